From an optimization exercise on the open Yosys and OpenROAD flow, aimed at small area and a short achievable clock period; shortcuts taken in it are not production practice. RTL that was checked went through simulation tests only; none was proved equivalent to the original. Order is by start time. A run may have started before the one above it ended, and the first run may already hold edits. Some runs may be left out. An edit can pass the tests and still lose a function that they never use. For runs 7 to 12, only the layout was checked, not whether the RTL still works. Power and IR drop assume default switching activity.

`flow/design.v`:
```
module fa(
input a,input b,input ci, output s, output co
);
reg s_out,c_out;
always @(*)
begin
s_out=a^b^ci;
c_out=a&b|a&ci|b&ci;
end
assign s=s_out;
assign co=c_out;
endmodule
module add17bit_2sComp(
   input 		     [16:0]		A,
	input 		     [16:0]		B,
	input 		         		ci,
	output		     [16:0]		calculate_out
);
wire [16:0] s;
wire [16:0] co;
fa fa0(A[0],B[0],ci,s[0],co[0]);
fa fa1(A[1],B[1],co[0],s[1],co[1]);
fa fa2(A[2],B[2],co[1],s[2],co[2]);
fa fa3(A[3],B[3],co[2],s[3],co[3]);
fa fa4(A[4],B[4],co[3],s[4],co[4]);
fa fa5(A[5],B[5],co[4],s[5],co[5]);
fa fa6(A[6],B[6],co[5],s[6],co[6]);
fa fa7(A[7],B[7],co[6],s[7],co[7]);
fa fa8(A[8],B[8],co[7],s[8],co[8]);
fa fa9(A[9],B[9],co[8],s[9],co[9]);
fa fa10(A[10],B[10],co[9],s[10],co[10]);
fa fa11(A[11],B[11],co[10],s[11],co[11]);
fa fa12(A[12],B[12],co[11],s[12],co[12]);
fa fa13(A[13],B[13],co[12],s[13],co[13]);
fa fa14(A[14],B[14],co[13],s[14],co[14]);
fa fa15(A[15],B[15],co[14],s[15],co[15]);
fa fa16(A[16],B[16],co[15],s[16],co[16]);
assign calculate_out[16:0]=s;
endmodule 
module add20bit_2sComp(
   input 		     [19:0]		A,
	input 		     [19:0]		B,
	input 		         		ci,
	output		     [19:0]		calculate_out
);
wire [19:0] s;
wire [19:0] co;
fa fa0(A[0],B[0],ci,s[0],co[0]);
fa fa1(A[1],B[1],co[0],s[1],co[1]);
fa fa2(A[2],B[2],co[1],s[2],co[2]);
fa fa3(A[3],B[3],co[2],s[3],co[3]);
fa fa4(A[4],B[4],co[3],s[4],co[4]);
fa fa5(A[5],B[5],co[4],s[5],co[5]);
fa fa6(A[6],B[6],co[5],s[6],co[6]);
fa fa7(A[7],B[7],co[6],s[7],co[7]);
fa fa8(A[8],B[8],co[7],s[8],co[8]);
fa fa9(A[9],B[9],co[8],s[9],co[9]);
fa fa10(A[10],B[10],co[9],s[10],co[10]);
fa fa11(A[11],B[11],co[10],s[11],co[11]);
fa fa12(A[12],B[12],co[11],s[12],co[12]);
fa fa13(A[13],B[13],co[12],s[13],co[13]);
fa fa14(A[14],B[14],co[13],s[14],co[14]);
fa fa15(A[15],B[15],co[14],s[15],co[15]);
fa fa16(A[16],B[16],co[15],s[16],co[16]);
fa fa17(A[17],B[17],co[16],s[17],co[17]);
fa fa18(A[18],B[18],co[17],s[18],co[18]);
fa fa19(A[19],B[19],co[18],s[19],co[19]);
assign calculate_out[19:0]=s;
endmodule 
module bin2bcd
(
	input wire [9:0] bin,
	output wire [3:0] bcd2,bcd1,bcd0,
	output reg neg
);
reg [9:0] abs_bin, rem, ones;
reg [3:0] tens, honds;
always @ (*) begin
	if (bin[9] == 1'b1) 
		begin
		abs_bin = (~bin) + 10'b00_0000_0001;
		neg = 1'b1;
		end
	else 
		begin
		abs_bin = bin;
		neg = 1'b0;
		end
	if (abs_bin >= 10'd500)
		begin
		honds = 4'h5;
		rem = abs_bin - 10'd500; 
		end 
	else if (abs_bin >= 10'd400 && abs_bin < 10'd500)
	   begin
		honds = 4'h4;
		rem = abs_bin - 10'd400;
		end
	else if (abs_bin >= 10'd300 && abs_bin < 10'd400)
	   begin
		honds = 4'h3;
		rem = abs_bin - 10'd300;
		end
	else if (abs_bin >= 10'd200 && abs_bin < 10'd300)
	   begin
		honds = 4'h2;
		rem = abs_bin - 10'd200;
		end
	else if (abs_bin >= 10'd100 && abs_bin < 10'd200)
	   begin
		honds = 4'h1;
		rem = abs_bin - 10'd100;
		end
	else 
	   begin
		honds = 4'h0;
		rem = abs_bin;
		end
	if (rem >= 10'd090)
		begin
		tens = 4'h9;
		ones = rem - 10'd090;
		end
	else if (rem >= 10'd080 && rem < 10'd090)
		begin
		tens = 4'h8;
		ones = rem - 10'd080;
		end
	else if (rem >= 10'd070 && rem < 10'd080)
		begin
		tens = 4'h7;
		ones = rem - 10'd070;
		end
	else if (rem >= 10'd060 && rem < 10'd070)
		begin
		tens = 4'h6;
		ones = rem - 10'd060;
		end
	else if (rem >= 10'd050 && rem < 10'd060)
		begin
		tens = 4'h5;
		ones = rem - 10'd050;
		end
	else if (rem >= 10'd040 && rem < 10'd050)
		begin
		tens = 4'h4;
		ones = rem - 10'd040;
		end
	else if (rem >= 10'd030 && rem < 10'd040)
		begin
		tens = 4'h3;
		ones = rem - 10'd030;
		end
	else if (rem >= 10'd020 && rem < 10'd030)
		begin
		tens = 4'h2;
		ones = rem - 10'd020;
		end
	else if (rem >= 10'd010 && rem < 10'd020)
		begin
		tens = 4'h1;
		ones = rem - 10'd010;
		end
	else 
		begin
		tens = 4'h0;
		ones = rem;
		end
end
assign bcd0 = ones [3:0];
assign bcd1 = tens;
assign bcd2 = honds;
endmodule 
module edge_detection ( 
input clock, 
input input_signal, 
output reg rising_transition
);
reg n; 
wire rising_transition_c;
assign rising_transition_c = ~n & input_signal;
always @(posedge clock) begin 
n                 <= input_signal; 
rising_transition <= rising_transition_c; 
end
endmodule
module cal(
input clk,
input [1:0] KEY,
input [6:2] SW,
input [15:0] smooth_out,
output [1:0] LEDR,
output reg nothing,
output reg [9:0] BCD_in
);
reg enable1;
reg enable2;
reg state_c, state;
reg [15:0] operand1, operand2;
wire [16:0] num1, num2, num3, num4;
wire [16:0] calculate_out1, calculate_out2;
wire load, reset;
wire reset_edge, load_edge;
assign reset = ~KEY[0];
assign load = ~KEY[1];
edge_detection my_edge1(.clock(clk),.input_signal(reset),.rising_transition(reset_edge));
edge_detection my_edge2(.clock(clk),.input_signal(load),.rising_transition(load_edge));
reg [1:0] LED;
assign LEDR[1:0] = LED[1:0];
always @ (*) begin
state_c = state;
LED = 2'b01;
enable1 = 1'b0;
enable2 = 1'b0;
case (state)
1'b0:begin LED = 2'b01; if (load_edge == 1'b1) begin state_c = 1'b1; enable1 = 1'b1; end end
1'b1:begin LED = 2'b10; if (load_edge == 1'b1) begin state_c = 1'b0; enable2 = 1'b1; end end
endcase
if (reset_edge == 1'b1) begin
state_c = 1'b0;
LED = 2'b01;
end
end
always @ (posedge clk) begin
	state <= state_c;
	if (enable1 == 1'b1) begin
		operand1 <= smooth_out;
	end
	if (enable2 == 1'b1) begin
		operand2 <= smooth_out;
   end
end
parameter smooth = 5'b00_001;
parameter operand_1 = 5'b00_010;
parameter operand_2 = 5'b00_100;
parameter add = 5'b01_000;
parameter sub = 5'b10_000;
assign num1 = {operand1[15],operand1};
assign num2 = {operand2[15],operand2};
assign num3 = {operand1[15],operand1};
assign num4 = ~({operand2[15],operand2});
always @ (*) begin
	case (SW[6:2])
	smooth: begin
		BCD_in = smooth_out[9:0];
		nothing = 1'b0;
	end
	operand_1: begin
		BCD_in = operand1[9:0];
		nothing = 1'b0;
	end
	operand_2: begin
		BCD_in = operand2[9:0];
		nothing = 1'b0;
	end
	add: begin
		BCD_in = calculate_out1[9:0];
		nothing = 1'b0;
	end
	sub: begin
		BCD_in = calculate_out2[9:0];
		nothing = 1'b0;
	end
	default: begin
		BCD_in = 10'd0;
		nothing = 1'b1;
	end
	endcase
end
add17bit_2sComp my_add(.A(num1), .B(num2), .ci(1'b0), .calculate_out(calculate_out1));
add17bit_2sComp my_sub(.A(num3), .B(num4), .ci(1'b1), .calculate_out(calculate_out2));
endmodule 
module seg7(
	output		     [7:0]		HEX0,
	output		     [7:0]		HEX1,
	output		     [7:0]		HEX2,
	output		     [7:0]		HEX3,
	output		     [7:0]		HEX4,
	output		     [7:0]		HEX5,
	input                      clk,
	input                      rst,
	input                      nothing,
   input 		     [11:0]		display,
	input                      neg
);
  reg [31:0] out; 
  reg [12:0] count, count_c;  
always @(count or rst) begin
		count_c = count + 13'd1;
		if (count == 13'd4400) begin
		count_c = 13'd0;
		end
		if (rst == 1'b1) begin
		count_c = 13'd0;
		end
end
always @ (posedge clk) begin
	count <= count_c;
end
always @(*) begin
	 case (display [3:0])  
	 4'b0000: begin 
	 out [7:0] = 8'b11000000; 
	 end 
	 4'b0001: begin 
	 out [7:0] = 8'b11111001; 
	 end 
	 4'b0010: begin 
	 out [7:0] = 8'b10100100; 
	 end 
	 4'b0011: begin 
	 out [7:0] = 8'b10110000; 
	 end 
	 4'b0100: begin 
	 out [7:0] = 8'b10011001; 
	 end 
	 4'b0101: begin 
	 out [7:0]= 8'b10010010; 
	 end 
	 4'b0110: begin 
	 out [7:0]= 8'b10000010; 
	 end 
	 4'b0111: begin 
	 out [7:0]= 8'b11111000; 
	 end
	 4'b1000: begin 
	 out [7:0]= 8'b10000000; 
	 end 
	 4'b1001: begin 
	 out [7:0]= 8'b10010000; 
	 end 
	 4'b1010: begin 
	 out [7:0]= 8'b10001000; 
	 end 
	 4'b1011: begin 
	 out [7:0]= 8'b10000011; 
	 end
	 4'b1100: begin 
	 out [7:0]= 8'b11000110; 
	 end 
	 4'b1101: begin 
	 out [7:0]= 8'b10100001; 
	 end 
	 4'b1110: begin 
	 out [7:0]= 8'b10000110; 
	 end 
	 4'b1111: begin 
	 out [7:0]= 8'b10001110; 
	 end
	 default: begin 
	 out [7:0]= 8'b11111111; 
	 end 
	 endcase 
	 case (display [7:4])  
	 4'b0000: begin 
	 out [15:8]= 8'b11000000; 
	 end 
	 4'b0001: begin 
	 out [15:8]= 8'b11111001; 
	 end 
	 4'b0010: begin 
	 out [15:8]= 8'b10100100; 
	 end 
	 4'b0011: begin 
	 out [15:8]= 8'b10110000; 
	 end 
	 4'b0100: begin 
	 out [15:8]= 8'b10011001; 
	 end 
	 4'b0101: begin 
	 out [15:8]= 8'b10010010; 
	 end 
	 4'b0110: begin 
	 out [15:8]= 8'b10000010; 
	 end 
	 4'b0111: begin 
	 out [15:8]= 8'b11111000; 
	 end
	 4'b1000: begin 
	 out [15:8]= 8'b10000000; 
	 end 
	 4'b1001: begin 
	 out [15:8]= 8'b10010000; 
	 end 
	 4'b1010: begin 
	 out [15:8]= 8'b10001000; 
	 end 
	 4'b1011: begin 
	 out [15:8]= 8'b10000011; 
	 end
	 4'b1100: begin 
	 out [15:8]= 8'b11000110; 
	 end 
	 4'b1101: begin 
	 out [15:8]= 8'b10100001; 
	 end 
	 4'b1110: begin 
	 out [15:8]= 8'b10000110; 
	 end 
	 4'b1111: begin 
	 out [15:8]= 8'b10001110; 
	 end
	 default: begin 
	 out [15:8]= 8'b11111111; 
	 end 
	 endcase 
	 case (display [11:8])  
	 4'b0000: begin 
	 out [23:16]= 8'b11000000; 
	 end 
	 4'b0001: begin 
	 out [23:16]= 8'b11111001; 
	 end 
	 4'b0010: begin 
	 out [23:16]= 8'b10100100; 
	 end 
	 4'b0011: begin 
	 out [23:16]= 8'b10110000; 
	 end 
	 4'b0100: begin 
	 out [23:16]= 8'b10011001; 
	 end 
	 4'b0101: begin 
	 out [23:16]= 8'b10010010; 
	 end 
	 4'b0110: begin 
	 out [23:16]= 8'b10000010; 
	 end 
	 4'b0111: begin 
	 out [23:16]= 8'b11111000; 
	 end
	 4'b1000: begin 
	 out [23:16]= 8'b10000000; 
	 end 
	 4'b1001: begin 
	 out [23:16]= 8'b10010000; 
	 end 
	 4'b1010: begin 
	 out [23:16]= 8'b10001000; 
	 end 
	 4'b1011: begin 
	 out [23:16]= 8'b10000011; 
	 end
	 4'b1100: begin 
	 out [23:16]= 8'b11000110; 
	 end 
	 4'b1101: begin 
	 out [23:16]= 8'b10100001; 
	 end 
	 4'b1110: begin 
	 out [23:16]= 8'b10000110; 
	 end 
	 4'b1111: begin 
	 out [23:16]= 8'b10001110; 
	 end
	 default: begin 
	 out [23:16]= 8'b11111111; 
	 end 
	 endcase 
	 case (neg)
	 1'b1: begin
	 out [31:24]= 8'b10111111;
	 end
	 default: begin 
	 out [31:24]= 8'b11111111; 
	 end 
	 endcase
    if (nothing == 1'b1) begin 
	 if (count <= 13'd2200) begin
	 out [7:0] = 8'b1011_1111;
	 out[15:8] = 8'b1011_1111;
	 out[23:16] = 8'b1011_1111; 
	 out[31:24] = 8'b1011_1111;
	 end 
	 else begin
	 out [7:0] = 8'b1111_1111;
	 out[15:8] = 8'b1111_1111;
	 out[23:16] = 8'b1111_1111; 
	 out[31:24] = 8'b1111_1111;
	 end
	 end
 end 
assign HEX0[7:0]=out[7:0];
assign HEX1[7:0]=out[15:8];
assign HEX2[7:0]=out[23:16];
assign HEX3[7:0]=out[31:24];
assign HEX4[7:0]= 8'b11111111;
assign HEX5[7:0]= 8'b11111111;
endmodule
module smooth_filter(
input clk,
input reset,
input [15:0] in,
input [1:0] SW,
output [15:0] out
);
reg [6:0] count, count_c;
wire en;
always @(reset or count) begin
	if (reset == 1'b1) begin
		count_c = 7'd0;
	end
	else begin
		count_c = count + 7'd1;
	end
end
assign en = (count == 7'd99);
reg [15:0] r1, r2, r3, r4, r5, r6, r7, r8, r9, r10, r11, r12, r13, r14, r15, r16;
always @ (posedge clk) begin
	count <= count_c;
	if (en == 1'b1) begin
		r1 <= in;
		r2 <= r1;
		r3 <= r2;
		r4 <= r3;
		r5 <= r4;
		r6 <= r5;
		r7 <= r6;
		r8 <= r7;
		r9 <= r8;
		r10 <= r9;
		r11 <= r10;
		r12 <= r11;
		r13 <= r12;
		r14 <= r13;
		r15 <= r14;
		r16 <= r15;
	end
end
reg [19:0] sum;
wire [19:0] num1, num2, num3, num4, num5, num6, num7, num8;
wire [19:0] num9, num10, num11, num12, num13, num14, num15, num16;
wire ci=1'b0;
wire [19:0] calculate_out1, calculate_out2, calculate_out3, calculate_out4,
            calculate_out5, calculate_out6, calculate_out7, calculate_out8,
				calculate_out9, calculate_out10, calculate_out11, calculate_out12,
				calculate_out13, calculate_out14, calculate_out15;
assign num1 = {{4{r1[15]}},r1};
assign num2 = {{4{r2[15]}},r2};
assign num3 = {{4{r3[15]}},r3};
assign num4 = {{4{r4[15]}},r4};
assign num5 = {{4{r5[15]}},r5};
assign num6 = {{4{r6[15]}},r6};
assign num7 = {{4{r7[15]}},r7};
assign num8 = {{4{r8[15]}},r8};
assign num9 = {{4{r9[15]}},r9};
assign num10 = {{4{r10[15]}},r10};
assign num11 = {{4{r11[15]}},r11};
assign num12 = {{4{r12[15]}},r12};
assign num13 = {{4{r13[15]}},r13};
assign num14 = {{4{r14[15]}},r14};
assign num15 = {{4{r15[15]}},r15};
assign num16 = {{4{r16[15]}},r16};
always @(*) begin
	sum = num1;
	case (SW[1:0]) 
	2'b00:begin 
		sum = num1;
	end
	2'b01:begin
		sum = calculate_out1;
		sum = sum >> 1; 
	end
	2'b10:begin
		sum = calculate_out3;
		sum = sum >> 2;  
	end
	2'b11:begin
		sum = calculate_out15;
		sum = sum >> 4;  
	end
	endcase 
end
assign out = sum[15:0];
add20bit_2sComp my_adder1 (.A(num1),.B(num2),.ci(ci),.calculate_out(calculate_out1));
add20bit_2sComp my_adder2 (.A(calculate_out1),.B(num3),.ci(ci),.calculate_out(calculate_out2));
add20bit_2sComp my_adder3(.A(calculate_out2),.B(num4),.ci(ci),.calculate_out(calculate_out3));
add20bit_2sComp my_adder4(.A(calculate_out3),.B(num5),.ci(ci),.calculate_out(calculate_out4));
add20bit_2sComp my_adder5 (.A(calculate_out4),.B(num6),.ci(ci),.calculate_out(calculate_out5));
add20bit_2sComp my_adder6(.A(calculate_out5),.B(num7),.ci(ci),.calculate_out(calculate_out6));
add20bit_2sComp my_adder7(.A(calculate_out6),.B(num8),.ci(ci),.calculate_out(calculate_out7));
add20bit_2sComp my_adder8 (.A(calculate_out7),.B(num9),.ci(ci),.calculate_out(calculate_out8));
add20bit_2sComp my_adder9(.A(calculate_out8),.B(num10),.ci(ci),.calculate_out(calculate_out9));
add20bit_2sComp my_adder10(.A(calculate_out9),.B(num11),.ci(ci),.calculate_out(calculate_out10));
add20bit_2sComp my_adder11(.A(calculate_out10),.B(num12),.ci(ci),.calculate_out(calculate_out11));
add20bit_2sComp my_adder12(.A(calculate_out11),.B(num13),.ci(ci),.calculate_out(calculate_out12));
add20bit_2sComp my_adder13(.A(calculate_out12),.B(num14),.ci(ci),.calculate_out(calculate_out13));
add20bit_2sComp my_adder14(.A(calculate_out13),.B(num15),.ci(ci),.calculate_out(calculate_out14));
add20bit_2sComp my_adder15(.A(calculate_out14),.B(num16),.ci(ci),.calculate_out(calculate_out15));
endmodule 
module calc_top (
   input              clk,
   input              rst,
   input      [15:0]  data_x,
   input      [1:0]   KEY,
   input      [6:0]   SW,
   output     [7:0]   HEX0,
   output     [7:0]   HEX1,
   output     [7:0]   HEX2,
   output     [7:0]   HEX3,
   output     [7:0]   HEX4,
   output     [7:0]   HEX5,
   output     [1:0]   LEDR
   );
wire [3:0] bcd2, bcd1, bcd0;
wire neg;
wire [15:0] smooth_out;
wire nothing;
wire [9:0] BCD_in;
smooth_filter my_filter (.clk(clk), .reset(rst), .in(data_x[15:0]), .SW(SW[1:0]), .out(smooth_out));
cal my_cal (.clk(clk), .KEY(KEY), .SW(SW[6:2]), .smooth_out(smooth_out), .LEDR(LEDR[1:0]), .nothing(nothing), .BCD_in(BCD_in));
bin2bcd my_bin2bcd (.bin(BCD_in), .bcd2(bcd2), .bcd1(bcd1), .bcd0(bcd0), .neg(neg));
seg7 my_seg7 (.HEX0(HEX0), .HEX1(HEX1), .HEX2(HEX2), .HEX3(HEX3), .HEX4(HEX4), .HEX5(HEX5), .clk(clk), .rst(rst), .nothing(nothing), .display({bcd2, bcd1, bcd0}), .neg(neg));
endmodule
```
`flow/config.mk`:
```
export PLATFORM = sky130hd
export DESIGN_NAME = calc_top
export DESIGN_NICKNAME = calc_top
export VERILOG_FILES = /design/flow/design.v
export SDC_FILE = /design/flow/constraint.sdc
export NUM_CORES = 4
export LEC_CHECK = 0
export CAP_MARGIN = 20
export CORE_MARGIN = 2
export CORE_UTILIZATION = 40
export SLEW_MARGIN = 20
```
`flow/constraint.sdc`:
```
create_clock -name core_clock -period 28.0 [get_ports {clk}]
set_input_delay 5.6000 -clock core_clock [delete_from_list [all_inputs] [get_ports {clk}]]
set_output_delay 5.6000 -clock core_clock [all_outputs]
set_load 0.01 [all_outputs]
```
`flow/run.sh`:
```
#!/bin/bash
# synth_recipe.tcl (not shown) runs the flow's synth.tcl, then flattens the netlist and writes it again
# the make line also repeats each setting of config.mk as NAME=value (left out here)
make -C /OpenROAD-flow-scripts/flow DESIGN_CONFIG=/design/flow/config.mk WORK_HOME=/design/flow/orfs CLKGATE_MAP_FILE= SYNTH_SCRIPT=/design/flow/synth_recipe.tcl finish
```
==> impl_results.md, run 1 <==
- Synthesized flop and latch total: approximately 270
- Worst slew margin: 31.17%
- Critical path endpoint category: output pin
- CTS Buf Count: 28
- Worst setup SP type: flip-flop
- H-tree levels: 1
- Synth top cells by count: 244 x edfxtp_1, 193 x fa_1, 125 x inv_1
- Final Hold Viols: 0
- TritonCTS clock tree: built
- Sum Neg Setup Slack: 0 ns
- Synthesized netlist cell count: 1298
- Met3 Wirelength: about 1800 µm
- Die height: 213.9 µm
- Post-synth top area share: 41.57%
- Core Area: 0.04327 mm²
- Initial antenna violation count: 0
- Pleak: 0.007345 µW
- Post-Syn Area: 0.01762 mm²
- Top cells by area, synth: edfxtp_1 42%, fa_1 22%, ha_1 4.1%, dfxtp_1 2.8%, inv_1 2.7%
- Number of global-route vias before repair: approximately 11000
- Pre-CTS setup slack: 0.7143 ns
- Dpl hpwl: 26910 µm
- Hold_buf cts: 0
- WP data required: around 22 ns
- Hold Path End: my_cal.my_edge2.rising_transition
- Root Driver: clkbuf_16
- WP data arrival: 21.34 ns
- PortBufs: 48
- Reg clk slew, reported paths: 0.06 ns
- Post-layout nets: 1662
- Count leader, synth: edfxtp_1
- Setup WS post-layout: 1.056 ns
- GP Congestion: 0.9087
- Max_cap viols: 0
- # DRC: 0
- Final max-slew violation count: 0
- Vias: 10600
- PwrDens: 53.15 mW/mm²
- Area of the die: approximately 0.046 mm²
- Largest family of logic cells by synthesized area: adder cells
- Tcrit/Tclk final: between 90% and 100%
- Yosys Warn Count: 6
- Drt total wl: 35660 µm
- Rows: 76
- Post-DR vias/cell: 5.324
- Complex-gate fraction of the synthesized area: between 10% and 20%
- Post-route minimum period: approximately 27 ns
- Worst slew pin tran: 1.032 ns
- Initial Util: a little over 40%
- Clock skew: 0.04121 ns
- Hold_sp: my_cal.my_edge2.n
- Status: complete, no violations
- Fmax: 0.03711 GHz
- Seq/Total Area, Yosys: 44.41%
- FF-to-FF Start: my_filter.r1[0]
- Post-DRT Antenna Nets: 0
- Drt first-iter violations: ~940
- Hold WC Path Type: flip-flop to flip-flop
- Min Hold Slack: 0.3893 ns
- Max clock buf depth: 3
- Met2 routed WL: 16230 µm
- Clock latency (worst-skew pair): 0.57 ns
- Reg2reg path depth: 36
- Worst path max stage delay: ~0.64 ns
- Post-synthesis async set-or-reset flop share: 0%
- Mux cell area share after synthesis: under 10%
- Diode count: 0
- R2R setup slack: 12.93 ns
- Post-layout util: 45.75%
- Reg2reg end: my_cal.operand1[9]
- Remaining Overflow, GRT: 0
- Pre-Repair DR Iteration Count: 5
- Share of cells above drive strength 1: between 10% and 20%
- First-pass GRT wire length: 59640 µm
- Synthesized area per cell: 13.58 µm²
- IO Pins: 77
- Critical path class: flip-flop to output pin
- Post-Synth XOR/XNOR Area: 2.733%
- Synth area leader: edfxtp_1
- Fillers: a little under 4000
- Slowest cell on crit path: fa_2
- Clk sinks: 269
- Placed Area: 0.01881 mm²
- Adder-cell share of the synthesized area: about a quarter
- Wl on met1: approximately 17000 µm
- Synth Flop Type: edfxtp_1
- Largest net degree at the start of global routing: between 80 and 90
- DR top layer: met4
- Area Growth Syn to Fin: 12.31%
- Simple-gate share of the synthesized area: a little under a tenth
- Wirelength per Cell: 17.91 µm
- Worst-path maximum fanout: 6
- Fin area: a little under 0.02 mm²
- EDFF count, synth: 244
- RSZ-0062 raised after global routing: false
- GRT Util Overall: 16.03%
- Hold depth: 1
- DIE WIDTH: 213.9 µm
- Yosys cell types: 99
- Endpoints failing setup: 0
- Maximum VDD drop: 0.04556 mV
- Critical path's most frequent cell: fa_1
## final cells by class
cell class	instances	area, µm²	area share (%)
timing repair buffer	91	803.3	4.058
clock buffer	41	769.5	3.887
clock inverter	11	92.59	0.4678
multi-input combinational	867	9092	45.94
sequential	269	7828	39.54
tap	585	732.0	3.698
inverter	127	476.7	2.408
## through the flow
stage / std cells / total power, µW
2_1_floorplan: 1323 / 619.6
3_3_place_gp: 1929 / 694.3
3_5_place_dp: 1929 / 697.9
4_1_cts: 1981 / 1059
5_1_grt: 1991 / 1106
6_report: 1991 / 1052
## per-layer routing
metal	global-route usage, %	vias up
li1	-	4863
met1	23.76	5399
met2	24.37	280
met3	2.329	58
met4	5.058	0
met5	0	-
## logic make-up (layout without fill, tap and decap cells)
logic type	after synthesis	in the layout
mux	16	16
compound gates	231	231
other cells	1	26
flops	269	269
buf+inv	187	270
simple gates	293	293
fa+ha+maj	254	254
xor+xnor	47	47
## worst max path at each step
stage               startpoint      end  cells past startpoint  slack (ns)
2_1_floorplan  my_filter.r1[0]  HEX0[0]                     57        2.57
3_3_place_gp   my_filter.r1[0]  HEX0[1]                     62        0.74
3_5_place_dp   my_filter.r1[0]  HEX0[1]                     62        0.71
4_1_cts        my_filter.r1[0]  HEX0[1]                     60        0.03
5_1_grt        my_filter.r1[0]  HEX0[1]                     62       0.007
6_report       my_filter.r1[0]  HEX0[1]                     61        1.06
## what timing repair did
action / 4_1_cts / 5_1_grt
pin swaps: 1 / 2
setup buffers: 0 / 10
endpoints found under the setup margin: 1 / 14
gates resized for setup: 1 / 9
cloned: 0 / 0
## critical path: cells and delay by family (launching register included)
kind | cells | cell delay, ns
simple gates | 4 | 1.07
flops | 1 | 0.39
buf+inv | 8 | 1.48
fa+ha+maj | 30 | 13.53
compound gates | 13 | 2.66
xor+xnor | 6 | 1.60
## where the power goes
group	switching (µW)	internal [µW]	total [µW]
clock network	155	200	355
logic	154	105	259
registers	2.10	435	438
total	312	740	1050
## cells in the final DEF, fill, tap and decap left out, types with 10 or more instances in the layout
cell	synthesis	routed
nand2_1	52	51
clkbuf_16	0	28
inv_1	125	125
nand4_1	16	16
edfxtp_1	244	244
conb_1	1	26
a21o_1	13	13
nand3_1	27	27
a211oi_1	15	14
buf_4	28	43
fa_1	193	192
o31ai_1	11	11
and3_1	21	21
nor3_1	23	23
ha_1	58	58
dfxtp_1	25	25
nand2b_1	15	15
o21ai_0	23	22
nor2_1	54	53
clkdlybuf4s50_1	0	48
xnor2_1	32	30
nand3b_1	11	11
clkbuf_1	14	11
xor2_1	10	10
nor4_1	11	10
or3_1	13	13
o211ai_1	11	11
a21oi_1	36	36
==> run 2, diff against run 1 <==
--- a/flow/design.v
+++ b/flow/design.v
@@ -603,12 +603,106 @@
    output     [1:0]   LEDR
    );
-wire [3:0] bcd2, bcd1, bcd0;
-wire neg;
-wire [15:0] smooth_out;
-wire nothing;
-wire [9:0] BCD_in;
-smooth_filter my_filter (.clk(clk), .reset(rst), .in(data_x[15:0]), .SW(SW[1:0]), .out(smooth_out));
-cal my_cal (.clk(clk), .KEY(KEY), .SW(SW[6:2]), .smooth_out(smooth_out), .LEDR(LEDR[1:0]), .nothing(nothing), .BCD_in(BCD_in));
-bin2bcd my_bin2bcd (.bin(BCD_in), .bcd2(bcd2), .bcd1(bcd1), .bcd0(bcd0), .neg(neg));
-seg7 my_seg7 (.HEX0(HEX0), .HEX1(HEX1), .HEX2(HEX2), .HEX3(HEX3), .HEX4(HEX4), .HEX5(HEX5), .clk(clk), .rst(rst), .nothing(nothing), .display({bcd2, bcd1, bcd0}), .neg(neg));
+reg [6:0] cnt;
+wire strobe = (cnt == 7'd99);
+always @(posedge clk) cnt <= rst ? 7'd0 : cnt + 7'd1;
+reg [13:0] n1;                  
+reg [14*15-1:0] ring;           
+reg [3:0]  q;                   
+reg        pend;                
+reg        acc;                 
+reg [13:0] sa;                  
+reg [11:0] sb;                  
+reg [9:0]  f2, f4, f16;         
+wire ins = pend & (q == 4'd0);
+wire [13:0] tail = ring[14*15-1:14*14];
+always @(posedge clk) begin
+   ring <= {ring[14*14-1:0], ins ? n1 : tail};
+   if (!ins) q <= (q == 4'd14) ? 4'd0 : q + 4'd1;
+   pend <= strobe | (pend & ~ins);
+   acc  <= ins | (acc & (q != 4'd14));
+   sa <= ins ? 14'd0 : sa + (acc ? tail : 14'd0);
+   sb <= ins ? 12'd0 : sb + ((acc && q >= 4'd12) ? tail[11:0] : 12'd0);
+   if (strobe) begin
+      n1  <= data_x[13:0];
+      f2  <= (data_x[10:0] + n1[10:0]) >> 1;
+      f4  <= (data_x[11:0] + sb) >> 2;
+      f16 <= (data_x[13:0] + sa) >> 4;
+   end
+end
+reg [9:0] f;
+always @(*) begin
+   case (SW[1:0])
+   2'b00: f = n1[9:0];
+   2'b01: f = f2;
+   2'b10: f = f4;
+   default: f = f16;
+   endcase
+end
+reg kn0, kn1, reset_edge, load_edge, state;
+reg [9:0] op1, op2;
+always @(posedge clk) begin
+   kn0 <= ~KEY[0];
+   kn1 <= ~KEY[1];
+   reset_edge <= ~KEY[0] & ~kn0;
+   load_edge  <= ~KEY[1] & ~kn1;
+   if (reset_edge) state <= 1'b0;
+   else if (load_edge) state <= ~state;
+   if (load_edge & ~state) op1 <= f;
+   if (load_edge &  state) op2 <= f;
+end
+assign LEDR = (reset_edge | ~state) ? 2'b01 : 2'b10;
+wire [9:0] sum_v = op1 + op2;
+wire [9:0] dif_v = op1 - op2;
+reg [9:0] v;
+reg nothing;
+always @(*) begin
+   nothing = 1'b0;
+   case (SW[6:2])
+   5'b00001: v = f;
+   5'b00010: v = op1;
+   5'b00100: v = op2;
+   5'b01000: v = sum_v;
+   5'b10000: v = dif_v;
+   default: begin v = 10'd0; nothing = 1'b1; end
+   endcase
+end
+wire neg = v[9];
+wire [9:0] a = neg ? -v : v;
+reg [2:0] h;
+reg [6:0] r;
+always @(*) begin
+   if (a >= 10'd500)      begin h = 3'd5; r = a - 10'd500; end
+   else if (a >= 10'd400) begin h = 3'd4; r = a - 10'd400; end
+   else if (a >= 10'd300) begin h = 3'd3; r = a - 10'd300; end
+   else if (a >= 10'd200) begin h = 3'd2; r = a - 10'd200; end
+   else if (a >= 10'd100) begin h = 3'd1; r = a - 10'd100; end
+   else                   begin h = 3'd0; r = a[6:0]; end
+end
+wire [3:0] t = r / 7'd10;
+wire [3:0] o = r % 7'd10;
+function [6:0] seg;
+   input [3:0] d;
+   case (d)
+   4'd0: seg = 7'h40;
+   4'd1: seg = 7'h79;
+   4'd2: seg = 7'h24;
+   4'd3: seg = 7'h30;
+   4'd4: seg = 7'h19;
+   4'd5: seg = 7'h12;
+   4'd6: seg = 7'h02;
+   4'd7: seg = 7'h78;
+   4'd8: seg = 7'h00;
+   default: seg = 7'h10;
+   endcase
+endfunction
+reg [12:0] bcnt;
+always @(posedge clk) bcnt <= (rst || bcnt == 13'd4400) ? 13'd0 : bcnt + 13'd1;
+wire dash = (bcnt <= 13'd2200);
+wire [6:0] blank = dash ? 7'h3f : 7'h7f;
+assign HEX0 = {1'b1, nothing ? blank : seg(o)};
+assign HEX1 = {1'b1, nothing ? blank : seg(t)};
+assign HEX2 = {1'b1, nothing ? blank : seg({1'b0, h})};
+assign HEX3 = {1'b1, nothing ? blank : (neg ? 7'h3f : 7'h7f)};
+assign HEX4 = 8'hff;
+assign HEX5 = 8'hff;
 endmodule
==> run 2 against run 1 <==
Design area is 20% lower. Core utilization is 0.59 points higher. Area after synthesis is 22% lower. Still clean. Hold slack worse by 0.070 ns. Non-clock buffer count is 39 lower. Die area is 21% lower. Total power is 9.2% higher. Global-route usage is 1.4 points lower.
==> impl_results.md, run 2 <==
- Drt total wl: 25950 µm (was 35660 µm)
- Worst slew margin: 36.51% (was 31.17%)
- Synthesized netlist cell count: 1221 (was 1298)
- Wirelength per Cell: 14.75 µm (was 17.91 µm)
- Post-DR vias/cell: 5.003 (was 5.324)
- GP Congestion: 0.8487 (was 0.9087)
- Dpl hpwl: 18740 µm (was 26910 µm)
- Seq/Total Area, Yosys: 52.86% (was 44.41%)
- Commonest non-fill, non-tap cell in the layout: dfxtp_1 (was edfxtp_1)
- Synthesized flop and latch total: 331 (was 269)
- IO Pins: 77 (unchanged)
- Total setup buffers inserted after CTS: 0 (unchanged)
- Pre-Repair DR Iteration Count: 6 (was 5)
- Share of cells above drive strength 1: 9.739% (was 10.74%)
- EDFF count, synth: 68 (was 244)
- Tcrit/Tclk final: 74.86% (was 96.23%)
- Post-DRT Antenna Nets: 0 (unchanged)
- Endpoints failing setup: 0 (unchanged)
- Fmax: 0.04771 GHz (was 0.03711 GHz)
- Worst-path maximum fanout: 13 (was 6)
- Sum Neg Setup Slack: 0 ns (unchanged)
- Yosys cell types: 98 (was 99)
- Largest regs: ring x210, n1 x14, sa x14
- Final max-slew violation count: 0 (unchanged)
- Clock power share: 41.1% (was 33.7%)
- Clock latency (worst-skew pair): 0.51 ns (was 0.57 ns)
- WP buf/inv: 6 (was 8)
- WP data required: 22.40 ns (about the same)
- Vias: 8801 (was 10600)
- Synth Flop Type: dfxtp_1 (was edfxtp_1)
- # DRC: 0 (unchanged)
- Max clock buf depth: 3 (unchanged)
- Post-route minimum period: 20.96 ns (was 26.94 ns)
- Cell family with most CP delay: simple AND/OR/NAND/NOR gates (was adder cells)
- Post-Syn Area: 0.01382 mm² (was 0.01762 mm²)
- PortBufs: 48 (unchanged)
- Initial antenna violation count: 1 (was 0)
- Synth area leader: dfxtp_1 (was edfxtp_1)
- DIE WIDTH: 189.9 µm (was 213.9 µm)
- Max reg flops: 210
- Post-cts gate resize count: 0 (was 1)
- Root Driver: clkbuf_16 (unchanged)
- Synth top cells by count: 263 x dfxtp_1, 100 x ha_1, 97 x nor2_1 (was 244 x edfxtp_1, 193 x fa_1, 125 x inv_1)
- Placed Area: 0.01464 mm² (was 0.01881 mm²)
- Synthesized area per cell: 11.32 µm² (was 13.58 µm²)
- Flop pwr share: 44.2% (was 41.6%)
- Max_cap viols: 0 (unchanged)
- Drt first-iter violations: 470 (was 935)
- Clock skew: 0.01901 ns (was 0.04121 ns)
- RSZ-0062 raised after global routing: false (unchanged)
- WP data arrival: 15.36 ns (was 21.34 ns)
- Slowest cell on crit path: nor4_2 (was fa_2)
- Worst slew pin tran: 0.9504 ns (was 1.032 ns)
- Fin area: 0.01589 mm² (was 0.01979 mm²)
- Die height: 189.9 µm (was 213.9 µm)
- Hold_buf cts: 0 (unchanged)
- Final Hold Viols: 0 (unchanged)
- Remaining Overflow, GRT: 0 (unchanged)
- Worst setup SP type: primary input (was flip-flop)
- First-pass GRT wire length: 43080 µm (was 59640 µm)
- Sw Ratio: 25.38% (was 29.61%)
- Area Growth Syn to Fin: 14.95% (was 12.31%)
- Critical path endpoint category: output pin (unchanged)
- Maximum VDD drop: 0.05012 mV (was 0.04556 mV)
- P_sw: 291.5 µW (was 311.5 µW)
- Count leader, synth: dfxtp_1 (was edfxtp_1)
- Post-synthesis async set-or-reset flop share: 0% (unchanged)
- Initial Util: 40.32% (was 40.73%)
- Worst path max stage delay: 0.81 ns (was 0.64 ns)
- Rows: 68 (was 76)
- Gate power share: 14.7% (was 24.7%)
- GRT Util Overall: 14.62% (was 16.03%)
- PwrDens: 72.27 mW/mm² (was 53.15 mW/mm²)
- P_int: 856.9 µW (was 740.4 µW)
- Diode count: 0 (unchanged)
- Commonest non-fill, non-tap cells in the layout: 263 x dfxtp_1, 100 x ha_1, 97 x nor2_1 (was 244 x edfxtp_1, 192 x fa_1, 125 x inv_1)
- Top cells by area, synth: dfxtp_1 38%, edfxtp_1 15%, ha_1 9.1%, xnor2_1 3.7%, nor2_1 2.6% (was edfxtp_1 42%, fa_1 22%, ha_1 4.1%, dfxtp_1 2.8%, inv_1 2.7%)
- H-tree levels: 2 (was 1)
- Status: complete, no violations (unchanged)
- Number of global-route vias before repair: 8720 (was 11083)
- TritonCTS clock tree: built (unchanged)
- Post-layout nets: 1408 (was 1662)
- Largest net degree at the start of global routing: 46 (was 83)
- Critical path class: primary input to output pin (was flip-flop to output pin)
- Core Area: 0.03429 mm² (was 0.04327 mm²)
- Largest Register: ring
- Pleak: 0.006340 µW (was 0.007345 µW)
- CTS Buf Count: 35 (was 28)
- Hold WC Path Type: flip-flop to flip-flop (unchanged)
- Critical path's most frequent cell: inv_1 (was fa_1)
- Clk sinks: 331 (was 269)
- Area of the die: 0.03606 mm² (was 0.04576 mm²)
- Yosys Warn Count: 1 (was 6)
- Reg clk slew, reported paths: 0.06 ns (about the same)
- Post-synth top area share: 38.09% (was 41.57%)
==> run 2: cell families after synthesis <==
family | synth area share (%)
multiplexers | 3.467
AND/OR/NAND/NOR | 12.25
buffers and inverters | 4.109
XOR/XNOR | 5.702
adder cells (fa/ha/maj) | 9.776
other | 0.02713
flip-flops | 52.86
AO/OA/AOI/OAI | 11.81
==> run 2: power by group through the flow <==
stage / clock (µW) / sequential (µW) / combinational (µW)
CTS: 486 / 507 / 168
global placement: 0 / 517 / 164
detailed placement: 0 / 518 / 167
global route: 507 / 509 / 189
floorplan: 0 / 513 / 132
finish: 472 / 507 / 169
==> run 2: final timing paths <==
check	startpoint	endpoint	slack, ns	cells after the start
worst min register to register	ring[10]	ring[24]	0.32	0
worst max-delay path	SW[3]	HEX0[5]	7.04	29
worst min-delay path	ring[10]	ring[24]	0.32	0
worst max register to register	acc	sb[11]	24.36	17
==> run 2: worst register-to-register path: stages (launching register included) <==
cell and delay, ns:
dfxtp_1 0.65, nand2_1 0.19, inv_1 0.14, nand3_1 0.13
inv_1 0.09, ha_1 0.22, a21o_1 0.19, a21o_1 0.20
a21o_1 0.18, a21oi_1 0.25, o21bai_1 0.10, a21oi_1 0.27
o21bai_1 0.12, a21oi_1 0.32, o21bai_1 0.10, a21oi_1 0.19
xnor2_1 0.14, nor2_1 0.05
==> run 2: cell type report <==
cell class,count,area (µm²)
well taps,455,569.3
clock buffers,50,1110
repair buffers,52,510.5
flip-flops and latches,331,7307
clock inverters,14,128.9
fillers,3125,18400
inverters,57,214.0
multi-input cells,800,6051
==> run 2: metal layers <==
metal / share of wire [%] / wire [µm] / GRT usage, %
met4: 2.1 / 550 / 4.562
met2: 46 / 11900 / 24.19
met3: 4.0 / 1042 / 2.638
met5: 0.050 / 13 / 0
met1: 48 / 12450 / 19.46
==> run 2: per-stage QoR <==
stage          hold slack, ns  instances  power, µW  util [%]  worst slack (ns)
5_1_grt                0.3264       1759       1204     46.34             6.331
6_report               0.3197       1759       1148     46.34             7.039
3_5_place_dp           0.3121       1695      684.8     42.71             7.169
3_3_place_gp           0.3105       1695      680.7     42.71             7.183
2_1_floorplan          0.3096       1246      645.2         -             9.769
4_1_cts                0.3233       1759       1161     46.32             7.127
==> run 3, diff against run 2 <==
--- a/flow/config.mk
+++ b/flow/config.mk
@@ -8,4 +8,6 @@
 export CAP_MARGIN = 20
 export CORE_MARGIN = 2
-export CORE_UTILIZATION = 40
+export CORE_UTILIZATION = 65
+export CTS_BUF_LIST = sky130_fd_sc_hd__clkbuf_4
+export CTS_CLUSTER_SIZE = 20
 export SLEW_MARGIN = 20
==> run 3 against run 2 <==
Still clean. Synthesized cell count did not move. Via count rose by 4.4%. Area after synthesis is the same. Total power down 7.4%. Global-route usage is 9.7 points higher. Fmax shrank 0.42%. Setup slack worse by 0.089 ns. Critical path depth down 1. Core utilization up 27 points. Clock power down 18%. Die area down 38%. Sequential power is essentially flat. Critical path type unchanged. Critical endpoint unchanged.
==> impl_results.md, run 3 <==
- Status: complete, no violations (unchanged)
- Synth Flop Type: dfxtp_1 (unchanged)
- Pleak: 0.006331 µW (was 0.006340 µW)
- Setup WS post-layout: 6.950 ns (was 7.039 ns)
- Fmax: 0.04751 GHz (was 0.04771 GHz)
- Reg clk slew, reported paths: 0.07 ns (was 0.06 ns)
- Seq/Total Area, Yosys: 52.86% (unchanged)
- P_sw: 295.6 µW (was 291.5 µW)
- Overall power consumption: 1063 µW (was 1148 µW)
- EDFF count, synth: 68 (unchanged)
- Post-cts gate resize count: 0 (unchanged)
- Worst setup SP type: primary input (unchanged)
- First-pass GRT wire length: 43740 µm (was 43080 µm)
- Commonest non-fill, non-tap cells in the layout: 263 x dfxtp_1, 120 x clkbuf_4, 100 x ha_1 (was 263 x dfxtp_1, 100 x ha_1, 97 x nor2_1)
- Root Driver: clkbuf_4 (was clkbuf_16)
- Max clock buf depth: 3 (unchanged)
- Maximum VDD drop: 0.06077 mV (was 0.05012 mV)
- Critical path class: primary input to output pin (unchanged)
- Largest regs: ring x210, n1 x14, sa x14 (unchanged)
- Synth area leader: dfxtp_1 (unchanged)
- Post-layout nets: 1451 (was 1408)
- Gate power share: 16.0% (was 14.7%)
- Worst slew margin: 29.03% (was 36.51%)
- Dpl hpwl: 18400 µm (was 18740 µm)
- Fillers: 1482 (was 3125)
- Count leader, synth: dfxtp_1 (unchanged)
- RSZ-0062 raised after global routing: false (unchanged)
- DIE WIDTH: 149.8 µm (was 189.9 µm)
- Commonest non-fill, non-tap cell in the layout: dfxtp_1 (unchanged)
- Pre-CTS setup slack: 7.115 ns (was 7.169 ns)
- Initial antenna violation count: 1 (unchanged)
- Share of cells above drive strength 1: 14.02% (was 9.739%)
- Post-DRT Antenna Nets: 0 (unchanged)
- Rows: 53 (was 68)
- Number of global-route vias before repair: 9119 (was 8720)
- GP Congestion: 0.8903 (was 0.8487)
- Simple-gate share of the synthesized area: 12.25% (unchanged)
- Pwr top: sequential cells (unchanged)
- Critical path endpoint category: output pin (unchanged)
- Synthesized netlist cell count: 1221 (unchanged)
- Wirelength per Cell: 15.62 µm (was 14.75 µm)
- Final Hold Viols: 0 (unchanged)
- WP data required: 22.40 ns (about the same)
- Die height: 149.8 µm (was 189.9 µm)
- Pre-Repair DR Iteration Count: 5 (was 6)
- Complex-gate fraction of the synthesized area: 11.81% (unchanged)
- Sum Neg Setup Slack: 0 ns (unchanged)
- Hold WC Path Type: flip-flop to flip-flop (unchanged)
- Area Growth Syn to Fin: 11.78% (was 14.95%)
- Post-Syn Area: 0.01382 mm² (unchanged)
- TritonCTS clock tree: built (unchanged)
- IO Pins: 77 (unchanged)
- Post-synth top area share: 38.09% (unchanged)
- Comb group: 171 µW (was 169 µW)
- CTS Buf Count: 79 (was 35)
- Post-route minimum period: 21.05 ns (was 20.96 ns)
- Mux cell area share after synthesis: 3.467% (unchanged)
- Sw Ratio: 27.81% (was 25.38%)
- Post-Synth XOR/XNOR Area: 5.702% (unchanged)
- Max_cap viols: 0 (unchanged)
- # DRC: 0 (unchanged)
- Worst-path maximum fanout: 13 (unchanged)
- Total setup buffers inserted after CTS: 0 (unchanged)
- Yosys Warn Count: 1 (unchanged)
- Endpoints failing setup: 0 (unchanged)
- Largest net degree at the start of global routing: 46 (unchanged)
- Worst slew pin tran: 1.065 ns (was 0.9504 ns)
- Post-DR vias/cell: 5.536 (was 5.003)
- Drt first-iter violations: 505 (was 470)
- Largest family of logic cells by synthesized area: simple AND/OR/NAND/NOR gates (unchanged)
- Post-synthesis async set-or-reset flop share: 0% (unchanged)
-- run 3: cell count changes in the layout (fill, tap and decap cells not counted), moves of 2 or more --
| cell | change |
|---|---|
| clkbuf_8 | -5 |
| clkbuf_16 | -41 |
| clkinv_2 | -3 |
| clkbuf_4 | +120 |
| inv_4 | -2 |
| clkbuf_1 | -4 |
| clkinv_1 | +16 |
-- run 3: logic make-up (layout without fill, tap and decap cells) --
kind of cell               Yosys count  after routing
AOI/OAI and AO/OA                  224            224
xor gates and xnor gates            87             87
adders and majority gates          106            106
buffers and inverters              115            253
DFF                                331            331
muxes                               33             33
other                                1             27
and+or+nand+nor                    324            324
-- run 3: final timing paths --
kind,start,to,slack [ns],cells past startpoint
setup / recovery,SW[4],HEX0[5],6.95,28
hold / removal,ring[38],ring[52],0.30,0
setup reg to reg,acc,sb[10],24.34,17
hold reg to reg,ring[38],ring[52],0.30,0
-- run 3: layout make-up --
| class | count | area, µm² | share of cell area [%] |
|---|---|---|---|
| timing repair buffer | 51 | 503.0 | 3.255 |
| multi-input combinational | 800 | 6043 | 39.11 |
| inverter | 57 | 214.0 | 1.385 |
| clock buffer | 120 | 900.9 | 5.830 |
| antenna | 1 | 2.502 | 0.01620 |
| tap | 275 | 344.1 | 2.227 |
| sequential | 331 | 7307 | 47.29 |
| clock inverter | 25 | 136.4 | 0.8827 |
-- run 3: critical path: stages --
cell	delay [ns]
clkdlybuf4s50_1	0.54
or3_1	0.56
nor2_1	0.42
mux2i_1	0.40
ha_1	0.30
nor2b_1	0.15
o311ai_0	0.66
a21oi_1	0.20
or4_2	0.70
nand3_1	0.42
nand2b_1	0.16
xnor2_1	0.54
inv_1	0.27
ha_1	0.31
a21oi_1	0.22
inv_1	0.10
o41ai_4	0.64
a211oi_1	0.22
nor4_2	0.79
a21oi_2	0.20
a221o_1	0.34
a22oi_1	0.37
inv_1	0.16
ha_1	0.21
inv_1	0.07
a21oi_1	0.04
a311o_1	0.34
clkdlybuf4s50_1	0.48
-- run 3: routing by layer --
metal	global-route usage, %	up-vias	part of all wire, %
met5	0	-	0
met3	4.177	39	4.7
met4	8.821	0	1.7
li1	-	4544	-
met1	33.39	4384	46
met2	39.20	222	47
-- run 3: through the flow --
step	utilization [%]	std cells	hold slack (ns)	cell area [µm²]
5_1_grt	73.73	1660	0.2871	15450
3_3_place_gp	68.77	1514	0.3100	14410
2_1_floorplan	-	1246	0.3096	13920
4_1_cts	73.72	1659	0.2944	15450
6_report	73.73	1660	0.2951	15450
3_5_place_dp	68.77	1514	0.3121	14410
==> run 4, diff against run 3 <==
--- a/flow/config.mk
+++ b/flow/config.mk
@@ -9,5 +9,4 @@
 export CORE_MARGIN = 2
 export CORE_UTILIZATION = 65
-export CTS_BUF_LIST = sky130_fd_sc_hd__clkbuf_4
-export CTS_CLUSTER_SIZE = 20
+export CTS_BUF_LIST = sky130_fd_sc_hd__clkbuf_8
 export SLEW_MARGIN = 20
==> run 4 against run 3 <==
Sequential power hardly changed. Critical endpoint unchanged. Clock skew decreased by 0.043 ns. Largest power group unchanged. First-iteration DRC count grew 4.0%. Flip-flop and latch count did not move.
==> impl_results.md, run 4 <==
- Top cells by area, synth: dfxtp_1 38%, edfxtp_1 15%, ha_1 9.1%, xnor2_1 3.7%, nor2_1 2.6% (unchanged)
- PortBufs: 48 (unchanged)
- Reg2reg end: sb[10] (unchanged)
- Post-Synth XOR/XNOR Area: 5.702% (unchanged)
- Rows: 53 (unchanged)
- Slowest cell on crit path: nor4_2 (unchanged)
- Final max-slew violation count: 0 (unchanged)
- Fillers: 1459 (was 1482)
- PwrDens: 70.49 mW/mm² (was 68.80 mW/mm²)
- Vias: 8959 (was 9189)
- Worst slew pin tran: 1.069 ns (was 1.065 ns)
- Synthesized flop and latch total: 331 (unchanged)
- Critical path class: primary input to output pin (unchanged)
- Top Usage Layer GRT: met2 (unchanged)
- GRT Util Overall: 24.24% (was 24.37%)
- Synth area leader: dfxtp_1 (unchanged)
- Post-cts gate resize count: 0 (unchanged)
- Commonest non-fill, non-tap cells in the layout: 263 x dfxtp_1, 100 x ha_1, 97 x nor2_1 (was 263 x dfxtp_1, 120 x clkbuf_4, 100 x ha_1)
- Flop pwr share: 46.4% (was 47.7%)
- Number of global-route vias before repair: 8870 (was 9119)
- Diode count: 0 (was 1)
- FF-to-FF Start: acc (unchanged)
- Area occupied by multi-input gates: 0.006043 mm² (unchanged)
- Largest family of logic cells by synthesized area: simple AND/OR/NAND/NOR gates (unchanged)
- Max clock buf depth: 3 (unchanged)
- Drt total wl: 25960 µm (was 25930 µm)
- Post-layout nets: 1421 (was 1451)
- Worst path max stage delay: 0.78 ns (was 0.79 ns)
- Total setup buffers inserted after CTS: 0 (unchanged)
- Area Growth Syn to Fin: 12.27% (was 11.78%)
- H-tree levels: 2 (was 3)
- Sw Ratio: 26.16% (was 27.81%)
- Core Area: 0.02096 mm² (unchanged)
- Post-DRT Antenna Nets: 0 (unchanged)
- Largest net degree at the start of global routing: 46 (unchanged)
- First-pass GRT wire length: 43630 µm (was 43740 µm)
- Setup WS post-layout: 6.975 ns (was 6.950 ns)
- Yosys Warn Count: 1 (unchanged)
- Worst setup SP type: primary input (unchanged)
- Post-route minimum period: 21.02 ns (was 21.05 ns)
- Simple-gate share of the synthesized area: 12.25% (unchanged)
- Status: complete, no violations (unchanged)
- Min Hold Slack: 0.3125 ns (was 0.2951 ns)
- Synth top cells by count: 263 x dfxtp_1, 100 x ha_1, 97 x nor2_1 (unchanged)
- EDFF count, synth: 68 (unchanged)
- # DRC: 0 (unchanged)
- Share of cells above drive strength 1: 10.67% (was 14.02%)
- Post-layout util: 74.06% (was 73.73%)
- Tcrit/Tclk final: 75.09% (was 75.18%)
- Area of the die: 0.02245 mm² (unchanged)
- WP data arrival: 15.42 ns (was 15.45 ns)
- Post-Syn Area: 0.01382 mm² (unchanged)
- Post-synthesis async set-or-reset flop share: 0% (unchanged)
- Root Driver: clkbuf_8 (was clkbuf_4)
- Reg2reg path depth: 17 (unchanged)
- Adder-cell share of the synthesized area: 9.776% (unchanged)
- CTS Buf Count: 49 (was 79)
- Crit path to: HEX0[5] (unchanged)
- Sum Neg Setup Slack: 0 ns (unchanged)
- WP data required: 22.40 ns (about the same)
- Post-DR vias/cell: 5.578 (was 5.536)
- R2R setup slack: 24.24 ns (was 24.34 ns)
- Endpoints failing setup: 0 (unchanged)
- Clock power share: 38.1% (was 36.3%)
- Post-synth top area share: 38.09% (unchanged)
- P_int: 807.8 µW (was 767.3 µW)
- Mux cell area share after synthesis: 3.467% (unchanged)
- Worst-path maximum fanout: 13 (unchanged)
- DIE WIDTH: 149.8 µm (unchanged)
- Overall power consumption: 1094 µW (was 1063 µW)
- Yosys cell types: 98 (unchanged)
- Hold WC Path Type: flip-flop to flip-flop (unchanged)
- Max reg flops: 210 (unchanged)
- Max_cap viols: 0 (unchanged)
- Clk sinks: 331 (unchanged)
- Final Hold Viols: 0 (unchanged)
- Largest Register: ring (unchanged)
- Initial Util: 65.97% (unchanged)
- TritonCTS clock tree: built (unchanged)
- IO Pins: 77 (unchanged)
- Reg clk slew, reported paths: 0.06 ns (was 0.07 ns)
- Die height: 149.8 µm (unchanged)
- Seq/Total Area, Yosys: 52.86% (unchanged)
- Remaining Overflow, GRT: 0 (unchanged)
- Initial antenna violation count: 0 (was 1)
- Fmax: 0.04756 GHz (was 0.04751 GHz)
- Critical path's most frequent cell: inv_1 (unchanged)
- Count leader, synth: dfxtp_1 (unchanged)
- Dpl hpwl: 18400 µm (unchanged)
- P_sw: 286.2 µW (was 295.6 µW)
- Hold_buf cts: 0 (unchanged)
- RSZ-0062 raised after global routing: false (unchanged)
- Pre-Repair DR Iteration Count: 5 (unchanged)
- Setup crit start: SW[4] (unchanged)
- Worst slew margin: 28.72% (was 29.03%)
- Clock latency (worst-skew pair): 0.56 ns (was 0.71 ns)
- Clock skew: 0.02884 ns (was 0.07189 ns)
- Pre-CTS setup slack: 7.115 ns (unchanged)
- Critical path endpoint category: output pin (unchanged)
- Synthesized netlist cell count: 1221 (unchanged)
- FF/Latch Area: 0.007307 mm² (unchanged)
- Largest regs: ring x210, n1 x14, sa x14 (unchanged)
run 4: cell counts after synthesis:
Identical to the previous run, type by type.
run 4: layout make-up:
cell class	instances	area share, %
repair buffers	51	3.241
clock buffers	66	5.853
multi-input cells	800	38.94
flip-flops and latches	331	47.08
inverters	57	1.379
well taps	275	2.217
clock inverters	26	1.290
run 4: worst min path at each step:
| stage | start | to | slack (ns) | cells past startpoint |
|---|---|---|---|---|
| final | ring[6] | ring[20] | 0.31 | 0 |
| after global routing | ring[6] | ring[20] | 0.32 | 0 |
| after CTS | ring[6] | ring[20] | 0.31 | 0 |
| after detailed placement | ring[115] | ring[129] | 0.31 | 0 |
| after global placement | ring[30] | ring[44] | 0.31 | 0 |
| after floorplan | ring[86] | ring[100] | 0.31 | 0 |
run 4: cell families (layout without fill, tap and decap cells):
family,after synthesis,in the layout
other,1,26
xor gates and xnor gates,87,87
and+or+nand+nor,324,324
AOI/OAI and AO/OA,224,224
buffers and inverters,115,200
DFF,331,331
muxes,33,33
adders and majority gates,106,106
run 4: per-layer routing:
metal  wire length (µm)  vias to the layer above
met1              11920                     4260
met4                445                        0
met2              12340                      225
met3               1259                       41
met5                  0                        -
li1                   -                     4433
run 4: stage by stage:
step	cells	cell area, µm²
6_report	1606	15520
5_1_grt	1606	15520
4_1_cts	1606	15520
3_5_place_dp	1514	14410
3_3_place_gp	1514	14410
2_1_floorplan	1246	13920
run 4: worst max-delay path: cells and delay by family:
| kind | cells | cell delay (ns) |
|---|---|---|
| multiplexers | 1 | 0.39 |
| AO/OA/AOI/OAI | 10 | 3.24 |
| XOR/XNOR | 1 | 0.54 |
| AND/OR/NAND/NOR | 7 | 3.20 |
| buffers and inverters | 6 | 1.62 |
| adder cells (fa/ha/maj) | 3 | 0.82 |
run 4: power groups by stage:
stage | Clock, µW | Combinational [µW] | Sequential (µW)
final | 416 | 170 | 507
after floorplan | 0 | 132 | 513
after global placement | 0 | 164 | 517
after detailed placement | 0 | 168 | 518
after CTS | 426 | 169 | 507
after global routing | 447 | 190 | 508
==> run 5, diff against run 4 <==
==> flow/flow/run.sh (new file) <==
#!/bin/bash
# Own layout flow: the standard synthesis, then the combinational logic
# between the registers is mapped again by ABC for area (the registers,
# their names and cell types stay as the standard synthesis made them),
# then the standard layout steps from floorplan to finish.
set -euo pipefail
W=$(pwd)
R=$W/orfs/results/$FLOW_PLATFORM/calc_top/base
YOSYS=yosys
[[ -x $FLOW_HOME/../tools/install/yosys/bin/yosys ]] && YOSYS=$FLOW_HOME/../tools/install/yosys/bin/yosys

bash standard.sh synth > $W/std_synth.log 2>&1
cp $R/1_2_yosys.v $W/std_netlist.v

DONT_USE=$(make -s -C $FLOW_HOME DESIGN_CONFIG=$W/config.mk WORK_HOME=$W/orfs print-DONT_USE_CELLS | sed -n 's/^DONT_USE_CELLS: *//p' | tail -1)
LIB=$(make -s -C $FLOW_HOME DESIGN_CONFIG=$W/config.mk WORK_HOME=$W/orfs print-LIB_FILES | sed -n 's/^LIB_FILES: *//p' | tail -1)
export REMAP_IN=$W/std_netlist.v REMAP_OUT=$W/remap_netlist.v REMAP_LIB="$LIB" REMAP_DONT_USE="$DONT_USE" REMAP_TOP=$FLOW_TOP
$YOSYS -c $W/flow/remap.tcl > $W/remap.log 2>&1
cp $W/remap_netlist.v $R/1_2_yosys.v
rm -f $R/1_synth.odb $R/1_synth.sdc

bash standard.sh BUFFER_PORTS_ARGS="-buffer_cell sky130_fd_sc_hd__buf_2" finish > $W/layout.log 2>&1
==> flow/flow/remap.tcl (new file) <==
# Map the standard synthesis's combinational logic again, for area.
# Registers are kept as black boxes, so their instances, names and cell
# types are untouched.
yosys -import
set lib [lindex $::env(REMAP_LIB) 0]
read_liberty -ignore_miss_func -ignore_miss_dir $lib
read_verilog $::env(REMAP_IN)
hierarchy -top $::env(REMAP_TOP)
setattr -mod -set blackbox 1 sky130_fd_sc_hd__*df*
flatten
opt_clean -purge
tee -o remap_before.txt stat
set du {}
foreach c $::env(REMAP_DONT_USE) { lappend du -dont_use $c }
abc -liberty $lib {*}$du -script "+strash;ifraig;dc2;irw;dc2;dch,-f;amap;topo;dnsize"
opt_clean -purge
hilomap -singleton -hicell sky130_fd_sc_hd__conb_1 HI -locell sky130_fd_sc_hd__conb_1 LO
setundef -zero
splitnets
opt_clean -purge
insbuf -buf sky130_fd_sc_hd__buf_4 A X
read_liberty -lib -ignore_miss_func -ignore_miss_dir $lib
hierarchy -top $::env(REMAP_TOP)
tee -o remap_stat.txt stat -liberty $lib
check -assert
write_verilog -noattr -nohex -nodec $::env(REMAP_OUT)
==> flow/standard.sh (new file) <==
#!/bin/bash
# synth_recipe.tcl (not shown) runs the flow's synth.tcl, then flattens the netlist and writes it again
# the make line also repeats each setting of config.mk as NAME=value (left out here)
make -C /OpenROAD-flow-scripts/flow DESIGN_CONFIG=/design/flow/config.mk WORK_HOME=/design/flow/orfs CLKGATE_MAP_FILE= SYNTH_SCRIPT=/design/flow/synth_recipe.tcl "${@:-finish}"
--- a/flow/config.mk
+++ b/flow/config.mk
@@ -9,4 +9,6 @@
 export CORE_MARGIN = 2
 export CORE_UTILIZATION = 65
-export CTS_BUF_LIST = sky130_fd_sc_hd__clkbuf_8
+export CTS_BUF_LIST = sky130_fd_sc_hd__clkbuf_16
+export CTS_CLUSTER_DIAMETER = 60
+export CTS_CLUSTER_SIZE = 30
 export SLEW_MARGIN = 20
removed: flow/run.sh
==> run 5 against run 4 <==
Still clean on timing, DRC and antenna. Setup slack better by 0.92 ns. Register-to-register slack worse by 1.1 ns. Core utilization is 1.4 points lower. Highest routed layer unchanged.
==> impl_results.md, run 5 <==
- Synthesized area per cell: 9.729 µm² (was 11.32 µm²)
- TritonCTS clock tree: built (unchanged)
- Critical path class: primary input to output pin (unchanged)
- RSZ-0062 raised after global routing: false (unchanged)
- Maximum VDD drop: 0.07759 mV (was 0.06666 mV)
- Final Hold Viols: 0 (unchanged)
- Min Hold Slack: 0.3276 ns (was 0.3125 ns)
- Diode count: 0 (unchanged)
- Critical path's most frequent cell: clkinv_1 (was inv_1)
- Drt total wl: 23400 µm (was 25960 µm)
- Number of global-route vias before repair: 8054 (was 8870)
- Post-layout nets: 1312 (was 1421)
- CTS Buf Count: 18 (was 49)
- Post-cts gate resize count: 0 (unchanged)
- Commonest non-fill, non-tap cells in the layout: 263 x dfxtp_1, 211 x nor2_1, 119 x clkinv_1 (was 263 x dfxtp_1, 100 x ha_1, 97 x nor2_1)
- WP data required: 22.40 ns (about the same)
- Core Area: 0.01784 mm² (was 0.02096 mm²)
- Critical path endpoint category: output pin (unchanged)
- Drt first-iter violations: 587 (was 525)
- Hold WC Path Type: flip-flop to flip-flop (unchanged)
- Remaining Overflow, GRT: 0 (unchanged)
- Fmax: 0.04974 GHz (was 0.04756 GHz)
- Sum Neg Setup Slack: 0 ns (unchanged)
- R2R setup slack: 23.12 ns (was 24.24 ns)
- DIE WIDTH: 138.6 µm (was 149.8 µm)
- Rows: 49 (was 53)
- IO Pins: 77 (unchanged)
- Worst slew margin: 30.15% (was 28.72%)
- Pleak: 0.004842 µW (was 0.006348 µW)
- Area Growth Syn to Fin: 10.14% (was 12.27%)
- Initial Util: 65.99% (was 65.97%)
- Slowest cell on crit path: nor3_1 (was nor4_2)
- Worst setup SP type: primary input (unchanged)
- WP data arrival: 14.51 ns (was 15.42 ns)
- Max_cap viols: 0 (unchanged)
- Reg clk slew, reported paths: 0.10 ns (was 0.06 ns)
- Initial antenna violation count: 0 (unchanged)
- Post-DR vias/cell: 5.602 (was 5.578)
- Clk sinks: 331 (unchanged)
- Largest net degree at the start of global routing: 46 (unchanged)
- GP Congestion: 0.9003 (was 0.8903)
- Max reg flops: 210 (unchanged)
- H-tree levels: 1 (was 2)
- GRT Util Overall: 24.40% (was 24.24%)
- Hold_buf cts: 0 (unchanged)
- # DRC: 0 (unchanged)
- Total setup buffers inserted after CTS: 0 (unchanged)
- Endpoints failing setup: 0 (unchanged)
- Clock skew: 0.03057 ns (was 0.02884 ns)
- PortBufs: 48 (unchanged)
- Status: complete, no violations (unchanged)
- Largest regs: ring x210, n1 x14, sa x14 (unchanged)
- Vias: 8549 (was 8959)
- Commonest non-fill, non-tap cell in the layout: dfxtp_1 (unchanged)
- Worst slew pin tran: 1.044 ns (was 1.069 ns)
- Fin area: 0.01297 mm² (was 0.01552 mm²)
- Die height: 138.6 µm (was 149.8 µm)
- Synthesized netlist cell count: 1210 (was 1221)
- Final max-slew violation count: 0 (unchanged)
- Post-Syn Area: 0.01177 mm² (was 0.01382 mm²)
- First-pass GRT wire length: 38750 µm (was 43630 µm)
- Root Driver: clkbuf_16 (was clkbuf_8)
- Post-route minimum period: 20.11 ns (was 21.02 ns)
- Share of cells above drive strength 1: 6.785% (was 10.67%)
- Placed Area: 0.01227 mm² (was 0.01441 mm²)
- Yosys Warn Count: 1 (unchanged)
- Area of the die: 0.01920 mm² (was 0.02245 mm²)
- Max clock buf depth: 3 (unchanged)
- Worst path max stage delay: 0.60 ns (was 0.78 ns)
- Wirelength per Cell: 15.33 µm (was 16.16 µm)
- Dpl hpwl: 15530 µm (was 18400 µm)
- Pre-Repair DR Iteration Count: 7 (was 5)
- PwrDens: 81.87 mW/mm² (was 70.49 mW/mm²)
- Worst-path maximum fanout: 12 (was 13)
- Tcrit/Tclk final: 71.81% (was 75.09%)
- Largest Register: ring (unchanged)
- Clock latency (worst-skew pair): 0.51 ns (was 0.56 ns)
- Post-DRT Antenna Nets: 0 (unchanged)
- Overall power consumption: 1062 µW (was 1094 µW)
- Fillers: 1249 (was 1459)
## run 5: cell type report
class                           instances  area (µm²)  share of cell area [%]
Sequential cell                       331        7307                   56.35
Multi-Input combinational cell        759        3934                   30.34
Clock buffer                           19       475.5                   3.667
Inverter                              119       446.7                   3.445
Timing Repair Buffer                   56       300.3                   2.316
Tap cell                              229       286.5                   2.210
Clock inverter                         13       216.5                   1.669
## run 5: stage by stage
step / setup slack (ns) / std cells / utilization, %
floorplan: 9.144 / 1235 / -
global placement: 8.002 / 1494 / 68.80
detailed placement: 8.114 / 1494 / 68.80
CTS: 8.068 / 1526 / 72.68
global route: 6.882 / 1526 / 72.68
finish: 7.894 / 1526 / 72.68
## run 5: worst paths after layout
kind	cells past startpoint	startpoint	end
max	42	SW[2]	HEX0[3]
min	0	ring[89]	ring[103]
max reg2reg	23	acc	sa[13]
min reg2reg	0	ring[89]	ring[103]
## run 5: critical path: cells and delay by family
family | cells | cell delay [ns]
buffers and inverters | 10 | 1.73
AND/OR/NAND/NOR | 18 | 3.68
AO/OA/AOI/OAI | 14 | 3.49
## run 5: report_power, final
group / internal (µW) / switching (µW)
registers: 518 / 20.1
logic: 76.0 / 132
clock network: 153 / 163
## run 5: per-layer routing
layer  track usage [%]  wire length, µm  up-vias
met5                 0                0        -
met1             32.50            10220     3908
met4             7.358              546        0
met2             42.34            11360      252
li1                  -                -     4348
met3             2.866             1280       41
==> run 6, diff against run 5 <==
--- a/flow/config.mk
+++ b/flow/config.mk
@@ -9,6 +9,5 @@
 export CORE_MARGIN = 2
 export CORE_UTILIZATION = 65
-export CTS_BUF_LIST = sky130_fd_sc_hd__clkbuf_16
-export CTS_CLUSTER_DIAMETER = 60
-export CTS_CLUSTER_SIZE = 30
+export CTS_BUF_LIST = sky130_fd_sc_hd__clkbuf_8
+export CTS_CLUSTER_SIZE = 25
 export SLEW_MARGIN = 20
==> run 6 against run 5 <==
Still clean. Fmax up 0.11%. Flip-flop and latch count unchanged. Clock power up 22%. Total power up 6.5%. Design area up 2.4%. Sequential power about the same. Largest power group unchanged.
==> impl_results.md, run 6 <==
- Status: complete, no violations (unchanged)
- Pre-CTS setup slack: 8.114 ns (unchanged)
- Sum Neg Setup Slack: 0 ns (unchanged)
- DIE WIDTH: 138.6 µm (unchanged)
- Worst-path maximum fanout: 12 (unchanged)
- Synthesized netlist cell count: 1210 (unchanged)
- Initial antenna violation count: 0 (unchanged)
- Clk sinks: 331 (unchanged)
- Drt first-iter violations: 475 (was 587)
- Wirelength per Cell: 14.55 µm (was 15.33 µm)
- Post-DRT Antenna Nets: 0 (unchanged)
- Hold_buf cts: 0 (unchanged)
- Largest net degree at the start of global routing: 46 (unchanged)
- Commonest non-fill, non-tap cell in the layout: dfxtp_1 (unchanged)
- Largest regs: ring x210, n1 x14, sa x14 (unchanged)
- Number of global-route vias before repair: 8273 (was 8054)
- Commonest non-fill, non-tap cells in the layout: 263 x dfxtp_1, 211 x nor2_1, 120 x clkinv_1 (was 263 x dfxtp_1, 211 x nor2_1, 119 x clkinv_1)
- Diode count: 0 (unchanged)
- Max reg flops: 210 (unchanged)
- Fillers: 1231 (was 1249)
- Hold Path End: ring[89] (was ring[103])
- Pre-Repair DR Iteration Count: 5 (was 7)
- Hold_sp: ring[75] (was ring[89])
- Clock skew: 0.04320 ns (was 0.03057 ns)
- Largest Register: ring (unchanged)
- Rows: 49 (unchanged)
- Fmax: 0.04979 GHz (was 0.04974 GHz)
- Hold WC Path Type: flip-flop to flip-flop (unchanged)
- Area Growth Syn to Fin: 12.73% (was 10.14%)
- Clock latency (worst-skew pair): 0.57 ns (was 0.51 ns)
- Reg clk slew, reported paths: 0.07 ns (was 0.10 ns)
- CTS Buf Count: 47 (was 18)
- WP data required: 22.40 ns (about the same)
- GRT Util Overall: 24.24% (was 24.40%)
- Remaining Overflow, GRT: 0 (unchanged)
- Final max-slew violation count: 0 (unchanged)
- Post-layout nets: 1341 (was 1312)
- Yosys Warn Count: 1 (unchanged)
- Share of cells above drive strength 1: 9.467% (was 6.785%)
- Critical path endpoint category: output pin (unchanged)
- Total setup buffers inserted after CTS: 0 (unchanged)
- Max_cap viols: 0 (unchanged)
- Max clock buf depth: 3 (unchanged)
- Hold depth: 0 (unchanged)
- PwrDens: 85.22 mW/mm² (was 81.87 mW/mm²)
- Setup WS post-layout: 7.917 ns (was 7.894 ns)
- R2R setup slack: 23.35 ns (was 23.12 ns)
- TritonCTS clock tree: built (unchanged)
- Post-route minimum period: 20.08 ns (was 20.11 ns)
- WP data arrival: 14.48 ns (was 14.51 ns)
- Reg2reg end: sa[13] (unchanged)
- Drt total wl: 23000 µm (was 23400 µm)
- Worst slew pin tran: 1.049 ns (was 1.044 ns)
- Endpoints failing setup: 0 (unchanged)
- Die height: 138.6 µm (unchanged)
- Slowest cell on crit path: nor3_1 (unchanged)
- Reg2reg path depth: 23 (unchanged)
- Post-Syn Area: 0.01177 mm² (unchanged)
- Tcrit/Tclk final: 71.72% (was 71.81%)
- Worst path max stage delay: 0.59 ns (was 0.60 ns)
- IO Pins: 77 (unchanged)
- # DRC: 0 (unchanged)
- Core Area: 0.01784 mm² (unchanged)
- Worst setup SP type: primary input (unchanged)
- Fin area: 0.01327 mm² (was 0.01297 mm²)
- First-pass GRT wire length: 38470 µm (was 38750 µm)
- H-tree levels: 2 (was 1)
- Area of the die: 0.01920 mm² (unchanged)
- Vias: 8717 (was 8549)
- Critical path class: primary input to output pin (unchanged)
- GP Congestion: 0.9003 (unchanged)
- Placed Area: 0.01227 mm² (unchanged)
- Post-DR vias/cell: 5.514 (was 5.602)
- FF-to-FF Start: acc (unchanged)
- Initial Util: 65.99% (unchanged)
- Final Hold Viols: 0 (unchanged)
- PortBufs: 48 (unchanged)
- Post-layout util: 74.39% (was 72.68%)
- Dpl hpwl: 15530 µm (unchanged)
- Worst slew margin: 29.82% (was 30.15%)
- Maximum VDD drop: 0.06594 mV (was 0.07759 mV)
- Min Hold Slack: 0.3132 ns (was 0.3276 ns)
- Critical path's most frequent cell: clkinv_1 (unchanged)
- Pleak: 0.005082 µW (was 0.004842 µW)
- RSZ-0062 raised after global routing: false (unchanged)
- Root Driver: clkbuf_8 (was clkbuf_16)
- Post-cts gate resize count: 0 (unchanged)
- Synthesized area per cell: 9.729 µm² (unchanged)
==> run 6: cell types whose count changed in the layout (fill, tap and decap cells not counted), sizes merged <==
cell | before | now
clkbuf | 19 | 59
clkinv | 123 | 125
inv | 6 | 19
==> run 6: final cells by class <==
class,count,area [µm²],area share [%]
clock buffer,59,812.0,6.119
clock inverter,28,185.2,1.395
inverter,119,446.7,3.366
multi-input combinational,759,3934,29.64
sequential,331,7307,55.06
tap,229,286.5,2.159
timing repair buffer,56,300.3,2.263
==> run 6: power by group <==
part / leakage, µW / total, µW / switching (µW) / internal (µW)
clock: 0.000575 / 385 / 175 / 210
combinational: 0.00174 / 207 / 131 / 76.0
sequential: 0.00277 / 539 / 20.1 / 519
==> run 6: metal layers <==
layer / wire [µm] / part of all wire [%] / vias up / GRT usage (%)
met4: 653 / 2.8 / 0 / 9.828
met2: 10750 / 47 / 261 / 40.41
met5: 0 / 0 / - / 0
met1: 10260 / 45 / 3952 / 31.53
li1: - / - / 4446 / -
met3: 1339 / 5.8 / 58 / 4.558
==> run 6: worst max path at each step <==
stage / from / to / slack (ns) / cells after the start
after global placement: SW[2] / HEX0[3] / 8.00 / 42
final: SW[2] / HEX0[3] / 7.92 / 42
after detailed placement: SW[2] / HEX0[3] / 8.11 / 42
after floorplan: SW[4] / HEX0[3] / 9.14 / 44
after global routing: SW[4] / HEX0[3] / 6.90 / 42
after CTS: SW[2] / HEX0[3] / 8.09 / 42
==> run 6: worst max-delay path, delay by kind of cell <==
| kind | cells | cell delay (ns) |
|---|---|---|
| buffers and inverters | 10 | 1.73 |
| AOI/OAI and AO/OA | 14 | 3.47 |
| and+or+nand+nor | 18 | 3.67 |
==> run 6: stage by stage <==
step	cells	power (µW)
after floorplan	1235	702.8
after global placement	1494	744.3
after detailed placement	1494	750.7
after CTS	1581	1136
after global routing	1581	1191
final	1581	1131
==> run 7, diff against run 6 <==
--- a/flow/design.v
+++ b/flow/design.v
@@ -614,18 +614,23 @@
 reg [11:0] sb;                  
 reg [9:0]  f2, f4, f16;         
-wire ins = pend & (q == 4'd0);
+wire q_first = (q == 4'b0001);
+wire q_last  = (q == 4'b1000);  
+wire q_b     = (q == 4'b1110) | (q == 4'b1100) | q_last;    
+wire ins = pend & q_first;
 wire [13:0] tail = ring[14*15-1:14*14];
+wire [13:0] sa_sum = sa + (strobe ? data_x[13:0] : acc ? tail : 14'd0);
+wire [11:0] sb_sum = sb + (strobe ? data_x[11:0] : (acc & q_b) ? tail[11:0] : 12'd0);
 always @(posedge clk) begin
    ring <= {ring[14*14-1:0], ins ? n1 : tail};
-   if (!ins) q <= (q == 4'd14) ? 4'd0 : q + 4'd1;
+   if (!ins) q <= {q[2:0], q[3] ^ q[2] | q == 4'd0};
    pend <= strobe | (pend & ~ins);
-   acc  <= ins | (acc & (q != 4'd14));
-   sa <= ins ? 14'd0 : sa + (acc ? tail : 14'd0);
-   sb <= ins ? 12'd0 : sb + ((acc && q >= 4'd12) ? tail[11:0] : 12'd0);
+   acc  <= ins | (acc & ~q_last);
+   sa <= ins ? 14'd0 : sa_sum;
+   sb <= ins ? 12'd0 : sb_sum;
    if (strobe) begin
       n1  <= data_x[13:0];
       f2  <= (data_x[10:0] + n1[10:0]) >> 1;
-      f4  <= (data_x[11:0] + sb) >> 2;
-      f16 <= (data_x[13:0] + sa) >> 4;
+      f4  <= sb_sum[11:2];
+      f16 <= sa_sum[13:4];
    end
 end
--- a/flow/flow/run.sh
+++ b/flow/flow/run.sh
@@ -20,3 +20,3 @@
 rm -f $R/1_synth.odb $R/1_synth.sdc
 
-bash standard.sh BUFFER_PORTS_ARGS="-buffer_cell sky130_fd_sc_hd__buf_2" finish > $W/layout.log 2>&1
+bash standard.sh SETUP_SLACK_MARGIN=10 BUFFER_PORTS_ARGS="-buffer_cell sky130_fd_sc_hd__buf_2" finish > $W/layout.log 2>&1
--- a/flow/config.mk
+++ b/flow/config.mk
@@ -9,5 +9,6 @@
 export CORE_MARGIN = 2
 export CORE_UTILIZATION = 65
-export CTS_BUF_LIST = sky130_fd_sc_hd__clkbuf_8
-export CTS_CLUSTER_SIZE = 25
+export CTS_BUF_LIST = sky130_fd_sc_hd__clkbuf_16
+export CTS_CLUSTER_DIAMETER = 60
+export CTS_CLUSTER_SIZE = 30
 export SLEW_MARGIN = 20
==> run 7 against run 6 <==
Die area fell by 2.6%. Clock skew is 0.025 ns lower. Cell count is 3.7% lower. Largest cell class unchanged. Still clean on timing, DRC and antenna. Setup slack better by 2.4 ns. Routed wire length rose by 2.5%.
==> impl_results.md, run 7 <==
- P_int: 661.5 µW (was 804.9 µW)
- Largest regs: ring x210, n1 x14, sa x14 (unchanged)
- Area of the die: 0.01871 mm² (was 0.01920 mm²)
- FF-to-FF Start: cnt[0] (was acc)
- GRT Util Overall: 24.70% (was 24.24%)
- TritonCTS clock tree: built (unchanged)
- Drt total wl: 23590 µm (was 23000 µm)
- Reg2reg end: sa[13] (unchanged)
- Gate power share: 14.4% (was 18.3%)
- Flop pwr share: 55.1% (was 47.6%)
- Slowest cell on crit path: o41ai_2 (was nor3_1)
- Share of cells above drive strength 1: 16.42% (was 9.467%)
- Clock latency (worst-skew pair): 0.51 ns (was 0.57 ns)
- Remaining Overflow, GRT: 0 (unchanged)
- Initial antenna violation count: 0 (unchanged)
- Maximum VDD drop: 0.06935 mV (was 0.06594 mV)
- Post-DR vias/cell: 5.509 (was 5.514)
- RSZ-0062 raised after global routing: false (unchanged)
- WP data required: 22.40 ns (about the same)
- Status: complete, no violations (unchanged)
- R2R setup slack: 21.91 ns (was 23.35 ns)
- WP buf/inv: 11 (was 10)
- Dpl hpwl: 14580 µm (was 15530 µm)
- # DRC: 0 (unchanged)
- Setup crit start: SW[4] (was SW[2])
- Met3 Resource Use GR: 3.333% (was 4.558%)
- Final Hold Viols: 0 (unchanged)
- Root Driver: clkbuf_16 (was clkbuf_8)
- WP data arrival: 12.11 ns (was 14.48 ns)
- Reg2reg path depth: 29 (was 23)
- Setup WS post-layout: 10.29 ns (was 7.917 ns)
- Final max-slew violation count: 0 (unchanged)
- Diode count: 0 (unchanged)
- DIE WIDTH: 136.8 µm (was 138.6 µm)
- Synthesized area per cell: 9.838 µm² (was 9.729 µm²)
- Max clock buf depth: 3 (unchanged)
- GP Congestion: 0.9232 (was 0.9003)
- Max reg flops: 210 (unchanged)
- Max_cap viols: 0 (unchanged)
- Wirelength per Cell: 15.50 µm (was 14.55 µm)
- Clock skew: 0.01842 ns (was 0.04320 ns)
- Number of global-route vias before repair: 7729 (was 8273)
- Critical path endpoint category: output pin (unchanged)
- Pre-Repair DR Iteration Count: 5 (unchanged)
- P_sw: 245.3 µW (was 326.1 µW)
- Pre-CTS setup slack: 8.234 ns (was 8.114 ns)
- Vias: 8384 (was 8717)
- IO Pins: 77 (unchanged)
- H-tree levels: 1 (was 2)
- Die height: 136.8 µm (was 138.6 µm)
- Pleak: 0.005010 µW (was 0.005082 µW)
- Area Growth Syn to Fin: 15.87% (was 12.73%)
- Largest net degree at the start of global routing: 50 (was 46)
- Crit path to: HEX0[6] (was HEX0[3])
- Hold WC Path Type: flip-flop to flip-flop (unchanged)
- Synthesized netlist cell count: 1165 (was 1210)
- Post-layout util: 76.78% (was 74.39%)
- Worst path max stage delay: 0.37 ns (was 0.59 ns)
- Post-route minimum period: 17.71 ns (was 20.08 ns)
- CP Depth: 46 (was 42)
- Post-layout nets: 1313 (was 1341)
- Initial Util: 66.26% (was 65.99%)
- First-pass GRT wire length: 36710 µm (was 38470 µm)
- Rows: 48 (was 49)
- Post-Syn Area: 0.01146 mm² (was 0.01177 mm²)
- Commonest non-fill, non-tap cells in the layout: 263 x dfxtp_1, 216 x nor2_1, 110 x clkinv_1 (was 263 x dfxtp_1, 211 x nor2_1, 120 x clkinv_1)
- Clk sinks: 331 (unchanged)
- Sw Ratio: 27.05% (was 28.83%)
- CTS Buf Count: 17 (was 47)
- Sum Neg Setup Slack: 0 ns (unchanged)
- Critical path class: primary input to output pin (unchanged)
- PwrDens: 68.28 mW/mm² (was 85.22 mW/mm²)
- Endpoints failing setup: 0 (unchanged)
- Core Area: 0.01730 mm² (was 0.01784 mm²)
- PortBufs: 48 (unchanged)
- Worst-path maximum fanout: 6 (was 12)
- Yosys Warn Count: 1 (unchanged)
- Worst slew margin: 21.65% (was 29.82%)
- Met1 Use GR: 33.28% (was 31.53%)
- Commonest non-fill, non-tap cell in the layout: dfxtp_1 (unchanged)
- Fmax: 0.05645 GHz (was 0.04979 GHz)
- Worst slew pin tran: 1.170 ns (was 1.049 ns)
- GR met2 Demand/Resource: 41.81% (was 40.41%)
- Tcrit/Tclk final: 63.27% (was 71.72%)
- Clock power share: 30.5% (was 34.0%)
- Largest Register: ring (unchanged)
- Top Usage Layer GRT: met2 (unchanged)
- Worst setup SP type: primary input (unchanged)
- Cell family with most CP delay: compound AO/OA/AOI/OAI gates (was simple AND/OR/NAND/NOR gates)
- Critical path's most frequent cell: nor2_2 (was clkinv_1)
- Post-DRT Antenna Nets: 0 (unchanged)
- Drt first-iter violations: 609 (was 475)
- Reg clk slew, reported paths: 0.10 ns (was 0.07 ns)
[run 7: power by group through the flow]
stage / sequential [µW] / combinational, µW / clock [µW]
floorplan: 508 / 72.0 / 0
global placement: 509 / 93.9 / 0
detailed placement: 510 / 95.5 / 0
CTS: 499 / 108 / 282
global route: 500 / 143 / 298
finish: 499 / 131 / 277
[run 7: cell type report]
| class | instances | area [µm²] |
|---|---|---|
| clock inverter | 13 | 132.6 |
| fill | 1137 | 4016 |
| inverter | 132 | 523.0 |
| clock buffer | 17 | 425.4 |
| timing repair buffer | 102 | 648.1 |
| tap | 225 | 281.5 |
| sequential | 331 | 7307 |
| multi-input combinational | 702 | 3963 |
[run 7: stage by stage]
stage          instances  cell area (µm²)  total power [µW]  hold slack, ns
2_1_floorplan       1190            11550             580.0          0.3096
3_3_place_gp        1444            11940             602.9          0.3097
3_5_place_dp        1444            11940             605.1          0.3121
4_1_cts             1487            12790             889.9          0.3302
5_1_grt             1522            13280             941.3          0.3250
6_report            1522            13280             906.8          0.3273
[run 7: how the worst min path moves through the flow]
stage / start / end / slack [ns] / cells past startpoint
after detailed placement: ring[15] / ring[29] / 0.31 / 0
after global placement: ring[31] / ring[45] / 0.31 / 0
after CTS: ring[31] / ring[45] / 0.33 / 0
after floorplan: ring[86] / ring[100] / 0.31 / 0
after global routing: ring[31] / ring[45] / 0.32 / 0
final: ring[31] / ring[45] / 0.33 / 0
[run 7: repair_timing]
action                     in CTS  in global routing
setup endpoints to repair      14                 14
pin swaps                       8                 28
hold buffers                    0                  0
buffers inserted               12                 35
gates cloned                    1                  0
gates resized for setup        58                 77
[run 7: per-layer routing]
| layer | vias to the layer above | share of wire, % |
|---|---|---|
| met5 | - | 0 |
| met4 | 0 | 2.4 |
| met3 | 52 | 5.1 |
| met2 | 226 | 48 |
| met1 | 3894 | 45 |
| li1 | 4212 | - |
==> run 8, diff against run 7 <==
--- a/flow/flow/run.sh
+++ b/flow/flow/run.sh
@@ -20,3 +20,3 @@
 rm -f $R/1_synth.odb $R/1_synth.sdc
 
-bash standard.sh SETUP_SLACK_MARGIN=10 BUFFER_PORTS_ARGS="-buffer_cell sky130_fd_sc_hd__buf_2" finish > $W/layout.log 2>&1
+bash standard.sh BUFFER_PORTS_ARGS="-buffer_cell sky130_fd_sc_hd__buf_2" finish > $W/layout.log 2>&1
==> run 8 against run 7 <==
Sequential power about the same. Non-clock buffer count decreased by 47. Via count decreased by 3.0%. Hold slack got worse by 0.015 ns. Total power down 2.7%. First-iteration DRC count is 3.0% higher. Cell count down 3.2%. Register-to-register slack improved by 0.03 ns. Die area unchanged. Flip-flop and latch count stayed put. Critical path type unchanged. Critical endpoint is now HEX0[3]. Largest power group unchanged.
==> impl_results.md, run 8 <==
- Status: complete, no violations (unchanged)
- Core Area: 0.01730 mm² (unchanged)
- # DRC: 0 (unchanged)
- WP data arrival: 14.72 ns (was 12.11 ns)
- Fmax: 0.04921 GHz (was 0.05645 GHz)
- Initial antenna violation count: 2 (was 0)
- Max clock buf depth: 3 (unchanged)
- Commonest non-fill, non-tap cell in the layout: dfxtp_1 (unchanged)
- Max reg flops: 210 (unchanged)
- Post-layout nets: 1265 (was 1313)
- Slowest cell on crit path: a222oi_1 (was o41ai_2)
- Reg clk slew, reported paths: 0.10 ns (about the same)
- Clock skew: 0.04386 ns (was 0.01842 ns)
- Worst-path maximum fanout: 20 (was 6)
- Number of global-route vias before repair: 7662 (was 7729)
- Critical path's most frequent cell: clkinv_1 (was nor2_2)
- Remaining Overflow, GRT: 0 (unchanged)
- Dpl hpwl: 15020 µm (was 14580 µm)
- Worst path max stage delay: 0.73 ns (was 0.37 ns)
- Post-DR vias/cell: 5.518 (was 5.509)
- Yosys Warn Count: 1 (unchanged)
- Setup WS post-layout: 7.678 ns (was 10.29 ns)
- DIE WIDTH: 136.8 µm (unchanged)
- GRT Util Overall: 24.49% (was 24.70%)
- Area Growth Syn to Fin: 9.269% (was 15.87%)
- TritonCTS clock tree: built (unchanged)
- Wirelength per Cell: 15.37 µm (was 15.50 µm)
- Area of the die: 0.01871 mm² (unchanged)
- Tcrit/Tclk final: 72.58% (was 63.27%)
- Root Driver: clkbuf_16 (unchanged)
- First-pass GRT wire length: 36290 µm (was 36710 µm)
- Worst setup SP type: primary input (unchanged)
- Total setup buffers inserted after CTS: 0 (was 12)
- PwrDens: 70.46 mW/mm² (was 68.28 mW/mm²)
- GP Congestion: 0.8994 (was 0.9232)
- RSZ-0062 raised after global routing: false (unchanged)
- Pleak: 0.004679 µW (was 0.005010 µW)
- PortBufs: 48 (unchanged)
- Min Hold Slack: 0.3127 ns (was 0.3273 ns)
- Endpoints failing setup: 0 (unchanged)
- Final Hold Viols: 0 (unchanged)
- Placed cell count: 1444 (unchanged)
- Synthesized area per cell: 9.838 µm² (unchanged)
- Post-Layout Cell Count: 1474 (was 1522)
- Post-Syn Area: 0.01146 mm² (unchanged)
- Sum Neg Setup Slack: 0 ns (unchanged)
- Largest net degree at the start of global routing: 50 (unchanged)
- Rows: 48 (unchanged)
- Critical path class: primary input to output pin (unchanged)
- WP data required: 22.40 ns (about the same)
- Post-DRT Antenna Nets: 0 (unchanged)
- R2R setup slack: 21.94 ns (was 21.91 ns)
- Worst slew pin tran: 1.068 ns (was 1.170 ns)
- Clock latency (worst-skew pair): 0.52 ns (was 0.51 ns)
- Overall power consumption: 882.4 µW (was 906.8 µW)
- Die height: 136.8 µm (unchanged)
- Clk sinks: 331 (unchanged)
- Drt first-iter violations: 627 (was 609)
- Post-cts gate resize count: 0 (was 58)
- Drt total wl: 22650 µm (was 23590 µm)
- Vias: 8133 (was 8384)
- Synthesized netlist cell count: 1165 (unchanged)
- Maximum VDD drop: 0.07162 mV (was 0.06935 mV)
- Post-route minimum period: 20.32 ns (was 17.71 ns)
- CTS Buf Count: 17 (unchanged)
- Commonest non-fill, non-tap cells in the layout: 263 x dfxtp_1, 239 x nor2_1, 132 x clkinv_1 (was 263 x dfxtp_1, 216 x nor2_1, 110 x clkinv_1)
- Largest Register: ring (unchanged)
- Pre-Repair DR Iteration Count: 5 (unchanged)
- Critical path endpoint category: output pin (unchanged)
- H-tree levels: 1 (unchanged)
- Largest regs: ring x210, n1 x14, sa x14 (unchanged)
- Pre-CTS setup slack: 7.938 ns (was 8.234 ns)
- Worst slew margin: 28.53% (was 21.65%)
- Hold WC Path Type: flip-flop to flip-flop (unchanged)
- IO Pins: 77 (unchanged)
- Fillers: 1264 (was 1137)
- Initial Util: 66.26% (unchanged)
- Max_cap viols: 0 (unchanged)
- Share of cells above drive strength 1: 6.490% (was 16.42%)
- Final max-slew violation count: 0 (unchanged)
- Hold_buf cts: 0 (unchanged)
-- run 8: final timing paths --
check | startpoint | endpoint | cells past startpoint
max | SW[0] | HEX0[3] | 39
min | ring[176] | ring[190] | 0
max reg2reg | cnt[0] | sa[13] | 29
min reg2reg | ring[176] | ring[190] | 0
-- run 8: per-layer routing --
layer  vias up  part of all wire [%]  wire length, µm  GRT usage, %
li1       4129                     -                -             -
met1      3752                    45            10140         33.01
met2       230                    48            10900         42.17
met3        22                   5.3             1197         3.148
met4         0                   1.8              410         6.243
met5         -                     0                0             0
-- run 8: cell type report --
| type | instances | area [µm²] | area share, % |
|---|---|---|---|
| antenna | 1 | 2.502 | 0.01998 |
| clock inverter | 11 | 126.4 | 1.009 |
| inverter | 132 | 495.5 | 3.956 |
| clock buffer | 18 | 450.4 | 3.597 |
| timing repair buffer | 55 | 292.8 | 2.338 |
| multi-input combinational | 701 | 3567 | 28.48 |
| tap | 225 | 281.5 | 2.248 |
| sequential | 331 | 7307 | 58.35 |
-- run 8: metrics by stage --
step | util, % | instance area (µm²)
5_1_grt | 72.39 | 12520
6_report | 72.40 | 12520
2_1_floorplan | - | 11550
3_3_place_gp | 69.05 | 11940
4_1_cts | 72.39 | 12520
3_5_place_dp | 69.05 | 11940
-- run 8: critical path, delay by kind of cell --
kind	cells	cell delay [ns]
simple gates	13	2.38
compound gates	15	3.69
buf+inv	11	2.99
-- run 8: power breakdown --
group          internal (µW)  switching, µW
clock                    127            158
combinational           30.7           67.6
sequential               494           5.52
total                    651            232
==> run 9, diff against run 8 <==
--- a/flow/flow/run.sh
+++ b/flow/flow/run.sh
@@ -20,3 +20,3 @@
 rm -f $R/1_synth.odb $R/1_synth.sdc
 
-bash standard.sh BUFFER_PORTS_ARGS="-buffer_cell sky130_fd_sc_hd__buf_2" finish > $W/layout.log 2>&1
+bash standard.sh SETUP_SLACK_MARGIN=16 BUFFER_PORTS_ARGS="-buffer_cell sky130_fd_sc_hd__buf_2" finish > $W/layout.log 2>&1
==> run 9 against run 8 <==
Clock skew is 0.00095 ns higher. Count of clock-buffer cells in the layout is 1 higher. Routed wire length increased by 19%. Design area grew 14%. Critical path depth is 11 higher. Non-clock buffer count is 95 higher. Largest cell class unchanged. Fmax increased by 15%. Flip-flop and latch count is the same. Total power up 11%.
==> impl_results.md, run 9 <==
- Share of cells above drive strength 1: 24.11% (was 6.490%)
- Hold WC Path Type: flip-flop to flip-flop (unchanged)
- Max clock buf depth: 3 (unchanged)
- H-tree levels: 1 (unchanged)
- Diode count: 0 (was 1)
- Remaining Overflow, GRT: 0 (unchanged)
- Cell family with most CP delay: compound AO/OA/AOI/OAI gates (unchanged)
- Critical path class: primary input to output pin (unchanged)
- Largest net degree at the start of global routing: 50 (unchanged)
- Worst path max stage delay: 0.32 ns (was 0.73 ns)
- Fmax: 0.05656 GHz (was 0.04921 GHz)
- Commonest non-fill, non-tap cells in the layout: 263 x dfxtp_1, 205 x nor2_1, 101 x clkinv_1 (was 263 x dfxtp_1, 239 x nor2_1, 132 x clkinv_1)
- Initial antenna violation count: 0 (was 2)
- Drt total wl: 26970 µm (was 22650 µm)
- Wirelength per Cell: 17.14 µm (was 15.37 µm)
- Fin area: 0.01424 mm² (was 0.01252 mm²)
- Area occupied by multi-input gates: 0.004299 mm² (was 0.003567 mm²)
- Initial Util: 66.26% (unchanged)
- TritonCTS clock tree: built (unchanged)
- RSZ-0062 raised after global routing: true (was false)
- Post-layout nets: 1362 (was 1265)
- Critical path's most frequent cell: nor2_4 (was clkinv_1)
- Die height: 136.8 µm (unchanged)
- FF/Latch Area: 0.007307 mm² (unchanged)
- Clock latency (worst-skew pair): 0.53 ns (was 0.52 ns)
- Rows: 48 (unchanged)
- PortBufs: 48 (unchanged)
- Dpl hpwl: 15390 µm (was 15020 µm)
- Worst setup SP type: primary input (unchanged)
- Sum Neg Setup Slack: 0 ns (unchanged)
- GP Congestion: 0.8514 (was 0.8994)
- Vias: 8907 (was 8133)
- Post-Syn Area: 0.01146 mm² (unchanged)
- Number of global-route vias before repair: 8411 (was 7662)
- IO Pins: 77 (unchanged)
- Core Area: 0.01730 mm² (unchanged)
- Clk sinks: 331 (unchanged)
- # DRC: 0 (unchanged)
- Root Driver: clkbuf_16 (unchanged)
- Setup WS post-layout: 10.32 ns (was 7.678 ns)
- Commonest non-fill, non-tap cell in the layout: dfxtp_1 (unchanged)
- Worst slew pin tran: 1.003 ns (was 1.068 ns)
- Hold_buf cts: 0 (unchanged)
- First-pass GRT wire length: 39410 µm (was 36290 µm)
- WP data required: 22.40 ns (about the same)
- Final Hold Viols: 0 (unchanged)
- Placed Area: 0.01219 mm² (was 0.01194 mm²)
- PwrDens: 68.95 mW/mm² (was 70.46 mW/mm²)
- Area Growth Syn to Fin: 24.24% (was 9.269%)
- Status: complete, no violations (unchanged)
- Pre-CTS setup slack: 9.178 ns (was 7.938 ns)
- Worst slew margin: 32.87% (was 28.53%)
- Post-route minimum period: 17.68 ns (was 20.32 ns)
- Synthesized area per cell: 9.838 µm² (unchanged)
- Endpoints failing setup: 0 (unchanged)
- CTS Buf Count: 19 (was 17)
- Max_cap viols: 0 (unchanged)
- Pleak: 0.005406 µW (was 0.004679 µW)
- Post-DR vias/cell: 5.662 (was 5.518)
- Yosys Warn Count: 1 (unchanged)
- WP buf/inv: 15 (was 11)
- Largest regs: ring x210, n1 x14, sa x14 (unchanged)
- Drt first-iter violations: 615 (was 627)
- Slowest cell on crit path: a222oi_1 (unchanged)
- Tcrit/Tclk final: 63.15% (was 72.58%)
- Post-DRT Antenna Nets: 0 (unchanged)
- Synthesized netlist cell count: 1165 (unchanged)
- Pre-Repair DR Iteration Count: 5 (unchanged)
- Maximum VDD drop: 0.06380 mV (was 0.07162 mV)
- DIE WIDTH: 136.8 µm (unchanged)
- GRT Util Overall: 26.57% (was 24.49%)
- Area of the die: 0.01871 mm² (unchanged)
- Final max-slew violation count: 0 (unchanged)
- Fillers: 981 (was 1264)
- WP data arrival: 12.08 ns (was 14.72 ns)
- Largest Register: ring (unchanged)
- Reg clk slew, reported paths: 0.11 ns (was 0.10 ns)
- Critical path endpoint category: output pin (unchanged)
- Max reg flops: 210 (unchanged)
- Clock skew: 0.04481 ns (was 0.04386 ns)
- Worst-path maximum fanout: 6 (was 20)
run 9: timing repair:
item / CTS / global route
gates resized for setup: 105 / 78
pin swaps: 46 / 38
setup buffers: 68 / 26
setup endpoints to repair: 22 / 22
gates cloned: 0 / 0
run 9: path summary, 6_finish.rpt:
kind         startpoint        to  slack (ns)  cells after the start
max reg2reg      cnt[0]    sa[13]       21.90                     29
min            ring[22]  ring[36]        0.32                      0
min reg2reg    ring[22]  ring[36]        0.32                      0
max               SW[3]   HEX1[3]       10.32                     50
run 9: through the flow:
step | power [µW] | hold WS (ns) | cells | util (%)
2_1_floorplan | 591.7 | 0.3096 | 1190 | -
3_3_place_gp | 616.6 | 0.3108 | 1445 | 70.49
4_1_cts | 962.8 | 0.3184 | 1547 | 79.59
5_1_grt | 1016 | 0.3257 | 1573 | 82.32
6_report | 981.8 | 0.3241 | 1573 | 82.32
3_5_place_dp | 618.7 | 0.3121 | 1445 | 70.49
run 9: cell type report:
| type | count | share of cell area, % |
|---|---|---|
| multi-input cells | 701 | 30.19 |
| flip-flops and latches | 331 | 51.32 |
| repair buffers | 150 | 7.750 |
| inverters | 132 | 4.016 |
| clock buffers | 19 | 3.339 |
| clock inverters | 15 | 1.406 |
| well taps | 225 | 1.977 |
run 9: where the power goes:
| group | leakage, µW | internal [µW] | switching (µW) |
|---|---|---|---|
| registers | 0.00277 | 494 | 6.18 |
| clock network | 0.000337 | 138 | 171 |
| logic | 0.00230 | 68.5 | 105 |
run 9: layer usage:
metal,share of wire [%],up-vias,track usage [%]
met5,0,-,0
met4,4.1,0,9.794
met3,5.0,97,3.333
met2,50,326,48.11
met1,40,4161,32.49
li1,-,4323,-
==> run 10, diff against run 9 <==
--- a/flow/flow/run.sh
+++ b/flow/flow/run.sh
@@ -20,3 +20,3 @@
 rm -f $R/1_synth.odb $R/1_synth.sdc
 
-bash standard.sh SETUP_SLACK_MARGIN=16 BUFFER_PORTS_ARGS="-buffer_cell sky130_fd_sc_hd__buf_2" finish > $W/layout.log 2>&1
+bash standard.sh SETUP_SLACK_MARGIN=13 BUFFER_PORTS_ARGS="-buffer_cell sky130_fd_sc_hd__buf_2" finish > $W/layout.log 2>&1
==> run 10 against run 9 <==
Still clean. Clock power decreased by about 10%. Die area stayed put. Fmax increased by 0.41%. Register-to-register slack hardly changed. Critical endpoint is now HEX0[6]. Largest cell class unchanged.
==> impl_results.md, run 10 <==
- Fmax: 0.05679 GHz (was 0.05656 GHz)
- Clock skew: 0.03000 ns (was 0.04481 ns)
- Worst path max stage delay: 0.36 ns (was 0.32 ns)
- Status: complete, no violations (unchanged)
- Initial antenna violation count: 1 (was 0)
- Max_cap viols: 0 (unchanged)
- Reg2reg end: sa[13] (unchanged)
- Final max-slew violation count: 0 (unchanged)
- Fillers: 929 (was 981)
- Rows: 48 (unchanged)
- Setup WS post-layout: 10.39 ns (was 10.32 ns)
- Critical path class: primary input to output pin (unchanged)
- Pleak: 0.005434 µW (was 0.005406 µW)
- PortBufs: 48 (unchanged)
- WP data arrival: 12.01 ns (was 12.08 ns)
- GP Congestion: 0.8905 (was 0.8514)
- Post-DR vias/cell: 5.772 (was 5.662)
- Post-layout nets: 1372 (was 1362)
- Pre-Repair DR Iteration Count: 5 (unchanged)
- Dpl hpwl: 14770 µm (was 15390 µm)
- Root Driver: clkbuf_16 (unchanged)
- Synthesized netlist cell count: 1165 (unchanged)
- Synthesized area per cell: 9.838 µm² (unchanged)
- Post-Syn Area: 0.01146 mm² (unchanged)
- CTS Buf Count: 17 (was 19)
- Yosys Warn Count: 1 (unchanged)
- Final Hold Viols: 0 (unchanged)
- Remaining Overflow, GRT: 0 (unchanged)
- Die height: 136.8 µm (unchanged)
- Largest regs: ring x210, n1 x14, sa x14 (unchanged)
- Maximum VDD drop: 0.07911 mV (was 0.06380 mV)
- Worst slew margin: 31.02% (was 32.87%)
- Hold_sp: ring[175] (was ring[22])
- Area Growth Syn to Fin: 24.13% (was 24.24%)
- Commonest non-fill, non-tap cell in the layout: dfxtp_1 (unchanged)
- Worst-path maximum fanout: 9 (was 6)
- Worst setup SP type: primary input (unchanged)
- Cell family with most CP delay: compound AO/OA/AOI/OAI gates (unchanged)
- Share of cells above drive strength 1: 24.63% (was 24.11%)
- Largest Register: ring (unchanged)
- WP buf/inv: 11 (was 15)
- Clk sinks: 331 (unchanged)
- Worst slew pin tran: 1.031 ns (was 1.003 ns)
- FF-to-FF Start: cnt[6] (was cnt[0])
- Drt total wl: 27780 µm (was 26970 µm)
- First-pass GRT wire length: 38900 µm (was 39410 µm)
- Hold WC Path Type: flip-flop to flip-flop (unchanged)
- Reg clk slew, reported paths: 0.11 ns (about the same)
- Commonest non-fill, non-tap cells in the layout: 263 x dfxtp_1, 203 x nor2_1, 99 x clkinv_1 (was 263 x dfxtp_1, 205 x nor2_1, 101 x clkinv_1)
- Sum Neg Setup Slack: 0 ns (unchanged)
- TritonCTS clock tree: built (unchanged)
- Number of global-route vias before repair: 8308 (was 8411)
- Max reg flops: 210 (unchanged)
- Critical path's most frequent cell: nor2_4 (unchanged)
- Crit path to: HEX0[6] (was HEX1[3])
- Clock latency (worst-skew pair): 0.52 ns (was 0.53 ns)
- R2R setup slack: 21.89 ns (was 21.90 ns)
- PwrDens: 67.41 mW/mm² (was 68.95 mW/mm²)
- Largest net degree at the start of global routing: 50 (unchanged)
- IO Pins: 77 (unchanged)
- GRT Util Overall: 26.21% (was 26.57%)
- Pre-CTS setup slack: 9.364 ns (was 9.178 ns)
- Post-route minimum period: 17.61 ns (was 17.68 ns)
- Critical path endpoint category: output pin (unchanged)
- H-tree levels: 1 (unchanged)
- Tcrit/Tclk final: 62.89% (was 63.15%)
- # DRC: 0 (unchanged)
- Min Hold Slack: 0.3314 ns (was 0.3241 ns)
- CP Depth: 45 (was 50)
- Setup crit start: SW[3] (unchanged)
- Area of the die: 0.01871 mm² (unchanged)
- Vias: 9131 (was 8907)
- Wirelength per Cell: 17.56 µm (was 17.14 µm)
- Drt first-iter violations: 853 (was 615)
- Reg2reg path depth: 29 (unchanged)
- Max clock buf depth: 3 (unchanged)
- Core Area: 0.01730 mm² (unchanged)
- Initial Util: 66.26% (unchanged)
- Endpoints failing setup: 0 (unchanged)
- RSZ-0062 raised after global routing: true (unchanged)
- WP data required: 22.40 ns (about the same)
- Post-DRT Antenna Nets: 0 (unchanged)
- DIE WIDTH: 136.8 µm (unchanged)
- Slowest cell on crit path: o211ai_1 (was a222oi_1)
run 10: cell types whose count changed in the layout (fill, tap and decap cells not counted), moves of 3 or more:
cell      previous run  this run
buf_2               41        44
buf_4               92        96
buf_6               14        19
clkinv_2            12        16
inv_2                5         8
inv_4                7         3
nand2_1             51        54
o21ai_0             43        46
o21ai_1             11         8
run 10: area by class of cell:
| type | count | area [µm²] | area share [%] |
|---|---|---|---|
| Sequential cell | 331 | 7307 | 51.36 |
| Multi-Input combinational cell | 702 | 4318 | 30.35 |
| Timing Repair Buffer | 161 | 1185 | 8.329 |
| Inverter | 132 | 565.5 | 3.975 |
| Clock buffer | 17 | 425.4 | 2.990 |
| Tap cell | 225 | 281.5 | 1.979 |
| Clock inverter | 13 | 141.4 | 0.9938 |
| Antenna cell | 1 | 2.502 | 0.01759 |
run 10: routing by layer:
layer	global-route usage, %	vias to the layer above	part of all wire [%]
met2	45.58	426	49
met3	3.889	117	7.1
met5	0	-	0
met4	11.97	0	4.2
li1	-	4351	-
met1	32.32	4237	40
run 10: how the worst min path moves through the flow:
stage                     end  cells past startpoint
floorplan           ring[100]                      0
global placement     ring[17]                      0
detailed placement   ring[81]                      0
CTS                 ring[189]                      0
global route        ring[189]                      0
finish              ring[189]                      0
run 10: stage by stage:
| stage | instances | total power [µW] | util, % | cell area (µm²) |
|---|---|---|---|---|
| 6_report | 1582 | 959.0 | 82.25 | 14230 |
| 5_1_grt | 1581 | 992.2 | 82.23 | 14220 |
| 4_1_cts | 1548 | 926.2 | 79.25 | 13710 |
| 3_5_place_dp | 1445 | 617.5 | 70.44 | 12180 |
| 3_3_place_gp | 1445 | 615.2 | 70.44 | 12180 |
| 2_1_floorplan | 1190 | 591.6 | - | 11790 |
run 10: worst reg2reg max path: cells and delay by family, from the launching register on:
kind / cells / cell delay, ns
AOI/OAI and AO/OA: 8 / 1.48
buffers and inverters: 2 / 1.25
DFF: 1 / 0.39
and+or+nand+nor: 19 / 2.92
run 10: repair_timing:
| action | 4_1_cts | 5_1_grt |
|---|---|---|
| pin swaps | 46 | 46 |
| hold buffers | 0 | 0 |
| setup endpoints to repair | 21 | 22 |
| cloned | 1 | 0 |
| setup buffers | 72 | 33 |
| resized for setup | 113 | 76 |
run 10: power breakdown:
part	total [µW]	internal (µW)	switching (µW)
sequential	499	494	5.66
combinational	181	70.4	111
clock	278	120	158
==> run 11, diff against run 10 <==
--- a/flow/design.v
+++ b/flow/design.v
@@ -604,6 +604,7 @@
    );
 reg [6:0] cnt;
-wire strobe = (cnt == 7'd99);
-always @(posedge clk) cnt <= rst ? 7'd0 : cnt + 7'd1;
+wire strobe = (cnt == 7'd46);
+always @(posedge clk)
+   cnt <= rst ? 7'd0 : {cnt[5:0], cnt[6] ^ cnt[5] ^ (cnt[5:0] == 6'd0)};
 reg [13:0] n1;                  
 reg [14*15-1:0] ring;           
@@ -673,17 +674,19 @@
 end
 wire neg = v[9];
-wire [9:0] a = neg ? -v : v;
-reg [2:0] h;
-reg [6:0] r;
-always @(*) begin
-   if (a >= 10'd500)      begin h = 3'd5; r = a - 10'd500; end
-   else if (a >= 10'd400) begin h = 3'd4; r = a - 10'd400; end
-   else if (a >= 10'd300) begin h = 3'd3; r = a - 10'd300; end
-   else if (a >= 10'd200) begin h = 3'd2; r = a - 10'd200; end
-   else if (a >= 10'd100) begin h = 3'd1; r = a - 10'd100; end
-   else                   begin h = 3'd0; r = a[6:0]; end
-end
-wire [3:0] t = r / 7'd10;
-wire [3:0] o = r % 7'd10;
+wire [8:0] m = v[8:0];
+wire g1 = neg ? (m <= 9'd412) : (m >= 9'd100);
+wire g2 = neg ? (m <= 9'd312) : (m >= 9'd200);
+wire g3 = neg ? (m <= 9'd212) : (m >= 9'd300);
+wire g4 = neg ? (m <= 9'd112) : (m >= 9'd400);
+wire g5 = neg ? (m <= 9'd12)  : (m >= 9'd500);
+wire [2:0] h = g5 ? 3'd5 : g4 ? 3'd4 : g3 ? 3'd3 : g2 ? 3'd2 : g1 ? 3'd1 : 3'd0;
+wire [6:0] u = m[6:0] ^ {7{neg}};
+wire [6:0] k = (neg ? 7'd1 : 7'd0) - (g5 ? 7'd116 : g4 ? 7'd16 : g3 ? 7'd44 : g2 ? 7'd72 : g1 ? 7'd100 : 7'd0);
+wire [6:0] r = u + k;
+wire t1 = r >= 7'd10, t2 = r >= 7'd20, t3 = r >= 7'd30, t4 = r >= 7'd40, t5 = r >= 7'd50,
+     t6 = r >= 7'd60, t7 = r >= 7'd70, t8 = r >= 7'd80, t9 = r >= 7'd90;
+wire [3:0] t = t9 ? 4'd9 : t8 ? 4'd8 : t7 ? 4'd7 : t6 ? 4'd6 : t5 ? 4'd5 :
+               t4 ? 4'd4 : t3 ? 4'd3 : t2 ? 4'd2 : t1 ? 4'd1 : 4'd0;
+wire [3:0] o = r[3:0] - {t[2:0], 1'b0} - {t[0], 3'b0};    
 function [6:0] seg;
    input [3:0] d;
@@ -701,7 +704,12 @@
    endcase
 endfunction
-reg [12:0] bcnt;
-always @(posedge clk) bcnt <= (rst || bcnt == 13'd4400) ? 13'd0 : bcnt + 13'd1;
-wire dash = (bcnt <= 13'd2200);
+reg        dash;
+reg [11:0] bk;
+wire bk_end = dash ? (bk == 12'd2371) : (bk == 12'd3233);
+always @(posedge clk) begin
+   if (rst) dash <= 1'b1;
+   else if (bk_end) dash <= ~dash;
+   bk <= (rst | bk_end) ? 12'd0 : {bk[10:0], ~(bk[11] ^ bk[10] ^ bk[9] ^ bk[3])};
+end
 wire [6:0] blank = dash ? 7'h3f : 7'h7f;
 assign HEX0 = {1'b1, nothing ? blank : seg(o)};
--- a/flow/flow/run.sh
+++ b/flow/flow/run.sh
@@ -20,3 +20,3 @@
 rm -f $R/1_synth.odb $R/1_synth.sdc
 
-bash standard.sh SETUP_SLACK_MARGIN=13 BUFFER_PORTS_ARGS="-buffer_cell sky130_fd_sc_hd__buf_2" finish > $W/layout.log 2>&1
+bash standard.sh SETUP_SLACK_MARGIN=10 BUFFER_PORTS_ARGS="-buffer_cell sky130_fd_sc_hd__buf_2" finish > $W/layout.log 2>&1
==> run 11 against run 10 <==
Cell count shrank 2.7%. Sequential power shrank 1%. Routed wire length grew 2.8%. Hold slack lost 0.0026 ns. Clock skew shrank 0.0026 ns. Largest power group unchanged. Count of clock-buffer cells in the layout grew 1. Die area shrank 1.9%. Register-to-register slack gained 0.64 ns. Global-route usage shrank 0.72 points. Still clean. Synthesized cell count shrank 3.9%. Clock power grew 2%. Non-clock buffer count grew 7.
==> impl_results.md, run 11 <==
- Critical path class: primary input to output pin (unchanged)
- Vias: 9006 (was 9131)
- Worst slew margin: 14.46% (was 31.02%)
- Cell family with most CP delay: compound AO/OA/AOI/OAI gates (unchanged)
- Worst path max stage delay: 1.01 ns (was 0.36 ns)
- Max_cap viols: 0 (unchanged)
- Post-DR vias/cell: 5.848 (was 5.772)
- IO Pins: 77 (unchanged)
- WP buf/inv: 23 (was 11)
- Maximum VDD drop: 0.07308 mV (was 0.07911 mV)
- Commonest non-fill, non-tap cells in the layout: 263 x dfxtp_1, 190 x nor2_1, 104 x buf_4 (was 263 x dfxtp_1, 203 x nor2_1, 99 x clkinv_1)
- Initial antenna violation count: 1 (unchanged)
- PwrDens: 79.32 mW/mm² (was 67.41 mW/mm²)
- Largest net degree at the start of global routing: 40 (was 50)
- Rows: 48 (unchanged)
- Max clock buf depth: 3 (unchanged)
- Post-Syn Area: 0.01123 mm² (was 0.01146 mm²)
- Fillers: 970 (was 929)
- First-pass GRT wire length: 37350 µm (was 38900 µm)
- Number of global-route vias before repair: 7874 (was 8308)
- Final Hold Viols: 0 (unchanged)
- Root Driver: clkbuf_16 (unchanged)
- Status: complete, no violations (unchanged)
- H-tree levels: 1 (unchanged)
- Final max-slew violation count: 0 (unchanged)
- WP data arrival: 13.15 ns (was 12.01 ns)
- Area Growth Syn to Fin: 23.32% (was 24.13%)
- Clock latency (worst-skew pair): 0.51 ns (was 0.52 ns)
- Area of the die: 0.01835 mm² (was 0.01871 mm²)
- Wirelength per Cell: 18.54 µm (was 17.56 µm)
- Post-layout util: 80.94% (was 82.25%)
- PortBufs: 48 (unchanged)
- Clock skew: 0.02742 ns (was 0.03000 ns)
- Diode count: 0 (was 1)
- Critical path endpoint category: output pin (unchanged)
- Synthesized area per cell: 10.03 µm² (was 9.838 µm²)
- Largest Register: ring (unchanged)
- Sum Neg Setup Slack: 0 ns (unchanged)
- WP data required: 22.40 ns (about the same)
- Pleak: 0.005462 µW (was 0.005434 µW)
- Worst-path maximum fanout: 8 (was 9)
- Clk sinks: 331 (unchanged)
- Post-DRT Antenna Nets: 0 (unchanged)
- RSZ-0062 raised after global routing: true (unchanged)
- GP Congestion: 0.8424 (was 0.8905)
- Synthesized netlist cell count: 1120 (was 1165)
- GRT Util Overall: 25.49% (was 26.21%)
- Initial Util: 65.63% (was 66.26%)
- Remaining Overflow, GRT: 0 (unchanged)
- Critical path's most frequent cell: buf_4 (was nor2_4)
- Post-route minimum period: 18.75 ns (was 17.61 ns)
- Dpl hpwl: 13930 µm (was 14770 µm)
- Commonest non-fill, non-tap cell in the layout: dfxtp_1 (unchanged)
- Drt first-iter violations: 763 (was 853)
- Yosys Warn Count: 1 (unchanged)
- Worst setup SP type: primary input (unchanged)
- Drt total wl: 28550 µm (was 27780 µm)
- Share of cells above drive strength 1: 23.50% (was 24.63%)
- Tcrit/Tclk final: 66.95% (was 62.89%)
- Pre-Repair DR Iteration Count: 5 (unchanged)
- Hold WC Path Type: flip-flop to flip-flop (unchanged)
- TritonCTS clock tree: built (unchanged)
- CTS Buf Count: 17 (unchanged)
- # DRC: 0 (unchanged)
- Area occupied by multi-input gates: 0.003978 mm² (was 0.004318 mm²)
- Worst slew pin tran: 1.272 ns (was 1.031 ns)
- Die height: 135.5 µm (was 136.8 µm)
- Largest regs: ring x210, n1 x14, sa x14 (unchanged)
- Post-layout nets: 1333 (was 1372)
- Reg clk slew, reported paths: 0.10 ns (was 0.11 ns)
- Endpoints failing setup: 0 (unchanged)
- FF/Latch Area: 0.007307 mm² (unchanged)
- Core Area: 0.01712 mm² (was 0.01730 mm²)
- DIE WIDTH: 135.5 µm (was 136.8 µm)
- Slowest cell on crit path: o31ai_1 (was o211ai_1)
- Fmax: 0.05335 GHz (was 0.05679 GHz)
- Max reg flops: 210 (unchanged)
run 11: cell type report:
cell class,instances,area share (%)
Multi-Input combinational cell,666,28.71
Timing Repair Buffer,168,8.788
Inverter,122,3.595
Clock inverter,10,0.8761
Tap cell,225,2.032
Clock buffer,18,3.251
Sequential cell,331,52.75
run 11: final timing paths:
check / from / end / slack (ns) / cells past startpoint
max: SW[3] / HEX0[5] / 9.25 / 50
min: ring[138] / ring[152] / 0.33 / 0
max reg2reg: cnt[2] / sa[13] / 22.53 / 33
min reg2reg: ring[138] / ring[152] / 0.33 / 0
run 11: timing repair:
item                                    CTS  global route
setup buffers                            81            31
pin swaps                                31            52
hold buffers                              0             0
resized for setup                        89           101
endpoints found under the setup margin   14            14
run 11: stage by stage:
stage	total power, µW	setup slack [ns]	hold WS [ns]	area, µm²	std cells
finish	1099	9.255	0.3288	13850	1540
global route	1126	8.911	0.3242	13850	1540
CTS	986.4	9.966	0.3288	13260	1509
detailed placement	628.5	8.591	0.3121	11790	1400
global placement	626.1	8.754	0.3098	11790	1400
floorplan	601.2	10.01	0.3096	11390	1145
run 11: where the power goes:
part | internal (µW) | leakage (µW) | switching (µW)
logic | 133 | 0.00238 | 190
clock network | 125 | 0.000286 | 159
registers | 489 | 0.00280 | 2.53
run 11: per-layer routing:
metal	track usage, %	wire, µm	part of all wire (%)
met2	44.56	13580	48
met4	8.681	1570	5.5
met1	32.50	11100	39
met3	3.966	2305	8.1
met5	0	0	0
==> run 12, diff against run 11 <==
--- a/flow/flow/remap.tcl
+++ b/flow/flow/remap.tcl
@@ -13,5 +13,5 @@
 set du {}
 foreach c $::env(REMAP_DONT_USE) { lappend du -dont_use $c }
-abc -liberty $lib {*}$du -script "+strash;ifraig;dc2;irw;dc2;dch,-f;amap;topo;dnsize"
+abc -liberty $lib {*}$du -script "+strash;dc2;b;dch,-f;map,-D,2000;topo;dnsize"
 opt_clean -purge
 hilomap -singleton -hicell sky130_fd_sc_hd__conb_1 HI -locell sky130_fd_sc_hd__conb_1 LO
==> run 12 against run 11 <==
Cell count rose by 6.8%. Design area shrank 2.3%. Via count increased by 2.7%. Hold slack got worse by 0.0070 ns. Non-clock buffer count shrank 115. Critical path type unchanged. Largest cell class unchanged.
==> impl_results.md, run 12 <==
- Status: complete, no violations (unchanged)
- Post-DRT Antenna Nets: 0 (unchanged)
- Sw Ratio: 30.00% (was 31.94%)
- Clk sinks: 331 (unchanged)
- Commonest non-fill, non-tap cell in the layout: dfxtp_1 (unchanged)
- Worst setup SP type: primary input (unchanged)
- Wirelength per Cell: 15.24 µm (was 18.54 µm)
- PortBufs: 48 (unchanged)
- Critical path class: primary input to output pin (unchanged)
- Commonest non-fill, non-tap cells in the layout: 263 x dfxtp_1, 227 x nand2_1, 136 x nor2_1 (was 263 x dfxtp_1, 190 x nor2_1, 104 x buf_4)
- Dpl hpwl: 17270 µm (was 13930 µm)
- Initial antenna violation count: 0 (was 1)
- Reg2reg end: sa[13] (unchanged)
- Placed Area: 0.01283 mm² (was 0.01179 mm²)
- Max reg flops: 210 (unchanged)
- Sum Neg Setup Slack: 0 ns (unchanged)
- Clock latency (worst-skew pair): 0.53 ns (was 0.51 ns)
- Worst slew margin: 34.02% (was 14.46%)
- Fmax: 0.05750 GHz (was 0.05335 GHz)
- FF-to-FF Start: cnt[3] (was cnt[2])
- Largest regs: ring x210, n1 x14, sa x14 (unchanged)
- Pre-Repair DR Iteration Count: 6 (was 5)
- Maximum VDD drop: 0.07578 mV (was 0.07308 mV)
- Post-route minimum period: 17.39 ns (was 18.75 ns)
- Vias: 9251 (was 9006)
- Total setup buffers inserted after CTS: 0 (was 81)
- First-pass GRT wire length: 40940 µm (was 37350 µm)
- Synthesized area per cell: 9.327 µm² (was 10.03 µm²)
- Largest net degree at the start of global routing: 45 (was 40)
- P_int: 686.7 µW (was 747.8 µW)
- Clock power share: 31.4% (was 25.8%)
- WP data required: 22.40 ns (about the same)
- Gate power share: 18.5% (was 29.4%)
- Post-layout nets: 1425 (was 1333)
- Max_cap viols: 0 (unchanged)
- Hold depth: 0 (unchanged)
- Hold Path End: ring[66] (was ring[152])
- Reg2reg path depth: 25 (was 33)
- PwrDens: 72.47 mW/mm² (was 79.32 mW/mm²)
- GRT Util Overall: 25.05% (was 25.49%)
- R2R setup slack: 23.32 ns (was 22.53 ns)
- Drt first-iter violations: 636 (was 763)
- Fin area: 0.01354 mm² (was 0.01385 mm²)
- P_sw: 294.3 µW (was 351.0 µW)
- Synthesized netlist cell count: 1324 (was 1120)
- Die height: 141.8 µm (was 135.5 µm)
- Reg clk slew, reported paths: 0.10 ns (about the same)
- TritonCTS clock tree: built (unchanged)
- Post-DR vias/cell: 5.627 (was 5.848)
- Final max-slew violation count: 0 (unchanged)
- Final Hold Viols: 0 (unchanged)
- Number of global-route vias before repair: 8741 (was 7874)
- Hold_buf cts: 0 (unchanged)
- Largest Register: ring (unchanged)
- Yosys Warn Count: 1 (unchanged)
- DIE WIDTH: 141.8 µm (was 135.5 µm)
- # DRC: 0 (unchanged)
- Share of cells above drive strength 1: 7.447% (was 23.50%)
- Diode count: 0 (unchanged)
- Post-cts gate resize count: 0 (was 89)
- RSZ-0062 raised after global routing: false (was true)
- Clock skew: 0.04556 ns (was 0.02742 ns)
- Worst path max stage delay: 0.40 ns (was 1.01 ns)
- Remaining Overflow, GRT: 0 (unchanged)
- Pleak: 0.005479 µW (was 0.005462 µW)
- Post-Syn Area: 0.01235 mm² (was 0.01123 mm²)
- Slowest cell on crit path: nor2_1 (was o31ai_1)
- Area of the die: 0.02012 mm² (was 0.01835 mm²)
- Drt total wl: 25050 µm (was 28550 µm)
- Core Area: 0.01864 mm² (was 0.01712 mm²)
- Initial Util: 66.24% (was 65.63%)
- Critical path endpoint category: output pin (unchanged)
- WP data arrival: 11.79 ns (was 13.15 ns)
- Area Growth Syn to Fin: 9.625% (was 23.32%)
- Root Driver: clkbuf_16 (unchanged)
- Max clock buf depth: 3 (unchanged)
- GP Congestion: 0.8813 (was 0.8424)
- IO Pins: 77 (unchanged)
- Flop pwr share: 50.1% (was 44.8%)
- Fillers: 1419 (was 970)
- H-tree levels: 1 (unchanged)
- Tcrit/Tclk final: 62.12% (was 66.95%)
- Worst-path maximum fanout: 18 (was 8)
- Rows: 50 (was 48)
- Endpoints failing setup: 0 (unchanged)
- Critical path's most frequent cell: nand2_1 (was buf_4)
- Hold_sp: ring[52] (was ring[138])
- CTS Buf Count: 19 (was 17)
- Worst slew pin tran: 0.9860 ns (was 1.272 ns)
- Hold WC Path Type: flip-flop to flip-flop (unchanged)
## run 12: worst max path at each step
stage,end,startpoint,cells after the start
global placement,HEX0[3],SW[2],30
detailed placement,HEX0[3],SW[2],30
finish,HEX1[2],SW[2],29
CTS,HEX1[6],SW[2],29
floorplan,HEX1[6],SW[2],27
global route,HEX0[3],SW[2],30
## run 12: power by group through the flow
stage          clock [µW]  sequential (µW)  combinational [µW]
3_3_place_gp            0              502                 174
5_1_grt               330              492                 202
3_5_place_dp            0              503                 174
4_1_cts               313              492                 175
2_1_floorplan           0              502                 136
6_report              308              492                 181
## run 12: worst max-delay path, delay by kind of cell
kind            cells  cell delay, ns
compound gates      6            1.44
buf+inv             2            0.27
simple gates       21            4.47
## run 12: metal layers
layer  up-vias  part of all wire (%)  global-route usage, %
li1       4642                     -                      -
met4         0                   2.7                  8.474
met2       270                    48                  43.87
met3        55                   5.4                  3.375
met5         -                     0                      0
met1      4284                    44                  32.23
## run 12: cell type report
cell class,count,area [µm²],share of cell area [%]
multi-input cells,867,4523,33.41
well taps,234,292.8,2.163
inverters,126,473.0,3.494
clock inverters,14,188.9,1.396
repair buffers,53,277.8,2.052
flip-flops and latches,331,7307,53.97
clock buffers,19,475.5,3.512
## run 12: through the flow
stage	power [µW]	hold slack, ns	setup WS (ns)	cells	util [%]
5_1_grt	1023	0.3290	10.04	1644	72.62
3_5_place_dp	676.8	0.3121	10.09	1611	68.84
2_1_floorplan	638.2	0.3096	11.77	1349	-
4_1_cts	980.5	0.3251	10.07	1644	72.40
3_3_place_gp	676.1	0.3102	10.11	1611	68.84
6_report	981.0	0.3218	10.61	1644	72.62
==> run 13, diff against run 12 <==
--- a/flow/design.v
+++ b/flow/design.v
@@ -674,19 +674,87 @@
 end
 wire neg = v[9];
-wire [8:0] m = v[8:0];
-wire g1 = neg ? (m <= 9'd412) : (m >= 9'd100);
-wire g2 = neg ? (m <= 9'd312) : (m >= 9'd200);
-wire g3 = neg ? (m <= 9'd212) : (m >= 9'd300);
-wire g4 = neg ? (m <= 9'd112) : (m >= 9'd400);
-wire g5 = neg ? (m <= 9'd12)  : (m >= 9'd500);
-wire [2:0] h = g5 ? 3'd5 : g4 ? 3'd4 : g3 ? 3'd3 : g2 ? 3'd2 : g1 ? 3'd1 : 3'd0;
-wire [6:0] u = m[6:0] ^ {7{neg}};
-wire [6:0] k = (neg ? 7'd1 : 7'd0) - (g5 ? 7'd116 : g4 ? 7'd16 : g3 ? 7'd44 : g2 ? 7'd72 : g1 ? 7'd100 : 7'd0);
-wire [6:0] r = u + k;
-wire t1 = r >= 7'd10, t2 = r >= 7'd20, t3 = r >= 7'd30, t4 = r >= 7'd40, t5 = r >= 7'd50,
-     t6 = r >= 7'd60, t7 = r >= 7'd70, t8 = r >= 7'd80, t9 = r >= 7'd90;
-wire [3:0] t = t9 ? 4'd9 : t8 ? 4'd8 : t7 ? 4'd7 : t6 ? 4'd6 : t5 ? 4'd5 :
-               t4 ? 4'd4 : t3 ? 4'd3 : t2 ? 4'd2 : t1 ? 4'd1 : 4'd0;
-wire [3:0] o = r[3:0] - {t[2:0], 1'b0} - {t[0], 3'b0};    
+wire [4:0] hi = v[8:4] ^ {5{neg}};
+reg [3:0] lo_o, hi_o, hi_t;
+reg lo_t;
+reg [2:0] hi_h;
+always @(*) begin
+   case ({neg, v[3:0]})
+   5'd0: begin lo_o = 4'd0; lo_t = 1'b0; end
+   5'd1: begin lo_o = 4'd1; lo_t = 1'b0; end
+   5'd2: begin lo_o = 4'd2; lo_t = 1'b0; end
+   5'd3: begin lo_o = 4'd3; lo_t = 1'b0; end
+   5'd4: begin lo_o = 4'd4; lo_t = 1'b0; end
+   5'd5: begin lo_o = 4'd5; lo_t = 1'b0; end
+   5'd6: begin lo_o = 4'd6; lo_t = 1'b0; end
+   5'd7: begin lo_o = 4'd7; lo_t = 1'b0; end
+   5'd8: begin lo_o = 4'd8; lo_t = 1'b0; end
+   5'd9: begin lo_o = 4'd9; lo_t = 1'b0; end
+   5'd10: begin lo_o = 4'd0; lo_t = 1'b1; end
+   5'd11: begin lo_o = 4'd1; lo_t = 1'b1; end
+   5'd12: begin lo_o = 4'd2; lo_t = 1'b1; end
+   5'd13: begin lo_o = 4'd3; lo_t = 1'b1; end
+   5'd14: begin lo_o = 4'd4; lo_t = 1'b1; end
+   5'd15: begin lo_o = 4'd5; lo_t = 1'b1; end
+   5'd16: begin lo_o = 4'd6; lo_t = 1'b1; end
+   5'd17: begin lo_o = 4'd5; lo_t = 1'b1; end
+   5'd18: begin lo_o = 4'd4; lo_t = 1'b1; end
+   5'd19: begin lo_o = 4'd3; lo_t = 1'b1; end
+   5'd20: begin lo_o = 4'd2; lo_t = 1'b1; end
+   5'd21: begin lo_o = 4'd1; lo_t = 1'b1; end
+   5'd22: begin lo_o = 4'd0; lo_t = 1'b1; end
+   5'd23: begin lo_o = 4'd9; lo_t = 1'b0; end
+   5'd24: begin lo_o = 4'd8; lo_t = 1'b0; end
+   5'd25: begin lo_o = 4'd7; lo_t = 1'b0; end
+   5'd26: begin lo_o = 4'd6; lo_t = 1'b0; end
+   5'd27: begin lo_o = 4'd5; lo_t = 1'b0; end
+   5'd28: begin lo_o = 4'd4; lo_t = 1'b0; end
+   5'd29: begin lo_o = 4'd3; lo_t = 1'b0; end
+   5'd30: begin lo_o = 4'd2; lo_t = 1'b0; end
+   5'd31: begin lo_o = 4'd1; lo_t = 1'b0; end
+   default: begin lo_o = 4'd0; lo_t = 1'b0; end
+   endcase
+   case (hi)
+   5'd0: begin hi_o = 4'd0; hi_t = 4'd0; hi_h = 3'd0; end
+   5'd1: begin hi_o = 4'd6; hi_t = 4'd1; hi_h = 3'd0; end
+   5'd2: begin hi_o = 4'd2; hi_t = 4'd3; hi_h = 3'd0; end
+   5'd3: begin hi_o = 4'd8; hi_t = 4'd4; hi_h = 3'd0; end
+   5'd4: begin hi_o = 4'd4; hi_t = 4'd6; hi_h = 3'd0; end
+   5'd5: begin hi_o = 4'd0; hi_t = 4'd8; hi_h = 3'd0; end
+   5'd6: begin hi_o = 4'd6; hi_t = 4'd9; hi_h = 3'd0; end
+   5'd7: begin hi_o = 4'd2; hi_t = 4'd1; hi_h = 3'd1; end
+   5'd8: begin hi_o = 4'd8; hi_t = 4'd2; hi_h = 3'd1; end
+   5'd9: begin hi_o = 4'd4; hi_t = 4'd4; hi_h = 3'd1; end
+   5'd10: begin hi_o = 4'd0; hi_t = 4'd6; hi_h = 3'd1; end
+   5'd11: begin hi_o = 4'd6; hi_t = 4'd7; hi_h = 3'd1; end
+   5'd12: begin hi_o = 4'd2; hi_t = 4'd9; hi_h = 3'd1; end
+   5'd13: begin hi_o = 4'd8; hi_t = 4'd0; hi_h = 3'd2; end
+   5'd14: begin hi_o = 4'd4; hi_t = 4'd2; hi_h = 3'd2; end
+   5'd15: begin hi_o = 4'd0; hi_t = 4'd4; hi_h = 3'd2; end
+   5'd16: begin hi_o = 4'd6; hi_t = 4'd5; hi_h = 3'd2; end
+   5'd17: begin hi_o = 4'd2; hi_t = 4'd7; hi_h = 3'd2; end
+   5'd18: begin hi_o = 4'd8; hi_t = 4'd8; hi_h = 3'd2; end
+   5'd19: begin hi_o = 4'd4; hi_t = 4'd0; hi_h = 3'd3; end
+   5'd20: begin hi_o = 4'd0; hi_t = 4'd2; hi_h = 3'd3; end
+   5'd21: begin hi_o = 4'd6; hi_t = 4'd3; hi_h = 3'd3; end
+   5'd22: begin hi_o = 4'd2; hi_t = 4'd5; hi_h = 3'd3; end
+   5'd23: begin hi_o = 4'd8; hi_t = 4'd6; hi_h = 3'd3; end
+   5'd24: begin hi_o = 4'd4; hi_t = 4'd8; hi_h = 3'd3; end
+   5'd25: begin hi_o = 4'd0; hi_t = 4'd0; hi_h = 3'd4; end
+   5'd26: begin hi_o = 4'd6; hi_t = 4'd1; hi_h = 3'd4; end
+   5'd27: begin hi_o = 4'd2; hi_t = 4'd3; hi_h = 3'd4; end
+   5'd28: begin hi_o = 4'd8; hi_t = 4'd4; hi_h = 3'd4; end
+   5'd29: begin hi_o = 4'd4; hi_t = 4'd6; hi_h = 3'd4; end
+   5'd30: begin hi_o = 4'd0; hi_t = 4'd8; hi_h = 3'd4; end
+   5'd31: begin hi_o = 4'd6; hi_t = 4'd9; hi_h = 3'd4; end
+   default: begin hi_o = 4'd0; hi_t = 4'd0; hi_h = 3'd0; end
+   endcase
+end
+wire [4:0] os = hi_o + lo_o;
+wire c1 = os >= 5'd10;
+wire [3:0] o = c1 ? os - 5'd10 : os;
+wire [4:0] ts = hi_t + lo_t + c1;
+wire c2 = ts >= 5'd10;
+wire [3:0] t = c2 ? ts - 5'd10 : ts;
+wire [2:0] h = hi_h + c2;
 function [6:0] seg;
    input [3:0] d;
==> flow/flow/run.sh (replaced) <==
#!/bin/bash
# Own layout flow: the standard synthesis, then the combinational logic
# between the registers is mapped again by ABC (the registers, their names
# and cell types stay as the standard synthesis made them), then the standard flow's
# standard layout steps from floorplan to finish, with timing repair aiming
# past zero slack and plain buffers on the ports.
set -euo pipefail
W=$(pwd)
R=$W/orfs/results/$FLOW_PLATFORM/calc_top/base
ABC_SCRIPT="+strash;dc2;b;dch,-f;map,-D,2000;topo;dnsize"
MARGIN=11
YOSYS=yosys
[[ -x $FLOW_HOME/../tools/install/yosys/bin/yosys ]] && YOSYS=$FLOW_HOME/../tools/install/yosys/bin/yosys

bash standard.sh synth > $W/std_synth.log 2>&1
cp $R/1_2_yosys.v $W/std_netlist.v

DONT_USE=$(make -s -C $FLOW_HOME DESIGN_CONFIG=$W/config.mk WORK_HOME=$W/orfs print-DONT_USE_CELLS | sed -n 's/^DONT_USE_CELLS: *//p' | tail -1)
LIB=$(make -s -C $FLOW_HOME DESIGN_CONFIG=$W/config.mk WORK_HOME=$W/orfs print-LIB_FILES | sed -n 's/^LIB_FILES: *//p' | tail -1)
export REMAP_IN=$W/std_netlist.v REMAP_OUT=$W/remap_netlist.v REMAP_LIB="$LIB" \
       REMAP_DONT_USE="$DONT_USE" REMAP_TOP=$FLOW_TOP REMAP_SCRIPT="$ABC_SCRIPT"
$YOSYS -c $W/flow/remap.tcl > $W/remap.log 2>&1
cp $W/remap_netlist.v $R/1_2_yosys.v
rm -f $R/1_synth.odb $R/1_synth.sdc

bash standard.sh SETUP_SLACK_MARGIN=$MARGIN \
   BUFFER_PORTS_ARGS="-buffer_cell sky130_fd_sc_hd__buf_2" finish > $W/layout.log 2>&1
--- a/flow/flow/remap.tcl
+++ b/flow/flow/remap.tcl
@@ -13,5 +13,5 @@
 set du {}
 foreach c $::env(REMAP_DONT_USE) { lappend du -dont_use $c }
-abc -liberty $lib {*}$du -script "+strash;dc2;b;dch,-f;map,-D,2000;topo;dnsize"
+abc -liberty $lib {*}$du -script $::env(REMAP_SCRIPT)
 opt_clean -purge
 hilomap -singleton -hicell sky130_fd_sc_hd__conb_1 HI -locell sky130_fd_sc_hd__conb_1 LO
==> run 13 against run 12 <==
Still clean. Sequential power grew 2%. Clock skew shrank 0.0014 ns. Via count shrank 3.5%. Synthesized cell count shrank 1.1%. Critical path depth is the same. Combinational power shrank 45%. Total power shrank 7.9%. Non-clock buffer count shrank 2. Global-route usage is essentially flat. Fmax grew 6.5%. Area after synthesis shrank 2.4%. Clock power shrank 2%.
==> impl_results.md, run 13 <==
- Status: complete, no violations (unchanged)
- Hold Path End: ring[196] (was ring[66])
- Largest Register: ring (unchanged)
- Post-Layout Cell Count: 1620 (was 1644)
- CTS Buf Count: 18 (was 19)
- Hold WC Path Type: flip-flop to flip-flop (unchanged)
- Worst setup SP type: primary input (unchanged)
- Post-DR vias/cell: 5.510 (was 5.627)
- Remaining Overflow, GRT: 0 (unchanged)
- PwrDens: 68.30 mW/mm² (was 72.47 mW/mm²)
- Synthesized netlist cell count: 1309 (was 1324)
- Root Driver: clkbuf_16 (unchanged)
- Drt total wl: 24640 µm (was 25050 µm)
- GRT Util Overall: 25.06% (was 25.05%)
- Critical path class: primary input to output pin (unchanged)
- Max_cap viols: 0 (unchanged)
- Diode count: 0 (unchanged)
- Cell family with most CP delay: simple AND/OR/NAND/NOR gates (unchanged)
- Reg2reg end: f16[9] (was sa[13])
- Dpl hpwl: 16550 µm (was 17270 µm)
- Die height: 140.2 µm (was 141.8 µm)
- Critical path's most frequent cell: nand2_1 (unchanged)
- Post-layout util: 73.12% (was 72.62%)
- Reg2reg path depth: 27 (was 25)
- Hold_sp: ring[182] (was ring[52])
- Hold depth: 0 (unchanged)
- Commonest non-fill, non-tap cells in the layout: 263 x dfxtp_1, 249 x nand2_1, 158 x nor2_1 (was 263 x dfxtp_1, 227 x nand2_1, 136 x nor2_1)
- Post-route minimum period: 16.34 ns (was 17.39 ns)
- Post-DRT Antenna Nets: 0 (unchanged)
- DIE WIDTH: 140.2 µm (was 141.8 µm)
- R2R setup slack: 21.47 ns (was 23.32 ns)
- Clock skew: 0.04419 ns (was 0.04556 ns)
- WP buf/inv: 2 (unchanged)
- Pre-Repair DR Iteration Count: 23 (was 6)
- Max clock buf depth: 3 (unchanged)
- Yosys Warn Count: 1 (unchanged)
- Area occupied by multi-input gates: 0.004131 mm² (was 0.004523 mm²)
- WP data required: 22.40 ns (about the same)
- Tcrit/Tclk final: 58.34% (was 62.12%)
- First-pass GRT wire length: 40100 µm (was 40940 µm)
- Wirelength per Cell: 15.21 µm (was 15.24 µm)
- IO Pins: 77 (unchanged)
- Fillers: 1324 (was 1419)
- Core Area: 0.01809 mm² (was 0.01864 mm²)
- TritonCTS clock tree: built (unchanged)
- Final Hold Viols: 0 (unchanged)
- Commonest non-fill, non-tap cell in the layout: dfxtp_1 (unchanged)
- Final max-slew violation count: 0 (unchanged)
- Sum Neg Setup Slack: 0 ns (unchanged)
- RSZ-0062 raised after global routing: false (unchanged)
- Worst slew margin: 29.40% (was 34.02%)
- Maximum VDD drop: 0.06740 mV (was 0.07578 mV)
- Largest net degree at the start of global routing: 52 (was 45)
- H-tree levels: 1 (unchanged)
- WP data arrival: 10.74 ns (was 11.79 ns)
- Worst slew pin tran: 1.058 ns (was 0.9860 ns)
- Drt first-iter violations: 507 (was 636)
- Share of cells above drive strength 1: 7.620% (was 7.447%)
- Worst path max stage delay: 0.45 ns (was 0.40 ns)
- Initial antenna violation count: 1 (was 0)
- Clk sinks: 331 (unchanged)
- # DRC: 0 (unchanged)
- Endpoints failing setup: 0 (unchanged)
- Critical path endpoint category: output pin (unchanged)
- Placed cell count: 1589 (was 1611)
- Worst-path maximum fanout: 13 (was 18)
- Area of the die: 0.01964 mm² (was 0.02012 mm²)
- Max reg flops: 210 (unchanged)
- PortBufs: 48 (unchanged)
- FF-to-FF Start: cnt[4] (was cnt[3])
- Number of global-route vias before repair: 8506 (was 8741)
- Vias: 8926 (was 9251)
- Area Growth Syn to Fin: 9.750% (was 9.625%)
- Pleak: 0.005327 µW (was 0.005479 µW)
- Largest regs: ring x210, n1 x14, sa x14 (unchanged)
- Fmax: 0.06121 GHz (was 0.05750 GHz)
- Reg clk slew, reported paths: 0.10 ns (about the same)
- Slowest cell on crit path: o211ai_1 (was nor2_1)
- Initial Util: 66.63% (was 66.24%)
- GP Congestion: 0.8661 (was 0.8813)
- Post-Syn Area: 0.01205 mm² (was 0.01235 mm²)
- FF/Latch Area: 0.007307 mm² (unchanged)
- Synthesized area per cell: 9.206 µm² (was 9.327 µm²)
- Clock latency (worst-skew pair): 0.53 ns (about the same)
- Rows: 49 (was 50)
- Post-layout nets: 1407 (was 1425)
[run 13: layout make-up]
cell class	instances	share of cell area, %
clock inverters	12	1.277
clock buffers	19	3.595
flip-flops and latches	331	55.25
well taps	229	2.167
multi-input cells	820	31.24
inverters	158	4.484
repair buffers	51	1.987
[run 13: worst max path at each step]
stage,startpoint,endpoint,slack [ns],cells after the start
2_1_floorplan,SW[3],HEX1[0],12.20,23
3_3_place_gp,SW[3],HEX1[0],11.05,25
3_5_place_dp,SW[3],HEX1[0],10.93,28
4_1_cts,SW[3],HEX1[0],11.01,28
5_1_grt,SW[3],HEX2[1],11.06,29
6_report,SW[3],HEX2[5],11.66,29
[run 13: repair_timing]
| item | in CTS | in global routing |
|---|---|---|
| setup endpoints to repair | 14 | 21 |
| pin swaps | 0 | 2 |
| buffers inserted | 0 | 0 |
| hold endpoints to repair | 0 | 0 |
| cloned | 0 | 0 |
| gates resized for setup | 1 | 13 |
| hold buffers | 0 | 0 |
[run 13: per-layer routing]
metal | wire (µm) | vias to the layer above | global-route usage, %
met2 | 12330 | 226 | 45.56
met5 | 0 | - | 0
met3 | 962 | 62 | 2.872
met1 | 10570 | 4179 | 31.19
met4 | 774 | 0 | 8.293
li1 | - | 4459 | -
[run 13: report_power, final]
group / switching [µW] / total, µW / internal, µW
clock: 167 / 303 / 136
sequential: 4.91 / 500 / 495
combinational: 67.3 / 100 / 32.6
total: 240 / 903 / 664
[run 13: through the flow]
step	instance area (µm²)	hold WS (ns)	power, µW	setup slack (ns)
detailed placement	12510	0.3121	607.1	10.93
global placement	12510	0.3095	604.7	11.05
finish	13230	0.3215	903.3	11.66
CTS	13160	0.3260	904.6	11.01
floorplan	12140	0.3096	584.3	12.20
global route	13230	0.3326	937.7	11.06
[run 13: worst register-to-register path: cells and delay by family (launching register included)]
family / cells / cell delay, ns
AOI/OAI and AO/OA: 7 / 1.71
DFF: 1 / 0.35
buffers and inverters: 4 / 1.31
and+or+nand+nor: 16 / 3.01
==> run 14, diff against run 13 <==
--- a/flow/flow/run.sh
+++ b/flow/flow/run.sh
@@ -8,6 +8,6 @@
 W=$(pwd)
 R=$W/orfs/results/$FLOW_PLATFORM/calc_top/base
-ABC_SCRIPT="+strash;dc2;b;dch,-f;map,-D,2000;topo;dnsize"
-MARGIN=11
+ABC_SCRIPT="+strash;dc2;b;dch,-f;map,-D,3000;topo;dnsize"
+MARGIN=10
 YOSYS=yosys
 [[ -x $FLOW_HOME/../tools/install/yosys/bin/yosys ]] && YOSYS=$FLOW_HOME/../tools/install/yosys/bin/yosys
==> run 14 against run 13 <==
Routed wire length fell by 6.6%. Cell count shrank 0.80%. Setup slack lost 0.77 ns. Largest cell class unchanged. Sequential share of layout area rose by 0.63 points. Count of clock-buffer cells in the layout is 1 higher. Area after synthesis shrank 0.80%. Register-to-register slack better by 0.85 ns. Still clean. First-iteration DRC count rose by 6.3%. Combinational power about the same. Hold slack got worse by 0.0041 ns. Clock skew shrank 0.011 ns. Via count down 3.8%.
==> impl_results.md, run 14 <==
- Status: complete, no violations (unchanged)
- Max_cap viols: 0 (unchanged)
- Area occupied by multi-input gates: 0.003959 mm² (was 0.004131 mm²)
- Max reg flops: 210 (unchanged)
- IO Pins: 77 (unchanged)
- Drt total wl: 23020 µm (was 24640 µm)
- Synthesized area per cell: 9.238 µm² (was 9.206 µm²)
- Die height: 139.6 µm (was 140.2 µm)
- Reg clk slew, reported paths: 0.11 ns (was 0.10 ns)
- Maximum VDD drop: 0.08014 mV (was 0.06740 mV)
- Post-DRT Antenna Nets: 0 (unchanged)
- Commonest non-fill, non-tap cells in the layout: 263 x dfxtp_1, 247 x nand2_1, 163 x clkinv_1 (was 263 x dfxtp_1, 249 x nand2_1, 158 x nor2_1)
- GRT Util Overall: 23.75% (was 25.06%)
- Drt first-iter violations: 539 (was 507)
- Worst slew pin tran: 0.9784 ns (was 1.058 ns)
- Critical path endpoint category: output pin (unchanged)
- Root Driver: clkbuf_16 (unchanged)
- Post-Syn Area: 0.01195 mm² (was 0.01205 mm²)
- Synthesized netlist cell count: 1294 (was 1309)
- First-pass GRT wire length: 38140 µm (was 40100 µm)
- Sum Neg Setup Slack: 0 ns (unchanged)
- Pre-Repair DR Iteration Count: 4 (was 23)
- Pleak: 0.005267 µW (was 0.005327 µW)
- Worst slew margin: 34.27% (was 29.40%)
- Fmax: 0.05848 GHz (was 0.06121 GHz)
- Tcrit/Tclk final: 61.08% (was 58.34%)
- Endpoints failing setup: 0 (unchanged)
- Post-layout nets: 1392 (was 1407)
- Yosys Warn Count: 1 (unchanged)
- Largest regs: ring x210, n1 x14, sa x14 (unchanged)
- Area Growth Syn to Fin: 9.389% (was 9.750%)
- TritonCTS clock tree: built (unchanged)
- Dpl hpwl: 15620 µm (was 16550 µm)
- DIE WIDTH: 139.6 µm (was 140.2 µm)
- Clk sinks: 331 (unchanged)
- Worst-path maximum fanout: 10 (was 13)
- Remaining Overflow, GRT: 0 (unchanged)
- Clock skew: 0.03283 ns (was 0.04419 ns)
- FF/Latch Area: 0.007307 mm² (unchanged)
- Clock latency (worst-skew pair): 0.51 ns (was 0.53 ns)
- CTS Buf Count: 18 (unchanged)
- Core Area: 0.01802 mm² (was 0.01809 mm²)
- Fillers: 1348 (was 1324)
- Final max-slew violation count: 0 (unchanged)
- Final Hold Viols: 0 (unchanged)
- Hold WC Path Type: flip-flop to flip-flop (unchanged)
- Number of global-route vias before repair: 8266 (was 8506)
- Area of the die: 0.01949 mm² (was 0.01964 mm²)
- Setup WS post-layout: 10.90 ns (was 11.66 ns)
- PortBufs: 48 (unchanged)
- WP data required: 22.40 ns (about the same)
- Post-route minimum period: 17.10 ns (was 16.34 ns)
- Post-DR vias/cell: 5.343 (was 5.510)
- GP Congestion: 0.8642 (was 0.8661)
- Largest net degree at the start of global routing: 50 (was 52)
- # DRC: 0 (unchanged)
- WP data arrival: 11.50 ns (was 10.74 ns)
- PwrDens: 68.90 mW/mm² (was 68.30 mW/mm²)
- Total setup buffers inserted after CTS: 0 (unchanged)
- Post-layout util: 72.55% (was 73.12%)
- Pre-CTS setup slack: 10.62 ns (was 10.93 ns)
- Max clock buf depth: 3 (unchanged)
- Worst setup SP type: primary input (unchanged)
- Initial antenna violation count: 1 (unchanged)
- Rows: 49 (unchanged)
- Share of cells above drive strength 1: 6.754% (was 7.620%)
- Overall power consumption: 900.9 µW (was 903.3 µW)
- Wirelength per Cell: 14.32 µm (was 15.21 µm)
- Vias: 8587 (was 8926)
- H-tree levels: 1 (unchanged)
- Commonest non-fill, non-tap cell in the layout: dfxtp_1 (unchanged)
- Largest Register: ring (unchanged)
- RSZ-0062 raised after global routing: false (unchanged)
- Initial Util: 66.32% (was 66.63%)
- Critical path class: primary input to output pin (unchanged)
==> run 14: path summary, 6_finish.rpt <==
path / start / end / slack, ns / cells after the start
min reg2reg: ring[139] / ring[153] / 0.32 / 0
max: SW[3] / HEX1[0] / 10.90 / 28
max reg2reg: cnt[4] / f16[9] / 22.32 / 28
min: ring[139] / ring[153] / 0.32 / 0
==> run 14: worst max-delay path: stages <==
cell and delay, ns:
buf_2 0.10, nor2_1 0.18, nand3_1 0.36, nand2_1 0.15, nor2_1 0.06, o21bai_1 0.25
nand4_1 0.20, nand3_1 0.14, nand3_1 0.10, o211ai_1 0.15, a31oi_1 0.20, o211ai_1 0.43
nand3_1 0.23, nand2_1 0.36, nand2_1 0.12, nand2_1 0.27, clkinv_1 0.20, o2111ai_1 0.17
nand3_1 0.25, nor2_1 0.23, nand3_1 0.09, a21oi_1 0.33, o22ai_1 0.21, xnor3_4 0.39
a31oi_1 0.31, nor2_1 0.08, o21ai_0 0.16, buf_2 0.16
==> run 14: cell type report <==
type / instances / area share, %
Antenna cell: 1 / 0.01914
Clock buffer: 20 / 3.827
Clock inverter: 12 / 1.120
Inverter: 163 / 4.679
Multi-Input combinational cell: 800 / 30.27
Sequential cell: 331 / 55.88
Tap cell: 229 / 2.191
Timing Repair Buffer: 51 / 2.009
==> run 14: report_power, final <==
part / leakage (µW) / switching (µW) / internal, µW
Clock: 0.000330 / 162 / 140
Sequential: 0.00275 / 4.68 / 496
Combinational: 0.00218 / 66.4 / 32.7
==> run 14: through the flow <==
stage | std cells | hold WS [ns] | instance area (µm²)
final | 1607 | 0.3174 | 13080
after CTS | 1606 | 0.3203 | 13060
after detailed placement | 1574 | 0.3121 | 12410
after global placement | 1574 | 0.3097 | 12410
after global routing | 1607 | 0.3212 | 13080
after floorplan | 1319 | 0.3096 | 12050
==> run 14: routing by layer <==
layer | global-route usage [%] | wire length, µm
met5 | 0 | 0
met4 | 9.632 | 716
met3 | 3.131 | 902
met2 | 41.20 | 11150
met1 | 30.28 | 10250
==> run 14: what timing repair did <==
| action | CTS | global route |
|---|---|---|
| resized for setup | 0 | 2 |
| endpoints found under the setup margin | 0 | 19 |
| hold buffers | 0 | 0 |
==> run 15, diff against run 14 <==
--- a/flow/design.v
+++ b/flow/design.v
@@ -660,17 +660,8 @@
 wire [9:0] sum_v = op1 + op2;
 wire [9:0] dif_v = op1 - op2;
-reg [9:0] v;
-reg nothing;
-always @(*) begin
-   nothing = 1'b0;
-   case (SW[6:2])
-   5'b00001: v = f;
-   5'b00010: v = op1;
-   5'b00100: v = op2;
-   5'b01000: v = sum_v;
-   5'b10000: v = dif_v;
-   default: begin v = 10'd0; nothing = 1'b1; end
-   endcase
-end
+wire [9:0] v = ({10{SW[2]}} & f)   | ({10{SW[3]}} & op1)   | ({10{SW[4]}} & op2) |
+               ({10{SW[5]}} & sum_v) | ({10{SW[6]}} & dif_v);
+wire nothing = (SW[6:2] != 5'b00001) & (SW[6:2] != 5'b00010) & (SW[6:2] != 5'b00100) &
+               (SW[6:2] != 5'b01000) & (SW[6:2] != 5'b10000);
 wire neg = v[9];
 wire [4:0] hi = v[8:4] ^ {5{neg}};
--- a/flow/flow/run.sh
+++ b/flow/flow/run.sh
@@ -8,6 +8,6 @@
 W=$(pwd)
 R=$W/orfs/results/$FLOW_PLATFORM/calc_top/base
-ABC_SCRIPT="+strash;dc2;b;dch,-f;map,-D,3000;topo;dnsize"
-MARGIN=10
+ABC_SCRIPT="+strash;dc2;b;dch,-f;map,-D,2000;topo;dnsize"
+MARGIN=12
 YOSYS=yosys
 [[ -x $FLOW_HOME/../tools/install/yosys/bin/yosys ]] && YOSYS=$FLOW_HOME/../tools/install/yosys/bin/yosys
==> run 15 against run 14 <==
Still clean on timing, DRC and antenna. Clock power increased by 3%. Die area increased by 0.43%. Flip-flop and latch count unchanged. Setup slack improved by 1.5 ns. Area after synthesis increased by 0.44%. Critical path type unchanged. Highest routed layer unchanged.
==> impl_results.md, run 15 <==
- DIE WIDTH: 139.9 µm (was 139.6 µm)
- Post-DRT Antenna Nets: 0 (unchanged)
- Status: complete, no violations (unchanged)
- WP data arrival: 10.03 ns (was 11.50 ns)
- IO Pins: 77 (unchanged)
- GRT Util Overall: 25.56% (was 23.75%)
- Tcrit/Tclk final: 55.83% (was 61.08%)
- Synthesized netlist cell count: 1296 (was 1294)
- Post-layout nets: 1397 (was 1392)
- Hold WC Path Type: flip-flop to flip-flop (unchanged)
- Max clock buf depth: 3 (unchanged)
- Final Hold Viols: 0 (unchanged)
- Post-DR vias/cell: 5.512 (was 5.343)
- Share of cells above drive strength 1: 8.098% (was 6.754%)
- Reg clk slew, reported paths: 0.11 ns (about the same)
- Initial antenna violation count: 0 (was 1)
- GP Congestion: 0.8939 (was 0.8642)
- Final max-slew violation count: 0 (unchanged)
- Fmax: 0.06397 GHz (was 0.05848 GHz)
- Drt first-iter violations: 535 (was 539)
- Clock latency (worst-skew pair): 0.52 ns (was 0.51 ns)
- RSZ-0062 raised after global routing: false (unchanged)
- Rows: 49 (unchanged)
- H-tree levels: 1 (unchanged)
- Clock skew: 0.02994 ns (was 0.03283 ns)
- Critical path endpoint category: output pin (unchanged)
- Wirelength per Cell: 15.56 µm (was 14.32 µm)
- Commonest non-fill, non-tap cells in the layout: 263 x dfxtp_1, 216 x nand2_1, 160 x nor2_1 (was 263 x dfxtp_1, 247 x nand2_1, 163 x clkinv_1)
- Critical path class: primary input to output pin (unchanged)
- Area Growth Syn to Fin: 10.23% (was 9.389%)
- Clk sinks: 331 (unchanged)
- Hold_buf cts: 0 (unchanged)
- Worst-path maximum fanout: 13 (was 10)
- Root Driver: clkbuf_16 (unchanged)
- Worst slew margin: 34.95% (was 34.27%)
- TritonCTS clock tree: built (unchanged)
- Diode count: 0 (was 1)
- Vias: 8885 (was 8587)
- Synthesized area per cell: 9.264 µm² (was 9.238 µm²)
- Fillers: 1292 (was 1348)
- Max_cap viols: 0 (unchanged)
- Max reg flops: 210 (unchanged)
- Pre-CTS setup slack: 11.17 ns (was 10.62 ns)
- Number of global-route vias before repair: 8590 (was 8266)
- CTS Buf Count: 19 (was 18)
- Largest net degree at the start of global routing: 46 (was 50)
- Worst slew pin tran: 0.9721 ns (was 0.9784 ns)
- Maximum VDD drop: 0.07428 mV (was 0.08014 mV)
- Post-Syn Area: 0.01201 mm² (was 0.01195 mm²)
- Post-Layout Cell Count: 1612 (was 1607)
- Remaining Overflow, GRT: 0 (unchanged)
- Placed cell count: 1576 (was 1574)
- Initial Util: 66.61% (was 66.32%)
- Sum Neg Setup Slack: 0 ns (unchanged)
- Largest regs: ring x210, n1 x14, sa x14 (unchanged)
- # DRC: 0 (unchanged)
- Largest Register: ring (unchanged)
- Post-route minimum period: 15.63 ns (was 17.10 ns)
- Area of the die: 0.01957 mm² (was 0.01949 mm²)
- Core Area: 0.01802 mm² (unchanged)
- Drt total wl: 25090 µm (was 23020 µm)
- Die height: 139.9 µm (was 139.6 µm)
- Overall power consumption: 934.8 µW (was 900.9 µW)
- PortBufs: 48 (unchanged)
- Commonest non-fill, non-tap cell in the layout: dfxtp_1 (unchanged)
- Pleak: 0.005284 µW (was 0.005267 µW)
- PwrDens: 70.63 mW/mm² (was 68.90 mW/mm²)
- First-pass GRT wire length: 40700 µm (was 38140 µm)
- WP data required: 22.40 ns (about the same)
- Setup WS post-layout: 12.37 ns (was 10.90 ns)
- Pre-Repair DR Iteration Count: 5 (was 4)
- Endpoints failing setup: 0 (unchanged)
- Yosys Warn Count: 1 (unchanged)
- Worst setup SP type: primary input (unchanged)
- Dpl hpwl: 16860 µm (was 15620 µm)
[run 15: layout make-up]
class	count	area [µm²]	area share, %
clock buffer	20	500.5	3.781
clock inverter	14	193.9	1.465
inverter	140	529.3	3.999
multi-input combinational	825	4140	31.28
sequential	331	7307	55.21
tap	229	286.5	2.165
timing repair buffer	53	277.8	2.099
[run 15: power by group]
group          leakage, µW  switching (µW)  internal, µW
Clock             0.000344             168           143
Sequential         0.00276            2.18           489
Combinational      0.00218            88.9          43.3
Total              0.00528             259           676
[run 15: layer usage]
layer	wire (µm)	GRT usage, %	vias up
li1	-	-	4469
met1	10400	31.55	4104
met2	12820	46.19	251
met3	1074	2.974	61
met4	785	9.632	0
met5	0	0	-
[run 15: worst paths after layout]
kind         startpoint  slack (ns)         to  cells after the start
max reg2reg      cnt[3]       23.25     f16[9]                     20
min reg2reg   ring[140]        0.31  ring[154]                      0
max               SW[1]       12.37    HEX2[0]                     22
min           ring[140]        0.31  ring[154]                      0
[run 15: repair_timing]
action	in CTS	in global routing
buffers inserted	0	2
endpoints found under the setup margin	21	15
resized for setup	6	9
[run 15: stage by stage]
step	area (µm²)	util, %	hold WS, ns
2_1_floorplan	12100	-	0.3096
3_3_place_gp	12470	69.19	0.3098
3_5_place_dp	12470	69.19	0.3121
4_1_cts	13200	73.21	0.3139
5_1_grt	13240	73.43	0.3147
6_report	13240	73.43	0.3142
[run 15: worst max-delay path, stage by stage]
cell and delay (ns):
buf_2 0.26, clkinv_2 0.25, a21oi_1 0.17, a22oi_1 0.14, nand2_1 0.10, o221ai_1 0.14, a31o_2 0.29, clkinv_1 0.12
nand3_2 0.18, a22oi_1 0.46, clkinv_1 0.21, o21bai_1 0.20, o21bai_1 0.16, nand4_1 0.12, o22ai_2 0.23, a31oi_1 0.18
o22ai_2 0.28, nand4_1 0.25, o21ai_1 0.26, a21oi_1 0.07, o21ai_0 0.17, buf_2 0.16
==> run 16, diff against run 15 <==
--- a/flow/flow/run.sh
+++ b/flow/flow/run.sh
@@ -9,5 +9,5 @@
 R=$W/orfs/results/$FLOW_PLATFORM/calc_top/base
 ABC_SCRIPT="+strash;dc2;b;dch,-f;map,-D,2000;topo;dnsize"
-MARGIN=12
+MARGIN=14
 YOSYS=yosys
 [[ -x $FLOW_HOME/../tools/install/yosys/bin/yosys ]] && YOSYS=$FLOW_HOME/../tools/install/yosys/bin/yosys
==> run 16 against run 15 <==
Critical endpoint is now HEX2[6]. Register-to-register slack got worse by 0.16 ns. Routed wire length increased by 12%. Global-route usage increased by 2.0 points. Critical path type unchanged. Flip-flop and latch count unchanged. Die area unchanged. Fmax increased by 4.5%. Hold slack improved by 0.011 ns. Cell count increased by 3.2%. Via count increased by 6.9%. First-iteration DRC count increased by 38%.
==> impl_results.md, run 16 <==
- TritonCTS clock tree: built (unchanged)
- CTS Buf Count: 19 (unchanged)
- Number of global-route vias before repair: 9246 (was 8590)
- Tcrit/Tclk final: 53.40% (was 55.83%)
- Synthesized netlist cell count: 1296 (unchanged)
- WP data arrival: 9.35 ns (was 10.03 ns)
- Vias: 9496 (was 8885)
- Placed Area: 0.01265 mm² (was 0.01247 mm²)
- Commonest non-fill, non-tap cells in the layout: 263 x dfxtp_1, 193 x nand2_1, 152 x nor2_1 (was 263 x dfxtp_1, 216 x nand2_1, 160 x nor2_1)
- Diode count: 0 (unchanged)
- Clk sinks: 331 (unchanged)
- Clock latency (worst-skew pair): 0.52 ns (about the same)
- Yosys Warn Count: 1 (unchanged)
- Post-DRT Antenna Nets: 0 (unchanged)
- Worst slew pin tran: 1.061 ns (was 0.9721 ns)
- Final Hold Viols: 0 (unchanged)
- Area Growth Syn to Fin: 20.89% (was 10.23%)
- Largest regs: ring x210, n1 x14, sa x14 (unchanged)
- Max_cap viols: 0 (unchanged)
- Max clock buf depth: 3 (unchanged)
- First-pass GRT wire length: 43990 µm (was 40700 µm)
- Largest net degree at the start of global routing: 46 (unchanged)
- WP buf/inv: 8 (was 5)
- Post-Syn Area: 0.01201 mm² (unchanged)
- GRT Util Overall: 27.55% (was 25.56%)
- Wirelength per Cell: 16.92 µm (was 15.56 µm)
- Critical path endpoint category: output pin (unchanged)
- IO Pins: 77 (unchanged)
- Initial Util: 66.61% (unchanged)
- Initial antenna violation count: 0 (unchanged)
- Root Driver: clkbuf_16 (unchanged)
- Final max-slew violation count: 0 (unchanged)
- Dpl hpwl: 17050 µm (was 16860 µm)
- Worst-path maximum fanout: 6 (was 13)
- Worst slew margin: 29.00% (was 34.95%)
- Critical path's most frequent cell: buf_6
- Post-DR vias/cell: 5.710 (was 5.512)
- Slowest cell on crit path: a311oi_4 (was a22oi_1)
- Post-layout nets: 1448 (was 1397)
- Max reg flops: 210 (unchanged)
- Maximum VDD drop: 0.07941 mV (was 0.07428 mV)
- Largest Register: ring (unchanged)
- Remaining Overflow, GRT: 0 (unchanged)
- Rows: 49 (unchanged)
- PwrDens: 70.54 mW/mm² (was 70.63 mW/mm²)
- GP Congestion: 0.9294 (was 0.8939)
- Pleak: 0.005747 µW (was 0.005284 µW)
- Drt total wl: 28130 µm (was 25090 µm)
- Sum Neg Setup Slack: 0 ns (unchanged)
- Worst setup SP type: primary input (unchanged)
- Clock skew: 0.03519 ns (was 0.02994 ns)
- WP data required: 22.40 ns (about the same)
- Status: complete, no violations (unchanged)
- Share of cells above drive strength 1: 18.34% (was 8.098%)
- RSZ-0062 raised after global routing: true (was false)
- Fmax: 0.06688 GHz (was 0.06397 GHz)
- H-tree levels: 1 (unchanged)
- Post-route minimum period: 14.95 ns (was 15.63 ns)
- PortBufs: 48 (unchanged)
- Die height: 139.9 µm (unchanged)
- Area of the die: 0.01957 mm² (unchanged)
- Endpoints failing setup: 0 (unchanged)
- Core Area: 0.01802 mm² (unchanged)
- Cell family with most CP delay: compound AO/OA/AOI/OAI gates (unchanged)
- Synthesized area per cell: 9.264 µm² (unchanged)
- Pre-Repair DR Iteration Count: 7 (was 5)
- Hold_buf cts: 0 (unchanged)
- Drt first-iter violations: 738 (was 535)
- Hold WC Path Type: flip-flop to flip-flop (unchanged)
- Critical path class: primary input to output pin (unchanged)
- Commonest non-fill, non-tap cell in the layout: dfxtp_1 (unchanged)
- # DRC: 0 (unchanged)
- Reg clk slew, reported paths: 0.11 ns (about the same)
- Fin area: 0.01452 mm² (was 0.01324 mm²)
- Worst path max stage delay: 0.37 ns (was 0.46 ns)
- DIE WIDTH: 139.9 µm (unchanged)
run 16: area by class of cell:
cell class	instances	area, µm²
clock buffer	19	475.5
clock inverter	15	214.0
timing repair buffer	102	827.0
timing repair inverter	2	25.02
fill	1069	3510
inverter	140	583.1
multi-input combinational	825	4797
sequential	331	7307
tap	229	286.5
run 16: what timing repair did:
| action | CTS | global route |
|---|---|---|
| pin swaps | 39 | 23 |
| buffers inserted | 42 | 7 |
| setup endpoints to repair | 21 | 21 |
| cloned | 4 | 0 |
| resized for setup | 122 | 29 |
run 16: per-stage QoR:
stage	hold WS, ns	utilization, %	power (µW)	worst slack, ns	cells
finish	0.3254	80.53	1024	13.05	1663
global route	0.3310	80.53	1063	12.89	1663
CTS	0.3315	79.22	997.8	13.37	1656
detailed placement	0.3121	70.20	638.3	12.33	1576
global placement	0.3098	70.20	636.1	12.38	1576
floorplan	0.3096	-	609.3	13.74	1321
run 16: report_power, final:
group          switching [µW]  internal [µW]  total, µW
clock                     172            139        311
sequential               2.20            489        491
combinational             133           87.9        221
run 16: path summary, 6_finish.rpt:
path	start	endpoint	slack [ns]	cells past startpoint
setup reg to reg	acc	sa[13]	23.09	20
hold / removal	ring[117]	ring[131]	0.33	0
hold reg to reg	ring[117]	ring[131]	0.33	0
setup / recovery	SW[1]	HEX2[6]	13.05	26
run 16: routing by layer:
layer | global-route usage (%) | routed length (µm)
met1 | 33.89 | 11260
met4 | 12.26 | 1146
met3 | 3.795 | 1722
met5 | 0 | 0
met2 | 48.55 | 14000
==> run 17, diff against run 16 <==
--- a/flow/flow/run.sh
+++ b/flow/flow/run.sh
@@ -9,5 +9,5 @@
 R=$W/orfs/results/$FLOW_PLATFORM/calc_top/base
 ABC_SCRIPT="+strash;dc2;b;dch,-f;map,-D,2000;topo;dnsize"
-MARGIN=14
+MARGIN=13
 YOSYS=yosys
 [[ -x $FLOW_HOME/../tools/install/yosys/bin/yosys ]] && YOSYS=$FLOW_HOME/../tools/install/yosys/bin/yosys
--- a/flow/config.mk
+++ b/flow/config.mk
@@ -8,5 +8,5 @@
 export CAP_MARGIN = 20
 export CORE_MARGIN = 2
-export CORE_UTILIZATION = 65
+export CORE_UTILIZATION = 75
 export CTS_BUF_LIST = sky130_fd_sc_hd__clkbuf_16
 export CTS_CLUSTER_DIAMETER = 60
==> run 17 against run 16 <==
Setup slack worse by 0.052 ns. Non-clock buffer count shrank 20. Total power down 8.6%. Critical path depth shrank 3. Global-route usage is 6.3 points higher. Cell count shrank 2.4%. Critical path type unchanged. Count of clock-buffer cells in the layout shrank 3. Area after synthesis unchanged. Hold slack worse by 0.0016 ns. Flip-flop and latch count is the same. Combinational power shrank 19%. Clock power down 14%.
==> impl_results.md, run 17 <==
- Status: complete, no violations (unchanged)
- Max reg flops: 210 (unchanged)
- Area Growth Syn to Fin: 15.98% (was 20.89%)
- Post-DR vias/cell: 6.248 (was 5.710)
- Post-route minimum period: 15.00 ns (was 14.95 ns)
- DIE WIDTH: 130.5 µm (was 139.9 µm)
- Clock skew: 0.04208 ns (was 0.03519 ns)
- Core Area: 0.01577 mm² (was 0.01802 mm²)
- Critical path endpoint category: output pin (unchanged)
- PwrDens: 67.23 mW/mm² (was 70.54 mW/mm²)
- Worst slew margin: 25.68% (was 29.00%)
- Post-DRT Antenna Nets: 0 (unchanged)
- WP data arrival: 9.40 ns (was 9.35 ns)
- RSZ-0062 raised after global routing: true (unchanged)
- Commonest non-fill, non-tap cells in the layout: 263 x dfxtp_1, 203 x nand2_1, 155 x nor2_1 (was 263 x dfxtp_1, 193 x nand2_1, 152 x nor2_1)
- Max clock buf depth: 3 (unchanged)
- Slowest cell on crit path: o221ai_4 (was a311oi_4)
- Maximum VDD drop: 0.09359 mV (was 0.07941 mV)
- Worst slew pin tran: 1.106 ns (was 1.061 ns)
- Diode count: 0 (unchanged)
- PortBufs: 48 (unchanged)
- Met3 Resource Use GR: 4.601% (was 3.795%)
- Fmax: 0.06665 GHz (was 0.06688 GHz)
- Initial Util: 76.13% (was 66.61%)
- Chain of cells forming the critical path: buf_16 > a21oi_1 > a22oi_1 > nand2_1 > o221ai_1 > nand3b_1 > inv_2 > a311oi_2 > nor2_4 > nor2_1 > o211ai_1 > buf_4 > nand3_2 > o221ai_4 > nand3_2 > nand2_2 > nand3_4 > nand4_1 > buf_4 > o2bb2ai_1 > nand2_1 > nand2_1 > buf_2
- Met1 Use GR: 40.24% (was 33.89%)
- Yosys Warn Count: 1 (unchanged)
- Synthesized area per cell: 9.264 µm² (unchanged)
- Critical path class: primary input to output pin (unchanged)
- Largest regs: ring x210, n1 x14, sa x14 (unchanged)
- GR met2 Demand/Resource: 61.27% (was 48.55%)
- Setup crit start: SW[0] (was SW[1])
- Root Driver: clkbuf_16 (unchanged)
- Tcrit/Tclk final: 53.59% (was 53.40%)
- Post-Syn Area: 0.01201 mm² (unchanged)
- Worst setup SP type: primary input (unchanged)
- Reg clk slew, reported paths: 0.11 ns (about the same)
- GP Congestion: 0.8913 (was 0.9294)
- Pre-Repair DR Iteration Count: 9 (was 7)
- Largest net degree at the start of global routing: 46 (unchanged)
- Rows: 46 (was 49)
- Share of cells above drive strength 1: 14.71% (was 18.34%)
- Clk sinks: 331 (unchanged)
- Pre-CTS setup slack: 11.41 ns (was 12.33 ns)
- R2R setup slack: 22.39 ns (was 23.09 ns)
- WP data required: 22.40 ns (about the same)
- Fin area: 0.01392 mm² (was 0.01452 mm²)
- CTS Buf Count: 16 (was 19)
- Crit path to: HEX2[5] (was HEX2[6])
- Placed Area: 0.01246 mm² (was 0.01265 mm²)
- Remaining Overflow, GRT: 0 (unchanged)
- Drt total wl: 32170 µm (was 28130 µm)
- Final max-slew violation count: 0 (unchanged)
- Fillers: 707 (was 1069)
- H-tree levels: 1 (unchanged)
- Worst-path maximum fanout: 6 (unchanged)
- Post-Layout Cell Count: 1623 (was 1663)
- Pleak: 0.005513 µW (was 0.005747 µW)
- Vias: 10140 (was 9496)
- Worst path max stage delay: 0.37 ns (about the same)
- Drt first-iter violations: 1287 (was 738)
- Final Hold Viols: 0 (unchanged)
- Reg2reg end: sa[13] (unchanged)
- Post-layout util: 88.30% (was 80.53%)
- Reg2reg path depth: 20 (unchanged)
- Top Usage Layer GRT: met2 (unchanged)
- Hold WC Path Type: flip-flop to flip-flop (unchanged)
- # DRC: 0 (unchanged)
- Max_cap viols: 0 (unchanged)
- Area of the die: 0.01704 mm² (was 0.01957 mm²)
- Commonest non-fill, non-tap cell in the layout: dfxtp_1 (unchanged)
- IO Pins: 77 (unchanged)
- Clock latency (worst-skew pair): 0.53 ns (was 0.52 ns)
- Largest Register: ring (unchanged)
- Critical path's most frequent cell: nand2_1 (was buf_6)
- Placed cell count: 1563 (was 1576)
- Dpl hpwl: 18560 µm (was 17050 µm)
- Sum Neg Setup Slack: 0 ns (unchanged)
- GRT Util Overall: 33.89% (was 27.55%)
- Number of global-route vias before repair: 9088 (was 9246)
- FF-to-FF Start: acc (unchanged)
- Synthesized netlist cell count: 1296 (unchanged)
- TritonCTS clock tree: built (unchanged)
- Initial antenna violation count: 0 (unchanged)
- Endpoints failing setup: 0 (unchanged)
- First-pass GRT wire length: 44990 µm (was 43990 µm)
- Wirelength per Cell: 19.82 µm (was 16.92 µm)
- Setup WS post-layout: 13.00 ns (was 13.05 ns)
- Post-layout nets: 1426 (was 1448)
- Die height: 130.5 µm (was 139.9 µm)
==> run 17: cell count changes in the layout (fill, tap and decap cells not counted), moves of 8 or more <==
cell and delta:
nand2_1 +10, o21ai_0 +8, buf_4 -12, nand2_2 -9
==> run 17: repair_timing <==
item	CTS	global route
gates resized for setup	35	109
pin swaps	6	28
cloned	0	6
buffers inserted	8	20
hold buffers	0	0
endpoints found under the setup margin	21	21
==> run 17: worst min path at each step <==
stage	start	endpoint	slack [ns]	cells after the start
final	ring[108]	ring[122]	0.32	0
after global routing	ring[111]	ring[125]	0.32	0
after CTS	ring[108]	ring[122]	0.33	0
after detailed placement	ring[69]	ring[83]	0.31	0
after global placement	ring[150]	ring[164]	0.31	0
after floorplan	ring[86]	ring[100]	0.31	0
==> run 17: metal layers <==
metal | vias up | wire length (µm)
li1 | 4515 | -
met1 | 4697 | 11450
met2 | 710 | 15850
met3 | 218 | 2607
met4 | 0 | 2254
met5 | - | 0
==> run 17: area by class of cell <==
cell class,instances,area (µm²),area share (%)
flip-flops and latches,331,7307,52.48
multi-input cells,825,4609,33.10
repair buffers,82,634.4,4.556
inverters,140,565.5,4.061
clock buffers,16,400.4,2.875
well taps,216,270.3,1.941
clock inverters,10,115.1,0.8267
repair inverters,3,22.52,0.1617
==> run 17: metrics by stage <==
| stage | hold slack [ns] | power (µW) |
|---|---|---|
| after floorplan | 0.3096 | 600.2 |
| after global placement | 0.3096 | 625.6 |
| after detailed placement | 0.3121 | 628.6 |
| after CTS | 0.3305 | 892.5 |
| after global routing | 0.3249 | 964.1 |
| final | 0.3238 | 936.1 |
==> run 17: where the power goes <==
group | switching, µW | internal (µW) | total [µW] | leakage [µW]
sequential | 2.52 | 489 | 492 | 0.00276
clock | 154 | 111 | 266 | 0.000266
combinational | 114 | 64.9 | 179 | 0.00249
total | 271 | 666 | 936 | 0.00551
==> run 17: worst max-delay path: cells and delay by family <==
family,cells,cell delay (ns)
AND/OR/NAND/NOR,11,1.70
buffers and inverters,5,0.82
AO/OA/AOI/OAI,7,1.29
==> run 18, diff against run 17 <==
--- a/flow/flow/run.sh
+++ b/flow/flow/run.sh
@@ -8,5 +8,5 @@
 W=$(pwd)
 R=$W/orfs/results/$FLOW_PLATFORM/calc_top/base
-ABC_SCRIPT="+strash;dc2;b;dch,-f;map,-D,2000;topo;dnsize"
+ABC_SCRIPT="+strash;dch,-f;amap;topo;dnsize"
 MARGIN=13
 YOSYS=yosys
--- a/flow/config.mk
+++ b/flow/config.mk
@@ -8,5 +8,5 @@
 export CAP_MARGIN = 20
 export CORE_MARGIN = 2
-export CORE_UTILIZATION = 75
+export CORE_UTILIZATION = 65
 export CTS_BUF_LIST = sky130_fd_sc_hd__clkbuf_16
 export CTS_CLUSTER_DIAMETER = 60
==> run 18 against run 17 <==
Design area down 1.3%. Cell count decreased by 8.5%. Core utilization decreased by 8.0 points. Largest cell class unchanged.
==> impl_results.md, run 18 <==
- Largest regs: ring x210, n1 x14, sa x14 (unchanged)
- Slowest cell on crit path: a31oi_2 (was o221ai_4)
- Max reg flops: 210 (unchanged)
- Clock skew: 0.03446 ns (was 0.04208 ns)
- Remaining Overflow, GRT: 0 (unchanged)
- Area Growth Syn to Fin: 22.22% (was 15.98%)
- Hold_sp: ring[102] (was ring[108])
- Endpoints failing setup: 0 (unchanged)
- H-tree levels: 1 (unchanged)
- GRT Util Overall: 25.96% (was 33.89%)
- Root Driver: clkbuf_16 (unchanged)
- PortBufs: 48 (unchanged)
- WP data arrival: 10.77 ns (was 9.40 ns)
- WP data required: 22.40 ns (about the same)
- Min Hold Slack: 0.3234 ns (was 0.3238 ns)
- CTS Buf Count: 17 (was 16)
- Drt first-iter violations: 651 (was 1287)
- Die height: 135.6 µm (was 130.5 µm)
- # DRC: 0 (unchanged)
- Status: complete, no violations (unchanged)
- Post-DRT Antenna Nets: 0 (unchanged)
- Pre-Repair DR Iteration Count: 7 (was 9)
- Gate power share: 23.6% (was 19.1%)
- Setup crit start: SW[0] (unchanged)
- Top Usage Layer GRT: met2 (unchanged)
- Rows: 48 (was 46)
- Tcrit/Tclk final: 58.45% (was 53.59%)
- Fin area: 0.01375 mm² (was 0.01392 mm²)
- Commonest non-fill, non-tap cell in the layout: dfxtp_1 (unchanged)
- First-pass GRT wire length: 38120 µm (was 44990 µm)
- Final max-slew violation count: 0 (unchanged)
- Hold WC Path Type: flip-flop to flip-flop (unchanged)
- Worst-path maximum fanout: 8 (was 6)
- Area of the die: 0.01838 mm² (was 0.01704 mm²)
- Critical path class: primary input to output pin (unchanged)
- RSZ-0062 raised after global routing: true (unchanged)
- Sw Ratio: 29.38% (was 28.90%)
- Flop pwr share: 48.5% (was 52.5%)
- Post-Syn Area: 0.01125 mm² (was 0.01201 mm²)
- Post-DR vias/cell: 5.774 (was 6.248)
- Clock latency (worst-skew pair): 0.51 ns (was 0.53 ns)
- GP Congestion: 0.8965 (was 0.8913)
- Placed Area: 0.01200 mm² (was 0.01246 mm²)
- Maximum VDD drop: 0.06472 mV (was 0.09359 mV)
- PwrDens: 73.61 mW/mm² (was 67.23 mW/mm²)
- DIE WIDTH: 135.6 µm (was 130.5 µm)
- Clk sinks: 331 (unchanged)
- Largest Register: ring (unchanged)
- Worst path max stage delay: 0.29 ns (was 0.37 ns)
- Pleak: 0.005211 µW (was 0.005513 µW)
- Post-route minimum period: 16.37 ns (was 15.00 ns)
- Fmax: 0.06110 GHz (was 0.06665 GHz)
- Drt total wl: 25240 µm (was 32170 µm)
- Reg2reg end: f16[9] (was sa[13])
- Share of cells above drive strength 1: 22.06% (was 14.71%)
- Dpl hpwl: 14510 µm (was 18560 µm)
- Hold depth: 0 (unchanged)
- Vias: 8575 (was 10140)
- Largest net degree at the start of global routing: 41 (was 46)
- Post-Layout Cell Count: 1485 (was 1623)
- Sum Neg Setup Slack: 0 ns (unchanged)
- Reg2reg path depth: 27 (was 20)
- IO Pins: 77 (unchanged)
- WP buf/inv: 11 (was 5)
- Met3 Resource Use GR: 4.115% (was 4.601%)
- Max_cap viols: 0 (unchanged)
- Placed cell count: 1376 (was 1563)
- Diode count: 0 (unchanged)
- Max clock buf depth: 3 (unchanged)
- Final Hold Viols: 0 (unchanged)
- Hold Path End: ring[116] (was ring[122])
- Commonest non-fill, non-tap cells in the layout: 263 x dfxtp_1, 128 x nor2_1, 90 x clkinv_1 (was 263 x dfxtp_1, 203 x nand2_1, 155 x nor2_1)
- Post-layout nets: 1276 (was 1426)
- Post-layout util: 80.33% (was 88.30%)
- Synthesized area per cell: 10.28 µm² (was 9.264 µm²)
- Worst setup SP type: primary input (unchanged)
- Initial antenna violation count: 0 (unchanged)
- Yosys Warn Count: 1 (unchanged)
- Worst slew pin tran: 1.058 ns (was 1.106 ns)
- Cell family with most CP delay: compound AO/OA/AOI/OAI gates (was simple AND/OR/NAND/NOR gates)
- Initial Util: 65.72% (was 76.13%)
- Critical path endpoint category: output pin (unchanged)
- GR met2 Demand/Resource: 45.29% (was 61.27%)
- Clock power share: 27.9% (was 28.4%)
- P_int: 714.7 µW (was 665.6 µW)
- Worst slew margin: 29.18% (was 25.68%)
- Wirelength per Cell: 17.00 µm (was 19.82 µm)
- R2R setup slack: 22.02 ns (was 22.39 ns)
- FF-to-FF Start: cnt[4] (was acc)
- Met1 Use GR: 32.78% (was 40.24%)
- TritonCTS clock tree: built (unchanged)
- Number of global-route vias before repair: 7990 (was 9088)
- P_sw: 297.3 µW (was 270.5 µW)
- Core Area: 0.01712 mm² (was 0.01577 mm²)
- Synthesized netlist cell count: 1094 (was 1296)
- Reg clk slew, reported paths: 0.11 ns (about the same)
## run 18: how the worst max path moves through the flow
stage	to	cells after the start
2_1_floorplan	HEX2[3]	36
3_3_place_gp	HEX1[6]	34
3_5_place_dp	HEX1[6]	34
4_1_cts	HEX2[1]	30
5_1_grt	HEX2[1]	34
6_report	HEX2[5]	37
## run 18: final cells by class
cell class                      count  area, µm²
Clock buffer                       18      450.4
Clock inverter                     12      135.1
Fill cell                        1048       3367
Inverter                          110      486.7
Multi-Input combinational cell    652       4065
Sequential cell                   331       7307
Tap cell                          225      281.5
Timing Repair Buffer              136       1007
Timing Repair inverter              1      16.27
## run 18: what timing repair did
item | CTS | global route
resized for setup | 95 | 36
hold buffers | 0 | 0
setup buffers | 54 | 23
pin swaps | 44 | 36
setup endpoints to repair | 21 | 21
cloned | 2 | 0
hold endpoints to repair | 0 | 0
## run 18: through the flow
step | power (µW) | setup slack (ns)
final | 1012 | 11.63
after detailed placement | 633.2 | 10.69
after floorplan | 605.6 | 12.19
after global placement | 630.6 | 10.77
after global routing | 1048 | 11.21
after CTS | 972.2 | 12.03
## run 18: power by group through the flow
stage / clock, µW / combinational, µW / sequential, µW
finish: 282 / 239 / 491
global route: 302 / 255 / 491
CTS: 286 / 195 / 491
detailed placement: 0 / 132 / 502
global placement: 0 / 129 / 501
floorplan: 0 / 105 / 501
## run 18: per-layer routing
| metal | up-vias | share of wire [%] | routed length [µm] |
|---|---|---|---|
| li1 | 4137 | - | - |
| met1 | 4053 | 41 | 10440 |
| met2 | 294 | 50 | 12530 |
| met3 | 91 | 5.2 | 1310 |
| met4 | 0 | 3.8 | 957 |
| met5 | - | 0 | 0 |
==> run 19, diff against run 18 <==
--- a/flow/flow/run.sh
+++ b/flow/flow/run.sh
@@ -8,5 +8,5 @@
 W=$(pwd)
 R=$W/orfs/results/$FLOW_PLATFORM/calc_top/base
-ABC_SCRIPT="+strash;dch,-f;amap;topo;dnsize"
+ABC_SCRIPT="+strash;dc2;b;dch,-f;map,-D,2000;topo;dnsize"
 MARGIN=13
 YOSYS=yosys
--- a/flow/config.mk
+++ b/flow/config.mk
@@ -9,6 +9,6 @@
 export CORE_MARGIN = 2
 export CORE_UTILIZATION = 65
-export CTS_BUF_LIST = sky130_fd_sc_hd__clkbuf_16
-export CTS_CLUSTER_DIAMETER = 60
-export CTS_CLUSTER_SIZE = 30
+export CTS_BUF_LIST = sky130_fd_sc_hd__clkbuf_8
+export CTS_CLUSTER_DIAMETER = 50
+export CTS_CLUSTER_SIZE = 20
 export SLEW_MARGIN = 20
==> run 19 against run 18 <==
Critical path type unchanged. Flip-flop and latch count unchanged. Register-to-register slack improved by 1.2 ns. Largest power group unchanged. Via count is 4.6% higher.
==> impl_results.md, run 19 <==
- GRT Util Overall: 24.86% (was 25.96%)
- WP data arrival: 9.25 ns (was 10.77 ns)
- Pleak: 0.005419 µW (was 0.005211 µW)
- P_sw: 271.4 µW (was 297.3 µW)
- R2R setup slack: 23.17 ns (was 22.02 ns)
- FF-to-FF Start: acc (was cnt[4])
- Reg2reg end: sa[13] (was f16[9])
- Largest regs: ring x210, n1 x14, sa x14 (unchanged)
- Critical path endpoint category: output pin (unchanged)
- Post-Syn Area: 0.01201 mm² (was 0.01125 mm²)
- Fmax: 0.06732 GHz (was 0.06110 GHz)
- Worst setup SP type: primary input (unchanged)
- Post-DR vias/cell: 5.474 (was 5.774)
- Clock latency (worst-skew pair): 0.60 ns (was 0.51 ns)
- Area of the die: 0.01957 mm² (was 0.01838 mm²)
- Worst slew pin tran: 1.015 ns (was 1.058 ns)
- Dpl hpwl: 17110 µm (was 14510 µm)
- Crit path to: HEX0[0] (was HEX2[5])
- Share of cells above drive strength 1: 14.11% (was 22.06%)
- Remaining Overflow, GRT: 0 (unchanged)
- Worst slew margin: 31.84% (was 29.18%)
- Endpoints failing setup: 0 (unchanged)
- Commonest non-fill, non-tap cell in the layout: dfxtp_1 (unchanged)
- Diode count: 0 (unchanged)
- Sw Ratio: 29.48% (was 29.38%)
- Area occupied by multi-input gates: 0.004513 mm² (was 0.004065 mm²)
- Drt total wl: 24650 µm (was 25240 µm)
- Chain of cells forming the critical path: buf_6 > inv_8 > a21oi_1 > a22oi_2 > a22oi_1 > o221a_2 > and3_1 > nand2_1 > o211a_1 > a31oi_2 > o21ai_1 > nand3_1 > nand4_1 > o22ai_4 > buf_4 > buf_4 > nand2_1 > nand2_2 > nand2_1 > nor2_1 > a21oi_1 > o21ai_1 > buf_2
- Hold WC Path Type: flip-flop to flip-flop (unchanged)
- Max_cap viols: 0 (unchanged)
- Post-layout util: 75.74% (was 80.33%)
- PwrDens: 67.44 mW/mm² (was 73.61 mW/mm²)
- Synthesized area per cell: 9.264 µm² (was 10.28 µm²)
- FF/Latch Area: 0.007307 mm² (unchanged)
- Final max-slew violation count: 0 (unchanged)
- IO Pins: 77 (unchanged)
- Gate power share: 17.5% (was 23.6%)
- Initial antenna violation count: 0 (unchanged)
- Status: complete, no violations (unchanged)
- DIE WIDTH: 139.9 µm (was 135.6 µm)
- Critical path class: primary input to output pin (unchanged)
- TritonCTS clock tree: built (unchanged)
- Cell family with most CP delay: compound AO/OA/AOI/OAI gates (unchanged)
- Post-layout nets: 1418 (was 1276)
- Rows: 49 (was 48)
- Maximum VDD drop: 0.06415 mV (was 0.06472 mV)
- Hold depth: 0 (unchanged)
- RSZ-0062 raised after global routing: false (was true)
- Flop pwr share: 53.4% (was 48.5%)
- H-tree levels: 1 (unchanged)
- WP buf/inv: 5 (was 11)
- Fillers: 1261 (was 1048)
- Post-route minimum period: 14.85 ns (was 16.37 ns)
- Worst path max stage delay: 0.31 ns (was 0.29 ns)
- Clk sinks: 331 (unchanged)
- Area Growth Syn to Fin: 13.70% (was 22.22%)
- Number of global-route vias before repair: 8604 (was 7990)
- Largest Register: ring (unchanged)
- Setup crit start: SW[1] (was SW[0])
- PortBufs: 48 (unchanged)
- Synthesized netlist cell count: 1296 (was 1094)
- Wirelength per Cell: 15.04 µm (was 17.00 µm)
- Core Area: 0.01802 mm² (was 0.01712 mm²)
- Final Hold Viols: 0 (unchanged)
- P_int: 649.3 µW (was 714.7 µW)
- Max reg flops: 210 (unchanged)
- Root Driver: clkbuf_8 (was clkbuf_16)
- Sum Neg Setup Slack: 0 ns (unchanged)
- CP Depth: 23 (was 37)
- Clock power share: 29.1% (was 27.9%)
- Drt first-iter violations: 475 (was 651)
- Worst-path maximum fanout: 13 (was 8)
- Hold_buf cts: 0 (unchanged)
- Overall power consumption: 920.6 µW (was 1012 µW)
- WP data required: 22.40 ns (about the same)
- Post-DRT Antenna Nets: 0 (unchanged)
- Critical path's most frequent cell: nand2_1
- Reg clk slew, reported paths: 0.11 ns (about the same)
- First-pass GRT wire length: 40170 µm (was 38120 µm)
- Tcrit/Tclk final: 53.05% (was 58.45%)
- Largest net degree at the start of global routing: 46 (was 41)
- Pre-Repair DR Iteration Count: 5 (was 7)
- Vias: 8972 (was 8575)
- CTS Buf Count: 26 (was 17)
- Yosys Warn Count: 1 (unchanged)
- Initial Util: 66.61% (was 65.72%)
- Slowest cell on crit path: and3_1 (was a31oi_2)
- Max clock buf depth: 3 (unchanged)
- Reg2reg path depth: 20 (was 27)
- Commonest non-fill, non-tap cells in the layout: 263 x dfxtp_1, 204 x nand2_1, 155 x nor2_1 (was 263 x dfxtp_1, 128 x nor2_1, 90 x clkinv_1)
- # DRC: 0 (unchanged)
- GP Congestion: 0.8958 (was 0.8965)
- Clock skew: 0.05868 ns (was 0.03446 ns)
- Die height: 139.9 µm (was 135.6 µm)
## run 19: cell count changes in the layout (fill, tap and decap cells not counted), moves of 14 or more
| cell | change |
|---|---|
| o21ai_0 | +23 |
| buf_4 | -60 |
| xor2_1 | +22 |
| o22ai_1 | -33 |
| nor2_1 | +27 |
| nor2b_1 | -38 |
| nand4_1 | +14 |
| nand3_1 | +51 |
| clkbuf_16 | -18 |
| nand2_1 | +136 |
| clkinv_1 | +41 |
| clkbuf_8 | +27 |
## run 19: area by class of cell
| cell class | count | area share [%] |
|---|---|---|
| Clock buffer | 27 | 2.722 |
| Clock inverter | 20 | 1.439 |
| Inverter | 140 | 4.124 |
| Multi-Input combinational cell | 825 | 33.06 |
| Sequential cell | 331 | 53.52 |
| Tap cell | 229 | 2.099 |
| Timing Repair Buffer | 67 | 3.034 |
## run 19: per-layer routing
layer	up-vias	track usage (%)	share of wire [%]
li1	4517	-	-
met1	4160	32.05	43
met2	232	42.95	50
met3	63	3.214	4.4
met4	0	9.737	3.4
met5	-	0	0
## run 19: metrics by stage
| stage | area (µm²) | std cells | setup slack (ns) | hold slack [ns] |
|---|---|---|---|---|
| floorplan | 12110 | 1321 | 13.01 | 0.3096 |
| global placement | 12480 | 1576 | 11.54 | 0.3096 |
| detailed placement | 12480 | 1576 | 11.46 | 0.3121 |
| CTS | 13230 | 1629 | 13.02 | 0.3162 |
| global route | 13650 | 1639 | 12.82 | 0.3152 |
| finish | 13650 | 1639 | 13.15 | 0.3103 |
## run 19: power by group through the flow
stage | Clock [µW] | Sequential (µW) | Combinational [µW]
after floorplan | 0 | 502 | 98.4
final | 268 | 491 | 161
after global routing | 291 | 492 | 179
after detailed placement | 0 | 502 | 127
after global placement | 0 | 502 | 125
after CTS | 274 | 491 | 135
## run 19: worst min-delay path by stage
stage,start,slack [ns],end
detailed placement,ring[67],0.31,ring[81]
finish,ring[69],0.31,ring[83]
CTS,ring[69],0.32,ring[83]
global placement,ring[150],0.31,ring[164]
global route,ring[69],0.32,ring[83]
floorplan,ring[86],0.31,ring[100]
## run 19: repair_timing
item                       4_1_cts  5_1_grt
setup endpoints to repair       21       21
pin swaps                        6       13
buffers inserted                 6       10
resized for setup               32       86
==> run 20, diff against run 19 <==
--- a/flow/flow/run.sh
+++ b/flow/flow/run.sh
@@ -8,5 +8,5 @@
 W=$(pwd)
 R=$W/orfs/results/$FLOW_PLATFORM/calc_top/base
-ABC_SCRIPT="+strash;dc2;b;dch,-f;map,-D,2000;topo;dnsize"
+ABC_SCRIPT="+strash;&get,-n;&dch,-f;&nf,-p;&put;topo;dnsize"
 MARGIN=13
 YOSYS=yosys
--- a/flow/config.mk
+++ b/flow/config.mk
@@ -9,6 +9,6 @@
 export CORE_MARGIN = 2
 export CORE_UTILIZATION = 65
-export CTS_BUF_LIST = sky130_fd_sc_hd__clkbuf_8
-export CTS_CLUSTER_DIAMETER = 50
-export CTS_CLUSTER_SIZE = 20
+export CTS_BUF_LIST = sky130_fd_sc_hd__clkbuf_16
+export CTS_CLUSTER_DIAMETER = 60
+export CTS_CLUSTER_SIZE = 30
 export SLEW_MARGIN = 20
==> run 20 against run 19 <==
Combinational power grew 34%. Cell count fell by 15%. Core utilization grew 1.2 points. Clock power up 5%. Critical path depth down 4. Design area is 0.89% higher. Flip-flop and latch count stayed put. Sequential share of layout area shrank 0.47 points. Hold slack better by 0.018 ns. Critical path type unchanged. Largest cell class unchanged.
==> impl_results.md, run 20 <==
- CTS Buf Count: 17 (was 26)
- Placed Area: 0.01252 mm² (was 0.01248 mm²)
- Synthesized netlist cell count: 1038 (was 1296)
- TritonCTS clock tree: built (unchanged)
- Fin area: 0.01377 mm² (was 0.01365 mm²)
- Commonest non-fill, non-tap cell in the layout: dfxtp_1 (unchanged)
- Post-layout nets: 1182 (was 1418)
- WP data arrival: 10.03 ns (was 9.25 ns)
- Tcrit/Tclk final: 55.84% (was 53.05%)
- Clk sinks: 331 (unchanged)
- Max reg flops: 210 (unchanged)
- Root Driver: clkbuf_16 (was clkbuf_8)
- Wl on met1: 10480 µm (unchanged)
- # DRC: 0 (unchanged)
- Critical path endpoint category: output pin (unchanged)
- Reg2reg path depth: 17 (was 20)
- Fmax: 0.06396 GHz (was 0.06732 GHz)
- Dpl hpwl: 14670 µm (was 17110 µm)
- Hold depth: 0 (unchanged)
- Initial Util: 65.91% (was 66.61%)
- DIE WIDTH: 138.7 µm (was 139.9 µm)
- Post-layout util: 76.94% (was 75.74%)
- DR top layer: met4 (unchanged)
- Final max-slew violation count: 0 (unchanged)
- Status: complete, no violations (unchanged)
- Reg clk slew, reported paths: 0.10 ns (was 0.11 ns)
- Synthesized area per cell: 11.37 µm² (was 9.264 µm²)
- Met2 routed WL: 10720 µm (was 12250 µm)
- Initial antenna violation count: 0 (unchanged)
- Max_cap viols: 0 (unchanged)
- Endpoints failing setup: 0 (unchanged)
- Number of global-route vias before repair: 7488 (was 8604)
- Largest regs: ring x210, n1 x14, sa x14 (unchanged)
- WP data required: 22.40 ns (about the same)
- Post-Layout Cell Count: 1395 (was 1639)
- Commonest non-fill, non-tap cells in the layout: 263 x dfxtp_1, 89 x nor2_1, 85 x nand2_1 (was 263 x dfxtp_1, 204 x nand2_1, 155 x nor2_1)
- Worst-path maximum fanout: 6 (was 13)
- Clock skew: 0.03104 ns (was 0.05868 ns)
- Die height: 138.7 µm (was 139.9 µm)
- Diode count: 0 (unchanged)
- Max clock buf depth: 3 (unchanged)
- Share of cells above drive strength 1: 16.64% (was 14.11%)
- GP Congestion: 0.8545 (was 0.8958)
- H-tree levels: 1 (unchanged)
- Drt total wl: 22510 µm (was 24650 µm)
- Area Growth Syn to Fin: 16.73% (was 13.70%)
- Post-Syn Area: 0.01180 mm² (was 0.01201 mm²)
- Remaining Overflow, GRT: 0 (unchanged)
- Pre-Repair DR Iteration Count: 5 (unchanged)
- Wirelength per Cell: 16.14 µm (was 15.04 µm)
- Drt first-iter violations: 406 (was 475)
- Area of the die: 0.01925 mm² (was 0.01957 mm²)
- Maximum VDD drop: 0.07365 mV (was 0.06415 mV)
- Hold WC Path Type: flip-flop to flip-flop (unchanged)
- Core Area: 0.01790 mm² (was 0.01802 mm²)
- Critical path class: primary input to output pin (unchanged)
- FF-to-FF Start: cnt[4] (was acc)
- PwrDens: 71.79 mW/mm² (was 67.44 mW/mm²)
- Largest Register: ring (unchanged)
- Clock latency (worst-skew pair): 0.51 ns (was 0.60 ns)
- Vias: 7677 (was 8972)
- Yosys Warn Count: 1 (unchanged)
- PortBufs: 48 (unchanged)
- Met3 Wirelength: 896 µm (was 1095 µm)
- R2R setup slack: 22.35 ns (was 23.17 ns)
- Post-DR vias/cell: 5.503 (was 5.474)
- Reg2reg end: sb[11] (was sa[13])
- Final Hold Viols: 0 (unchanged)
- First-pass GRT wire length: 37410 µm (was 40170 µm)
- Post-DRT Antenna Nets: 0 (unchanged)
- RSZ-0062 raised after global routing: true (was false)
- Sum Neg Setup Slack: 0 ns (unchanged)
- Worst slew margin: 43.65% (was 31.84%)
- Hold_buf cts: 0 (unchanged)
- IO Pins: 77 (unchanged)
- Placed cell count: 1321 (was 1576)
- Rows: 49 (unchanged)
- Pleak: 0.005175 µW (was 0.005419 µW)
- Hold_sp: ring[45] (was ring[69])
- Hold Path End: ring[59] (was ring[83])
- Worst slew pin tran: 0.8448 ns (was 1.015 ns)
- GRT Util Overall: 23.50% (was 24.86%)
- Worst setup SP type: primary input (unchanged)
- Largest net degree at the start of global routing: 61 (was 46)
- Post-route minimum period: 15.63 ns (was 14.85 ns)
[run 20: worst max-delay path by stage]
stage	start	to	slack [ns]	cells past startpoint
2_1_floorplan	SW[0]	HEX2[4]	12.69	15
3_3_place_gp	SW[0]	HEX2[4]	11.58	17
3_5_place_dp	SW[0]	HEX2[4]	11.50	17
4_1_cts	SW[0]	HEX2[4]	12.41	19
5_1_grt	SW[0]	HEX2[4]	12.13	20
6_report	SW[0]	HEX2[4]	12.37	19
[run 20: where the power goes]
group,internal (µW),switching (µW),total [µW]
logic,101,115,216
registers,488,2.76,491
clock network,126,155,281
total,716,273,989
[run 20: worst max-delay path, stage by stage]
cell and delay, ns:
buf_12 0.10, mux4_2 0.52, a222oi_1 0.39, o31ai_2 0.17
a21oi_4 0.21, buf_12 0.13, buf_16 0.12, xnor2_2 0.16
nand2_2 0.10, a221o_1 0.40, a31o_1 0.27, and2_0 0.24
o21bai_4 0.26, a31oi_4 0.15, o21bai_4 0.25, nor3b_4 0.32
xor2_2 0.14, or3_4 0.38, buf_6 0.12
[run 20: timing repair]
action	in CTS	in global routing
endpoints found under the setup margin	21	21
resized for setup	35	18
pin swaps	24	8
setup buffers	35	7
cloned	2	0
[run 20: layer usage]
metal | vias up | GRT usage (%)
met5 | - | 0
met4 | 0 | 5.157
met3 | 34 | 2.935
met2 | 177 | 39.53
met1 | 3630 | 33.23
li1 | 3836 | -
[run 20: final cells by class]
cell class / count / area [µm²]
repair buffers: 97 / 721.9
flip-flops and latches: 331 / 7307
inverters: 14 / 53.80
well taps: 229 / 286.5
fillers: 1130 / 4129
multi-input cells: 694 / 4826
clock buffers: 18 / 450.4
clock inverters: 12 / 127.6
[run 20: metrics by stage]
stage               power [µW]  hold WS (ns)  setup WS, ns
detailed placement       665.3        0.3121         11.50
floorplan                635.3        0.3096         12.69
CTS                      974.0        0.3297         12.41
finish                   988.8        0.3283         12.37
global placement         662.9        0.3101         11.58
global route              1029        0.3321         12.13
==> run 21, diff against run 20 <==
--- a/flow/flow/run.sh
+++ b/flow/flow/run.sh
@@ -8,5 +8,5 @@
 W=$(pwd)
 R=$W/orfs/results/$FLOW_PLATFORM/calc_top/base
-ABC_SCRIPT="+strash;&get,-n;&dch,-f;&nf,-p;&put;topo;dnsize"
+ABC_SCRIPT="+strash;dc2;b;dch,-f;map,-D,2000;topo;dnsize"
 MARGIN=13
 YOSYS=yosys
==> run 21 against run 20 <==
Still clean. Sequential share of layout area is 0.18 points higher. Global-route usage increased by 2.0 points. Synthesized cell count rose by 25%. Non-clock buffer count shrank 30. First-iteration DRC count grew 54%. Clock power rose by 5%. Critical path depth up 4. Total power down 3.9%. Critical endpoint is now HEX2[2].
==> impl_results.md, run 21 <==
- Status: complete, no violations (unchanged)
- Initial antenna violation count: 0 (unchanged)
- Post-Syn Area: 0.01201 mm² (was 0.01180 mm²)
- IO Pins: 77 (unchanged)
- RSZ-0062 raised after global routing: false (was true)
- Number of global-route vias before repair: 8614 (was 7488)
- Synthesized area per cell: 9.264 µm² (was 11.37 µm²)
- Worst slew margin: 34.32% (was 43.65%)
- PwrDens: 69.22 mW/mm² (was 71.79 mW/mm²)
- Synthesized netlist cell count: 1296 (was 1038)
- Hold WC Path Type: flip-flop to flip-flop (unchanged)
- PortBufs: 48 (unchanged)
- Worst path max stage delay: 0.38 ns (was 0.52 ns)
- Post-route minimum period: 14.85 ns (was 15.63 ns)
- First-pass GRT wire length: 41180 µm (was 37410 µm)
- Slowest cell on crit path: o221ai_4 (was mux4_2)
- Post-DR vias/cell: 5.582 (was 5.503)
- Endpoints failing setup: 0 (unchanged)
- FF-to-FF Start: cnt[1] (was cnt[4])
- Setup crit start: SW[1] (was SW[0])
- Sum Neg Setup Slack: 0 ns (unchanged)
- Max reg flops: 210 (unchanged)
- Pleak: 0.005422 µW (was 0.005175 µW)
- Yosys Warn Count: 1 (unchanged)
- # DRC: 0 (unchanged)
- Reg2reg path depth: 20 (was 17)
- Critical path's most frequent cell: nand2_2
- Post-DRT Antenna Nets: 0 (unchanged)
- Root Driver: clkbuf_16 (unchanged)
- Max clock buf depth: 3 (unchanged)
- Remaining Overflow, GRT: 0 (unchanged)
- Setup WS post-layout: 13.15 ns (was 12.37 ns)
- Final max-slew violation count: 0 (unchanged)
- Die height: 139.9 µm (was 138.7 µm)
- Post-layout nets: 1410 (was 1182)
- FF/Latch Area: 0.007307 mm² (unchanged)
- Hold depth: 0 (unchanged)
- GP Congestion: 0.8958 (was 0.8545)
- Largest net degree at the start of global routing: 46 (was 61)
- Worst-path maximum fanout: 13 (was 6)
- Tcrit/Tclk final: 53.04% (was 55.84%)
- Clock latency (worst-skew pair): 0.51 ns (about the same)
- Share of cells above drive strength 1: 13.56% (was 16.64%)
- Reg clk slew, reported paths: 0.10 ns (about the same)
- Largest regs: ring x210, n1 x14, sa x14 (unchanged)
- Wirelength per Cell: 15.67 µm (was 16.14 µm)
- Initial Util: 66.61% (was 65.91%)
- Drt first-iter violations: 624 (was 406)
- Vias: 9059 (was 7677)
- Pre-CTS setup slack: 11.46 ns (was 11.50 ns)
- Rows: 49 (unchanged)
- Fillers: 1225 (was 1130)
- DIE WIDTH: 139.9 µm (was 138.7 µm)
- Largest Register: ring (unchanged)
- Critical path class: primary input to output pin (unchanged)
- Commonest non-fill, non-tap cell in the layout: dfxtp_1 (unchanged)
- Critical path endpoint category: output pin (unchanged)
- GRT Util Overall: 25.48% (was 23.50%)
- Area Growth Syn to Fin: 14.33% (was 16.73%)
- Worst setup SP type: primary input (unchanged)
- Chain of cells forming the critical path: buf_6 > inv_8 > a21oi_1 > a22oi_2 > a2111oi_4 > o311ai_2 > a31o_2 > nand2_1 > nand2_2 > nand2_2 > nand2_1 > o211ai_1 > nand3_2 > o221ai_4 > nand3_2 > nand2_2 > nand3_4 > nand4_1 > buf_6 > o21ai_2 > buf_4 > o21ai_0 > buf_2 (was buf_12 > mux4_2 > a222oi_1 > o31ai_2 > a21oi_4 > buf_12 > buf_16 > xnor2_2 > nand2_2 > a221o_1 > a31o_1 > and2_0 > o21bai_4 > a31oi_4 > o21bai_4 > nor3b_4 > xor2_2 > or3_4 > buf_6)
- CTS Buf Count: 18 (was 17)
- WP data arrival: 9.25 ns (was 10.03 ns)
- Final Hold Viols: 0 (unchanged)
- Clk sinks: 331 (unchanged)
- Worst slew pin tran: 0.9776 ns (was 0.8448 ns)
- Drt total wl: 25440 µm (was 22510 µm)
- Core Area: 0.01802 mm² (was 0.01790 mm²)
- WP data required: 22.40 ns (about the same)
- Pre-Repair DR Iteration Count: 5 (unchanged)
- Diode count: 0 (unchanged)
- Fmax: 0.06733 GHz (was 0.06396 GHz)
- Max_cap viols: 0 (unchanged)
- Commonest non-fill, non-tap cells in the layout: 263 x dfxtp_1, 204 x nand2_1, 153 x nor2_1 (was 263 x dfxtp_1, 89 x nor2_1, 85 x nand2_1)
- Maximum VDD drop: 0.08467 mV (was 0.07365 mV)
- Hold_sp: ring[159] (was ring[45])
- H-tree levels: 1 (unchanged)
- Area occupied by multi-input gates: 0.004522 mm² (was 0.004826 mm²)
- Area of the die: 0.01957 mm² (was 0.01925 mm²)
- Overall power consumption: 950.2 µW (was 988.8 µW)
- TritonCTS clock tree: built (unchanged)
- Dpl hpwl: 17110 µm (was 14670 µm)
- Clock skew: 0.03210 ns (was 0.03104 ns)
[run 21: stage by stage]
| step | hold WS [ns] | area (µm²) | std cells | utilization (%) |
|---|---|---|---|---|
| 4_1_cts | 0.3236 | 13290 | 1613 | 73.75 |
| 3_3_place_gp | 0.3096 | 12480 | 1576 | 69.23 |
| 5_1_grt | 0.3295 | 13730 | 1623 | 76.16 |
| 6_report | 0.3298 | 13730 | 1623 | 76.16 |
| 3_5_place_dp | 0.3121 | 12480 | 1576 | 69.23 |
| 2_1_floorplan | 0.3096 | 12110 | 1321 | - |
[run 21: power by group]
group | internal, µW | switching, µW | leakage (µW)
clock | 134 | 161 | 0.000316
combinational | 58.0 | 106 | 0.00235
sequential | 489 | 2.09 | 0.00276
total | 681 | 269 | 0.00542
[run 21: worst paths after layout]
check / end / slack [ns]
max reg2reg: f16[9] / 23.13
min: ring[173] / 0.33
min reg2reg: ring[173] / 0.33
max: HEX2[2] / 13.15
[run 21: timing repair]
item | in CTS | in global routing
hold buffers | 0 | 0
buffers inserted | 6 | 10
gates resized for setup | 32 | 90
pin swaps | 6 | 14
endpoints found under the setup margin | 21 | 21
[run 21: final cells by class]
type                       count  area share (%)
inverter                     140           4.129
clock inverter                12           1.130
timing repair buffer          67           3.017
clock buffer                  19           3.464
tap                          229           2.087
sequential                   331           53.23
multi-input combinational    825           32.94
[run 21: critical path: cells and delay by family]
kind | cells | cell delay, ns
buffers and inverters | 5 | 0.67
and+or+nand+nor | 9 | 1.16
AOI/OAI and AO/OA | 9 | 1.82
[run 21: per-layer routing]
| layer | GRT usage, % | vias up | wire, µm |
|---|---|---|---|
| met5 | 0 | - | 0 |
| met4 | 9.211 | 0 | 740 |
| met3 | 3.043 | 63 | 1102 |
| met2 | 44.96 | 250 | 12950 |
| met1 | 32.54 | 4252 | 10640 |
| li1 | - | 4494 | - |
==> run 22, diff against run 21 <==
--- a/flow/flow/run.sh
+++ b/flow/flow/run.sh
@@ -8,5 +8,5 @@
 W=$(pwd)
 R=$W/orfs/results/$FLOW_PLATFORM/calc_top/base
-ABC_SCRIPT="+strash;dc2;b;dch,-f;map,-D,2000;topo;dnsize"
+ABC_SCRIPT="+strash;dc2;b;dch,-f;map,-D,1500;topo;dnsize"
 MARGIN=13
 YOSYS=yosys
==> run 22 against run 21 <==
Still clean. Register-to-register slack about the same. Die area is the same. Sequential share of layout area stayed put. Setup slack unchanged. Critical path depth unchanged. Area after synthesis stayed put. Cell count stayed put. Core utilization did not move. Fmax unchanged. Critical path type unchanged. Highest routed layer unchanged.
==> impl_results.md, run 22 <==
- Reg2reg path depth: 20 (unchanged)
- Critical path endpoint category: output pin (unchanged)
- Hold Path End: ring[173] (unchanged)
- IO Pins: 77 (unchanged)
- Commonest non-fill, non-tap cell in the layout: dfxtp_1 (unchanged)
- Pre-Repair DR Iteration Count: 5 (unchanged)
- Largest regs: ring x210, n1 x14, sa x14 (unchanged)
- Number of global-route vias before repair: 8614 (unchanged)
- Drt total wl: 25440 µm (unchanged)
- Tcrit/Tclk final: 53.04% (unchanged)
- Vias: 9059 (unchanged)
- Dpl hpwl: 17110 µm (unchanged)
- Wirelength per Cell: 15.67 µm (unchanged)
- Post-DR vias/cell: 5.582 (unchanged)
- CTS Buf Count: 18 (unchanged)
- DIE WIDTH: 139.9 µm (unchanged)
- Hold depth: 0 (unchanged)
- Hold_sp: ring[159] (unchanged)
- WP data required: 22.40 ns (about the same)
- Clock skew: 0.03210 ns (unchanged)
- Status: complete, no violations (unchanged)
- Pleak: 0.005422 µW (unchanged)
- Yosys Warn Count: 1 (unchanged)
- Area Growth Syn to Fin: 14.33% (unchanged)
- Die height: 139.9 µm (unchanged)
- Maximum VDD drop: 0.08467 mV (unchanged)
- Final Hold Viols: 0 (unchanged)
- Area of the die: 0.01957 mm² (unchanged)
- Worst-path maximum fanout: 13 (unchanged)
- Synthesized area per cell: 9.264 µm² (unchanged)
- Core Area: 0.01802 mm² (unchanged)
- GRT Util Overall: 25.48% (unchanged)
- Post-DRT Antenna Nets: 0 (unchanged)
- WP data arrival: 9.25 ns (about the same)
- Reg clk slew, reported paths: 0.10 ns (about the same)
- Min Hold Slack: 0.3298 ns (unchanged)
- Diode count: 0 (unchanged)
- Remaining Overflow, GRT: 0 (unchanged)
- First-pass GRT wire length: 41180 µm (unchanged)
- FF-to-FF Start: cnt[1] (unchanged)
- Overall power consumption: 950.2 µW (unchanged)
- Post-Syn Area: 0.01201 mm² (unchanged)
- Worst slew pin tran: 0.9776 ns (unchanged)
- Sum Neg Setup Slack: 0 ns (unchanged)
- Fillers: 1225 (unchanged)
- Clk sinks: 331 (unchanged)
- FF/Latch Area: 0.007307 mm² (unchanged)
- Commonest non-fill, non-tap cells in the layout: 263 x dfxtp_1, 204 x nand2_1, 153 x nor2_1 (unchanged)
- Rows: 49 (unchanged)
- Initial antenna violation count: 0 (unchanged)
- Largest Register: ring (unchanged)
- TritonCTS clock tree: built (unchanged)
- Fin area: 0.01373 mm² (unchanged)
- Worst setup SP type: primary input (unchanged)
- Clock latency (worst-skew pair): 0.51 ns (about the same)
- Post-route minimum period: 14.85 ns (unchanged)
- Endpoints failing setup: 0 (unchanged)
- R2R setup slack: 23.13 ns (about the same)
- Initial Util: 66.61% (unchanged)
- Max clock buf depth: 3 (unchanged)
- Max reg flops: 210 (unchanged)
- Reg2reg end: f16[9] (unchanged)
- PortBufs: 48 (unchanged)
- Largest net degree at the start of global routing: 46 (unchanged)
- GP Congestion: 0.8958 (unchanged)
- Post-layout nets: 1410 (unchanged)
- H-tree levels: 1 (unchanged)
- # DRC: 0 (unchanged)
- Final max-slew violation count: 0 (unchanged)
- PwrDens: 69.22 mW/mm² (unchanged)
- Worst slew margin: 34.32% (unchanged)
- Share of cells above drive strength 1: 13.56% (unchanged)
- Area occupied by multi-input gates: 0.004522 mm² (unchanged)
- Critical path class: primary input to output pin (unchanged)
- Fmax: 0.06733 GHz (unchanged)
- Max_cap viols: 0 (unchanged)
- Drt first-iter violations: 624 (unchanged)
- Root Driver: clkbuf_16 (unchanged)
- RSZ-0062 raised after global routing: false (unchanged)
- Hold WC Path Type: flip-flop to flip-flop (unchanged)
- Synthesized netlist cell count: 1296 (unchanged)
- Placed Area: 0.01248 mm² (unchanged)
[run 22: critical path, stage by stage]
cell and delay [ns]:
buf_6 0.16, inv_8 0.07, a21oi_1 0.16, a22oi_2 0.15
a2111oi_4 0.36, o311ai_2 0.17, a31o_2 0.23, nand2_1 0.13
nand2_2 0.13, nand2_2 0.13, nand2_1 0.07, o211ai_1 0.17
nand3_2 0.20, o221ai_4 0.38, nand3_2 0.17, nand2_2 0.11
nand3_4 0.10, nand4_1 0.12, buf_6 0.14, o21ai_2 0.07
buf_4 0.14, o21ai_0 0.13, buf_2 0.16
[run 22: final cells by class]
type | count | area share (%)
clock buffer | 19 | 3.464
clock inverter | 12 | 1.130
inverter | 140 | 4.129
multi-input combinational | 825 | 32.94
sequential | 331 | 53.23
tap | 229 | 2.087
timing repair buffer | 67 | 3.017
[run 22: timing repair]
action                                  in CTS  in global routing
resized for setup                           32                 90
hold buffers                                 0                  0
setup buffers                                6                 10
endpoints found under the setup margin      21                 21
pin swaps                                    6                 14
[run 22: metrics by stage]
stage / setup WS, ns / cells / util (%)
5_1_grt: 12.87 / 1623 / 76.16
6_report: 13.15 / 1623 / 76.16
3_5_place_dp: 11.46 / 1576 / 69.23
4_1_cts: 13.02 / 1613 / 73.75
2_1_floorplan: 13.01 / 1321 / -
3_3_place_gp: 11.54 / 1576 / 69.23
[run 22: how the worst max path moves through the flow]
stage	from	to	slack, ns	depth (start not counted)
2_1_floorplan	SW[0]	HEX2[0]	13.01	20
3_3_place_gp	SW[0]	HEX2[3]	11.54	20
3_5_place_dp	SW[0]	HEX2[3]	11.46	22
4_1_cts	SW[1]	HEX1[0]	13.02	22
5_1_grt	SW[1]	HEX2[6]	12.87	21
6_report	SW[1]	HEX2[2]	13.15	23
[run 22: layer usage]
layer / part of all wire [%] / GRT usage [%] / vias up
met5: 0 / 0 / -
met3: 4.3 / 3.043 / 63
met4: 2.9 / 9.211 / 0
met2: 51 / 44.96 / 250
met1: 42 / 32.54 / 4252
li1: - / - / 4494
[run 22: power by group]
group          switching, µW  internal (µW)  leakage [µW]
clock network            161            134      0.000316
registers               2.09            489       0.00276
logic                    106           58.0       0.00235
total                    269            681       0.00542
==> run 23, diff against run 22 <==
--- a/flow/flow/run.sh
+++ b/flow/flow/run.sh
@@ -8,5 +8,6 @@
 W=$(pwd)
 R=$W/orfs/results/$FLOW_PLATFORM/calc_top/base
-ABC_SCRIPT="+strash;dc2;b;dch,-f;map,-D,1500;topo;dnsize"
+ABC_SCRIPT="+strash;dc2;b;dch,-f;map;topo;dnsize"
+ABC_SCRIPT2="+strash;dch,-f;amap;topo;dnsize"
 MARGIN=13
 YOSYS=yosys
@@ -19,5 +20,6 @@
 LIB=$(make -s -C $FLOW_HOME DESIGN_CONFIG=$W/config.mk WORK_HOME=$W/orfs print-LIB_FILES | sed -n 's/^LIB_FILES: *//p' | tail -1)
 export REMAP_IN=$W/std_netlist.v REMAP_OUT=$W/remap_netlist.v REMAP_LIB="$LIB" \
-       REMAP_DONT_USE="$DONT_USE" REMAP_TOP=$FLOW_TOP REMAP_SCRIPT="$ABC_SCRIPT"
+       REMAP_DONT_USE="$DONT_USE" REMAP_TOP=$FLOW_TOP REMAP_SCRIPT="$ABC_SCRIPT" \
+       REMAP_SCRIPT2="$ABC_SCRIPT2"
 $YOSYS -c $W/flow/remap.tcl > $W/remap.log 2>&1
 cp $W/remap_netlist.v $R/1_2_yosys.v
--- a/flow/flow/remap.tcl
+++ b/flow/flow/remap.tcl
@@ -1,5 +1,6 @@
-# Map the standard synthesis's combinational logic again, for area.
-# Registers are kept as black boxes, so their instances, names and cell
-# types are untouched.
+# Map the standard synthesis's combinational logic again.  The cone that
+# drives the outputs (the critical paths, from SW to HEX) is mapped for
+# delay, the rest for area.  Registers are kept as black boxes, so their
+# instances, names and cell types are untouched.
 yosys -import
 set lib [lindex $::env(REMAP_LIB) 0]
@@ -10,8 +11,10 @@
 flatten
 opt_clean -purge
-tee -o remap_before.txt stat
 set du {}
 foreach c $::env(REMAP_DONT_USE) { lappend du -dont_use $c }
-abc -liberty $lib {*}$du -script $::env(REMAP_SCRIPT)
+select -set oc o:HEX* o:LEDR* %u %ci*:-sky130_fd_sc_hd__dfxtp_1:-sky130_fd_sc_hd__edfxtp_1
+abc -liberty $lib {*}$du -script $::env(REMAP_SCRIPT) @oc
+select -clear
+abc -liberty $lib {*}$du -script $::env(REMAP_SCRIPT2)
 opt_clean -purge
 hilomap -singleton -hicell sky130_fd_sc_hd__conb_1 HI -locell sky130_fd_sc_hd__conb_1 LO
==> run 23 against run 22 <==
Still clean on timing, DRC and antenna. Core utilization rose by 0.16 points. Clock power rose by 6%. Clock skew up 0.0028 ns. Non-clock buffer count rose by 11. Fmax fell by 0.48%. Area after synthesis decreased by 1.4%. Total power up 2.2%. Critical path type unchanged.
==> impl_results.md, run 23 <==
- Synthesized area per cell: 9.605 µm² (was 9.264 µm²)
- Min Hold Slack: 0.3223 ns (was 0.3298 ns)
- Post-DR vias/cell: 5.732 (was 5.582)
- Largest regs: ring x210, n1 x14, sa x14 (unchanged)
- Sum Neg Setup Slack: 0 ns (unchanged)
- Core Area: 0.01790 mm² (was 0.01802 mm²)
- Rows: 49 (unchanged)
- Worst path max stage delay: 0.33 ns (was 0.38 ns)
- GRT Util Overall: 25.37% (was 25.48%)
- R2R setup slack: 22.61 ns (was 23.13 ns)
- DIE WIDTH: 138.9 µm (was 139.9 µm)
- Post-route minimum period: 14.92 ns (was 14.85 ns)
- Number of global-route vias before repair: 8501 (was 8614)
- Endpoints failing setup: 0 (unchanged)
- Initial antenna violation count: 1 (was 0)
- Synthesized netlist cell count: 1232 (was 1296)
- Post-DRT Antenna Nets: 0 (unchanged)
- CTS Buf Count: 19 (was 18)
- H-tree levels: 1 (unchanged)
- Worst slew pin tran: 1.105 ns (was 0.9776 ns)
- Maximum VDD drop: 0.07743 mV (was 0.08467 mV)
- Yosys Warn Count: 1 (unchanged)
- Pleak: 0.005269 µW (was 0.005422 µW)
- Post-Syn Area: 0.01183 mm² (was 0.01201 mm²)
- WP data required: 22.40 ns (about the same)
- Drt first-iter violations: 651 (was 624)
- Largest net degree at the start of global routing: 50 (was 46)
- Gate power share: 17.2% (about the same)
- P_sw: 277.8 µW (was 268.7 µW)
- Initial Util: 66.10% (was 66.61%)
- Reg clk slew, reported paths: 0.10 ns (about the same)
- Critical path class: primary input to output pin (unchanged)
- Area Growth Syn to Fin: 15.45% (was 14.33%)
- # DRC: 0 (unchanged)
- Hold WC Path Type: flip-flop to flip-flop (unchanged)
- TritonCTS clock tree: built (unchanged)
- WP data arrival: 9.32 ns (was 9.25 ns)
- Max clock buf depth: 3 (unchanged)
- Largest Register: ring (unchanged)
- Commonest non-fill, non-tap cells in the layout: 263 x dfxtp_1, 167 x nand2_1, 136 x nor2_1 (was 263 x dfxtp_1, 204 x nand2_1, 153 x nor2_1)
- Root Driver: clkbuf_16 (unchanged)
- Final Hold Viols: 0 (unchanged)
- Max reg flops: 210 (unchanged)
- Vias: 9017 (was 9059)
- Tcrit/Tclk final: 53.30% (was 53.04%)
- Chain of cells forming the critical path: buf_8 > inv_8 > a21oi_2 > a22oi_2 > buf_4 > a221oi_2 > o211ai_1 > inv_2 > nand2_1 > a22oi_2 > nand4_1 > nand3_4 > o21bai_1 > o211ai_1 > buf_4 > nand3_4 > nand2_4 > nand3_4 > buf_4 > nand4_1 > nand4_1 > nand3_1 > nand2_1 > buf_2 (was buf_6 > inv_8 > a21oi_1 > a22oi_2 > a2111oi_4 > o311ai_2 > a31o_2 > nand2_1 > nand2_2 > nand2_2 > nand2_1 > o211ai_1 > nand3_2 > o221ai_4 > nand3_2 > nand2_2 > nand3_4 > nand4_1 > buf_6 > o21ai_2 > buf_4 > o21ai_0 > buf_2)
- Share of cells above drive strength 1: 13.03% (was 13.56%)
- Status: complete, no violations (unchanged)
- Clock latency (worst-skew pair): 0.52 ns (was 0.51 ns)
- Post-Layout Cell Count: 1573 (was 1623)
- Fmax: 0.06701 GHz (was 0.06733 GHz)
- Worst slew margin: 26.20% (was 34.32%)
- Fillers: 1215 (was 1225)
- Clock power share: 32.2% (was 31.1%)
- RSZ-0062 raised after global routing: false (unchanged)
- Worst-path maximum fanout: 13 (unchanged)
- IO Pins: 77 (unchanged)
- Hold_buf cts: 0 (unchanged)
- First-pass GRT wire length: 40220 µm (was 41180 µm)
- Drt total wl: 25320 µm (was 25440 µm)
- PwrDens: 71.06 mW/mm² (was 69.22 mW/mm²)
- Clk sinks: 331 (unchanged)
- WP buf/inv: 7 (was 5)
- Placed cell count: 1512 (was 1576)
- Clock skew: 0.03492 ns (was 0.03210 ns)
- Sw Ratio: 28.62% (was 28.28%)
- PortBufs: 48 (unchanged)
- Commonest non-fill, non-tap cell in the layout: dfxtp_1 (unchanged)
- Remaining Overflow, GRT: 0 (unchanged)
- Dpl hpwl: 15980 µm (was 17110 µm)
- Slowest cell on crit path: a22oi_2 (was o221ai_4)
- GP Congestion: 0.9358 (was 0.8958)
- Die height: 138.9 µm (was 139.9 µm)
- Max_cap viols: 0 (unchanged)
- Flop pwr share: 50.6% (was 51.7%)
- Worst setup SP type: primary input (unchanged)
- Final max-slew violation count: 0 (unchanged)
- Pre-Repair DR Iteration Count: 6 (was 5)
- Post-layout nets: 1358 (was 1410)
- P_int: 693.0 µW (was 681.5 µW)
- Cell family with most CP delay: compound AO/OA/AOI/OAI gates (unchanged)
- Wirelength per Cell: 16.09 µm (was 15.67 µm)
- Area of the die: 0.01930 mm² (was 0.01957 mm²)
- Critical path endpoint category: output pin (unchanged)
## run 23: stage by stage
stage | power (µW) | worst slack (ns) | instance area, µm² | utilization, %
6_report | 970.8 | 13.08 | 13660 | 76.31
5_1_grt | 1010 | 12.91 | 13660 | 76.30
4_1_cts | 951.4 | 13.01 | 13210 | 73.78
3_5_place_dp | 633.5 | 11.39 | 12300 | 68.68
3_3_place_gp | 631.6 | 11.48 | 12300 | 68.68
2_1_floorplan | 603.7 | 13.21 | 11930 | -
## run 23: metal layers
metal	track usage (%)	part of all wire, %
met4	10.15	3.6
met1	33.33	43
met3	4.523	7.1
met2	42.16	47
met5	0	0
## run 23: worst paths after layout
check,from,endpoint,cells past startpoint
max,SW[1],HEX1[3],24
min,ring[130],ring[144],0
max reg2reg,cnt[0],sb[11],29
min reg2reg,ring[130],ring[144],0
## run 23: layout make-up
cell class	count	area, µm²	share of cell area (%)
clock inverters	13	191.4	1.401
diodes	1	2.502	0.01832
multi-input cells	779	4395	32.17
repair buffers	78	491.7	3.599
well taps	229	286.5	2.097
inverters	122	486.7	3.563
clock buffers	20	500.5	3.663
flip-flops and latches	331	7307	53.48
## run 23: power groups by stage
stage / Clock, µW / Combinational, µW / Sequential, µW
4_1_cts: 318 / 142 / 491
6_report: 313 / 167 / 491
3_5_place_dp: 0 / 131 / 502
2_1_floorplan: 0 / 102 / 502
3_3_place_gp: 0 / 130 / 502
5_1_grt: 334 / 184 / 492
## run 23: repair_timing
item	4_1_cts	5_1_grt
setup endpoints to repair	21	21
gates resized for setup	41	63
cloned	0	1
buffers inserted	7	19
pin swaps	5	27
==> run 24, diff against run 23 <==
--- a/flow/config.mk
+++ b/flow/config.mk
@@ -12,3 +12,4 @@
 export CTS_CLUSTER_DIAMETER = 60
 export CTS_CLUSTER_SIZE = 30
+export PLACE_DENSITY = 0.8
 export SLEW_MARGIN = 20
==> run 24 against run 23 <==
Setup slack improved by 0.097 ns. Sequential share of layout area increased by 0.91 points. Via count decreased by 1.1%. Synthesized cell count unchanged. Fmax increased by 0.65%. Total power decreased by 0.62%. Non-clock buffer count decreased by 11. Global-route usage decreased by 0.71 points. Critical path type unchanged. Highest routed layer unchanged.
==> impl_results.md, run 24 <==
- Clk sinks: 331 (unchanged)
- Hold WC Path Type: flip-flop to flip-flop (unchanged)
- Endpoints failing setup: 0 (unchanged)
- Sum Neg Setup Slack: 0 ns (unchanged)
- CTS Buf Count: 19 (unchanged)
- Gate power share: 16.3% (was 17.2%)
- Post-layout util: 75.04% (was 76.31%)
- Post-Layout Cell Count: 1562 (was 1573)
- Clock power share: 32.8% (was 32.2%)
- Pre-Repair DR Iteration Count: 5 (was 6)
- GRT Util Overall: 24.67% (was 25.37%)
- Rows: 49 (unchanged)
- Root Driver: clkbuf_16 (unchanged)
- Status: complete, no violations (unchanged)
- IO Pins: 77 (unchanged)
- Drt total wl: 24420 µm (was 25320 µm)
- Area Growth Syn to Fin: 13.52% (was 15.45%)
- PwrDens: 71.82 mW/mm² (was 71.06 mW/mm²)
- Hold_sp: ring[101] (was ring[130])
- Initial antenna violation count: 1 (unchanged)
- Synthesized area per cell: 9.605 µm² (unchanged)
- Largest net degree at the start of global routing: 50 (unchanged)
- Clock latency (worst-skew pair): 0.53 ns (was 0.52 ns)
- Remaining Overflow, GRT: 0 (unchanged)
- Tcrit/Tclk final: 52.95% (was 53.30%)
- Number of global-route vias before repair: 8426 (was 8501)
- Post-layout nets: 1347 (was 1358)
- FF/Latch Area: 0.007307 mm² (unchanged)
- Area occupied by multi-input gates: 0.004255 mm² (was 0.004395 mm²)
- Worst slew margin: 33.77% (was 26.20%)
- FF-to-FF Start: cnt[0] (unchanged)
- DIE WIDTH: 138.9 µm (unchanged)
- Largest Register: ring (unchanged)
- GP Congestion: 0.9456 (was 0.9358)
- Synthesized netlist cell count: 1232 (unchanged)
- Vias: 8922 (was 9017)
- Critical path endpoint category: output pin (unchanged)
- Pleak: 0.005182 µW (was 0.005269 µW)
- Dpl hpwl: 16190 µm (was 15980 µm)
- Max_cap viols: 0 (unchanged)
- Commonest non-fill, non-tap cell in the layout: dfxtp_1 (unchanged)
- Yosys Warn Count: 1 (unchanged)
- Flop pwr share: 50.9% (was 50.6%)
- Max clock buf depth: 3 (unchanged)
- P_sw: 276.1 µW (was 277.8 µW)
- Wirelength per Cell: 15.63 µm (was 16.09 µm)
- Worst-path maximum fanout: 19 (was 13)
- Chain of cells forming the critical path: buf_6 > inv_8 > nand2_1 > a22oi_2 > nand2_1 > o221ai_1 > a31oi_1 > nand2_2 > nand4_1 > buf_4 > clkinv_1 > nor2_2 > nand4_1 > nand3_2 > a211oi_2 > nand4_1 > a21oi_2 > buf_4 > xnor3_1 > nand2_1 > nand3_1 > a31o_2 > buf_2 (was buf_8 > inv_8 > a21oi_2 > a22oi_2 > buf_4 > a221oi_2 > o211ai_1 > inv_2 > nand2_1 > a22oi_2 > nand4_1 > nand3_4 > o21bai_1 > o211ai_1 > buf_4 > nand3_4 > nand2_4 > nand3_4 > buf_4 > nand4_1 > nand4_1 > nand3_1 > nand2_1 > buf_2)
- H-tree levels: 1 (unchanged)
- TritonCTS clock tree: built (unchanged)
- Clock skew: 0.03193 ns (was 0.03492 ns)
- PortBufs: 48 (unchanged)
- Final max-slew violation count: 0 (unchanged)
- Post-DR vias/cell: 5.712 (was 5.732)
- Critical path class: primary input to output pin (unchanged)
- Worst slew pin tran: 0.9897 ns (was 1.105 ns)
- # DRC: 0 (unchanged)
- Drt first-iter violations: 794 (was 651)
- Initial Util: 66.10% (unchanged)
- Area of the die: 0.01930 mm² (unchanged)
- WP data arrival: 9.23 ns (was 9.32 ns)
- Post-route minimum period: 14.83 ns (was 14.92 ns)
- Core Area: 0.01790 mm² (unchanged)
- Largest regs: ring x210, n1 x14, sa x14 (unchanged)
- RSZ-0062 raised after global routing: false (unchanged)
- Post-DRT Antenna Nets: 0 (unchanged)
- Post-Syn Area: 0.01183 mm² (unchanged)
- First-pass GRT wire length: 39490 µm (was 40220 µm)
- Slowest cell on crit path: a211oi_2 (was a22oi_2)
- Max reg flops: 210 (unchanged)
- R2R setup slack: 21.92 ns (was 22.61 ns)
- Worst setup SP type: primary input (unchanged)
- Worst path max stage delay: 0.27 ns (was 0.33 ns)
- Placed cell count: 1512 (unchanged)
- Hold_buf cts: 0 (unchanged)
- P_int: 688.7 µW (was 693.0 µW)
- Die height: 138.9 µm (unchanged)
- Reg clk slew, reported paths: 0.10 ns (about the same)
- Fmax: 0.06745 GHz (was 0.06701 GHz)
- Fillers: 1250 (was 1215)
- Maximum VDD drop: 0.07866 mV (was 0.07743 mV)
- Share of cells above drive strength 1: 11.64% (was 13.03%)
- Sw Ratio: 28.61% (was 28.62%)
- Final Hold Viols: 0 (unchanged)
- Commonest non-fill, non-tap cells in the layout: 263 x dfxtp_1, 169 x nand2_1, 135 x nor2_1 (was 263 x dfxtp_1, 167 x nand2_1, 136 x nor2_1)
- Setup crit start: SW[0] (was SW[1])
- WP data required: 22.40 ns (about the same)
==> run 24: worst paths after layout <==
path	end	depth (start not counted)
min reg2reg	ring[115]	0
max	HEX1[0]	23
min	ring[115]	0
max reg2reg	sb[11]	28
==> run 24: per-layer routing <==
metal / global-route usage, % / vias up / wire (µm)
met5: 0 / - / 0
met4: 8.028 / 0 / 652
met3: 3.142 / 57 / 1496
met2: 41.66 / 324 / 11710
met1: 33.42 / 4130 / 10560
li1: - / 4411 / -
==> run 24: timing repair <==
action                     in CTS  in global routing
setup endpoints to repair      21                 20
resized for setup              43                 30
setup buffers                   9                  7
pin swaps                       8                  9
cloned                          0                  0
==> run 24: power by group through the flow <==
stage / sequential (µW) / combinational [µW] / clock (µW)
floorplan: 502 / 102 / 0
global placement: 502 / 130 / 0
detailed placement: 502 / 133 / 0
CTS: 491 / 143 / 320
global route: 492 / 172 / 336
finish: 491 / 157 / 317
==> run 24: final cells by class <==
type | count | share of cell area [%]
Clock inverter | 13 | 1.555
Sequential cell | 331 | 54.39
Antenna cell | 1 | 0.01863
Inverter | 122 | 3.558
Clock buffer | 20 | 3.725
Tap cell | 229 | 2.133
Timing Repair Buffer | 67 | 2.943
Multi-Input combinational cell | 779 | 31.68
==> run 24: metrics by stage <==
step	hold WS (ns)	power (µW)	cell area, µm²	worst slack, ns
floorplan	0.3096	603.7	11930	13.21
detailed placement	0.3121	634.6	12300	11.41
CTS	0.3223	953.3	13250	13.02
finish	0.3180	964.8	13430	13.17
global placement	0.3098	631.7	12300	11.56
global route	0.3213	999.7	13430	12.99
==> run 24: worst max-delay path: cells and delay by family <==
family,cells,cell delay [ns]
compound gates,6,1.18
xor+xnor,1,0.27
buf+inv,6,0.86
simple gates,10,1.31
==> run 25, diff against run 24 <==
--- a/flow/config.mk
+++ b/flow/config.mk
@@ -9,7 +9,6 @@
 export CORE_MARGIN = 2
 export CORE_UTILIZATION = 65
-export CTS_BUF_LIST = sky130_fd_sc_hd__clkbuf_16
-export CTS_CLUSTER_DIAMETER = 60
-export CTS_CLUSTER_SIZE = 30
-export PLACE_DENSITY = 0.8
+export CTS_BUF_LIST = sky130_fd_sc_hd__clkbuf_8
+export CTS_CLUSTER_DIAMETER = 50
+export CTS_CLUSTER_SIZE = 20
 export SLEW_MARGIN = 20
==> run 25 against run 24 <==
Still clean on timing, DRC and antenna. Cell count is 1.0% higher. Clock skew is 0.0020 ns lower. Global-route usage is 0.73 points lower. Clock power is 15% lower. Critical path depth is 2 lower. Flip-flop and latch count stayed put. First-iteration DRC count is 19% lower. Non-clock buffer count is 2 higher. Highest routed layer unchanged.
==> impl_results.md, run 25 <==
- Status: complete, no violations (unchanged)
- Synthesized area per cell: 9.605 µm² (unchanged)
- Post-route minimum period: 14.87 ns (was 14.83 ns)
- Worst slew pin tran: 1.082 ns (was 0.9897 ns)
- Critical path endpoint category: output pin (unchanged)
- IO Pins: 77 (unchanged)
- Chain of cells forming the critical path: buf_6 > inv_8 > nand2_1 > a22oi_2 > a21oi_4 > buf_4 > a31oi_2 > nor2_1 > nand4_1 > nand3_4 > o21bai_1 > o211ai_1 > buf_4 > o2bb2ai_2 > nand3_4 > buf_4 > nand4_1 > nand4_1 > nand3_1 > nand2_1 > buf_2 (was buf_6 > inv_8 > nand2_1 > a22oi_2 > nand2_1 > o221ai_1 > a31oi_1 > nand2_2 > nand4_1 > buf_4 > clkinv_1 > nor2_2 > nand4_1 > nand3_2 > a211oi_2 > nand4_1 > a21oi_2 > buf_4 > xnor3_1 > nand2_1 > nand3_1 > a31o_2 > buf_2)
- Fmax: 0.06725 GHz (was 0.06745 GHz)
- Max clock buf depth: 3 (unchanged)
- Initial Util: 66.10% (unchanged)
- H-tree levels: 1 (unchanged)
- Reg2reg path depth: 30 (was 28)
- Share of cells above drive strength 1: 13.06% (was 11.64%)
- Tcrit/Tclk final: 53.10% (was 52.95%)
- Max_cap viols: 0 (unchanged)
- Final Hold Viols: 0 (unchanged)
- Dpl hpwl: 15980 µm (was 16190 µm)
- Post-layout nets: 1356 (was 1347)
- Post-DR vias/cell: 5.541 (was 5.712)
- TritonCTS clock tree: built (unchanged)
- Fin area: 0.01344 mm² (was 0.01343 mm²)
- CTS Buf Count: 26 (was 19)
- Slowest cell on crit path: a31oi_2 (was a211oi_2)
- Hold WC Path Type: flip-flop to flip-flop (unchanged)
- Endpoints failing setup: 0 (unchanged)
- Placed cell count: 1512 (unchanged)
- Initial antenna violation count: 1 (unchanged)
- PwrDens: 68.50 mW/mm² (was 71.82 mW/mm²)
- Hold depth: 0 (unchanged)
- Hold Path End: ring[93] (was ring[115])
- Die height: 138.9 µm (unchanged)
- Post-Layout Cell Count: 1578 (was 1562)
- Cell family with most CP delay: compound AO/OA/AOI/OAI gates (was simple AND/OR/NAND/NOR gates)
- DIE WIDTH: 138.9 µm (unchanged)
- Post-Syn Area: 0.01183 mm² (unchanged)
- Pre-Repair DR Iteration Count: 5 (unchanged)
- Rows: 49 (unchanged)
- RSZ-0062 raised after global routing: false (unchanged)
- Worst-path maximum fanout: 19 (unchanged)
- Max reg flops: 210 (unchanged)
- Clock latency (worst-skew pair): 0.58 ns (was 0.53 ns)
- PortBufs: 48 (unchanged)
- GRT Util Overall: 23.93% (was 24.67%)
- Reg2reg end: sb[11] (unchanged)
- GP Congestion: 0.9358 (was 0.9456)
- WP buf/inv: 6 (unchanged)
- Remaining Overflow, GRT: 0 (unchanged)
- Yosys Warn Count: 1 (unchanged)
- FF-to-FF Start: cnt[0] (unchanged)
- Core Area: 0.01790 mm² (unchanged)
- Commonest non-fill, non-tap cells in the layout: 263 x dfxtp_1, 165 x nand2_1, 136 x nor2_1 (was 263 x dfxtp_1, 169 x nand2_1, 135 x nor2_1)
- Hold_buf cts: 0 (unchanged)
- First-pass GRT wire length: 38300 µm (was 39490 µm)
- Post-layout util: 75.06% (was 75.04%)
- Maximum VDD drop: 0.05869 mV (was 0.07866 mV)
- Area Growth Syn to Fin: 13.55% (was 13.52%)
- Vias: 8744 (was 8922)
- WP data arrival: 9.27 ns (was 9.23 ns)
- Sum Neg Setup Slack: 0 ns (unchanged)
- Commonest non-fill, non-tap cell in the layout: dfxtp_1 (unchanged)
- Post-DRT Antenna Nets: 0 (unchanged)
- Worst path max stage delay: 0.37 ns (was 0.27 ns)
- Area of the die: 0.01930 mm² (unchanged)
- Drt total wl: 23600 µm (was 24420 µm)
- Clk sinks: 331 (unchanged)
- Largest net degree at the start of global routing: 50 (unchanged)
- Placed Area: 0.01230 mm² (unchanged)
- Wirelength per Cell: 14.95 µm (was 15.63 µm)
- Hold_sp: ring[79] (was ring[101])
- Reg clk slew, reported paths: 0.11 ns (was 0.10 ns)
- Fillers: 1257 (was 1250)
- Final max-slew violation count: 0 (unchanged)
- Largest Register: ring (unchanged)
- Worst slew margin: 27.73% (was 33.77%)
- Synthesized netlist cell count: 1232 (unchanged)
- Root Driver: clkbuf_8 (was clkbuf_16)
- # DRC: 0 (unchanged)
- Pleak: 0.005196 µW (was 0.005182 µW)
- Critical path class: primary input to output pin (unchanged)
- R2R setup slack: 22.69 ns (was 21.92 ns)
- WP data required: 22.40 ns (about the same)
- Worst setup SP type: primary input (unchanged)
- Number of global-route vias before repair: 8317 (was 8426)
- Drt first-iter violations: 641 (was 794)
- Clock skew: 0.02993 ns (was 0.03193 ns)
- Largest regs: ring x210, n1 x14, sa x14 (unchanged)
[run 25: area by class of cell]
class	count	area [µm²]	area share, %
well taps	229	286.5	2.132
clock inverters	19	187.7	1.397
inverters	122	495.5	3.687
repair buffers	69	410.4	3.054
multi-input cells	779	4363	32.47
clock buffers	28	385.4	2.868
diodes	1	2.502	0.01862
flip-flops and latches	331	7307	54.38
[run 25: worst reg2reg max path: cells and delay by family, from the launching register on]
kind,cells,cell delay (ns)
AO/OA/AOI/OAI,12,2.05
buffers and inverters,7,1.34
flip-flops,1,0.32
AND/OR/NAND/NOR,11,1.58
[run 25: worst max-delay path by stage]
| stage | startpoint | end | cells after the start |
|---|---|---|---|
| 2_1_floorplan | SW[0] | HEX2[5] | 18 |
| 3_3_place_gp | SW[0] | HEX1[0] | 20 |
| 3_5_place_dp | SW[0] | HEX2[3] | 21 |
| 4_1_cts | SW[0] | HEX2[3] | 21 |
| 5_1_grt | SW[0] | HEX1[3] | 22 |
| 6_report | SW[0] | HEX1[3] | 21 |
[run 25: routing by layer]
layer | global-route usage (%) | routed length [µm] | up-vias | share of wire (%)
li1 | - | - | 4435 | -
met1 | 32.38 | 10730 | 4007 | 45
met2 | 39.41 | 10800 | 243 | 46
met3 | 3.764 | 1365 | 59 | 5.8
met4 | 8.931 | 703 | 0 | 3.0
met5 | 0 | 0 | - | 0
[run 25: what timing repair did]
item / 4_1_cts / 5_1_grt
gates resized for setup: 41 / 54
setup endpoints to repair: 21 / 21
buffers inserted: 6 / 12
pin swaps: 6 / 20
[run 25: stage by stage]
stage | worst slack (ns) | hold WS, ns | total power, µW
2_1_floorplan | 13.21 | 0.3096 | 603.7
3_3_place_gp | 11.48 | 0.3098 | 631.6
3_5_place_dp | 11.39 | 0.3121 | 633.5
4_1_cts | 13.01 | 0.3196 | 907.0
5_1_grt | 12.91 | 0.3182 | 962.2
6_report | 13.13 | 0.3215 | 920.4
[run 25: power breakdown]
part / switching (µW) / internal [µW] / total [µW] / leakage (µW)
clock: 163 / 104 / 268 / 0.000314
sequential: 2.12 / 489 / 491 / 0.00275
combinational: 103 / 58.8 / 162 / 0.00213
==> run 26, diff against run 25 <==
--- a/flow/flow/run.sh
+++ b/flow/flow/run.sh
@@ -26,4 +26,5 @@
 rm -f $R/1_synth.odb $R/1_synth.sdc
 
+bash standard.sh BUFFER_PORTS_ARGS="-buffer_cell sky130_fd_sc_hd__buf_2" place > $W/layout_place.log 2>&1
 bash standard.sh SETUP_SLACK_MARGIN=$MARGIN \
    BUFFER_PORTS_ARGS="-buffer_cell sky130_fd_sc_hd__buf_2" finish > $W/layout.log 2>&1
--- a/flow/config.mk
+++ b/flow/config.mk
@@ -9,6 +9,7 @@
 export CORE_MARGIN = 2
 export CORE_UTILIZATION = 65
-export CTS_BUF_LIST = sky130_fd_sc_hd__clkbuf_8
-export CTS_CLUSTER_DIAMETER = 50
-export CTS_CLUSTER_SIZE = 20
+export CTS_BUF_LIST = sky130_fd_sc_hd__clkbuf_16
+export CTS_CLUSTER_DIAMETER = 60
+export CTS_CLUSTER_SIZE = 30
+export PLACE_DENSITY = 0.8
 export SLEW_MARGIN = 20
==> run 26 against run 25 <==
Still clean on timing, DRC and antenna. Via count increased by 2.0%. Routed wire length increased by 3.5%. Register-to-register slack worse by 0.77 ns. Design area is essentially flat. Count of clock-buffer cells in the layout down 8. Sequential power barely moved. Combinational power shrank 3%. Flip-flop and latch count stayed put. Sequential share of layout area about the same. Die area unchanged. Critical endpoint is now HEX1[0]. Largest cell class unchanged.
==> impl_results.md, run 26 <==
- Largest Register: ring (unchanged)
- RSZ-0062 raised after global routing: false (unchanged)
- Clock skew: 0.03193 ns (was 0.02993 ns)
- H-tree levels: 1 (unchanged)
- Drt first-iter violations: 794 (was 641)
- TritonCTS clock tree: built (unchanged)
- Worst setup SP type: primary input (unchanged)
- Core Area: 0.01790 mm² (unchanged)
- Gate power share: 16.3% (was 17.6%)
- Placed Area: 0.01230 mm² (unchanged)
- Synthesized area per cell: 9.605 µm² (unchanged)
- Area Growth Syn to Fin: 13.52% (was 13.55%)
- Critical path class: primary input to output pin (unchanged)
- Clock power share: 32.8% (was 29.1%)
- Hold WC Path Type: flip-flop to flip-flop (unchanged)
- Dpl hpwl: 16190 µm (was 15980 µm)
- Post-layout nets: 1347 (was 1356)
- Final max-slew violation count: 0 (unchanged)
- Area of the die: 0.01930 mm² (unchanged)
- Remaining Overflow, GRT: 0 (unchanged)
- Clk sinks: 331 (unchanged)
- Commonest non-fill, non-tap cells in the layout: 263 x dfxtp_1, 169 x nand2_1, 135 x nor2_1 (was 263 x dfxtp_1, 165 x nand2_1, 136 x nor2_1)
- Drt total wl: 24420 µm (was 23600 µm)
- Largest regs: ring x210, n1 x14, sa x14 (unchanged)
- Fillers: 1250 (was 1257)
- Sw Ratio: 28.61% (was 29.14%)
- Maximum VDD drop: 0.07866 mV (was 0.05869 mV)
- Post-Syn Area: 0.01183 mm² (unchanged)
- Area occupied by multi-input gates: 0.004255 mm² (was 0.004363 mm²)
- Worst slew pin tran: 0.9897 ns (was 1.082 ns)
- Slowest cell on crit path: a211oi_2 (was a31oi_2)
- Overall power consumption: 964.8 µW (was 920.4 µW)
- Tcrit/Tclk final: 52.95% (was 53.10%)
- Root Driver: clkbuf_16 (was clkbuf_8)
- CTS Buf Count: 19 (was 26)
- Vias: 8922 (was 8744)
- Clock latency (worst-skew pair): 0.53 ns (was 0.58 ns)
- Post-route minimum period: 14.83 ns (was 14.87 ns)
- DIE WIDTH: 138.9 µm (unchanged)
- Min Hold Slack: 0.3180 ns (was 0.3215 ns)
- First-pass GRT wire length: 39490 µm (was 38300 µm)
- Post-DR vias/cell: 5.712 (was 5.541)
- Critical path endpoint category: output pin (unchanged)
- Chain of cells forming the critical path: buf_6 > inv_8 > nand2_1 > a22oi_2 > nand2_1 > o221ai_1 > a31oi_1 > nand2_2 > nand4_1 > buf_4 > clkinv_1 > nor2_2 > nand4_1 > nand3_2 > a211oi_2 > nand4_1 > a21oi_2 > buf_4 > xnor3_1 > nand2_1 > nand3_1 > a31o_2 > buf_2 (was buf_6 > inv_8 > nand2_1 > a22oi_2 > a21oi_4 > buf_4 > a31oi_2 > nor2_1 > nand4_1 > nand3_4 > o21bai_1 > o211ai_1 > buf_4 > o2bb2ai_2 > nand3_4 > buf_4 > nand4_1 > nand4_1 > nand3_1 > nand2_1 > buf_2)
- Fmax: 0.06745 GHz (was 0.06725 GHz)
- Yosys Warn Count: 1 (unchanged)
- IO Pins: 77 (unchanged)
- Setup WS post-layout: 13.17 ns (was 13.13 ns)
- Commonest non-fill, non-tap cell in the layout: dfxtp_1 (unchanged)
- Die height: 138.9 µm (unchanged)
- Worst-path maximum fanout: 19 (unchanged)
- P_sw: 276.1 µW (was 268.2 µW)
- GP Congestion: 0.9456 (was 0.9358)
- Final Hold Viols: 0 (unchanged)
- Status: complete, no violations (unchanged)
- Max clock buf depth: 3 (unchanged)
- PortBufs: 48 (unchanged)
- Worst path max stage delay: 0.27 ns (was 0.37 ns)
- Rows: 49 (unchanged)
- GRT Util Overall: 24.67% (was 23.93%)
- Share of cells above drive strength 1: 11.64% (was 13.06%)
- Fin area: 0.01343 mm² (was 0.01344 mm²)
- Max_cap viols: 0 (unchanged)
- Wirelength per Cell: 15.63 µm (was 14.95 µm)
- Cell family with most CP delay: simple AND/OR/NAND/NOR gates (was compound AO/OA/AOI/OAI gates)
- Pre-CTS setup slack: 11.41 ns (was 11.39 ns)
- WP data arrival: 9.23 ns (was 9.27 ns)
- Endpoints failing setup: 0 (unchanged)
- WP data required: 22.40 ns (about the same)
- R2R setup slack: 21.92 ns (was 22.69 ns)
- Initial antenna violation count: 1 (unchanged)
- # DRC: 0 (unchanged)
- Post-DRT Antenna Nets: 0 (unchanged)
- WP buf/inv: 6 (unchanged)
- Reg clk slew, reported paths: 0.10 ns (was 0.11 ns)
- Max reg flops: 210 (unchanged)
- Initial Util: 66.10% (unchanged)
- PwrDens: 71.82 mW/mm² (was 68.50 mW/mm²)
- FF/Latch Area: 0.007307 mm² (unchanged)
- Largest net degree at the start of global routing: 50 (unchanged)
- Worst slew margin: 33.77% (was 27.73%)
- Sum Neg Setup Slack: 0 ns (unchanged)
- Pre-Repair DR Iteration Count: 5 (unchanged)
- Hold_buf cts: 0 (unchanged)
- Flop pwr share: 50.9% (was 53.4%)
- Synthesized netlist cell count: 1232 (unchanged)
- Pleak: 0.005182 µW (was 0.005196 µW)
- Number of global-route vias before repair: 8426 (was 8317)
- P_int: 688.7 µW (was 652.2 µW)
## run 26: changes by cell type in the layout (fill, tap and decap cells not counted), sizes merged
cell and change:
buf -2, clkbuf -8, bufinv -1, clkinvlp -1, clkinv +4, inv -8
## run 26: layout make-up
cell class	count	area share, %
well taps	229	2.133
clock inverters	13	1.555
inverters	122	3.558
flip-flops and latches	331	54.39
clock buffers	20	3.725
multi-input cells	779	31.68
diodes	1	0.01863
repair buffers	67	2.943
## run 26: worst reg2reg max path, delay by kind of cell (launching register included)
family | cells | cell delay, ns
and+or+nand+nor | 10 | 1.45
AOI/OAI and AO/OA | 12 | 2.38
DFF | 1 | 0.32
buffers and inverters | 6 | 1.83
## run 26: final timing paths
| path | endpoint | cells past startpoint | from |
|---|---|---|---|
| worst max-delay path | HEX1[0] | 23 | SW[0] |
| worst min-delay path | ring[115] | 0 | ring[101] |
| worst max register to register | sb[11] | 28 | cnt[0] |
| worst min register to register | ring[115] | 0 | ring[101] |
## run 26: power by group through the flow
stage	clock, µW	combinational (µW)	sequential, µW
after detailed placement	0	133	502
final	317	157	491
after global placement	0	130	502
after floorplan	0	102	502
after global routing	336	172	492
after CTS	320	143	491
## run 26: stage by stage
step,utilization (%),std cells
after floorplan,-,1257
after global placement,68.68,1512
after detailed placement,68.68,1512
after CTS,74.04,1554
after global routing,75.04,1562
final,75.04,1562
## run 26: timing repair
item,4_1_cts,5_1_grt
buffers inserted,9,7
pin swaps,8,9
endpoints found under the setup margin,21,20
resized for setup,43,30
## run 26: layer usage
layer	GRT usage [%]	vias up	part of all wire, %
li1	-	4411	-
met1	33.42	4130	43
met2	41.66	324	48
met3	3.142	57	6.1
met4	8.028	0	2.7
met5	0	-	0
==> run 27, diff against run 26 <==
--- a/flow/flow/run.sh
+++ b/flow/flow/run.sh
@@ -26,5 +26,4 @@
 rm -f $R/1_synth.odb $R/1_synth.sdc
 
-bash standard.sh BUFFER_PORTS_ARGS="-buffer_cell sky130_fd_sc_hd__buf_2" place > $W/layout_place.log 2>&1
 bash standard.sh SETUP_SLACK_MARGIN=$MARGIN \
    BUFFER_PORTS_ARGS="-buffer_cell sky130_fd_sc_hd__buf_2" finish > $W/layout.log 2>&1
--- a/flow/config.mk
+++ b/flow/config.mk
@@ -9,7 +9,7 @@
 export CORE_MARGIN = 2
 export CORE_UTILIZATION = 65
-export CTS_BUF_LIST = sky130_fd_sc_hd__clkbuf_16
-export CTS_CLUSTER_DIAMETER = 60
-export CTS_CLUSTER_SIZE = 30
+export CTS_BUF_LIST = sky130_fd_sc_hd__clkbuf_8
+export CTS_CLUSTER_DIAMETER = 50
+export CTS_CLUSTER_SIZE = 20
 export PLACE_DENSITY = 0.8
 export SLEW_MARGIN = 20
==> run 27 against run 26 <==
Still clean on timing, DRC and antenna. Sequential power barely moved. Critical path depth fell by 1. Clock power fell by 18%. Setup slack got worse by 0.053 ns. Core utilization fell by 0.85 points. Via count fell by 0.18%. Routed wire length fell by 1.4%. Area after synthesis did not move. Non-clock buffer count rose by 1. Fmax fell by 0.36%. Highest routed layer unchanged.
==> impl_results.md, run 27 <==
- Status: complete, no violations (unchanged)
- Wirelength per Cell: 15.29 µm (was 15.63 µm)
- PortBufs: 48 (unchanged)
- Largest net degree at the start of global routing: 50 (unchanged)
- CTS Buf Count: 25 (was 19)
- Share of cells above drive strength 1: 12.42% (was 11.64%)
- Post-Syn Area: 0.01183 mm² (unchanged)
- Reg clk slew, reported paths: 0.11 ns (was 0.10 ns)
- Critical path's most frequent cell: nand3_2
- Largest Register: ring (unchanged)
- Max clock buf depth: 3 (unchanged)
- Hold WC Path Type: flip-flop to flip-flop (unchanged)
- Setup crit start: SW[1] (was SW[0])
- Root Driver: clkbuf_8 (was clkbuf_16)
- Fin area: 0.01328 mm² (was 0.01343 mm²)
- Final Hold Viols: 0 (unchanged)
- Pleak: 0.005145 µW (was 0.005182 µW)
- Initial Util: 66.10% (unchanged)
- WP buf/inv: 3 (was 6)
- Tcrit/Tclk final: 53.14% (was 52.95%)
- CP Depth: 22 (was 23)
- Reg2reg path depth: 28 (unchanged)
- WP data required: 22.40 ns (about the same)
- R2R setup slack: 21.98 ns (was 21.92 ns)
- Largest regs: ring x210, n1 x14, sa x14 (unchanged)
- Worst slew margin: 36.60% (was 33.77%)
- # DRC: 0 (unchanged)
- First-pass GRT wire length: 38810 µm (was 39490 µm)
- Reg2reg end: sb[11] (unchanged)
- Fillers: 1284 (was 1250)
- Commonest non-fill, non-tap cell in the layout: dfxtp_1 (unchanged)
- GRT Util Overall: 24.31% (was 24.67%)
- Area Growth Syn to Fin: 12.23% (was 13.52%)
- Post-layout nets: 1354 (was 1347)
- Placed Area: 0.01230 mm² (unchanged)
- Maximum VDD drop: 0.06065 mV (was 0.07866 mV)
- FF-to-FF Start: cnt[0] (unchanged)
- Vias: 8906 (was 8922)
- Worst path max stage delay: 0.34 ns (was 0.27 ns)
- Post-DR vias/cell: 5.655 (was 5.712)
- Pre-Repair DR Iteration Count: 7 (was 5)
- Max_cap viols: 0 (unchanged)
- Final max-slew violation count: 0 (unchanged)
- IO Pins: 77 (unchanged)
- RSZ-0062 raised after global routing: true (was false)
- WP data arrival: 9.28 ns (was 9.23 ns)
- Worst slew pin tran: 0.9475 ns (was 0.9897 ns)
- Dpl hpwl: 16190 µm (unchanged)
- Clk sinks: 331 (unchanged)
- Die height: 138.9 µm (unchanged)
- Area of the die: 0.01930 mm² (unchanged)
- Post-route minimum period: 14.88 ns (was 14.83 ns)
- PwrDens: 68.36 mW/mm² (was 71.82 mW/mm²)
- Synthesized netlist cell count: 1232 (unchanged)
- Critical path endpoint category: output pin (unchanged)
- GP Congestion: 0.9456 (unchanged)
- Crit path to: HEX2[0] (was HEX1[0])
- Worst-path maximum fanout: 13 (was 19)
- Remaining Overflow, GRT: 0 (unchanged)
- Clock skew: 0.04245 ns (was 0.03193 ns)
- Drt total wl: 24090 µm (was 24420 µm)
- Hold_buf cts: 0 (unchanged)
- Sum Neg Setup Slack: 0 ns (unchanged)
- Rows: 49 (unchanged)
- DIE WIDTH: 138.9 µm (unchanged)
- Drt first-iter violations: 746 (was 794)
- Chain of cells forming the critical path: buf_6 > inv_8 > a21oi_1 > a22oi_2 > nand2_1 > o221ai_1 > a31oi_1 > nand2_2 > nand4_1 > a22oi_2 > nand4_1 > nand3_2 > o21bai_2 > o211ai_1 > nand3_2 > nand2_4 > nand3_2 > nand3_2 > nand2_1 > o21ai_2 > o2bb2ai_1 > buf_2 (was buf_6 > inv_8 > nand2_1 > a22oi_2 > nand2_1 > o221ai_1 > a31oi_1 > nand2_2 > nand4_1 > buf_4 > clkinv_1 > nor2_2 > nand4_1 > nand3_2 > a211oi_2 > nand4_1 > a21oi_2 > buf_4 > xnor3_1 > nand2_1 > nand3_1 > a31o_2 > buf_2)
- Post-DRT Antenna Nets: 0 (unchanged)
- Number of global-route vias before repair: 8346 (was 8426)
- Synthesized area per cell: 9.605 µm² (unchanged)
- Max reg flops: 210 (unchanged)
- Initial antenna violation count: 1 (unchanged)
- Cell family with most CP delay: compound AO/OA/AOI/OAI gates (was simple AND/OR/NAND/NOR gates)
- Slowest cell on crit path: o211ai_1 (was a211oi_2)
- Worst setup SP type: primary input (unchanged)
- H-tree levels: 1 (unchanged)
- TritonCTS clock tree: built (unchanged)
- Commonest non-fill, non-tap cells in the layout: 263 x dfxtp_1, 169 x nand2_1, 137 x nor2_1 (was 263 x dfxtp_1, 169 x nand2_1, 135 x nor2_1)
- Yosys Warn Count: 1 (unchanged)
- Core Area: 0.01790 mm² (unchanged)
- Critical path class: primary input to output pin (unchanged)
- Endpoints failing setup: 0 (unchanged)
- Clock latency (worst-skew pair): 0.60 ns (was 0.53 ns)
- Fmax: 0.06721 GHz (was 0.06745 GHz)
run 27: repair_timing:
action                     CTS  global route
pin swaps                    7            16
setup buffers                8             9
setup endpoints to repair   21            19
resized for setup           42            37
run 27: worst min-delay path by stage:
stage	end	start	slack, ns	cells past startpoint
6_report	ring[54]	ring[40]	0.32	0
4_1_cts	ring[191]	ring[177]	0.31	0
3_5_place_dp	ring[150]	ring[136]	0.31	0
2_1_floorplan	ring[100]	ring[86]	0.31	0
3_3_place_gp	ring[69]	ring[55]	0.31	0
5_1_grt	ring[82]	ring[68]	0.32	0
run 27: routing by layer:
metal	GRT usage (%)	part of all wire [%]	vias up
met5	0	0	-
met4	9.250	3.2	0
met3	3.280	6.0	73
met2	40.01	47	278
met1	33.19	43	4119
li1	-	-	4436
run 27: layout make-up:
cell class	count	area [µm²]	area share [%]
clock inverters	19	168.9	1.272
clock buffers	26	357.8	2.694
diodes	1	2.502	0.01884
multi-input cells	779	4264	32.11
inverters	122	483.0	3.636
flip-flops and latches	331	7307	55.02
well taps	229	286.5	2.157
repair buffers	68	411.6	3.099
run 27: metrics by stage:
step / instances / hold WS, ns / setup WS, ns / total power, µW / utilization, %
final: 1575 / 0.3194 / 13.12 / 907.9 / 74.19
after global routing: 1575 / 0.3192 / 12.96 / 946.6 / 74.19
after CTS: 1565 / 0.3132 / 13.01 / 897.5 / 72.95
after detailed placement: 1512 / 0.3121 / 11.41 / 634.6 / 68.68
after global placement: 1512 / 0.3098 / 11.56 / 631.7 / 68.68
after floorplan: 1257 / 0.3096 / 13.21 / 603.7 / -
run 27: where the power goes:
| part | switching [µW] | total, µW | internal (µW) |
|---|---|---|---|
| Combinational | 102 | 158 | 56.0 |
| Clock | 161 | 259 | 97.2 |
| Sequential | 2.16 | 491 | 489 |
| Total | 266 | 908 | 642 |
==> run 28, diff against run 27 <==
--- a/flow/config.mk
+++ b/flow/config.mk
@@ -10,6 +10,6 @@
 export CORE_UTILIZATION = 65
 export CTS_BUF_LIST = sky130_fd_sc_hd__clkbuf_8
-export CTS_CLUSTER_DIAMETER = 50
-export CTS_CLUSTER_SIZE = 20
+export CTS_CLUSTER_DIAMETER = 40
+export CTS_CLUSTER_SIZE = 16
 export PLACE_DENSITY = 0.8
 export SLEW_MARGIN = 20
==> run 28 against run 27 <==
Still clean on timing, DRC and antenna. Via count about the same. Sequential share of layout area down 0.39 points. Sequential power hardly changed. Largest power group unchanged. Highest routed layer unchanged.
==> impl_results.md, run 28 <==
- Worst setup SP type: primary input (unchanged)
- Remaining Overflow, GRT: 0 (unchanged)
- Vias: 8900 (was 8906)
- TritonCTS clock tree: built (unchanged)
- Dpl hpwl: 16190 µm (unchanged)
- Drt total wl: 24020 µm (was 24090 µm)
- Synthesized area per cell: 9.605 µm² (unchanged)
- Hold WC Path Type: flip-flop to flip-flop (unchanged)
- PwrDens: 69.24 mW/mm² (was 68.36 mW/mm²)
- Reg2reg end: sb[11] (unchanged)
- Slowest cell on crit path: a221oi_2 (was o211ai_1)
- Commonest non-fill, non-tap cell in the layout: dfxtp_1 (unchanged)
- R2R setup slack: 21.91 ns (was 21.98 ns)
- Overall power consumption: 926.1 µW (was 907.9 µW)
- Endpoints failing setup: 0 (unchanged)
- Post-Layout Cell Count: 1589 (was 1575)
- Area of the die: 0.01930 mm² (unchanged)
- Pre-CTS setup slack: 11.41 ns (unchanged)
- Pleak: 0.005182 µW (was 0.005145 µW)
- Clock skew: 0.01494 ns (was 0.04245 ns)
- Tcrit/Tclk final: 52.95% (was 53.14%)
- FF-to-FF Start: cnt[0] (unchanged)
- Area Growth Syn to Fin: 13.03% (was 12.23%)
- Worst path max stage delay: 0.30 ns (was 0.34 ns)
- Synthesized netlist cell count: 1232 (unchanged)
- Core Area: 0.01790 mm² (unchanged)
- Wirelength per Cell: 15.12 µm (was 15.29 µm)
- WP data arrival: 9.23 ns (was 9.28 ns)
- Max reg flops: 210 (unchanged)
- Hold Path End: ring[123] (was ring[54])
- Clock latency (worst-skew pair): 0.57 ns (was 0.60 ns)
- Largest regs: ring x210, n1 x14, sa x14 (unchanged)
- Setup crit start: SW[1] (unchanged)
- Reg clk slew, reported paths: 0.09 ns (was 0.11 ns)
- RSZ-0062 raised after global routing: false (was true)
- Chain of cells forming the critical path: buf_4 > a21oi_1 > a22oi_2 > a221oi_2 > o211ai_1 > buf_4 > buf_4 > buf_4 > nor2_1 > o22ai_1 > nand4_1 > a21boi_2 > o211ai_1 > buf_4 > nand3_2 > nand2_2 > a31oi_4 > a31oi_4 > buf_4 > nand3_1 > nand2_1 > buf_2 (was buf_6 > inv_8 > a21oi_1 > a22oi_2 > nand2_1 > o221ai_1 > a31oi_1 > nand2_2 > nand4_1 > a22oi_2 > nand4_1 > nand3_2 > o21bai_2 > o211ai_1 > nand3_2 > nand2_4 > nand3_2 > nand3_2 > nand2_1 > o21ai_2 > o2bb2ai_1 > buf_2)
- Hold_sp: ring[109] (was ring[40])
- Die height: 138.9 µm (unchanged)
- Post-DR vias/cell: 5.601 (was 5.655)
- PortBufs: 48 (unchanged)
- Critical path endpoint category: output pin (unchanged)
- Setup WS post-layout: 13.17 ns (was 13.12 ns)
- WP data required: 22.40 ns (about the same)
- IO Pins: 77 (unchanged)
- GRT Util Overall: 24.03% (was 24.31%)
- Final Hold Viols: 0 (unchanged)
- Initial Util: 66.10% (unchanged)
- CTS Buf Count: 31 (was 25)
- Worst slew pin tran: 1.022 ns (was 0.9475 ns)
- Number of global-route vias before repair: 8408 (was 8346)
- Initial antenna violation count: 1 (unchanged)
- Clk sinks: 331 (unchanged)
- Yosys Warn Count: 1 (unchanged)
- Post-layout nets: 1364 (was 1354)
- Rows: 49 (unchanged)
- # DRC: 0 (unchanged)
- Pre-Repair DR Iteration Count: 5 (was 7)
- Status: complete, no violations (unchanged)
- Wl on met1: 10510 µm (was 10460 µm)
- Hold depth: 0 (unchanged)
- Worst slew margin: 31.59% (was 36.60%)
- Share of cells above drive strength 1: 13.39% (was 12.42%)
- Post-route minimum period: 14.83 ns (was 14.88 ns)
- Critical path class: primary input to output pin (unchanged)
- Post-Syn Area: 0.01183 mm² (unchanged)
- H-tree levels: 1 (unchanged)
- Largest Register: ring (unchanged)
- Met2 routed WL: 11430 µm (was 11400 µm)
- Sum Neg Setup Slack: 0 ns (unchanged)
- Met3 Wirelength: 1404 µm (was 1450 µm)
- Reg2reg path depth: 28 (unchanged)
- Maximum VDD drop: 0.06398 mV (was 0.06065 mV)
- GP Congestion: 0.9456 (unchanged)
- Max_cap viols: 0 (unchanged)
- First-pass GRT wire length: 38630 µm (was 38810 µm)
- Max clock buf depth: 3 (unchanged)
- Commonest non-fill, non-tap cells in the layout: 263 x dfxtp_1, 168 x nand2_1, 134 x nor2_1 (was 263 x dfxtp_1, 169 x nand2_1, 137 x nor2_1)
- Worst-path maximum fanout: 13 (unchanged)
- Critical path's most frequent cell: buf_4 (was nand3_2)
- Hold_buf cts: 0 (unchanged)
- Final max-slew violation count: 0 (unchanged)
- Post-layout util: 74.71% (was 74.19%)
- DIE WIDTH: 138.9 µm (unchanged)
- Root Driver: clkbuf_8 (unchanged)
- Drt first-iter violations: 762 (was 746)
- Largest net degree at the start of global routing: 50 (unchanged)
- Post-DRT Antenna Nets: 0 (unchanged)
- DR top layer: met4 (unchanged)
- Placed cell count: 1512 (unchanged)
- Fmax: 0.06745 GHz (was 0.06721 GHz)
-- run 28: report_power, final --
part | switching (µW) | total (µW) | internal, µW
logic | 101 | 158 | 56.4
clock network | 163 | 277 | 114
registers | 2.14 | 491 | 489
-- run 28: how the worst max path moves through the flow --
stage          slack [ns]       to  depth (start not counted)
4_1_cts             13.00  HEX2[3]                         20
6_report            13.17  HEX2[2]                         22
3_3_place_gp        11.56  HEX2[3]                         21
3_5_place_dp        11.41  HEX1[0]                         20
2_1_floorplan       13.21  HEX2[5]                         18
5_1_grt             12.92  HEX2[2]                         22
-- run 28: layout make-up --
type                       count  area, µm²
sequential                   331       7307
fill                        1279       4527
multi-input combinational    779       4253
inverter                     122      478.0
clock buffer                  32      440.4
timing repair buffer          72      429.2
tap                          229      286.5
clock inverter                23      178.9
antenna                        1      2.502
-- run 28: routing by layer --
metal | global-route usage (%) | up-vias
met5 | 0 | -
met4 | 9.038 | 0
met3 | 3.695 | 62
met2 | 39.85 | 266
met1 | 32.27 | 4117
li1 | - | 4455
-- run 28: metrics by stage --
stage	area (µm²)	hold WS (ns)
after floorplan	11930	0.3096
after CTS	13130	0.3128
after global placement	12300	0.3098
after global routing	13380	0.3043
final	13380	0.3138
after detailed placement	12300	0.3121
-- run 28: repair_timing --
item | 4_1_cts | 5_1_grt
endpoints found under the hold margin | 0 | 0
gates resized for setup | 39 | 34
setup endpoints to repair | 21 | 19
pin swaps | 6 | 13
buffers inserted | 8 | 13
-- run 28: worst max-delay path, delay by kind of cell --
kind | cells | cell delay (ns)
AO/OA/AOI/OAI | 9 | 1.81
buffers and inverters | 7 | 1.14
AND/OR/NAND/NOR | 6 | 0.65
==> run 29, diff against run 28 <==
--- a/flow/flow/run.sh
+++ b/flow/flow/run.sh
@@ -10,5 +10,5 @@
 ABC_SCRIPT="+strash;dc2;b;dch,-f;map;topo;dnsize"
 ABC_SCRIPT2="+strash;dch,-f;amap;topo;dnsize"
-MARGIN=13
+MARGIN=13.5
 YOSYS=yosys
 [[ -x $FLOW_HOME/../tools/install/yosys/bin/yosys ]] && YOSYS=$FLOW_HOME/../tools/install/yosys/bin/yosys
--- a/flow/config.mk
+++ b/flow/config.mk
@@ -10,6 +10,6 @@
 export CORE_UTILIZATION = 65
 export CTS_BUF_LIST = sky130_fd_sc_hd__clkbuf_8
-export CTS_CLUSTER_DIAMETER = 40
-export CTS_CLUSTER_SIZE = 16
+export CTS_CLUSTER_DIAMETER = 50
+export CTS_CLUSTER_SIZE = 20
 export PLACE_DENSITY = 0.8
 export SLEW_MARGIN = 20
==> run 29 against run 28 <==
Flip-flop and latch count unchanged. Setup slack lost 0.17 ns. Area after synthesis unchanged. Count of clock-buffer cells in the layout down 4. Combinational power grew 46%. Still clean on timing, DRC and antenna. Routed wire length grew 18%. Total power rose by 8.1%. Hold slack worse by 0.0059 ns. Synthesized cell count stayed put. Cell count increased by 2.3%. Sequential share of layout area is 3.2 points lower.
==> impl_results.md, run 29 <==
- Status: complete, no violations (unchanged)
- Max clock buf depth: 3 (unchanged)
- Core Area: 0.01790 mm² (unchanged)
- Top Usage Layer GRT: met2 (unchanged)
- Root Driver: clkbuf_8 (unchanged)
- Clock skew: 0.02517 ns (was 0.01494 ns)
- Maximum VDD drop: 0.08003 mV (was 0.06398 mV)
- Worst slew margin: 23.20% (was 31.59%)
- Diode count: 0 (was 1)
- Final max-slew violation count: 0 (unchanged)
- # DRC: 0 (unchanged)
- Worst slew pin tran: 1.150 ns (was 1.022 ns)
- Pleak: 0.005532 µW (was 0.005182 µW)
- GR met2 Demand/Resource: 45.24% (was 39.85%)
- Post-Syn Area: 0.01183 mm² (unchanged)
- IO Pins: 77 (unchanged)
- H-tree levels: 1 (unchanged)
- Yosys Warn Count: 1 (unchanged)
- Final Hold Viols: 0 (unchanged)
- Commonest non-fill, non-tap cells in the layout: 263 x dfxtp_1, 148 x nand2_1, 130 x nor2_1 (was 263 x dfxtp_1, 168 x nand2_1, 134 x nor2_1)
- Clk sinks: 331 (unchanged)
- CTS Buf Count: 27 (was 31)
- Worst-path maximum fanout: 13 (unchanged)
- Critical path endpoint category: output pin (unchanged)
- Fmax: 0.06667 GHz (was 0.06745 GHz)
- Tcrit/Tclk final: 53.57% (was 52.95%)
- Post-Layout Cell Count: 1625 (was 1589)
- GP Congestion: 0.9379 (was 0.9456)
- DIE WIDTH: 138.9 µm (unchanged)
- Clock latency (worst-skew pair): 0.59 ns (was 0.57 ns)
- Largest net degree at the start of global routing: 50 (unchanged)
- Met1 Use GR: 34.23% (was 32.27%)
- Met3 Resource Use GR: 3.349% (was 3.695%)
- Initial antenna violation count: 0 (was 1)
- Area Growth Syn to Fin: 20.00% (was 13.03%)
- Worst setup SP type: primary input (unchanged)
- Remaining Overflow, GRT: 0 (unchanged)
- Reg clk slew, reported paths: 0.11 ns (was 0.09 ns)
- GRT Util Overall: 26.35% (was 24.03%)
- Hold WC Path Type: flip-flop to flip-flop (unchanged)
- Largest Register: ring (unchanged)
- TritonCTS clock tree: built (unchanged)
- Critical path class: primary input to output pin (unchanged)
- Die height: 138.9 µm (unchanged)
- WP data arrival: 9.40 ns (was 9.23 ns)
- Hold_buf cts: 0 (unchanged)
- Post-route minimum period: 15.00 ns (was 14.83 ns)
- Wirelength per Cell: 17.46 µm (was 15.12 µm)
- Placed cell count: 1513 (was 1512)
- Commonest non-fill, non-tap cell in the layout: dfxtp_1 (unchanged)
- Post-layout nets: 1402 (was 1364)
- Largest regs: ring x210, n1 x14, sa x14 (unchanged)
- Area of the die: 0.01930 mm² (unchanged)
- Drt total wl: 28380 µm (was 24020 µm)
- Sum Neg Setup Slack: 0 ns (unchanged)
- Drt first-iter violations: 1019 (was 762)
- Post-DRT Antenna Nets: 0 (unchanged)
- Vias: 9750 (was 8900)
- Dpl hpwl: 16570 µm (was 16190 µm)
- PortBufs: 48 (unchanged)
- Rows: 49 (unchanged)
- Number of global-route vias before repair: 9008 (was 8408)
- Endpoints failing setup: 0 (unchanged)
- First-pass GRT wire length: 42190 µm (was 38630 µm)
- Max_cap viols: 0 (unchanged)
- RSZ-0062 raised after global routing: true (was false)
- Max reg flops: 210 (unchanged)
- PwrDens: 70.51 mW/mm² (was 69.24 mW/mm²)
- Synthesized area per cell: 9.605 µm² (unchanged)
- Post-DR vias/cell: 6.000 (was 5.601)
- Pre-Repair DR Iteration Count: 8 (was 5)
- Initial Util: 66.10% (unchanged)
- Share of cells above drive strength 1: 19.99% (was 13.39%)
- Synthesized netlist cell count: 1232 (unchanged)
- WP data required: 22.40 ns (about the same)
## run 29: area by class of cell
| cell class | instances | area, µm² |
|---|---|---|
| Clock inverter | 22 | 214.0 |
| Inverter | 122 | 495.5 |
| Sequential cell | 331 | 7307 |
| Timing Repair Buffer | 112 | 834.6 |
| Fill cell | 1099 | 3701 |
| Tap cell | 229 | 286.5 |
| Clock buffer | 28 | 385.4 |
| Timing Repair inverter | 2 | 17.52 |
| Multi-Input combinational cell | 779 | 4661 |
## run 29: path summary, 6_finish.rpt
kind | end | start | slack [ns] | depth (start not counted)
max | HEX1[0] | SW[1] | 13.00 | 22
min | ring[54] | ring[40] | 0.31 | 0
max reg2reg | sb[11] | cnt[0] | 22.18 | 28
min reg2reg | ring[54] | ring[40] | 0.31 | 0
## run 29: layer usage
metal	up-vias	wire length [µm]
met5	-	0
met4	0	1552
met3	172	1963
met2	504	13540
met1	4531	11320
li1	4543	-
## run 29: what timing repair did
action,4_1_cts,5_1_grt
setup buffers,44,15
pin swaps,47,41
setup endpoints to repair,21,21
gates cloned,3,0
gates resized for setup,114,75
## run 29: where the power goes
group	internal, µW	total [µW]	switching [µW]
registers	489	491	2.27
logic	88.5	230	142
clock network	107	280	173
total	685	1000	317
## run 29: through the flow
stage	setup WS (ns)	total power (µW)	util [%]	instance area, µm²	hold slack, ns
6_report	13.00	1001	79.33	14200	0.3079
3_5_place_dp	11.91	634.3	68.79	12310	0.3121
4_1_cts	13.46	945.2	76.99	13780	0.3091
3_3_place_gp	11.95	632.7	68.79	12310	0.3103
5_1_grt	12.81	1033	79.33	14200	0.3055
2_1_floorplan	13.55	603.9	-	11940	0.3096
## run 29: critical path, stage by stage
cell and delay, ns:
buf_16 0.13, clkinv_4 0.08, a21oi_1 0.16, a22oi_2 0.07, buf_4 0.16, a21oi_4 0.22
nand3_4 0.23, nand2_1 0.26, nand4_1 0.30, nand3_1 0.20, nand3_2 0.13, a21boi_2 0.29
o211ai_1 0.17, buf_4 0.23, nand3_4 0.12, buf_4 0.13, nand4_1 0.14, buf_4 0.18
nand2_1 0.07, nand2_1 0.11, a31o_2 0.28, buf_6 0.12
==> run 30, diff against run 29 <==
--- a/flow/design.v
+++ b/flow/design.v
@@ -667,41 +667,41 @@
 wire [4:0] hi = v[8:4] ^ {5{neg}};
 reg [3:0] lo_o, hi_o, hi_t;
-reg lo_t;
+reg [0:0] lo_t;
 reg [2:0] hi_h;
 always @(*) begin
    case ({neg, v[3:0]})
-   5'd0: begin lo_o = 4'd0; lo_t = 1'b0; end
-   5'd1: begin lo_o = 4'd1; lo_t = 1'b0; end
-   5'd2: begin lo_o = 4'd2; lo_t = 1'b0; end
-   5'd3: begin lo_o = 4'd3; lo_t = 1'b0; end
-   5'd4: begin lo_o = 4'd4; lo_t = 1'b0; end
-   5'd5: begin lo_o = 4'd5; lo_t = 1'b0; end
-   5'd6: begin lo_o = 4'd6; lo_t = 1'b0; end
-   5'd7: begin lo_o = 4'd7; lo_t = 1'b0; end
-   5'd8: begin lo_o = 4'd8; lo_t = 1'b0; end
-   5'd9: begin lo_o = 4'd9; lo_t = 1'b0; end
-   5'd10: begin lo_o = 4'd0; lo_t = 1'b1; end
-   5'd11: begin lo_o = 4'd1; lo_t = 1'b1; end
-   5'd12: begin lo_o = 4'd2; lo_t = 1'b1; end
-   5'd13: begin lo_o = 4'd3; lo_t = 1'b1; end
-   5'd14: begin lo_o = 4'd4; lo_t = 1'b1; end
-   5'd15: begin lo_o = 4'd5; lo_t = 1'b1; end
-   5'd16: begin lo_o = 4'd6; lo_t = 1'b1; end
-   5'd17: begin lo_o = 4'd5; lo_t = 1'b1; end
-   5'd18: begin lo_o = 4'd4; lo_t = 1'b1; end
-   5'd19: begin lo_o = 4'd3; lo_t = 1'b1; end
-   5'd20: begin lo_o = 4'd2; lo_t = 1'b1; end
-   5'd21: begin lo_o = 4'd1; lo_t = 1'b1; end
-   5'd22: begin lo_o = 4'd0; lo_t = 1'b1; end
-   5'd23: begin lo_o = 4'd9; lo_t = 1'b0; end
-   5'd24: begin lo_o = 4'd8; lo_t = 1'b0; end
-   5'd25: begin lo_o = 4'd7; lo_t = 1'b0; end
-   5'd26: begin lo_o = 4'd6; lo_t = 1'b0; end
-   5'd27: begin lo_o = 4'd5; lo_t = 1'b0; end
-   5'd28: begin lo_o = 4'd4; lo_t = 1'b0; end
-   5'd29: begin lo_o = 4'd3; lo_t = 1'b0; end
-   5'd30: begin lo_o = 4'd2; lo_t = 1'b0; end
-   5'd31: begin lo_o = 4'd1; lo_t = 1'b0; end
-   default: begin lo_o = 4'd0; lo_t = 1'b0; end
+   5'd0: begin lo_o = 4'd0; lo_t = 1'd0; end
+   5'd1: begin lo_o = 4'd1; lo_t = 1'd0; end
+   5'd2: begin lo_o = 4'd2; lo_t = 1'd0; end
+   5'd3: begin lo_o = 4'd3; lo_t = 1'd0; end
+   5'd4: begin lo_o = 4'd4; lo_t = 1'd0; end
+   5'd5: begin lo_o = 4'd5; lo_t = 1'd0; end
+   5'd6: begin lo_o = 4'd6; lo_t = 1'd0; end
+   5'd7: begin lo_o = 4'd7; lo_t = 1'd0; end
+   5'd8: begin lo_o = 4'd8; lo_t = 1'd0; end
+   5'd9: begin lo_o = 4'd9; lo_t = 1'd0; end
+   5'd10: begin lo_o = 4'd0; lo_t = 1'd1; end
+   5'd11: begin lo_o = 4'd1; lo_t = 1'd1; end
+   5'd12: begin lo_o = 4'd2; lo_t = 1'd1; end
+   5'd13: begin lo_o = 4'd3; lo_t = 1'd1; end
+   5'd14: begin lo_o = 4'd4; lo_t = 1'd1; end
+   5'd15: begin lo_o = 4'd5; lo_t = 1'd1; end
+   5'd16: begin lo_o = 4'd6; lo_t = 1'd1; end
+   5'd17: begin lo_o = 4'd5; lo_t = 1'd1; end
+   5'd18: begin lo_o = 4'd4; lo_t = 1'd1; end
+   5'd19: begin lo_o = 4'd3; lo_t = 1'd1; end
+   5'd20: begin lo_o = 4'd2; lo_t = 1'd1; end
+   5'd21: begin lo_o = 4'd1; lo_t = 1'd1; end
+   5'd22: begin lo_o = 4'd0; lo_t = 1'd1; end
+   5'd23: begin lo_o = 4'd9; lo_t = 1'd0; end
+   5'd24: begin lo_o = 4'd8; lo_t = 1'd0; end
+   5'd25: begin lo_o = 4'd7; lo_t = 1'd0; end
+   5'd26: begin lo_o = 4'd6; lo_t = 1'd0; end
+   5'd27: begin lo_o = 4'd5; lo_t = 1'd0; end
+   5'd28: begin lo_o = 4'd4; lo_t = 1'd0; end
+   5'd29: begin lo_o = 4'd3; lo_t = 1'd0; end
+   5'd30: begin lo_o = 4'd2; lo_t = 1'd0; end
+   5'd31: begin lo_o = 4'd1; lo_t = 1'd0; end
+   default: begin lo_o = 4'd0; lo_t = 1'd0; end
    endcase
    case (hi)
--- a/flow/flow/run.sh
+++ b/flow/flow/run.sh
@@ -8,7 +8,7 @@
 W=$(pwd)
 R=$W/orfs/results/$FLOW_PLATFORM/calc_top/base
-ABC_SCRIPT="+strash;dc2;b;dch,-f;map;topo;dnsize"
+ABC_SCRIPT="+strash;dc2;b;dch,-f;map,-a;topo;dnsize"
 ABC_SCRIPT2="+strash;dch,-f;amap;topo;dnsize"
-MARGIN=13.5
+MARGIN=13
 YOSYS=yosys
 [[ -x $FLOW_HOME/../tools/install/yosys/bin/yosys ]] && YOSYS=$FLOW_HOME/../tools/install/yosys/bin/yosys
--- a/flow/config.mk
+++ b/flow/config.mk
@@ -10,6 +10,6 @@
 export CORE_UTILIZATION = 65
 export CTS_BUF_LIST = sky130_fd_sc_hd__clkbuf_8
-export CTS_CLUSTER_DIAMETER = 50
-export CTS_CLUSTER_SIZE = 20
+export CTS_CLUSTER_DIAMETER = 40
+export CTS_CLUSTER_SIZE = 16
 export PLACE_DENSITY = 0.8
 export SLEW_MARGIN = 20
==> run 30 against run 29 <==
Fmax shrank 3.9%. Flip-flop and latch count stayed put. Hold slack gained 0.019 ns. Sequential power about the same. Routed wire length shrank 5.0%. First-iteration DRC count shrank 17%. Core utilization up 2.7 points. Critical path depth up 13. Total power increased by 4.2%. Largest power group unchanged.
==> impl_results.md, run 30 <==
- CTS Buf Count: 34 (was 27)
- TritonCTS clock tree: built (unchanged)
- Worst slew pin tran: 1.129 ns (was 1.150 ns)
- Final Hold Viols: 0 (unchanged)
- First-pass GRT wire length: 38870 µm (was 42190 µm)
- Slowest cell on crit path: or3_4 (was nand4_1)
- P_sw: 307.8 µW (was 316.6 µW)
- Commonest non-fill, non-tap cells in the layout: 263 x dfxtp_1, 156 x nor2_1, 112 x clkinv_1 (was 263 x dfxtp_1, 148 x nand2_1, 130 x nor2_1)
- P_int: 735.4 µW (was 684.6 µW)
- Hold WC Path Type: flip-flop to flip-flop (unchanged)
- Gate power share: 23.5% (was 23.0%)
- DIE WIDTH: 136.7 µm (was 138.9 µm)
- Synthesized netlist cell count: 1190 (was 1232)
- FF-to-FF Start: cnt[0] (unchanged)
- Largest regs: ring x210, n1 x14, sa x14 (unchanged)
- Fmax: 0.06404 GHz (was 0.06667 GHz)
- Setup crit start: SW[0] (was SW[1])
- Worst path max stage delay: 0.36 ns (was 0.30 ns)
- Sw Ratio: 29.50% (was 31.62%)
- Maximum VDD drop: 0.06385 mV (was 0.08003 mV)
- Post-DR vias/cell: 5.651 (was 6.000)
- Reg2reg path depth: 29 (was 28)
- Status: complete, no violations (unchanged)
- PwrDens: 73.82 mW/mm² (was 70.51 mW/mm²)
- Initial Util: 66.41% (was 66.10%)
- Final max-slew violation count: 0 (unchanged)
- Clock skew: 0.03183 ns (was 0.02517 ns)
- Reg clk slew, reported paths: 0.09 ns (was 0.11 ns)
- Drt first-iter violations: 843 (was 1019)
- Clk sinks: 331 (unchanged)
- Root Driver: clkbuf_8 (unchanged)
- Clock latency (worst-skew pair): 0.54 ns (was 0.59 ns)
- Post-layout nets: 1391 (was 1402)
- WP data arrival: 10.01 ns (was 9.40 ns)
- Yosys Warn Count: 1 (unchanged)
- Max reg flops: 210 (unchanged)
- Share of cells above drive strength 1: 24.19% (was 19.99%)
- Post-layout util: 81.98% (was 79.33%)
- Diode count: 0 (unchanged)
- Cell family with most CP delay: simple AND/OR/NAND/NOR gates (unchanged)
- Max clock buf depth: 3 (unchanged)
- Core Area: 0.01724 mm² (was 0.01790 mm²)
- Critical path endpoint category: output pin (unchanged)
- H-tree levels: 2 (was 1)
- Pleak: 0.005558 µW (was 0.005532 µW)
- Pre-Repair DR Iteration Count: 5 (was 8)
- Post-Syn Area: 0.01145 mm² (was 0.01183 mm²)
- Worst slew margin: 24.45% (was 23.20%)
- Post-DRT Antenna Nets: 0 (unchanged)
- GP Congestion: 0.8738 (was 0.9379)
- Tcrit/Tclk final: 55.77% (was 53.57%)
- Sum Neg Setup Slack: 0 ns (unchanged)
- Crit path to: HEX2[3] (was HEX1[0])
- Dpl hpwl: 15000 µm (was 16570 µm)
- Drt total wl: 26950 µm (was 28380 µm)
- Area of the die: 0.01869 mm² (was 0.01930 mm²)
- WP buf/inv: 13 (was 7)
- Wirelength per Cell: 16.70 µm (was 17.46 µm)
- Hold_buf cts: 0 (unchanged)
- Rows: 48 (was 49)
- Largest Register: ring (unchanged)
- CP Depth: 35 (was 22)
- Die height: 136.7 µm (was 138.9 µm)
- Worst setup SP type: primary input (unchanged)
- R2R setup slack: 22.53 ns (was 22.18 ns)
- Initial antenna violation count: 0 (unchanged)
- Hold_sp: ring[58] (was ring[40])
- Flop pwr share: 47.1% (was 49.1%)
- Clock power share: 29.4% (was 27.9%)
- Remaining Overflow, GRT: 0 (unchanged)
- PortBufs: 48 (unchanged)
- Synthesized area per cell: 9.618 µm² (was 9.605 µm²)
- Number of global-route vias before repair: 8310 (was 9008)
- Reg2reg end: sb[11] (unchanged)
- Endpoints failing setup: 0 (unchanged)
- Worst-path maximum fanout: 7 (was 13)
- Commonest non-fill, non-tap cell in the layout: dfxtp_1 (unchanged)
- Critical path class: primary input to output pin (unchanged)
- IO Pins: 77 (unchanged)
- Area Growth Syn to Fin: 23.46% (was 20.00%)
- Largest net degree at the start of global routing: 50 (unchanged)
- Vias: 9121 (was 9750)
- WP data required: 22.40 ns (about the same)
- RSZ-0062 raised after global routing: true (unchanged)
- Max_cap viols: 0 (unchanged)
- Post-route minimum period: 15.61 ns (was 15.00 ns)
- GRT Util Overall: 26.30% (was 26.35%)
- # DRC: 0 (unchanged)
- Critical path's most frequent cell: nor2_4 (was buf_4)
## run 30: per-stage QoR
step                power (µW)  instance area, µm²  setup WS (ns)  hold slack, ns  std cells
global route              1078               14130          12.22          0.3346       1614
floorplan                596.1               11710          12.97          0.3096       1215
detailed placement       621.8               12080          11.77          0.3121       1466
global placement         619.6               12080          11.83          0.3101       1466
CTS                      979.9               13620          12.59          0.3227       1589
finish                    1043               14130          12.39          0.3268       1614
## run 30: layout make-up
class,instances,area [µm²]
Multi-Input combinational cell,720,4200
Sequential cell,331,7307
Clock inverter,25,196.4
Timing Repair Buffer,138,1028
Timing Repair inverter,1,16.27
Inverter,138,605.6
Clock buffer,36,495.5
Fill cell,967,3105
Tap cell,225,281.5
## run 30: repair_timing
action,CTS,global route
gates cloned,2,0
pin swaps,31,34
setup endpoints to repair,21,21
setup buffers,60,25
gates resized for setup,97,83
## run 30: power groups by stage
stage	Combinational [µW]	Sequential, µW	Clock (µW)
after floorplan	94.7	501	0
after global placement	118	502	0
after detailed placement	120	502	0
after CTS	177	491	312
after global routing	257	491	330
final	245	491	307
## run 30: worst min-delay path by stage
stage               cells past startpoint        end  slack, ns
floorplan                               0  ring[100]       0.31
finish                                  0   ring[72]       0.33
global placement                        0  ring[207]       0.31
CTS                                     0  ring[164]       0.32
detailed placement                      0  ring[169]       0.31
global route                            0   ring[33]       0.33
## run 30: per-layer routing
layer,wire length (µm),global-route usage (%),vias up
li1,-,-,4339
met1,10900,33.94,4205
met2,13020,44.78,464
met3,1925,4.556,113
met4,1114,9.317,0
met5,0,0,-
==> run 31, diff against run 30 <==
--- a/flow/flow/run.sh
+++ b/flow/flow/run.sh
@@ -8,5 +8,5 @@
 W=$(pwd)
 R=$W/orfs/results/$FLOW_PLATFORM/calc_top/base
-ABC_SCRIPT="+strash;dc2;b;dch,-f;map,-a;topo;dnsize"
+ABC_SCRIPT="+strash;dc2;b;dch,-f;map;topo;dnsize"
 ABC_SCRIPT2="+strash;dch,-f;amap;topo;dnsize"
 MARGIN=13
==> run 31 against run 30 <==
Via count shrank 2.4%. Routed wire length is 11% lower. Highest routed layer unchanged. Die area rose by 3.3%. Count of clock-buffer cells in the layout fell by 4. Hold slack worse by 0.013 ns. Fmax rose by 5.3%. Register-to-register slack worse by 0.62 ns.
==> impl_results.md, run 31 <==
- Final Hold Viols: 0 (unchanged)
- Largest Register: ring (unchanged)
- WP data arrival: 9.23 ns (was 10.01 ns)
- Status: complete, no violations (unchanged)
- Sum Neg Setup Slack: 0 ns (unchanged)
- Wirelength per Cell: 15.12 µm (was 16.70 µm)
- Clock skew: 0.01494 ns (was 0.03183 ns)
- Number of global-route vias before repair: 8408 (was 8310)
- Clock latency (worst-skew pair): 0.57 ns (was 0.54 ns)
- Rows: 49 (was 48)
- PwrDens: 69.24 mW/mm² (was 73.82 mW/mm²)
- Core Area: 0.01790 mm² (was 0.01724 mm²)
- Area Growth Syn to Fin: 13.03% (was 23.46%)
- Post-Syn Area: 0.01183 mm² (was 0.01145 mm²)
- Largest net degree at the start of global routing: 50 (unchanged)
- Remaining Overflow, GRT: 0 (unchanged)
- Min Hold Slack: 0.3138 ns (was 0.3268 ns)
- Drt total wl: 24020 µm (was 26950 µm)
- H-tree levels: 1 (was 2)
- Synthesized area per cell: 9.605 µm² (was 9.618 µm²)
- PortBufs: 48 (unchanged)
- FF/Latch Area: 0.007307 mm² (unchanged)
- Commonest non-fill, non-tap cell in the layout: dfxtp_1 (unchanged)
- WP data required: 22.40 ns (about the same)
- Fillers: 1279 (was 967)
- Post-layout util: 74.71% (was 81.98%)
- Slowest cell on crit path: a221oi_2 (was or3_4)
- Dpl hpwl: 16190 µm (was 15000 µm)
- Cell family with most CP delay: compound AO/OA/AOI/OAI gates (was simple AND/OR/NAND/NOR gates)
- Worst slew pin tran: 1.022 ns (was 1.129 ns)
- Pre-Repair DR Iteration Count: 5 (unchanged)
- Pleak: 0.005182 µW (was 0.005558 µW)
- Maximum VDD drop: 0.06398 mV (was 0.06385 mV)
- Initial Util: 66.10% (was 66.41%)
- Post-route minimum period: 14.83 ns (was 15.61 ns)
- GRT Util Overall: 24.03% (was 26.30%)
- Tcrit/Tclk final: 52.95% (was 55.77%)
- Endpoints failing setup: 0 (unchanged)
- Die height: 138.9 µm (was 136.7 µm)
- Initial antenna violation count: 1 (was 0)
- Fmax: 0.06745 GHz (was 0.06404 GHz)
- Critical path class: primary input to output pin (unchanged)
- Area occupied by multi-input gates: 0.004253 mm² (was 0.004200 mm²)
- Worst slew margin: 31.59% (was 24.45%)
- Worst setup SP type: primary input (unchanged)
- GP Congestion: 0.9456 (was 0.8738)
- Max clock buf depth: 3 (unchanged)
- Share of cells above drive strength 1: 13.39% (was 24.19%)
- Synthesized netlist cell count: 1232 (was 1190)
- Chain of cells forming the critical path: buf_4 > a21oi_1 > a22oi_2 > a221oi_2 > o211ai_1 > buf_4 > buf_4 > buf_4 > nor2_1 > o22ai_1 > nand4_1 > a21boi_2 > o211ai_1 > buf_4 > nand3_2 > nand2_2 > a31oi_4 > a31oi_4 > buf_4 > nand3_1 > nand2_1 > buf_2
- Hold WC Path Type: flip-flop to flip-flop (unchanged)
- Post-DRT Antenna Nets: 0 (unchanged)
- Yosys Warn Count: 1 (unchanged)
- Reg clk slew, reported paths: 0.09 ns (about the same)
- Worst-path maximum fanout: 13 (was 7)
- DIE WIDTH: 138.9 µm (was 136.7 µm)
- Largest regs: ring x210, n1 x14, sa x14 (unchanged)
- Drt first-iter violations: 762 (was 843)
- Commonest non-fill, non-tap cells in the layout: 263 x dfxtp_1, 168 x nand2_1, 134 x nor2_1 (was 263 x dfxtp_1, 156 x nor2_1, 112 x clkinv_1)
- Root Driver: clkbuf_8 (unchanged)
- Max_cap viols: 0 (unchanged)
- WP buf/inv: 7 (was 13)
- Critical path endpoint category: output pin (unchanged)
- Final max-slew violation count: 0 (unchanged)
- Area of the die: 0.01930 mm² (was 0.01869 mm²)
- Hold_buf cts: 0 (unchanged)
- First-pass GRT wire length: 38630 µm (was 38870 µm)
- Vias: 8900 (was 9121)
- IO Pins: 77 (unchanged)
- TritonCTS clock tree: built (unchanged)
- Worst path max stage delay: 0.30 ns (was 0.36 ns)
- # DRC: 0 (unchanged)
- CTS Buf Count: 31 (was 34)
- Post-layout nets: 1364 (was 1391)
- Clk sinks: 331 (unchanged)
- RSZ-0062 raised after global routing: false (was true)
- Critical path's most frequent cell: buf_4 (was nor2_4)
- Post-DR vias/cell: 5.601 (was 5.651)
- Max reg flops: 210 (unchanged)
==> run 31: per-stage QoR <==
| stage | power (µW) | std cells | instance area, µm² | setup WS, ns |
|---|---|---|---|---|
| final | 926.1 | 1589 | 13380 | 13.17 |
| after global routing | 966.5 | 1589 | 13380 | 12.92 |
| after CTS | 916.9 | 1575 | 13130 | 13.00 |
| after detailed placement | 634.6 | 1512 | 12300 | 11.41 |
| after global placement | 631.7 | 1512 | 12300 | 11.56 |
| after floorplan | 603.7 | 1257 | 11930 | 13.21 |
==> run 31: path summary, 6_finish.rpt <==
path,start,end,slack (ns),cells past startpoint
setup / recovery,SW[1],HEX2[2],13.17,22
hold / removal,ring[109],ring[123],0.31,0
setup reg to reg,cnt[0],sb[11],21.91,28
hold reg to reg,ring[109],ring[123],0.31,0
==> run 31: where the power goes <==
| part | switching, µW | total (µW) | internal (µW) |
|---|---|---|---|
| logic | 101 | 158 | 56.4 |
| registers | 2.14 | 491 | 489 |
| clock network | 163 | 277 | 114 |
| total | 267 | 926 | 660 |
==> run 31: layer usage <==
metal	global-route usage, %	share of wire [%]	vias up
met2	39.85	48	266
li1	-	-	4455
met1	32.27	44	4117
met4	9.038	2.8	0
met3	3.695	5.8	62
met5	0	0	-
==> run 31: timing repair <==
action | 4_1_cts | 5_1_grt
resized for setup | 39 | 34
setup buffers | 8 | 13
setup endpoints to repair | 21 | 19
pin swaps | 6 | 13
==> run 31: area by class of cell <==
cell class                      instances  share of cell area (%)
Sequential cell                       331                   54.63
Multi-Input combinational cell        779                   31.80
Inverter                              122                   3.573
Clock buffer                           32                   3.293
Timing Repair Buffer                   72                   3.209
Tap cell                              229                   2.142
Clock inverter                         23                   1.338
Antenna cell                            1                 0.01871
==> run 32, diff against run 31 <==
--- a/flow/flow/run.sh
+++ b/flow/flow/run.sh
@@ -27,3 +27,3 @@
 
 bash standard.sh SETUP_SLACK_MARGIN=$MARGIN \
-   BUFFER_PORTS_ARGS="-buffer_cell sky130_fd_sc_hd__buf_2" finish > $W/layout.log 2>&1
+   BUFFER_PORTS_ARGS="-buffer_cell sky130_fd_sc_hd__buf_1" finish > $W/layout.log 2>&1
==> run 32 against run 31 <==
Combinational power is essentially flat. Area after synthesis stayed put. Largest power group unchanged. Critical path type unchanged. Flip-flop and latch count unchanged.
==> impl_results.md, run 32 <==
- Post-DR vias/cell: 5.737 (was 5.601)
- First-pass GRT wire length: 40080 µm (was 38630 µm)
- Setup WS post-layout: 13.07 ns (was 13.17 ns)
- Synthesized netlist cell count: 1232 (unchanged)
- Initial antenna violation count: 0 (was 1)
- Pleak: 0.005211 µW (was 0.005182 µW)
- Die height: 138.9 µm (unchanged)
- Wirelength per Cell: 15.67 µm (was 15.12 µm)
- Tcrit/Tclk final: 53.30% (was 52.95%)
- Hold depth: 0 (unchanged)
- Max clock buf depth: 3 (unchanged)
- Final Hold Viols: 0 (unchanged)
- Drt first-iter violations: 641 (was 762)
- Reg2reg path depth: 28 (unchanged)
- Synthesized area per cell: 9.605 µm² (unchanged)
- Hold_sp: ring[65] (was ring[109])
- Hold WC Path Type: flip-flop to flip-flop (unchanged)
- Pre-CTS setup slack: 10.88 ns (was 11.41 ns)
- Post-route minimum period: 14.93 ns (was 14.83 ns)
- Max_cap viols: 0 (unchanged)
- Area occupied by multi-input gates: 0.004279 mm² (was 0.004253 mm²)
- PortBufs: 48 (unchanged)
- Commonest non-fill, non-tap cells in the layout: 263 x dfxtp_1, 166 x nand2_1, 137 x nor2_1 (was 263 x dfxtp_1, 168 x nand2_1, 134 x nor2_1)
- Post-layout nets: 1378 (was 1364)
- Hold_buf cts: 0 (unchanged)
- Clock skew: 0.05510 ns (was 0.01494 ns)
- RSZ-0062 raised after global routing: true (was false)
- Root Driver: clkbuf_8 (unchanged)
- Status: complete, no violations (unchanged)
- Drt total wl: 25100 µm (was 24020 µm)
- Worst setup SP type: primary input (unchanged)
- CTS Buf Count: 34 (was 31)
- H-tree levels: 2 (was 1)
- Max reg flops: 210 (unchanged)
- Vias: 9190 (was 8900)
- # DRC: 0 (unchanged)
- P_int: 693.7 µW (was 659.6 µW)
- Endpoints failing setup: 0 (unchanged)
- Critical path class: primary input to output pin (unchanged)
- Final max-slew violation count: 0 (unchanged)
- PwrDens: 71.12 mW/mm² (was 69.24 mW/mm²)
- IO Pins: 77 (unchanged)
- Hold Path End: ring[79] (was ring[123])
- Gate power share: 16.6% (was 17.0%)
- Core Area: 0.01790 mm² (unchanged)
- Area Growth Syn to Fin: 14.30% (was 13.03%)
- Pre-Repair DR Iteration Count: 5 (unchanged)
- Remaining Overflow, GRT: 0 (unchanged)
- Worst slew pin tran: 1.067 ns (was 1.022 ns)
- Worst slew margin: 28.63% (was 31.59%)
- R2R setup slack: 22.31 ns (was 21.91 ns)
- Critical path endpoint category: output pin (unchanged)
- Sum Neg Setup Slack: 0 ns (unchanged)
- Reg clk slew, reported paths: 0.10 ns (was 0.09 ns)
- Diode count: 0 (was 1)
- WP data arrival: 9.33 ns (was 9.23 ns)
- Fmax: 0.06700 GHz (was 0.06745 GHz)
- Largest net degree at the start of global routing: 50 (unchanged)
- FF/Latch Area: 0.007307 mm² (unchanged)
- Commonest non-fill, non-tap cell in the layout: dfxtp_1 (unchanged)
- Sw Ratio: 27.88% (was 28.78%)
- Clock power share: 32.3% (was 29.9%)
- Fillers: 1226 (was 1279)
- Initial Util: 66.10% (unchanged)
- Largest Register: ring (unchanged)
- GP Congestion: 0.9050 (was 0.9456)
- GRT Util Overall: 25.13% (was 24.03%)
- P_sw: 268.2 µW (was 266.6 µW)
- Dpl hpwl: 16180 µm (was 16190 µm)
- Yosys Warn Count: 1 (unchanged)
- Worst-path maximum fanout: 19 (was 13)
- Largest regs: ring x210, n1 x14, sa x14 (unchanged)
- Reg2reg end: sb[11] (unchanged)
- Maximum VDD drop: 0.05871 mV (was 0.06398 mV)
- Rows: 49 (unchanged)
- Post-Syn Area: 0.01183 mm² (unchanged)
- Post-DRT Antenna Nets: 0 (unchanged)
- WP data required: 22.40 ns (about the same)
- Area of the die: 0.01930 mm² (unchanged)
- Clk sinks: 331 (unchanged)
- Share of cells above drive strength 1: 11.94% (was 13.39%)
- TritonCTS clock tree: built (unchanged)
- DIE WIDTH: 138.9 µm (unchanged)
- Clock latency (worst-skew pair): 0.54 ns (was 0.57 ns)
- Number of global-route vias before repair: 8652 (was 8408)
- Flop pwr share: 51.1% (was 53.0%)
- FF-to-FF Start: cnt[0] (unchanged)
run 32: how the worst max path moves through the flow:
stage	start	to	slack, ns	cells past startpoint
2_1_floorplan	SW[0]	HEX2[5]	13.21	18
3_3_place_gp	SW[0]	HEX2[3]	11.04	21
3_5_place_dp	SW[0]	HEX2[3]	10.88	21
4_1_cts	SW[1]	HEX2[3]	13.00	21
5_1_grt	SW[0]	HEX2[3]	12.90	24
6_report	SW[0]	HEX2[0]	13.07	23
run 32: per-stage QoR:
step	cell area (µm²)	hold WS (ns)	cells	power [µW]	util [%]
floorplan	11930	0.3096	1257	603.7	-
global placement	12240	0.3096	1513	629.9	68.39
detailed placement	12240	0.3121	1513	632.4	68.39
CTS	13170	0.3252	1582	949.7	73.58
global route	13530	0.3291	1602	1002	75.55
finish	13530	0.3217	1602	961.9	75.55
run 32: final cells by class:
cell class,instances,share of cell area (%)
multi-input cells,779,31.64
clock inverters,20,1.314
inverters,122,3.589
clock buffers,38,3.867
flip-flops and latches,331,54.02
well taps,229,2.118
repair buffers,83,3.451
run 32: metal layers:
metal  routed length, µm  share of wire, %  global-route usage, %
met5                   0                 0                      0
met1               10940                44                  33.07
met4                 751               3.0                  9.410
met2               11940                48                  42.03
met3                1469               5.9                  4.420
run 32: power groups by stage:
| stage | clock [µW] | sequential, µW | combinational, µW |
|---|---|---|---|
| floorplan | 0 | 502 | 102 |
| global placement | 0 | 502 | 128 |
| finish | 311 | 491 | 160 |
| global route | 335 | 492 | 175 |
| detailed placement | 0 | 502 | 130 |
| CTS | 318 | 491 | 141 |
run 32: worst max-delay path, cell delays in order:
cell and delay (ns):
buf_8 0.15, clkinv_8 0.10, nand2_1 0.08, a22oi_2 0.25, nand2_1 0.09, o221ai_1 0.11, a31oi_1 0.09, nand2_2 0.21
nand4_1 0.35, inv_2 0.17, nor2_4 0.05, nand4_1 0.12, nand3_2 0.15, o21bai_1 0.25, o211ai_1 0.30, buf_4 0.18
o2bb2ai_2 0.15, nand3_2 0.19, nand3_2 0.14, nand2_1 0.12, o21ai_2 0.15, o2bb2ai_1 0.12, buf_1 0.16
run 32: what timing repair did:
action,in CTS,in global routing
pin swaps,5,13
setup buffers,11,20
setup endpoints to repair,21,21
gates resized for setup,41,50
==> run 33, diff against run 32 <==
--- a/flow/flow/run.sh
+++ b/flow/flow/run.sh
@@ -26,4 +26,4 @@
 rm -f $R/1_synth.odb $R/1_synth.sdc
 
-bash standard.sh SETUP_SLACK_MARGIN=$MARGIN \
-   BUFFER_PORTS_ARGS="-buffer_cell sky130_fd_sc_hd__buf_1" finish > $W/layout.log 2>&1
+bash standard.sh SETUP_SLACK_MARGIN=$MARGIN SETUP_MOVE_SEQUENCE=unbuffer,sizeup,swap,buffer \
+   BUFFER_PORTS_ARGS="-buffer_cell sky130_fd_sc_hd__buf_2" finish > $W/layout.log 2>&1
==> run 33 against run 32 <==
Total power down 3.7%. Routed wire length is 4.3% lower. Sequential power barely moved. Hold slack lost 0.0078 ns. Setup slack better by 0.099 ns. Flip-flop and latch count stayed put.
==> impl_results.md, run 33 <==
- Critical path endpoint category: output pin (unchanged)
- GRT Util Overall: 24.03% (was 25.13%)
- WP data arrival: 9.23 ns (was 9.33 ns)
- Worst-path maximum fanout: 13 (was 19)
- Clock latency (worst-skew pair): 0.57 ns (was 0.54 ns)
- Worst slew pin tran: 1.022 ns (was 1.067 ns)
- Tcrit/Tclk final: 52.95% (was 53.30%)
- Met1 Use GR: 32.27% (was 33.07%)
- Worst setup SP type: primary input (unchanged)
- Fin area: 0.01338 mm² (was 0.01353 mm²)
- Fmax: 0.06745 GHz (was 0.06700 GHz)
- Share of cells above drive strength 1: 13.39% (was 11.94%)
- PwrDens: 69.24 mW/mm² (was 71.12 mW/mm²)
- Final Hold Viols: 0 (unchanged)
- Vias: 8900 (was 9190)
- Commonest non-fill, non-tap cells in the layout: 263 x dfxtp_1, 168 x nand2_1, 134 x nor2_1 (was 263 x dfxtp_1, 166 x nand2_1, 137 x nor2_1)
- Post-DR vias/cell: 5.601 (was 5.737)
- Max reg flops: 210 (unchanged)
- Placed Area: 0.01230 mm² (was 0.01224 mm²)
- P_sw: 266.6 µW (was 268.2 µW)
- WP data required: 22.40 ns (about the same)
- PortBufs: 48 (unchanged)
- Maximum VDD drop: 0.06398 mV (was 0.05871 mV)
- Wirelength per Cell: 15.12 µm (was 15.67 µm)
- Largest net degree at the start of global routing: 50 (unchanged)
- Initial antenna violation count: 1 (was 0)
- Met3 Resource Use GR: 3.695% (was 4.420%)
- Reg clk slew, reported paths: 0.09 ns (was 0.10 ns)
- Drt first-iter violations: 762 (was 641)
- Max clock buf depth: 3 (unchanged)
- Drt total wl: 24020 µm (was 25100 µm)
- Critical path class: primary input to output pin (unchanged)
- First-pass GRT wire length: 38630 µm (was 40080 µm)
- Yosys Warn Count: 1 (unchanged)
- Clock skew: 0.01494 ns (was 0.05510 ns)
- CTS Buf Count: 31 (was 34)
- Status: complete, no violations (unchanged)
- Clk sinks: 331 (unchanged)
- Area Growth Syn to Fin: 13.03% (was 14.30%)
- Area of the die: 0.01930 mm² (unchanged)
- RSZ-0062 raised after global routing: false (was true)
- GR met2 Demand/Resource: 39.85% (was 42.03%)
- DIE WIDTH: 138.9 µm (unchanged)
- # DRC: 0 (unchanged)
- Post-Syn Area: 0.01183 mm² (unchanged)
- P_int: 659.6 µW (was 693.7 µW)
- Top Usage Layer GRT: met2 (unchanged)
- Max_cap viols: 0 (unchanged)
- Number of global-route vias before repair: 8408 (was 8652)
- Hold WC Path Type: flip-flop to flip-flop (unchanged)
- Commonest non-fill, non-tap cell in the layout: dfxtp_1 (unchanged)
- Largest Register: ring (unchanged)
- Die height: 138.9 µm (unchanged)
- H-tree levels: 1 (was 2)
- Pleak: 0.005182 µW (was 0.005211 µW)
- Largest regs: ring x210, n1 x14, sa x14 (unchanged)
- Sw Ratio: 28.78% (was 27.88%)
- Initial Util: 66.10% (unchanged)
- Synthesized area per cell: 9.605 µm² (unchanged)
- Dpl hpwl: 16190 µm (was 16180 µm)
- Rows: 49 (unchanged)
- Final max-slew violation count: 0 (unchanged)
- Gate power share: 17.0% (was 16.6%)
- Reg2reg path depth: 28 (unchanged)
- Worst slew margin: 31.59% (was 28.63%)
- Remaining Overflow, GRT: 0 (unchanged)
- Overall power consumption: 926.1 µW (was 961.9 µW)
- Flop pwr share: 53.0% (was 51.1%)
- Post-DRT Antenna Nets: 0 (unchanged)
- Synthesized netlist cell count: 1232 (unchanged)
- Root Driver: clkbuf_8 (unchanged)
- IO Pins: 77 (unchanged)
- GP Congestion: 0.9456 (was 0.9050)
- Endpoints failing setup: 0 (unchanged)
- Clock power share: 29.9% (was 32.3%)
- Hold depth: 0 (unchanged)
- Post-layout util: 74.71% (was 75.55%)
- TritonCTS clock tree: built (unchanged)
- Post-layout nets: 1364 (was 1378)
- Post-route minimum period: 14.83 ns (was 14.93 ns)
- Sum Neg Setup Slack: 0 ns (unchanged)
- Core Area: 0.01790 mm² (unchanged)
- Pre-Repair DR Iteration Count: 5 (unchanged)
run 33: area by class of cell:
class | instances | area [µm²]
clock inverters | 23 | 178.9
repair buffers | 72 | 429.2
fillers | 1279 | 4527
flip-flops and latches | 331 | 7307
diodes | 1 | 2.502
clock buffers | 32 | 440.4
well taps | 229 | 286.5
inverters | 122 | 478.0
multi-input cells | 779 | 4253
run 33: metrics by stage:
step                hold WS, ns  std cells  setup slack [ns]
floorplan                0.3096       1257             13.21
global placement         0.3098       1512             11.56
detailed placement       0.3121       1512             11.41
CTS                      0.3128       1575             13.00
global route             0.3043       1589             12.92
finish                   0.3138       1589             13.17
run 33: path summary, 6_finish.rpt:
check	from	end	slack (ns)
worst min-delay path	ring[109]	ring[123]	0.31
worst min register to register	ring[109]	ring[123]	0.31
worst max register to register	cnt[0]	sb[11]	21.91
worst max-delay path	SW[1]	HEX2[2]	13.17
run 33: power by group through the flow:
stage	Combinational (µW)	Sequential, µW	Clock [µW]
after floorplan	102	502	0
after global placement	130	502	0
after detailed placement	133	502	0
after CTS	141	491	284
after global routing	172	492	303
final	158	491	277
run 33: routing by layer:
metal  vias to the layer above  wire length (µm)
met5                         -                 0
li1                       4455                 -
met2                       266             11430
met3                        62              1404
met4                         0               682
met1                      4117             10510
run 33: repair_timing:
action | 4_1_cts | 5_1_grt
pin swaps | 6 | 13
buffers inserted | 8 | 13
hold buffers | 0 | 0
hold endpoints to repair | 0 | 0
endpoints found under the setup margin | 21 | 19
resized for setup | 39 | 34
run 33: worst max-delay path: stages:
cell and delay, ns:
buf_4 0.18, a21oi_1 0.22, a22oi_2 0.17, a221oi_2 0.30, o211ai_1 0.17, buf_4 0.18, buf_4 0.15, buf_4 0.15
nor2_1 0.15, o22ai_1 0.16, nand4_1 0.18, a21boi_2 0.25, o211ai_1 0.13, buf_4 0.18, nand3_2 0.11, nand2_2 0.09
a31oi_4 0.26, a31oi_4 0.15, buf_4 0.16, nand3_1 0.07, nand2_1 0.05, buf_2 0.14
==> run 34, diff against run 33 <==
--- a/flow/flow/run.sh
+++ b/flow/flow/run.sh
@@ -26,4 +26,4 @@
 rm -f $R/1_synth.odb $R/1_synth.sdc
 
-bash standard.sh SETUP_SLACK_MARGIN=$MARGIN SETUP_MOVE_SEQUENCE=unbuffer,sizeup,swap,buffer \
+bash standard.sh SETUP_SLACK_MARGIN=$MARGIN SKIP_GATE_CLONING=1 \
    BUFFER_PORTS_ARGS="-buffer_cell sky130_fd_sc_hd__buf_2" finish > $W/layout.log 2>&1
==> run 34 against run 33 <==
Still clean. Synthesized cell count unchanged. Setup slack unchanged. Core utilization unchanged. Flip-flop and latch count unchanged. Fmax unchanged. Largest cell class unchanged. Highest routed layer unchanged.
==> impl_results.md, run 34 <==
- Clock skew: 0.01494 ns (unchanged)
- Area Growth Syn to Fin: 13.03% (unchanged)
- Max reg flops: 210 (unchanged)
- Worst path max stage delay: 0.30 ns (about the same)
- Synthesized netlist cell count: 1232 (unchanged)
- H-tree levels: 1 (unchanged)
- First-pass GRT wire length: 38630 µm (unchanged)
- GRT Util Overall: 24.03% (unchanged)
- Sum Neg Setup Slack: 0 ns (unchanged)
- Root Driver: clkbuf_8 (unchanged)
- Pre-Repair DR Iteration Count: 5 (unchanged)
- Post-Layout Cell Count: 1589 (unchanged)
- Hold_buf cts: 0 (unchanged)
- Clk sinks: 331 (unchanged)
- RSZ-0062 raised after global routing: false (unchanged)
- Post-DR vias/cell: 5.601 (unchanged)
- Max clock buf depth: 3 (unchanged)
- Max_cap viols: 0 (unchanged)
- Fmax: 0.06745 GHz (unchanged)
- Remaining Overflow, GRT: 0 (unchanged)
- Chain of cells forming the critical path: buf_4 > a21oi_1 > a22oi_2 > a221oi_2 > o211ai_1 > buf_4 > buf_4 > buf_4 > nor2_1 > o22ai_1 > nand4_1 > a21boi_2 > o211ai_1 > buf_4 > nand3_2 > nand2_2 > a31oi_4 > a31oi_4 > buf_4 > nand3_1 > nand2_1 > buf_2 (unchanged)
- Initial antenna violation count: 1 (unchanged)
- Cell family with most CP delay: compound AO/OA/AOI/OAI gates (unchanged)
- Worst setup SP type: primary input (unchanged)
- WP buf/inv: 7 (unchanged)
- # DRC: 0 (unchanged)
- DIE WIDTH: 138.9 µm (unchanged)
- TritonCTS clock tree: built (unchanged)
- Setup WS post-layout: 13.17 ns (unchanged)
- Drt first-iter violations: 762 (unchanged)
- Placed Area: 0.01230 mm² (unchanged)
- Commonest non-fill, non-tap cells in the layout: 263 x dfxtp_1, 168 x nand2_1, 134 x nor2_1 (unchanged)
- Number of global-route vias before repair: 8408 (unchanged)
- Largest net degree at the start of global routing: 50 (unchanged)
- Largest regs: ring x210, n1 x14, sa x14 (unchanged)
- Min Hold Slack: 0.3138 ns (unchanged)
- Slowest cell on crit path: a221oi_2 (unchanged)
- Critical path endpoint category: output pin (unchanged)
- Dpl hpwl: 16190 µm (unchanged)
- Initial Util: 66.10% (unchanged)
- Share of cells above drive strength 1: 13.39% (unchanged)
- Critical path class: primary input to output pin (unchanged)
- Tcrit/Tclk final: 52.95% (unchanged)
- Rows: 49 (unchanged)
- Yosys Warn Count: 1 (unchanged)
- Largest Register: ring (unchanged)
- Wirelength per Cell: 15.12 µm (unchanged)
- IO Pins: 77 (unchanged)
- Vias: 8900 (unchanged)
- Post-layout nets: 1364 (unchanged)
- Worst slew pin tran: 1.022 ns (unchanged)
- WP data required: 22.40 ns (about the same)
- PortBufs: 48 (unchanged)
- PwrDens: 69.24 mW/mm² (unchanged)
- Synthesized area per cell: 9.605 µm² (unchanged)
- Hold WC Path Type: flip-flop to flip-flop (unchanged)
- Pre-CTS setup slack: 11.41 ns (unchanged)
- Clock latency (worst-skew pair): 0.57 ns (about the same)
- Post-DRT Antenna Nets: 0 (unchanged)
- Area of the die: 0.01930 mm² (unchanged)
- Maximum VDD drop: 0.06398 mV (unchanged)
- Status: complete, no violations (unchanged)
- Worst-path maximum fanout: 13 (unchanged)
- Reg clk slew, reported paths: 0.09 ns (about the same)
- WP data arrival: 9.23 ns (about the same)
- Commonest non-fill, non-tap cell in the layout: dfxtp_1 (unchanged)
- Post-route minimum period: 14.83 ns (unchanged)
- GP Congestion: 0.9456 (unchanged)
- CTS Buf Count: 31 (unchanged)
- Final Hold Viols: 0 (unchanged)
- Fin area: 0.01338 mm² (unchanged)
- Final max-slew violation count: 0 (unchanged)
- Critical path's most frequent cell: buf_4 (unchanged)
- Endpoints failing setup: 0 (unchanged)
- Worst slew margin: 31.59% (unchanged)
- Pleak: 0.005182 µW (unchanged)
- Core Area: 0.01790 mm² (unchanged)
- Post-Syn Area: 0.01183 mm² (unchanged)
- Placed cell count: 1512 (unchanged)
- Die height: 138.9 µm (unchanged)
- R2R setup slack: 21.91 ns (about the same)
- Drt total wl: 24020 µm (unchanged)
-- run 34: final timing paths --
check                                  to  depth (start not counted)       from
worst max-delay path              HEX2[2]                         22      SW[1]
worst min-delay path            ring[123]                          0  ring[109]
worst max register to register     sb[11]                         28     cnt[0]
worst min register to register  ring[123]                          0  ring[109]
-- run 34: per-layer routing --
metal	GRT usage (%)	up-vias	share of wire, %
li1	-	4455	-
met1	32.27	4117	44
met2	39.85	266	48
met3	3.695	62	5.8
met4	9.038	0	2.8
met5	0	-	0
-- run 34: area by class of cell --
| type | count | area [µm²] |
|---|---|---|
| diodes | 1 | 2.502 |
| clock buffers | 32 | 440.4 |
| clock inverters | 23 | 178.9 |
| fillers | 1279 | 4527 |
| inverters | 122 | 478.0 |
| multi-input cells | 779 | 4253 |
| flip-flops and latches | 331 | 7307 |
| well taps | 229 | 286.5 |
| repair buffers | 72 | 429.2 |
-- run 34: worst register-to-register path: cells and delay by family (launching register included) --
kind | cells | cell delay [ns]
flops | 1 | 0.31
compound gates | 12 | 2.39
simple gates | 10 | 1.44
buf+inv | 6 | 1.85
-- run 34: repair_timing --
action	4_1_cts	5_1_grt
gates resized for setup	39	34
setup buffers	8	13
setup endpoints to repair	21	19
pin swaps	6	13
-- run 34: metrics by stage --
stage	total power [µW]	utilization (%)
final	926.1	74.71
after CTS	916.9	73.35
after global routing	966.5	74.71
after detailed placement	634.6	68.68
after global placement	631.7	68.68
after floorplan	603.7	-
-- run 34: power breakdown --
part | internal, µW | leakage [µW] | switching (µW)
Clock | 114 | 0.000323 | 163
Combinational | 56.4 | 0.00211 | 101
Sequential | 489 | 0.00275 | 2.14
==> run 35, diff against run 34 <==
--- a/flow/flow/run.sh
+++ b/flow/flow/run.sh
@@ -8,5 +8,5 @@
 W=$(pwd)
 R=$W/orfs/results/$FLOW_PLATFORM/calc_top/base
-ABC_SCRIPT="+strash;dc2;b;dch,-f;map;topo;dnsize"
+ABC_SCRIPT="+strash;dc2;b;dch,-f;map;topo;upsize;dnsize"
 ABC_SCRIPT2="+strash;dch,-f;amap;topo;dnsize"
 MARGIN=13
@@ -26,4 +26,4 @@
 rm -f $R/1_synth.odb $R/1_synth.sdc
 
-bash standard.sh SETUP_SLACK_MARGIN=$MARGIN SKIP_GATE_CLONING=1 \
+bash standard.sh SETUP_SLACK_MARGIN=$MARGIN \
    BUFFER_PORTS_ARGS="-buffer_cell sky130_fd_sc_hd__buf_2" finish > $W/layout.log 2>&1
==> run 35 against run 34 <==
Global-route usage grew 0.85 points. Critical path depth decreased by 1. Total power increased by 6.7%. Sequential share of layout area fell by 1.1 points. Flip-flop and latch count stayed put. Count of clock-buffer cells in the layout is 4 higher. Design area is 2.1% higher. Combinational power about the same. Synthesized cell count did not move. Largest power group unchanged. Highest routed layer unchanged.
==> impl_results.md, run 35 <==
- Drt total wl: 24890 µm (was 24020 µm)
- Post-Layout Cell Count: 1588 (was 1589)
- WP buf/inv: 7 (unchanged)
- Placed cell count: 1513 (was 1512)
- H-tree levels: 2 (was 1)
- Max_cap viols: 0 (unchanged)
- Die height: 140.1 µm (was 138.9 µm)
- Max clock buf depth: 3 (unchanged)
- Pre-Repair DR Iteration Count: 18 (was 5)
- Fmax: 0.06770 GHz (was 0.06745 GHz)
- Worst path max stage delay: 0.38 ns (was 0.30 ns)
- Worst slew pin tran: 1.105 ns (was 1.022 ns)
- Pleak: 0.005318 µW (was 0.005182 µW)
- Largest net degree at the start of global routing: 50 (unchanged)
- Root Driver: clkbuf_8 (unchanged)
- Synthesized area per cell: 9.776 µm² (was 9.605 µm²)
- Setup WS post-layout: 13.23 ns (was 13.17 ns)
- Hold_buf cts: 0 (unchanged)
- First-pass GRT wire length: 39780 µm (was 38630 µm)
- Synthesized netlist cell count: 1232 (unchanged)
- Largest regs: ring x210, n1 x14, sa x14 (unchanged)
- Hold WC Path Type: flip-flop to flip-flop (unchanged)
- # DRC: 0 (unchanged)
- Worst slew margin: 26.17% (was 31.59%)
- Cell family with most CP delay: compound AO/OA/AOI/OAI gates (unchanged)
- Remaining Overflow, GRT: 0 (unchanged)
- Drt first-iter violations: 696 (was 762)
- Critical path's most frequent cell: buf_4 (unchanged)
- Post-Syn Area: 0.01204 mm² (was 0.01183 mm²)
- RSZ-0062 raised after global routing: false (unchanged)
- Final Hold Viols: 0 (unchanged)
- Largest Register: ring (unchanged)
- Diode count: 0 (was 1)
- P_int: 716.6 µW (was 659.6 µW)
- Critical path class: primary input to output pin (unchanged)
- Clock latency (worst-skew pair): 0.54 ns (was 0.57 ns)
- Pre-CTS setup slack: 12.72 ns (was 11.41 ns)
- PwrDens: 72.39 mW/mm² (was 69.24 mW/mm²)
- Post-layout nets: 1364 (unchanged)
- Post-route minimum period: 14.77 ns (was 14.83 ns)
- Post-DRT Antenna Nets: 0 (unchanged)
- TritonCTS clock tree: built (unchanged)
- Critical path endpoint category: output pin (unchanged)
- Flop pwr share: 49.7% (was 53.0%)
- DIE WIDTH: 140.1 µm (was 138.9 µm)
- Gate power share: 16.0% (was 17.0%)
- Tcrit/Tclk final: 52.75% (was 52.95%)
- Dpl hpwl: 16830 µm (was 16190 µm)
- Yosys Warn Count: 1 (unchanged)
- GP Congestion: 0.8943 (was 0.9456)
- Maximum VDD drop: 0.06097 mV (was 0.06398 mV)
- Initial antenna violation count: 0 (was 1)
- Post-layout util: 75.48% (was 74.71%)
- Area of the die: 0.01963 mm² (was 0.01930 mm²)
- Wirelength per Cell: 15.68 µm (was 15.12 µm)
- Share of cells above drive strength 1: 14.94% (was 13.39%)
- Area Growth Syn to Fin: 13.34% (was 13.03%)
- Endpoints failing setup: 0 (unchanged)
- Slowest cell on crit path: a221o_1 (was a221oi_2)
- Post-DR vias/cell: 5.712 (was 5.601)
- Clock skew: 0.05934 ns (was 0.01494 ns)
- Clock power share: 34.3% (was 29.9%)
- WP data required: 22.40 ns (about the same)
- IO Pins: 77 (unchanged)
- Worst-path maximum fanout: 19 (was 13)
- Chain of cells forming the critical path: buf_6 > inv_6 > nand2_1 > a22oi_2 > a221o_1 > nor2_4 > clkinv_2 > nand4_1 > buf_4 > nand4_1 > buf_4 > a21oi_1 > nor2_1 > o311a_1 > a21oi_2 > o22ai_2 > buf_4 > a41oi_1 > o21a_1 > a31o_1 > buf_2 (was buf_4 > a21oi_1 > a22oi_2 > a221oi_2 > o211ai_1 > buf_4 > buf_4 > buf_4 > nor2_1 > o22ai_1 > nand4_1 > a21boi_2 > o211ai_1 > buf_4 > nand3_2 > nand2_2 > a31oi_4 > a31oi_4 > buf_4 > nand3_1 > nand2_1 > buf_2)
- CTS Buf Count: 34 (was 31)
- Worst setup SP type: primary input (unchanged)
- PortBufs: 48 (unchanged)
- Vias: 9071 (was 8900)
- Sum Neg Setup Slack: 0 ns (unchanged)
- Number of global-route vias before repair: 8559 (was 8408)
- Commonest non-fill, non-tap cells in the layout: 263 x dfxtp_1, 166 x nand2_1, 135 x nor2_1 (was 263 x dfxtp_1, 168 x nand2_1, 134 x nor2_1)
- Sw Ratio: 27.48% (was 28.78%)
- Final max-slew violation count: 0 (unchanged)
- Clk sinks: 331 (unchanged)
- Initial Util: 66.59% (was 66.10%)
- Rows: 49 (unchanged)
- Reg clk slew, reported paths: 0.09 ns (about the same)
- Status: complete, no violations (unchanged)
- GRT Util Overall: 24.88% (was 24.03%)
- Commonest non-fill, non-tap cell in the layout: dfxtp_1 (unchanged)
- Max reg flops: 210 (unchanged)
- Core Area: 0.01809 mm² (was 0.01790 mm²)
- P_sw: 271.6 µW (was 266.6 µW)
- WP data arrival: 9.17 ns (was 9.23 ns)
==> run 35: repair_timing <==
item / CTS / global route
gates resized for setup: 13 / 40
pin swaps: 3 / 14
endpoints found under the setup margin: 19 / 21
buffers inserted: 3 / 14
==> run 35: path summary, 6_finish.rpt <==
kind,slack (ns),start,endpoint,cells after the start
worst max-delay path,13.23,SW[0],HEX1[0],21
worst min-delay path,0.29,ring[101],ring[115],0
worst max register to register,22.44,cnt[0],sb[11],27
worst min register to register,0.29,ring[101],ring[115],0
==> run 35: final cells by class <==
cell class / count / area, µm²
Inverter: 122 / 470.5
Timing Repair Buffer: 69 / 410.4
Fill cell: 1227 / 4436
Multi-Input combinational cell: 779 / 4395
Clock buffer: 36 / 495.5
Tap cell: 229 / 286.5
Clock inverter: 22 / 285.3
Sequential cell: 331 / 7307
==> run 35: power by group through the flow <==
stage	Combinational [µW]	Sequential [µW]	Clock, µW
2_1_floorplan	111	502	0
3_3_place_gp	140	502	0
3_5_place_dp	141	502	0
4_1_cts	145	491	344
5_1_grt	175	492	361
6_report	158	491	338
==> run 35: routing by layer <==
metal | global-route usage (%) | vias up | wire length [µm]
met5 | 0 | - | 0
met4 | 9.038 | 0 | 569
met3 | 4.034 | 64 | 1419
met2 | 42.49 | 296 | 12090
met1 | 32.37 | 4255 | 10820
li1 | - | 4456 | -
==> run 35: stage by stage <==
| step | power, µW | instance area, µm² | hold slack (ns) |
|---|---|---|---|
| after floorplan | 612.2 | 12140 | 0.3096 |
| after global placement | 641.6 | 12510 | 0.3104 |
| after detailed placement | 643.3 | 12510 | 0.3121 |
| after CTS | 980.7 | 13370 | 0.2861 |
| after global routing | 1028 | 13650 | 0.2836 |
| final | 988.2 | 13650 | 0.2886 |
==> run 36, diff against run 35 <==
--- a/flow/flow/run.sh
+++ b/flow/flow/run.sh
@@ -8,5 +8,5 @@
 W=$(pwd)
 R=$W/orfs/results/$FLOW_PLATFORM/calc_top/base
-ABC_SCRIPT="+strash;dc2;b;dch,-f;map;topo;upsize;dnsize"
+ABC_SCRIPT="+strash;dc2;b;dch,-f;map;buffer;topo;dnsize"
 ABC_SCRIPT2="+strash;dch,-f;amap;topo;dnsize"
 MARGIN=13
==> run 36 against run 35 <==
Still clean on timing, DRC and antenna. Via count is 1.7% higher. Core utilization is 0.95 points higher. Hold slack better by 0.014 ns. Global-route usage is 0.24 points lower. Critical path type unchanged. Highest routed layer unchanged.
==> impl_results.md, run 36 <==
- # DRC: 0 (unchanged)
- Critical path class: primary input to output pin (unchanged)
- RSZ-0062 raised after global routing: true (was false)
- Pleak: 0.005580 µW (was 0.005318 µW)
- Worst setup SP type: primary input (unchanged)
- Drt total wl: 25440 µm (was 24890 µm)
- H-tree levels: 1 (was 2)
- Core Area: 0.01796 mm² (was 0.01809 mm²)
- GP Congestion: 0.9322 (was 0.8943)
- Largest Register: ring (unchanged)
- Max_cap viols: 0 (unchanged)
- Wirelength per Cell: 15.79 µm (was 15.68 µm)
- Synthesized netlist cell count: 1240 (was 1232)
- PortBufs: 48 (unchanged)
- First-pass GRT wire length: 39750 µm (was 39780 µm)
- Clock skew: 0.02374 ns (was 0.05934 ns)
- Largest regs: ring x210, n1 x14, sa x14 (unchanged)
- Post-DRT Antenna Nets: 0 (unchanged)
- Post-layout nets: 1386 (was 1364)
- Largest net degree at the start of global routing: 50 (unchanged)
- Die height: 139.1 µm (was 140.1 µm)
- Initial Util: 66.07% (was 66.59%)
- PwrDens: 70.40 mW/mm² (was 72.39 mW/mm²)
- Fmax: 0.06698 GHz (was 0.06770 GHz)
- Yosys Warn Count: 1 (unchanged)
- Initial antenna violation count: 1 (was 0)
- TritonCTS clock tree: built (unchanged)
- Share of cells above drive strength 1: 15.79% (was 14.94%)
- Worst slew margin: 29.94% (was 26.17%)
- Post-route minimum period: 14.93 ns (was 14.77 ns)
- Final max-slew violation count: 0 (unchanged)
- Rows: 49 (unchanged)
- Vias: 9223 (was 9071)
- Remaining Overflow, GRT: 0 (unchanged)
- Worst slew pin tran: 1.047 ns (was 1.105 ns)
- Drt first-iter violations: 672 (was 696)
- Post-Layout Cell Count: 1611 (was 1588)
- Tcrit/Tclk final: 53.32% (was 52.75%)
- Synthesized area per cell: 9.571 µm² (was 9.776 µm²)
- Dpl hpwl: 16370 µm (was 16830 µm)
- Post-DR vias/cell: 5.725 (was 5.712)
- WP data required: 22.40 ns (about the same)
- CTS Buf Count: 31 (was 34)
- Root Driver: clkbuf_8 (unchanged)
- Commonest non-fill, non-tap cell in the layout: dfxtp_1 (unchanged)
- GRT Util Overall: 24.64% (was 24.88%)
- Fillers: 1227 (unchanged)
- Area Growth Syn to Fin: 15.68% (was 13.34%)
- Area of the die: 0.01935 mm² (was 0.01963 mm²)
- Reg clk slew, reported paths: 0.10 ns (was 0.09 ns)
- Status: complete, no violations (unchanged)
- Clock latency (worst-skew pair): 0.59 ns (was 0.54 ns)
- Max clock buf depth: 3 (unchanged)
- IO Pins: 77 (unchanged)
- Endpoints failing setup: 0 (unchanged)
- Hold WC Path Type: flip-flop to flip-flop (unchanged)
- Clk sinks: 331 (unchanged)
- Sum Neg Setup Slack: 0 ns (unchanged)
- Hold_buf cts: 0 (unchanged)
- Number of global-route vias before repair: 8536 (was 8559)
- Commonest non-fill, non-tap cells in the layout: 263 x dfxtp_1, 162 x nand2_1, 135 x nor2_1 (was 263 x dfxtp_1, 166 x nand2_1, 135 x nor2_1)
- DIE WIDTH: 139.1 µm (was 140.1 µm)
- Maximum VDD drop: 0.06273 mV (was 0.06097 mV)
- WP data arrival: 9.33 ns (was 9.17 ns)
- Max reg flops: 210 (unchanged)
- Post-Syn Area: 0.01187 mm² (was 0.01204 mm²)
- Final Hold Viols: 0 (unchanged)
- Critical path endpoint category: output pin (unchanged)
- Placed cell count: 1512 (was 1513)
- Worst-path maximum fanout: 13 (was 19)
- Pre-Repair DR Iteration Count: 5 (was 18)
## run 36: timing repair
action,CTS,global route
gates cloned,0,0
pin swaps,8,29
buffers inserted,10,33
endpoints found under the setup margin,21,21
gates resized for setup,43,61
## run 36: path summary, 6_finish.rpt
path / start / end / slack, ns / depth (start not counted)
max: SW[1] / HEX1[2] / 13.07 / 23
min: ring[136] / ring[150] / 0.30 / 0
max reg2reg: cnt[0] / sb[11] / 21.94 / 29
min reg2reg: ring[136] / ring[150] / 0.30 / 0
## run 36: layout make-up
class / count / area (µm²) / area share, %
diodes: 1 / 2.502 / 0.01823
clock buffers: 32 / 440.4 / 3.208
well taps: 229 / 286.5 / 2.087
flip-flops and latches: 331 / 7307 / 53.23
clock inverters: 23 / 225.2 / 1.641
repair buffers: 94 / 603.1 / 4.393
inverters: 122 / 478.0 / 3.482
multi-input cells: 779 / 4385 / 31.94
## run 36: worst max-delay path, cell delays in order
cell and delay (ns):
buf_8 0.14, clkinvlp_4 0.11, buf_4 0.14, a21oi_4 0.12, a22oi_2 0.10, nand2_1 0.09, o221ai_1 0.15, a31oi_1 0.22
nand2_2 0.18, nand4_1 0.30, a22oi_2 0.17, nand4_1 0.14, nand3_2 0.14, a211oi_2 0.29, nand4_1 0.20, a21oi_2 0.26
buf_4 0.16, xnor3_2 0.28, buf_4 0.16, buf_4 0.12, nand2_1 0.05, o21ai_0 0.06, buf_2 0.16
## run 36: where the power goes
part / leakage [µW] / internal (µW) / switching [µW]
Combinational: 0.00246 / 67.1 / 108
Clock: 0.000367 / 134 / 167
Sequential: 0.00275 / 489 / 2.14
Total: 0.00558 / 690 / 277
## run 36: per-stage QoR
step	setup slack (ns)	utilization [%]	power [µW]	instance area [µm²]	hold slack (ns)
final	13.07	76.42	966.4	13730	0.3021
after global routing	12.88	76.41	1008	13730	0.3085
after CTS	13.01	73.60	941.6	13220	0.3065
after detailed placement	11.53	68.45	633.4	12300	0.3121
after global placement	11.59	68.45	630.9	12300	0.3102
after floorplan	13.58	-	603.6	11960	0.3096
## run 36: routing by layer
layer	vias up	GRT usage, %	share of wire [%]
met5	-	0	0
met4	0	8.506	3.4
met3	77	3.488	6.6
met2	386	41.38	48
met1	4277	33.12	42
li1	4483	-	-
==> run 37, diff against run 36 <==
--- a/flow/flow/run.sh
+++ b/flow/flow/run.sh
@@ -8,7 +8,7 @@
 W=$(pwd)
 R=$W/orfs/results/$FLOW_PLATFORM/calc_top/base
-ABC_SCRIPT="+strash;dc2;b;dch,-f;map;buffer;topo;dnsize"
+ABC_SCRIPT="+strash;dc2;b;dch,-f;map;topo;dnsize"
 ABC_SCRIPT2="+strash;dch,-f;amap;topo;dnsize"
-MARGIN=13
+MARGIN=13.3
 YOSYS=yosys
 [[ -x $FLOW_HOME/../tools/install/yosys/bin/yosys ]] && YOSYS=$FLOW_HOME/../tools/install/yosys/bin/yosys
==> run 37 against run 36 <==
Combinational power is 13% higher. Flip-flop and latch count unchanged. Still clean on timing, DRC and antenna. Synthesized cell count is 0.65% lower. Critical endpoint unchanged. Largest power group unchanged.
==> impl_results.md, run 37 <==
- Critical path class: primary input to output pin (unchanged)
- Commonest non-fill, non-tap cells in the layout: 263 x dfxtp_1, 150 x nand2_1, 130 x nor2_1 (was 263 x dfxtp_1, 162 x nand2_1, 135 x nor2_1)
- Max clock buf depth: 3 (unchanged)
- Endpoints failing setup: 0 (unchanged)
- GP Congestion: 0.9013 (was 0.9322)
- P_sw: 286.4 µW (was 276.9 µW)
- Die height: 138.9 µm (was 139.1 µm)
- Clk sinks: 331 (unchanged)
- Post-route minimum period: 14.76 ns (was 14.93 ns)
- Worst-path maximum fanout: 6 (was 13)
- PortBufs: 48 (unchanged)
- Flop pwr share: 49.9% (was 50.8%)
- RSZ-0062 raised after global routing: true (unchanged)
- Largest Register: ring (unchanged)
- Placed Area: 0.01231 mm² (was 0.01230 mm²)
- Pre-Repair DR Iteration Count: 8 (was 5)
- Commonest non-fill, non-tap cell in the layout: dfxtp_1 (unchanged)
- GRT Util Overall: 25.41% (was 24.64%)
- Tcrit/Tclk final: 52.70% (was 53.32%)
- Worst setup SP type: primary input (unchanged)
- Pleak: 0.005470 µW (was 0.005580 µW)
- Clock skew: 0.05033 ns (was 0.02374 ns)
- Initial antenna violation count: 0 (was 1)
- WP data required: 22.40 ns (about the same)
- First-pass GRT wire length: 40670 µm (was 39750 µm)
- Setup WS post-layout: 13.24 ns (was 13.07 ns)
- Clock latency (worst-skew pair): 0.62 ns (was 0.59 ns)
- # DRC: 0 (unchanged)
- Post-DRT Antenna Nets: 0 (unchanged)
- Share of cells above drive strength 1: 18.84% (was 15.79%)
- Fmax: 0.06777 GHz (was 0.06698 GHz)
- Drt total wl: 26810 µm (was 25440 µm)
- WP data arrival: 9.16 ns (was 9.33 ns)
- Synthesized netlist cell count: 1232 (was 1240)
- Drt first-iter violations: 762 (was 672)
- Wirelength per Cell: 16.61 µm (was 15.79 µm)
- Number of global-route vias before repair: 8674 (was 8536)
- Synthesized area per cell: 9.605 µm² (was 9.571 µm²)
- Sw Ratio: 29.09% (was 28.65%)
- Post-layout nets: 1393 (was 1386)
- Status: complete, no violations (unchanged)
- Critical path endpoint category: output pin (unchanged)
- Fillers: 1164 (was 1227)
- Area of the die: 0.01930 mm² (was 0.01935 mm²)
- Fin area: 0.01413 mm² (was 0.01373 mm²)
- Post-layout util: 78.95% (was 76.42%)
- PwrDens: 69.65 mW/mm² (was 70.40 mW/mm²)
- Worst slew pin tran: 1.057 ns (was 1.047 ns)
- Hold WC Path Type: flip-flop to flip-flop (unchanged)
- Dpl hpwl: 16730 µm (was 16370 µm)
- Worst slew margin: 29.39% (was 29.94%)
- Sum Neg Setup Slack: 0 ns (unchanged)
- Max_cap viols: 0 (unchanged)
- Gate power share: 20.0% (was 18.1%)
- Post-DR vias/cell: 5.787 (was 5.725)
- Final Hold Viols: 0 (unchanged)
- Reg clk slew, reported paths: 0.10 ns (about the same)
- DIE WIDTH: 138.9 µm (was 139.1 µm)
- H-tree levels: 1 (unchanged)
- Area Growth Syn to Fin: 19.43% (was 15.68%)
- Largest net degree at the start of global routing: 50 (unchanged)
- Initial Util: 66.10% (was 66.07%)
- Core Area: 0.01790 mm² (was 0.01796 mm²)
- IO Pins: 77 (unchanged)
- Maximum VDD drop: 0.06091 mV (was 0.06273 mV)
- Yosys Warn Count: 1 (unchanged)
- Rows: 49 (unchanged)
- Final max-slew violation count: 0 (unchanged)
- Diode count: 0 (was 1)
- Remaining Overflow, GRT: 0 (unchanged)
- Root Driver: clkbuf_8 (unchanged)
- Min Hold Slack: 0.3211 ns (was 0.3021 ns)
- TritonCTS clock tree: built (unchanged)
- Hold_buf cts: 0 (unchanged)
- Pre-CTS setup slack: 11.82 ns (was 11.53 ns)
- P_int: 698.0 µW (was 689.6 µW)
- Vias: 9340 (was 9223)
- Largest regs: ring x210, n1 x14, sa x14 (unchanged)
- Max reg flops: 210 (unchanged)
- CTS Buf Count: 30 (was 31)
- Post-Syn Area: 0.01183 mm² (was 0.01187 mm²)
- Clock power share: 30.1% (was 31.1%)
[run 37: final timing paths]
| check | from | to | slack (ns) | depth (start not counted) |
|---|---|---|---|---|
| setup / recovery | SW[0] | HEX1[2] | 13.24 | 22 |
| hold / removal | ring[66] | ring[80] | 0.32 | 0 |
| setup reg to reg | cnt[4] | sb[11] | 22.33 | 29 |
| hold reg to reg | ring[66] | ring[80] | 0.32 | 0 |
[run 37: power groups by stage]
stage               logic, µW  clock network (µW)  registers [µW]
floorplan                 102                   0             502
global placement          130                   0             502
detailed placement        132                   0             502
CTS                       153                 303             491
global route              211                 320             492
finish                    197                 296             491
[run 37: metal layers]
metal	track usage (%)	vias to the layer above	share of wire [%]	wire, µm
met5	0	-	0	0
met3	3.591	88	5.6	1495
li1	-	4520	-	-
met1	33.10	4377	41	11100
met4	10.63	0	3.7	996
met2	43.01	355	49	13210
[run 37: repair_timing]
item | CTS | global route
setup endpoints to repair | 21 | 21
pin swaps | 16 | 48
cloned | 0 | 5
buffers inserted | 16 | 29
gates resized for setup | 68 | 105
[run 37: layout make-up]
cell class                      count  area [µm²]  share of cell area, %
Multi-Input combinational cell    779        4612                  32.63
Clock buffer                       33       454.2                  3.214
Tap cell                          229       286.5                  2.027
Timing Repair Buffer              100       757.0                  5.356
Clock inverter                     18       196.4                  1.390
Inverter                          122       503.0                  3.559
Sequential cell                   331        7307                  51.70
Timing Repair inverter              2       17.52                 0.1239
[run 37: worst max-delay path, cell delays in order]
cell and delay, ns:
buf_16 0.13, a21oi_1 0.19, a22oi_2 0.15, nand2_1 0.10
o221ai_2 0.10, a31oi_1 0.21, nand2_2 0.17, a31oi_4 0.33
nor2_4 0.09, nand4_1 0.15, nand3_4 0.13, o21bai_2 0.24
o211ai_1 0.27, buf_4 0.19, nand3_4 0.11, buf_6 0.15
nand4_1 0.20, nand2_1 0.12, nand2_1 0.13, nand2_1 0.07
o21ai_0 0.16, buf_2 0.15
[run 37: stage by stage]
stage,total power (µW),instances
2_1_floorplan,603.8,1257
3_3_place_gp,631.8,1513
3_5_place_dp,634.3,1513
4_1_cts,946.4,1580
5_1_grt,1022,1614
6_report,984.4,1614
==> run 38, diff against run 37 <==
--- a/flow/flow/run.sh
+++ b/flow/flow/run.sh
@@ -10,5 +10,5 @@
 ABC_SCRIPT="+strash;dc2;b;dch,-f;map;topo;dnsize"
 ABC_SCRIPT2="+strash;dch,-f;amap;topo;dnsize"
-MARGIN=13.3
+MARGIN=12.7
 YOSYS=yosys
 [[ -x $FLOW_HOME/../tools/install/yosys/bin/yosys ]] && YOSYS=$FLOW_HOME/../tools/install/yosys/bin/yosys
==> run 38 against run 37 <==
Cell count down 2.4%. Via count down 4.7%. Core utilization down 5.5 points. Critical path depth down 2. Die area unchanged. Critical path type unchanged.
==> impl_results.md, run 38 <==
- Clock latency (worst-skew pair): 0.57 ns (was 0.62 ns)
- Setup WS post-layout: 12.91 ns (was 13.24 ns)
- Max_cap viols: 0 (unchanged)
- Status: complete, no violations (unchanged)
- RSZ-0062 raised after global routing: true (unchanged)
- IO Pins: 77 (unchanged)
- First-pass GRT wire length: 38490 µm (was 40670 µm)
- Initial Util: 66.10% (unchanged)
- Worst-path maximum fanout: 19 (was 6)
- Post-layout nets: 1350 (was 1393)
- Number of global-route vias before repair: 8337 (was 8674)
- Synthesized netlist cell count: 1232 (unchanged)
- Reg clk slew, reported paths: 0.09 ns (was 0.10 ns)
- Worst slew margin: 33.31% (was 29.39%)
- Area Growth Syn to Fin: 11.04% (was 19.43%)
- Maximum VDD drop: 0.06395 mV (was 0.06091 mV)
- DIE WIDTH: 138.9 µm (unchanged)
- WP data arrival: 9.49 ns (was 9.16 ns)
- Hold_buf cts: 0 (unchanged)
- Slowest cell on crit path: a22oi_1 (was a31oi_4)
- Pre-Repair DR Iteration Count: 5 (was 8)
- Dpl hpwl: 16190 µm (was 16730 µm)
- Setup crit start: SW[0] (unchanged)
- Largest net degree at the start of global routing: 50 (unchanged)
- Post-DR vias/cell: 5.653 (was 5.787)
- Endpoints failing setup: 0 (unchanged)
- Remaining Overflow, GRT: 0 (unchanged)
- H-tree levels: 1 (unchanged)
- Area of the die: 0.01930 mm² (unchanged)
- Synthesized area per cell: 9.605 µm² (unchanged)
- # DRC: 0 (unchanged)
- Post-Syn Area: 0.01183 mm² (unchanged)
- Pre-CTS setup slack: 11.41 ns (was 11.82 ns)
- Wirelength per Cell: 14.93 µm (was 16.61 µm)
- Commonest non-fill, non-tap cell in the layout: dfxtp_1 (unchanged)
- Critical path endpoint category: output pin (unchanged)
- GP Congestion: 0.9456 (was 0.9013)
- GRT Util Overall: 23.94% (was 25.41%)
- WP data required: 22.40 ns (about the same)
- CTS Buf Count: 31 (was 30)
- Initial antenna violation count: 1 (was 0)
- Drt total wl: 23520 µm (was 26810 µm)
- Post-route minimum period: 15.09 ns (was 14.76 ns)
- Tcrit/Tclk final: 53.90% (was 52.70%)
- Placed cell count: 1512 (was 1513)
- Vias: 8904 (was 9340)
- Worst slew pin tran: 0.9967 ns (was 1.057 ns)
- Drt first-iter violations: 754 (was 762)
- Pleak: 0.005098 µW (was 0.005470 µW)
- Final Hold Viols: 0 (unchanged)
- Placed Area: 0.01230 mm² (was 0.01231 mm²)
- Die height: 138.9 µm (unchanged)
- Yosys Warn Count: 1 (unchanged)
- Worst setup SP type: primary input (unchanged)
- Commonest non-fill, non-tap cells in the layout: 263 x dfxtp_1, 173 x nand2_1, 137 x nor2_1 (was 263 x dfxtp_1, 150 x nand2_1, 130 x nor2_1)
- Clk sinks: 331 (unchanged)
- Core Area: 0.01790 mm² (unchanged)
- Fmax: 0.06626 GHz (was 0.06777 GHz)
- Share of cells above drive strength 1: 10.86% (was 18.84%)
- Critical path's most frequent cell: nand2_1 (unchanged)
- Sum Neg Setup Slack: 0 ns (unchanged)
- Post-Layout Cell Count: 1575 (was 1614)
- Hold_sp: ring[136] (was ring[66])
- Cell family with most CP delay: compound AO/OA/AOI/OAI gates (unchanged)
- TritonCTS clock tree: built (unchanged)
- Hold WC Path Type: flip-flop to flip-flop (unchanged)
- Root Driver: clkbuf_8 (unchanged)
- Chain of cells forming the critical path: buf_4 > inv_8 > nand2_1 > a22oi_1 > a211oi_1 > nand2_1 > o2111a_1 > nor2_1 > nand4_1 > nand3_1 > a211oi_2 > nand4_1 > a21oi_2 > o22ai_1 > nand3_1 > nand2_1 > nand2_1 > nand2_1 > a31o_2 > buf_2 (was buf_16 > a21oi_1 > a22oi_2 > nand2_1 > o221ai_2 > a31oi_1 > nand2_2 > a31oi_4 > nor2_4 > nand4_1 > nand3_4 > o21bai_2 > o211ai_1 > buf_4 > nand3_4 > buf_6 > nand4_1 > nand2_1 > nand2_1 > nand2_1 > o21ai_0 > buf_2)
- Worst path max stage delay: 0.43 ns (was 0.33 ns)
- Max clock buf depth: 3 (unchanged)
- PortBufs: 48 (unchanged)
- Fin area: 0.01314 mm² (was 0.01413 mm²)
- Final max-slew violation count: 0 (unchanged)
- FF-to-FF Start: cnt[0] (was cnt[4])
- Clock skew: 0.01535 ns (was 0.05033 ns)
- WP buf/inv: 3 (was 4)
- Critical path class: primary input to output pin (unchanged)
- PwrDens: 69.58 mW/mm² (was 69.65 mW/mm²)
- Max reg flops: 210 (unchanged)
- Rows: 49 (unchanged)
- Largest regs: ring x210, n1 x14, sa x14 (unchanged)
- Largest Register: ring (unchanged)
- Post-DRT Antenna Nets: 0 (unchanged)
[run 38: stage by stage]
step	utilization, %	hold slack (ns)	total power, µW
floorplan	-	0.3096	603.7
global placement	68.68	0.3098	631.7
detailed placement	68.68	0.3121	634.6
CTS	72.79	0.3128	912.8
global route	73.40	0.3043	953.9
finish	73.40	0.3134	914.3
[run 38: path summary, 6_finish.rpt]
path	end	slack, ns	cells past startpoint
max reg2reg	sb[11]	22.01	28
min reg2reg	ring[150]	0.31	0
min	ring[150]	0.31	0
max	HEX1[0]	12.91	20
[run 38: layout make-up]
class,count,area [µm²]
Sequential cell,331,7307
Fill cell,1326,4762
Multi-Input combinational cell,779,4134
Inverter,122,470.5
Clock buffer,32,440.4
Timing Repair Buffer,58,320.3
Tap cell,229,286.5
Clock inverter,23,178.9
Antenna cell,1,2.502
[run 38: per-layer routing]
| metal | part of all wire [%] | GRT usage (%) | vias up | wire length [µm] |
|---|---|---|---|---|
| met3 | 5.7 | 3.315 | 64 | 1341 |
| met1 | 44 | 32.57 | 4136 | 10360 |
| met5 | 0 | 0 | - | 0 |
| li1 | - | - | 4425 | - |
| met2 | 47 | 39.67 | 279 | 11150 |
| met4 | 2.8 | 8.666 | 0 | 668 |
[run 38: report_power, final]
part	internal (µW)	switching [µW]	leakage, µW
combinational	49.6	96.2	0.00202
clock	114	163	0.000323
sequential	489	2.11	0.00275
total	653	261	0.00510
[run 38: what timing repair did]
item,CTS,global route
setup endpoints to repair,21,16
pin swaps,2,6
setup buffers,5,2
resized for setup,21,25
==> run 39, diff against run 38 <==
--- a/flow/flow/run.sh
+++ b/flow/flow/run.sh
@@ -10,5 +10,5 @@
 ABC_SCRIPT="+strash;dc2;b;dch,-f;map;topo;dnsize"
 ABC_SCRIPT2="+strash;dch,-f;amap;topo;dnsize"
-MARGIN=12.7
+MARGIN=13
 YOSYS=yosys
 [[ -x $FLOW_HOME/../tools/install/yosys/bin/yosys ]] && YOSYS=$FLOW_HOME/../tools/install/yosys/bin/yosys
--- a/flow/config.mk
+++ b/flow/config.mk
@@ -9,5 +9,5 @@
 export CORE_MARGIN = 2
 export CORE_UTILIZATION = 65
-export CTS_BUF_LIST = sky130_fd_sc_hd__clkbuf_8
+export CTS_BUF_LIST = sky130_fd_sc_hd__clkbuf_4 sky130_fd_sc_hd__clkbuf_8
 export CTS_CLUSTER_DIAMETER = 40
 export CTS_CLUSTER_SIZE = 16
==> run 39 against run 38 <==
Via count grew 0.19%. Global-route usage increased by 0.075 points. Synthesized cell count stayed put. Largest power group unchanged. Routed wire length is 1.8% higher. Combinational power grew 8%. Setup slack better by 0.26 ns. Still clean on timing, DRC and antenna. Sequential share of layout area shrank 1.0 points. Register-to-register slack lost 0.08 ns. First-iteration DRC count rose by 2.5%. Total power grew 1.9%. Core utilization grew 1.4 points. Clock power up 2%.
==> impl_results.md, run 39 <==
- Status: complete, no violations (unchanged)
- Post-DRT Antenna Nets: 0 (unchanged)
- Pre-Repair DR Iteration Count: 5 (unchanged)
- Critical path endpoint category: output pin (unchanged)
- WP data arrival: 9.23 ns (was 9.49 ns)
- Worst-path maximum fanout: 13 (was 19)
- Max reg flops: 210 (unchanged)
- Post-DR vias/cell: 5.614 (was 5.653)
- Synthesized netlist cell count: 1232 (unchanged)
- Post-layout nets: 1364 (was 1350)
- H-tree levels: 1 (unchanged)
- Post-Syn Area: 0.01183 mm² (unchanged)
- Sum Neg Setup Slack: 0 ns (unchanged)
- RSZ-0062 raised after global routing: false (was true)
- Fmax: 0.06742 GHz (was 0.06626 GHz)
- Max_cap viols: 0 (unchanged)
- Chain of cells forming the critical path: buf_4 > inv_8 > a21oi_2 > a22oi_2 > nand2_1 > o221ai_1 > a31oi_1 > nand2_2 > buf_4 > a31oi_4 > nor2_2 > nand4_1 > nand3_2 > a211oi_2 > nand4_1 > a21oi_2 > buf_4 > xnor3_1 > nand2_1 > nand3_1 > a31o_2 > buf_2 (was buf_4 > inv_8 > nand2_1 > a22oi_1 > a211oi_1 > nand2_1 > o2111a_1 > nor2_1 > nand4_1 > nand3_1 > a211oi_2 > nand4_1 > a21oi_2 > o22ai_1 > nand3_1 > nand2_1 > nand2_1 > nand2_1 > a31o_2 > buf_2)
- First-pass GRT wire length: 38600 µm (was 38490 µm)
- IO Pins: 77 (unchanged)
- Core Area: 0.01790 mm² (unchanged)
- Largest regs: ring x210, n1 x14, sa x14 (unchanged)
- PortBufs: 48 (unchanged)
- Dpl hpwl: 16190 µm (unchanged)
- Max clock buf depth: 3 (unchanged)
- Slowest cell on crit path: a211oi_2 (was a22oi_1)
- Root Driver: clkbuf_8 (unchanged)
- Synthesized area per cell: 9.605 µm² (unchanged)
- Initial Util: 66.10% (unchanged)
- Rows: 49 (unchanged)
- Initial antenna violation count: 1 (unchanged)
- Clock skew: 0.01754 ns (was 0.01535 ns)
- Clock latency (worst-skew pair): 0.57 ns (about the same)
- Area of the die: 0.01930 mm² (unchanged)
- Reg clk slew, reported paths: 0.09 ns (about the same)
- Vias: 8921 (was 8904)
- DIE WIDTH: 138.9 µm (unchanged)
- Reg2reg path depth: 28 (unchanged)
- WP data required: 22.40 ns (about the same)
- Endpoints failing setup: 0 (unchanged)
- Critical path class: primary input to output pin (unchanged)
- Largest net degree at the start of global routing: 50 (unchanged)
- Pleak: 0.005180 µW (was 0.005098 µW)
- Worst slew pin tran: 0.9919 ns (was 0.9967 ns)
- PwrDens: 69.54 mW/mm² (was 69.58 mW/mm²)
- Area Growth Syn to Fin: 13.15% (was 11.04%)
- Commonest non-fill, non-tap cell in the layout: dfxtp_1 (unchanged)
- TritonCTS clock tree: built (unchanged)
- Worst setup SP type: primary input (unchanged)
- GRT Util Overall: 24.02% (was 23.94%)
- Tcrit/Tclk final: 52.97% (was 53.90%)
- Share of cells above drive strength 1: 13.69% (was 10.86%)
- GP Congestion: 0.9456 (unchanged)
- Worst slew margin: 33.63% (was 33.31%)
- Clk sinks: 331 (unchanged)
- Final Hold Viols: 0 (unchanged)
- Number of global-route vias before repair: 8412 (was 8337)
- Commonest non-fill, non-tap cells in the layout: 263 x dfxtp_1, 168 x nand2_1, 134 x nor2_1 (was 263 x dfxtp_1, 173 x nand2_1, 137 x nor2_1)
- Drt first-iter violations: 773 (was 754)
- Yosys Warn Count: 1 (unchanged)
- Hold WC Path Type: flip-flop to flip-flop (unchanged)
- CTS Buf Count: 31 (unchanged)
- Drt total wl: 23930 µm (was 23520 µm)
- Post-layout util: 74.80% (was 73.40%)
- Maximum VDD drop: 0.06393 mV (was 0.06395 mV)
- Wirelength per Cell: 15.06 µm (was 14.93 µm)
- Worst path max stage delay: 0.27 ns (was 0.43 ns)
- Post-route minimum period: 14.83 ns (was 15.09 ns)
- # DRC: 0 (unchanged)
- Die height: 138.9 µm (unchanged)
- Final max-slew violation count: 0 (unchanged)
- Remaining Overflow, GRT: 0 (unchanged)
- Largest Register: ring (unchanged)
- Hold depth: 0 (unchanged)
- Critical path's most frequent cell: buf_4 (was nand2_1)
run 39: cell types whose count changed in the layout (fill, tap and decap cells not counted), moves of 3 or more:
cell,change
buf_4,+13
nand2_1,-5
nand2_2,+5
a22oi_1,-4
a22oi_2,+4
clkbuf_4,+4
inv_1,-4
a21oi_1,-3
a21oi_2,+3
nor2_1,-3
run 39: final timing paths:
kind | start | end | slack (ns)
setup / recovery | SW[1] | HEX1[0] | 13.17
hold / removal | ring[109] | ring[123] | 0.31
setup reg to reg | cnt[0] | sb[11] | 21.93
hold reg to reg | ring[109] | ring[123] | 0.31
run 39: what timing repair did:
item,CTS,global route
endpoints found under the setup margin,21,19
pin swaps,6,13
hold endpoints to repair,0,0
buffers inserted,8,13
hold buffers,0,0
gates resized for setup,39,34
run 39: metrics by stage:
step           setup slack [ns]  cells  total power (µW)  hold slack [ns]  area [µm²]
4_1_cts                   13.00   1575             922.1           0.3130       13150
3_3_place_gp              11.56   1512             631.7           0.3098       12300
2_1_floorplan             13.21   1257             603.7           0.3096       11930
3_5_place_dp              11.41   1512             634.6           0.3121       12300
5_1_grt                   12.92   1589             971.5           0.3045       13390
6_report                  13.17   1589             931.2           0.3131       13390
run 39: cell type report:
type,instances,area (µm²)
antenna,1,2.502
clock buffer,36,470.5
clock inverter,19,163.9
fill,1276,4512
inverter,122,478.0
multi-input combinational,779,4253
sequential,331,7307
tap,229,286.5
timing repair buffer,72,429.2
run 39: metal layers:
metal  vias up  track usage, %  wire length (µm)
met4         0           9.038               686
li1       4461               -                 -
met5         -               0                 0
met3        69           3.695              1510
met1      4092           32.25             10320
met2       299           39.82             11420
run 39: where the power goes:
group | internal [µW] | switching [µW]
registers | 489 | 2.14
logic | 56.4 | 101
clock network | 120 | 163
run 39: worst max-delay path, delay by kind of cell:
kind / cells / cell delay, ns
AOI/OAI and AO/OA: 8 / 1.63
xor gates and xnor gates: 1 / 0.26
buffers and inverters: 5 / 0.75
and+or+nand+nor: 8 / 0.98
==> run 40, diff against run 39 <==
--- a/flow/config.mk
+++ b/flow/config.mk
@@ -9,7 +9,7 @@
 export CORE_MARGIN = 2
 export CORE_UTILIZATION = 65
-export CTS_BUF_LIST = sky130_fd_sc_hd__clkbuf_4 sky130_fd_sc_hd__clkbuf_8
-export CTS_CLUSTER_DIAMETER = 40
-export CTS_CLUSTER_SIZE = 16
+export CTS_BUF_LIST = sky130_fd_sc_hd__clkbuf_8
+export CTS_CLUSTER_DIAMETER = 45
+export CTS_CLUSTER_SIZE = 18
 export PLACE_DENSITY = 0.8
 export SLEW_MARGIN = 20
==> run 40 against run 39 <==
Flip-flop and latch count unchanged. First-iteration DRC count is 3.9% lower. Sequential power barely moved. Clock skew up 0.011 ns. Total power up 1.3%. Critical endpoint is now HEX2[2]. Core utilization grew 0.056 points. Combinational power about the same. Critical path depth up 1. Sequential share of layout area hardly changed.
==> impl_results.md, run 40 <==
- Post-Syn Area: 0.01183 mm² (unchanged)
- Initial antenna violation count: 1 (unchanged)
- WP data required: 22.40 ns (about the same)
- Area of the die: 0.01930 mm² (unchanged)
- Final Hold Viols: 0 (unchanged)
- Final max-slew violation count: 0 (unchanged)
- Critical path class: primary input to output pin (unchanged)
- Vias: 8946 (was 8921)
- WP data arrival: 9.25 ns (was 9.23 ns)
- Commonest non-fill, non-tap cells in the layout: 263 x dfxtp_1, 168 x nand2_1, 134 x nor2_1 (unchanged)
- Max clock buf depth: 3 (unchanged)
- GP Congestion: 0.9456 (unchanged)
- Commonest non-fill, non-tap cell in the layout: dfxtp_1 (unchanged)
- Max_cap viols: 0 (unchanged)
- Die height: 138.9 µm (unchanged)
- First-pass GRT wire length: 38870 µm (was 38600 µm)
- Fillers: 1260 (was 1276)
- Yosys Warn Count: 1 (unchanged)
- Sw Ratio: 29.07% (was 28.60%)
- Post-DR vias/cell: 5.641 (was 5.614)
- Rows: 49 (unchanged)
- Hold_buf cts: 0 (unchanged)
- Worst slew margin: 30.89% (was 33.63%)
- RSZ-0062 raised after global routing: false (unchanged)
- Reg clk slew, reported paths: 0.10 ns (was 0.09 ns)
- Critical path endpoint category: output pin (unchanged)
- Post-DRT Antenna Nets: 0 (unchanged)
- Root Driver: clkbuf_8 (unchanged)
- CTS Buf Count: 30 (was 31)
- Dpl hpwl: 16190 µm (unchanged)
- Clk sinks: 331 (unchanged)
- Post-layout nets: 1360 (was 1364)
- Drt total wl: 24110 µm (was 23930 µm)
- Core Area: 0.01790 mm² (unchanged)
- Sum Neg Setup Slack: 0 ns (unchanged)
- Clock power share: 31.2% (was 30.4%)
- P_sw: 274.1 µW (was 266.3 µW)
- Largest regs: ring x210, n1 x14, sa x14 (unchanged)
- Hold WC Path Type: flip-flop to flip-flop (unchanged)
- H-tree levels: 1 (unchanged)
- Wirelength per Cell: 15.20 µm (was 15.06 µm)
- Worst setup SP type: primary input (unchanged)
- Gate power share: 16.7% (was 16.9%)
- TritonCTS clock tree: built (unchanged)
- Tcrit/Tclk final: 53.03% (was 52.97%)
- # DRC: 0 (unchanged)
- Overall power consumption: 943.1 µW (was 931.2 µW)
- Drt first-iter violations: 743 (was 773)
- DIE WIDTH: 138.9 µm (unchanged)
- P_int: 668.9 µW (was 664.9 µW)
- Area Growth Syn to Fin: 13.24% (was 13.15%)
- Synthesized netlist cell count: 1232 (unchanged)
- PwrDens: 70.38 mW/mm² (was 69.54 mW/mm²)
- Worst-path maximum fanout: 13 (unchanged)
- Maximum VDD drop: 0.07379 mV (was 0.06393 mV)
- Fmax: 0.06735 GHz (was 0.06742 GHz)
- Clock latency (worst-skew pair): 0.59 ns (was 0.57 ns)
- Largest Register: ring (unchanged)
- PortBufs: 48 (unchanged)
- Number of global-route vias before repair: 8432 (was 8412)
- Post-route minimum period: 14.85 ns (was 14.83 ns)
- Clock skew: 0.02868 ns (was 0.01754 ns)
- Endpoints failing setup: 0 (unchanged)
- Largest net degree at the start of global routing: 50 (unchanged)
- Pleak: 0.005201 µW (was 0.005180 µW)
- Remaining Overflow, GRT: 0 (unchanged)
- GRT Util Overall: 24.29% (was 24.02%)
- Share of cells above drive strength 1: 13.35% (was 13.69%)
- Status: complete, no violations (unchanged)
- Pre-Repair DR Iteration Count: 5 (unchanged)
- Worst slew pin tran: 1.033 ns (was 0.9919 ns)
- Initial Util: 66.10% (unchanged)
- Synthesized area per cell: 9.605 µm² (unchanged)
- Flop pwr share: 52.1% (was 52.7%)
- IO Pins: 77 (unchanged)
- Max reg flops: 210 (unchanged)
[run 40: critical path: stages]
cell      delay [ns]
buf_4           0.22
inv_8           0.08
a21oi_1         0.17
a22oi_2         0.13
a221o_1         0.41
nor2_4          0.15
clkinv_2        0.13
nand4_1         0.13
nand4_1         0.23
buf_4           0.21
nand3_1         0.07
nand3_1         0.11
a21boi_2        0.22
o211ai_1        0.13
buf_4           0.18
nand3_2         0.11
nand2_2         0.09
a31oi_4         0.26
a31oi_4         0.15
buf_4           0.16
nand3_1         0.08
nand2_1         0.05
buf_2           0.14
[run 40: path summary, 6_finish.rpt]
kind | cells past startpoint | from | endpoint | slack (ns)
setup / recovery | 23 | SW[1] | HEX2[2] | 13.15
hold reg to reg | 0 | ring[179] | ring[193] | 0.31
setup reg to reg | 29 | cnt[0] | sb[11] | 21.88
hold / removal | 0 | ring[179] | ring[193] | 0.31
[run 40: power groups by stage]
| stage | clock network (µW) | logic, µW | registers (µW) |
|---|---|---|---|
| floorplan | 0 | 102 | 502 |
| global placement | 0 | 130 | 502 |
| detailed placement | 0 | 133 | 502 |
| CTS | 300 | 141 | 491 |
| global route | 319 | 172 | 492 |
| finish | 294 | 158 | 491 |
[run 40: through the flow]
stage / cells / setup WS [ns] / cell area, µm² / hold WS, ns / util (%)
final: 1586 / 13.15 / 13400 / 0.3137 / 74.85
after global routing: 1586 / 12.96 / 13400 / 0.3146 / 74.85
after CTS: 1575 / 13.01 / 13180 / 0.3160 / 73.60
after detailed placement: 1512 / 11.41 / 12300 / 0.3121 / 68.68
after global placement: 1512 / 11.56 / 12300 / 0.3098 / 68.68
after floorplan: 1257 / 13.21 / 11930 / 0.3096 / -
[run 40: layout make-up]
type | instances | area [µm²] | area share [%]
well taps | 229 | 286.5 | 2.138
inverters | 122 | 478.0 | 3.567
clock inverters | 24 | 236.5 | 1.765
multi-input cells | 779 | 4257 | 31.76
diodes | 1 | 2.502 | 0.01867
repair buffers | 69 | 406.6 | 3.035
clock buffers | 31 | 426.7 | 3.184
flip-flops and latches | 331 | 7307 | 54.53
[run 40: repair_timing]
item | CTS | global route
endpoints found under the setup margin | 21 | 19
buffers inserted | 8 | 10
endpoints found under the hold margin | 0 | 0
pin swaps | 7 | 14
gates resized for setup | 39 | 35
[run 40: routing by layer]
metal / wire length, µm / global-route usage [%]
met5: 0 / 0
met4: 742 / 9.516
met3: 1437 / 3.798
met2: 11480 / 40.32
met1: 10450 / 32.39
==> run 41, diff against run 40 <==
--- a/flow/config.mk
+++ b/flow/config.mk
@@ -8,8 +8,8 @@
 export CAP_MARGIN = 20
 export CORE_MARGIN = 2
-export CORE_UTILIZATION = 65
+export CORE_UTILIZATION = 60
 export CTS_BUF_LIST = sky130_fd_sc_hd__clkbuf_8
-export CTS_CLUSTER_DIAMETER = 45
-export CTS_CLUSTER_SIZE = 18
+export CTS_CLUSTER_DIAMETER = 40
+export CTS_CLUSTER_SIZE = 16
 export PLACE_DENSITY = 0.8
 export SLEW_MARGIN = 20
==> run 41 against run 40 <==
Critical path type unchanged. Clock skew decreased by 0.0098 ns. Critical path depth increased by 2. First-iteration DRC count shrank 37%. Sequential share of layout area decreased by 0.72 points. Synthesized cell count stayed put. Core utilization is 4.9 points lower. Largest power group unchanged.
==> impl_results.md, run 41 <==
- Overall power consumption: 951.0 µW (was 943.1 µW)
- Die height: 144.4 µm (was 138.9 µm)
- DIE WIDTH: 144.4 µm (was 138.9 µm)
- Hold WC Path Type: flip-flop to flip-flop (unchanged)
- H-tree levels: 1 (unchanged)
- Post-Syn Area: 0.01183 mm² (unchanged)
- Worst-path maximum fanout: 19 (was 13)
- Largest Register: ring (unchanged)
- Reg clk slew, reported paths: 0.09 ns (was 0.10 ns)
- Maximum VDD drop: 0.05731 mV (was 0.07379 mV)
- GRT Util Overall: 22.84% (was 24.29%)
- Share of cells above drive strength 1: 13.38% (was 13.35%)
- Post-DRT Antenna Nets: 0 (unchanged)
- Post-layout util: 70.00% (was 74.85%)
- WP data arrival: 9.22 ns (was 9.25 ns)
- Placed Area: 0.01234 mm² (was 0.01230 mm²)
- Endpoints failing setup: 0 (unchanged)
- CTS Buf Count: 30 (unchanged)
- Clk sinks: 331 (unchanged)
- Wirelength per Cell: 14.86 µm (was 15.20 µm)
- PwrDens: 70.04 mW/mm² (was 70.38 mW/mm²)
- Synthesized netlist cell count: 1232 (unchanged)
- Worst path max stage delay: 0.29 ns (was 0.41 ns)
- # DRC: 0 (unchanged)
- IO Pins: 77 (unchanged)
- Commonest non-fill, non-tap cells in the layout: 263 x dfxtp_1, 169 x nand2_1, 136 x nor2_1 (was 263 x dfxtp_1, 168 x nand2_1, 134 x nor2_1)
- Critical path's most frequent cell: nand2_1 (was buf_4)
- Final Hold Viols: 0 (unchanged)
- Hold_buf cts: 0 (unchanged)
- Pleak: 0.005268 µW (was 0.005201 µW)
- Tcrit/Tclk final: 52.95% (was 53.03%)
- PortBufs: 48 (unchanged)
- Core Area: 0.01940 mm² (was 0.01790 mm²)
- Post-DR vias/cell: 5.514 (was 5.641)
- Vias: 8965 (was 8946)
- Fmax: 0.06745 GHz (was 0.06735 GHz)
- Largest regs: ring x210, n1 x14, sa x14 (unchanged)
- Commonest non-fill, non-tap cell in the layout: dfxtp_1 (unchanged)
- Number of global-route vias before repair: 8126 (was 8432)
- Max reg flops: 210 (unchanged)
- Status: complete, no violations (unchanged)
- Max_cap viols: 0 (unchanged)
- Dpl hpwl: 15990 µm (was 16190 µm)
- Rows: 51 (was 49)
- Slowest cell on crit path: nand2_1 (was a221o_1)
- Worst slew margin: 30.41% (was 30.89%)
- Clock latency (worst-skew pair): 0.58 ns (was 0.59 ns)
- WP data required: 22.40 ns (about the same)
- Initial antenna violation count: 2 (was 1)
- Remaining Overflow, GRT: 0 (unchanged)
- Drt total wl: 24170 µm (was 24110 µm)
- Worst slew pin tran: 1.042 ns (was 1.033 ns)
- Clock skew: 0.01886 ns (was 0.02868 ns)
- Max clock buf depth: 3 (unchanged)
- Initial Util: 61.00% (was 66.10%)
- Largest net degree at the start of global routing: 50 (unchanged)
- Post-layout nets: 1363 (was 1360)
- First-pass GRT wire length: 38180 µm (was 38870 µm)
- TritonCTS clock tree: built (unchanged)
- Pre-Repair DR Iteration Count: 6 (was 5)
- Final max-slew violation count: 0 (unchanged)
- Critical path endpoint category: output pin (unchanged)
- Yosys Warn Count: 1 (unchanged)
- Fin area: 0.01358 mm² (was 0.01340 mm²)
- Worst setup SP type: primary input (unchanged)
- Synthesized area per cell: 9.605 µm² (unchanged)
- Root Driver: clkbuf_8 (unchanged)
- Area Growth Syn to Fin: 14.75% (was 13.24%)
- GP Congestion: 0.9035 (was 0.9456)
- Drt first-iter violations: 467 (was 743)
- Area of the die: 0.02086 mm² (was 0.01930 mm²)
- Post-route minimum period: 14.82 ns (was 14.85 ns)
- Sum Neg Setup Slack: 0 ns (unchanged)
- RSZ-0062 raised after global routing: false (unchanged)
- Critical path class: primary input to output pin (unchanged)
run 41: what timing repair did:
action	in CTS	in global routing
gates resized for setup	37	57
setup buffers	1	18
pin swaps	3	16
hold endpoints to repair	0	0
cloned	0	2
endpoints found under the setup margin	21	21
run 41: stage by stage:
stage	hold WS, ns	instances	worst slack, ns
after floorplan	0.3096	1257	13.21
after global placement	0.3107	1548	11.44
after detailed placement	0.3121	1548	11.42
after CTS	0.3137	1605	13.00
after global routing	0.3151	1626	12.89
final	0.3138	1626	13.18
run 41: layout make-up:
| type | count | area, µm² |
|---|---|---|
| sequential | 331 | 7307 |
| timing repair buffer | 71 | 432.9 |
| clock inverter | 26 | 246.5 |
| fill | 1471 | 5819 |
| inverter | 122 | 484.2 |
| clock buffer | 30 | 412.9 |
| antenna | 1 | 2.502 |
| multi-input combinational | 780 | 4362 |
| tap | 265 | 331.6 |
run 41: per-layer routing:
layer / vias up / share of wire, % / track usage [%]
met1: 4178 / 43 / 30.33
li1: 4456 / - / -
met4: 2 / 2.7 / 7.256
met2: 269 / 48 / 38.59
met3: 60 / 5.8 / 3.609
met5: - / 0.033 / 0
run 41: worst max-delay path, delay by kind of cell:
kind / cells / cell delay (ns)
AO/OA/AOI/OAI: 4 / 0.66
buffers and inverters: 4 / 0.56
AND/OR/NAND/NOR: 17 / 2.40
run 41: worst paths after layout:
path | to | slack, ns | cells after the start | startpoint
max reg2reg | sb[11] | 21.92 | 28 | cnt[0]
min | ring[87] | 0.31 | 0 | ring[73]
max | HEX1[3] | 13.18 | 25 | SW[0]
min reg2reg | ring[87] | 0.31 | 0 | ring[73]
run 41: report_power, final:
part / internal [µW] / switching [µW] / total [µW]
Clock: 135 / 161 / 296
Sequential: 489 / 2.07 / 491
Combinational: 59.4 / 105 / 164
Total: 683 / 268 / 951
==> run 42, diff against run 41 <==
--- a/flow/config.mk
+++ b/flow/config.mk
@@ -8,8 +8,8 @@
 export CAP_MARGIN = 20
 export CORE_MARGIN = 2
-export CORE_UTILIZATION = 60
+export CORE_UTILIZATION = 70
 export CTS_BUF_LIST = sky130_fd_sc_hd__clkbuf_8
 export CTS_CLUSTER_DIAMETER = 40
 export CTS_CLUSTER_SIZE = 16
-export PLACE_DENSITY = 0.8
+export PLACE_DENSITY = 0.85
 export SLEW_MARGIN = 20
==> run 42 against run 41 <==
Setup slack worse by 0.050 ns. Global-route usage grew 7.5 points. Total power is 1.2% higher. Fmax decreased by 0.34%. Synthesized cell count stayed put. Die area decreased by 14%. Core utilization up 11 points. First-iteration DRC count up 49%. Area after synthesis is the same. Critical endpoint is now HEX0[1]. Largest cell class unchanged.
==> impl_results.md, run 42 <==
- Post-Syn Area: 0.01183 mm² (unchanged)
- Vias: 9264 (was 8965)
- First-pass GRT wire length: 42990 µm (was 38180 µm)
- IO Pins: 77 (unchanged)
- Placed Area: 0.01228 mm² (was 0.01234 mm²)
- Hold WC Path Type: flip-flop to flip-flop (unchanged)
- # DRC: 0 (unchanged)
- Post-Layout Cell Count: 1578 (was 1626)
- Maximum VDD drop: 0.08029 mV (was 0.05731 mV)
- Dpl hpwl: 17210 µm (was 15990 µm)
- Clock latency (worst-skew pair): 0.55 ns (was 0.58 ns)
- GP Congestion: 0.9082 (was 0.9035)
- Remaining Overflow, GRT: 0 (unchanged)
- Pre-Repair DR Iteration Count: 6 (unchanged)
- Area Growth Syn to Fin: 13.21% (was 14.75%)
- Rows: 47 (was 51)
- WP data arrival: 9.28 ns (was 9.22 ns)
- WP data required: 22.40 ns (about the same)
- Max clock buf depth: 3 (unchanged)
- Post-DRT Antenna Nets: 0 (unchanged)
- Fin area: 0.01340 mm² (was 0.01358 mm²)
- Wirelength per Cell: 17.38 µm (was 14.86 µm)
- Drt total wl: 27430 µm (was 24170 µm)
- TritonCTS clock tree: built (unchanged)
- Commonest non-fill, non-tap cells in the layout: 263 x dfxtp_1, 170 x nand2_1, 136 x nor2_1 (was 263 x dfxtp_1, 169 x nand2_1, 136 x nor2_1)
- Number of global-route vias before repair: 8750 (was 8126)
- Synthesized netlist cell count: 1232 (unchanged)
- H-tree levels: 2 (was 1)
- Max reg flops: 210 (unchanged)
- CTS Buf Count: 34 (was 30)
- Largest regs: ring x210, n1 x14, sa x14 (unchanged)
- Post-layout nets: 1359 (was 1363)
- Worst-path maximum fanout: 19 (unchanged)
- Worst slew pin tran: 1.040 ns (was 1.042 ns)
- Die height: 134.0 µm (was 144.4 µm)
- Largest Register: ring (unchanged)
- PortBufs: 48 (unchanged)
- Tcrit/Tclk final: 53.13% (was 52.95%)
- Reg clk slew, reported paths: 0.11 ns (was 0.09 ns)
- Clk sinks: 331 (unchanged)
- Status: complete, no violations (unchanged)
- Synthesized area per cell: 9.605 µm² (unchanged)
- Max_cap viols: 0 (unchanged)
- Clock skew: 0.03596 ns (was 0.01886 ns)
- Final Hold Viols: 0 (unchanged)
- Worst setup SP type: primary input (unchanged)
- Area of the die: 0.01796 mm² (was 0.02086 mm²)
- Critical path endpoint category: output pin (unchanged)
- Pleak: 0.005210 µW (was 0.005268 µW)
- PwrDens: 71.85 mW/mm² (was 70.04 mW/mm²)
- Final max-slew violation count: 0 (unchanged)
- Pre-CTS setup slack: 11.43 ns (was 11.42 ns)
- Critical path class: primary input to output pin (unchanged)
- Fmax: 0.06723 GHz (was 0.06745 GHz)
- Drt first-iter violations: 698 (was 467)
- Hold_buf cts: 0 (unchanged)
- GRT Util Overall: 30.30% (was 22.84%)
- Core Area: 0.01658 mm² (was 0.01940 mm²)
- Commonest non-fill, non-tap cell in the layout: dfxtp_1 (unchanged)
- Initial Util: 71.36% (was 61.00%)
- Share of cells above drive strength 1: 13.04% (was 13.38%)
- Overall power consumption: 962.5 µW (was 951.0 µW)
- DIE WIDTH: 134.0 µm (was 144.4 µm)
- Post-DR vias/cell: 5.871 (was 5.514)
- Initial antenna violation count: 2 (unchanged)
- Setup WS post-layout: 13.12 ns (was 13.18 ns)
- RSZ-0062 raised after global routing: true (was false)
- Post-route minimum period: 14.88 ns (was 14.82 ns)
- Yosys Warn Count: 1 (unchanged)
- Sum Neg Setup Slack: 0 ns (unchanged)
- Largest net degree at the start of global routing: 50 (unchanged)
- Worst slew margin: 30.39% (was 30.41%)
- Endpoints failing setup: 0 (unchanged)
- Placed cell count: 1503 (was 1548)
- Root Driver: clkbuf_8 (unchanged)
[run 42: worst max-delay path, stage by stage]
cell and delay [ns]:
buf_6 0.19, inv_8 0.09, a21oi_1 0.16, a22oi_1 0.13, a221oi_1 0.31, nand3_1 0.19, nor2_1 0.26, o21ai_0 0.16
o311ai_0 0.14, o21ai_1 0.23, a211oi_2 0.32, nand4_1 0.22, a21oi_2 0.28, buf_4 0.16, nand3_1 0.10, a21oi_2 0.21
nor3_1 0.09, or2_2 0.27, buf_2 0.14
[run 42: path summary, 6_finish.rpt]
| check | startpoint | to | slack, ns | cells past startpoint |
|---|---|---|---|---|
| worst max-delay path | SW[0] | HEX0[1] | 13.12 | 19 |
| worst min-delay path | ring[179] | ring[193] | 0.32 | 0 |
| worst max register to register | cnt[0] | sb[11] | 21.70 | 29 |
| worst min register to register | ring[179] | ring[193] | 0.32 | 0 |
[run 42: cell type report]
| class | count | area [µm²] |
|---|---|---|
| diodes | 1 | 2.502 |
| clock buffers | 36 | 495.5 |
| clock inverters | 25 | 209.0 |
| fillers | 1005 | 3187 |
| inverters | 122 | 479.2 |
| multi-input cells | 779 | 4255 |
| flip-flops and latches | 331 | 7307 |
| well taps | 220 | 275.3 |
| repair buffers | 64 | 372.9 |
[run 42: per-stage QoR]
| step | hold slack (ns) | util (%) |
|---|---|---|
| 2_1_floorplan | 0.3096 | - |
| 3_3_place_gp | 0.3099 | 74.08 |
| 3_5_place_dp | 0.3121 | 74.08 |
| 4_1_cts | 0.3212 | 79.41 |
| 5_1_grt | 0.3203 | 80.78 |
| 6_report | 0.3190 | 80.78 |
[run 42: power breakdown]
| part | total (µW) | internal, µW | switching (µW) |
|---|---|---|---|
| combinational | 156 | 55.0 | 101 |
| sequential | 491 | 489 | 2.30 |
| clock | 316 | 138 | 177 |
| total | 963 | 682 | 280 |
[run 42: per-layer routing]
metal	track usage [%]	vias to the layer above	share of wire (%)
met1	37.81	4305	39
li1	-	4451	-
met3	5.820	91	7.0
met2	52.34	415	50
met4	12.05	2	3.0
met5	0	-	0.026
[run 42: repair_timing]
item                                    CTS  global route
gates resized for setup                  37            37
pin swaps                                 4            11
buffers inserted                          5             8
endpoints found under the setup margin   21            21
==> run 43, diff against run 42 <==
--- a/flow/config.mk
+++ b/flow/config.mk
@@ -6,10 +6,10 @@
 export NUM_CORES = 4
 export LEC_CHECK = 0
-export CAP_MARGIN = 20
+export CAP_MARGIN = 10
 export CORE_MARGIN = 2
-export CORE_UTILIZATION = 70
+export CORE_UTILIZATION = 65
 export CTS_BUF_LIST = sky130_fd_sc_hd__clkbuf_8
 export CTS_CLUSTER_DIAMETER = 40
 export CTS_CLUSTER_SIZE = 16
-export PLACE_DENSITY = 0.85
-export SLEW_MARGIN = 20
+export PLACE_DENSITY = 0.8
+export SLEW_MARGIN = 10
==> run 43 against run 42 <==
Critical endpoint is now HEX2[2]. Die area grew 7.5%. Non-clock buffer count grew 8. Critical path depth grew 3. Still clean on timing, DRC and antenna. Setup slack gained 0.039 ns. Sequential power is essentially flat.
==> impl_results.md, run 43 <==
- TritonCTS clock tree: built (unchanged)
- Slowest cell on crit path: a221oi_2 (was a211oi_2)
- Area Growth Syn to Fin: 13.00% (was 13.21%)
- Hold_buf cts: 0 (unchanged)
- Sum Neg Setup Slack: 0 ns (unchanged)
- DIE WIDTH: 138.9 µm (was 134.0 µm)
- Worst slew margin: 24.19% (was 30.39%)
- Initial antenna violation count: 1 (was 2)
- Setup WS post-layout: 13.16 ns (was 13.12 ns)
- Placed Area: 0.01230 mm² (was 0.01228 mm²)
- Met2 routed WL: 11450 µm (was 13850 µm)
- First-pass GRT wire length: 38630 µm (was 42990 µm)
- P_sw: 266.9 µW (was 280.3 µW)
- Wl on met1: 10500 µm (was 10820 µm)
- Sw Ratio: 28.81% (was 29.12%)
- Clock latency (worst-skew pair): 0.57 ns (was 0.55 ns)
- Maximum VDD drop: 0.06398 mV (was 0.08029 mV)
- Remaining Overflow, GRT: 0 (unchanged)
- Number of global-route vias before repair: 8408 (was 8750)
- Initial Util: 66.10% (was 71.36%)
- Tcrit/Tclk final: 52.99% (was 53.13%)
- Hold WC Path Type: flip-flop to flip-flop (unchanged)
- RSZ-0062 raised after global routing: false (was true)
- Min Hold Slack: 0.3134 ns (was 0.3190 ns)
- Critical path class: primary input to output pin (unchanged)
- Area occupied by multi-input gates: 0.004250 mm² (was 0.004255 mm²)
- Rows: 49 (was 47)
- Met3 Wirelength: 1381 µm (was 1932 µm)
- Critical path endpoint category: output pin (unchanged)
- IO Pins: 77 (unchanged)
- Final max-slew violation count: 0 (unchanged)
- Synthesized area per cell: 9.605 µm² (unchanged)
- Post-layout nets: 1364 (was 1359)
- Max_cap viols: 0 (unchanged)
- Endpoints failing setup: 0 (unchanged)
- CTS Buf Count: 31 (was 34)
- Post-layout util: 74.70% (was 80.78%)
- Core Area: 0.01790 mm² (was 0.01658 mm²)
- Vias: 8911 (was 9264)
- Gate power share: 17.0% (was 16.2%)
- Worst-path maximum fanout: 13 (was 19)
- Pre-Repair DR Iteration Count: 5 (was 6)
- # DRC: 0 (unchanged)
- Commonest non-fill, non-tap cell in the layout: dfxtp_1 (unchanged)
- Root Driver: clkbuf_8 (unchanged)
- Clock skew: 0.01550 ns (was 0.03596 ns)
- WP data arrival: 9.24 ns (was 9.28 ns)
- Post-DR vias/cell: 5.608 (was 5.871)
- Worst setup SP type: primary input (unchanged)
- Fillers: 1281 (was 1005)
- Final Hold Viols: 0 (unchanged)
- H-tree levels: 1 (was 2)
- Flop pwr share: 53.0% (was 51.0%)
- Clk sinks: 331 (unchanged)
- Cell family with most CP delay: compound AO/OA/AOI/OAI gates (unchanged)
- Drt first-iter violations: 792 (was 698)
- Pre-CTS setup slack: 11.41 ns (was 11.43 ns)
- WP buf/inv: 7 (was 4)
- GRT Util Overall: 24.03% (was 30.30%)
- Commonest non-fill, non-tap cells in the layout: 263 x dfxtp_1, 168 x nand2_1, 134 x nor2_1 (was 263 x dfxtp_1, 170 x nand2_1, 136 x nor2_1)
- FF/Latch Area: 0.007307 mm² (unchanged)
- Synthesized netlist cell count: 1232 (unchanged)
- Fmax: 0.06740 GHz (was 0.06723 GHz)
- Yosys Warn Count: 1 (unchanged)
- Worst path max stage delay: 0.30 ns (was 0.32 ns)
- P_int: 659.6 µW (was 682.3 µW)
- Critical path's most frequent cell: buf_4
- Post-DRT Antenna Nets: 0 (unchanged)
- Post-route minimum period: 14.84 ns (was 14.88 ns)
- Largest Register: ring (unchanged)
- Area of the die: 0.01930 mm² (was 0.01796 mm²)
- Reg clk slew, reported paths: 0.09 ns (was 0.11 ns)
- Post-Syn Area: 0.01183 mm² (unchanged)
- Drt total wl: 24010 µm (was 27430 µm)
- Die height: 138.9 µm (was 134.0 µm)
- Dpl hpwl: 16190 µm (was 17210 µm)
- Share of cells above drive strength 1: 13.32% (was 13.04%)
- Max reg flops: 210 (unchanged)
- GP Congestion: 0.9456 (was 0.9082)
- DR top layer: met4 (was met5)
- Largest net degree at the start of global routing: 50 (unchanged)
- Fin area: 0.01337 mm² (was 0.01340 mm²)
- Worst slew pin tran: 1.135 ns (was 1.040 ns)
- Clock power share: 30.0% (was 32.8%)
- Status: complete, no violations (unchanged)
- PortBufs: 48 (unchanged)
- Chain of cells forming the critical path: buf_4 > a21oi_1 > a22oi_2 > a221oi_2 > o211ai_1 > buf_4 > buf_4 > buf_4 > nor2_1 > o22ai_1 > nand4_1 > a21boi_2 > o211ai_1 > buf_4 > nand3_2 > nand2_2 > a31oi_4 > a31oi_4 > buf_4 > nand3_1 > nand2_1 > buf_2 (was buf_6 > inv_8 > a21oi_1 > a22oi_1 > a221oi_1 > nand3_1 > nor2_1 > o21ai_0 > o311ai_0 > o21ai_1 > a211oi_2 > nand4_1 > a21oi_2 > buf_4 > nand3_1 > a21oi_2 > nor3_1 > or2_2 > buf_2)
- PwrDens: 69.28 mW/mm² (was 71.85 mW/mm²)
- Largest regs: ring x210, n1 x14, sa x14 (unchanged)
- WP data required: 22.40 ns (about the same)
- Wirelength per Cell: 15.11 µm (was 17.38 µm)
- Pleak: 0.005182 µW (was 0.005210 µW)
- Max clock buf depth: 3 (unchanged)
[run 43: cell types whose count changed in the layout (fill, tap and decap cells not counted), moves of 2 or more]
cell and change:
clkbuf_8 -4, buf_4 +9, nor2_2 +2, inv_8 -3
nor2_1 -2, inv_6 -2, nand2_2 +3, nand3_2 +2
clkinvlp_4 +2, nand2_1 -2
[run 43: what timing repair did]
item / 4_1_cts / 5_1_grt
resized for setup: 39 / 34
pin swaps: 6 / 13
buffers inserted: 8 / 13
endpoints found under the setup margin: 21 / 19
[run 43: area by class of cell]
type | count | share of cell area, %
diodes | 1 | 0.01871
clock buffers | 32 | 3.293
clock inverters | 23 | 1.338
inverters | 122 | 3.574
multi-input cells | 779 | 31.78
flip-flops and latches | 331 | 54.64
well taps | 229 | 2.143
repair buffers | 72 | 3.209
[run 43: through the flow]
step,std cells,power [µW]
3_3_place_gp,1512,631.7
5_1_grt,1589,966.5
2_1_floorplan,1257,603.7
6_report,1589,926.4
4_1_cts,1575,916.9
3_5_place_dp,1512,634.6
[run 43: metal layers]
layer | vias to the layer above | GRT usage [%]
met5 | - | 0
met4 | 0 | 9.038
met3 | 62 | 3.695
met2 | 279 | 39.85
met1 | 4116 | 32.27
li1 | 4454 | -
[run 43: final timing paths]
path,startpoint,end,slack [ns],cells after the start
setup / recovery,SW[1],HEX2[2],13.16,22
hold / removal,ring[136],ring[150],0.31,0
setup reg to reg,cnt[0],sb[11],21.90,28
hold reg to reg,ring[136],ring[150],0.31,0
[run 43: power by group through the flow]
stage                     clock network (µW)  registers [µW]  logic, µW
after floorplan                            0             502        102
after global placement                     0             502        130
after detailed placement                   0             502        133
after CTS                                284             491        141
after global routing                     303             492        172
final                                    278             491        158
==> run 44, diff against run 43 <==
--- a/flow/config.mk
+++ b/flow/config.mk
@@ -6,5 +6,5 @@
 export NUM_CORES = 4
 export LEC_CHECK = 0
-export CAP_MARGIN = 10
+export CAP_MARGIN = 0
 export CORE_MARGIN = 2
 export CORE_UTILIZATION = 65
@@ -13,3 +13,3 @@
 export CTS_CLUSTER_SIZE = 16
 export PLACE_DENSITY = 0.8
-export SLEW_MARGIN = 10
+export SLEW_MARGIN = 0
==> run 44 against run 43 <==
Count of clock-buffer cells in the layout is the same. Routed wire length is the same. Design area is the same. Combinational power is essentially flat. Clock skew is the same. Setup slack is the same. Core utilization is the same. Still clean on timing, DRC and antenna. Highest routed layer unchanged. Critical path depth is the same. Largest power group unchanged. Non-clock buffer count is the same. Fmax is the same.
==> impl_results.md, run 44 <==
- Post-Syn Area: 0.01183 mm² (unchanged)
- Pre-Repair DR Iteration Count: 5 (unchanged)
- Fin area: 0.01337 mm² (unchanged)
- H-tree levels: 1 (unchanged)
- Clk sinks: 331 (unchanged)
- Status: complete, no violations (unchanged)
- IO Pins: 77 (unchanged)
- GRT Util Overall: 24.03% (unchanged)
- Vias: 8911 (unchanged)
- Post-DR vias/cell: 5.608 (unchanged)
- Tcrit/Tclk final: 52.99% (unchanged)
- Largest Register: ring (unchanged)
- Final Hold Viols: 0 (unchanged)
- Pre-CTS setup slack: 11.41 ns (unchanged)
- Die height: 138.9 µm (unchanged)
- Synthesized netlist cell count: 1232 (unchanged)
- PortBufs: 48 (unchanged)
- WP buf/inv: 7 (unchanged)
- Hold_buf cts: 0 (unchanged)
- Wirelength per Cell: 15.11 µm (unchanged)
- Fmax: 0.06740 GHz (unchanged)
- Drt first-iter violations: 792 (unchanged)
- CP Depth: 22 (unchanged)
- # DRC: 0 (unchanged)
- Critical path class: primary input to output pin (unchanged)
- Maximum VDD drop: 0.06398 mV (unchanged)
- Final max-slew violation count: 0 (unchanged)
- Top Usage Layer GRT: met2 (unchanged)
- TritonCTS clock tree: built (unchanged)
- Area Growth Syn to Fin: 13.00% (unchanged)
- Met3 Resource Use GR: 3.695% (unchanged)
- Drt total wl: 24010 µm (unchanged)
- Synthesized area per cell: 9.605 µm² (unchanged)
- Commonest non-fill, non-tap cells in the layout: 263 x dfxtp_1, 168 x nand2_1, 134 x nor2_1 (unchanged)
- Yosys Warn Count: 1 (unchanged)
- Dpl hpwl: 16190 µm (unchanged)
- Critical path's most frequent cell: buf_4 (unchanged)
- Chain of cells forming the critical path: buf_4 > a21oi_1 > a22oi_2 > a221oi_2 > o211ai_1 > buf_4 > buf_4 > buf_4 > nor2_1 > o22ai_1 > nand4_1 > a21boi_2 > o211ai_1 > buf_4 > nand3_2 > nand2_2 > a31oi_4 > a31oi_4 > buf_4 > nand3_1 > nand2_1 > buf_2 (unchanged)
- Critical path endpoint category: output pin (unchanged)
- Post-route minimum period: 14.84 ns (unchanged)
- Clock latency (worst-skew pair): 0.57 ns (about the same)
- Reg2reg path depth: 28 (unchanged)
- Setup WS post-layout: 13.16 ns (unchanged)
- Hold WC Path Type: flip-flop to flip-flop (unchanged)
- Endpoints failing setup: 0 (unchanged)
- RSZ-0062 raised after global routing: false (unchanged)
- Overall power consumption: 926.4 µW (unchanged)
- Rows: 49 (unchanged)
- Worst setup SP type: primary input (unchanged)
- Post-DRT Antenna Nets: 0 (unchanged)
- Slowest cell on crit path: a221oi_2 (unchanged)
- Worst path max stage delay: 0.30 ns (about the same)
- Max reg flops: 210 (unchanged)
- Worst slew margin: 24.19% (unchanged)
- Root Driver: clkbuf_8 (unchanged)
- Met1 Use GR: 32.27% (unchanged)
- Initial Util: 66.10% (unchanged)
- Share of cells above drive strength 1: 13.32% (unchanged)
- Largest net degree at the start of global routing: 50 (unchanged)
- CTS Buf Count: 31 (unchanged)
- Cell family with most CP delay: compound AO/OA/AOI/OAI gates (unchanged)
- Core Area: 0.01790 mm² (unchanged)
- GP Congestion: 0.9456 (unchanged)
- WP data required: 22.40 ns (about the same)
- Number of global-route vias before repair: 8408 (unchanged)
- Max clock buf depth: 3 (unchanged)
- Commonest non-fill, non-tap cell in the layout: dfxtp_1 (unchanged)
- DIE WIDTH: 138.9 µm (unchanged)
- Sum Neg Setup Slack: 0 ns (unchanged)
- GR met2 Demand/Resource: 39.85% (unchanged)
- Max_cap viols: 0 (unchanged)
- PwrDens: 69.28 mW/mm² (unchanged)
- Worst-path maximum fanout: 13 (unchanged)
- Hold depth: 0 (unchanged)
- Post-layout nets: 1364 (unchanged)
- Worst slew pin tran: 1.135 ns (unchanged)
- Placed Area: 0.01230 mm² (unchanged)
- Largest regs: ring x210, n1 x14, sa x14 (unchanged)
- Remaining Overflow, GRT: 0 (unchanged)
- Clock skew: 0.01550 ns (unchanged)
- Pleak: 0.005182 µW (unchanged)
- WP data arrival: 9.24 ns (about the same)
- Post-layout util: 74.70% (unchanged)
- Area of the die: 0.01930 mm² (unchanged)
- Initial antenna violation count: 1 (unchanged)
- First-pass GRT wire length: 38630 µm (unchanged)
- Reg clk slew, reported paths: 0.09 ns (about the same)
-- run 44: worst register-to-register path, delay by kind of cell (launching register included) --
kind	cells	cell delay [ns]
DFF	1	0.31
and+or+nand+nor	10	1.44
AOI/OAI and AO/OA	12	2.39
buffers and inverters	6	1.85
-- run 44: cell type report --
cell class / instances / area (µm²)
multi-input cells: 779 / 4250
diodes: 1 / 2.502
fillers: 1281 / 4529
clock buffers: 32 / 440.4
inverters: 122 / 478.0
repair buffers: 72 / 429.2
clock inverters: 23 / 178.9
flip-flops and latches: 331 / 7307
well taps: 229 / 286.5
-- run 44: what timing repair did --
| action | 4_1_cts | 5_1_grt |
|---|---|---|
| pin swaps | 6 | 13 |
| setup endpoints to repair | 21 | 19 |
| resized for setup | 39 | 34 |
| setup buffers | 8 | 13 |
-- run 44: worst paths after layout --
kind,end,start,slack (ns)
worst min register to register,ring[150],ring[136],0.31
worst min-delay path,ring[150],ring[136],0.31
worst max register to register,sb[11],cnt[0],21.90
worst max-delay path,HEX2[2],SW[1],13.16
-- run 44: metal layers --
layer / vias up / routed length [µm]
li1: 4454 / -
met1: 4116 / 10500
met2: 279 / 11450
met3: 62 / 1381
met4: 0 / 678
met5: - / 0
-- run 44: power breakdown --
group	internal, µW	total [µW]	switching, µW
clock	114	278	163
sequential	489	491	2.14
combinational	56.3	158	101
-- run 44: metrics by stage --
step                hold WS, ns  cells
floorplan                0.3096   1257
global placement         0.3098   1512
detailed placement       0.3121   1512
CTS                      0.3128   1575
global route             0.3043   1589
finish                   0.3134   1589
==> run 45, diff against run 44 <==
--- a/flow/config.mk
+++ b/flow/config.mk
@@ -6,5 +6,5 @@
 export NUM_CORES = 4
 export LEC_CHECK = 0
-export CAP_MARGIN = 0
+export CAP_MARGIN = 20
 export CORE_MARGIN = 2
 export CORE_UTILIZATION = 65
@@ -13,3 +13,4 @@
 export CTS_CLUSTER_SIZE = 16
 export PLACE_DENSITY = 0.8
-export SLEW_MARGIN = 0
+export PLACE_DENSITY_LB_ADDON = 0.1
+export SLEW_MARGIN = 20
==> run 45 against run 44 <==
Still clean. Critical path depth down 1. Flip-flop and latch count unchanged. Cell count down 0.25%. Critical endpoint is now HEX1[3]. Largest cell class unchanged. Largest power group unchanged.
==> impl_results.md, run 45 <==
- Status: complete, no violations (unchanged)
- Endpoints failing setup: 0 (unchanged)
- Core Area: 0.01790 mm² (unchanged)
- Share of cells above drive strength 1: 13.50% (was 13.32%)
- Clock skew: 0.05593 ns (was 0.01550 ns)
- Vias: 8950 (was 8911)
- Largest net degree at the start of global routing: 50 (unchanged)
- Initial Util: 66.10% (unchanged)
- Number of global-route vias before repair: 8333 (was 8408)
- Area of the die: 0.01930 mm² (unchanged)
- Commonest non-fill, non-tap cell in the layout: dfxtp_1 (unchanged)
- Wl on met1: 10700 µm (was 10500 µm)
- Initial antenna violation count: 0 (was 1)
- Reg2reg end: sb[11] (unchanged)
- Setup crit start: SW[1] (unchanged)
- First-pass GRT wire length: 38170 µm (was 38630 µm)
- Root Driver: clkbuf_8 (unchanged)
- Diode count: 0 (was 1)
- Post-layout util: 75.31% (was 74.70%)
- Critical path class: primary input to output pin (unchanged)
- Area Growth Syn to Fin: 13.92% (was 13.00%)
- Post-route minimum period: 14.86 ns (was 14.84 ns)
- # DRC: 0 (unchanged)
- Crit path to: HEX1[3] (was HEX2[2])
- Drt total wl: 24210 µm (was 24010 µm)
- Worst path max stage delay: 0.37 ns (was 0.30 ns)
- TritonCTS clock tree: built (unchanged)
- R2R setup slack: 22.70 ns (was 21.90 ns)
- Area occupied by multi-input gates: 0.004344 mm² (was 0.004250 mm²)
- Overall power consumption: 934.4 µW (was 926.4 µW)
- WP data required: 22.40 ns (about the same)
- Synthesized netlist cell count: 1232 (unchanged)
- CTS Buf Count: 30 (was 31)
- Remaining Overflow, GRT: 0 (unchanged)
- Reg clk slew, reported paths: 0.09 ns (about the same)
- Synthesized area per cell: 9.605 µm² (unchanged)
- Yosys Warn Count: 1 (unchanged)
- Die height: 138.9 µm (unchanged)
- Max clock buf depth: 3 (unchanged)
- Reg2reg path depth: 29 (was 28)
- DR top layer: met4 (unchanged)
- GRT Util Overall: 23.71% (was 24.03%)
- Rows: 49 (unchanged)
- Final max-slew violation count: 0 (unchanged)
- Hold WC Path Type: flip-flop to flip-flop (unchanged)
- RSZ-0062 raised after global routing: true (was false)
- Largest regs: ring x210, n1 x14, sa x14 (unchanged)
- FF-to-FF Start: cnt[0] (unchanged)
- Post-Syn Area: 0.01183 mm² (unchanged)
- Critical path's most frequent cell: nand4_1 (was buf_4)
- DIE WIDTH: 138.9 µm (unchanged)
- Critical path endpoint category: output pin (unchanged)
- Max reg flops: 210 (unchanged)
- Wirelength per Cell: 15.27 µm (was 15.11 µm)
- Clock latency (worst-skew pair): 0.60 ns (was 0.57 ns)
- Sum Neg Setup Slack: 0 ns (unchanged)
- Final Hold Viols: 0 (unchanged)
- Post-DRT Antenna Nets: 0 (unchanged)
- Max_cap viols: 0 (unchanged)
- Met3 Wirelength: 1359 µm (was 1381 µm)
- Post-DR vias/cell: 5.647 (was 5.608)
- Slowest cell on crit path: a211oi_1 (was a221oi_2)
- Tcrit/Tclk final: 53.08% (was 52.99%)
- PwrDens: 69.31 mW/mm² (was 69.28 mW/mm²)
- Met2 routed WL: 11580 µm (was 11450 µm)
- Largest Register: ring (unchanged)
- Fmax: 0.06729 GHz (was 0.06740 GHz)
- Post-layout nets: 1365 (was 1364)
- Maximum VDD drop: 0.06450 mV (was 0.06398 mV)
- Clk sinks: 331 (unchanged)
- WP data arrival: 9.26 ns (was 9.24 ns)
- Dpl hpwl: 16230 µm (was 16190 µm)
- Chain of cells forming the critical path: buf_6 > inv_8 > a21oi_1 > a22oi_1 > a211oi_1 > nand2_2 > o2111a_2 > o2bb2ai_2 > a22oi_1 > a211oi_2 > nand4_1 > nand2_2 > nand3_4 > nand2_4 > nand3_4 > buf_6 > nand4_1 > nand4_1 > nand3_1 > nand2_1 > buf_2 (was buf_4 > a21oi_1 > a22oi_2 > a221oi_2 > o211ai_1 > buf_4 > buf_4 > buf_4 > nor2_1 > o22ai_1 > nand4_1 > a21boi_2 > o211ai_1 > buf_4 > nand3_2 > nand2_2 > a31oi_4 > a31oi_4 > buf_4 > nand3_1 > nand2_1 > buf_2)
- IO Pins: 77 (unchanged)
- Drt first-iter violations: 622 (was 792)
- PortBufs: 48 (unchanged)
- GP Congestion: 0.8968 (was 0.9456)
- H-tree levels: 1 (unchanged)
- Pre-Repair DR Iteration Count: 8 (was 5)
- Worst-path maximum fanout: 13 (unchanged)
- Worst slew margin: 33.57% (was 24.19%)
- Pleak: 0.005232 µW (was 0.005182 µW)
- Worst setup SP type: primary input (unchanged)
- Worst slew pin tran: 0.9928 ns (was 1.135 ns)
- FF/Latch Area: 0.007307 mm² (unchanged)
- Commonest non-fill, non-tap cells in the layout: 263 x dfxtp_1, 168 x nand2_1, 136 x nor2_1 (was 263 x dfxtp_1, 168 x nand2_1, 134 x nor2_1)
- Fillers: 1292 (was 1281)
==> run 45: layout make-up <==
| cell class | count | area share [%] |
|---|---|---|
| sequential | 331 | 54.20 |
| multi-input combinational | 779 | 32.22 |
| inverter | 122 | 3.601 |
| timing repair buffer | 74 | 3.406 |
| clock buffer | 30 | 3.063 |
| tap | 229 | 2.125 |
| clock inverter | 20 | 1.383 |
==> run 45: worst max-delay path: cells and delay by family <==
kind            cells  cell delay (ns)
buf+inv             4             0.53
compound gates      7             1.72
simple gates       10             1.37
==> run 45: worst min-delay path by stage <==
stage	startpoint	end	cells past startpoint	slack, ns
final	ring[50]	ring[64]	0	0.32
after global routing	ring[50]	ring[64]	0	0.31
after CTS	ring[50]	ring[64]	0	0.32
after detailed placement	ring[8]	ring[22]	0	0.31
after global placement	ring[1]	ring[15]	0	0.31
after floorplan	ring[86]	ring[100]	0	0.31
==> run 45: per-stage QoR <==
| stage | cells | cell area (µm²) | hold slack [ns] | setup slack (ns) |
|---|---|---|---|---|
| after floorplan | 1257 | 11930 | 0.3096 | 13.21 |
| after global placement | 1514 | 12310 | 0.3101 | 11.35 |
| after detailed placement | 1514 | 12310 | 0.3121 | 11.30 |
| after CTS | 1567 | 13100 | 0.3176 | 13.02 |
| after global routing | 1585 | 13480 | 0.3092 | 12.94 |
| final | 1585 | 13480 | 0.3176 | 13.14 |
==> run 45: metal layers <==
layer	up-vias	global-route usage [%]
li1	4447	-
met1	4157	31.82
met2	288	39.77
met3	58	3.764
met4	0	7.868
met5	-	0
==> run 45: power by group <==
| part | switching (µW) | internal, µW |
|---|---|---|
| clock | 159 | 117 |
| sequential | 2.22 | 489 |
| combinational | 105 | 62.4 |
| total | 266 | 668 |
==> run 45: timing repair <==
action,in CTS,in global routing
hold buffers,0,0
endpoints found under the setup margin,21,21
pin swaps,5,21
buffers inserted,3,18
gates resized for setup,42,50
==> run 46, diff against run 45 <==
--- a/flow/config.mk
+++ b/flow/config.mk
@@ -12,5 +12,5 @@
 export CTS_CLUSTER_DIAMETER = 40
 export CTS_CLUSTER_SIZE = 16
+export GPL_ROUTABILITY_DRIVEN = 0
 export PLACE_DENSITY = 0.8
-export PLACE_DENSITY_LB_ADDON = 0.1
 export SLEW_MARGIN = 20
==> run 46 against run 45 <==
Register-to-register slack got worse by 0.85 ns. Core utilization decreased by 0.15 points. Die area did not move. Synthesized cell count stayed put. Routed wire length increased by 2.0%. Cell count grew 0.25%. Sequential power barely moved. Non-clock buffer count fell by 4. Critical path depth increased by 1. Still clean. First-iteration DRC count is 10% higher. Total power is 0.38% higher. Fmax is 0.28% lower.
==> impl_results.md, run 46 <==
- Pleak: 0.005213 µW (was 0.005232 µW)
- Rows: 49 (unchanged)
- DIE WIDTH: 138.9 µm (unchanged)
- Max_cap viols: 0 (unchanged)
- Clock latency (worst-skew pair): 0.60 ns (about the same)
- Worst slew pin tran: 1.055 ns (was 0.9928 ns)
- Wirelength per Cell: 15.54 µm (was 15.27 µm)
- Clk sinks: 331 (unchanged)
- Post-DR vias/cell: 5.759 (was 5.647)
- Commonest non-fill, non-tap cells in the layout: 263 x dfxtp_1, 166 x nand2_1, 138 x nor2_1 (was 263 x dfxtp_1, 168 x nand2_1, 136 x nor2_1)
- Fin area: 0.01345 mm² (was 0.01348 mm²)
- Largest net degree at the start of global routing: 50 (unchanged)
- Maximum VDD drop: 0.05726 mV (was 0.06450 mV)
- Drt total wl: 24690 µm (was 24210 µm)
- Initial antenna violation count: 1 (was 0)
- Endpoints failing setup: 0 (unchanged)
- IO Pins: 77 (unchanged)
- Worst-path maximum fanout: 13 (unchanged)
- Synthesized area per cell: 9.605 µm² (unchanged)
- GRT Util Overall: 24.63% (was 23.71%)
- Post-layout util: 75.15% (was 75.31%)
- Largest regs: ring x210, n1 x14, sa x14 (unchanged)
- Area Growth Syn to Fin: 13.69% (was 13.92%)
- Placed Area: 0.01229 mm² (was 0.01231 mm²)
- Hold WC Path Type: flip-flop to flip-flop (unchanged)
- Vias: 9151 (was 8950)
- WP data arrival: 9.30 ns (was 9.26 ns)
- Max reg flops: 210 (unchanged)
- Yosys Warn Count: 1 (unchanged)
- Fmax: 0.06710 GHz (was 0.06729 GHz)
- Critical path's most frequent cell: a31oi_4 (was nand4_1)
- Core Area: 0.01790 mm² (unchanged)
- Worst slew margin: 29.52% (was 33.57%)
- Sum Neg Setup Slack: 0 ns (unchanged)
- H-tree levels: 1 (unchanged)
- Synthesized netlist cell count: 1232 (unchanged)
- # DRC: 0 (unchanged)
- Final Hold Viols: 0 (unchanged)
- Post-layout nets: 1362 (was 1365)
- PortBufs: 48 (unchanged)
- Commonest non-fill, non-tap cell in the layout: dfxtp_1 (unchanged)
- Cell family with most CP delay: compound AO/OA/AOI/OAI gates (unchanged)
- RSZ-0062 raised after global routing: true (unchanged)
- Die height: 138.9 µm (unchanged)
- Critical path endpoint category: output pin (unchanged)
- Slowest cell on crit path: o211ai_1 (was a211oi_1)
- Post-route minimum period: 14.90 ns (was 14.86 ns)
- Root Driver: clkbuf_8 (unchanged)
- Area of the die: 0.01930 mm² (unchanged)
- Worst path max stage delay: 0.37 ns (about the same)
- Remaining Overflow, GRT: 0 (unchanged)
- Status: complete, no violations (unchanged)
- Pre-Repair DR Iteration Count: 8 (unchanged)
- Final max-slew violation count: 0 (unchanged)
- Reg clk slew, reported paths: 0.09 ns (about the same)
- Largest Register: ring (unchanged)
- Critical path class: primary input to output pin (unchanged)
- Drt first-iter violations: 684 (was 622)
- Clock skew: 0.03130 ns (was 0.05593 ns)
- Post-Syn Area: 0.01183 mm² (unchanged)
- TritonCTS clock tree: built (unchanged)
- Post-DRT Antenna Nets: 0 (unchanged)
- WP data required: 22.40 ns (about the same)
- Chain of cells forming the critical path: buf_6 > inv_8 > a21oi_2 > a22oi_2 > nand2_1 > o221ai_1 > a31oi_1 > nand2_2 > a31oi_4 > nor2_1 > nand4_1 > nand3_2 > o21bai_1 > o211ai_1 > nand3_2 > nand2_2 > a31oi_4 > a31oi_4 > buf_4 > clkinv_1 > o21ai_0 > buf_2 (was buf_6 > inv_8 > a21oi_1 > a22oi_1 > a211oi_1 > nand2_2 > o2111a_2 > o2bb2ai_2 > a22oi_1 > a211oi_2 > nand4_1 > nand2_2 > nand3_4 > nand2_4 > nand3_4 > buf_6 > nand4_1 > nand4_1 > nand3_1 > nand2_1 > buf_2)
- Share of cells above drive strength 1: 13.32% (was 13.50%)
- Dpl hpwl: 15840 µm (was 16230 µm)
- WP buf/inv: 5 (was 4)
- Number of global-route vias before repair: 8480 (was 8333)
- CTS Buf Count: 31 (was 30)
- Max clock buf depth: 3 (unchanged)
- PwrDens: 69.72 mW/mm² (was 69.31 mW/mm²)
- Worst setup SP type: primary input (unchanged)
- First-pass GRT wire length: 39620 µm (was 38170 µm)
- Tcrit/Tclk final: 53.23% (was 53.08%)
- Initial Util: 66.10% (unchanged)
==> run 46: changes by cell type in the layout (fill, tap and decap cells not counted), moves of 3 or more <==
| cell | before | now |
|---|---|---|
| buf_4 | 24 | 21 |
| clkinv_8 | 4 | 0 |
| clkinvlp_4 | 1 | 4 |
| nand3_2 | 1 | 7 |
| nand3_4 | 5 | 1 |
==> run 46: final timing paths <==
| check | startpoint | endpoint | slack (ns) | cells after the start |
|---|---|---|---|---|
| setup / recovery | SW[1] | HEX2[5] | 13.10 | 22 |
| hold / removal | ring[66] | ring[80] | 0.32 | 0 |
| setup reg to reg | cnt[0] | sb[11] | 21.85 | 29 |
| hold reg to reg | ring[66] | ring[80] | 0.32 | 0 |
==> run 46: timing repair <==
item	in CTS	in global routing
hold buffers	0	0
resized for setup	34	50
pin swaps	6	12
setup endpoints to repair	21	21
setup buffers	9	11
==> run 46: worst reg2reg max path, delay by kind of cell, from the launching register on <==
family                 cells  cell delay, ns
AND/OR/NAND/NOR           11            1.88
buffers and inverters      6            1.79
flip-flops                 1            0.31
AO/OA/AOI/OAI             12            2.13
==> run 46: layout make-up <==
type,count,area [µm²]
diodes,1,2.502
clock buffers,32,440.4
clock inverters,25,202.7
fillers,1265,4448
inverters,122,483.0
multi-input cells,779,4307
flip-flops and latches,331,7307
well taps,229,286.5
repair buffers,70,425.4
==> run 46: stage by stage <==
stage,setup WS [ns],total power [µW],hold WS (ns),instances
floorplan,13.21,603.7,0.3096,1257
CTS,13.00,925.2,0.3163,1577
global placement,11.55,629.9,0.3103,1511
detailed placement,11.48,632.3,0.3121,1511
global route,12.87,978.2,0.3266,1589
finish,13.10,938.0,0.3212,1589
==> run 46: per-layer routing <==
layer  vias to the layer above  global-route usage, %  part of all wire [%]  wire (µm)
li1                       4450                      -                     -          -
met1                      4202                  33.35                    42      10480
met2                       419                  41.12                    48      11800
met3                        80                  3.522                   6.8       1667
met4                         0                  8.506                   3.0        744
met5                         -                      0                     0          0
==> run 46: power breakdown <==
group | switching (µW) | total (µW) | leakage [µW] | internal [µW]
Combinational | 102 | 158 | 0.00211 | 55.9
Clock | 165 | 289 | 0.000351 | 124
Sequential | 2.21 | 491 | 0.00275 | 489
Total | 269 | 938 | 0.00521 | 669
==> run 47, diff against run 46 <==
--- a/flow/flow/run.sh
+++ b/flow/flow/run.sh
@@ -1,8 +1,10 @@
 #!/bin/bash
 # Own layout flow: the standard synthesis, then the combinational logic
-# between the registers is mapped again by ABC (the registers, their names
-# and cell types stay as the standard synthesis made them), then the standard flow's
+# between the registers is mapped again by ABC, the cone that drives the
+# outputs for delay and the rest for area (the registers, their names and
+# cell types stay as the standard synthesis made them), then the standard flow's
 # standard layout steps from floorplan to finish, with timing repair aiming
-# past zero slack and plain buffers on the ports.
+# past zero slack and plain buffers on the ports.  Each tool's output goes
+# to a log file of its own in the work folder.
 set -euo pipefail
 W=$(pwd)
@@ -17,6 +19,8 @@
 cp $R/1_2_yosys.v $W/std_netlist.v
 
-DONT_USE=$(make -s -C $FLOW_HOME DESIGN_CONFIG=$W/config.mk WORK_HOME=$W/orfs print-DONT_USE_CELLS | sed -n 's/^DONT_USE_CELLS: *//p' | tail -1)
-LIB=$(make -s -C $FLOW_HOME DESIGN_CONFIG=$W/config.mk WORK_HOME=$W/orfs print-LIB_FILES | sed -n 's/^LIB_FILES: *//p' | tail -1)
+make -s -C $FLOW_HOME DESIGN_CONFIG=$W/config.mk WORK_HOME=$W/orfs \
+   print-DONT_USE_CELLS print-LIB_FILES > $W/flow_vars.log 2>&1
+DONT_USE=$(sed -n 's/^DONT_USE_CELLS: *//p' $W/flow_vars.log | tail -1)
+LIB=$(sed -n 's/^LIB_FILES: *//p' $W/flow_vars.log | tail -1)
 export REMAP_IN=$W/std_netlist.v REMAP_OUT=$W/remap_netlist.v REMAP_LIB="$LIB" \
        REMAP_DONT_USE="$DONT_USE" REMAP_TOP=$FLOW_TOP REMAP_SCRIPT="$ABC_SCRIPT" \
--- a/flow/config.mk
+++ b/flow/config.mk
@@ -12,5 +12,4 @@
 export CTS_CLUSTER_DIAMETER = 40
 export CTS_CLUSTER_SIZE = 16
-export GPL_ROUTABILITY_DRIVEN = 0
 export PLACE_DENSITY = 0.8
 export SLEW_MARGIN = 20
==> run 47 against run 46 <==
Routed wire length down 2.7%. Flip-flop and latch count unchanged. Design area down 0.59%. Synthesized cell count unchanged. First-iteration DRC count up 11%. Critical endpoint is now HEX2[2]. Largest cell class unchanged. Largest power group unchanged.
==> impl_results.md, run 47 <==
- PortBufs: 48 (unchanged)
- Initial Util: 66.10% (unchanged)
- Final Hold Viols: 0 (unchanged)
- Area Growth Syn to Fin: 13.03% (was 13.69%)
- Largest Register: ring (unchanged)
- First-pass GRT wire length: 38630 µm (was 39620 µm)
- Drt first-iter violations: 762 (was 684)
- Sum Neg Setup Slack: 0 ns (unchanged)
- Critical path class: primary input to output pin (unchanged)
- Reg2reg path depth: 28 (was 29)
- Root Driver: clkbuf_8 (unchanged)
- Post-Syn Area: 0.01183 mm² (unchanged)
- Post-DRT Antenna Nets: 0 (unchanged)
- Chain of cells forming the critical path: buf_4 > a21oi_1 > a22oi_2 > a221oi_2 > o211ai_1 > buf_4 > buf_4 > buf_4 > nor2_1 > o22ai_1 > nand4_1 > a21boi_2 > o211ai_1 > buf_4 > nand3_2 > nand2_2 > a31oi_4 > a31oi_4 > buf_4 > nand3_1 > nand2_1 > buf_2 (was buf_6 > inv_8 > a21oi_2 > a22oi_2 > nand2_1 > o221ai_1 > a31oi_1 > nand2_2 > a31oi_4 > nor2_1 > nand4_1 > nand3_2 > o21bai_1 > o211ai_1 > nand3_2 > nand2_2 > a31oi_4 > a31oi_4 > buf_4 > clkinv_1 > o21ai_0 > buf_2)
- Post-DR vias/cell: 5.601 (was 5.759)
- Area of the die: 0.01930 mm² (unchanged)
- DIE WIDTH: 138.9 µm (unchanged)
- Clock skew: 0.01494 ns (was 0.03130 ns)
- Yosys Warn Count: 1 (unchanged)
- CTS Buf Count: 31 (unchanged)
- Die height: 138.9 µm (unchanged)
- Initial antenna violation count: 1 (unchanged)
- # DRC: 0 (unchanged)
- Dpl hpwl: 16190 µm (was 15840 µm)
- Clk sinks: 331 (unchanged)
- GRT Util Overall: 24.03% (was 24.63%)
- Synthesized area per cell: 9.605 µm² (unchanged)
- Vias: 8900 (was 9151)
- Placed cell count: 1512 (was 1511)
- Share of cells above drive strength 1: 13.39% (was 13.32%)
- Slowest cell on crit path: a221oi_2 (was o211ai_1)
- Remaining Overflow, GRT: 0 (unchanged)
- Post-route minimum period: 14.83 ns (was 14.90 ns)
- Critical path's most frequent cell: buf_4 (was a31oi_4)
- PwrDens: 69.24 mW/mm² (was 69.72 mW/mm²)
- Worst-path maximum fanout: 13 (unchanged)
- Final max-slew violation count: 0 (unchanged)
- H-tree levels: 1 (unchanged)
- Hold depth: 0 (unchanged)
- FF-to-FF Start: cnt[0] (unchanged)
- Drt total wl: 24020 µm (was 24690 µm)
- Setup crit start: SW[1] (unchanged)
- Hold_buf cts: 0 (unchanged)
- Tcrit/Tclk final: 52.95% (was 53.23%)
- Hold WC Path Type: flip-flop to flip-flop (unchanged)
- Core Area: 0.01790 mm² (unchanged)
- Pleak: 0.005182 µW (was 0.005213 µW)
- GP Congestion: 0.9456
- Max_cap viols: 0 (unchanged)
- Largest regs: ring x210, n1 x14, sa x14 (unchanged)
- WP data required: 22.40 ns (about the same)
- Post-Layout Cell Count: 1589 (unchanged)
- WP data arrival: 9.23 ns (was 9.30 ns)
- Wirelength per Cell: 15.12 µm (was 15.54 µm)
- IO Pins: 77 (unchanged)
- Largest net degree at the start of global routing: 50 (unchanged)
- Worst slew margin: 31.59% (was 29.52%)
- Maximum VDD drop: 0.06398 mV (was 0.05726 mV)
- Endpoints failing setup: 0 (unchanged)
- Clock latency (worst-skew pair): 0.57 ns (was 0.60 ns)
- Worst path max stage delay: 0.30 ns (was 0.37 ns)
- RSZ-0062 raised after global routing: false (was true)
- Fmax: 0.06745 GHz (was 0.06710 GHz)
- Worst slew pin tran: 1.022 ns (was 1.055 ns)
- Max reg flops: 210 (unchanged)
- Post-layout nets: 1364 (was 1362)
- Commonest non-fill, non-tap cell in the layout: dfxtp_1 (unchanged)
- Worst setup SP type: primary input (unchanged)
- Min Hold Slack: 0.3138 ns (was 0.3212 ns)
- TritonCTS clock tree: built (unchanged)
- Number of global-route vias before repair: 8408 (was 8480)
- Commonest non-fill, non-tap cells in the layout: 263 x dfxtp_1, 168 x nand2_1, 134 x nor2_1 (was 263 x dfxtp_1, 166 x nand2_1, 138 x nor2_1)
- Critical path endpoint category: output pin (unchanged)
- Status: complete, no violations (unchanged)
- Hold_sp: ring[109] (was ring[66])
- Pre-Repair DR Iteration Count: 5 (was 8)
- Reg clk slew, reported paths: 0.09 ns (about the same)
- Rows: 49 (unchanged)
- Synthesized netlist cell count: 1232 (unchanged)
- Max clock buf depth: 3 (unchanged)
==> run 47: repair_timing <==
item | in CTS | in global routing
hold endpoints to repair | 0 | 0
setup endpoints to repair | 21 | 19
pin swaps | 6 | 13
gates resized for setup | 39 | 34
buffers inserted | 8 | 13
cloned | 0 | 0
==> run 47: where the power goes <==
group	switching [µW]	leakage (µW)	internal, µW
Clock	163	0.000323	114
Combinational	101	0.00211	56.4
Sequential	2.14	0.00275	489
Total	267	0.00518	660
==> run 47: layout make-up <==
class / count / area [µm²]
diodes: 1 / 2.502
clock buffers: 32 / 440.4
clock inverters: 23 / 178.9
fillers: 1279 / 4527
inverters: 122 / 478.0
multi-input cells: 779 / 4253
flip-flops and latches: 331 / 7307
well taps: 229 / 286.5
repair buffers: 72 / 429.2
==> run 47: final timing paths <==
check,to,slack (ns)
max,HEX2[2],13.17
min,ring[123],0.31
max reg2reg,sb[11],21.91
min reg2reg,ring[123],0.31
==> run 47: worst max-delay path, delay by kind of cell <==
family | cells | cell delay, ns
buffers and inverters | 7 | 1.14
AO/OA/AOI/OAI | 9 | 1.81
AND/OR/NAND/NOR | 6 | 0.65
==> run 47: layer usage <==
metal / global-route usage (%) / vias up / share of wire, %
met1: 32.27 / 4117 / 44
met4: 9.038 / 0 / 2.8
met5: 0 / - / 0
li1: - / 4455 / -
met3: 3.695 / 62 / 5.8
met2: 39.85 / 266 / 48
==> run 47: stage by stage <==
step	util, %	total power [µW]	setup WS [ns]	cell area, µm²
2_1_floorplan	-	603.7	13.21	11930
3_3_place_gp	68.68	631.7	11.56	12300
3_5_place_dp	68.68	634.6	11.41	12300
4_1_cts	73.35	916.9	13.00	13130
5_1_grt	74.71	966.5	12.92	13380
6_report	74.71	926.1	13.17	13380
==> run 48, diff against run 47 <==
--- a/flow/config.mk
+++ b/flow/config.mk
@@ -12,4 +12,4 @@
 export CTS_CLUSTER_DIAMETER = 40
 export CTS_CLUSTER_SIZE = 16
-export PLACE_DENSITY = 0.8
+export PLACE_DENSITY = 0.7
 export SLEW_MARGIN = 20
==> run 48 against run 47 <==
Via count shrank 0.58%. Largest cell class unchanged. Clock power grew 7.9%. Fmax shrank 0.43%. Still clean. Die area is the same.
==> impl_results.md, run 48 <==
- Status: complete, no violations (unchanged)
- Cell family with most CP delay: compound AO/OA/AOI/OAI gates (unchanged)
- Initial Util: 66.10% (unchanged)
- Max clock buf depth: 3 (unchanged)
- Largest regs: ring x210, n1 x14, sa x14 (unchanged)
- Commonest non-fill, non-tap cells in the layout: 263 x dfxtp_1, 165 x nand2_1, 136 x nor2_1 (was 263 x dfxtp_1, 168 x nand2_1, 134 x nor2_1)
- Area of the die: 0.01930 mm² (unchanged)
- Placed cell count: 1512 (unchanged)
- Tcrit/Tclk final: 53.18% (was 52.95%)
- CTS Buf Count: 30 (was 31)
- Initial antenna violation count: 1 (unchanged)
- Rows: 49 (unchanged)
- Worst slew pin tran: 0.9841 ns (was 1.022 ns)
- Worst setup SP type: primary input (unchanged)
- Drt total wl: 23680 µm (was 24020 µm)
- Critical path's most frequent cell: nand4_1 (was buf_4)
- Overall power consumption: 952.5 µW (was 926.1 µW)
- Post-Syn Area: 0.01183 mm² (unchanged)
- Reg clk slew, reported paths: 0.10 ns (was 0.09 ns)
- Dpl hpwl: 15980 µm (was 16190 µm)
- Max reg flops: 210 (unchanged)
- Final max-slew violation count: 0 (unchanged)
- Number of global-route vias before repair: 8248 (was 8408)
- GP Congestion: 0.9358 (was 0.9456)
- Fmax: 0.06716 GHz (was 0.06745 GHz)
- Slowest cell on crit path: a22oi_2 (was a221oi_2)
- Largest Register: ring (unchanged)
- Synthesized area per cell: 9.605 µm² (unchanged)
- Pleak: 0.005247 µW (was 0.005182 µW)
- Critical path endpoint category: output pin (unchanged)
- Wirelength per Cell: 14.92 µm (was 15.12 µm)
- Endpoints failing setup: 0 (unchanged)
- Final Hold Viols: 0 (unchanged)
- Post-Layout Cell Count: 1587 (was 1589)
- Synthesized netlist cell count: 1232 (unchanged)
- Worst path max stage delay: 0.34 ns (was 0.30 ns)
- Area Growth Syn to Fin: 14.26% (was 13.03%)
- Post-DR vias/cell: 5.575 (was 5.601)
- IO Pins: 77 (unchanged)
- Worst slew margin: 34.15% (was 31.59%)
- Clock skew: 0.03838 ns (was 0.01494 ns)
- Share of cells above drive strength 1: 13.71% (was 13.39%)
- Worst-path maximum fanout: 19 (was 13)
- # DRC: 0 (unchanged)
- Sum Neg Setup Slack: 0 ns (unchanged)
- Clock latency (worst-skew pair): 0.60 ns (was 0.57 ns)
- Drt first-iter violations: 643 (was 762)
- Critical path class: primary input to output pin (unchanged)
- Fillers: 1248 (was 1279)
- DIE WIDTH: 138.9 µm (unchanged)
- Hold WC Path Type: flip-flop to flip-flop (unchanged)
- First-pass GRT wire length: 38310 µm (was 38630 µm)
- TritonCTS clock tree: built (unchanged)
- PortBufs: 48 (unchanged)
- H-tree levels: 1 (unchanged)
- Remaining Overflow, GRT: 0 (unchanged)
- Root Driver: clkbuf_8 (unchanged)
- Post-layout nets: 1361 (was 1364)
- Commonest non-fill, non-tap cell in the layout: dfxtp_1 (unchanged)
- Max_cap viols: 0 (unchanged)
- Clk sinks: 331 (unchanged)
- Hold_buf cts: 0 (unchanged)
- Post-route minimum period: 14.89 ns (was 14.83 ns)
- PwrDens: 70.44 mW/mm² (was 69.24 mW/mm²)
- Maximum VDD drop: 0.06334 mV (was 0.06398 mV)
- Yosys Warn Count: 1 (unchanged)
- Pre-Repair DR Iteration Count: 5 (unchanged)
- WP data arrival: 9.29 ns (was 9.23 ns)
- RSZ-0062 raised after global routing: false (unchanged)
- Die height: 138.9 µm (unchanged)
- Post-DRT Antenna Nets: 0 (unchanged)
- Chain of cells forming the critical path: buf_6 > inv_8 > nand2_1 > a22oi_2 > a221oi_2 > o211ai_1 > clkinv_2 > nand2_4 > nand4_1 > nand4_1 > nand3_2 > o21bai_2 > o211ai_1 > buf_4 > o2bb2ai_2 > nand3_4 > buf_4 > nand4_1 > nand4_1 > nand3_1 > nand2_1 > buf_2 (was buf_4 > a21oi_1 > a22oi_2 > a221oi_2 > o211ai_1 > buf_4 > buf_4 > buf_4 > nor2_1 > o22ai_1 > nand4_1 > a21boi_2 > o211ai_1 > buf_4 > nand3_2 > nand2_2 > a31oi_4 > a31oi_4 > buf_4 > nand3_1 > nand2_1 > buf_2)
- Core Area: 0.01790 mm² (unchanged)
- GRT Util Overall: 23.93% (was 24.03%)
- WP buf/inv: 6 (was 7)
- Largest net degree at the start of global routing: 50 (unchanged)
- WP data required: 22.40 ns (about the same)
- Vias: 8848 (was 8900)
run 48: final timing paths:
kind,from,end,slack [ns],depth (start not counted)
setup / recovery,SW[0],HEX1[3],13.11,22
hold reg to reg,ring[109],ring[123],0.32,0
hold / removal,ring[109],ring[123],0.32,0
setup reg to reg,cnt[0],sb[11],22.63,30
run 48: stage by stage:
step                      utilization, %  hold slack, ns  setup slack [ns]  area, µm²
after floorplan                        -          0.3096             13.21      11930
after global placement             68.68          0.3098             11.48      12300
after detailed placement           68.68          0.3121             11.39      12300
after CTS                          73.61          0.3241             13.02      13180
after global routing               75.52          0.3238             12.83      13520
final                              75.53          0.3175             13.11      13520
run 48: cell type report:
cell class / count / area (µm²) / share of cell area, %
clock inverters: 21 / 210.2 / 1.555
repair buffers: 70 / 417.9 / 3.091
multi-input cells: 779 / 4350 / 32.17
flip-flops and latches: 331 / 7307 / 54.04
inverters: 122 / 479.2 / 3.544
diodes: 1 / 2.502 / 0.01851
clock buffers: 34 / 467.9 / 3.461
well taps: 229 / 286.5 / 2.119
run 48: repair_timing:
item,CTS,global route
pin swaps,6,19
setup endpoints to repair,21,21
setup buffers,5,14
gates resized for setup,41,50
run 48: report_power, final:
group	total, µW	switching (µW)	internal, µW	leakage (µW)
Combinational	162	103	59.4	0.00212
Sequential	491	2.13	489	0.00275
Clock	299	162	137	0.000371
run 48: routing by layer:
metal  track usage [%]  share of wire, %  wire, µm  vias up
li1                  -                 -         -     4445
met1             32.42                45     10680     4095
met2             38.99                46     10860      251
met3             4.075               5.9      1395       57
met4             9.197               3.1       744        0
met5                 0                 0         0        -
run 48: worst register-to-register path: cells and delay by family, from the launching register on:
kind            cells  cell delay (ns)
simple gates       11             1.58
buf+inv             7             1.35
compound gates     12             2.08
flops               1             0.31
==> run 49, diff against run 48 <==
--- a/flow/config.mk
+++ b/flow/config.mk
@@ -12,4 +12,4 @@
 export CTS_CLUSTER_DIAMETER = 40
 export CTS_CLUSTER_SIZE = 16
-export PLACE_DENSITY = 0.7
+export PLACE_DENSITY = 0.9
 export SLEW_MARGIN = 20
==> run 49 against run 48 <==
Setup slack got worse by 0.020 ns. Critical path type unchanged. Clock power rose by 5%. Largest power group unchanged. Non-clock buffer count fell by 2. Combinational power barely moved. Area after synthesis did not move. Clock skew fell by 0.0030 ns. Cell count fell by 0.32%. Critical path depth fell by 3. Still clean on timing, DRC and antenna. Critical endpoint is now HEX0[1]. Core utilization fell by 0.15 points. Via count rose by 3.7%. Design area fell by 0.19%. Fmax fell by 0.13%.
==> impl_results.md, run 49 <==
- Status: complete, no violations (unchanged)
- Post-route minimum period: 14.91 ns (was 14.89 ns)
- Wirelength per Cell: 16.47 µm (was 14.92 µm)
- RSZ-0062 raised after global routing: false (unchanged)
- Commonest non-fill, non-tap cells in the layout: 263 x dfxtp_1, 167 x nand2_1, 135 x nor2_1 (was 263 x dfxtp_1, 165 x nand2_1, 136 x nor2_1)
- Post-layout nets: 1359 (was 1361)
- DIE WIDTH: 138.9 µm (unchanged)
- Largest regs: ring x210, n1 x14, sa x14 (unchanged)
- Chain of cells forming the critical path: buf_8 > a21oi_1 > a22oi_2 > a221o_1 > nor2_4 > clkinv_2 > nand4_1 > nand4_1 > buf_4 > a21oi_2 > nor2_1 > o311a_1 > a21oi_2 > buf_4 > nand3_1 > a21oi_1 > nor3_1 > or2_2 > buf_2 (was buf_6 > inv_8 > nand2_1 > a22oi_2 > a221oi_2 > o211ai_1 > clkinv_2 > nand2_4 > nand4_1 > nand4_1 > nand3_2 > o21bai_2 > o211ai_1 > buf_4 > o2bb2ai_2 > nand3_4 > buf_4 > nand4_1 > nand4_1 > nand3_1 > nand2_1 > buf_2)
- PortBufs: 48 (unchanged)
- CTS Buf Count: 30 (unchanged)
- Post-DRT Antenna Nets: 0 (unchanged)
- Synthesized netlist cell count: 1232 (unchanged)
- Min Hold Slack: 0.3214 ns (was 0.3175 ns)
- Critical path endpoint category: output pin (unchanged)
- Post-Syn Area: 0.01183 mm² (unchanged)
- Clk sinks: 331 (unchanged)
- Reg clk slew, reported paths: 0.09 ns (was 0.10 ns)
- Area Growth Syn to Fin: 14.04% (was 14.26%)
- Max_cap viols: 0 (unchanged)
- Yosys Warn Count: 1 (unchanged)
- Initial Util: 66.10% (unchanged)
- Tcrit/Tclk final: 53.25% (was 53.18%)
- Root Driver: clkbuf_8 (unchanged)
- Worst slew pin tran: 1.024 ns (was 0.9841 ns)
- Largest Register: ring (unchanged)
- Dpl hpwl: 16580 µm (was 15980 µm)
- Vias: 9179 (was 8848)
- WP data arrival: 9.31 ns (was 9.29 ns)
- IO Pins: 77 (unchanged)
- Overall power consumption: 966.4 µW (was 952.5 µW)
- Commonest non-fill, non-tap cell in the layout: dfxtp_1 (unchanged)
- GP Congestion: 0.9411 (was 0.9358)
- Drt total wl: 26050 µm (was 23680 µm)
- Remaining Overflow, GRT: 0 (unchanged)
- Sum Neg Setup Slack: 0 ns (unchanged)
- First-pass GRT wire length: 41750 µm (was 38310 µm)
- Final Hold Viols: 0 (unchanged)
- Clock skew: 0.03538 ns (was 0.03838 ns)
- # DRC: 0 (unchanged)
- Number of global-route vias before repair: 8812 (was 8248)
- Worst slew margin: 31.46% (was 34.15%)
- H-tree levels: 1 (unchanged)
- Area of the die: 0.01930 mm² (unchanged)
- Core Area: 0.01790 mm² (unchanged)
- GRT Util Overall: 26.03% (was 23.93%)
- PwrDens: 71.61 mW/mm² (was 70.44 mW/mm²)
- Share of cells above drive strength 1: 13.31% (was 13.71%)
- Endpoints failing setup: 0 (unchanged)
- Max clock buf depth: 3 (unchanged)
- Hold WC Path Type: flip-flop to flip-flop (unchanged)
- Initial antenna violation count: 1 (unchanged)
- Post-DR vias/cell: 5.802 (was 5.575)
- Critical path class: primary input to output pin (unchanged)
- Drt first-iter violations: 751 (was 643)
- Fmax: 0.06707 GHz (was 0.06716 GHz)
- TritonCTS clock tree: built (unchanged)
- Slowest cell on crit path: a221o_1 (was a22oi_2)
- Clock latency (worst-skew pair): 0.60 ns (about the same)
- Synthesized area per cell: 9.605 µm² (unchanged)
- Final max-slew violation count: 0 (unchanged)
- Max reg flops: 210 (unchanged)
- Maximum VDD drop: 0.06338 mV (was 0.06334 mV)
- Worst-path maximum fanout: 19 (unchanged)
- Pleak: 0.005233 µW (was 0.005247 µW)
- Worst setup SP type: primary input (unchanged)
- WP data required: 22.40 ns (about the same)
- Pre-Repair DR Iteration Count: 5 (unchanged)
- Hold_buf cts: 0 (unchanged)
- Die height: 138.9 µm (unchanged)
- Worst path max stage delay: 0.37 ns (was 0.34 ns)
- Largest net degree at the start of global routing: 50 (unchanged)
- Rows: 49 (unchanged)
==> run 49: final timing paths <==
check,endpoint,slack [ns],from,cells past startpoint
worst max-delay path,HEX0[1],13.09,SW[0],19
worst min-delay path,ring[173],0.32,ring[159],0
worst max register to register,sb[11],22.23,cnt[0],29
worst min register to register,ring[173],0.32,ring[159],0
==> run 49: metal layers <==
metal	vias up	global-route usage (%)	part of all wire, %
met5	-	0	0
met4	0	9.463	3.2
met3	82	3.108	6.7
met2	397	44.44	49
met1	4265	34.57	41
li1	4435	-	-
==> run 49: critical path, delay by kind of cell <==
family                 cells  cell delay, ns
AO/OA/AOI/OAI              7            1.69
buffers and inverters      5            0.77
AND/OR/NAND/NOR            7            1.21
==> run 49: what timing repair did <==
item	CTS	global route
setup buffers	5	11
gates resized for setup	45	41
pin swaps	7	11
endpoints found under the setup margin	21	20
endpoints found under the hold margin	0	0
==> run 49: report_power, final <==
part | total (µW) | internal, µW | switching, µW
registers | 491 | 489 | 2.18
clock network | 315 | 150 | 165
logic | 160 | 57.3 | 103
==> run 49: layout make-up <==
cell class | count | area, µm²
antenna | 1 | 2.502
clock buffer | 32 | 440.4
clock inverter | 20 | 259.0
fill | 1198 | 4407
inverter | 122 | 488.0
multi-input combinational | 779 | 4303
sequential | 331 | 7307
tap | 229 | 286.5
timing repair buffer | 68 | 409.1
==> run 49: metrics by stage <==
step / cells / utilization, % / setup slack [ns] / instance area, µm²
6_report: 1582 / 75.38 / 13.09 / 13500
5_1_grt: 1582 / 75.38 / 12.94 / 13500
4_1_cts: 1570 / 73.88 / 13.01 / 13230
3_5_place_dp: 1513 / 68.72 / 11.32 / 12300
3_3_place_gp: 1513 / 68.72 / 11.44 / 12300
2_1_floorplan: 1257 / - / 13.21 / 11930

==> re-timing with driven ports <==
How much do the figures lean on ideal ports? The routed layouts below were timed once more, with nothing changed but the port constraints.
Step 1 assumes that a clkbuf_16 drives the clock port and a buf_2 every other input.
Step 2 moves the port delays by t, midway between the first and last clock arrival at a register: inputs arrive t later, outputs are due t later. That takes back most of the time a late clock gives input paths.
a / b / c = no drivers / after step 1 / after step 2; a / b = the first two.
run | shift t [ns] | slack for setup (ns) | worst setup path at the end
run 1 | 0.603 | 1.056 / 1.005 / 1.608 | register to output
run 2 | 0.553 | 7.039 / 7.013 / 7.013 | input to output
run 3 | 0.720 | 6.950 / 6.926 / 6.926 | input to output
run 4 | 0.589 | 6.975 / 6.951 / 6.951 | input to output
run 5 | 0.540 | 7.894 / 7.873 / 7.873 | input to output
run 6 | 0.590 | 7.917 / 7.896 / 7.896 | input to output
run 7 | 0.554 | 10.286 / 10.262 / 10.262 | input to output
run 8 | 0.545 | 7.678 / 7.654 / 7.654 | input to output
run 9 | 0.552 | 10.318 / 10.279 / 10.279 | input to output
run 10 | 0.546 | 10.390 / 10.350 / 10.350 | input to output
run 11 | 0.542 | 9.255 / 9.215 / 9.215 | input to output
run 12 | 0.552 | 10.607 / 10.587 / 10.587 | input to output
run 13 | 0.557 | 11.664 / 11.644 / 11.644 | input to output
run 14 | 0.543 | 10.899 / 10.879 / 10.879 | input to output
run 15 | 0.554 | 12.369 / 12.347 / 12.347 | input to output
run 16 | 0.552 | 13.048 / 12.878 / 12.878 | input to output
run 17 | 0.557 | 12.996 / 12.799 / 12.799 | input to output
run 18 | 0.540 | 11.634 / 11.499 / 11.499 | input to output
run 19 | 0.610 | 13.146 / 13.109 / 13.109 | input to output
run 20 | 0.540 | 12.366 / 12.303 / 12.303 | input to output
run 21 | 0.538 | 13.148 / 13.111 / 13.111 | input to output
run 22 | 0.538 | 13.148 / 13.111 / 13.111 | input to output
run 23 | 0.553 | 13.077 / 12.996 / 12.996 | input to output
run 24 | 0.557 | 13.174 / 13.123 / 13.123 | input to output
run 25 | 0.603 | 13.131 / 13.085 / 13.085 | input to output
run 26 | 0.557 | 13.174 / 13.123 / 13.123 | input to output
run 27 | 0.617 | 13.121 / 13.064 / 13.064 | input to output
run 28 | 0.602 | 13.174 / 13.136 / 13.136 | input to output
run 29 | 0.619 | 13.001 / 12.821 / 12.821 | input to output
run 30 | 0.568 | 12.386 / 12.212 / 12.212 | input to output
run 31 | 0.602 | 13.174 / 13.136 / 13.136 | input to output
run 32 | 0.557 | 13.075 / 13.018 / 13.018 | input to output
run 33 | 0.602 | 13.174 / 13.136 / 13.136 | input to output
run 34 | 0.602 | 13.174 / 13.136 / 13.136 | input to output
run 35 | 0.559 | 13.229 / 13.162 / 13.162 | input to output
run 36 | 0.623 | 13.071 / 12.990 / 12.990 | input to output
run 37 | 0.635 | 13.243 / 13.080 / 13.080 | input to output
run 38 | 0.603 | 12.907 / 12.862 / 12.862 | input to output
run 39 | 0.601 | 13.168 / 13.122 / 13.122 | input to output
run 40 | 0.612 | 13.152 / 13.103 / 13.103 | input to output
run 41 | 0.618 | 13.175 / 13.082 / 13.082 | input to output
run 42 | 0.581 | 13.125 / 13.071 / 13.071 | input to output
run 43 | 0.601 | 13.163 / 13.126 / 13.126 | input to output
run 44 | 0.601 | 13.163 / 13.126 / 13.126 | input to output
run 45 | 0.607 | 13.138 / 13.067 / 13.067 | input to output
run 46 | 0.619 | 13.096 / 13.037 / 13.037 | input to output
run 47 | 0.602 | 13.174 / 13.136 / 13.136 | input to output
run 48 | 0.617 | 13.109 / 13.049 / 13.049 | input to output
run 49 | 0.629 | 13.089 / 13.027 / 13.027 | input to output
After both steps setup and hold are still met in every run listed. The setup slack of run 17, which loses most, moves by -0.197 ns with the drivers and by -0.197 ns with both steps.
